This design comes from an exercise in tuning for small area, a short achievable clock period and few clock cycles per item on the open sky130 flow, not from production work.
RTL that was checked went through simulation tests only; none was proved equivalent to the original.
Runs are listed by start time; runs that overlapped did not see each other's results, and the first one shown may already differ from the original design.
Some runs may be left out. An edit can pass the tests and still lose a function that they never use.
No functional check of the RTL was part of runs 2, 3 and 5 to 9.

$ cat flow/run.sh
#!/bin/bash
# synth_recipe.tcl (not shown) runs the flow's synth.tcl, then flattens the netlist and writes it again
# the make line also repeats each setting of config.mk as NAME=value (left out here)
make -C /OpenROAD-flow-scripts/flow DESIGN_CONFIG=/design/flow/config.mk WORK_HOME=/design/flow/orfs CLKGATE_MAP_FILE= SYNTH_SCRIPT=/design/flow/synth_recipe.tcl finish
$ cat flow/config.mk
export PLATFORM = sky130hd
export DESIGN_NAME = net_4_8_12_16_16_1_10
export DESIGN_NICKNAME = net_4_8_12_16_16_1_10
export VERILOG_FILES = /design/flow/design.v
export SDC_FILE = /design/flow/constraint.sdc
export NUM_CORES = 4
export LEC_CHECK = 0
export CAP_MARGIN = 20
export CORE_MARGIN = 2
export CORE_UTILIZATION = 40
export SLEW_MARGIN = 20
$ cat flow/constraint.sdc
create_clock -name core_clock -period 10.0 [get_ports {clk}]
set_input_delay 2.0000 -clock core_clock [delete_from_list [all_inputs] [get_ports {clk}]]
set_output_delay 2.0000 -clock core_clock [all_outputs]
set_load 0.01 [all_outputs]
$ cat flow/design.v
module net_4_8_12_16_16_1_10 (clk, reset, input_valid, input_ready, input_data, output_valid, output_ready, output_data);
parameter M1 = 8;
parameter M2 = 12;
parameter M3 = 16;
parameter N = 4;
parameter T = 16;
parameter R = 1;
parameter B = 10;
parameter P1 = 2;
parameter P2 = 3;
parameter P3 = 4;
input clk, reset, input_valid, output_ready;
input signed [T-1:0] input_data;
output logic signed [T-1:0] output_data;
output output_valid, input_ready;
logic output_ready1, output_ready2;
logic output_valid1, output_valid2;
logic [T-1:0] output_data1, output_data2;
l1_fc1_8_4_16_1_2 #(8, 4, 16, 1, 2) layer1(clk, reset, input_valid, input_ready, input_data, output_valid1, output_ready1, output_data1);
l2_fc2_12_8_16_1_3 #(12, 8, 16, 1, 3) layer2(clk, reset, output_valid1, output_ready1, output_data1, output_valid2, output_ready2, output_data2);
l3_fc3_16_12_16_1_4 #(16, 12, 16, 1, 4) layer3(clk, reset, output_valid2, output_ready2, output_data2, output_valid, output_ready, output_data);
endmodule
module l1_fc1_8_4_16_1_2(clk, reset, input_valid, input_ready, input_data, output_valid, output_ready, output_data);
parameter M = 8;
parameter N = 4;
parameter T = 16;
parameter R = 1;
parameter P = 2;
input clk, reset, input_valid, output_ready;
input signed [T-1:0] input_data;
output logic signed [T-1:0] output_data;
output output_valid, input_ready;
logic wr_en_x, clear_acc, en_acc, valid_en_acc;
localparam WIDTH_W=T, SIZE_W=(M*N);
localparam LOGSIZE_W = $clog2(SIZE_W); 
logic [LOGSIZE_W-1:0] addr_w;
localparam WIDTH_X=T, SIZE_X=(N);
localparam LOGSIZE_X = $clog2(SIZE_X); 
logic [LOGSIZE_X-1:0] addr_x;
logic signed [T-1:0] mem_x;
logic signed [T-1:0] mem_w_1;
logic signed [T-1:0] mem_w_2;
logic signed [T-1:0] output_data_1;
logic signed [T-1:0] output_data_2;
localparam SEL = P;
localparam LOGSIZE_SEL = $clog2(SEL);
logic [LOGSIZE_SEL:0] sel;
	memory #(16, 4) memV_l1_fc1_8_4_16_1_2(clk, input_data, mem_x, addr_x, wr_en_x);
	l1_fc1_8_4_16_1_2_W_rom_1 romW_1(clk, addr_w, mem_w_1);
	l1_fc1_8_4_16_1_2_W_rom_2 romW_2(clk, addr_w, mem_w_2);
	l1_fc1_8_4_16_1_2_control #(8, 4, 16, 1, 2) control_l1_fc1_8_4_16_1_2(clk, reset, input_valid, output_ready, addr_x, wr_en_x, addr_w, clear_acc, valid_en_acc, input_ready, output_valid, sel);
	l1_fc1_8_4_16_1_2_datapath #(8, 4, 16, 1, 2) dp_1_l1_fc1_8_4_16_1_2(clk, reset, input_data, addr_x, wr_en_x, addr_w, clear_acc, valid_en_acc, output_data_1, mem_x, mem_w_1);
	l1_fc1_8_4_16_1_2_datapath #(8, 4, 16, 1, 2) dp_2_l1_fc1_8_4_16_1_2(clk, reset, input_data, addr_x, wr_en_x, addr_w, clear_acc, valid_en_acc, output_data_2, mem_x, mem_w_2);
	always_comb begin
		if (sel == 0)
			output_data = output_data_1;
		else if (sel == 1)
			output_data = output_data_2;
		else 
			output_data = output_data_1;
	end
endmodule
module l1_fc1_8_4_16_1_2_datapath(clk, reset, input_data, addr_x, wr_en_x, addr_w, clear_acc, valid_en_acc, output_data, mem_x, mem_w);
parameter M = 8;
parameter N = 4;
parameter T = 16;
parameter R = 1;
parameter P = 2;
input clk, reset;
input signed [T-1:0] input_data;
input wr_en_x, clear_acc, valid_en_acc;
localparam WIDTH_W=T, SIZE_W=(M*N);
localparam LOGSIZE_W = $clog2(SIZE_W); 
input [LOGSIZE_W-1:0] addr_w;
localparam WIDTH_X=T, SIZE_X=(N);
localparam LOGSIZE_X = $clog2(SIZE_X); 
input [LOGSIZE_X-1:0] addr_x;
output logic signed [T-1:0] output_data;		
input logic signed [T-1:0] mem_x, mem_w;
logic en_acc, temp;
logic signed [T-1:0] wire_add, wire_mul_out, acc_in, wire_fb, output_acc, input_relu;
logic signed [(2*T)-1:0] wire_mul; 
	always_comb begin 
		wire_mul = mem_x * mem_w;
		if(wire_mul > ((2**(T-1)) -1)) begin
			wire_mul_out = (2**(T-1)) -1;
		end
		else if (wire_mul < (-(2**(T-1))))begin
			wire_mul_out = -(2**(T-1));
		end
		else begin
			wire_mul_out = wire_mul;  
		end
		wire_add = acc_in + output_acc;
		wire_fb = output_acc;
		if((wire_fb[T-1] && acc_in[T-1] && (~wire_add[T-1])) || (~wire_fb[T-1]) && (~acc_in[T-1]) && (wire_add[T-1])) begin
			if(wire_fb[T-1] == 0) begin
				wire_add = (2**(T-1)) -1;				
			end
			else begin
				wire_add = -(2**(T-1));			
			end
		end
		else begin
				wire_add = acc_in + wire_fb;
		end							
	end
	dff reg_C1(valid_en_acc, temp, clk, reset);
	dff reg_C2(temp, en_acc, clk, reset);
	dff #(T) reg_C3(wire_mul_out, acc_in, clk, reset);
	acc #(T) reg_acc(wire_add, output_acc, clk, en_acc, clear_acc);	
	always_comb begin
		input_relu = output_acc;
		if (R == 1) begin		
			if(output_acc[T-1] == 0) begin
				output_data = input_relu;				
			end
			else begin
				output_data = 0;			
			end
		end
		else begin
			output_data = input_relu;
		end
	end
endmodule
module l1_fc1_8_4_16_1_2_control(clk, reset, input_valid, output_ready, addr_x, wr_en_x, addr_w, clear_acc, valid_en_acc, input_ready, output_valid, sel);
input clk, reset, input_valid, output_ready;
output logic output_valid, input_ready;	
output logic wr_en_x, clear_acc, valid_en_acc;
parameter M = 8;
parameter N = 4;
parameter T = 16;
parameter R = 1;
parameter P = 2;
localparam WIDTH_W=T, SIZE_W=(M*N); 
localparam LOGSIZE_W = $clog2(SIZE_W); 
output logic [LOGSIZE_W-1:0] addr_w;
localparam WIDTH_X=T, SIZE_X=N;	
localparam LOGSIZE_X = $clog2(SIZE_X); 
output logic [LOGSIZE_X-1:0] addr_x;
localparam SIZE_M = (M/P);
localparam LOGSIZE_M = $clog2(SIZE_M);
localparam SIZE_COUNT_READ = N+1;
localparam LOGSIZE_COUNT_READ = $clog2(SIZE_COUNT_READ);
localparam SIZE_COUNT_ACC = ((M+1)/P);
localparam LOGSIZE_COUNT_ACC = $clog2(SIZE_COUNT_ACC);
localparam SIZE_COUNT_MUX = P;
localparam LOGSIZE_COUNT_MUX = $clog2(SIZE_COUNT_MUX);
parameter [2:0] rst=3'b000, idle=3'b001, load_x=3'b011, read=3'b100, output_state=3'b101, clear=3'b110, done=3'b111;   
logic [2:0] state;
logic reset_countX, reset_count_op, reset_count_acc, reset_count_read, reset_en_acc, reset_mux; 
logic incr_vector, incr_row, incr_count_read, incr_en_acc, incr_mux;
logic overflow_v, overflow_row, overflow_acc, overflow_count_read, overflow_en_acc, overflow_mux;
logic [LOGSIZE_X:0] count_x, count;
logic [LOGSIZE_M:0] count_acc;
logic flag_acc; 
logic [LOGSIZE_COUNT_READ:0] count_read;
logic [LOGSIZE_COUNT_ACC:0] count_en_acc;
output logic [LOGSIZE_COUNT_MUX:0] sel;
counter #(N) countV(clk, reset_countX, incr_vector, count_x, overflow_v);	
counter #(N) countOP(clk, reset_count_op, incr_row, count, overflow_row);  
counter #(M/P) countCLR(clk, reset_count_acc, flag_acc, count_acc, overflow_acc);  
counter #(N+1) countREAD(clk, reset_count_read, incr_count_read, count_read, overflow_count_read);
counter #((M+1)/P) countACC(clk, reset_en_acc, incr_en_acc, count_en_acc, overflow_en_acc);
counter #(P) countMUX(clk, reset_mux, incr_mux, sel, overflow_mux);
always_comb begin
	if (overflow_count_read == 1)
		flag_acc = 1;
	else
		flag_acc = 0;
end
always_comb begin
  if ((state == load_x) && (input_valid == 1) && (overflow_v == 0))
		incr_vector = 1;
	else
		incr_vector = 0;
end
always_comb begin 
 if ((input_valid == 1) && (state == load_x)) begin
 		if (overflow_v == 1) begin
		  input_ready = 0;
		  wr_en_x = 0;
		end
		else begin
		  input_ready = 1;
  		wr_en_x = 1;
		end
	end
	else begin
		wr_en_x =0;
		input_ready = 0;
	end
end
always_comb begin
	if (state == output_state) begin
		if (overflow_mux == 0)
			output_valid = 1;
		else
			output_valid = 0;
	end
	else
		output_valid = 0;
end
always_comb begin
	if (state == rst) begin
		addr_w = 0;
		addr_x = 0;
		clear_acc = 1;
	end
	else if (state == load_x) begin
		addr_w = 0;
		addr_x = count_x;
		clear_acc = 0;
	end
	else if (state == idle) begin
		addr_w = 0;
		addr_x = 0;
		clear_acc = 0;
	end
	else if (state == read) begin
		addr_w = (count + (count_acc*N));
		addr_x = count;
		clear_acc = 0;
	end
	else if (state == output_state) begin
		addr_w = 0;
		addr_x = 0;
		clear_acc = 0;
	end
	else if (state == clear) begin
		addr_w = 0;
		addr_x = 0;
		clear_acc = 1;
	end
	else if (state == done) begin
		addr_w = 0;
		addr_x = 0;
		clear_acc = 1;
	end
	else begin
		addr_w = 0;
		addr_x = 0;
		clear_acc = 0;
	end
end
always_comb begin
	if (state == read) begin
		if (overflow_row == 1)
		    incr_row = 0;
		else
    		incr_row = 1;
		if (overflow_en_acc == 0) begin
		    incr_en_acc = 1;
		end
		else begin
		    incr_en_acc = 0;
		end
		incr_count_read = 1;
	end
	else begin
		incr_row = 0;
		incr_en_acc = 0;
		incr_count_read = 0;
	end
end
always_comb begin
	if ((state == read) && (overflow_row ==0))
		valid_en_acc = 1;
	else
		valid_en_acc = 0;
end
always_comb begin
	if((state == output_state) && (output_ready == 1))
		incr_mux = 1;
	else
		incr_mux = 0;
end
	always_ff @(posedge clk) begin
		if (reset == 1) begin
			state <= rst;
			reset_countX <= 1;
 			reset_count_op <= 1;
			reset_count_acc <= 1;
			reset_count_read <= 1;
			reset_en_acc <= 1;
			reset_mux <= 1;
		end		
	else begin
 		 if ((overflow_v == 0) && (overflow_row == 0) && (overflow_acc == 0))begin 
			state <= load_x;
			reset_countX <= 0;
 			reset_count_op <= 0;
			reset_count_acc <= 0;
			reset_count_read <= 0;
			reset_en_acc <= 0;
			reset_mux <= 0;
		end
		else if (((state == load_x) || (state == clear)) && (overflow_v == 1) && (overflow_acc == 0))begin 
			state <= idle;
			reset_countX <= 0;
 			reset_count_op <= 0;
			reset_count_acc <= 0;
			reset_count_read <= 0;
			reset_en_acc <= 0;
			reset_mux <= 0;
		end
		else if ((state == idle) && (overflow_v == 1) && (overflow_acc == 0)) begin
			state <= read;
			reset_countX <= 0;
 			reset_count_op <= 0;
			reset_count_acc <= 0;
			reset_count_read <= 0;
			reset_en_acc <= 0;
			reset_mux <= 0;	
		end
		else if ((overflow_v == 1) && (overflow_row == 1) && (overflow_count_read == 1)) begin
			state <= output_state;
			reset_countX <= 0;
 			reset_count_op <= 0;
			reset_count_acc <= 0;
			reset_count_read <= 1;
			reset_en_acc <= 1;
			reset_mux <= 0;
		end
		else if ((state == output_state) && (overflow_mux == 1) && (overflow_v == 1) && (overflow_acc == 0)) begin
			state <= clear;
			reset_countX <= 0;
 			reset_count_op <= 1;
			reset_count_acc <= 0;
			reset_count_read <= 0;
			reset_en_acc <= 0;
			reset_mux <= 1;
		end
    else if ((state == output_state) && (overflow_mux == 1) && (overflow_v == 1) && (overflow_acc == 1)) begin
			state <= done;
			reset_countX <= 1;
 			reset_count_op <= 1;
			reset_count_acc <= 1;
			reset_count_read <= 1;
			reset_en_acc <= 1;
			reset_mux <= 1;
		end
	 end				
	end			
endmodule
module l1_fc1_8_4_16_1_2_W_rom_1(clk, addr, z);
   input clk;
   input [4:0] addr;
   output logic signed [15:0] z;
   always_ff @(posedge clk) begin
      case(addr)
        0: z <= 16'd1;
        1: z <= -16'd5;
        2: z <= -16'd8;
        3: z <= -16'd7;
        4: z <= 16'd2;
        5: z <= -16'd7;
        6: z <= 16'd5;
        7: z <= 16'd7;
        8: z <= 16'd4;
        9: z <= -16'd7;
        10: z <= 16'd6;
        11: z <= 16'd7;
        12: z <= -16'd2;
        13: z <= 16'd4;
        14: z <= 16'd1;
        15: z <= 16'd1;
      endcase
   end
endmodule
module l1_fc1_8_4_16_1_2_W_rom_2(clk, addr, z);
   input clk;
   input [4:0] addr;
   output logic signed [15:0] z;
   always_ff @(posedge clk) begin
      case(addr)
        0: z <= 16'd1;
        1: z <= -16'd3;
        2: z <= 16'd7;
        3: z <= 16'd4;
        4: z <= 16'd6;
        5: z <= -16'd1;
        6: z <= 16'd7;
        7: z <= 16'd5;
        8: z <= 16'd7;
        9: z <= 16'd7;
        10: z <= 16'd3;
        11: z <= -16'd8;
        12: z <= 16'd4;
        13: z <= 16'd2;
        14: z <= -16'd4;
        15: z <= -16'd3;
      endcase
   end
endmodule
module l2_fc2_12_8_16_1_3(clk, reset, input_valid, input_ready, input_data, output_valid, output_ready, output_data);
parameter M = 12;
parameter N = 8;
parameter T = 16;
parameter R = 1;
parameter P = 3;
input clk, reset, input_valid, output_ready;
input signed [T-1:0] input_data;
output logic signed [T-1:0] output_data;
output output_valid, input_ready;
logic wr_en_x, clear_acc, en_acc, valid_en_acc;
localparam WIDTH_W=T, SIZE_W=(M*N);
localparam LOGSIZE_W = $clog2(SIZE_W); 
logic [LOGSIZE_W-1:0] addr_w;
localparam WIDTH_X=T, SIZE_X=(N);
localparam LOGSIZE_X = $clog2(SIZE_X); 
logic [LOGSIZE_X-1:0] addr_x;
logic signed [T-1:0] mem_x;
logic signed [T-1:0] mem_w_1;
logic signed [T-1:0] mem_w_2;
logic signed [T-1:0] mem_w_3;
logic signed [T-1:0] output_data_1;
logic signed [T-1:0] output_data_2;
logic signed [T-1:0] output_data_3;
localparam SEL = P;
localparam LOGSIZE_SEL = $clog2(SEL);
logic [LOGSIZE_SEL:0] sel;
	memory #(16, 8) memV_l2_fc2_12_8_16_1_3(clk, input_data, mem_x, addr_x, wr_en_x);
	l2_fc2_12_8_16_1_3_W_rom_1 romW_1(clk, addr_w, mem_w_1);
	l2_fc2_12_8_16_1_3_W_rom_2 romW_2(clk, addr_w, mem_w_2);
	l2_fc2_12_8_16_1_3_W_rom_3 romW_3(clk, addr_w, mem_w_3);
	l2_fc2_12_8_16_1_3_control #(12, 8, 16, 1, 3) control_l2_fc2_12_8_16_1_3(clk, reset, input_valid, output_ready, addr_x, wr_en_x, addr_w, clear_acc, valid_en_acc, input_ready, output_valid, sel);
	l2_fc2_12_8_16_1_3_datapath #(12, 8, 16, 1, 3) dp_1_l2_fc2_12_8_16_1_3(clk, reset, input_data, addr_x, wr_en_x, addr_w, clear_acc, valid_en_acc, output_data_1, mem_x, mem_w_1);
	l2_fc2_12_8_16_1_3_datapath #(12, 8, 16, 1, 3) dp_2_l2_fc2_12_8_16_1_3(clk, reset, input_data, addr_x, wr_en_x, addr_w, clear_acc, valid_en_acc, output_data_2, mem_x, mem_w_2);
	l2_fc2_12_8_16_1_3_datapath #(12, 8, 16, 1, 3) dp_3_l2_fc2_12_8_16_1_3(clk, reset, input_data, addr_x, wr_en_x, addr_w, clear_acc, valid_en_acc, output_data_3, mem_x, mem_w_3);
	always_comb begin
		if (sel == 0)
			output_data = output_data_1;
		else if (sel == 1)
			output_data = output_data_2;
		else if (sel == 2)
			output_data = output_data_3;
		else 
			output_data = output_data_1;
	end
endmodule
module l2_fc2_12_8_16_1_3_datapath(clk, reset, input_data, addr_x, wr_en_x, addr_w, clear_acc, valid_en_acc, output_data, mem_x, mem_w);
parameter M = 12;
parameter N = 8;
parameter T = 16;
parameter R = 1;
parameter P = 3;
input clk, reset;
input signed [T-1:0] input_data;
input wr_en_x, clear_acc, valid_en_acc;
localparam WIDTH_W=T, SIZE_W=(M*N);
localparam LOGSIZE_W = $clog2(SIZE_W); 
input [LOGSIZE_W-1:0] addr_w;
localparam WIDTH_X=T, SIZE_X=(N);
localparam LOGSIZE_X = $clog2(SIZE_X); 
input [LOGSIZE_X-1:0] addr_x;
output logic signed [T-1:0] output_data;		
input logic signed [T-1:0] mem_x, mem_w;
logic en_acc, temp;
logic signed [T-1:0] wire_add, wire_mul_out, acc_in, wire_fb, output_acc, input_relu;
logic signed [(2*T)-1:0] wire_mul; 
	always_comb begin 
		wire_mul = mem_x * mem_w;
		if(wire_mul > ((2**(T-1)) -1)) begin
			wire_mul_out = (2**(T-1)) -1;
		end
		else if (wire_mul < (-(2**(T-1))))begin
			wire_mul_out = -(2**(T-1));
		end
		else begin
			wire_mul_out = wire_mul;  
		end
		wire_add = acc_in + output_acc;
		wire_fb = output_acc;
		if((wire_fb[T-1] && acc_in[T-1] && (~wire_add[T-1])) || (~wire_fb[T-1]) && (~acc_in[T-1]) && (wire_add[T-1])) begin
			if(wire_fb[T-1] == 0) begin
				wire_add = (2**(T-1)) -1;				
			end
			else begin
				wire_add = -(2**(T-1));			
			end
		end
		else begin
				wire_add = acc_in + wire_fb;
		end							
	end
	dff reg_C1(valid_en_acc, temp, clk, reset);
	dff reg_C2(temp, en_acc, clk, reset);
	dff #(T) reg_C3(wire_mul_out, acc_in, clk, reset);
	acc #(T) reg_acc(wire_add, output_acc, clk, en_acc, clear_acc);	
	always_comb begin
		input_relu = output_acc;
		if (R == 1) begin		
			if(output_acc[T-1] == 0) begin
				output_data = input_relu;				
			end
			else begin
				output_data = 0;			
			end
		end
		else begin
			output_data = input_relu;
		end
	end
endmodule
module l2_fc2_12_8_16_1_3_control(clk, reset, input_valid, output_ready, addr_x, wr_en_x, addr_w, clear_acc, valid_en_acc, input_ready, output_valid, sel);
input clk, reset, input_valid, output_ready;
output logic output_valid, input_ready;	
output logic wr_en_x, clear_acc, valid_en_acc;
parameter M = 12;
parameter N = 8;
parameter T = 16;
parameter R = 1;
parameter P = 3;
localparam WIDTH_W=T, SIZE_W=(M*N); 
localparam LOGSIZE_W = $clog2(SIZE_W); 
output logic [LOGSIZE_W-1:0] addr_w;
localparam WIDTH_X=T, SIZE_X=N;	
localparam LOGSIZE_X = $clog2(SIZE_X); 
output logic [LOGSIZE_X-1:0] addr_x;
localparam SIZE_M = (M/P);
localparam LOGSIZE_M = $clog2(SIZE_M);
localparam SIZE_COUNT_READ = N+1;
localparam LOGSIZE_COUNT_READ = $clog2(SIZE_COUNT_READ);
localparam SIZE_COUNT_ACC = ((M+1)/P);
localparam LOGSIZE_COUNT_ACC = $clog2(SIZE_COUNT_ACC);
localparam SIZE_COUNT_MUX = P;
localparam LOGSIZE_COUNT_MUX = $clog2(SIZE_COUNT_MUX);
parameter [2:0] rst=3'b000, idle=3'b001, load_x=3'b011, read=3'b100, output_state=3'b101, clear=3'b110, done=3'b111;   
logic [2:0] state;
logic reset_countX, reset_count_op, reset_count_acc, reset_count_read, reset_en_acc, reset_mux; 
logic incr_vector, incr_row, incr_count_read, incr_en_acc, incr_mux;
logic overflow_v, overflow_row, overflow_acc, overflow_count_read, overflow_en_acc, overflow_mux;
logic [LOGSIZE_X:0] count_x, count;
logic [LOGSIZE_M:0] count_acc;
logic flag_acc; 
logic [LOGSIZE_COUNT_READ:0] count_read;
logic [LOGSIZE_COUNT_ACC:0] count_en_acc;
output logic [LOGSIZE_COUNT_MUX:0] sel;
counter #(N) countV(clk, reset_countX, incr_vector, count_x, overflow_v);	
counter #(N) countOP(clk, reset_count_op, incr_row, count, overflow_row);  
counter #(M/P) countCLR(clk, reset_count_acc, flag_acc, count_acc, overflow_acc);  
counter #(N+1) countREAD(clk, reset_count_read, incr_count_read, count_read, overflow_count_read);
counter #((M+1)/P) countACC(clk, reset_en_acc, incr_en_acc, count_en_acc, overflow_en_acc);
counter #(P) countMUX(clk, reset_mux, incr_mux, sel, overflow_mux);
always_comb begin
	if (overflow_count_read == 1)
		flag_acc = 1;
	else
		flag_acc = 0;
end
always_comb begin
  if ((state == load_x) && (input_valid == 1) && (overflow_v == 0))
		incr_vector = 1;
	else
		incr_vector = 0;
end
always_comb begin 
 if ((input_valid == 1) && (state == load_x)) begin
 		if (overflow_v == 1) begin
		  input_ready = 0;
		  wr_en_x = 0;
		end
		else begin
		  input_ready = 1;
  		wr_en_x = 1;
		end
	end
	else begin
		wr_en_x =0;
		input_ready = 0;
	end
end
always_comb begin
	if (state == output_state) begin
		if (overflow_mux == 0)
			output_valid = 1;
		else
			output_valid = 0;
	end
	else
		output_valid = 0;
end
always_comb begin
	if (state == rst) begin
		addr_w = 0;
		addr_x = 0;
		clear_acc = 1;
	end
	else if (state == load_x) begin
		addr_w = 0;
		addr_x = count_x;
		clear_acc = 0;
	end
	else if (state == idle) begin
		addr_w = 0;
		addr_x = 0;
		clear_acc = 0;
	end
	else if (state == read) begin
		addr_w = (count + (count_acc*N));
		addr_x = count;
		clear_acc = 0;
	end
	else if (state == output_state) begin
		addr_w = 0;
		addr_x = 0;
		clear_acc = 0;
	end
	else if (state == clear) begin
		addr_w = 0;
		addr_x = 0;
		clear_acc = 1;
	end
	else if (state == done) begin
		addr_w = 0;
		addr_x = 0;
		clear_acc = 1;
	end
	else begin
		addr_w = 0;
		addr_x = 0;
		clear_acc = 0;
	end
end
always_comb begin
	if (state == read) begin
		if (overflow_row == 1)
		    incr_row = 0;
		else
    		incr_row = 1;
		if (overflow_en_acc == 0) begin
		    incr_en_acc = 1;
		end
		else begin
		    incr_en_acc = 0;
		end
		incr_count_read = 1;
	end
	else begin
		incr_row = 0;
		incr_en_acc = 0;
		incr_count_read = 0;
	end
end
always_comb begin
	if ((state == read) && (overflow_row ==0))
		valid_en_acc = 1;
	else
		valid_en_acc = 0;
end
always_comb begin
	if((state == output_state) && (output_ready == 1))
		incr_mux = 1;
	else
		incr_mux = 0;
end
	always_ff @(posedge clk) begin
		if (reset == 1) begin
			state <= rst;
			reset_countX <= 1;
 			reset_count_op <= 1;
			reset_count_acc <= 1;
			reset_count_read <= 1;
			reset_en_acc <= 1;
			reset_mux <= 1;
		end		
	else begin
 		 if ((overflow_v == 0) && (overflow_row == 0) && (overflow_acc == 0))begin 
			state <= load_x;
			reset_countX <= 0;
 			reset_count_op <= 0;
			reset_count_acc <= 0;
			reset_count_read <= 0;
			reset_en_acc <= 0;
			reset_mux <= 0;
		end
		else if (((state == load_x) || (state == clear)) && (overflow_v == 1) && (overflow_acc == 0))begin 
			state <= idle;
			reset_countX <= 0;
 			reset_count_op <= 0;
			reset_count_acc <= 0;
			reset_count_read <= 0;
			reset_en_acc <= 0;
			reset_mux <= 0;
		end
		else if ((state == idle) && (overflow_v == 1) && (overflow_acc == 0)) begin
			state <= read;
			reset_countX <= 0;
 			reset_count_op <= 0;
			reset_count_acc <= 0;
			reset_count_read <= 0;
			reset_en_acc <= 0;
			reset_mux <= 0;	
		end
		else if ((overflow_v == 1) && (overflow_row == 1) && (overflow_count_read == 1)) begin
			state <= output_state;
			reset_countX <= 0;
 			reset_count_op <= 0;
			reset_count_acc <= 0;
			reset_count_read <= 1;
			reset_en_acc <= 1;
			reset_mux <= 0;
		end
		else if ((state == output_state) && (overflow_mux == 1) && (overflow_v == 1) && (overflow_acc == 0)) begin
			state <= clear;
			reset_countX <= 0;
 			reset_count_op <= 1;
			reset_count_acc <= 0;
			reset_count_read <= 0;
			reset_en_acc <= 0;
			reset_mux <= 1;
		end
    else if ((state == output_state) && (overflow_mux == 1) && (overflow_v == 1) && (overflow_acc == 1)) begin
			state <= done;
			reset_countX <= 1;
 			reset_count_op <= 1;
			reset_count_acc <= 1;
			reset_count_read <= 1;
			reset_en_acc <= 1;
			reset_mux <= 1;
		end
	 end				
	end			
endmodule
module l2_fc2_12_8_16_1_3_W_rom_1(clk, addr, z);
   input clk;
   input [6:0] addr;
   output logic signed [15:0] z;
   always_ff @(posedge clk) begin
      case(addr)
        0: z <= 16'd5;
        1: z <= -16'd4;
        2: z <= -16'd1;
        3: z <= -16'd2;
        4: z <= 16'd2;
        5: z <= -16'd2;
        6: z <= -16'd6;
        7: z <= -16'd4;
        8: z <= 16'd3;
        9: z <= 16'd5;
        10: z <= -16'd8;
        11: z <= -16'd1;
        12: z <= -16'd1;
        13: z <= -16'd4;
        14: z <= 16'd4;
        15: z <= -16'd4;
        16: z <= 16'd6;
        17: z <= 16'd2;
        18: z <= -16'd5;
        19: z <= 16'd7;
        20: z <= 16'd0;
        21: z <= -16'd2;
        22: z <= -16'd1;
        23: z <= -16'd5;
        24: z <= 16'd1;
        25: z <= 16'd7;
        26: z <= -16'd2;
        27: z <= -16'd3;
        28: z <= 16'd3;
        29: z <= 16'd5;
        30: z <= -16'd3;
        31: z <= 16'd1;
      endcase
   end
endmodule
module l2_fc2_12_8_16_1_3_W_rom_2(clk, addr, z);
   input clk;
   input [6:0] addr;
   output logic signed [15:0] z;
   always_ff @(posedge clk) begin
      case(addr)
        0: z <= 16'd0;
        1: z <= 16'd7;
        2: z <= -16'd5;
        3: z <= -16'd2;
        4: z <= -16'd1;
        5: z <= -16'd6;
        6: z <= -16'd5;
        7: z <= -16'd5;
        8: z <= 16'd1;
        9: z <= -16'd5;
        10: z <= 16'd2;
        11: z <= -16'd5;
        12: z <= 16'd2;
        13: z <= 16'd5;
        14: z <= -16'd1;
        15: z <= -16'd6;
        16: z <= -16'd5;
        17: z <= -16'd1;
        18: z <= 16'd2;
        19: z <= 16'd2;
        20: z <= 16'd4;
        21: z <= -16'd1;
        22: z <= 16'd6;
        23: z <= -16'd3;
        24: z <= -16'd1;
        25: z <= 16'd0;
        26: z <= 16'd0;
        27: z <= 16'd7;
        28: z <= 16'd7;
        29: z <= 16'd7;
        30: z <= -16'd5;
        31: z <= -16'd6;
      endcase
   end
endmodule
module l2_fc2_12_8_16_1_3_W_rom_3(clk, addr, z);
   input clk;
   input [6:0] addr;
   output logic signed [15:0] z;
   always_ff @(posedge clk) begin
      case(addr)
        0: z <= -16'd5;
        1: z <= -16'd6;
        2: z <= -16'd5;
        3: z <= -16'd5;
        4: z <= -16'd7;
        5: z <= 16'd6;
        6: z <= -16'd5;
        7: z <= -16'd1;
        8: z <= 16'd4;
        9: z <= 16'd2;
        10: z <= 16'd0;
        11: z <= -16'd5;
        12: z <= 16'd4;
        13: z <= 16'd4;
        14: z <= -16'd1;
        15: z <= -16'd8;
        16: z <= 16'd2;
        17: z <= 16'd1;
        18: z <= 16'd0;
        19: z <= -16'd4;
        20: z <= -16'd2;
        21: z <= 16'd7;
        22: z <= -16'd2;
        23: z <= -16'd6;
        24: z <= -16'd1;
        25: z <= 16'd5;
        26: z <= 16'd5;
        27: z <= -16'd5;
        28: z <= -16'd4;
        29: z <= 16'd3;
        30: z <= 16'd0;
        31: z <= 16'd7;
      endcase
   end
endmodule
module l3_fc3_16_12_16_1_4(clk, reset, input_valid, input_ready, input_data, output_valid, output_ready, output_data);
parameter M = 16;
parameter N = 12;
parameter T = 16;
parameter R = 1;
parameter P = 4;
input clk, reset, input_valid, output_ready;
input signed [T-1:0] input_data;
output logic signed [T-1:0] output_data;
output output_valid, input_ready;
logic wr_en_x, clear_acc, en_acc, valid_en_acc;
localparam WIDTH_W=T, SIZE_W=(M*N);
localparam LOGSIZE_W = $clog2(SIZE_W); 
logic [LOGSIZE_W-1:0] addr_w;
localparam WIDTH_X=T, SIZE_X=(N);
localparam LOGSIZE_X = $clog2(SIZE_X); 
logic [LOGSIZE_X-1:0] addr_x;
logic signed [T-1:0] mem_x;
logic signed [T-1:0] mem_w_1;
logic signed [T-1:0] mem_w_2;
logic signed [T-1:0] mem_w_3;
logic signed [T-1:0] mem_w_4;
logic signed [T-1:0] output_data_1;
logic signed [T-1:0] output_data_2;
logic signed [T-1:0] output_data_3;
logic signed [T-1:0] output_data_4;
localparam SEL = P;
localparam LOGSIZE_SEL = $clog2(SEL);
logic [LOGSIZE_SEL:0] sel;
	memory #(16, 12) memV_l3_fc3_16_12_16_1_4(clk, input_data, mem_x, addr_x, wr_en_x);
	l3_fc3_16_12_16_1_4_W_rom_1 romW_1(clk, addr_w, mem_w_1);
	l3_fc3_16_12_16_1_4_W_rom_2 romW_2(clk, addr_w, mem_w_2);
	l3_fc3_16_12_16_1_4_W_rom_3 romW_3(clk, addr_w, mem_w_3);
	l3_fc3_16_12_16_1_4_W_rom_4 romW_4(clk, addr_w, mem_w_4);
	l3_fc3_16_12_16_1_4_control #(16, 12, 16, 1, 4) control_l3_fc3_16_12_16_1_4(clk, reset, input_valid, output_ready, addr_x, wr_en_x, addr_w, clear_acc, valid_en_acc, input_ready, output_valid, sel);
	l3_fc3_16_12_16_1_4_datapath #(16, 12, 16, 1, 4) dp_1_l3_fc3_16_12_16_1_4(clk, reset, input_data, addr_x, wr_en_x, addr_w, clear_acc, valid_en_acc, output_data_1, mem_x, mem_w_1);
	l3_fc3_16_12_16_1_4_datapath #(16, 12, 16, 1, 4) dp_2_l3_fc3_16_12_16_1_4(clk, reset, input_data, addr_x, wr_en_x, addr_w, clear_acc, valid_en_acc, output_data_2, mem_x, mem_w_2);
	l3_fc3_16_12_16_1_4_datapath #(16, 12, 16, 1, 4) dp_3_l3_fc3_16_12_16_1_4(clk, reset, input_data, addr_x, wr_en_x, addr_w, clear_acc, valid_en_acc, output_data_3, mem_x, mem_w_3);
	l3_fc3_16_12_16_1_4_datapath #(16, 12, 16, 1, 4) dp_4_l3_fc3_16_12_16_1_4(clk, reset, input_data, addr_x, wr_en_x, addr_w, clear_acc, valid_en_acc, output_data_4, mem_x, mem_w_4);
	always_comb begin
		if (sel == 0)
			output_data = output_data_1;
		else if (sel == 1)
			output_data = output_data_2;
		else if (sel == 2)
			output_data = output_data_3;
		else if (sel == 3)
			output_data = output_data_4;
		else 
			output_data = output_data_1;
	end
endmodule
module l3_fc3_16_12_16_1_4_datapath(clk, reset, input_data, addr_x, wr_en_x, addr_w, clear_acc, valid_en_acc, output_data, mem_x, mem_w);
parameter M = 16;
parameter N = 12;
parameter T = 16;
parameter R = 1;
parameter P = 4;
input clk, reset;
input signed [T-1:0] input_data;
input wr_en_x, clear_acc, valid_en_acc;
localparam WIDTH_W=T, SIZE_W=(M*N);
localparam LOGSIZE_W = $clog2(SIZE_W); 
input [LOGSIZE_W-1:0] addr_w;
localparam WIDTH_X=T, SIZE_X=(N);
localparam LOGSIZE_X = $clog2(SIZE_X); 
input [LOGSIZE_X-1:0] addr_x;
output logic signed [T-1:0] output_data;		
input logic signed [T-1:0] mem_x, mem_w;
logic en_acc, temp;
logic signed [T-1:0] wire_add, wire_mul_out, acc_in, wire_fb, output_acc, input_relu;
logic signed [(2*T)-1:0] wire_mul; 
	always_comb begin 
		wire_mul = mem_x * mem_w;
		if(wire_mul > ((2**(T-1)) -1)) begin
			wire_mul_out = (2**(T-1)) -1;
		end
		else if (wire_mul < (-(2**(T-1))))begin
			wire_mul_out = -(2**(T-1));
		end
		else begin
			wire_mul_out = wire_mul;  
		end
		wire_add = acc_in + output_acc;
		wire_fb = output_acc;
		if((wire_fb[T-1] && acc_in[T-1] && (~wire_add[T-1])) || (~wire_fb[T-1]) && (~acc_in[T-1]) && (wire_add[T-1])) begin
			if(wire_fb[T-1] == 0) begin
				wire_add = (2**(T-1)) -1;				
			end
			else begin
				wire_add = -(2**(T-1));			
			end
		end
		else begin
				wire_add = acc_in + wire_fb;
		end							
	end
	dff reg_C1(valid_en_acc, temp, clk, reset);
	dff reg_C2(temp, en_acc, clk, reset);
	dff #(T) reg_C3(wire_mul_out, acc_in, clk, reset);
	acc #(T) reg_acc(wire_add, output_acc, clk, en_acc, clear_acc);	
	always_comb begin
		input_relu = output_acc;
		if (R == 1) begin		
			if(output_acc[T-1] == 0) begin
				output_data = input_relu;				
			end
			else begin
				output_data = 0;			
			end
		end
		else begin
			output_data = input_relu;
		end
	end
endmodule
module l3_fc3_16_12_16_1_4_control(clk, reset, input_valid, output_ready, addr_x, wr_en_x, addr_w, clear_acc, valid_en_acc, input_ready, output_valid, sel);
input clk, reset, input_valid, output_ready;
output logic output_valid, input_ready;	
output logic wr_en_x, clear_acc, valid_en_acc;
parameter M = 16;
parameter N = 12;
parameter T = 16;
parameter R = 1;
parameter P = 4;
localparam WIDTH_W=T, SIZE_W=(M*N); 
localparam LOGSIZE_W = $clog2(SIZE_W); 
output logic [LOGSIZE_W-1:0] addr_w;
localparam WIDTH_X=T, SIZE_X=N;	
localparam LOGSIZE_X = $clog2(SIZE_X); 
output logic [LOGSIZE_X-1:0] addr_x;
localparam SIZE_M = (M/P);
localparam LOGSIZE_M = $clog2(SIZE_M);
localparam SIZE_COUNT_READ = N+1;
localparam LOGSIZE_COUNT_READ = $clog2(SIZE_COUNT_READ);
localparam SIZE_COUNT_ACC = ((M+1)/P);
localparam LOGSIZE_COUNT_ACC = $clog2(SIZE_COUNT_ACC);
localparam SIZE_COUNT_MUX = P;
localparam LOGSIZE_COUNT_MUX = $clog2(SIZE_COUNT_MUX);
parameter [2:0] rst=3'b000, idle=3'b001, load_x=3'b011, read=3'b100, output_state=3'b101, clear=3'b110, done=3'b111;   
logic [2:0] state;
logic reset_countX, reset_count_op, reset_count_acc, reset_count_read, reset_en_acc, reset_mux; 
logic incr_vector, incr_row, incr_count_read, incr_en_acc, incr_mux;
logic overflow_v, overflow_row, overflow_acc, overflow_count_read, overflow_en_acc, overflow_mux;
logic [LOGSIZE_X:0] count_x, count;
logic [LOGSIZE_M:0] count_acc;
logic flag_acc; 
logic [LOGSIZE_COUNT_READ:0] count_read;
logic [LOGSIZE_COUNT_ACC:0] count_en_acc;
output logic [LOGSIZE_COUNT_MUX:0] sel;
counter #(N) countV(clk, reset_countX, incr_vector, count_x, overflow_v);	
counter #(N) countOP(clk, reset_count_op, incr_row, count, overflow_row);  
counter #(M/P) countCLR(clk, reset_count_acc, flag_acc, count_acc, overflow_acc);  
counter #(N+1) countREAD(clk, reset_count_read, incr_count_read, count_read, overflow_count_read);
counter #((M+1)/P) countACC(clk, reset_en_acc, incr_en_acc, count_en_acc, overflow_en_acc);
counter #(P) countMUX(clk, reset_mux, incr_mux, sel, overflow_mux);
always_comb begin
	if (overflow_count_read == 1)
		flag_acc = 1;
	else
		flag_acc = 0;
end
always_comb begin
  if ((state == load_x) && (input_valid == 1) && (overflow_v == 0))
		incr_vector = 1;
	else
		incr_vector = 0;
end
always_comb begin 
 if ((input_valid == 1) && (state == load_x)) begin
 		if (overflow_v == 1) begin
		  input_ready = 0;
		  wr_en_x = 0;
		end
		else begin
		  input_ready = 1;
  		wr_en_x = 1;
		end
	end
	else begin
		wr_en_x =0;
		input_ready = 0;
	end
end
always_comb begin
	if (state == output_state) begin
		if (overflow_mux == 0)
			output_valid = 1;
		else
			output_valid = 0;
	end
	else
		output_valid = 0;
end
always_comb begin
	if (state == rst) begin
		addr_w = 0;
		addr_x = 0;
		clear_acc = 1;
	end
	else if (state == load_x) begin
		addr_w = 0;
		addr_x = count_x;
		clear_acc = 0;
	end
	else if (state == idle) begin
		addr_w = 0;
		addr_x = 0;
		clear_acc = 0;
	end
	else if (state == read) begin
		addr_w = (count + (count_acc*N));
		addr_x = count;
		clear_acc = 0;
	end
	else if (state == output_state) begin
		addr_w = 0;
		addr_x = 0;
		clear_acc = 0;
	end
	else if (state == clear) begin
		addr_w = 0;
		addr_x = 0;
		clear_acc = 1;
	end
	else if (state == done) begin
		addr_w = 0;
		addr_x = 0;
		clear_acc = 1;
	end
	else begin
		addr_w = 0;
		addr_x = 0;
		clear_acc = 0;
	end
end
always_comb begin
	if (state == read) begin
		if (overflow_row == 1)
		    incr_row = 0;
		else
    		incr_row = 1;
		if (overflow_en_acc == 0) begin
		    incr_en_acc = 1;
		end
		else begin
		    incr_en_acc = 0;
		end
		incr_count_read = 1;
	end
	else begin
		incr_row = 0;
		incr_en_acc = 0;
		incr_count_read = 0;
	end
end
always_comb begin
	if ((state == read) && (overflow_row ==0))
		valid_en_acc = 1;
	else
		valid_en_acc = 0;
end
always_comb begin
	if((state == output_state) && (output_ready == 1))
		incr_mux = 1;
	else
		incr_mux = 0;
end
	always_ff @(posedge clk) begin
		if (reset == 1) begin
			state <= rst;
			reset_countX <= 1;
 			reset_count_op <= 1;
			reset_count_acc <= 1;
			reset_count_read <= 1;
			reset_en_acc <= 1;
			reset_mux <= 1;
		end		
	else begin
 		 if ((overflow_v == 0) && (overflow_row == 0) && (overflow_acc == 0))begin 
			state <= load_x;
			reset_countX <= 0;
 			reset_count_op <= 0;
			reset_count_acc <= 0;
			reset_count_read <= 0;
			reset_en_acc <= 0;
			reset_mux <= 0;
		end
		else if (((state == load_x) || (state == clear)) && (overflow_v == 1) && (overflow_acc == 0))begin 
			state <= idle;
			reset_countX <= 0;
 			reset_count_op <= 0;
			reset_count_acc <= 0;
			reset_count_read <= 0;
			reset_en_acc <= 0;
			reset_mux <= 0;
		end
		else if ((state == idle) && (overflow_v == 1) && (overflow_acc == 0)) begin
			state <= read;
			reset_countX <= 0;
 			reset_count_op <= 0;
			reset_count_acc <= 0;
			reset_count_read <= 0;
			reset_en_acc <= 0;
			reset_mux <= 0;	
		end
		else if ((overflow_v == 1) && (overflow_row == 1) && (overflow_count_read == 1)) begin
			state <= output_state;
			reset_countX <= 0;
 			reset_count_op <= 0;
			reset_count_acc <= 0;
			reset_count_read <= 1;
			reset_en_acc <= 1;
			reset_mux <= 0;
		end
		else if ((state == output_state) && (overflow_mux == 1) && (overflow_v == 1) && (overflow_acc == 0)) begin
			state <= clear;
			reset_countX <= 0;
 			reset_count_op <= 1;
			reset_count_acc <= 0;
			reset_count_read <= 0;
			reset_en_acc <= 0;
			reset_mux <= 1;
		end
    else if ((state == output_state) && (overflow_mux == 1) && (overflow_v == 1) && (overflow_acc == 1)) begin
			state <= done;
			reset_countX <= 1;
 			reset_count_op <= 1;
			reset_count_acc <= 1;
			reset_count_read <= 1;
			reset_en_acc <= 1;
			reset_mux <= 1;
		end
	 end				
	end			
endmodule
module l3_fc3_16_12_16_1_4_W_rom_1(clk, addr, z);
   input clk;
   input [7:0] addr;
   output logic signed [15:0] z;
   always_ff @(posedge clk) begin
      case(addr)
        0: z <= -16'd4;
        1: z <= -16'd8;
        2: z <= -16'd5;
        3: z <= 16'd2;
        4: z <= 16'd7;
        5: z <= 16'd2;
        6: z <= 16'd5;
        7: z <= 16'd0;
        8: z <= 16'd1;
        9: z <= -16'd5;
        10: z <= 16'd5;
        11: z <= -16'd4;
        12: z <= -16'd1;
        13: z <= -16'd6;
        14: z <= -16'd4;
        15: z <= 16'd4;
        16: z <= 16'd3;
        17: z <= -16'd7;
        18: z <= 16'd0;
        19: z <= -16'd6;
        20: z <= 16'd3;
        21: z <= -16'd1;
        22: z <= 16'd6;
        23: z <= -16'd7;
        24: z <= 16'd2;
        25: z <= 16'd2;
        26: z <= -16'd7;
        27: z <= 16'd3;
        28: z <= -16'd5;
        29: z <= -16'd8;
        30: z <= -16'd7;
        31: z <= 16'd0;
        32: z <= -16'd3;
        33: z <= 16'd3;
        34: z <= 16'd4;
        35: z <= 16'd3;
        36: z <= -16'd6;
        37: z <= 16'd6;
        38: z <= 16'd7;
        39: z <= 16'd1;
        40: z <= 16'd7;
        41: z <= 16'd5;
        42: z <= 16'd2;
        43: z <= -16'd5;
        44: z <= 16'd3;
        45: z <= -16'd3;
        46: z <= -16'd5;
        47: z <= -16'd4;
      endcase
   end
endmodule
module l3_fc3_16_12_16_1_4_W_rom_2(clk, addr, z);
   input clk;
   input [7:0] addr;
   output logic signed [15:0] z;
   always_ff @(posedge clk) begin
      case(addr)
        0: z <= -16'd8;
        1: z <= -16'd5;
        2: z <= 16'd5;
        3: z <= -16'd1;
        4: z <= 16'd3;
        5: z <= -16'd3;
        6: z <= -16'd2;
        7: z <= 16'd2;
        8: z <= -16'd3;
        9: z <= 16'd1;
        10: z <= 16'd5;
        11: z <= 16'd4;
        12: z <= 16'd6;
        13: z <= 16'd0;
        14: z <= 16'd3;
        15: z <= -16'd3;
        16: z <= -16'd2;
        17: z <= 16'd7;
        18: z <= 16'd3;
        19: z <= 16'd6;
        20: z <= -16'd7;
        21: z <= 16'd1;
        22: z <= 16'd7;
        23: z <= -16'd3;
        24: z <= -16'd8;
        25: z <= 16'd1;
        26: z <= 16'd1;
        27: z <= 16'd0;
        28: z <= 16'd3;
        29: z <= -16'd4;
        30: z <= 16'd3;
        31: z <= 16'd7;
        32: z <= -16'd1;
        33: z <= -16'd8;
        34: z <= 16'd6;
        35: z <= -16'd7;
        36: z <= 16'd6;
        37: z <= -16'd3;
        38: z <= -16'd1;
        39: z <= -16'd7;
        40: z <= 16'd1;
        41: z <= -16'd2;
        42: z <= -16'd1;
        43: z <= 16'd5;
        44: z <= -16'd2;
        45: z <= -16'd2;
        46: z <= -16'd2;
        47: z <= -16'd7;
      endcase
   end
endmodule
module l3_fc3_16_12_16_1_4_W_rom_3(clk, addr, z);
   input clk;
   input [7:0] addr;
   output logic signed [15:0] z;
   always_ff @(posedge clk) begin
      case(addr)
        0: z <= -16'd1;
        1: z <= 16'd2;
        2: z <= 16'd7;
        3: z <= 16'd3;
        4: z <= -16'd3;
        5: z <= -16'd1;
        6: z <= 16'd2;
        7: z <= 16'd2;
        8: z <= -16'd1;
        9: z <= 16'd6;
        10: z <= -16'd4;
        11: z <= -16'd2;
        12: z <= -16'd3;
        13: z <= -16'd4;
        14: z <= 16'd2;
        15: z <= -16'd5;
        16: z <= -16'd2;
        17: z <= -16'd3;
        18: z <= 16'd5;
        19: z <= 16'd6;
        20: z <= -16'd1;
        21: z <= -16'd6;
        22: z <= 16'd2;
        23: z <= -16'd5;
        24: z <= -16'd4;
        25: z <= 16'd6;
        26: z <= 16'd2;
        27: z <= -16'd8;
        28: z <= 16'd1;
        29: z <= 16'd1;
        30: z <= -16'd6;
        31: z <= -16'd5;
        32: z <= -16'd5;
        33: z <= -16'd5;
        34: z <= 16'd7;
        35: z <= -16'd2;
        36: z <= -16'd7;
        37: z <= 16'd2;
        38: z <= 16'd5;
        39: z <= -16'd2;
        40: z <= 16'd0;
        41: z <= -16'd8;
        42: z <= -16'd2;
        43: z <= 16'd2;
        44: z <= 16'd7;
        45: z <= -16'd3;
        46: z <= -16'd5;
        47: z <= 16'd6;
      endcase
   end
endmodule
module l3_fc3_16_12_16_1_4_W_rom_4(clk, addr, z);
   input clk;
   input [7:0] addr;
   output logic signed [15:0] z;
   always_ff @(posedge clk) begin
      case(addr)
        0: z <= 16'd0;
        1: z <= -16'd7;
        2: z <= 16'd6;
        3: z <= -16'd7;
        4: z <= -16'd4;
        5: z <= 16'd3;
        6: z <= -16'd3;
        7: z <= -16'd4;
        8: z <= 16'd6;
        9: z <= -16'd6;
        10: z <= 16'd3;
        11: z <= 16'd2;
        12: z <= -16'd5;
        13: z <= -16'd5;
        14: z <= -16'd3;
        15: z <= 16'd7;
        16: z <= 16'd2;
        17: z <= -16'd5;
        18: z <= -16'd8;
        19: z <= 16'd1;
        20: z <= 16'd4;
        21: z <= 16'd3;
        22: z <= 16'd6;
        23: z <= -16'd6;
        24: z <= -16'd4;
        25: z <= -16'd8;
        26: z <= 16'd7;
        27: z <= 16'd1;
        28: z <= 16'd3;
        29: z <= 16'd3;
        30: z <= -16'd4;
        31: z <= 16'd3;
        32: z <= -16'd4;
        33: z <= 16'd6;
        34: z <= -16'd5;
        35: z <= -16'd8;
        36: z <= -16'd6;
        37: z <= 16'd6;
        38: z <= -16'd7;
        39: z <= 16'd5;
        40: z <= -16'd5;
        41: z <= -16'd4;
        42: z <= -16'd7;
        43: z <= -16'd7;
        44: z <= 16'd1;
        45: z <= 16'd0;
        46: z <= -16'd6;
        47: z <= -16'd6;
      endcase
   end
endmodule
module acc(d, q, clk, en_acc, clear_acc);
	parameter 	WIDTH=1;	
	input [WIDTH-1:0] d;
	input clk, en_acc, clear_acc;
	output logic signed [WIDTH-1:0] q;			
	always_ff @(posedge clk) begin
		if (clear_acc == 1 ) begin
			q <= 0;
		end
		else begin 
		if (en_acc == 1) 
			q <= d;
		end	
	end
endmodule
module dff(d,q,clk,reset);
	parameter 	WIDTH=1;	
	input [WIDTH-1:0] d;
	input clk, reset;
	output logic signed [WIDTH-1:0] q;			
	always_ff @(posedge clk) begin
		if (reset == 1 ) begin
			q <= 0;
		end
		else begin
			q <= d;
		end	
	end
endmodule
module counter (clk, reset, incr, regOut, overflow);
parameter OF = 2;
localparam LOGSIZE_OF = $clog2(OF);
input clk, reset, incr;
output logic overflow;
output logic [LOGSIZE_OF:0] regOut;
	always_ff @(posedge clk) begin
		if (reset == 1)
			regOut <= 0;
		else if (incr ==1) begin
			if (overflow == 1) begin
				regOut <= 0; 
			end
  			else begin
			regOut <= regOut+1;
			end
		end
	end
	always_comb begin 
		if (regOut == OF) begin
			overflow = 1; 
		end
		else begin 
			overflow = 0;
		end
	end
endmodule
module memory(clk, data_in, data_out, addr, wr_en);
parameter WIDTH=14, SIZE=9;
localparam LOGSIZE=$clog2(SIZE);
input [WIDTH-1:0] data_in;
output logic [WIDTH-1:0] data_out;
input [LOGSIZE-1:0] addr;
input clk, wr_en;
logic [SIZE-1:0][WIDTH-1:0] mem;
	always_ff @(posedge clk) begin	
		data_out <= mem[addr];
		if (wr_en)
 		mem[addr] <= data_in;
 	end
endmodule	
==> impl_metrics.csv, run 1 <==
group,metric,value,unit
timing,skew,0.105,ns
clock_network,hold_buffers,0,
setup_path,critPathCapture,"layer2.dp_3_l2_fc2_12_8_16_1_3.reg_C3.q[6]",
die,die_y,543,um
routing,dr_total_vias,87300,
clock_network,cts_setup_buffers,0,
timing,finalCritPeriodShare,91.1,%
setup_path,worst_path_max_delay_cell,"o41ai_1",
logic_synthesis,synthSimpleGateAreaFrac,13.8,%
global_route,track_usage,21.1,%
clock_network,ctsResizeCount,0,
routing,wire_per_inst,18.5,um
logic_synthesis,syn-num-nets,15700,
setup_path,r2r-start,"layer2.romW_3.z[14]",
logic_synthesis,yosysSeqAreaShare,18.0,%
placement,hpwl,245000,um
die,io_pins,38,
die,initial_core_util,40.3,%
clock_network,cts_sinks,835,
global_route,grtUsageMet1,29.3,%
die,rows,197,
timing,fin_setup_tns,0,ns
routing,first_iter_violations,6125,
global_route,top_usage_layer,"met2",
worst_hold_path,hold_class,"reg2reg",
clock_network,h-tree-depth,3,
logic_synthesis,ys.flop_type,"edfxtp_1",
global_route,grtUsageMet2,34.8,%
logic_synthesis,yosysMostFrequentCell,"inv_1",
clock_network,cts_made_buffers,108,
logic_synthesis,synth_top_family_by_area,"adder cells",
timing,slew_headroom,18.1,%
placement,place.gp.congestion,0.898,
logic_synthesis,synthAdderAreaFrac,40.5,%
cells_and_area,num-nets-final,15500,
setup_path,path_class,"reg2reg",
global_route,antenna_found_initial,9,
clock_network,path_clk_slew,0.06,ns
die,dieArea,295000,um2
logic_synthesis,syn_avg_cell_area,8.93,um2
logic_synthesis,synth_compound_area_share,12.6,%
logic_synthesis,synthCells,13000,
die,die_w,543,um
cells_and_area,drive_above_1_share,3.85,%
cells_and_area,area.growth.synth_to_final,7.03,%
logic_synthesis,muxShareOfSynthArea,1.08,%
timing,tightest_slew,1.21,ns
timing,finalSetupViolations,0,
logic_synthesis,synth_xor_area_share,3.36,%
placement,io_buffers,36,
logic_synthesis,synthDistinctLibCells,101,
setup_path,rr_endpoint,"layer2.dp_3_l2_fc2_12_8_16_1_3.reg_C3.q[6]",
setup_path,crit_arrival,9.90,ns
clock_network,clk_latency,0.86,ns
setup_path,worst_setup_path_start_kind,"flop",
timing,rsz0062_at_grt,"no",
logic_synthesis,synth_area,116000,um2
clock_network,cts_tree,"built",
logic_synthesis,synth_top_cell_area_share,30.2,%
logic_synthesis,synth-seq-cells,835,
logic_synthesis,ys_warn_count,32,
global_route,grt_overflow,0,
setup_path,r2r_slack,0.89,ns
timing,maxSlewViolCount,0,
logic_synthesis,synth-edff-count,420,
routing,drc,0,
setup_path,cpMostUsedCell,"fa_1",
global_route,grt_max_degree,119,
setup_path,slowest_delay,1.06,ns
setup_path,crit_path_cell_trace,"clkinv_1 -> nor2_1 -> ha_1 -> a31o_2 -> fa_1 -> fa_1 -> inv_1 -> fa_1 -> inv_1 -> fa_1 -> inv_1 -> fa_1 -> inv_1 -> ha_1 -> or2_2 -> a2111oi_0 -> o311a_1 -> o21a_1 -> nor2_1 -> nor3_1 -> nand2_1 -> o41ai_1 -> nand2_1 -> a21oi_1",
setup_path,end_kind,"flop",
setup_path,critical_path_required,10.78,ns
die,core,288000,um2
setup_path,critPathMaxFanout,25,
global_route,grtUsageMet3,2.22,%
clock_network,clock_path_buffers,4,
routing,drt_pre_antenna_iters,5,
logic_synthesis,ys_top_cells_by_area,"fa_1, edfxtp_1, ha_1",
routing,routed_via_density,5.24,
setup_path,setup.worst_path.start,"layer2.romW_3.z[14]",
timing,period_needed,9.11,ns
global_route,grt_pass1_wl,498000,um
timing,finalHoldViolations,0,
placement,pre_cts_slack,1.10,ns
routing,wl,308000,um
job,maxCapViolations,0,
clock_network,cts_root_buf,"clkbuf_16",
logic_synthesis,synthArstFlopShare,0,%
logic_synthesis,synth_common_cells,"inv_1, fa_1, nand2_1",
timing,worst_slack,0.887,ns
logic_synthesis,yosysTopAreaCell,"fa_1",
setup_path,reg2reg_depth,24,
global_route,grt_pass1_vias,88800,
run_status,status,"no timing/DRC/antenna violations",
timing,fmax,110,MHz
routing,detail-route-antenna-nets,0,
## cells by family after synthesis
logic type	Yosys count
compound gates	2224
xor+xnor	445
fa+ha+maj	2707
buf+inv	3271
flops	835
mux	103
other cells	1
simple gates	3418
## worst min-delay path by stage
stage	start	end	cells past startpoint
after floorplan	layer1.dp_1_l1_fc1_8_4_16_1_2.reg_C1.q	layer1.dp_1_l1_fc1_8_4_16_1_2.reg_C2.q	1
after global placement	layer1.dp_1_l1_fc1_8_4_16_1_2.reg_C1.q	layer1.dp_1_l1_fc1_8_4_16_1_2.reg_C2.q	1
after detailed placement	layer1.dp_1_l1_fc1_8_4_16_1_2.reg_C1.q	layer1.dp_1_l1_fc1_8_4_16_1_2.reg_C2.q	1
after CTS	layer3.dp_4_l3_fc3_16_12_16_1_4.reg_C1.q	layer3.dp_4_l3_fc3_16_12_16_1_4.reg_C2.q	1
after global routing	layer3.dp_4_l3_fc3_16_12_16_1_4.reg_C1.q	layer3.dp_4_l3_fc3_16_12_16_1_4.reg_C2.q	1
final	layer1.dp_1_l1_fc1_8_4_16_1_2.reg_C1.q	layer1.dp_1_l1_fc1_8_4_16_1_2.reg_C2.q	1
## worst max-delay path: cells and delay by family (launching register included)
kind	cells	cell delay, ns
AO/OA/AOI/OAI	6	2.95
adder cells (fa/ha/maj)	7	2.82
AND/OR/NAND/NOR	6	1.51
flip-flops	1	0.98
buffers and inverters	5	0.85
## stage by stage
step           cells  instance area (um2)  hold WS [ns]  util [%]
5_1_grt        16700               124000         0.448      43.1
6_report       16700               124000         0.434      43.1
2_1_floorplan  13000               116000         0.414         -
3_5_place_dp   16500               121000         0.425      41.8
3_3_place_gp   16500               121000         0.419      41.8
4_1_cts        16700               124000         0.433      43.1
## state kept, by name, indices dropped and copies added (netlist names), 16 cells and up
name / cells
layer3.dp_2_l3_fc3_16_12_16_1_4.reg_acc.q: 16
layer3.dp_3_l3_fc3_16_12_16_1_4.reg_acc.q: 16
layer3.dp_4_l3_fc3_16_12_16_1_4.reg_C3.q: 16
layer2.dp_1_l2_fc2_12_8_16_1_3.reg_C3.q: 16
layer2.dp_2_l2_fc2_12_8_16_1_3.reg_C3.q: 16
layer2.dp_3_l2_fc2_12_8_16_1_3.reg_C3.q: 16
layer3.dp_1_l3_fc3_16_12_16_1_4.reg_C3.q: 16
layer3.memV_l3_fc3_16_12_16_1_4.mem: 192
layer3.dp_2_l3_fc3_16_12_16_1_4.reg_C3.q: 16
layer2.dp_1_l2_fc2_12_8_16_1_3.reg_acc.q: 16
layer1.memV_l1_fc1_8_4_16_1_2.data_out: 16
layer1.dp_2_l1_fc1_8_4_16_1_2.reg_acc.q: 16
layer3.dp_1_l3_fc3_16_12_16_1_4.reg_acc.q: 16
layer2.memV_l2_fc2_12_8_16_1_3.mem: 128
layer1.memV_l1_fc1_8_4_16_1_2.mem: 64
layer2.dp_3_l2_fc2_12_8_16_1_3.reg_acc.q: 16
layer3.dp_3_l3_fc3_16_12_16_1_4.reg_C3.q: 16
layer1.dp_1_l1_fc1_8_4_16_1_2.reg_acc.q: 16
layer1.dp_1_l1_fc1_8_4_16_1_2.reg_C3.q: 16
layer2.memV_l2_fc2_12_8_16_1_3.data_out: 16
layer3.dp_4_l3_fc3_16_12_16_1_4.reg_acc.q: 16
layer1.dp_2_l1_fc1_8_4_16_1_2.reg_C3.q: 16
layer2.dp_2_l2_fc2_12_8_16_1_3.reg_acc.q: 16
layer3.memV_l3_fc3_16_12_16_1_4.data_out: 16
## per-layer routing
layer  wire length (um)  vias up
li1                   -    41600
met1             139000    43100
met2             144000     2193
met3              16100      383
met4               9390        0
met5                  0        -
## cell usage in the layout, fill, tap and decap left out, drive strengths merged, types with 182 or more instances in the layout
cell type,netlist,routed
ha,957,957
nand2,1343,1343
edfxtp,420,420
dfxtp,415,415
nor2,663,663
a21oi,455,455
and2,351,351
xor2,182,182
o21ai,615,615
nand3,281,281
fa,1750,1750
xnor2,263,263
inv,2737,2745
## final cells by class
type / instances / area (um2)
antenna: 6 / 15.0
fill: 28600 / 164000
sequential: 835 / 20900
inverter: 2750 / 10300
timing repair buffer: 189 / 1520
multi-input combinational: 8898 / 83100
clock buffer: 143 / 3020
clock inverter: 56 / 648
tap: 3781 / 4730
Testbench counts, summed over its fixed seeds: cycles 26,760, items 192.
Power of run 1 is not shown: the default activity estimate is doubtful for this run.
==> inputs of run 2 (changes only) <==
==> flow/design.v (replaced) <==
module fcn_mac_u #(parameter FIRST = 0) (
  input  logic [14:0]        h,
  input  logic signed [3:0]  w,
  input  logic signed [15:0] acc_in,
  output logic signed [15:0] acc_out
);
  logic signed [19:0] p;
  logic signed [15:0] ps;
  logic signed [16:0] sum;
  always_comb begin
    p = $signed({1'b0, h}) * w;
    ps = (p > 20'sd32767) ? 16'sh7fff : (p < -20'sd32768) ? 16'sh8000 : p[15:0];
    sum = (FIRST ? 17'sd0 : {acc_in[15], acc_in}) + {ps[15], ps};
    acc_out = (sum[16] != sum[15]) ? {sum[16], {15{~sum[16]}}} : sum[15:0];
  end
endmodule
module fcn_mac_s #(parameter FIRST = 0) (
  input  logic signed [15:0] x,
  input  logic signed [3:0]  w,
  input  logic signed [15:0] acc_in,
  output logic signed [15:0] acc_out
);
  logic signed [19:0] p;
  logic signed [15:0] ps;
  logic signed [16:0] sum;
  always_comb begin
    p = x * w;
    ps = (p > 20'sd32767) ? 16'sh7fff : (p < -20'sd32768) ? 16'sh8000 : p[15:0];
    sum = (FIRST ? 17'sd0 : {acc_in[15], acc_in}) + {ps[15], ps};
    acc_out = (sum[16] != sum[15]) ? {sum[16], {15{~sum[16]}}} : sum[15:0];
  end
endmodule
module net_4_8_12_16_16_1_10 (clk, reset, input_valid, input_ready, input_data, output_valid, output_ready, output_data);
input clk, reset, input_valid, output_ready;
input signed [15:0] input_data;
output logic signed [15:0] output_data;
output output_valid, input_ready;
function automatic logic signed [3:0] l1_w(input logic [3:0] c, input int j);
  logic signed [3:0] w;
  w = 4'sd0;
  case (j)
    0: case (c)
      4'd0: w = 4'sd1;
      4'd1: w = 4'sd1;
      4'd2: w = 4'sd2;
      4'd3: w = 4'sd6;
      4'd4: w = 4'sd4;
      4'd5: w = 4'sd7;
      4'd6: w = -4'sd2;
      4'd7: w = 4'sd4;
      default: w = 4'sd0;
    endcase
    1: case (c)
      4'd1: w = -4'sd5;
      4'd2: w = -4'sd3;
      4'd3: w = -4'sd7;
      4'd4: w = -4'sd1;
      4'd5: w = -4'sd7;
      4'd6: w = 4'sd7;
      4'd7: w = 4'sd4;
      4'd8: w = 4'sd2;
      default: w = 4'sd0;
    endcase
    2: case (c)
      4'd2: w = -4'sd8;
      4'd3: w = 4'sd7;
      4'd4: w = 4'sd5;
      4'd5: w = 4'sd7;
      4'd6: w = 4'sd6;
      4'd7: w = 4'sd3;
      4'd8: w = 4'sd1;
      4'd9: w = -4'sd4;
      default: w = 4'sd0;
    endcase
    3: case (c)
      4'd3: w = -4'sd7;
      4'd4: w = 4'sd4;
      4'd5: w = 4'sd7;
      4'd6: w = 4'sd5;
      4'd7: w = 4'sd7;
      4'd8: w = -4'sd8;
      4'd9: w = 4'sd1;
      4'd10: w = -4'sd3;
      default: w = 4'sd0;
    endcase
    default: w = 4'sd0;
  endcase
  l1_w = w;
endfunction
function automatic logic signed [3:0] l2_w(input logic [3:0] c, input int j);
  logic signed [3:0] w;
  w = 4'sd0;
  case (j)
    0: case (c)
      4'd4: w = 4'sd5;
      4'd5: w = 4'sd0;
      4'd6: w = -4'sd5;
      4'd7: w = 4'sd3;
      4'd8: w = 4'sd1;
      4'd9: w = 4'sd4;
      4'd10: w = 4'sd6;
      4'd11: w = -4'sd5;
      4'd12: w = 4'sd2;
      4'd13: w = 4'sd1;
      4'd14: w = -4'sd1;
      4'd15: w = -4'sd1;
      default: w = 4'sd0;
    endcase
    1: case (c)
      4'd0: w = 4'sd5;
      4'd5: w = -4'sd4;
      4'd6: w = 4'sd7;
      4'd7: w = -4'sd6;
      4'd8: w = 4'sd5;
      4'd9: w = -4'sd5;
      4'd10: w = 4'sd2;
      4'd11: w = 4'sd2;
      4'd12: w = -4'sd1;
      4'd13: w = 4'sd1;
      4'd14: w = 4'sd7;
      4'd15: w = 4'sd0;
      default: w = 4'sd0;
    endcase
    2: case (c)
      4'd0: w = 4'sd0;
      4'd1: w = 4'sd5;
      4'd6: w = -4'sd1;
      4'd7: w = -4'sd5;
      4'd8: w = -4'sd5;
      4'd9: w = -4'sd8;
      4'd10: w = 4'sd2;
      4'd11: w = 4'sd0;
      4'd12: w = -4'sd5;
      4'd13: w = 4'sd2;
      4'd14: w = 4'sd0;
      4'd15: w = -4'sd2;
      default: w = 4'sd0;
    endcase
    3: case (c)
      4'd0: w = -4'sd3;
      4'd1: w = 4'sd7;
      4'd2: w = -4'sd5;
      4'd7: w = -4'sd2;
      4'd8: w = -4'sd2;
      4'd9: w = -4'sd5;
      4'd10: w = -4'sd1;
      4'd11: w = -4'sd5;
      4'd12: w = -4'sd5;
      4'd13: w = 4'sd7;
      4'd14: w = 4'sd2;
      4'd15: w = -4'sd4;
      default: w = 4'sd0;
    endcase
    4: case (c)
      4'd0: w = -4'sd2;
      4'd1: w = 4'sd3;
      4'd2: w = 4'sd7;
      4'd3: w = -4'sd4;
      4'd8: w = 4'sd2;
      4'd9: w = -4'sd1;
      4'd10: w = -4'sd7;
      4'd11: w = -4'sd1;
      4'd12: w = 4'sd2;
      4'd13: w = 4'sd4;
      4'd14: w = 4'sd0;
      4'd15: w = 4'sd4;
      default: w = 4'sd0;
    endcase
    5: case (c)
      4'd0: w = -4'sd1;
      4'd1: w = 4'sd7;
      4'd2: w = 4'sd5;
      4'd3: w = 4'sd7;
      4'd4: w = 4'sd3;
      4'd9: w = -4'sd2;
      4'd10: w = -4'sd6;
      4'd11: w = 4'sd6;
      4'd12: w = -4'sd4;
      4'd13: w = 4'sd5;
      4'd14: w = 4'sd4;
      4'd15: w = -4'sd2;
      default: w = 4'sd0;
    endcase
    6: case (c)
      4'd0: w = -4'sd1;
      4'd1: w = 4'sd6;
      4'd2: w = -4'sd2;
      4'd3: w = -4'sd3;
      4'd4: w = -4'sd5;
      4'd5: w = 4'sd0;
      4'd10: w = -4'sd6;
      4'd11: w = -4'sd5;
      4'd12: w = -4'sd5;
      4'd13: w = 4'sd4;
      4'd14: w = -4'sd1;
      4'd15: w = -4'sd1;
      default: w = 4'sd0;
    endcase
    7: case (c)
      4'd0: w = -4'sd8;
      4'd1: w = -4'sd5;
      4'd2: w = -4'sd3;
      4'd3: w = -4'sd6;
      4'd4: w = 4'sd1;
      4'd5: w = -4'sd6;
      4'd6: w = 4'sd7;
      4'd11: w = -4'sd4;
      4'd12: w = -4'sd5;
      4'd13: w = -4'sd1;
      4'd14: w = -4'sd4;
      4'd15: w = -4'sd6;
      default: w = 4'sd0;
    endcase
    default: w = 4'sd0;
  endcase
  l2_w = w;
endfunction
function automatic logic signed [3:0] l3_w(input logic [3:0] c, input int j);
  logic signed [3:0] w;
  w = 4'sd0;
  case (j)
    0: case (c)
      4'd0: w = -4'sd1;
      4'd1: w = 4'sd6;
      4'd2: w = -4'sd3;
      4'd3: w = -4'sd5;
      4'd4: w = 4'sd2;
      4'd5: w = -4'sd8;
      4'd6: w = -4'sd4;
      4'd7: w = -4'sd4;
      4'd8: w = -4'sd6;
      4'd9: w = 4'sd6;
      4'd10: w = -4'sd7;
      4'd11: w = -4'sd6;
      4'd12: w = -4'sd4;
      4'd13: w = -4'sd8;
      4'd14: w = -4'sd1;
      4'd15: w = 4'sd0;
      default: w = 4'sd0;
    endcase
    1: case (c)
      4'd0: w = -4'sd7;
      4'd1: w = -4'sd6;
      4'd2: w = 4'sd0;
      4'd3: w = -4'sd4;
      4'd4: w = -4'sd5;
      4'd5: w = 4'sd2;
      4'd6: w = 4'sd1;
      4'd7: w = 4'sd6;
      4'd8: w = -4'sd8;
      4'd9: w = 4'sd6;
      4'd10: w = -4'sd3;
      4'd11: w = 4'sd2;
      4'd12: w = 4'sd6;
      4'd13: w = -4'sd8;
      4'd14: w = -4'sd5;
      4'd15: w = 4'sd2;
      default: w = 4'sd0;
    endcase
    2: case (c)
      4'd0: w = 4'sd7;
      4'd1: w = 4'sd6;
      4'd2: w = -4'sd4;
      4'd3: w = 4'sd3;
      4'd4: w = 4'sd2;
      4'd5: w = -4'sd3;
      4'd6: w = -4'sd7;
      4'd7: w = 4'sd1;
      4'd8: w = 4'sd2;
      4'd9: w = 4'sd7;
      4'd10: w = 4'sd7;
      4'd11: w = -4'sd1;
      4'd12: w = 4'sd5;
      4'd13: w = -4'sd7;
      4'd14: w = -4'sd5;
      4'd15: w = 4'sd5;
      default: w = 4'sd0;
    endcase
    3: case (c)
      4'd0: w = -4'sd1;
      4'd1: w = 4'sd3;
      4'd2: w = -4'sd7;
      4'd3: w = 4'sd4;
      4'd4: w = -4'sd3;
      4'd5: w = -4'sd5;
      4'd6: w = 4'sd7;
      4'd7: w = 4'sd3;
      4'd8: w = 4'sd0;
      4'd9: w = -4'sd8;
      4'd10: w = 4'sd1;
      4'd11: w = 4'sd1;
      4'd12: w = -4'sd7;
      4'd13: w = -4'sd2;
      4'd14: w = 4'sd5;
      4'd15: w = 4'sd2;
      default: w = 4'sd0;
    endcase
    4: case (c)
      4'd0: w = 4'sd7;
      4'd1: w = 4'sd3;
      4'd2: w = -4'sd3;
      4'd3: w = -4'sd4;
      4'd4: w = 4'sd3;
      4'd5: w = -4'sd2;
      4'd6: w = -4'sd2;
      4'd7: w = 4'sd2;
      4'd8: w = -4'sd5;
      4'd9: w = 4'sd3;
      4'd10: w = 4'sd1;
      4'd11: w = 4'sd3;
      4'd12: w = 4'sd7;
      4'd13: w = 4'sd1;
      4'd14: w = 4'sd0;
      4'd15: w = -4'sd5;
      default: w = 4'sd0;
    endcase
    5: case (c)
      4'd0: w = -4'sd4;
      4'd1: w = 4'sd2;
      4'd2: w = -4'sd3;
      4'd3: w = -4'sd1;
      4'd4: w = 4'sd3;
      4'd5: w = -4'sd7;
      4'd6: w = 4'sd7;
      4'd7: w = -4'sd3;
      4'd8: w = -4'sd5;
      4'd9: w = -4'sd8;
      4'd10: w = -4'sd4;
      4'd11: w = 4'sd1;
      4'd12: w = 4'sd3;
      4'd13: w = 4'sd5;
      4'd14: w = -4'sd2;
      4'd15: w = -4'sd8;
      default: w = 4'sd0;
    endcase
    6: case (c)
      4'd0: w = -4'sd2;
      4'd1: w = -4'sd7;
      4'd2: w = 4'sd5;
      4'd3: w = -4'sd2;
      4'd4: w = 4'sd2;
      4'd5: w = -4'sd3;
      4'd6: w = 4'sd0;
      4'd7: w = 4'sd3;
      4'd8: w = 4'sd5;
      4'd9: w = -4'sd8;
      4'd10: w = -4'sd7;
      4'd11: w = 4'sd3;
      4'd12: w = -4'sd6;
      4'd13: w = -4'sd4;
      4'd14: w = 4'sd2;
      4'd15: w = -4'sd1;
      default: w = 4'sd0;
    endcase
    7: case (c)
      4'd0: w = 4'sd5;
      4'd1: w = 4'sd2;
      4'd2: w = -4'sd7;
      4'd3: w = 4'sd0;
      4'd4: w = 4'sd2;
      4'd5: w = 4'sd2;
      4'd6: w = -4'sd4;
      4'd7: w = -4'sd6;
      4'd8: w = 4'sd6;
      4'd9: w = 4'sd6;
      4'd10: w = 4'sd1;
      4'd11: w = 4'sd0;
      4'd12: w = 4'sd7;
      4'd13: w = -4'sd5;
      4'd14: w = 4'sd3;
      4'd15: w = -4'sd5;
      default: w = 4'sd0;
    endcase
    8: case (c)
      4'd0: w = 4'sd3;
      4'd1: w = -4'sd2;
      4'd2: w = 4'sd7;
      4'd3: w = 4'sd1;
      4'd4: w = 4'sd1;
      4'd5: w = -4'sd3;
      4'd6: w = -4'sd1;
      4'd7: w = 4'sd6;
      4'd8: w = 4'sd3;
      4'd9: w = -4'sd7;
      4'd10: w = -4'sd1;
      4'd11: w = 4'sd4;
      4'd12: w = -4'sd3;
      4'd13: w = -4'sd1;
      4'd14: w = -4'sd5;
      4'd15: w = -4'sd4;
      default: w = 4'sd0;
    endcase
    9: case (c)
      4'd0: w = 4'sd6;
      4'd1: w = -4'sd3;
      4'd2: w = -4'sd2;
      4'd3: w = -4'sd3;
      4'd4: w = 4'sd0;
      4'd5: w = -4'sd5;
      4'd6: w = 4'sd1;
      4'd7: w = 4'sd6;
      4'd8: w = -4'sd6;
      4'd9: w = -4'sd1;
      4'd10: w = 4'sd1;
      4'd11: w = -4'sd6;
      4'd12: w = 4'sd3;
      4'd13: w = 4'sd3;
      4'd14: w = -4'sd8;
      4'd15: w = -4'sd5;
      default: w = 4'sd0;
    endcase
    10: case (c)
      4'd0: w = 4'sd7;
      4'd1: w = -4'sd5;
      4'd2: w = -4'sd5;
      4'd3: w = -4'sd2;
      4'd4: w = -4'sd5;
      4'd5: w = -4'sd6;
      4'd6: w = 4'sd5;
      4'd7: w = 4'sd5;
      4'd8: w = -4'sd4;
      4'd9: w = 4'sd3;
      4'd10: w = 4'sd6;
      4'd11: w = 4'sd7;
      4'd12: w = 4'sd2;
      4'd13: w = 4'sd6;
      4'd14: w = 4'sd4;
      4'd15: w = 4'sd6;
      default: w = 4'sd0;
    endcase
    11: case (c)
      4'd0: w = -4'sd7;
      4'd1: w = -4'sd2;
      4'd2: w = -4'sd8;
      4'd3: w = -4'sd4;
      4'd4: w = -4'sd7;
      4'd5: w = 4'sd6;
      4'd6: w = -4'sd6;
      4'd7: w = -4'sd4;
      4'd8: w = 4'sd4;
      4'd9: w = -4'sd2;
      4'd10: w = 4'sd2;
      4'd11: w = -4'sd7;
      4'd12: w = -4'sd3;
      4'd13: w = -4'sd5;
      4'd14: w = -4'sd6;
      4'd15: w = 4'sd3;
      default: w = 4'sd0;
    endcase
    default: w = 4'sd0;
  endcase
  l3_w = w;
endfunction
  logic [3:0] c;            
  logic       v0, v1, v2;   
  logic [2:0] wcnt;         
  logic       ovalid, adv, empty, take, full_next, launch;
  assign ovalid = c[3] ? v1 : v2;
  assign adv    = ~(ovalid & ~output_ready);
  assign empty  = ~(v0 | v1 | v2);
  assign input_ready = ~wcnt[2] & ~(v0 & ({1'b0, c} < 5'(wcnt) + 5'd8));
  assign take      = input_valid & input_ready;
  assign full_next = wcnt[2] | (wcnt[1] & wcnt[0] & take);
  assign launch    = adv & full_next & (empty | (c == 4'd15));
  always_ff @(posedge clk) begin
    if (reset) begin
      c <= 4'd0;
      v0 <= 1'b0; v1 <= 1'b0; v2 <= 1'b0;
      wcnt <= 3'd0;
    end else begin
      if (launch)
        wcnt <= 3'd0;
      else if (take)
        wcnt <= wcnt + 3'd1;
      if (adv) begin
        c <= launch ? 4'd0 : c + 4'd1;
        if (launch | (c == 4'd15)) begin
          v0 <= launch; v1 <= v0; v2 <= v1;
        end
      end
    end
  end
  assign output_valid = ovalid;
  logic signed [15:0] x [4];
  always_ff @(posedge clk)
    if (take) x[wcnt[1:0]] <= input_data;
  logic signed [15:0] a1 [4];    
  logic signed [15:0] r1 [3];    
  for (genvar j = 0; j < 4; j++) begin : g_l1
    fcn_mac_s #(.FIRST(j == 0)) u (.x(x[j]), .w(l1_w(c, j)), .acc_in(j == 0 ? 16'sd0 : r1[j == 0 ? 0 : j-1]), .acc_out(a1[j]));
    if (j < 3) begin : g_r
      always_ff @(posedge clk) if (adv) r1[j] <= a1[j];
    end
  end
  logic [14:0] h1bus;
  assign h1bus = a1[3][15] ? 15'd0 : a1[3][14:0];
  logic [14:0] h1 [8];
  logic signed [15:0] a2 [8];
  logic signed [15:0] r2 [7];
  for (genvar j = 0; j < 8; j++) begin : g_l2
    always_ff @(posedge clk) if (adv && c == 4'(3 + j)) h1[j] <= h1bus;
    fcn_mac_u #(.FIRST(j == 0)) u (.h(h1[j]), .w(l2_w(c, j)), .acc_in(j == 0 ? 16'sd0 : r2[j == 0 ? 0 : j-1]), .acc_out(a2[j]));
    if (j < 7) begin : g_r
      always_ff @(posedge clk) if (adv) r2[j] <= a2[j];
    end
  end
  logic [14:0] h2bus;
  assign h2bus = a2[7][15] ? 15'd0 : a2[7][14:0];
  logic [14:0] h2 [12];
  logic signed [15:0] a3 [12];
  logic signed [15:0] r3 [11];
  for (genvar j = 0; j < 12; j++) begin : g_l3
    always_ff @(posedge clk) if (adv && c == 4'((11 + j) % 16)) h2[j] <= h2bus;
    fcn_mac_u #(.FIRST(j == 0)) u (.h(h2[j]), .w(l3_w(c, j)), .acc_in(j == 0 ? 16'sd0 : r3[j == 0 ? 0 : j-1]), .acc_out(a3[j]));
    if (j < 11) begin : g_r
      always_ff @(posedge clk) if (adv) r3[j] <= a3[j];
    end
  end
  logic [14:0] yreg;
  always_ff @(posedge clk) if (adv) yreg <= a3[11][15] ? 15'd0 : a3[11][14:0];
  assign output_data = {1'b0, yreg};
endmodule
==> impl_metrics.csv, run 2 <==
group,metric,value,unit
die,rows,178,
run_status,status,"no timing/DRC/antenna violations",
routing,drt_pre_antenna_iters,5,
die,die_w,490,um
cells_and_area,final_common_cell,"ha_1",
logic_synthesis,ys.flop_type,"edfxtp_1",
timing,maxSlewViolCount,0,
cells_and_area,largest_reg_flops,180,
placement,io_buffers,36,
clock_network,cts_setup_buffers,0,
cells_and_area,num-nets-final,11700,
placement,place.gp.congestion,0.935,
routing,dr_wl_met3,11100,um
die,io_pins,38,
routing,drc,0,
job,maxCapViolations,0,
logic_synthesis,yosysSeqAreaShare,25.0,%
setup_path,critPathCapture,"r2[4][7]",
setup_path,path_class,"reg2reg",
clock_network,path_clk_slew,0.06,ns
logic_synthesis,yosysMostFrequentCell,"ha_1",
worst_hold_path,hold_class,"reg2reg",
setup_path,r2r-start,"g_l2[4].u.w[3]",
logic_synthesis,synthDistinctLibCells,119,
clock_network,cts_tree,"built",
timing,worst_slack,0.874,ns
cells_and_area,utilization,43.2,%
global_route,track_usage,20.5,%
clock_network,ctsResizeCount,0,
timing,fin_setup_tns,0,ns
routing,route.top_layer_used,"met5",
logic_synthesis,synthCells,9727,
routing,first_iter_violations,4912,
clock_network,h-tree-depth,3,
logic_synthesis,synthArstFlopShare,0,%
die,initial_core_util,40.2,%
clock_network,hold_buffers,0,
setup_path,setup.worst_path.start,"g_l2[4].u.w[3]",
setup_path,reg2reg_depth,28,
placement,hpwl,199000,um
logic_synthesis,syn-num-nets,11700,
clock_network,cts_root_buf,"clkbuf_16",
logic_synthesis,synth_common_cells,"ha_1, and2_1, a21oi_1",
global_route,grt_pass1_vias,69900,
cells_and_area,final_cell_mix,"ha_1, and2_1, edfxtp_1",
cells_and_area,nFillCells,22500,
global_route,grt_max_degree,102,
setup_path,slowest_delay,0.71,ns
setup_path,critical_path_required,10.47,ns
setup_path,cpMostUsedCell,"fa_1",
placement,placed_cell_area,98100,um2
timing,finalHoldViolations,0,
global_route,grt_overflow,0,
cells_and_area,regMostFlops,"h2",
routing,wire_per_inst,19.2,um
clock_network,cts_made_buffers,96,
setup_path,rr_endpoint,"r2[4][7]",
logic_synthesis,synth_top_cell_area_share,22.8,%
clock_network,clock_path_buffers,3,
timing,tightest_slew,1.12,ns
routing,wl,248000,um
setup_path,critPathMaxFanout,17,
logic_synthesis,synth-seq-cells,821,
clock_network,clk_latency,0.77,ns
timing,slew_headroom,25.6,%
clock_network,cts_sinks,821,
timing,finalSetupViolations,0,
logic_synthesis,syn_avg_cell_area,9.70,um2
placement,pre_cts_slack,1.05,ns
logic_synthesis,synth-edff-count,715,
setup_path,r2r_slack,0.87,ns
timing,period_needed,9.13,ns
logic_synthesis,ys_warn_count,18,
global_route,grt_pass1_wl,393000,um
timing,fmax,110,MHz
cells_and_area,final_cell_area,101000,um2
cells_and_area,drive_above_1_share,3.86,%
global_route,antenna_found_initial,23,
routing,routed_via_density,5.43,
timing,skew,0.0518,ns
logic_synthesis,ys_top_cells_by_area,"edfxtp_1, ha_1, fa_1",
setup_path,worst_setup_path_start_kind,"flop",
routing,wl_met1,116000,um
setup_path,crit_arrival,9.59,ns
routing,detail-route-antenna-nets,0,
logic_synthesis,synth_area,94300,um2
routing,dr_total_vias,70200,
die,dieArea,240000,um2
die,die_y,490,um
cells_and_area,reg_top3,"h2 x180, r3 x176, h1 x120",
setup_path,end_kind,"flop",
cells_and_area,area.growth.synth_to_final,7.51,%
routing,dr_wl_met2,113000,um
die,core,235000,um2
timing,rsz0062_at_grt,"no",
setup_path,worst_path_max_delay_cell,"dfxtp_1",
timing,finalCritPeriodShare,91.3,%
logic_synthesis,yosysTopAreaCell,"edfxtp_1",
[run 2: cell types whose count changed in the layout (fill, tap and decap cells not counted), moves of 188 or more]
cell	change
inv_1	-2061
ha_1	+323
a21oi_1	+259
o21ai_0	-236
dfxtp_1	-305
nand3_1	-188
nand2_1	-812
edfxtp_1	+295
and2_1	+558
fa_1	-1056
nor2b_1	+289
[run 2: critical path, delay by kind of cell (launching register included)]
family,cells,cell delay (ns)
AND/OR/NAND/NOR,6,1.59
buffers and inverters,2,0.14
multiplexers,1,0.36
adder cells (fa/ha/maj),7,2.71
AO/OA/AOI/OAI,12,3.32
flip-flops,1,0.71
[run 2: cells by family after synthesis]
family	share of synthesized area, %
AND/OR/NAND/NOR	16.7
AO/OA/AOI/OAI	16.9
adder cells (fa/ha/maj)	31.9
buffers and inverters	3.75
flip-flops	25.0
XOR/XNOR	5.32
multiplexers	0.326
other	0.00398
[run 2: routing by layer]
layer  vias up  GRT usage (%)
li1      34200              -
met1     34200           28.8
met2      1440           33.0
met3       314           2.51
met4         8           6.39
met5         -              0
[run 2: how the worst min path moves through the flow]
stage | start | endpoint | slack (ns) | cells past startpoint
floorplan | v2 | v2 | 0.45 | 2
global placement | v2 | v2 | 0.46 | 2
detailed placement | v2 | v2 | 0.48 | 2
CTS | v2 | v2 | 0.49 | 2
global route | v2 | v2 | 0.54 | 2
finish | v2 | v2 | 0.50 | 2
[run 2: layout make-up]
type	instances	area, um2	share of cell area [%]
multi-input combinational	7988	67300	66.3
sequential	821	23600	23.3
tap	3150	3940	3.89
clock buffer	118	2580	2.54
inverter	676	2540	2.51
timing repair buffer	92	781	0.770
clock inverter	63	703	0.693
antenna	9	22.5	0.0222
[run 2: per-stage QoR]
step / instances / hold WS (ns)
6_report: 12900 / 0.503
5_1_grt: 12900 / 0.540
4_1_cts: 12900 / 0.490
3_5_place_dp: 12700 / 0.480
3_3_place_gp: 12700 / 0.462
2_1_floorplan: 9727 / 0.448
Power of run 2 is not shown: default switching activity piles up to over one toggle a cycle in this logic, so the estimate is an artifact.
==> inputs of run 3 (changes only) <==
==> flow/design.v (replaced) <==
module fcn_prod_u (
  input  logic [14:0]       h,
  input  logic signed [3:0] w,
  output logic [15:0]       pm,
  output logic              s
);
  logic        op;
  logic [3:0]  mag;
  logic [17:0] a, b, bx, m;
  always_comb begin
    s   = w[3];
    mag = s ? 4'(-w) : 4'(w);
    case (mag)
      4'd3, 4'd4, 4'd5, 4'd6: a = {1'b0, h, 2'b00};
      4'd7, 4'd8:             a = {h, 3'b000};
      default:                a = 18'd0;
    endcase
    case (mag)
      4'd1, 4'd3, 4'd5, 4'd7: b = {3'b000, h};
      4'd2, 4'd6:             b = {2'b00, h, 1'b0};
      default:                b = 18'd0;
    endcase
    op = (mag == 4'd3) || (mag == 4'd7);
    bx = b ^ {18{op}};
  end
  assign m = a + bx + 18'(op);
  assign pm = (m[17:15] != 3'd0) ? {s, {15{~s}}} : {1'b0, m[14:0]};
endmodule
module fcn_acc #(parameter FIRST = 0) (
  input  logic [15:0]        pm,
  input  logic               s,
  input  logic signed [15:0] acc_in,
  output logic signed [15:0] acc_out
);
  logic [16:0] a, bx, sum;
  assign a  = FIRST ? 17'd0 : {acc_in[15], acc_in};
  assign bx = {1'b0, pm} ^ {17{s}};
  assign sum = a + bx + 17'(s);
  assign acc_out = (sum[16] != sum[15]) ? {sum[16], {15{~sum[16]}}} : sum[15:0];
endmodule
module fcn_prod_s (
  input  logic signed [15:0] x,
  input  logic signed [3:0]  w,
  output logic [15:0]        pm,
  output logic               s
);
  logic signed [19:0] p;
  logic signed [15:0] ps;
  always_comb begin
    p  = x * w;
    ps = (p > 20'sd32767) ? 16'sh7fff : (p < -20'sd32768) ? 16'sh8000 : p[15:0];
    s  = ps[15];
    pm = s ? 16'(-ps) : ps;
  end
endmodule
module net_4_8_12_16_16_1_10 (clk, reset, input_valid, input_ready, input_data, output_valid, output_ready, output_data);
input clk, reset, input_valid, output_ready;
input signed [15:0] input_data;
output logic signed [15:0] output_data;
output output_valid, input_ready;
function automatic logic signed [3:0] l1_w(input logic [3:0] c, input int j);
  logic signed [3:0] w;
  w = 4'sd0;
  case (j)
    0: case (c)
      4'd0: w = 4'sd1;
      4'd1: w = 4'sd2;
      4'd2: w = 4'sd6;
      4'd3: w = 4'sd4;
      4'd4: w = 4'sd7;
      4'd5: w = -4'sd2;
      4'd6: w = 4'sd4;
      4'd15: w = 4'sd1;
      default: w = 4'sd0;
    endcase
    1: case (c)
      4'd0: w = -4'sd5;
      4'd1: w = -4'sd3;
      4'd2: w = -4'sd7;
      4'd3: w = -4'sd1;
      4'd4: w = -4'sd7;
      4'd5: w = 4'sd7;
      4'd6: w = 4'sd4;
      4'd7: w = 4'sd2;
      default: w = 4'sd0;
    endcase
    2: case (c)
      4'd1: w = -4'sd8;
      4'd2: w = 4'sd7;
      4'd3: w = 4'sd5;
      4'd4: w = 4'sd7;
      4'd5: w = 4'sd6;
      4'd6: w = 4'sd3;
      4'd7: w = 4'sd1;
      4'd8: w = -4'sd4;
      default: w = 4'sd0;
    endcase
    3: case (c)
      4'd2: w = -4'sd7;
      4'd3: w = 4'sd4;
      4'd4: w = 4'sd7;
      4'd5: w = 4'sd5;
      4'd6: w = 4'sd7;
      4'd7: w = -4'sd8;
      4'd8: w = 4'sd1;
      4'd9: w = -4'sd3;
      default: w = 4'sd0;
    endcase
    default: w = 4'sd0;
  endcase
  l1_w = w;
endfunction
function automatic logic signed [3:0] l2_w(input logic [3:0] c, input int j);
  logic signed [3:0] w;
  w = 4'sd0;
  case (j)
    0: case (c)
      4'd4: w = 4'sd5;
      4'd5: w = 4'sd0;
      4'd6: w = -4'sd5;
      4'd7: w = 4'sd3;
      4'd8: w = 4'sd1;
      4'd9: w = 4'sd4;
      4'd10: w = 4'sd6;
      4'd11: w = -4'sd5;
      4'd12: w = 4'sd2;
      4'd13: w = 4'sd1;
      4'd14: w = -4'sd1;
      4'd15: w = -4'sd1;
      default: w = 4'sd0;
    endcase
    1: case (c)
      4'd0: w = 4'sd5;
      4'd5: w = -4'sd4;
      4'd6: w = 4'sd7;
      4'd7: w = -4'sd6;
      4'd8: w = 4'sd5;
      4'd9: w = -4'sd5;
      4'd10: w = 4'sd2;
      4'd11: w = 4'sd2;
      4'd12: w = -4'sd1;
      4'd13: w = 4'sd1;
      4'd14: w = 4'sd7;
      4'd15: w = 4'sd0;
      default: w = 4'sd0;
    endcase
    2: case (c)
      4'd0: w = 4'sd0;
      4'd1: w = 4'sd5;
      4'd6: w = -4'sd1;
      4'd7: w = -4'sd5;
      4'd8: w = -4'sd5;
      4'd9: w = -4'sd8;
      4'd10: w = 4'sd2;
      4'd11: w = 4'sd0;
      4'd12: w = -4'sd5;
      4'd13: w = 4'sd2;
      4'd14: w = 4'sd0;
      4'd15: w = -4'sd2;
      default: w = 4'sd0;
    endcase
    3: case (c)
      4'd0: w = -4'sd3;
      4'd1: w = 4'sd7;
      4'd2: w = -4'sd5;
      4'd7: w = -4'sd2;
      4'd8: w = -4'sd2;
      4'd9: w = -4'sd5;
      4'd10: w = -4'sd1;
      4'd11: w = -4'sd5;
      4'd12: w = -4'sd5;
      4'd13: w = 4'sd7;
      4'd14: w = 4'sd2;
      4'd15: w = -4'sd4;
      default: w = 4'sd0;
    endcase
    4: case (c)
      4'd0: w = -4'sd2;
      4'd1: w = 4'sd3;
      4'd2: w = 4'sd7;
      4'd3: w = -4'sd4;
      4'd8: w = 4'sd2;
      4'd9: w = -4'sd1;
      4'd10: w = -4'sd7;
      4'd11: w = -4'sd1;
      4'd12: w = 4'sd2;
      4'd13: w = 4'sd4;
      4'd14: w = 4'sd0;
      4'd15: w = 4'sd4;
      default: w = 4'sd0;
    endcase
    5: case (c)
      4'd0: w = -4'sd1;
      4'd1: w = 4'sd7;
      4'd2: w = 4'sd5;
      4'd3: w = 4'sd7;
      4'd4: w = 4'sd3;
      4'd9: w = -4'sd2;
      4'd10: w = -4'sd6;
      4'd11: w = 4'sd6;
      4'd12: w = -4'sd4;
      4'd13: w = 4'sd5;
      4'd14: w = 4'sd4;
      4'd15: w = -4'sd2;
      default: w = 4'sd0;
    endcase
    6: case (c)
      4'd0: w = -4'sd1;
      4'd1: w = 4'sd6;
      4'd2: w = -4'sd2;
      4'd3: w = -4'sd3;
      4'd4: w = -4'sd5;
      4'd5: w = 4'sd0;
      4'd10: w = -4'sd6;
      4'd11: w = -4'sd5;
      4'd12: w = -4'sd5;
      4'd13: w = 4'sd4;
      4'd14: w = -4'sd1;
      4'd15: w = -4'sd1;
      default: w = 4'sd0;
    endcase
    7: case (c)
      4'd0: w = -4'sd8;
      4'd1: w = -4'sd5;
      4'd2: w = -4'sd3;
      4'd3: w = -4'sd6;
      4'd4: w = 4'sd1;
      4'd5: w = -4'sd6;
      4'd6: w = 4'sd7;
      4'd11: w = -4'sd4;
      4'd12: w = -4'sd5;
      4'd13: w = -4'sd1;
      4'd14: w = -4'sd4;
      4'd15: w = -4'sd6;
      default: w = 4'sd0;
    endcase
    default: w = 4'sd0;
  endcase
  l2_w = w;
endfunction
function automatic logic signed [3:0] l3_w(input logic [3:0] c, input int j);
  logic signed [3:0] w;
  w = 4'sd0;
  case (j)
    0: case (c)
      4'd0: w = 4'sd0;
      4'd1: w = -4'sd1;
      4'd2: w = 4'sd6;
      4'd3: w = -4'sd3;
      4'd4: w = -4'sd5;
      4'd5: w = 4'sd2;
      4'd6: w = -4'sd8;
      4'd7: w = -4'sd4;
      4'd8: w = -4'sd4;
      4'd9: w = -4'sd6;
      4'd10: w = 4'sd6;
      4'd11: w = -4'sd7;
      4'd12: w = -4'sd6;
      4'd13: w = -4'sd4;
      4'd14: w = -4'sd8;
      4'd15: w = -4'sd1;
      default: w = 4'sd0;
    endcase
    1: case (c)
      4'd0: w = 4'sd2;
      4'd1: w = -4'sd7;
      4'd2: w = -4'sd6;
      4'd3: w = 4'sd0;
      4'd4: w = -4'sd4;
      4'd5: w = -4'sd5;
      4'd6: w = 4'sd2;
      4'd7: w = 4'sd1;
      4'd8: w = 4'sd6;
      4'd9: w = -4'sd8;
      4'd10: w = 4'sd6;
      4'd11: w = -4'sd3;
      4'd12: w = 4'sd2;
      4'd13: w = 4'sd6;
      4'd14: w = -4'sd8;
      4'd15: w = -4'sd5;
      default: w = 4'sd0;
    endcase
    2: case (c)
      4'd0: w = 4'sd5;
      4'd1: w = 4'sd7;
      4'd2: w = 4'sd6;
      4'd3: w = -4'sd4;
      4'd4: w = 4'sd3;
      4'd5: w = 4'sd2;
      4'd6: w = -4'sd3;
      4'd7: w = -4'sd7;
      4'd8: w = 4'sd1;
      4'd9: w = 4'sd2;
      4'd10: w = 4'sd7;
      4'd11: w = 4'sd7;
      4'd12: w = -4'sd1;
      4'd13: w = 4'sd5;
      4'd14: w = -4'sd7;
      4'd15: w = -4'sd5;
      default: w = 4'sd0;
    endcase
    3: case (c)
      4'd0: w = 4'sd2;
      4'd1: w = -4'sd1;
      4'd2: w = 4'sd3;
      4'd3: w = -4'sd7;
      4'd4: w = 4'sd4;
      4'd5: w = -4'sd3;
      4'd6: w = -4'sd5;
      4'd7: w = 4'sd7;
      4'd8: w = 4'sd3;
      4'd9: w = 4'sd0;
      4'd10: w = -4'sd8;
      4'd11: w = 4'sd1;
      4'd12: w = 4'sd1;
      4'd13: w = -4'sd7;
      4'd14: w = -4'sd2;
      4'd15: w = 4'sd5;
      default: w = 4'sd0;
    endcase
    4: case (c)
      4'd0: w = -4'sd5;
      4'd1: w = 4'sd7;
      4'd2: w = 4'sd3;
      4'd3: w = -4'sd3;
      4'd4: w = -4'sd4;
      4'd5: w = 4'sd3;
      4'd6: w = -4'sd2;
      4'd7: w = -4'sd2;
      4'd8: w = 4'sd2;
      4'd9: w = -4'sd5;
      4'd10: w = 4'sd3;
      4'd11: w = 4'sd1;
      4'd12: w = 4'sd3;
      4'd13: w = 4'sd7;
      4'd14: w = 4'sd1;
      4'd15: w = 4'sd0;
      default: w = 4'sd0;
    endcase
    5: case (c)
      4'd0: w = -4'sd8;
      4'd1: w = -4'sd4;
      4'd2: w = 4'sd2;
      4'd3: w = -4'sd3;
      4'd4: w = -4'sd1;
      4'd5: w = 4'sd3;
      4'd6: w = -4'sd7;
      4'd7: w = 4'sd7;
      4'd8: w = -4'sd3;
      4'd9: w = -4'sd5;
      4'd10: w = -4'sd8;
      4'd11: w = -4'sd4;
      4'd12: w = 4'sd1;
      4'd13: w = 4'sd3;
      4'd14: w = 4'sd5;
      4'd15: w = -4'sd2;
      default: w = 4'sd0;
    endcase
    6: case (c)
      4'd0: w = -4'sd1;
      4'd1: w = -4'sd2;
      4'd2: w = -4'sd7;
      4'd3: w = 4'sd5;
      4'd4: w = -4'sd2;
      4'd5: w = 4'sd2;
      4'd6: w = -4'sd3;
      4'd7: w = 4'sd0;
      4'd8: w = 4'sd3;
      4'd9: w = 4'sd5;
      4'd10: w = -4'sd8;
      4'd11: w = -4'sd7;
      4'd12: w = 4'sd3;
      4'd13: w = -4'sd6;
      4'd14: w = -4'sd4;
      4'd15: w = 4'sd2;
      default: w = 4'sd0;
    endcase
    7: case (c)
      4'd0: w = -4'sd5;
      4'd1: w = 4'sd5;
      4'd2: w = 4'sd2;
      4'd3: w = -4'sd7;
      4'd4: w = 4'sd0;
      4'd5: w = 4'sd2;
      4'd6: w = 4'sd2;
      4'd7: w = -4'sd4;
      4'd8: w = -4'sd6;
      4'd9: w = 4'sd6;
      4'd10: w = 4'sd6;
      4'd11: w = 4'sd1;
      4'd12: w = 4'sd0;
      4'd13: w = 4'sd7;
      4'd14: w = -4'sd5;
      4'd15: w = 4'sd3;
      default: w = 4'sd0;
    endcase
    8: case (c)
      4'd0: w = -4'sd4;
      4'd1: w = 4'sd3;
      4'd2: w = -4'sd2;
      4'd3: w = 4'sd7;
      4'd4: w = 4'sd1;
      4'd5: w = 4'sd1;
      4'd6: w = -4'sd3;
      4'd7: w = -4'sd1;
      4'd8: w = 4'sd6;
      4'd9: w = 4'sd3;
      4'd10: w = -4'sd7;
      4'd11: w = -4'sd1;
      4'd12: w = 4'sd4;
      4'd13: w = -4'sd3;
      4'd14: w = -4'sd1;
      4'd15: w = -4'sd5;
      default: w = 4'sd0;
    endcase
    9: case (c)
      4'd0: w = -4'sd5;
      4'd1: w = 4'sd6;
      4'd2: w = -4'sd3;
      4'd3: w = -4'sd2;
      4'd4: w = -4'sd3;
      4'd5: w = 4'sd0;
      4'd6: w = -4'sd5;
      4'd7: w = 4'sd1;
      4'd8: w = 4'sd6;
      4'd9: w = -4'sd6;
      4'd10: w = -4'sd1;
      4'd11: w = 4'sd1;
      4'd12: w = -4'sd6;
      4'd13: w = 4'sd3;
      4'd14: w = 4'sd3;
      4'd15: w = -4'sd8;
      default: w = 4'sd0;
    endcase
    10: case (c)
      4'd0: w = 4'sd6;
      4'd1: w = 4'sd7;
      4'd2: w = -4'sd5;
      4'd3: w = -4'sd5;
      4'd4: w = -4'sd2;
      4'd5: w = -4'sd5;
      4'd6: w = -4'sd6;
      4'd7: w = 4'sd5;
      4'd8: w = 4'sd5;
      4'd9: w = -4'sd4;
      4'd10: w = 4'sd3;
      4'd11: w = 4'sd6;
      4'd12: w = 4'sd7;
      4'd13: w = 4'sd2;
      4'd14: w = 4'sd6;
      4'd15: w = 4'sd4;
      default: w = 4'sd0;
    endcase
    11: case (c)
      4'd0: w = 4'sd3;
      4'd1: w = -4'sd7;
      4'd2: w = -4'sd2;
      4'd3: w = -4'sd8;
      4'd4: w = -4'sd4;
      4'd5: w = -4'sd7;
      4'd6: w = 4'sd6;
      4'd7: w = -4'sd6;
      4'd8: w = -4'sd4;
      4'd9: w = 4'sd4;
      4'd10: w = -4'sd2;
      4'd11: w = 4'sd2;
      4'd12: w = -4'sd7;
      4'd13: w = -4'sd3;
      4'd14: w = -4'sd5;
      4'd15: w = -4'sd6;
      default: w = 4'sd0;
    endcase
    default: w = 4'sd0;
  endcase
  l3_w = w;
endfunction
  logic [3:0] c;            
  logic       v0, v1, v2;   
  logic [2:0] wcnt;         
  logic       ovalid, adv, empty, take, full_next, launch;
  assign ovalid = (c >= 4'd10) ? v1 : v2;
  assign adv    = ~(ovalid & ~output_ready);
  assign empty  = ~(v0 | v1 | v2);
  assign input_ready = ~wcnt[2] & ~(v0 & ({1'b0, c} < 5'(wcnt) + 5'd8));
  assign take      = input_valid & input_ready;
  assign full_next = wcnt[2] | (wcnt[1] & wcnt[0] & take);
  assign launch    = adv & full_next & (c == 4'd15);
  always_ff @(posedge clk) begin
    if (reset) begin
      c <= 4'd15;
      v0 <= 1'b0; v1 <= 1'b0; v2 <= 1'b0;
      wcnt <= 3'd0;
    end else begin
      if (launch)
        wcnt <= 3'd0;
      else if (take)
        wcnt <= wcnt + 3'd1;
      if (adv) begin
        c <= (empty & ~launch) ? 4'd15 : c + 4'd1;
        if (c == 4'd15) begin
          v0 <= launch; v1 <= v0; v2 <= v1;
        end
      end
    end
  end
  assign output_valid = ovalid;
  logic signed [15:0] x [4];
  always_ff @(posedge clk)
    if (take) x[wcnt[1:0]] <= input_data;
  logic signed [15:0] a1 [4];
  logic signed [15:0] r1 [4];
  logic [15:0] pm1 [4];
  logic        ps1 [4];
  for (genvar j = 0; j < 4; j++) begin : g_l1
    logic [15:0] pmc; logic psc;
    fcn_prod_s u_p (.x(x[j]), .w(l1_w(c, j)), .pm(pmc), .s(psc));
    always_ff @(posedge clk) if (adv) begin pm1[j] <= pmc; ps1[j] <= psc; end
    fcn_acc #(.FIRST(j == 0)) u_a (.pm(pm1[j]), .s(ps1[j]), .acc_in(j == 0 ? 16'sd0 : r1[j == 0 ? 0 : j-1]), .acc_out(a1[j]));
    if (j < 3) begin : g_r
      always_ff @(posedge clk) if (adv) r1[j] <= a1[j];
    end
  end
  logic [14:0] h1bus;
  assign h1bus = a1[3][15] ? 15'd0 : a1[3][14:0];
  logic [14:0] h1 [8];
  logic signed [15:0] a2 [8];
  logic signed [15:0] r2 [8];
  logic [15:0] pm2 [8];
  logic        ps2 [8];
  for (genvar j = 0; j < 8; j++) begin : g_l2
    always_ff @(posedge clk) if (adv && c == 4'((3 + j) % 16)) h1[j] <= h1bus;
    logic [15:0] pmc; logic psc;
    fcn_prod_u u_p (.h(h1[j]), .w(l2_w(c, j)), .pm(pmc), .s(psc));
    always_ff @(posedge clk) if (adv) begin pm2[j] <= pmc; ps2[j] <= psc; end
    fcn_acc #(.FIRST(j == 0)) u_a (.pm(pm2[j]), .s(ps2[j]), .acc_in(j == 0 ? 16'sd0 : r2[j == 0 ? 0 : j-1]), .acc_out(a2[j]));
    if (j < 7) begin : g_r
      always_ff @(posedge clk) if (adv) r2[j] <= a2[j];
    end
  end
  logic [14:0] h2bus;
  assign h2bus = a2[7][15] ? 15'd0 : a2[7][14:0];
  logic [14:0] h2 [12];
  logic signed [15:0] a3 [12];
  logic signed [15:0] r3 [12];
  logic [15:0] pm3 [12];
  logic        ps3 [12];
  for (genvar j = 0; j < 12; j++) begin : g_l3
    always_ff @(posedge clk) if (adv && c == 4'((12 + j) % 16)) h2[j] <= h2bus;
    logic [15:0] pmc; logic psc;
    fcn_prod_u u_p (.h(h2[j]), .w(l3_w(c, j)), .pm(pmc), .s(psc));
    always_ff @(posedge clk) if (adv) begin pm3[j] <= pmc; ps3[j] <= psc; end
    fcn_acc #(.FIRST(j == 0)) u_a (.pm(pm3[j]), .s(ps3[j]), .acc_in(j == 0 ? 16'sd0 : r3[j == 0 ? 0 : j-1]), .acc_out(a3[j]));
    if (j < 11) begin : g_r
      always_ff @(posedge clk) if (adv) r3[j] <= a3[j];
    end
  end
  logic [14:0] yreg;
  always_ff @(posedge clk) if (adv) yreg <= a3[11][15] ? 15'd0 : a3[11][14:0];
  assign output_data = {1'b0, yreg};
endmodule
==> impl_metrics.csv, run 3 <==
group,metric,value,unit
cells_and_area,final_common_cell,"a21oi_1",
logic_synthesis,synth_area,102000,um2
setup_path,crit_arrival,8.69,ns
logic_synthesis,synthArstFlopShare,0,%
global_route,track_usage,19.3,%
routing,first_iter_violations,5762,
placement,hpwl,192000,um
timing,finalHoldViolations,0,
logic_synthesis,yosysSeqAreaShare,35.3,%
logic_synthesis,synthCells,10600,
global_route,grt_pass1_wl,404000,um
timing,period_needed,8.01,ns
cells_and_area,num-nets-final,11500,
worst_hold_path,hold_class,"reg2reg",
cells_and_area,reg_top3,"pm3 x192, h2 x180, r3 x176",
logic_synthesis,ys.flop_type,"edfxtp_1",
clock_network,clock_path_buffers,3,
timing,fmax,125,MHz
clock_network,clk_latency,0.84,ns
logic_synthesis,synth_common_cells,"a21oi_1, edfxtp_1, ha_1",
global_route,grt_max_degree,166,
timing,fin_setup_tns,0,ns
clock_network,cts_tree,"built",
run_status,status,"no timing/DRC/antenna violations",
clock_network,ctsResizeCount,0,
die,die_y,508,um
routing,wl,255000,um
logic_synthesis,syn_avg_cell_area,9.60,um2
logic_synthesis,ys_warn_count,28,
routing,detail-route-antenna-nets,0,
routing,wire_per_inst,18.3,um
logic_synthesis,synth-seq-cells,1229,
logic_synthesis,synthDistinctLibCells,131,
global_route,antenna_found_initial,16,
timing,slew_headroom,23.1,%
setup_path,worst_setup_path_start_kind,"flop",
die,rows,184,
cells_and_area,largest_reg_flops,192,
timing,rsz0062_at_grt,"no",
cells_and_area,nFillCells,23800,
logic_synthesis,ys_top_cells_by_area,"edfxtp_1, ha_1, a21oi_1",
cells_and_area,drive_above_1_share,5.70,%
global_route,grt_pass1_vias,74200,
timing,skew,0.0324,ns
die,dieArea,258000,um2
routing,drt_pre_antenna_iters,8,
clock_network,cts_root_buf,"clkbuf_16",
timing,fin_hold_ws,0.487,ns
clock_network,h-tree-depth,4,
clock_network,hold_buffers,0,
global_route,grt_overflow,0,
cells_and_area,final_cell_mix,"a21oi_1, edfxtp_1, ha_1",
setup_path,critPathMaxFanout,20,
setup_path,path_class,"reg2reg",
routing,routed_via_density,5.61,
cells_and_area,area.growth.synth_to_final,8.59,%
timing,finalSetupViolations,0,
clock_network,path_clk_slew,0.06,ns
setup_path,slowest_delay,0.69,ns
routing,drc,0,
logic_synthesis,synth-edff-count,1123,
logic_synthesis,syn-num-nets,11600,
setup_path,cpMostUsedCell,"fa_1",
cells_and_area,regMostFlops,"pm3",
timing,tightest_slew,1.15,ns
die,die_w,508,um
setup_path,worst_path_max_delay_cell,"dfxtp_1",
setup_path,critical_path_required,10.68,ns
routing,dr_total_vias,77900,
clock_network,cts_setup_buffers,0,
clock_network,cts_made_buffers,146,
logic_synthesis,synth_top_cell_area_share,33.2,%
die,core,252000,um2
die,io_pins,38,
placement,place.gp.congestion,0.900,
placement,io_buffers,36,
die,initial_core_util,40.3,%
setup_path,end_kind,"flop",
logic_synthesis,yosysTopAreaCell,"edfxtp_1",
timing,finalCritPeriodShare,80.1,%
logic_synthesis,yosysMostFrequentCell,"a21oi_1",
job,maxCapViolations,0,
clock_network,cts_sinks,1229,
timing,maxSlewViolCount,0,
[run 3: cell families (layout without fill, tap and decap cells)]
kind of cell	count (synthesis)	count (layout)	share of synthesized area, %
buffers and inverters	854	835	3.51
other	1	4	0.00369
AOI/OAI and AO/OA	3310	3310	21.2
xor gates and xnor gates	1144	1144	9.88
adders and majority gates	1059	1059	14.1
muxes	326	326	3.31
and+or+nand+nor	2647	2647	12.7
DFF	1229	1229	35.3
[run 3: path summary, 6_finish.rpt]
kind	start	to	slack (ns)	cells after the start
max	c[3]	pm1[1][12]	1.99	27
min	v1	v2	0.49	2
max reg2reg	c[3]	pm1[1][12]	1.99	27
min reg2reg	v1	v2	0.49	2
[run 3: metal layers]
metal  part of all wire, %  global-route usage (%)  up-vias  wire, um
met1                    45                    25.8    37100    114000
li1                      -                       -    38600         -
met5                     0                       0        -         0
met3                   4.8                    2.19      369     12100
met2                    47                    32.5     1843    121000
met4                   3.0                    5.97        0      7640
[run 3: metrics by stage]
step	cell area [um2]	util [%]	worst slack (ns)	cells
after detailed placement	105000	41.6	2.14	13600
after floorplan	102000	-	1.17	10600
final	110000	43.8	1.99	13900
after global placement	105000	41.6	2.24	13600
after global routing	110000	43.8	1.30	13900
after CTS	110000	43.7	2.07	13900
[run 3: layout make-up]
type	count	area, um2	share of cell area, %
clock inverter	93	1330	1.20
tap	3348	4190	3.80
inverter	429	1610	1.46
multi-input combinational	8487	62200	56.4
sequential	1229	35800	32.5
clock buffer	179	3890	3.53
antenna	3	7.51	0.00681
timing repair buffer	134	1140	1.04
[run 3: critical path: cells and delay by family (launching register included)]
| kind | cells | cell delay, ns |
|---|---|---|
| buf+inv | 5 | 0.85 |
| flops | 1 | 0.69 |
| simple gates | 6 | 1.89 |
| fa+ha+maj | 6 | 2.43 |
| compound gates | 9 | 1.90 |
| xor+xnor | 1 | 0.10 |
Power of run 3 is not shown: the default activity estimate is doubtful for this run.
==> inputs of run 4 (changes only) <==
==> flow/design.v (replaced) <==
module fcn_mac_u #(parameter FIRST = 0) (
  input  logic [14:0]        h,
  input  logic signed [3:0]  w,
  input  logic signed [15:0] acc_in,
  output logic signed [15:0] acc_out
);
  logic signed [19:0] p;
  logic signed [15:0] ps, hs;
  logic signed [16:0] sum;
  always_comb begin
    hs = {1'b0, h};
    p = hs * w;
    ps = (p > 20'sd32767) ? 16'sh7fff : (p < -20'sd32768) ? 16'sh8000 : p[15:0];
    sum = (FIRST ? 17'sd0 : {acc_in[15], acc_in}) + {ps[15], ps};
    acc_out = (sum[16] != sum[15]) ? {sum[16], {15{~sum[16]}}} : sum[15:0];
  end
endmodule
module fcn_mac_s #(parameter FIRST = 0) (
  input  logic signed [15:0] x,
  input  logic signed [3:0]  w,
  input  logic signed [15:0] acc_in,
  output logic signed [15:0] acc_out
);
  logic signed [19:0] p;
  logic signed [15:0] ps;
  logic signed [16:0] sum;
  always_comb begin
    p = x * w;
    ps = (p > 20'sd32767) ? 16'sh7fff : (p < -20'sd32768) ? 16'sh8000 : p[15:0];
    sum = (FIRST ? 17'sd0 : {acc_in[15], acc_in}) + {ps[15], ps};
    acc_out = (sum[16] != sum[15]) ? {sum[16], {15{~sum[16]}}} : sum[15:0];
  end
endmodule
module net_4_8_12_16_16_1_10 (clk, reset, input_valid, input_ready, input_data, output_valid, output_ready, output_data);
input clk, reset, input_valid, output_ready;
input signed [15:0] input_data;
output logic signed [15:0] output_data;
output output_valid, input_ready;
function automatic logic signed [3:0] l1_w(input logic [3:0] c, input int j);
  logic signed [3:0] w;
  w = 4'sd0;
  case (j)
    0: case (c)
      4'd0: w = 4'sd1;
      4'd1: w = 4'sd1;
      4'd2: w = 4'sd2;
      4'd3: w = 4'sd6;
      4'd4: w = 4'sd4;
      4'd5: w = 4'sd7;
      4'd6: w = -4'sd2;
      4'd7: w = 4'sd4;
      default: w = 4'sd0;
    endcase
    1: case (c)
      4'd1: w = -4'sd5;
      4'd2: w = -4'sd3;
      4'd3: w = -4'sd7;
      4'd4: w = -4'sd1;
      4'd5: w = -4'sd7;
      4'd6: w = 4'sd7;
      4'd7: w = 4'sd4;
      4'd8: w = 4'sd2;
      default: w = 4'sd0;
    endcase
    2: case (c)
      4'd2: w = -4'sd8;
      4'd3: w = 4'sd7;
      4'd4: w = 4'sd5;
      4'd5: w = 4'sd7;
      4'd6: w = 4'sd6;
      4'd7: w = 4'sd3;
      4'd8: w = 4'sd1;
      4'd9: w = -4'sd4;
      default: w = 4'sd0;
    endcase
    3: case (c)
      4'd3: w = -4'sd7;
      4'd4: w = 4'sd4;
      4'd5: w = 4'sd7;
      4'd6: w = 4'sd5;
      4'd7: w = 4'sd7;
      4'd8: w = -4'sd8;
      4'd9: w = 4'sd1;
      4'd10: w = -4'sd3;
      default: w = 4'sd0;
    endcase
    default: w = 4'sd0;
  endcase
  l1_w = w;
endfunction
function automatic logic signed [3:0] l2_w(input logic [3:0] c, input int j);
  logic signed [3:0] w;
  w = 4'sd0;
  case (j)
    0: case (c)
      4'd4: w = 4'sd5;
      4'd5: w = 4'sd0;
      4'd6: w = -4'sd5;
      4'd7: w = 4'sd3;
      4'd8: w = 4'sd1;
      4'd9: w = 4'sd4;
      4'd10: w = 4'sd6;
      4'd11: w = -4'sd5;
      4'd12: w = 4'sd2;
      4'd13: w = 4'sd1;
      4'd14: w = -4'sd1;
      4'd15: w = -4'sd1;
      default: w = 4'sd0;
    endcase
    1: case (c)
      4'd0: w = 4'sd5;
      4'd5: w = -4'sd4;
      4'd6: w = 4'sd7;
      4'd7: w = -4'sd6;
      4'd8: w = 4'sd5;
      4'd9: w = -4'sd5;
      4'd10: w = 4'sd2;
      4'd11: w = 4'sd2;
      4'd12: w = -4'sd1;
      4'd13: w = 4'sd1;
      4'd14: w = 4'sd7;
      4'd15: w = 4'sd0;
      default: w = 4'sd0;
    endcase
    2: case (c)
      4'd0: w = 4'sd0;
      4'd1: w = 4'sd5;
      4'd6: w = -4'sd1;
      4'd7: w = -4'sd5;
      4'd8: w = -4'sd5;
      4'd9: w = -4'sd8;
      4'd10: w = 4'sd2;
      4'd11: w = 4'sd0;
      4'd12: w = -4'sd5;
      4'd13: w = 4'sd2;
      4'd14: w = 4'sd0;
      4'd15: w = -4'sd2;
      default: w = 4'sd0;
    endcase
    3: case (c)
      4'd0: w = -4'sd3;
      4'd1: w = 4'sd7;
      4'd2: w = -4'sd5;
      4'd7: w = -4'sd2;
      4'd8: w = -4'sd2;
      4'd9: w = -4'sd5;
      4'd10: w = -4'sd1;
      4'd11: w = -4'sd5;
      4'd12: w = -4'sd5;
      4'd13: w = 4'sd7;
      4'd14: w = 4'sd2;
      4'd15: w = -4'sd4;
      default: w = 4'sd0;
    endcase
    4: case (c)
      4'd0: w = -4'sd2;
      4'd1: w = 4'sd3;
      4'd2: w = 4'sd7;
      4'd3: w = -4'sd4;
      4'd8: w = 4'sd2;
      4'd9: w = -4'sd1;
      4'd10: w = -4'sd7;
      4'd11: w = -4'sd1;
      4'd12: w = 4'sd2;
      4'd13: w = 4'sd4;
      4'd14: w = 4'sd0;
      4'd15: w = 4'sd4;
      default: w = 4'sd0;
    endcase
    5: case (c)
      4'd0: w = -4'sd1;
      4'd1: w = 4'sd7;
      4'd2: w = 4'sd5;
      4'd3: w = 4'sd7;
      4'd4: w = 4'sd3;
      4'd9: w = -4'sd2;
      4'd10: w = -4'sd6;
      4'd11: w = 4'sd6;
      4'd12: w = -4'sd4;
      4'd13: w = 4'sd5;
      4'd14: w = 4'sd4;
      4'd15: w = -4'sd2;
      default: w = 4'sd0;
    endcase
    6: case (c)
      4'd0: w = -4'sd1;
      4'd1: w = 4'sd6;
      4'd2: w = -4'sd2;
      4'd3: w = -4'sd3;
      4'd4: w = -4'sd5;
      4'd5: w = 4'sd0;
      4'd10: w = -4'sd6;
      4'd11: w = -4'sd5;
      4'd12: w = -4'sd5;
      4'd13: w = 4'sd4;
      4'd14: w = -4'sd1;
      4'd15: w = -4'sd1;
      default: w = 4'sd0;
    endcase
    7: case (c)
      4'd0: w = -4'sd8;
      4'd1: w = -4'sd5;
      4'd2: w = -4'sd3;
      4'd3: w = -4'sd6;
      4'd4: w = 4'sd1;
      4'd5: w = -4'sd6;
      4'd6: w = 4'sd7;
      4'd11: w = -4'sd4;
      4'd12: w = -4'sd5;
      4'd13: w = -4'sd1;
      4'd14: w = -4'sd4;
      4'd15: w = -4'sd6;
      default: w = 4'sd0;
    endcase
    default: w = 4'sd0;
  endcase
  l2_w = w;
endfunction
function automatic logic signed [3:0] l3_w(input logic [3:0] c, input int j);
  logic signed [3:0] w;
  w = 4'sd0;
  case (j)
    0: case (c)
      4'd0: w = -4'sd1;
      4'd1: w = 4'sd6;
      4'd2: w = -4'sd3;
      4'd3: w = -4'sd5;
      4'd4: w = 4'sd2;
      4'd5: w = -4'sd8;
      4'd6: w = -4'sd4;
      4'd7: w = -4'sd4;
      4'd8: w = -4'sd6;
      4'd9: w = 4'sd6;
      4'd10: w = -4'sd7;
      4'd11: w = -4'sd6;
      4'd12: w = -4'sd4;
      4'd13: w = -4'sd8;
      4'd14: w = -4'sd1;
      4'd15: w = 4'sd0;
      default: w = 4'sd0;
    endcase
    1: case (c)
      4'd0: w = -4'sd7;
      4'd1: w = -4'sd6;
      4'd2: w = 4'sd0;
      4'd3: w = -4'sd4;
      4'd4: w = -4'sd5;
      4'd5: w = 4'sd2;
      4'd6: w = 4'sd1;
      4'd7: w = 4'sd6;
      4'd8: w = -4'sd8;
      4'd9: w = 4'sd6;
      4'd10: w = -4'sd3;
      4'd11: w = 4'sd2;
      4'd12: w = 4'sd6;
      4'd13: w = -4'sd8;
      4'd14: w = -4'sd5;
      4'd15: w = 4'sd2;
      default: w = 4'sd0;
    endcase
    2: case (c)
      4'd0: w = 4'sd7;
      4'd1: w = 4'sd6;
      4'd2: w = -4'sd4;
      4'd3: w = 4'sd3;
      4'd4: w = 4'sd2;
      4'd5: w = -4'sd3;
      4'd6: w = -4'sd7;
      4'd7: w = 4'sd1;
      4'd8: w = 4'sd2;
      4'd9: w = 4'sd7;
      4'd10: w = 4'sd7;
      4'd11: w = -4'sd1;
      4'd12: w = 4'sd5;
      4'd13: w = -4'sd7;
      4'd14: w = -4'sd5;
      4'd15: w = 4'sd5;
      default: w = 4'sd0;
    endcase
    3: case (c)
      4'd0: w = -4'sd1;
      4'd1: w = 4'sd3;
      4'd2: w = -4'sd7;
      4'd3: w = 4'sd4;
      4'd4: w = -4'sd3;
      4'd5: w = -4'sd5;
      4'd6: w = 4'sd7;
      4'd7: w = 4'sd3;
      4'd8: w = 4'sd0;
      4'd9: w = -4'sd8;
      4'd10: w = 4'sd1;
      4'd11: w = 4'sd1;
      4'd12: w = -4'sd7;
      4'd13: w = -4'sd2;
      4'd14: w = 4'sd5;
      4'd15: w = 4'sd2;
      default: w = 4'sd0;
    endcase
    4: case (c)
      4'd0: w = 4'sd7;
      4'd1: w = 4'sd3;
      4'd2: w = -4'sd3;
      4'd3: w = -4'sd4;
      4'd4: w = 4'sd3;
      4'd5: w = -4'sd2;
      4'd6: w = -4'sd2;
      4'd7: w = 4'sd2;
      4'd8: w = -4'sd5;
      4'd9: w = 4'sd3;
      4'd10: w = 4'sd1;
      4'd11: w = 4'sd3;
      4'd12: w = 4'sd7;
      4'd13: w = 4'sd1;
      4'd14: w = 4'sd0;
      4'd15: w = -4'sd5;
      default: w = 4'sd0;
    endcase
    5: case (c)
      4'd0: w = -4'sd4;
      4'd1: w = 4'sd2;
      4'd2: w = -4'sd3;
      4'd3: w = -4'sd1;
      4'd4: w = 4'sd3;
      4'd5: w = -4'sd7;
      4'd6: w = 4'sd7;
      4'd7: w = -4'sd3;
      4'd8: w = -4'sd5;
      4'd9: w = -4'sd8;
      4'd10: w = -4'sd4;
      4'd11: w = 4'sd1;
      4'd12: w = 4'sd3;
      4'd13: w = 4'sd5;
      4'd14: w = -4'sd2;
      4'd15: w = -4'sd8;
      default: w = 4'sd0;
    endcase
    6: case (c)
      4'd0: w = -4'sd2;
      4'd1: w = -4'sd7;
      4'd2: w = 4'sd5;
      4'd3: w = -4'sd2;
      4'd4: w = 4'sd2;
      4'd5: w = -4'sd3;
      4'd6: w = 4'sd0;
      4'd7: w = 4'sd3;
      4'd8: w = 4'sd5;
      4'd9: w = -4'sd8;
      4'd10: w = -4'sd7;
      4'd11: w = 4'sd3;
      4'd12: w = -4'sd6;
      4'd13: w = -4'sd4;
      4'd14: w = 4'sd2;
      4'd15: w = -4'sd1;
      default: w = 4'sd0;
    endcase
    7: case (c)
      4'd0: w = 4'sd5;
      4'd1: w = 4'sd2;
      4'd2: w = -4'sd7;
      4'd3: w = 4'sd0;
      4'd4: w = 4'sd2;
      4'd5: w = 4'sd2;
      4'd6: w = -4'sd4;
      4'd7: w = -4'sd6;
      4'd8: w = 4'sd6;
      4'd9: w = 4'sd6;
      4'd10: w = 4'sd1;
      4'd11: w = 4'sd0;
      4'd12: w = 4'sd7;
      4'd13: w = -4'sd5;
      4'd14: w = 4'sd3;
      4'd15: w = -4'sd5;
      default: w = 4'sd0;
    endcase
    8: case (c)
      4'd0: w = 4'sd3;
      4'd1: w = -4'sd2;
      4'd2: w = 4'sd7;
      4'd3: w = 4'sd1;
      4'd4: w = 4'sd1;
      4'd5: w = -4'sd3;
      4'd6: w = -4'sd1;
      4'd7: w = 4'sd6;
      4'd8: w = 4'sd3;
      4'd9: w = -4'sd7;
      4'd10: w = -4'sd1;
      4'd11: w = 4'sd4;
      4'd12: w = -4'sd3;
      4'd13: w = -4'sd1;
      4'd14: w = -4'sd5;
      4'd15: w = -4'sd4;
      default: w = 4'sd0;
    endcase
    9: case (c)
      4'd0: w = 4'sd6;
      4'd1: w = -4'sd3;
      4'd2: w = -4'sd2;
      4'd3: w = -4'sd3;
      4'd4: w = 4'sd0;
      4'd5: w = -4'sd5;
      4'd6: w = 4'sd1;
      4'd7: w = 4'sd6;
      4'd8: w = -4'sd6;
      4'd9: w = -4'sd1;
      4'd10: w = 4'sd1;
      4'd11: w = -4'sd6;
      4'd12: w = 4'sd3;
      4'd13: w = 4'sd3;
      4'd14: w = -4'sd8;
      4'd15: w = -4'sd5;
      default: w = 4'sd0;
    endcase
    10: case (c)
      4'd0: w = 4'sd7;
      4'd1: w = -4'sd5;
      4'd2: w = -4'sd5;
      4'd3: w = -4'sd2;
      4'd4: w = -4'sd5;
      4'd5: w = -4'sd6;
      4'd6: w = 4'sd5;
      4'd7: w = 4'sd5;
      4'd8: w = -4'sd4;
      4'd9: w = 4'sd3;
      4'd10: w = 4'sd6;
      4'd11: w = 4'sd7;
      4'd12: w = 4'sd2;
      4'd13: w = 4'sd6;
      4'd14: w = 4'sd4;
      4'd15: w = 4'sd6;
      default: w = 4'sd0;
    endcase
    11: case (c)
      4'd0: w = -4'sd7;
      4'd1: w = -4'sd2;
      4'd2: w = -4'sd8;
      4'd3: w = -4'sd4;
      4'd4: w = -4'sd7;
      4'd5: w = 4'sd6;
      4'd6: w = -4'sd6;
      4'd7: w = -4'sd4;
      4'd8: w = 4'sd4;
      4'd9: w = -4'sd2;
      4'd10: w = 4'sd2;
      4'd11: w = -4'sd7;
      4'd12: w = -4'sd3;
      4'd13: w = -4'sd5;
      4'd14: w = -4'sd6;
      4'd15: w = 4'sd3;
      default: w = 4'sd0;
    endcase
    default: w = 4'sd0;
  endcase
  l3_w = w;
endfunction
  logic [3:0] c;            
  logic       v0, v1, v2;   
  logic [2:0] wcnt;         
  logic       ovalid, adv, empty, take, full_next, launch;
  assign ovalid = c[3] ? v1 : v2;
  assign adv    = ~(ovalid & ~output_ready);
  assign empty  = ~(v0 | v1 | v2);
  assign input_ready = ~wcnt[2] & ~(v0 & ({1'b0, c} < 5'(wcnt) + 5'd8));
  assign take      = input_valid & input_ready;
  assign full_next = wcnt[2] | (wcnt[1] & wcnt[0] & take);
  assign launch    = adv & full_next & (empty | (c == 4'd15));
  always_ff @(posedge clk) begin
    if (reset) begin
      c <= 4'd0;
      v0 <= 1'b0; v1 <= 1'b0; v2 <= 1'b0;
      wcnt <= 3'd0;
    end else begin
      if (launch)
        wcnt <= 3'd0;
      else if (take)
        wcnt <= wcnt + 3'd1;
      if (adv) begin
        c <= launch ? 4'd0 : c + 4'd1;
        if (launch | (c == 4'd15)) begin
          v0 <= launch; v1 <= v0; v2 <= v1;
        end
      end
    end
  end
  assign output_valid = ovalid;
  logic signed [15:0] x [4];
  always_ff @(posedge clk)
    if (take) x[wcnt[1:0]] <= input_data;
  logic signed [15:0] a1 [4];    
  logic signed [15:0] r1 [3];    
  for (genvar j = 0; j < 4; j++) begin : g_l1
    fcn_mac_s #(.FIRST(j == 0)) u (.x(x[j]), .w(l1_w(c, j)), .acc_in(j == 0 ? 16'sd0 : r1[j == 0 ? 0 : j-1]), .acc_out(a1[j]));
    if (j < 3) begin : g_r
      always_ff @(posedge clk) if (adv) r1[j] <= a1[j];
    end
  end
  logic [14:0] h1bus;
  assign h1bus = a1[3][15] ? 15'd0 : a1[3][14:0];
  logic [14:0] h1 [8];
  logic signed [15:0] a2 [8];
  logic signed [15:0] r2 [7];
  for (genvar j = 0; j < 8; j++) begin : g_l2
    always_ff @(posedge clk) if (adv && c == 4'(3 + j)) h1[j] <= h1bus;
    fcn_mac_u #(.FIRST(j == 0)) u (.h(h1[j]), .w(l2_w(c, j)), .acc_in(j == 0 ? 16'sd0 : r2[j == 0 ? 0 : j-1]), .acc_out(a2[j]));
    if (j < 7) begin : g_r
      always_ff @(posedge clk) if (adv) r2[j] <= a2[j];
    end
  end
  logic [14:0] h2bus;
  assign h2bus = a2[7][15] ? 15'd0 : a2[7][14:0];
  logic [14:0] h2 [12];
  logic signed [15:0] a3 [12];
  logic signed [15:0] r3 [11];
  for (genvar j = 0; j < 12; j++) begin : g_l3
    always_ff @(posedge clk) if (adv && c == 4'((11 + j) % 16)) h2[j] <= h2bus;
    fcn_mac_u #(.FIRST(j == 0)) u (.h(h2[j]), .w(l3_w(c, j)), .acc_in(j == 0 ? 16'sd0 : r3[j == 0 ? 0 : j-1]), .acc_out(a3[j]));
    if (j < 11) begin : g_r
      always_ff @(posedge clk) if (adv) r3[j] <= a3[j];
    end
  end
  logic [14:0] yreg;
  always_ff @(posedge clk) if (adv) yreg <= a3[11][15] ? 15'd0 : a3[11][14:0];
  assign output_data = {1'b0, yreg};
endmodule
==> impl_metrics.csv, run 4 <==
group,metric,value,unit
logic_synthesis,yosysSeqAreaShare,24.7,%
placement,dp_cells,12900,
job,maxCapViolations,0,
die,dieArea,243000,um2
die,die_w,493,um
die,initial_core_util,40.2,%
setup_path,crit_arrival,8.95,ns
timing,slew_headroom,21.6,%
global_route,grt_pass1_wl,394000,um
clock_network,hold_buffers,0,
routing,first_iter_violations,4425,
cells_and_area,num-nets-final,11800,
logic_synthesis,ys_warn_count,18,
timing,maxSlewViolCount,0,
logic_synthesis,synth-seq-cells,821,
setup_path,worst_setup_path_start_kind,"flop",
timing,finalCritPeriodShare,85.6,%
logic_synthesis,synthDistinctLibCells,114,
timing,tightest_slew,1.18,ns
clock_network,cts_sinks,821,
global_route,grt_pass1_vias,72100,
setup_path,worst-path-buf-inv,5,
die,die_y,493,um
clock_network,clk_latency,0.78,ns
cells_and_area,drive_above_1_share,4.24,%
cells_and_area,largest_reg_flops,180,
clock_network,path_clk_slew,0.06,ns
global_route,grt_max_degree,93,
clock_network,cts_setup_buffers,0,
routing,drc,0,
die,rows,179,
die,core,238000,um2
clock_network,clock_path_buffers,3,
logic_synthesis,ys.flop_type,"edfxtp_1",
cells_and_area,area.growth.synth_to_final,7.83,%
cells_and_area,reg_top3,"h2 x180, r3 x176, h1 x120",
timing,period_needed,8.56,ns
placement,place.gp.congestion,0.908,
setup_path,crit_family,"compound AO/OA/AOI/OAI gates",
timing,worst_slack,1.44,ns
routing,dr_total_vias,71700,
routing,routed_via_density,5.48,
setup_path,end_kind,"flop",
timing,finalHoldViolations,0,
logic_synthesis,synth-edff-count,715,
timing,fin_setup_tns,0,ns
timing,finalSetupViolations,0,
cells_and_area,layoutNonFillerInstCount,13100,
routing,wire_per_inst,18.6,um
logic_synthesis,synth_common_cells,"ha_1, and2_1, a21oi_1",
cells_and_area,utilization,43.3,%
worst_hold_path,hold_class,"reg2reg",
logic_synthesis,synth_top_cell_area_share,22.5,%
cells_and_area,final_common_cell,"ha_1",
clock_network,cts_made_buffers,99,
routing,wl,244000,um
cells_and_area,regMostFlops,"h2",
setup_path,critPathMaxFanout,16,
logic_synthesis,syn-num-nets,11900,
logic_synthesis,yosysMostFrequentCell,"ha_1",
clock_network,h-tree-depth,3,
placement,io_buffers,36,
setup_path,critical_path_required,10.39,ns
placement,hpwl,196000,um
routing,drt_pre_antenna_iters,6,
placement,pre_cts_slack,1.35,ns
logic_synthesis,synthCells,9874,
cells_and_area,final_cell_mix,"ha_1, and2_1, a21oi_1",
setup_path,cpMostUsedCell,"fa_1",
global_route,grt_overflow,0,
global_route,track_usage,20.0,%
logic_synthesis,yosysTopAreaCell,"edfxtp_1",
clock_network,ctsResizeCount,0,
logic_synthesis,synth_area,95500,um2
logic_synthesis,synthArstFlopShare,0,%
routing,detail-route-antenna-nets,0,
timing,skew,0.0566,ns
setup_path,slowest_delay,0.81,ns
global_route,antenna_found_initial,21,
run_status,status,"no timing/DRC/antenna violations",
setup_path,path_class,"reg2reg",
logic_synthesis,syn_avg_cell_area,9.67,um2
timing,rsz0062_at_grt,"no",
clock_network,cts_root_buf,"clkbuf_16",
clock_network,cts_tree,"built",
setup_path,worst_path_max_delay_cell,"a21oi_2",
die,io_pins,38,
logic_synthesis,ys_top_cells_by_area,"edfxtp_1, ha_1, fa_1",
timing,fmax,117,MHz
[run 4: path summary, 6_finish.rpt]
path                                     start  slack, ns        end  cells after the start
worst max-delay path            g_l2[7].u.w[2]       1.44  h2[11][6]                     29
worst min-delay path                        v0       0.51         v0                      2
worst max register to register  g_l2[7].u.w[2]       1.44  h2[11][6]                     29
worst min register to register              v0       0.51         v0                      2
[run 4: cell type report]
| cell class | count | area [um2] |
|---|---|---|
| diodes | 7 | 17.5 |
| clock buffers | 119 | 2640 |
| clock inverters | 68 | 893 |
| fillers | 22700 | 135000 |
| inverters | 683 | 2570 |
| multi-input cells | 8111 | 68500 |
| flip-flops and latches | 821 | 23600 |
| well taps | 3167 | 3960 |
| repair buffers | 99 | 832 |
[run 4: cells by family (layout without fill, tap and decap cells)]
kind of cell / Yosys count / after routing / synth area share (%)
and+or+nand+nor: 3002 / 3002 / 17.0
buffers and inverters: 942 / 969 / 3.83
other: 1 / 8 / 0.00393
adders and majority gates: 2007 / 2007 / 31.7
DFF: 821 / 821 / 24.7
xor gates and xnor gates: 552 / 552 / 5.07
AOI/OAI and AO/OA: 2505 / 2505 / 17.2
muxes: 44 / 44 / 0.477
[run 4: through the flow]
step                      hold slack (ns)  area (um2)
after floorplan                     0.460       95500
after global placement              0.486       99300
after global routing                0.540      103000
after detailed placement            0.493       99400
final                               0.508      103000
after CTS                           0.503      103000
[run 4: worst register-to-register path: cells and delay by family, from the launching register on]
family                     cells  cell delay (ns)
AOI/OAI and AO/OA             12             3.19
adders and majority gates      7             2.74
and+or+nand+nor                5             1.00
buffers and inverters          5             0.63
DFF                            1             0.59
[run 4: routing by layer]
layer,part of all wire (%),up-vias,global-route usage (%)
met5,0.0082,-,0
met4,2.8,2,5.20
met3,3.8,306,2.15
met2,47,1373,33.5
met1,47,35000,27.3
li1,-,35100,-
Testbench counts for the RTL of run 4, summed over its fixed seeds: cycles 3,296, items 192.
Power of run 4 is not shown: default switching activity piles up to over one toggle a cycle in this logic, so the estimate is an artifact.
==> inputs of run 5 (changes only) <==
==> flow/design.v (replaced) <==
module fcn_prod #(parameter HW = 15) (
  input  logic [HW-1:0]     h,
  input  logic              hs,
  input  logic signed [3:0] w,
  output logic [15:0]       pm,
  output logic              s
);
  logic          op;
  logic [3:0]    mag;
  logic [HW+2:0] a, b, m;
  always_comb begin
    s   = hs ^ w[3];
    mag = w[3] ? 4'(-w) : 4'(w);
    case (mag)
      4'd3, 4'd4, 4'd5, 4'd6: a = {1'b0, h, 2'b00};
      4'd7, 4'd8:             a = {h, 3'b000};
      default:                a = '0;
    endcase
    case (mag)
      4'd1, 4'd3, 4'd5, 4'd7: b = {3'b000, h};
      4'd2, 4'd6:             b = {2'b00, h, 1'b0};
      default:                b = '0;
    endcase
    op = (mag == 4'd3) || (mag == 4'd7);
    m  = a + (b ^ {(HW+3){op}}) + (HW+3)'(op);
    pm = (m[HW+2:15] != '0) ? {s, {15{~s}}} : {1'b0, m[14:0]};
  end
endmodule
module fcn_acc (
  input  logic [15:0]        pm,
  input  logic               s,
  input  logic signed [15:0] acc_in,
  output logic signed [15:0] acc_out
);
  logic [16:0] sum;
  always_comb begin
    sum = {acc_in[15], acc_in} + ({1'b0, pm} ^ {17{s}}) + 17'(s);
    acc_out = (sum[16] != sum[15]) ? {sum[16], {15{~sum[16]}}} : sum[15:0];
  end
endmodule
module net_4_8_12_16_16_1_10 (clk, reset, input_valid, input_ready, input_data, output_valid, output_ready, output_data);
input clk, reset, input_valid, output_ready;
input signed [15:0] input_data;
output logic signed [15:0] output_data;
output output_valid, input_ready;
function automatic logic signed [3:0] l1_w(input logic [3:0] c, input int j);
  logic signed [3:0] w;
  w = 4'sd0;
  case (j)
    0: case (c)
      4'd0: w = 4'sd1;
      4'd1: w = 4'sd1;
      4'd2: w = 4'sd2;
      4'd3: w = 4'sd6;
      4'd4: w = 4'sd4;
      4'd5: w = 4'sd7;
      4'd6: w = -4'sd2;
      4'd7: w = 4'sd4;
      default: w = 4'sd0;
    endcase
    1: case (c)
      4'd0: w = -4'sd5;
      4'd1: w = -4'sd3;
      4'd2: w = -4'sd7;
      4'd3: w = -4'sd1;
      4'd4: w = -4'sd7;
      4'd5: w = 4'sd7;
      4'd6: w = 4'sd4;
      4'd7: w = 4'sd2;
      default: w = 4'sd0;
    endcase
    2: case (c)
      4'd1: w = -4'sd8;
      4'd2: w = 4'sd7;
      4'd3: w = 4'sd5;
      4'd4: w = 4'sd7;
      4'd5: w = 4'sd6;
      4'd6: w = 4'sd3;
      4'd7: w = 4'sd1;
      4'd8: w = -4'sd4;
      default: w = 4'sd0;
    endcase
    3: case (c)
      4'd2: w = -4'sd7;
      4'd3: w = 4'sd4;
      4'd4: w = 4'sd7;
      4'd5: w = 4'sd5;
      4'd6: w = 4'sd7;
      4'd7: w = -4'sd8;
      4'd8: w = 4'sd1;
      4'd9: w = -4'sd3;
      default: w = 4'sd0;
    endcase
    default: w = 4'sd0;
  endcase
  l1_w = w;
endfunction
function automatic logic signed [3:0] l2_w(input logic [3:0] c, input int j);
  logic signed [3:0] w;
  w = 4'sd0;
  case (j)
    0: case (c)
      4'd0: w = -4'sd1;
      4'd5: w = 4'sd5;
      4'd6: w = 4'sd0;
      4'd7: w = -4'sd5;
      4'd8: w = 4'sd3;
      4'd9: w = 4'sd1;
      4'd10: w = 4'sd4;
      4'd11: w = 4'sd6;
      4'd12: w = -4'sd5;
      4'd13: w = 4'sd2;
      4'd14: w = 4'sd1;
      4'd15: w = -4'sd1;
      default: w = 4'sd0;
    endcase
    1: case (c)
      4'd0: w = 4'sd5;
      4'd5: w = -4'sd4;
      4'd6: w = 4'sd7;
      4'd7: w = -4'sd6;
      4'd8: w = 4'sd5;
      4'd9: w = -4'sd5;
      4'd10: w = 4'sd2;
      4'd11: w = 4'sd2;
      4'd12: w = -4'sd1;
      4'd13: w = 4'sd1;
      4'd14: w = 4'sd7;
      4'd15: w = 4'sd0;
      default: w = 4'sd0;
    endcase
    2: case (c)
      4'd0: w = 4'sd0;
      4'd1: w = 4'sd5;
      4'd6: w = -4'sd1;
      4'd7: w = -4'sd5;
      4'd8: w = -4'sd5;
      4'd9: w = -4'sd8;
      4'd10: w = 4'sd2;
      4'd11: w = 4'sd0;
      4'd12: w = -4'sd5;
      4'd13: w = 4'sd2;
      4'd14: w = 4'sd0;
      4'd15: w = -4'sd2;
      default: w = 4'sd0;
    endcase
    3: case (c)
      4'd0: w = -4'sd3;
      4'd1: w = 4'sd7;
      4'd2: w = -4'sd5;
      4'd7: w = -4'sd2;
      4'd8: w = -4'sd2;
      4'd9: w = -4'sd5;
      4'd10: w = -4'sd1;
      4'd11: w = -4'sd5;
      4'd12: w = -4'sd5;
      4'd13: w = 4'sd7;
      4'd14: w = 4'sd2;
      4'd15: w = -4'sd4;
      default: w = 4'sd0;
    endcase
    4: case (c)
      4'd0: w = -4'sd2;
      4'd1: w = 4'sd3;
      4'd2: w = 4'sd7;
      4'd3: w = -4'sd4;
      4'd8: w = 4'sd2;
      4'd9: w = -4'sd1;
      4'd10: w = -4'sd7;
      4'd11: w = -4'sd1;
      4'd12: w = 4'sd2;
      4'd13: w = 4'sd4;
      4'd14: w = 4'sd0;
      4'd15: w = 4'sd4;
      default: w = 4'sd0;
    endcase
    5: case (c)
      4'd0: w = -4'sd1;
      4'd1: w = 4'sd7;
      4'd2: w = 4'sd5;
      4'd3: w = 4'sd7;
      4'd4: w = 4'sd3;
      4'd9: w = -4'sd2;
      4'd10: w = -4'sd6;
      4'd11: w = 4'sd6;
      4'd12: w = -4'sd4;
      4'd13: w = 4'sd5;
      4'd14: w = 4'sd4;
      4'd15: w = -4'sd2;
      default: w = 4'sd0;
    endcase
    6: case (c)
      4'd0: w = -4'sd1;
      4'd1: w = 4'sd6;
      4'd2: w = -4'sd2;
      4'd3: w = -4'sd3;
      4'd4: w = -4'sd5;
      4'd5: w = 4'sd0;
      4'd10: w = -4'sd6;
      4'd11: w = -4'sd5;
      4'd12: w = -4'sd5;
      4'd13: w = 4'sd4;
      4'd14: w = -4'sd1;
      4'd15: w = -4'sd1;
      default: w = 4'sd0;
    endcase
    7: case (c)
      4'd0: w = -4'sd8;
      4'd1: w = -4'sd5;
      4'd2: w = -4'sd3;
      4'd3: w = -4'sd6;
      4'd4: w = 4'sd1;
      4'd5: w = -4'sd6;
      4'd6: w = 4'sd7;
      4'd11: w = -4'sd4;
      4'd12: w = -4'sd5;
      4'd13: w = -4'sd1;
      4'd14: w = -4'sd4;
      4'd15: w = -4'sd6;
      default: w = 4'sd0;
    endcase
    default: w = 4'sd0;
  endcase
  l2_w = w;
endfunction
function automatic logic signed [3:0] l3_w(input logic [3:0] c, input int j);
  logic signed [3:0] w;
  w = 4'sd0;
  case (j)
    0: case (c)
      4'd0: w = 4'sd0;
      4'd1: w = -4'sd1;
      4'd2: w = 4'sd6;
      4'd3: w = -4'sd3;
      4'd4: w = -4'sd5;
      4'd5: w = 4'sd2;
      4'd6: w = -4'sd8;
      4'd7: w = -4'sd4;
      4'd8: w = -4'sd4;
      4'd9: w = -4'sd6;
      4'd10: w = 4'sd6;
      4'd11: w = -4'sd7;
      4'd12: w = -4'sd6;
      4'd13: w = -4'sd4;
      4'd14: w = -4'sd8;
      4'd15: w = -4'sd1;
      default: w = 4'sd0;
    endcase
    1: case (c)
      4'd0: w = 4'sd2;
      4'd1: w = -4'sd7;
      4'd2: w = -4'sd6;
      4'd3: w = 4'sd0;
      4'd4: w = -4'sd4;
      4'd5: w = -4'sd5;
      4'd6: w = 4'sd2;
      4'd7: w = 4'sd1;
      4'd8: w = 4'sd6;
      4'd9: w = -4'sd8;
      4'd10: w = 4'sd6;
      4'd11: w = -4'sd3;
      4'd12: w = 4'sd2;
      4'd13: w = 4'sd6;
      4'd14: w = -4'sd8;
      4'd15: w = -4'sd5;
      default: w = 4'sd0;
    endcase
    2: case (c)
      4'd0: w = 4'sd5;
      4'd1: w = 4'sd7;
      4'd2: w = 4'sd6;
      4'd3: w = -4'sd4;
      4'd4: w = 4'sd3;
      4'd5: w = 4'sd2;
      4'd6: w = -4'sd3;
      4'd7: w = -4'sd7;
      4'd8: w = 4'sd1;
      4'd9: w = 4'sd2;
      4'd10: w = 4'sd7;
      4'd11: w = 4'sd7;
      4'd12: w = -4'sd1;
      4'd13: w = 4'sd5;
      4'd14: w = -4'sd7;
      4'd15: w = -4'sd5;
      default: w = 4'sd0;
    endcase
    3: case (c)
      4'd0: w = 4'sd2;
      4'd1: w = -4'sd1;
      4'd2: w = 4'sd3;
      4'd3: w = -4'sd7;
      4'd4: w = 4'sd4;
      4'd5: w = -4'sd3;
      4'd6: w = -4'sd5;
      4'd7: w = 4'sd7;
      4'd8: w = 4'sd3;
      4'd9: w = 4'sd0;
      4'd10: w = -4'sd8;
      4'd11: w = 4'sd1;
      4'd12: w = 4'sd1;
      4'd13: w = -4'sd7;
      4'd14: w = -4'sd2;
      4'd15: w = 4'sd5;
      default: w = 4'sd0;
    endcase
    4: case (c)
      4'd0: w = -4'sd5;
      4'd1: w = 4'sd7;
      4'd2: w = 4'sd3;
      4'd3: w = -4'sd3;
      4'd4: w = -4'sd4;
      4'd5: w = 4'sd3;
      4'd6: w = -4'sd2;
      4'd7: w = -4'sd2;
      4'd8: w = 4'sd2;
      4'd9: w = -4'sd5;
      4'd10: w = 4'sd3;
      4'd11: w = 4'sd1;
      4'd12: w = 4'sd3;
      4'd13: w = 4'sd7;
      4'd14: w = 4'sd1;
      4'd15: w = 4'sd0;
      default: w = 4'sd0;
    endcase
    5: case (c)
      4'd0: w = -4'sd8;
      4'd1: w = -4'sd4;
      4'd2: w = 4'sd2;
      4'd3: w = -4'sd3;
      4'd4: w = -4'sd1;
      4'd5: w = 4'sd3;
      4'd6: w = -4'sd7;
      4'd7: w = 4'sd7;
      4'd8: w = -4'sd3;
      4'd9: w = -4'sd5;
      4'd10: w = -4'sd8;
      4'd11: w = -4'sd4;
      4'd12: w = 4'sd1;
      4'd13: w = 4'sd3;
      4'd14: w = 4'sd5;
      4'd15: w = -4'sd2;
      default: w = 4'sd0;
    endcase
    6: case (c)
      4'd0: w = -4'sd1;
      4'd1: w = -4'sd2;
      4'd2: w = -4'sd7;
      4'd3: w = 4'sd5;
      4'd4: w = -4'sd2;
      4'd5: w = 4'sd2;
      4'd6: w = -4'sd3;
      4'd7: w = 4'sd0;
      4'd8: w = 4'sd3;
      4'd9: w = 4'sd5;
      4'd10: w = -4'sd8;
      4'd11: w = -4'sd7;
      4'd12: w = 4'sd3;
      4'd13: w = -4'sd6;
      4'd14: w = -4'sd4;
      4'd15: w = 4'sd2;
      default: w = 4'sd0;
    endcase
    7: case (c)
      4'd0: w = -4'sd5;
      4'd1: w = 4'sd5;
      4'd2: w = 4'sd2;
      4'd3: w = -4'sd7;
      4'd4: w = 4'sd0;
      4'd5: w = 4'sd2;
      4'd6: w = 4'sd2;
      4'd7: w = -4'sd4;
      4'd8: w = -4'sd6;
      4'd9: w = 4'sd6;
      4'd10: w = 4'sd6;
      4'd11: w = 4'sd1;
      4'd12: w = 4'sd0;
      4'd13: w = 4'sd7;
      4'd14: w = -4'sd5;
      4'd15: w = 4'sd3;
      default: w = 4'sd0;
    endcase
    8: case (c)
      4'd0: w = -4'sd4;
      4'd1: w = 4'sd3;
      4'd2: w = -4'sd2;
      4'd3: w = 4'sd7;
      4'd4: w = 4'sd1;
      4'd5: w = 4'sd1;
      4'd6: w = -4'sd3;
      4'd7: w = -4'sd1;
      4'd8: w = 4'sd6;
      4'd9: w = 4'sd3;
      4'd10: w = -4'sd7;
      4'd11: w = -4'sd1;
      4'd12: w = 4'sd4;
      4'd13: w = -4'sd3;
      4'd14: w = -4'sd1;
      4'd15: w = -4'sd5;
      default: w = 4'sd0;
    endcase
    9: case (c)
      4'd0: w = -4'sd5;
      4'd1: w = 4'sd6;
      4'd2: w = -4'sd3;
      4'd3: w = -4'sd2;
      4'd4: w = -4'sd3;
      4'd5: w = 4'sd0;
      4'd6: w = -4'sd5;
      4'd7: w = 4'sd1;
      4'd8: w = 4'sd6;
      4'd9: w = -4'sd6;
      4'd10: w = -4'sd1;
      4'd11: w = 4'sd1;
      4'd12: w = -4'sd6;
      4'd13: w = 4'sd3;
      4'd14: w = 4'sd3;
      4'd15: w = -4'sd8;
      default: w = 4'sd0;
    endcase
    10: case (c)
      4'd0: w = 4'sd6;
      4'd1: w = 4'sd7;
      4'd2: w = -4'sd5;
      4'd3: w = -4'sd5;
      4'd4: w = -4'sd2;
      4'd5: w = -4'sd5;
      4'd6: w = -4'sd6;
      4'd7: w = 4'sd5;
      4'd8: w = 4'sd5;
      4'd9: w = -4'sd4;
      4'd10: w = 4'sd3;
      4'd11: w = 4'sd6;
      4'd12: w = 4'sd7;
      4'd13: w = 4'sd2;
      4'd14: w = 4'sd6;
      4'd15: w = 4'sd4;
      default: w = 4'sd0;
    endcase
    11: case (c)
      4'd0: w = 4'sd3;
      4'd1: w = -4'sd7;
      4'd2: w = -4'sd2;
      4'd3: w = -4'sd8;
      4'd4: w = -4'sd4;
      4'd5: w = -4'sd7;
      4'd6: w = 4'sd6;
      4'd7: w = -4'sd6;
      4'd8: w = -4'sd4;
      4'd9: w = 4'sd4;
      4'd10: w = -4'sd2;
      4'd11: w = 4'sd2;
      4'd12: w = -4'sd7;
      4'd13: w = -4'sd3;
      4'd14: w = -4'sd5;
      4'd15: w = -4'sd6;
      default: w = 4'sd0;
    endcase
    default: w = 4'sd0;
  endcase
  l3_w = w;
endfunction
  logic [3:0] c;            
  logic       v0, v1, v2;   
  logic [2:0] wcnt;         
  logic       ovalid, adv, empty, take, full_next, launch;
  assign ovalid = (c >= 4'd10) ? v1 : v2;
  assign adv    = ~(ovalid & ~output_ready);
  assign empty  = ~(v0 | v1 | v2);
  assign input_ready = ~wcnt[2] & ~(v0 & ({1'b0, c} < 5'(wcnt) + 5'd8));
  assign take      = input_valid & input_ready;
  assign full_next = wcnt[2] | (wcnt[1] & wcnt[0] & take);
  assign launch    = adv & full_next & (c == 4'd15);
  always_ff @(posedge clk) begin
    if (reset) begin
      c <= 4'd15;
      v0 <= 1'b0; v1 <= 1'b0; v2 <= 1'b0;
      wcnt <= 3'd0;
    end else begin
      if (launch)
        wcnt <= 3'd0;
      else if (take)
        wcnt <= wcnt + 3'd1;
      if (adv) begin
        c <= (empty & ~launch) ? 4'd15 : c + 4'd1;
        if (c == 4'd15) begin
          v0 <= launch; v1 <= v0; v2 <= v1;
        end
      end
    end
  end
  assign output_valid = ovalid;
  logic [15:0] xm [4];
  logic        xs [4];
  always_ff @(posedge clk)
    if (take) begin
      xm[wcnt[1:0]] <= input_data[15] ? 16'(-input_data) : input_data;
      xs[wcnt[1:0]] <= input_data[15];
    end
  logic signed [15:0] a1 [4];    
  logic signed [15:0] r1 [3];    
  logic [15:0] l1_pm0; logic l1_s0;
  fcn_prod #(16) l1_p0 (.h(xm[0]), .hs(xs[0]), .w(l1_w(c, 0)), .pm(l1_pm0), .s(l1_s0));
  assign a1[0] = (l1_s0 ? 16'(-l1_pm0) : l1_pm0);
  always_ff @(posedge clk) if (adv) r1[0] <= a1[0];
  logic [15:0] l1_pm1; logic l1_s1;
  fcn_prod #(16) l1_p1 (.h(xm[1]), .hs(xs[1]), .w(l1_w(c, 1)), .pm(l1_pm1), .s(l1_s1));
  logic [15:0] l1_qm1; logic l1_qs1;
  always_ff @(posedge clk) if (adv) begin l1_qm1 <= l1_pm1; l1_qs1 <= l1_s1; end
  fcn_acc l1_a1 (.pm(l1_qm1), .s(l1_qs1), .acc_in(r1[0]), .acc_out(a1[1]));
  always_ff @(posedge clk) if (adv) r1[1] <= a1[1];
  logic [15:0] l1_pm2; logic l1_s2;
  fcn_prod #(16) l1_p2 (.h(xm[2]), .hs(xs[2]), .w(l1_w(c, 2)), .pm(l1_pm2), .s(l1_s2));
  logic [15:0] l1_qm2; logic l1_qs2;
  always_ff @(posedge clk) if (adv) begin l1_qm2 <= l1_pm2; l1_qs2 <= l1_s2; end
  fcn_acc l1_a2 (.pm(l1_qm2), .s(l1_qs2), .acc_in(r1[1]), .acc_out(a1[2]));
  always_ff @(posedge clk) if (adv) r1[2] <= a1[2];
  logic [15:0] l1_pm3; logic l1_s3;
  fcn_prod #(16) l1_p3 (.h(xm[3]), .hs(xs[3]), .w(l1_w(c, 3)), .pm(l1_pm3), .s(l1_s3));
  logic [15:0] l1_qm3; logic l1_qs3;
  always_ff @(posedge clk) if (adv) begin l1_qm3 <= l1_pm3; l1_qs3 <= l1_s3; end
  fcn_acc l1_a3 (.pm(l1_qm3), .s(l1_qs3), .acc_in(r1[2]), .acc_out(a1[3]));
  logic [14:0] h1bus;    
  assign h1bus = a1[3][15] ? 15'd0 : a1[3][14:0];
  logic [14:0] h1 [8];
  for (genvar j = 0; j < 8; j++) begin : g_h1
    always_ff @(posedge clk) if (adv && c == 4'((3 + j) % 16)) h1[j] <= h1bus;
  end
  logic signed [15:0] a2 [8];    
  logic signed [15:0] r2 [7];    
  logic [15:0] l2_pm0; logic l2_s0;
  fcn_prod #(15) l2_p0 (.h(h1[0]), .hs(1'b0), .w(l2_w(c, 0)), .pm(l2_pm0), .s(l2_s0));
  assign a2[0] = (l2_s0 ? 16'(-l2_pm0) : l2_pm0);
  always_ff @(posedge clk) if (adv) r2[0] <= a2[0];
  logic [15:0] l2_pm1; logic l2_s1;
  fcn_prod #(15) l2_p1 (.h(h1[1]), .hs(1'b0), .w(l2_w(c, 1)), .pm(l2_pm1), .s(l2_s1));
  logic [15:0] l2_qm1; logic l2_qs1;
  always_ff @(posedge clk) if (adv) begin l2_qm1 <= l2_pm1; l2_qs1 <= l2_s1; end
  fcn_acc l2_a1 (.pm(l2_qm1), .s(l2_qs1), .acc_in(r2[0]), .acc_out(a2[1]));
  always_ff @(posedge clk) if (adv) r2[1] <= a2[1];
  logic [15:0] l2_pm2; logic l2_s2;
  fcn_prod #(15) l2_p2 (.h(h1[2]), .hs(1'b0), .w(l2_w(c, 2)), .pm(l2_pm2), .s(l2_s2));
  logic [15:0] l2_qm2; logic l2_qs2;
  always_ff @(posedge clk) if (adv) begin l2_qm2 <= l2_pm2; l2_qs2 <= l2_s2; end
  fcn_acc l2_a2 (.pm(l2_qm2), .s(l2_qs2), .acc_in(r2[1]), .acc_out(a2[2]));
  always_ff @(posedge clk) if (adv) r2[2] <= a2[2];
  logic [15:0] l2_pm3; logic l2_s3;
  fcn_prod #(15) l2_p3 (.h(h1[3]), .hs(1'b0), .w(l2_w(c, 3)), .pm(l2_pm3), .s(l2_s3));
  logic [15:0] l2_qm3; logic l2_qs3;
  always_ff @(posedge clk) if (adv) begin l2_qm3 <= l2_pm3; l2_qs3 <= l2_s3; end
  fcn_acc l2_a3 (.pm(l2_qm3), .s(l2_qs3), .acc_in(r2[2]), .acc_out(a2[3]));
  always_ff @(posedge clk) if (adv) r2[3] <= a2[3];
  logic [15:0] l2_pm4; logic l2_s4;
  fcn_prod #(15) l2_p4 (.h(h1[4]), .hs(1'b0), .w(l2_w(c, 4)), .pm(l2_pm4), .s(l2_s4));
  logic [15:0] l2_qm4; logic l2_qs4;
  always_ff @(posedge clk) if (adv) begin l2_qm4 <= l2_pm4; l2_qs4 <= l2_s4; end
  fcn_acc l2_a4 (.pm(l2_qm4), .s(l2_qs4), .acc_in(r2[3]), .acc_out(a2[4]));
  always_ff @(posedge clk) if (adv) r2[4] <= a2[4];
  logic [15:0] l2_pm5; logic l2_s5;
  fcn_prod #(15) l2_p5 (.h(h1[5]), .hs(1'b0), .w(l2_w(c, 5)), .pm(l2_pm5), .s(l2_s5));
  logic [15:0] l2_qm5; logic l2_qs5;
  always_ff @(posedge clk) if (adv) begin l2_qm5 <= l2_pm5; l2_qs5 <= l2_s5; end
  fcn_acc l2_a5 (.pm(l2_qm5), .s(l2_qs5), .acc_in(r2[4]), .acc_out(a2[5]));
  always_ff @(posedge clk) if (adv) r2[5] <= a2[5];
  logic [15:0] l2_pm6; logic l2_s6;
  fcn_prod #(15) l2_p6 (.h(h1[6]), .hs(1'b0), .w(l2_w(c, 6)), .pm(l2_pm6), .s(l2_s6));
  logic [15:0] l2_qm6; logic l2_qs6;
  always_ff @(posedge clk) if (adv) begin l2_qm6 <= l2_pm6; l2_qs6 <= l2_s6; end
  fcn_acc l2_a6 (.pm(l2_qm6), .s(l2_qs6), .acc_in(r2[5]), .acc_out(a2[6]));
  always_ff @(posedge clk) if (adv) r2[6] <= a2[6];
  logic [15:0] l2_pm7; logic l2_s7;
  fcn_prod #(15) l2_p7 (.h(h1[7]), .hs(1'b0), .w(l2_w(c, 7)), .pm(l2_pm7), .s(l2_s7));
  logic [15:0] l2_qm7; logic l2_qs7;
  always_ff @(posedge clk) if (adv) begin l2_qm7 <= l2_pm7; l2_qs7 <= l2_s7; end
  fcn_acc l2_a7 (.pm(l2_qm7), .s(l2_qs7), .acc_in(r2[6]), .acc_out(a2[7]));
  logic [14:0] h2bus;    
  assign h2bus = a2[7][15] ? 15'd0 : a2[7][14:0];
  logic [14:0] h2 [12];
  for (genvar j = 0; j < 12; j++) begin : g_h2
    always_ff @(posedge clk) if (adv && c == 4'((12 + j) % 16)) h2[j] <= h2bus;
  end
  logic signed [15:0] a3 [12];    
  logic signed [15:0] r3 [11];    
  logic [15:0] l3_pm0; logic l3_s0;
  fcn_prod #(15) l3_p0 (.h(h2[0]), .hs(1'b0), .w(l3_w(c, 0)), .pm(l3_pm0), .s(l3_s0));
  logic signed [15:0] l3_q0;
  always_ff @(posedge clk) if (adv) l3_q0 <= (l3_s0 ? 16'(-l3_pm0) : l3_pm0);
  assign a3[0] = l3_q0;
  always_ff @(posedge clk) if (adv) r3[0] <= a3[0];
  logic [15:0] l3_pm1; logic l3_s1;
  fcn_prod #(15) l3_p1 (.h(h2[1]), .hs(1'b0), .w(l3_w(c, 1)), .pm(l3_pm1), .s(l3_s1));
  logic [15:0] l3_qm1; logic l3_qs1;
  always_ff @(posedge clk) if (adv) begin l3_qm1 <= l3_pm1; l3_qs1 <= l3_s1; end
  fcn_acc l3_a1 (.pm(l3_qm1), .s(l3_qs1), .acc_in(r3[0]), .acc_out(a3[1]));
  always_ff @(posedge clk) if (adv) r3[1] <= a3[1];
  logic [15:0] l3_pm2; logic l3_s2;
  fcn_prod #(15) l3_p2 (.h(h2[2]), .hs(1'b0), .w(l3_w(c, 2)), .pm(l3_pm2), .s(l3_s2));
  logic [15:0] l3_qm2; logic l3_qs2;
  always_ff @(posedge clk) if (adv) begin l3_qm2 <= l3_pm2; l3_qs2 <= l3_s2; end
  fcn_acc l3_a2 (.pm(l3_qm2), .s(l3_qs2), .acc_in(r3[1]), .acc_out(a3[2]));
  always_ff @(posedge clk) if (adv) r3[2] <= a3[2];
  logic [15:0] l3_pm3; logic l3_s3;
  fcn_prod #(15) l3_p3 (.h(h2[3]), .hs(1'b0), .w(l3_w(c, 3)), .pm(l3_pm3), .s(l3_s3));
  logic [15:0] l3_qm3; logic l3_qs3;
  always_ff @(posedge clk) if (adv) begin l3_qm3 <= l3_pm3; l3_qs3 <= l3_s3; end
  fcn_acc l3_a3 (.pm(l3_qm3), .s(l3_qs3), .acc_in(r3[2]), .acc_out(a3[3]));
  always_ff @(posedge clk) if (adv) r3[3] <= a3[3];
  logic [15:0] l3_pm4; logic l3_s4;
  fcn_prod #(15) l3_p4 (.h(h2[4]), .hs(1'b0), .w(l3_w(c, 4)), .pm(l3_pm4), .s(l3_s4));
  logic [15:0] l3_qm4; logic l3_qs4;
  always_ff @(posedge clk) if (adv) begin l3_qm4 <= l3_pm4; l3_qs4 <= l3_s4; end
  fcn_acc l3_a4 (.pm(l3_qm4), .s(l3_qs4), .acc_in(r3[3]), .acc_out(a3[4]));
  always_ff @(posedge clk) if (adv) r3[4] <= a3[4];
  logic [15:0] l3_pm5; logic l3_s5;
  fcn_prod #(15) l3_p5 (.h(h2[5]), .hs(1'b0), .w(l3_w(c, 5)), .pm(l3_pm5), .s(l3_s5));
  logic [15:0] l3_qm5; logic l3_qs5;
  always_ff @(posedge clk) if (adv) begin l3_qm5 <= l3_pm5; l3_qs5 <= l3_s5; end
  fcn_acc l3_a5 (.pm(l3_qm5), .s(l3_qs5), .acc_in(r3[4]), .acc_out(a3[5]));
  always_ff @(posedge clk) if (adv) r3[5] <= a3[5];
  logic [15:0] l3_pm6; logic l3_s6;
  fcn_prod #(15) l3_p6 (.h(h2[6]), .hs(1'b0), .w(l3_w(c, 6)), .pm(l3_pm6), .s(l3_s6));
  logic [15:0] l3_qm6; logic l3_qs6;
  always_ff @(posedge clk) if (adv) begin l3_qm6 <= l3_pm6; l3_qs6 <= l3_s6; end
  fcn_acc l3_a6 (.pm(l3_qm6), .s(l3_qs6), .acc_in(r3[5]), .acc_out(a3[6]));
  always_ff @(posedge clk) if (adv) r3[6] <= a3[6];
  logic [15:0] l3_pm7; logic l3_s7;
  fcn_prod #(15) l3_p7 (.h(h2[7]), .hs(1'b0), .w(l3_w(c, 7)), .pm(l3_pm7), .s(l3_s7));
  logic [15:0] l3_qm7; logic l3_qs7;
  always_ff @(posedge clk) if (adv) begin l3_qm7 <= l3_pm7; l3_qs7 <= l3_s7; end
  fcn_acc l3_a7 (.pm(l3_qm7), .s(l3_qs7), .acc_in(r3[6]), .acc_out(a3[7]));
  always_ff @(posedge clk) if (adv) r3[7] <= a3[7];
  logic [15:0] l3_pm8; logic l3_s8;
  fcn_prod #(15) l3_p8 (.h(h2[8]), .hs(1'b0), .w(l3_w(c, 8)), .pm(l3_pm8), .s(l3_s8));
  logic [15:0] l3_qm8; logic l3_qs8;
  always_ff @(posedge clk) if (adv) begin l3_qm8 <= l3_pm8; l3_qs8 <= l3_s8; end
  fcn_acc l3_a8 (.pm(l3_qm8), .s(l3_qs8), .acc_in(r3[7]), .acc_out(a3[8]));
  always_ff @(posedge clk) if (adv) r3[8] <= a3[8];
  logic [15:0] l3_pm9; logic l3_s9;
  fcn_prod #(15) l3_p9 (.h(h2[9]), .hs(1'b0), .w(l3_w(c, 9)), .pm(l3_pm9), .s(l3_s9));
  logic [15:0] l3_qm9; logic l3_qs9;
  always_ff @(posedge clk) if (adv) begin l3_qm9 <= l3_pm9; l3_qs9 <= l3_s9; end
  fcn_acc l3_a9 (.pm(l3_qm9), .s(l3_qs9), .acc_in(r3[8]), .acc_out(a3[9]));
  always_ff @(posedge clk) if (adv) r3[9] <= a3[9];
  logic [15:0] l3_pm10; logic l3_s10;
  fcn_prod #(15) l3_p10 (.h(h2[10]), .hs(1'b0), .w(l3_w(c, 10)), .pm(l3_pm10), .s(l3_s10));
  logic [15:0] l3_qm10; logic l3_qs10;
  always_ff @(posedge clk) if (adv) begin l3_qm10 <= l3_pm10; l3_qs10 <= l3_s10; end
  fcn_acc l3_a10 (.pm(l3_qm10), .s(l3_qs10), .acc_in(r3[9]), .acc_out(a3[10]));
  always_ff @(posedge clk) if (adv) r3[10] <= a3[10];
  logic [15:0] l3_pm11; logic l3_s11;
  fcn_prod #(15) l3_p11 (.h(h2[11]), .hs(1'b0), .w(l3_w(c, 11)), .pm(l3_pm11), .s(l3_s11));
  logic [15:0] l3_qm11; logic l3_qs11;
  always_ff @(posedge clk) if (adv) begin l3_qm11 <= l3_pm11; l3_qs11 <= l3_s11; end
  fcn_acc l3_a11 (.pm(l3_qm11), .s(l3_qs11), .acc_in(r3[10]), .acc_out(a3[11]));
  logic [14:0] yreg;
  always_ff @(posedge clk) if (adv) yreg <= a3[11][15] ? 15'd0 : a3[11][14:0];
  assign output_data = {1'b0, yreg};
endmodule
--- a/flow/config.mk
+++ b/flow/config.mk
@@ -6,6 +6,8 @@
 export NUM_CORES = 4
 export LEC_CHECK = 0
+export ABC_CLOCK_PERIOD_IN_PS = 5000
 export CAP_MARGIN = 20
 export CORE_MARGIN = 2
 export CORE_UTILIZATION = 40
+export SETUP_SLACK_MARGIN = 4
 export SLEW_MARGIN = 20
==> impl_metrics.csv, run 5 <==
group,metric,value,unit
setup_path,worst_setup_path_start_kind,"flop",
setup_path,end_kind,"flop",
timing,finalHoldViolations,0,
logic_synthesis,syn-num-nets,10900,
logic_synthesis,yosysMostFrequentCell,"a21oi_1",
cells_and_area,final_common_cell,"edfxtp_1",
logic_synthesis,synthDistinctLibCells,116,
die,rows,179,
cells_and_area,reg_top3,"h2 x180, r3 x176, h1 x120",
placement,hpwl,181000,um
clock_network,cts_tree,"built",
setup_path,reg2reg_depth,27,
setup_path,worst-path-buf-inv,3,
logic_synthesis,syn_avg_cell_area,9.45,um2
cells_and_area,regMostFlops,"h2",
logic_synthesis,ys_warn_count,20,
timing,fmax,173,MHz
die,dieArea,242000,um2
routing,detail-route-antenna-nets,0,
cells_and_area,nFillCells,22300,
die,io_pins,38,
cells_and_area,area.growth.synth_to_final,10.6,%
timing,tightest_slew,1.27,ns
routing,dr_total_vias,74800,
run_status,status,"no timing/DRC/antenna violations",
placement,pre_cts_slack,2.59,ns
routing,wire_per_inst,18.7,um
logic_synthesis,synthArstFlopShare,0,%
clock_network,cts_root_buf,"clkbuf_16",
timing,rsz0062_at_grt,"yes",
clock_network,cts_sinks,1198,
routing,drc,0,
timing,worst_slack,4.22,ns
logic_synthesis,ys_top_cells_by_area,"edfxtp_1, ha_1, a21oi_1",
setup_path,slowest_delay,0.39,ns
cells_and_area,drive_above_1_share,7.79,%
logic_synthesis,yosysTopAreaCell,"edfxtp_1",
logic_synthesis,synth_common_cells,"a21oi_1, edfxtp_1, nor2_1",
worst_hold_path,hold_class,"reg2reg",
die,die_w,492,um
logic_synthesis,synth_top_cell_area_share,34.5,%
global_route,track_usage,19.9,%
timing,period_needed,5.78,ns
setup_path,critPathMaxFanout,7,
clock_network,cts_made_buffers,144,
placement,io_buffers,36,
routing,first_iter_violations,5630,
clock_network,clk_latency,0.81,ns
setup_path,worst_path_max_delay_cell,"a221o_1",
clock_network,h-tree-depth,4,
worst_hold_path,holdPathStages,0,
timing,finalSetupViolations,0,
die,die_y,492,um
cells_and_area,num-nets-final,10900,
timing,maxSlewViolCount,0,
logic_synthesis,ys.flop_type,"edfxtp_1",
routing,drt_pre_antenna_iters,6,
global_route,grt_pass1_wl,391000,um
routing,routed_via_density,5.62,
setup_path,path_class,"reg2reg",
setup_path,cp.depth,27,
logic_synthesis,synth-edff-count,1092,
clock_network,clock_path_buffers,3,
global_route,grt_overflow,0,
logic_synthesis,synthCells,10100,
logic_synthesis,synth-seq-cells,1198,
placement,dp_cells,13000,
cells_and_area,layoutNonFillerInstCount,13300,
timing,finalCritPeriodShare,57.8,%
global_route,grt_pass1_vias,70400,
global_route,antenna_found_initial,15,
job,maxCapViolations,0,
die,initial_core_util,40.1,%
setup_path,crit_arrival,6.42,ns
setup_path,crit_family,"compound AO/OA/AOI/OAI gates",
clock_network,path_clk_slew,0.06,ns
setup_path,critical_path_required,10.64,ns
die,core,237000,um2
logic_synthesis,yosysSeqAreaShare,36.7,%
timing,fin_setup_tns,0,ns
cells_and_area,final_cell_mix,"edfxtp_1, a21oi_1, nor2_1",
timing,skew,0.0412,ns
logic_synthesis,synth_area,95100,um2
timing,fin_hold_ws,0.421,ns
timing,slew_headroom,14.2,%
placement,place.gp.congestion,0.888,
routing,wl,249000,um
cells_and_area,largest_reg_flops,180,
global_route,grt_max_degree,178,
## run 5: cell types whose count changed in the layout (fill, tap and decap cells not counted), sizes merged, moves of 182 or more
cell,change
and2,-865
fa,-673
ha,-480
inv,-410
edfxtp,+377
nor2,+370
a21oi,+369
xor2,+354
a22o,+336
xnor2,+277
nand2,+268
nor2b,-247
mux2i,+228
o21a,+182
## run 5: what timing repair did
action | 4_1_cts | 5_1_grt
pin swaps | 9 | 29
gates cloned | 3 | 5
gates resized for setup | 77 | 107
hold endpoints to repair | 0 | 0
hold buffers | 0 | 0
buffers inserted | 24 | 51
endpoints found under the setup margin | 289 | 310
## run 5: metrics by stage
stage / util, % / instance area, um2
floorplan: - / 95300
CTS: 43.9 / 104000
finish: 44.4 / 105000
detailed placement: 41.8 / 99000
global route: 44.4 / 105000
global placement: 41.8 / 99000
## run 5: kinds of logic (layout without fill, tap and decap cells)
| group | count (synthesis) | count (layout) | synth area share [%] |
|---|---|---|---|
| compound gates | 3375 | 3377 | 23.2 |
| xor+xnor | 1184 | 1184 | 10.9 |
| fa+ha+maj | 821 | 821 | 11.0 |
| buf+inv | 737 | 798 | 3.11 |
| flops | 1198 | 1198 | 36.7 |
| mux | 329 | 329 | 3.58 |
| other cells | 1 | 3 | 0.00394 |
| simple gates | 2421 | 2423 | 11.5 |
## run 5: worst paths after layout
kind / endpoint / start / slack, ns
setup / recovery: r2[0][14] / l2_p0.w[0] / 4.22
hold reg to reg: r3[0][7] / l3_q0[7] / 0.42
setup reg to reg: r2[0][14] / l2_p0.w[0] / 4.22
hold / removal: r3[0][7] / l3_q0[7] / 0.42
## run 5: cell type report
cell class              count  area [um2]  share of cell area, %
inverters                 303        1200                   1.15
flip-flops and latches   1198       35000                   33.2
clock buffers             174        3870                   3.68
well taps                3167        3960                   3.77
clock inverters            87         835                  0.793
diodes                      2        5.00                0.00476
multi-input cells        8135       58400                   55.5
repair buffers            234        2010                   1.91
## run 5: layer usage
metal	vias up	track usage, %	part of all wire, %
met3	330	2.49	4.7
li1	37100	-	-
met2	1801	32.7	46
met4	4	5.59	2.5
met1	35600	27.3	46
met5	-	0	0.0096
Power of run 5 is not shown: the default activity estimate is doubtful for this run.
==> inputs of run 6 (changes only) <==
--- a/flow/design.v
+++ b/flow/design.v
@@ -463,12 +463,14 @@
   logic       v0, v1, v2;   
   logic [2:0] wcnt;         
-  logic       ovalid, adv, empty, take, full_next, launch;
-  assign ovalid = (c >= 4'd10) ? v1 : v2;
-  assign adv    = ~(ovalid & ~output_ready);
+  logic       pvalid;       
+  logic       skv;          
+  logic       adv;          
+  logic       empty, take, launch;
+  assign pvalid = (c >= 4'd10) ? v1 : v2;
+  assign adv    = ~skv;
   assign empty  = ~(v0 | v1 | v2);
   assign input_ready = ~wcnt[2] & ~(v0 & ({1'b0, c} < 5'(wcnt) + 5'd8));
-  assign take      = input_valid & input_ready;
-  assign full_next = wcnt[2] | (wcnt[1] & wcnt[0] & take);
-  assign launch    = adv & full_next & (c == 4'd15);
+  assign take   = input_valid & input_ready;
+  assign launch = adv & wcnt[2] & (c == 4'd15);
   always_ff @(posedge clk) begin
     if (reset) begin
@@ -476,4 +478,5 @@
       v0 <= 1'b0; v1 <= 1'b0; v2 <= 1'b0;
       wcnt <= 3'd0;
+      skv <= 1'b0;
     end else begin
       if (launch)
@@ -487,7 +490,10 @@
         end
       end
+      if (skv)
+        skv <= ~output_ready;
+      else
+        skv <= pvalid & ~output_ready;
     end
   end
-  assign output_valid = ovalid;
   logic [15:0] xm [4];
   logic        xs [4];
@@ -652,6 +658,8 @@
   always_ff @(posedge clk) if (adv) begin l3_qm11 <= l3_pm11; l3_qs11 <= l3_s11; end
   fcn_acc l3_a11 (.pm(l3_qm11), .s(l3_qs11), .acc_in(r3[10]), .acc_out(a3[11]));
-  logic [14:0] yreg;
+  logic [14:0] yreg, skd;
   always_ff @(posedge clk) if (adv) yreg <= a3[11][15] ? 15'd0 : a3[11][14:0];
-  assign output_data = {1'b0, yreg};
+  always_ff @(posedge clk) if (~skv) skd <= yreg;
+  assign output_valid = skv | pvalid;
+  assign output_data  = {1'b0, skv ? skd : yreg};
 endmodule
==> impl_metrics.csv, run 6 <==
group,metric,value,unit
setup_path,worst_setup_path_start_kind,"flop",
timing,fin_setup_tns,0,ns
die,dieArea,244000,um2
die,initial_core_util,40.3,%
cells_and_area,ff_latch_area,35300,um2
logic_synthesis,yosysSeqAreaShare,36.7,%
routing,drt_pre_antenna_iters,8,
setup_path,worst-path-buf-inv,3,
timing,worst_slack,4.14,ns
routing,drc,0,
setup_path,critPathMaxFanout,7,
cells_and_area,multi_input_area,59300,um2
logic_synthesis,synthCells,10200,
cells_and_area,num-nets-final,10900,
logic_synthesis,synthArstFlopShare,0,%
logic_synthesis,syn_avg_cell_area,9.43,um2
cells_and_area,area.growth.synth_to_final,11.0,%
die,core,238000,um2
setup_path,crit_family,"compound AO/OA/AOI/OAI gates",
placement,io_buffers,36,
timing,period_needed,5.86,ns
die,rows,179,
placement,hpwl,184000,um
logic_synthesis,synth-seq-cells,1214,
timing,finalHoldViolations,0,
setup_path,cp.depth,28,
timing,rsz0062_at_grt,"yes",
clock_network,clock_path_buffers,3,
logic_synthesis,synth_top_cell_area_share,34.1,%
setup_path,end_kind,"flop",
routing,wire_per_inst,18.9,um
cells_and_area,largest_reg_flops,180,
timing,fmax,171,MHz
cells_and_area,nFillCells,22400,
timing,maxSlewViolCount,0,
logic_synthesis,ys_warn_count,20,
cells_and_area,layoutNonFillerInstCount,13400,
setup_path,setup.worst_path.start,"c[3]",
setup_path,critical_path_required,10.61,ns
timing,tightest_slew,1.19,ns
job,maxCapViolations,0,
setup_path,slowest_delay,0.41,ns
setup_path,path_class,"reg2reg",
global_route,track_usage,19.9,%
global_route,grt_pass1_vias,72000,
logic_synthesis,synth_common_cells,"a21oi_1, edfxtp_1, ha_1",
cells_and_area,drive_above_1_share,8.11,%
routing,routed_via_density,5.72,
logic_synthesis,synthDistinctLibCells,106,
clock_network,cts_root_buf,"clkbuf_16",
die,io_pins,38,
global_route,grt_pass1_wl,396000,um
setup_path,rr_endpoint,"r1[0][14]",
worst_hold_path,worstHoldStart,"l3_q0[1]",
setup_path,worst_path_max_delay_cell,"dfxtp_4",
logic_synthesis,synth-edff-count,1092,
setup_path,r2r_slack,4.14,ns
setup_path,critPathCapture,"r1[0][14]",
setup_path,reg2reg_depth,28,
logic_synthesis,ys.flop_type,"edfxtp_1",
run_status,status,"no timing/DRC/antenna violations",
logic_synthesis,syn-num-nets,11000,
clock_network,path_clk_slew,0.06,ns
clock_network,cts_made_buffers,145,
cells_and_area,final_common_cell,"a21oi_1",
clock_network,h-tree-depth,4,
routing,wl,253000,um
worst_hold_path,hold_class,"reg2reg",
timing,finalCritPeriodShare,58.6,%
clock_network,cts_sinks,1214,
routing,detail-route-antenna-nets,0,
routing,dr_total_vias,76600,
logic_synthesis,yosysTopAreaCell,"edfxtp_1",
die,die_w,494,um
global_route,grt_max_degree,186,
routing,first_iter_violations,6281,
cells_and_area,regMostFlops,"h2",
cells_and_area,reg_top3,"h2 x180, r3 x176, h1 x120",
timing,finalSetupViolations,0,
setup_path,crit_arrival,6.47,ns
global_route,grt_overflow,0,
setup_path,cpMostUsedCell,"a21o_1",
timing,slew_headroom,20.2,%
placement,pre_cts_slack,2.00,ns
global_route,antenna_found_initial,15,
logic_synthesis,ys_top_cells_by_area,"edfxtp_1, ha_1, a21oi_1",
timing,skew,0.0444,ns
setup_path,r2r-start,"c[3]",
logic_synthesis,yosysMostFrequentCell,"a21oi_1",
cells_and_area,final_cell_mix,"a21oi_1, edfxtp_1, ha_1",
placement,dp_cells,13000,
die,die_y,494,um
placement,place.gp.congestion,0.905,
clock_network,cts_tree,"built",
clock_network,clk_latency,0.82,ns
logic_synthesis,synth_area,96100,um2
run 6: per-stage QoR:
step	hold slack [ns]	instance area, um2	utilization [%]
after floorplan	0.400	96200	-
after global placement	0.406	99800	41.9
after detailed placement	0.405	99800	41.9
after CTS	0.422	106000	44.3
after global routing	0.431	107000	44.7
final	0.419	107000	44.7
run 6: cell type report:
cell class | instances | share of cell area (%)
repair buffers | 204 | 1.65
clock inverters | 92 | 1.01
multi-input cells | 8179 | 55.6
diodes | 5 | 0.0117
flip-flops and latches | 1214 | 33.1
inverters | 356 | 1.30
clock buffers | 171 | 3.64
well taps | 3167 | 3.72
run 6: worst min path at each step:
stage | to | slack, ns | cells past startpoint
floorplan | r3[0][0] | 0.40 | 0
global placement | r3[0][5] | 0.41 | 0
detailed placement | r3[0][7] | 0.40 | 0
CTS | r3[0][1] | 0.42 | 0
global route | r3[0][7] | 0.43 | 0
finish | r3[0][1] | 0.42 | 0
run 6: routing by layer:
metal | routed length (um) | track usage (%)
met1 | 113000 | 26.5
met2 | 119000 | 33.5
met3 | 12400 | 2.58
met4 | 8310 | 6.27
met5 | 26 | 0
run 6: what timing repair did:
item	CTS	global route
buffers inserted	27	40
pin swaps	18	37
setup endpoints to repair	361	356
cloned	3	2
gates resized for setup	108	150
hold buffers	0	0
run 6: cell families after synthesis:
| family | after synthesis | share of synthesized area [%] |
|---|---|---|
| buffers and inverters | 797 | 3.25 |
| AND/OR/NAND/NOR | 2464 | 12.0 |
| multiplexers | 400 | 4.30 |
| AO/OA/AOI/OAI | 3274 | 21.8 |
| flip-flops | 1214 | 36.7 |
| XOR/XNOR | 1222 | 11.1 |
| adder cells (fa/ha/maj) | 816 | 10.8 |
| other | 1 | 0.00390 |
run 6: worst reg2reg max path, delay by kind of cell, from the launching register on:
family          cells  cell delay (ns)
fa+ha+maj           3             0.74
buf+inv             3             0.44
mux                 1             0.22
flops               1             0.41
simple gates        8             1.35
compound gates     12             2.33
xor+xnor            1             0.18
Power of run 6 is not shown: the default activity estimate is doubtful for this run.
==> inputs of run 7 (changes only) <==
==> flow/design.v (replaced) <==
module fcn_prod #(parameter HW = 15) (
  input  logic [HW-1:0] h,
  input  logic          hs,
  input  logic [5:0]    wc,
  output logic [15:0]   pm,
  output logic          s
);
  logic          op;
  logic [HW+2:0] a, b, m;
  always_comb begin
    s  = hs ^ wc[5];
    op = wc[4];
    a  = ({(HW+3){wc[3]}} & {1'b0, h, 2'b00}) | ({(HW+3){wc[2]}} & {h, 3'b000});
    b  = ({(HW+3){wc[1]}} & {3'b000, h}) | ({(HW+3){wc[0]}} & {2'b00, h, 1'b0});
    m  = a + (b ^ {(HW+3){op}}) + (HW+3)'(op);
    pm = (m[HW+2:15] != '0) ? {s, {15{~s}}} : {1'b0, m[14:0]};
  end
endmodule
module fcn_acc (
  input  logic [15:0]        pm,
  input  logic               s,
  input  logic signed [15:0] acc_in,
  output logic signed [15:0] acc_out
);
  logic [16:0] sum;
  always_comb begin
    sum = {acc_in[15], acc_in} + ({1'b0, pm} ^ {17{s}}) + 17'(s);
    acc_out = (sum[16] != sum[15]) ? {sum[16], {15{~sum[16]}}} : sum[15:0];
  end
endmodule
module net_4_8_12_16_16_1_10 (clk, reset, input_valid, input_ready, input_data, output_valid, output_ready, output_data);
input clk, reset, input_valid, output_ready;
input signed [15:0] input_data;
output logic signed [15:0] output_data;
output output_valid, input_ready;
function automatic logic [5:0] l1_w(input logic [3:0] c, input int j);
  logic [5:0] w;
  w = 6'd0;
  case (j)
    0: case (c)
      4'd0: w = 6'b000010;   
      4'd1: w = 6'b000001;   
      4'd2: w = 6'b001001;   
      4'd3: w = 6'b001000;   
      4'd4: w = 6'b010110;   
      4'd5: w = 6'b100001;   
      4'd6: w = 6'b001000;   
      4'd15: w = 6'b000010;   
      default: w = 6'd0;
    endcase
    1: case (c)
      4'd0: w = 6'b101010;   
      4'd1: w = 6'b111010;   
      4'd2: w = 6'b110110;   
      4'd3: w = 6'b100010;   
      4'd4: w = 6'b110110;   
      4'd5: w = 6'b010110;   
      4'd6: w = 6'b001000;   
      4'd7: w = 6'b000001;   
      default: w = 6'd0;
    endcase
    2: case (c)
      4'd1: w = 6'b100100;   
      4'd2: w = 6'b010110;   
      4'd3: w = 6'b001010;   
      4'd4: w = 6'b010110;   
      4'd5: w = 6'b001001;   
      4'd6: w = 6'b011010;   
      4'd7: w = 6'b000010;   
      4'd8: w = 6'b101000;   
      default: w = 6'd0;
    endcase
    3: case (c)
      4'd2: w = 6'b110110;   
      4'd3: w = 6'b001000;   
      4'd4: w = 6'b010110;   
      4'd5: w = 6'b001010;   
      4'd6: w = 6'b010110;   
      4'd7: w = 6'b100100;   
      4'd8: w = 6'b000010;   
      4'd9: w = 6'b111010;   
      default: w = 6'd0;
    endcase
    default: w = 6'd0;
  endcase
  l1_w = w;
endfunction
function automatic logic [5:0] l2_w(input logic [3:0] c, input int j);
  logic [5:0] w;
  w = 6'd0;
  case (j)
    0: case (c)
      4'd4: w = 6'b001010;   
      4'd5: w = 6'b000000;   
      4'd6: w = 6'b101010;   
      4'd7: w = 6'b011010;   
      4'd8: w = 6'b000010;   
      4'd9: w = 6'b001000;   
      4'd10: w = 6'b001001;   
      4'd11: w = 6'b101010;   
      4'd12: w = 6'b000001;   
      4'd13: w = 6'b000010;   
      4'd14: w = 6'b100010;   
      4'd15: w = 6'b100010;   
      default: w = 6'd0;
    endcase
    1: case (c)
      4'd0: w = 6'b001010;   
      4'd5: w = 6'b101000;   
      4'd6: w = 6'b010110;   
      4'd7: w = 6'b101001;   
      4'd8: w = 6'b001010;   
      4'd9: w = 6'b101010;   
      4'd10: w = 6'b000001;   
      4'd11: w = 6'b000001;   
      4'd12: w = 6'b100010;   
      4'd13: w = 6'b000010;   
      4'd14: w = 6'b010110;   
      4'd15: w = 6'b000000;   
      default: w = 6'd0;
    endcase
    2: case (c)
      4'd0: w = 6'b000000;   
      4'd1: w = 6'b001010;   
      4'd6: w = 6'b100010;   
      4'd7: w = 6'b101010;   
      4'd8: w = 6'b101010;   
      4'd9: w = 6'b100100;   
      4'd10: w = 6'b000001;   
      4'd11: w = 6'b000000;   
      4'd12: w = 6'b101010;   
      4'd13: w = 6'b000001;   
      4'd14: w = 6'b000000;   
      4'd15: w = 6'b100001;   
      default: w = 6'd0;
    endcase
    3: case (c)
      4'd0: w = 6'b111010;   
      4'd1: w = 6'b010110;   
      4'd2: w = 6'b101010;   
      4'd7: w = 6'b100001;   
      4'd8: w = 6'b100001;   
      4'd9: w = 6'b101010;   
      4'd10: w = 6'b100010;   
      4'd11: w = 6'b101010;   
      4'd12: w = 6'b101010;   
      4'd13: w = 6'b010110;   
      4'd14: w = 6'b000001;   
      4'd15: w = 6'b101000;   
      default: w = 6'd0;
    endcase
    4: case (c)
      4'd0: w = 6'b100001;   
      4'd1: w = 6'b011010;   
      4'd2: w = 6'b010110;   
      4'd3: w = 6'b101000;   
      4'd8: w = 6'b000001;   
      4'd9: w = 6'b100010;   
      4'd10: w = 6'b110110;   
      4'd11: w = 6'b100010;   
      4'd12: w = 6'b000001;   
      4'd13: w = 6'b001000;   
      4'd14: w = 6'b000000;   
      4'd15: w = 6'b001000;   
      default: w = 6'd0;
    endcase
    5: case (c)
      4'd0: w = 6'b100010;   
      4'd1: w = 6'b010110;   
      4'd2: w = 6'b001010;   
      4'd3: w = 6'b010110;   
      4'd4: w = 6'b011010;   
      4'd9: w = 6'b100001;   
      4'd10: w = 6'b101001;   
      4'd11: w = 6'b001001;   
      4'd12: w = 6'b101000;   
      4'd13: w = 6'b001010;   
      4'd14: w = 6'b001000;   
      4'd15: w = 6'b100001;   
      default: w = 6'd0;
    endcase
    6: case (c)
      4'd0: w = 6'b100010;   
      4'd1: w = 6'b001001;   
      4'd2: w = 6'b100001;   
      4'd3: w = 6'b111010;   
      4'd4: w = 6'b101010;   
      4'd5: w = 6'b000000;   
      4'd10: w = 6'b101001;   
      4'd11: w = 6'b101010;   
      4'd12: w = 6'b101010;   
      4'd13: w = 6'b001000;   
      4'd14: w = 6'b100010;   
      4'd15: w = 6'b100010;   
      default: w = 6'd0;
    endcase
    7: case (c)
      4'd0: w = 6'b100100;   
      4'd1: w = 6'b101010;   
      4'd2: w = 6'b111010;   
      4'd3: w = 6'b101001;   
      4'd4: w = 6'b000010;   
      4'd5: w = 6'b101001;   
      4'd6: w = 6'b010110;   
      4'd11: w = 6'b101000;   
      4'd12: w = 6'b101010;   
      4'd13: w = 6'b100010;   
      4'd14: w = 6'b101000;   
      4'd15: w = 6'b101001;   
      default: w = 6'd0;
    endcase
    default: w = 6'd0;
  endcase
  l2_w = w;
endfunction
function automatic logic [5:0] l3_w(input logic [3:0] c, input int j);
  logic [5:0] w;
  w = 6'd0;
  case (j)
    0: case (c)
      4'd0: w = 6'b000000;   
      4'd1: w = 6'b100010;   
      4'd2: w = 6'b001001;   
      4'd3: w = 6'b111010;   
      4'd4: w = 6'b101010;   
      4'd5: w = 6'b000001;   
      4'd6: w = 6'b100100;   
      4'd7: w = 6'b101000;   
      4'd8: w = 6'b101000;   
      4'd9: w = 6'b101001;   
      4'd10: w = 6'b001001;   
      4'd11: w = 6'b110110;   
      4'd12: w = 6'b101001;   
      4'd13: w = 6'b101000;   
      4'd14: w = 6'b100100;   
      4'd15: w = 6'b100010;   
      default: w = 6'd0;
    endcase
    1: case (c)
      4'd0: w = 6'b000001;   
      4'd1: w = 6'b110110;   
      4'd2: w = 6'b101001;   
      4'd3: w = 6'b000000;   
      4'd4: w = 6'b101000;   
      4'd5: w = 6'b101010;   
      4'd6: w = 6'b000001;   
      4'd7: w = 6'b000010;   
      4'd8: w = 6'b001001;   
      4'd9: w = 6'b100100;   
      4'd10: w = 6'b001001;   
      4'd11: w = 6'b111010;   
      4'd12: w = 6'b000001;   
      4'd13: w = 6'b001001;   
      4'd14: w = 6'b100100;   
      4'd15: w = 6'b101010;   
      default: w = 6'd0;
    endcase
    2: case (c)
      4'd0: w = 6'b001010;   
      4'd1: w = 6'b010110;   
      4'd2: w = 6'b001001;   
      4'd3: w = 6'b101000;   
      4'd4: w = 6'b011010;   
      4'd5: w = 6'b000001;   
      4'd6: w = 6'b111010;   
      4'd7: w = 6'b110110;   
      4'd8: w = 6'b000010;   
      4'd9: w = 6'b000001;   
      4'd10: w = 6'b010110;   
      4'd11: w = 6'b010110;   
      4'd12: w = 6'b100010;   
      4'd13: w = 6'b001010;   
      4'd14: w = 6'b110110;   
      4'd15: w = 6'b101010;   
      default: w = 6'd0;
    endcase
    3: case (c)
      4'd0: w = 6'b000001;   
      4'd1: w = 6'b100010;   
      4'd2: w = 6'b011010;   
      4'd3: w = 6'b110110;   
      4'd4: w = 6'b001000;   
      4'd5: w = 6'b111010;   
      4'd6: w = 6'b101010;   
      4'd7: w = 6'b010110;   
      4'd8: w = 6'b011010;   
      4'd9: w = 6'b000000;   
      4'd10: w = 6'b100100;   
      4'd11: w = 6'b000010;   
      4'd12: w = 6'b000010;   
      4'd13: w = 6'b110110;   
      4'd14: w = 6'b100001;   
      4'd15: w = 6'b001010;   
      default: w = 6'd0;
    endcase
    4: case (c)
      4'd0: w = 6'b101010;   
      4'd1: w = 6'b010110;   
      4'd2: w = 6'b011010;   
      4'd3: w = 6'b111010;   
      4'd4: w = 6'b101000;   
      4'd5: w = 6'b011010;   
      4'd6: w = 6'b100001;   
      4'd7: w = 6'b100001;   
      4'd8: w = 6'b000001;   
      4'd9: w = 6'b101010;   
      4'd10: w = 6'b011010;   
      4'd11: w = 6'b000010;   
      4'd12: w = 6'b011010;   
      4'd13: w = 6'b010110;   
      4'd14: w = 6'b000010;   
      4'd15: w = 6'b000000;   
      default: w = 6'd0;
    endcase
    5: case (c)
      4'd0: w = 6'b100100;   
      4'd1: w = 6'b101000;   
      4'd2: w = 6'b000001;   
      4'd3: w = 6'b111010;   
      4'd4: w = 6'b100010;   
      4'd5: w = 6'b011010;   
      4'd6: w = 6'b110110;   
      4'd7: w = 6'b010110;   
      4'd8: w = 6'b111010;   
      4'd9: w = 6'b101010;   
      4'd10: w = 6'b100100;   
      4'd11: w = 6'b101000;   
      4'd12: w = 6'b000010;   
      4'd13: w = 6'b011010;   
      4'd14: w = 6'b001010;   
      4'd15: w = 6'b100001;   
      default: w = 6'd0;
    endcase
    6: case (c)
      4'd0: w = 6'b100010;   
      4'd1: w = 6'b100001;   
      4'd2: w = 6'b110110;   
      4'd3: w = 6'b001010;   
      4'd4: w = 6'b100001;   
      4'd5: w = 6'b000001;   
      4'd6: w = 6'b111010;   
      4'd7: w = 6'b000000;   
      4'd8: w = 6'b011010;   
      4'd9: w = 6'b001010;   
      4'd10: w = 6'b100100;   
      4'd11: w = 6'b110110;   
      4'd12: w = 6'b011010;   
      4'd13: w = 6'b101001;   
      4'd14: w = 6'b101000;   
      4'd15: w = 6'b000001;   
      default: w = 6'd0;
    endcase
    7: case (c)
      4'd0: w = 6'b101010;   
      4'd1: w = 6'b001010;   
      4'd2: w = 6'b000001;   
      4'd3: w = 6'b110110;   
      4'd4: w = 6'b000000;   
      4'd5: w = 6'b000001;   
      4'd6: w = 6'b000001;   
      4'd7: w = 6'b101000;   
      4'd8: w = 6'b101001;   
      4'd9: w = 6'b001001;   
      4'd10: w = 6'b001001;   
      4'd11: w = 6'b000010;   
      4'd12: w = 6'b000000;   
      4'd13: w = 6'b010110;   
      4'd14: w = 6'b101010;   
      4'd15: w = 6'b011010;   
      default: w = 6'd0;
    endcase
    8: case (c)
      4'd0: w = 6'b101000;   
      4'd1: w = 6'b011010;   
      4'd2: w = 6'b100001;   
      4'd3: w = 6'b010110;   
      4'd4: w = 6'b000010;   
      4'd5: w = 6'b000010;   
      4'd6: w = 6'b111010;   
      4'd7: w = 6'b100010;   
      4'd8: w = 6'b001001;   
      4'd9: w = 6'b011010;   
      4'd10: w = 6'b110110;   
      4'd11: w = 6'b100010;   
      4'd12: w = 6'b001000;   
      4'd13: w = 6'b111010;   
      4'd14: w = 6'b100010;   
      4'd15: w = 6'b101010;   
      default: w = 6'd0;
    endcase
    9: case (c)
      4'd0: w = 6'b101010;   
      4'd1: w = 6'b001001;   
      4'd2: w = 6'b111010;   
      4'd3: w = 6'b100001;   
      4'd4: w = 6'b111010;   
      4'd5: w = 6'b000000;   
      4'd6: w = 6'b101010;   
      4'd7: w = 6'b000010;   
      4'd8: w = 6'b001001;   
      4'd9: w = 6'b101001;   
      4'd10: w = 6'b100010;   
      4'd11: w = 6'b000010;   
      4'd12: w = 6'b101001;   
      4'd13: w = 6'b011010;   
      4'd14: w = 6'b011010;   
      4'd15: w = 6'b100100;   
      default: w = 6'd0;
    endcase
    10: case (c)
      4'd0: w = 6'b001001;   
      4'd1: w = 6'b010110;   
      4'd2: w = 6'b101010;   
      4'd3: w = 6'b101010;   
      4'd4: w = 6'b100001;   
      4'd5: w = 6'b101010;   
      4'd6: w = 6'b101001;   
      4'd7: w = 6'b001010;   
      4'd8: w = 6'b001010;   
      4'd9: w = 6'b101000;   
      4'd10: w = 6'b011010;   
      4'd11: w = 6'b001001;   
      4'd12: w = 6'b010110;   
      4'd13: w = 6'b000001;   
      4'd14: w = 6'b001001;   
      4'd15: w = 6'b001000;   
      default: w = 6'd0;
    endcase
    11: case (c)
      4'd0: w = 6'b011010;   
      4'd1: w = 6'b110110;   
      4'd2: w = 6'b100001;   
      4'd3: w = 6'b100100;   
      4'd4: w = 6'b101000;   
      4'd5: w = 6'b110110;   
      4'd6: w = 6'b001001;   
      4'd7: w = 6'b101001;   
      4'd8: w = 6'b101000;   
      4'd9: w = 6'b001000;   
      4'd10: w = 6'b100001;   
      4'd11: w = 6'b000001;   
      4'd12: w = 6'b110110;   
      4'd13: w = 6'b111010;   
      4'd14: w = 6'b101010;   
      4'd15: w = 6'b101001;   
      default: w = 6'd0;
    endcase
    default: w = 6'd0;
  endcase
  l3_w = w;
endfunction
  logic [3:0] c;            
  logic       v0, v1, v2;   
  logic [2:0] wcnt;         
  logic       pvalid;       
  logic       skv;          
  logic       adv;          
  logic       empty, take, launch;
  assign pvalid = (c >= 4'd10) ? v1 : v2;
  assign adv    = ~skv;
  assign empty  = ~(v0 | v1 | v2);
  assign input_ready = ~wcnt[2] & ~(v0 & ({1'b0, c} < 5'(wcnt) + 5'd8));
  assign take   = input_valid & input_ready;
  assign launch = adv & wcnt[2] & (c == 4'd15);
  always_ff @(posedge clk) begin
    if (reset) begin
      c <= 4'd15;
      v0 <= 1'b0; v1 <= 1'b0; v2 <= 1'b0;
      wcnt <= 3'd0;
      skv <= 1'b0;
    end else begin
      if (launch)
        wcnt <= 3'd0;
      else if (take)
        wcnt <= wcnt + 3'd1;
      if (adv) begin
        c <= (empty & ~launch) ? 4'd15 : c + 4'd1;
        if (c == 4'd15) begin
          v0 <= launch; v1 <= v0; v2 <= v1;
        end
      end
      if (skv)
        skv <= ~output_ready;
      else
        skv <= pvalid & ~output_ready;
    end
  end
  logic [15:0] xm [4];
  logic        xs [4];
  always_ff @(posedge clk)
    if (take) begin
      xm[wcnt[1:0]] <= input_data[15] ? 16'(-input_data) : input_data;
      xs[wcnt[1:0]] <= input_data[15];
    end
  logic signed [15:0] a1 [4];    
  logic signed [15:0] r1 [3];    
  logic [15:0] l1_pm0; logic l1_s0;
  fcn_prod #(16) l1_p0 (.h(xm[0]), .hs(xs[0]), .wc(l1_w(c, 0)), .pm(l1_pm0), .s(l1_s0));
  logic [15:0] l1_qm0; logic l1_qs0;
  always_ff @(posedge clk) if (adv) begin l1_qm0 <= l1_pm0; l1_qs0 <= l1_s0; end
  assign a1[0] = l1_qs0 ? 16'(-l1_qm0) : l1_qm0;
  always_ff @(posedge clk) if (adv) r1[0] <= a1[0];
  logic [15:0] l1_pm1; logic l1_s1;
  fcn_prod #(16) l1_p1 (.h(xm[1]), .hs(xs[1]), .wc(l1_w(c, 1)), .pm(l1_pm1), .s(l1_s1));
  logic [15:0] l1_qm1; logic l1_qs1;
  always_ff @(posedge clk) if (adv) begin l1_qm1 <= l1_pm1; l1_qs1 <= l1_s1; end
  fcn_acc l1_a1 (.pm(l1_qm1), .s(l1_qs1), .acc_in(r1[0]), .acc_out(a1[1]));
  always_ff @(posedge clk) if (adv) r1[1] <= a1[1];
  logic [15:0] l1_pm2; logic l1_s2;
  fcn_prod #(16) l1_p2 (.h(xm[2]), .hs(xs[2]), .wc(l1_w(c, 2)), .pm(l1_pm2), .s(l1_s2));
  logic [15:0] l1_qm2; logic l1_qs2;
  always_ff @(posedge clk) if (adv) begin l1_qm2 <= l1_pm2; l1_qs2 <= l1_s2; end
  fcn_acc l1_a2 (.pm(l1_qm2), .s(l1_qs2), .acc_in(r1[1]), .acc_out(a1[2]));
  always_ff @(posedge clk) if (adv) r1[2] <= a1[2];
  logic [15:0] l1_pm3; logic l1_s3;
  fcn_prod #(16) l1_p3 (.h(xm[3]), .hs(xs[3]), .wc(l1_w(c, 3)), .pm(l1_pm3), .s(l1_s3));
  logic [15:0] l1_qm3; logic l1_qs3;
  always_ff @(posedge clk) if (adv) begin l1_qm3 <= l1_pm3; l1_qs3 <= l1_s3; end
  fcn_acc l1_a3 (.pm(l1_qm3), .s(l1_qs3), .acc_in(r1[2]), .acc_out(a1[3]));
  logic [14:0] h1bus;    
  assign h1bus = a1[3][15] ? 15'd0 : a1[3][14:0];
  logic [14:0] h1 [8];
  for (genvar j = 0; j < 8; j++) begin : g_h1
    always_ff @(posedge clk) if (adv && c == 4'((3 + j) % 16)) h1[j] <= h1bus;
  end
  logic signed [15:0] a2 [8];    
  logic signed [15:0] r2 [7];    
  logic [15:0] l2_pm0; logic l2_s0;
  fcn_prod #(15) l2_p0 (.h(h1[0]), .hs(1'b0), .wc(l2_w(c, 0)), .pm(l2_pm0), .s(l2_s0));
  logic [15:0] l2_qm0; logic l2_qs0;
  always_ff @(posedge clk) if (adv) begin l2_qm0 <= l2_pm0; l2_qs0 <= l2_s0; end
  assign a2[0] = l2_qs0 ? 16'(-l2_qm0) : l2_qm0;
  always_ff @(posedge clk) if (adv) r2[0] <= a2[0];
  logic [15:0] l2_pm1; logic l2_s1;
  fcn_prod #(15) l2_p1 (.h(h1[1]), .hs(1'b0), .wc(l2_w(c, 1)), .pm(l2_pm1), .s(l2_s1));
  logic [15:0] l2_qm1; logic l2_qs1;
  always_ff @(posedge clk) if (adv) begin l2_qm1 <= l2_pm1; l2_qs1 <= l2_s1; end
  fcn_acc l2_a1 (.pm(l2_qm1), .s(l2_qs1), .acc_in(r2[0]), .acc_out(a2[1]));
  always_ff @(posedge clk) if (adv) r2[1] <= a2[1];
  logic [15:0] l2_pm2; logic l2_s2;
  fcn_prod #(15) l2_p2 (.h(h1[2]), .hs(1'b0), .wc(l2_w(c, 2)), .pm(l2_pm2), .s(l2_s2));
  logic [15:0] l2_qm2; logic l2_qs2;
  always_ff @(posedge clk) if (adv) begin l2_qm2 <= l2_pm2; l2_qs2 <= l2_s2; end
  fcn_acc l2_a2 (.pm(l2_qm2), .s(l2_qs2), .acc_in(r2[1]), .acc_out(a2[2]));
  always_ff @(posedge clk) if (adv) r2[2] <= a2[2];
  logic [15:0] l2_pm3; logic l2_s3;
  fcn_prod #(15) l2_p3 (.h(h1[3]), .hs(1'b0), .wc(l2_w(c, 3)), .pm(l2_pm3), .s(l2_s3));
  logic [15:0] l2_qm3; logic l2_qs3;
  always_ff @(posedge clk) if (adv) begin l2_qm3 <= l2_pm3; l2_qs3 <= l2_s3; end
  fcn_acc l2_a3 (.pm(l2_qm3), .s(l2_qs3), .acc_in(r2[2]), .acc_out(a2[3]));
  always_ff @(posedge clk) if (adv) r2[3] <= a2[3];
  logic [15:0] l2_pm4; logic l2_s4;
  fcn_prod #(15) l2_p4 (.h(h1[4]), .hs(1'b0), .wc(l2_w(c, 4)), .pm(l2_pm4), .s(l2_s4));
  logic [15:0] l2_qm4; logic l2_qs4;
  always_ff @(posedge clk) if (adv) begin l2_qm4 <= l2_pm4; l2_qs4 <= l2_s4; end
  fcn_acc l2_a4 (.pm(l2_qm4), .s(l2_qs4), .acc_in(r2[3]), .acc_out(a2[4]));
  always_ff @(posedge clk) if (adv) r2[4] <= a2[4];
  logic [15:0] l2_pm5; logic l2_s5;
  fcn_prod #(15) l2_p5 (.h(h1[5]), .hs(1'b0), .wc(l2_w(c, 5)), .pm(l2_pm5), .s(l2_s5));
  logic [15:0] l2_qm5; logic l2_qs5;
  always_ff @(posedge clk) if (adv) begin l2_qm5 <= l2_pm5; l2_qs5 <= l2_s5; end
  fcn_acc l2_a5 (.pm(l2_qm5), .s(l2_qs5), .acc_in(r2[4]), .acc_out(a2[5]));
  always_ff @(posedge clk) if (adv) r2[5] <= a2[5];
  logic [15:0] l2_pm6; logic l2_s6;
  fcn_prod #(15) l2_p6 (.h(h1[6]), .hs(1'b0), .wc(l2_w(c, 6)), .pm(l2_pm6), .s(l2_s6));
  logic [15:0] l2_qm6; logic l2_qs6;
  always_ff @(posedge clk) if (adv) begin l2_qm6 <= l2_pm6; l2_qs6 <= l2_s6; end
  fcn_acc l2_a6 (.pm(l2_qm6), .s(l2_qs6), .acc_in(r2[5]), .acc_out(a2[6]));
  always_ff @(posedge clk) if (adv) r2[6] <= a2[6];
  logic [15:0] l2_pm7; logic l2_s7;
  fcn_prod #(15) l2_p7 (.h(h1[7]), .hs(1'b0), .wc(l2_w(c, 7)), .pm(l2_pm7), .s(l2_s7));
  logic [15:0] l2_qm7; logic l2_qs7;
  always_ff @(posedge clk) if (adv) begin l2_qm7 <= l2_pm7; l2_qs7 <= l2_s7; end
  fcn_acc l2_a7 (.pm(l2_qm7), .s(l2_qs7), .acc_in(r2[6]), .acc_out(a2[7]));
  logic [14:0] h2bus;    
  assign h2bus = a2[7][15] ? 15'd0 : a2[7][14:0];
  logic [14:0] h2 [12];
  for (genvar j = 0; j < 12; j++) begin : g_h2
    always_ff @(posedge clk) if (adv && c == 4'((12 + j) % 16)) h2[j] <= h2bus;
  end
  logic signed [15:0] a3 [12];    
  logic signed [15:0] r3 [11];    
  logic [15:0] l3_pm0; logic l3_s0;
  fcn_prod #(15) l3_p0 (.h(h2[0]), .hs(1'b0), .wc(l3_w(c, 0)), .pm(l3_pm0), .s(l3_s0));
  logic [15:0] l3_qm0; logic l3_qs0;
  always_ff @(posedge clk) if (adv) begin l3_qm0 <= l3_pm0; l3_qs0 <= l3_s0; end
  assign a3[0] = l3_qs0 ? 16'(-l3_qm0) : l3_qm0;
  always_ff @(posedge clk) if (adv) r3[0] <= a3[0];
  logic [15:0] l3_pm1; logic l3_s1;
  fcn_prod #(15) l3_p1 (.h(h2[1]), .hs(1'b0), .wc(l3_w(c, 1)), .pm(l3_pm1), .s(l3_s1));
  logic [15:0] l3_qm1; logic l3_qs1;
  always_ff @(posedge clk) if (adv) begin l3_qm1 <= l3_pm1; l3_qs1 <= l3_s1; end
  fcn_acc l3_a1 (.pm(l3_qm1), .s(l3_qs1), .acc_in(r3[0]), .acc_out(a3[1]));
  always_ff @(posedge clk) if (adv) r3[1] <= a3[1];
  logic [15:0] l3_pm2; logic l3_s2;
  fcn_prod #(15) l3_p2 (.h(h2[2]), .hs(1'b0), .wc(l3_w(c, 2)), .pm(l3_pm2), .s(l3_s2));
  logic [15:0] l3_qm2; logic l3_qs2;
  always_ff @(posedge clk) if (adv) begin l3_qm2 <= l3_pm2; l3_qs2 <= l3_s2; end
  fcn_acc l3_a2 (.pm(l3_qm2), .s(l3_qs2), .acc_in(r3[1]), .acc_out(a3[2]));
  always_ff @(posedge clk) if (adv) r3[2] <= a3[2];
  logic [15:0] l3_pm3; logic l3_s3;
  fcn_prod #(15) l3_p3 (.h(h2[3]), .hs(1'b0), .wc(l3_w(c, 3)), .pm(l3_pm3), .s(l3_s3));
  logic [15:0] l3_qm3; logic l3_qs3;
  always_ff @(posedge clk) if (adv) begin l3_qm3 <= l3_pm3; l3_qs3 <= l3_s3; end
  fcn_acc l3_a3 (.pm(l3_qm3), .s(l3_qs3), .acc_in(r3[2]), .acc_out(a3[3]));
  always_ff @(posedge clk) if (adv) r3[3] <= a3[3];
  logic [15:0] l3_pm4; logic l3_s4;
  fcn_prod #(15) l3_p4 (.h(h2[4]), .hs(1'b0), .wc(l3_w(c, 4)), .pm(l3_pm4), .s(l3_s4));
  logic [15:0] l3_qm4; logic l3_qs4;
  always_ff @(posedge clk) if (adv) begin l3_qm4 <= l3_pm4; l3_qs4 <= l3_s4; end
  fcn_acc l3_a4 (.pm(l3_qm4), .s(l3_qs4), .acc_in(r3[3]), .acc_out(a3[4]));
  always_ff @(posedge clk) if (adv) r3[4] <= a3[4];
  logic [15:0] l3_pm5; logic l3_s5;
  fcn_prod #(15) l3_p5 (.h(h2[5]), .hs(1'b0), .wc(l3_w(c, 5)), .pm(l3_pm5), .s(l3_s5));
  logic [15:0] l3_qm5; logic l3_qs5;
  always_ff @(posedge clk) if (adv) begin l3_qm5 <= l3_pm5; l3_qs5 <= l3_s5; end
  fcn_acc l3_a5 (.pm(l3_qm5), .s(l3_qs5), .acc_in(r3[4]), .acc_out(a3[5]));
  always_ff @(posedge clk) if (adv) r3[5] <= a3[5];
  logic [15:0] l3_pm6; logic l3_s6;
  fcn_prod #(15) l3_p6 (.h(h2[6]), .hs(1'b0), .wc(l3_w(c, 6)), .pm(l3_pm6), .s(l3_s6));
  logic [15:0] l3_qm6; logic l3_qs6;
  always_ff @(posedge clk) if (adv) begin l3_qm6 <= l3_pm6; l3_qs6 <= l3_s6; end
  fcn_acc l3_a6 (.pm(l3_qm6), .s(l3_qs6), .acc_in(r3[5]), .acc_out(a3[6]));
  always_ff @(posedge clk) if (adv) r3[6] <= a3[6];
  logic [15:0] l3_pm7; logic l3_s7;
  fcn_prod #(15) l3_p7 (.h(h2[7]), .hs(1'b0), .wc(l3_w(c, 7)), .pm(l3_pm7), .s(l3_s7));
  logic [15:0] l3_qm7; logic l3_qs7;
  always_ff @(posedge clk) if (adv) begin l3_qm7 <= l3_pm7; l3_qs7 <= l3_s7; end
  fcn_acc l3_a7 (.pm(l3_qm7), .s(l3_qs7), .acc_in(r3[6]), .acc_out(a3[7]));
  always_ff @(posedge clk) if (adv) r3[7] <= a3[7];
  logic [15:0] l3_pm8; logic l3_s8;
  fcn_prod #(15) l3_p8 (.h(h2[8]), .hs(1'b0), .wc(l3_w(c, 8)), .pm(l3_pm8), .s(l3_s8));
  logic [15:0] l3_qm8; logic l3_qs8;
  always_ff @(posedge clk) if (adv) begin l3_qm8 <= l3_pm8; l3_qs8 <= l3_s8; end
  fcn_acc l3_a8 (.pm(l3_qm8), .s(l3_qs8), .acc_in(r3[7]), .acc_out(a3[8]));
  always_ff @(posedge clk) if (adv) r3[8] <= a3[8];
  logic [15:0] l3_pm9; logic l3_s9;
  fcn_prod #(15) l3_p9 (.h(h2[9]), .hs(1'b0), .wc(l3_w(c, 9)), .pm(l3_pm9), .s(l3_s9));
  logic [15:0] l3_qm9; logic l3_qs9;
  always_ff @(posedge clk) if (adv) begin l3_qm9 <= l3_pm9; l3_qs9 <= l3_s9; end
  fcn_acc l3_a9 (.pm(l3_qm9), .s(l3_qs9), .acc_in(r3[8]), .acc_out(a3[9]));
  always_ff @(posedge clk) if (adv) r3[9] <= a3[9];
  logic [15:0] l3_pm10; logic l3_s10;
  fcn_prod #(15) l3_p10 (.h(h2[10]), .hs(1'b0), .wc(l3_w(c, 10)), .pm(l3_pm10), .s(l3_s10));
  logic [15:0] l3_qm10; logic l3_qs10;
  always_ff @(posedge clk) if (adv) begin l3_qm10 <= l3_pm10; l3_qs10 <= l3_s10; end
  fcn_acc l3_a10 (.pm(l3_qm10), .s(l3_qs10), .acc_in(r3[9]), .acc_out(a3[10]));
  always_ff @(posedge clk) if (adv) r3[10] <= a3[10];
  logic [15:0] l3_pm11; logic l3_s11;
  fcn_prod #(15) l3_p11 (.h(h2[11]), .hs(1'b0), .wc(l3_w(c, 11)), .pm(l3_pm11), .s(l3_s11));
  logic [15:0] l3_qm11; logic l3_qs11;
  always_ff @(posedge clk) if (adv) begin l3_qm11 <= l3_pm11; l3_qs11 <= l3_s11; end
  fcn_acc l3_a11 (.pm(l3_qm11), .s(l3_qs11), .acc_in(r3[10]), .acc_out(a3[11]));
  logic [14:0] yreg, skd;
  always_ff @(posedge clk) if (adv) yreg <= a3[11][15] ? 15'd0 : a3[11][14:0];
  always_ff @(posedge clk) if (~skv) skd <= yreg;
  assign output_valid = skv | pvalid;
  assign output_data  = {1'b0, skv ? skd : yreg};
endmodule
==> impl_metrics.csv, run 7 <==
group,metric,value,unit
placement,io_buffers,36,
logic_synthesis,synth_top_cell_area_share,37.6,%
clock_network,cts_root_buf,"clkbuf_16",
timing,fmax,179,MHz
timing,maxSlewViolCount,0,
logic_synthesis,synthDistinctLibCells,96,
logic_synthesis,ys_warn_count,20,
routing,detail-route-antenna-nets,0,
clock_network,path_clk_slew,0.06,ns
logic_synthesis,synth_common_cells,"edfxtp_1, xnor2_1, ha_1",
clock_network,cts_setup_buffers,0,
setup_path,worst_setup_path_start_kind,"flop",
routing,dr_total_vias,64500,
die,dieArea,229000,um2
logic_synthesis,synth_area,89900,um2
timing,finalSetupViolations,0,
global_route,grt_overflow,0,
setup_path,worst_path_max_delay_cell,"dfxtp_2",
logic_synthesis,yosysSeqAreaShare,41.3,%
cells_and_area,reg_top3,"h2 x180, r3 x176, h1 x120",
setup_path,critPathMaxFanout,153,
setup_path,crit_arrival,3.58,ns
die,io_pins,38,
routing,drt_pre_antenna_iters,6,
run_status,status,"no timing/DRC/antenna violations",
timing,skew,0.0585,ns
worst_hold_path,holdPathStages,1,
setup_path,critical_path_required,8.00,ns
setup_path,rr_endpoint,"h2[5][13]",
cells_and_area,final_common_cell,"edfxtp_1",
timing,worst_slack,4.42,ns
clock_network,cts_made_buffers,153,
logic_synthesis,ys.flop_type,"edfxtp_1",
logic_synthesis,synth-edff-count,1127,
setup_path,slowest_delay,0.90,ns
placement,place.gp.congestion,0.899,
die,die_y,478,um
setup_path,r2r-start,"l2_qs7",
routing,wl,231000,um
job,maxCapViolations,0,
setup_path,r2r_slack,4.76,ns
timing,period_needed,5.58,ns
routing,first_iter_violations,5417,
timing,slew_headroom,24.2,%
die,initial_core_util,40.1,%
global_route,track_usage,19.7,%
routing,drc,0,
logic_synthesis,synthCells,8513,
cells_and_area,num-nets-final,9223,
timing,finalCritPeriodShare,55.8,%
cells_and_area,drive_above_1_share,4.88,%
logic_synthesis,syn-num-nets,9305,
global_route,antenna_found_initial,11,
timing,fin_setup_tns,0,ns
timing,finalHoldViolations,0,
timing,rsz0062_at_grt,"no",
logic_synthesis,synthArstFlopShare,0,%
global_route,grt_pass1_vias,62400,
clock_network,ctsResizeCount,0,
clock_network,h-tree-depth,4,
logic_synthesis,yosysTopAreaCell,"edfxtp_1",
logic_synthesis,ys_top_cells_by_area,"edfxtp_1, ha_1, xnor2_1",
setup_path,crit_path_cell_trace,"clkinv_16 -> buf_4 -> nand2_1 -> clkdlybuf4s50_1",
cells_and_area,regMostFlops,"h2",
placement,hpwl,173000,um
setup_path,end_kind,"primary output",
clock_network,hold_buffers,0,
clock_network,clk_latency,0.82,ns
clock_network,cts_tree,"built",
setup_path,critPathCapture,"output_valid",
routing,routed_via_density,5.58,
die,rows,174,
global_route,grt_pass1_wl,358000,um
die,die_w,478,um
setup_path,setup.worst_path.start,"skv",
cells_and_area,largest_reg_flops,180,
die,core,224000,um2
clock_network,cts_sinks,1289,
logic_synthesis,syn_avg_cell_area,10.6,um2
cells_and_area,final_cell_mix,"edfxtp_1, xnor2_1, ha_1",
global_route,grt_max_degree,154,
timing,tightest_slew,1.13,ns
logic_synthesis,synth-seq-cells,1289,
worst_hold_path,hold_class,"reg2reg",
routing,wire_per_inst,20.0,um
logic_synthesis,yosysMostFrequentCell,"edfxtp_1",
placement,pre_cts_slack,4.36,ns
clock_network,clock_path_buffers,3,
cells_and_area,area.growth.synth_to_final,9.53,%
setup_path,path_class,"reg2out",
setup_path,reg2reg_depth,13,
[run 7: kinds of logic after synthesis]
logic type      Yosys count  synth area share [%]
fa+ha+maj               827                  11.5
buf+inv                 574                  2.53
compound gates         2756                  20.6
other cells               1               0.00417
xor+xnor               1435                  14.0
mux                     247                  2.81
simple gates           1384                  7.29
flops                  1289                  41.3
[run 7: stage by stage]
stage               std cells  area (um2)  hold WS [ns]  utilization [%]
floorplan                8513       89900         0.413                -
global placement        11300       93200         0.462             41.6
detailed placement      11300       93200         0.462             41.6
CTS                     11500       98300         0.475             43.9
global route            11600       98500         0.498             44.0
finish                  11600       98500         0.475             44.0
[run 7: worst min path at each step]
| stage | slack, ns | start | to |
|---|---|---|---|
| 2_1_floorplan | 0.41 | l2_p1.wc[5] | l2_qs1 |
| 3_3_place_gp | 0.46 | skd[14] | skd[14] |
| 3_5_place_dp | 0.46 | skd[14] | skd[14] |
| 4_1_cts | 0.48 | skd[14] | skd[14] |
| 5_1_grt | 0.50 | skd[3] | skd[3] |
| 6_report | 0.47 | skd[14] | skd[14] |
[run 7: metal layers]
| layer | track usage [%] | share of wire (%) |
|---|---|---|
| met3 | 2.37 | 4.4 |
| met2 | 32.1 | 46 |
| met5 | 0 | 0 |
| met1 | 27.6 | 47 |
| met4 | 5.12 | 2.2 |
[run 7: area by class of cell]
type	instances	area, um2
inverters	237	916
flip-flops and latches	1289	37100
diodes	3	7.51
clock buffers	188	4090
well taps	2992	3740
multi-input cells	6650	50700
clock inverters	93	1010
fillers	20800	126000
repair buffers	100	868
[run 7: critical path, delay by kind of cell (launching register included)]
kind,cells,cell delay (ns)
buffers and inverters,3,1.63
and+or+nand+nor,1,0.23
DFF,1,0.90
Power of run 7 is not shown: the default activity estimate is doubtful for this run.
==> inputs of run 8 (changes only) <==
==> flow/design.v (replaced) <==
module fcn_prod #(parameter HW = 15) (
  input  logic [HW-1:0] h,
  input  logic          hs,
  input  logic [5:0]    wc,
  output logic [15:0]   pm,
  output logic          s
);
  logic          op;
  logic [HW+2:0] a, b, m;
  always_comb begin
    s  = hs ^ wc[5];
    op = wc[4];
    a  = ({(HW+3){wc[3]}} & {1'b0, h, 2'b00}) | ({(HW+3){wc[2]}} & {h, 3'b000});
    b  = ({(HW+3){wc[1]}} & {3'b000, h}) | ({(HW+3){wc[0]}} & {2'b00, h, 1'b0});
    m  = a + (b ^ {(HW+3){op}}) + (HW+3)'(op);
    pm = (m[HW+2:15] != '0) ? {s, {15{~s}}} : {1'b0, m[14:0]};
  end
endmodule
module fcn_acc (
  input  logic [15:0]        pm,
  input  logic               s,
  input  logic signed [15:0] acc_in,
  output logic signed [15:0] acc_out
);
  logic [16:0] sum;
  always_comb begin
    sum = {acc_in[15], acc_in} + ({1'b0, pm} ^ {17{s}}) + 17'(s);
    acc_out = (sum[16] != sum[15]) ? {sum[16], {15{~sum[16]}}} : sum[15:0];
  end
endmodule
module net_4_8_12_16_16_1_10 (clk, reset, input_valid, input_ready, input_data, output_valid, output_ready, output_data);
input clk, reset, input_valid, output_ready;
input signed [15:0] input_data;
output logic signed [15:0] output_data;
output output_valid, input_ready;
function automatic logic [6:0] rom_a(input logic [3:0] c, input int j);
  logic [6:0] w;
  w = 7'd0;
  case (j)
    0: case (c)
      4'd0: w = 7'b1000010;   
      4'd1: w = 7'b1000001;   
      4'd2: w = 7'b1001001;   
      4'd3: w = 7'b0100010;   
      4'd4: w = 7'b0001010;   
      4'd5: w = 7'b0000000;   
      4'd6: w = 7'b0101010;   
      4'd7: w = 7'b0011010;   
      4'd8: w = 7'b0000010;   
      4'd9: w = 7'b0001000;   
      4'd10: w = 7'b0001001;   
      4'd11: w = 7'b0101010;   
      4'd12: w = 7'b0000001;   
      4'd13: w = 7'b0000010;   
      4'd14: w = 7'b0100010;   
      4'd15: w = 7'b1000010;   
      default: w = 7'd0;
    endcase
    1: case (c)
      4'd0: w = 7'b1101010;   
      4'd1: w = 7'b1111010;   
      4'd2: w = 7'b1110110;   
      4'd3: w = 7'b1100010;   
      4'd4: w = 7'b0001010;   
      4'd5: w = 7'b0101000;   
      4'd6: w = 7'b0010110;   
      4'd7: w = 7'b0101001;   
      4'd8: w = 7'b0001010;   
      4'd9: w = 7'b0101010;   
      4'd10: w = 7'b0000001;   
      4'd11: w = 7'b0000001;   
      4'd12: w = 7'b0100010;   
      4'd13: w = 7'b0000010;   
      4'd14: w = 7'b0010110;   
      4'd15: w = 7'b0000000;   
      default: w = 7'd0;
    endcase
    2: case (c)
      4'd0: w = 7'b0000000;   
      4'd1: w = 7'b1100100;   
      4'd2: w = 7'b1010110;   
      4'd3: w = 7'b1001010;   
      4'd4: w = 7'b1010110;   
      4'd5: w = 7'b0001010;   
      4'd6: w = 7'b0100010;   
      4'd7: w = 7'b0101010;   
      4'd8: w = 7'b0101010;   
      4'd9: w = 7'b0100100;   
      4'd10: w = 7'b0000001;   
      4'd11: w = 7'b0000000;   
      4'd12: w = 7'b0101010;   
      4'd13: w = 7'b0000001;   
      4'd14: w = 7'b0000000;   
      4'd15: w = 7'b0100001;   
      default: w = 7'd0;
    endcase
    3: case (c)
      4'd0: w = 7'b0111010;   
      4'd1: w = 7'b0010110;   
      4'd2: w = 7'b1110110;   
      4'd3: w = 7'b1001000;   
      4'd4: w = 7'b1010110;   
      4'd5: w = 7'b1001010;   
      4'd6: w = 7'b0101010;   
      4'd7: w = 7'b0100001;   
      4'd8: w = 7'b0100001;   
      4'd9: w = 7'b0101010;   
      4'd10: w = 7'b0100010;   
      4'd11: w = 7'b0101010;   
      4'd12: w = 7'b0101010;   
      4'd13: w = 7'b0010110;   
      4'd14: w = 7'b0000001;   
      4'd15: w = 7'b0101000;   
      default: w = 7'd0;
    endcase
    4: case (c)
      4'd0: w = 7'b0100001;   
      4'd1: w = 7'b0011010;   
      4'd2: w = 7'b0010110;   
      4'd3: w = 7'b1001000;   
      4'd4: w = 7'b1010110;   
      4'd5: w = 7'b1100001;   
      4'd6: w = 7'b1001000;   
      4'd7: w = 7'b0101000;   
      4'd8: w = 7'b0000001;   
      4'd9: w = 7'b0100010;   
      4'd10: w = 7'b0110110;   
      4'd11: w = 7'b0100010;   
      4'd12: w = 7'b0000001;   
      4'd13: w = 7'b0001000;   
      4'd14: w = 7'b0000000;   
      4'd15: w = 7'b0001000;   
      default: w = 7'd0;
    endcase
    5: case (c)
      4'd0: w = 7'b0100010;   
      4'd1: w = 7'b0010110;   
      4'd2: w = 7'b0001010;   
      4'd3: w = 7'b0010110;   
      4'd4: w = 7'b1110110;   
      4'd5: w = 7'b1010110;   
      4'd6: w = 7'b1001000;   
      4'd7: w = 7'b1000001;   
      4'd8: w = 7'b0011010;   
      4'd9: w = 7'b0100001;   
      4'd10: w = 7'b0101001;   
      4'd11: w = 7'b0001001;   
      4'd12: w = 7'b0101000;   
      4'd13: w = 7'b0001010;   
      4'd14: w = 7'b0001000;   
      4'd15: w = 7'b0100001;   
      default: w = 7'd0;
    endcase
    6: case (c)
      4'd0: w = 7'b0100010;   
      4'd1: w = 7'b0001001;   
      4'd2: w = 7'b0100001;   
      4'd3: w = 7'b0111010;   
      4'd4: w = 7'b0101010;   
      4'd5: w = 7'b1001001;   
      4'd6: w = 7'b1011010;   
      4'd7: w = 7'b1000010;   
      4'd8: w = 7'b1101000;   
      4'd9: w = 7'b0000000;   
      4'd10: w = 7'b0101001;   
      4'd11: w = 7'b0101010;   
      4'd12: w = 7'b0101010;   
      4'd13: w = 7'b0001000;   
      4'd14: w = 7'b0100010;   
      4'd15: w = 7'b0100010;   
      default: w = 7'd0;
    endcase
    7: case (c)
      4'd0: w = 7'b0100100;   
      4'd1: w = 7'b0101010;   
      4'd2: w = 7'b0111010;   
      4'd3: w = 7'b0101001;   
      4'd4: w = 7'b0000010;   
      4'd5: w = 7'b0101001;   
      4'd6: w = 7'b1010110;   
      4'd7: w = 7'b1100100;   
      4'd8: w = 7'b1000010;   
      4'd9: w = 7'b1111010;   
      4'd10: w = 7'b0010110;   
      4'd11: w = 7'b0101000;   
      4'd12: w = 7'b0101010;   
      4'd13: w = 7'b0100010;   
      4'd14: w = 7'b0101000;   
      4'd15: w = 7'b0101001;   
      default: w = 7'd0;
    endcase
    default: w = 7'd0;
  endcase
  rom_a = w;
endfunction
function automatic logic [6:0] rom_b(input logic [3:0] c, input int j);
  logic [6:0] w;
  w = 7'd0;
  case (j)
    0: case (c)
      4'd0: w = 7'b0000000;   
      4'd1: w = 7'b0100010;   
      4'd2: w = 7'b0001001;   
      4'd3: w = 7'b0111010;   
      4'd4: w = 7'b0101010;   
      4'd5: w = 7'b0000001;   
      4'd6: w = 7'b0100100;   
      4'd7: w = 7'b0101000;   
      4'd8: w = 7'b0101000;   
      4'd9: w = 7'b0101001;   
      4'd10: w = 7'b0001001;   
      4'd11: w = 7'b0110110;   
      4'd12: w = 7'b0101001;   
      4'd13: w = 7'b0101000;   
      4'd14: w = 7'b0100100;   
      4'd15: w = 7'b0100010;   
      default: w = 7'd0;
    endcase
    1: case (c)
      4'd0: w = 7'b0000001;   
      4'd1: w = 7'b0110110;   
      4'd2: w = 7'b0101001;   
      4'd3: w = 7'b0000000;   
      4'd4: w = 7'b0101000;   
      4'd5: w = 7'b0101010;   
      4'd6: w = 7'b0000001;   
      4'd7: w = 7'b0000010;   
      4'd8: w = 7'b0001001;   
      4'd9: w = 7'b0100100;   
      4'd10: w = 7'b0001001;   
      4'd11: w = 7'b0111010;   
      4'd12: w = 7'b0000001;   
      4'd13: w = 7'b0001001;   
      4'd14: w = 7'b0100100;   
      4'd15: w = 7'b0101010;   
      default: w = 7'd0;
    endcase
    2: case (c)
      4'd0: w = 7'b0001010;   
      4'd1: w = 7'b0010110;   
      4'd2: w = 7'b0001001;   
      4'd3: w = 7'b0101000;   
      4'd4: w = 7'b0011010;   
      4'd5: w = 7'b0000001;   
      4'd6: w = 7'b0111010;   
      4'd7: w = 7'b0110110;   
      4'd8: w = 7'b0000010;   
      4'd9: w = 7'b0000001;   
      4'd10: w = 7'b0010110;   
      4'd11: w = 7'b0010110;   
      4'd12: w = 7'b0100010;   
      4'd13: w = 7'b0001010;   
      4'd14: w = 7'b0110110;   
      4'd15: w = 7'b0101010;   
      default: w = 7'd0;
    endcase
    3: case (c)
      4'd0: w = 7'b0000001;   
      4'd1: w = 7'b0100010;   
      4'd2: w = 7'b0011010;   
      4'd3: w = 7'b0110110;   
      4'd4: w = 7'b0001000;   
      4'd5: w = 7'b0111010;   
      4'd6: w = 7'b0101010;   
      4'd7: w = 7'b0010110;   
      4'd8: w = 7'b0011010;   
      4'd9: w = 7'b0000000;   
      4'd10: w = 7'b0100100;   
      4'd11: w = 7'b0000010;   
      4'd12: w = 7'b0000010;   
      4'd13: w = 7'b0110110;   
      4'd14: w = 7'b0100001;   
      4'd15: w = 7'b0001010;   
      default: w = 7'd0;
    endcase
    4: case (c)
      4'd0: w = 7'b0101010;   
      4'd1: w = 7'b0010110;   
      4'd2: w = 7'b0011010;   
      4'd3: w = 7'b0111010;   
      4'd4: w = 7'b0101000;   
      4'd5: w = 7'b0011010;   
      4'd6: w = 7'b0100001;   
      4'd7: w = 7'b0100001;   
      4'd8: w = 7'b0000001;   
      4'd9: w = 7'b0101010;   
      4'd10: w = 7'b0011010;   
      4'd11: w = 7'b0000010;   
      4'd12: w = 7'b0011010;   
      4'd13: w = 7'b0010110;   
      4'd14: w = 7'b0000010;   
      4'd15: w = 7'b0000000;   
      default: w = 7'd0;
    endcase
    5: case (c)
      4'd0: w = 7'b0100100;   
      4'd1: w = 7'b0101000;   
      4'd2: w = 7'b0000001;   
      4'd3: w = 7'b0111010;   
      4'd4: w = 7'b0100010;   
      4'd5: w = 7'b0011010;   
      4'd6: w = 7'b0110110;   
      4'd7: w = 7'b0010110;   
      4'd8: w = 7'b0111010;   
      4'd9: w = 7'b0101010;   
      4'd10: w = 7'b0100100;   
      4'd11: w = 7'b0101000;   
      4'd12: w = 7'b0000010;   
      4'd13: w = 7'b0011010;   
      4'd14: w = 7'b0001010;   
      4'd15: w = 7'b0100001;   
      default: w = 7'd0;
    endcase
    6: case (c)
      4'd0: w = 7'b0100010;   
      4'd1: w = 7'b0100001;   
      4'd2: w = 7'b0110110;   
      4'd3: w = 7'b0001010;   
      4'd4: w = 7'b0100001;   
      4'd5: w = 7'b0000001;   
      4'd6: w = 7'b0111010;   
      4'd7: w = 7'b0000000;   
      4'd8: w = 7'b0011010;   
      4'd9: w = 7'b0001010;   
      4'd10: w = 7'b0100100;   
      4'd11: w = 7'b0110110;   
      4'd12: w = 7'b0011010;   
      4'd13: w = 7'b0101001;   
      4'd14: w = 7'b0101000;   
      4'd15: w = 7'b0000001;   
      default: w = 7'd0;
    endcase
    7: case (c)
      4'd0: w = 7'b0101010;   
      4'd1: w = 7'b0001010;   
      4'd2: w = 7'b0000001;   
      4'd3: w = 7'b0110110;   
      4'd4: w = 7'b0000000;   
      4'd5: w = 7'b0000001;   
      4'd6: w = 7'b0000001;   
      4'd7: w = 7'b0101000;   
      4'd8: w = 7'b0101001;   
      4'd9: w = 7'b0001001;   
      4'd10: w = 7'b0001001;   
      4'd11: w = 7'b0000010;   
      4'd12: w = 7'b0000000;   
      4'd13: w = 7'b0010110;   
      4'd14: w = 7'b0101010;   
      4'd15: w = 7'b0011010;   
      default: w = 7'd0;
    endcase
    8: case (c)
      4'd0: w = 7'b0101000;   
      4'd1: w = 7'b0011010;   
      4'd2: w = 7'b0100001;   
      4'd3: w = 7'b0010110;   
      4'd4: w = 7'b0000010;   
      4'd5: w = 7'b0000010;   
      4'd6: w = 7'b0111010;   
      4'd7: w = 7'b0100010;   
      4'd8: w = 7'b0001001;   
      4'd9: w = 7'b0011010;   
      4'd10: w = 7'b0110110;   
      4'd11: w = 7'b0100010;   
      4'd12: w = 7'b0001000;   
      4'd13: w = 7'b0111010;   
      4'd14: w = 7'b0100010;   
      4'd15: w = 7'b0101010;   
      default: w = 7'd0;
    endcase
    9: case (c)
      4'd0: w = 7'b0101010;   
      4'd1: w = 7'b0001001;   
      4'd2: w = 7'b0111010;   
      4'd3: w = 7'b0100001;   
      4'd4: w = 7'b0111010;   
      4'd5: w = 7'b0000000;   
      4'd6: w = 7'b0101010;   
      4'd7: w = 7'b0000010;   
      4'd8: w = 7'b0001001;   
      4'd9: w = 7'b0101001;   
      4'd10: w = 7'b0100010;   
      4'd11: w = 7'b0000010;   
      4'd12: w = 7'b0101001;   
      4'd13: w = 7'b0011010;   
      4'd14: w = 7'b0011010;   
      4'd15: w = 7'b0100100;   
      default: w = 7'd0;
    endcase
    10: case (c)
      4'd0: w = 7'b0001001;   
      4'd1: w = 7'b0010110;   
      4'd2: w = 7'b0101010;   
      4'd3: w = 7'b0101010;   
      4'd4: w = 7'b0100001;   
      4'd5: w = 7'b0101010;   
      4'd6: w = 7'b0101001;   
      4'd7: w = 7'b0001010;   
      4'd8: w = 7'b0001010;   
      4'd9: w = 7'b0101000;   
      4'd10: w = 7'b0011010;   
      4'd11: w = 7'b0001001;   
      4'd12: w = 7'b0010110;   
      4'd13: w = 7'b0000001;   
      4'd14: w = 7'b0001001;   
      4'd15: w = 7'b0001000;   
      default: w = 7'd0;
    endcase
    11: case (c)
      4'd0: w = 7'b0110110;   
      4'd1: w = 7'b0111010;   
      4'd2: w = 7'b0101010;   
      4'd3: w = 7'b0101001;   
      4'd4: w = 7'b0011010;   
      4'd5: w = 7'b0110110;   
      4'd6: w = 7'b0100001;   
      4'd7: w = 7'b0100100;   
      4'd8: w = 7'b0101000;   
      4'd9: w = 7'b0110110;   
      4'd10: w = 7'b0001001;   
      4'd11: w = 7'b0101001;   
      4'd12: w = 7'b0101000;   
      4'd13: w = 7'b0001000;   
      4'd14: w = 7'b0100001;   
      4'd15: w = 7'b0000001;   
      default: w = 7'd0;
    endcase
    default: w = 7'd0;
  endcase
  rom_b = w;
endfunction
  logic [3:0] c;            
  logic       v0, v1, v2;   
  logic [2:0] wcnt;         
  logic       pvalid;       
  logic       skv;          
  logic       adv;          
  logic       empty, take, launch;
  assign pvalid = (c >= 4'd14) ? v1 : v2;
  assign adv    = ~skv;
  assign empty  = ~(v0 | v1 | v2);
  assign input_ready = ~wcnt[2] & ~(v0 & ({1'b0, c} < 5'(wcnt) + 5'd8));
  assign take   = input_valid & input_ready;
  assign launch = adv & wcnt[2] & (c == 4'd15);
  always_ff @(posedge clk) begin
    if (reset) begin
      c <= 4'd15;
      v0 <= 1'b0; v1 <= 1'b0; v2 <= 1'b0;
      wcnt <= 3'd0;
      skv <= 1'b0;
    end else begin
      if (launch)
        wcnt <= 3'd0;
      else if (take)
        wcnt <= wcnt + 3'd1;
      if (adv) begin
        c <= (empty & ~launch) ? 4'd15 : c + 4'd1;
        if (c == 4'd15) begin
          v0 <= launch; v1 <= v0; v2 <= v1;
        end
      end
      if (skv)
        skv <= ~output_ready;
      else
        skv <= pvalid & ~output_ready;
    end
  end
  logic [15:0] xm [4];
  logic        xs [4];
  always_ff @(posedge clk)
    if (take) begin
      xm[wcnt[1:0]] <= input_data[15] ? 16'(-input_data) : input_data;
      xs[wcnt[1:0]] <= input_data[15];
    end
  logic signed [15:0] aa [8];    
  logic signed [15:0] ra [7];    
  logic [14:0] h1 [8];           
  logic [6:0] a0_w; logic [15:0] a0_pm, a0_qm; logic a0_s, a0_qs;
  assign a0_w = rom_a(c, 0);
  logic [15:0] a0_h; logic a0_hs;
  assign a0_h  = a0_w[6] ? xm[0] : {1'b0, h1[0]};
  assign a0_hs = a0_w[6] & xs[0];
  fcn_prod #(16) a0_p (.h(a0_h), .hs(a0_hs), .wc(a0_w[5:0]), .pm(a0_pm), .s(a0_s));
  always_ff @(posedge clk) if (adv) begin a0_qm <= a0_pm; a0_qs <= a0_s; end
  assign aa[0] = a0_qs ? 16'(-a0_qm) : a0_qm;
  always_ff @(posedge clk) if (adv) ra[0] <= aa[0];
  logic [6:0] a1_w; logic [15:0] a1_pm, a1_qm; logic a1_s, a1_qs;
  assign a1_w = rom_a(c, 1);
  logic [15:0] a1_h; logic a1_hs;
  assign a1_h  = a1_w[6] ? xm[1] : {1'b0, h1[1]};
  assign a1_hs = a1_w[6] & xs[1];
  fcn_prod #(16) a1_p (.h(a1_h), .hs(a1_hs), .wc(a1_w[5:0]), .pm(a1_pm), .s(a1_s));
  always_ff @(posedge clk) if (adv) begin a1_qm <= a1_pm; a1_qs <= a1_s; end
  fcn_acc a1_a (.pm(a1_qm), .s(a1_qs), .acc_in(ra[0]), .acc_out(aa[1]));
  always_ff @(posedge clk) if (adv) ra[1] <= aa[1];
  logic [6:0] a2_w; logic [15:0] a2_pm, a2_qm; logic a2_s, a2_qs;
  assign a2_w = rom_a(c, 2);
  logic [15:0] a2_h; logic a2_hs;
  assign a2_h  = a2_w[6] ? xm[2] : {1'b0, h1[2]};
  assign a2_hs = a2_w[6] & xs[2];
  fcn_prod #(16) a2_p (.h(a2_h), .hs(a2_hs), .wc(a2_w[5:0]), .pm(a2_pm), .s(a2_s));
  always_ff @(posedge clk) if (adv) begin a2_qm <= a2_pm; a2_qs <= a2_s; end
  fcn_acc a2_a (.pm(a2_qm), .s(a2_qs), .acc_in(ra[1]), .acc_out(aa[2]));
  always_ff @(posedge clk) if (adv) ra[2] <= aa[2];
  logic [6:0] a3_w; logic [15:0] a3_pm, a3_qm; logic a3_s, a3_qs;
  assign a3_w = rom_a(c, 3);
  logic [15:0] a3_h; logic a3_hs;
  assign a3_h  = a3_w[6] ? xm[3] : {1'b0, h1[3]};
  assign a3_hs = a3_w[6] & xs[3];
  fcn_prod #(16) a3_p (.h(a3_h), .hs(a3_hs), .wc(a3_w[5:0]), .pm(a3_pm), .s(a3_s));
  always_ff @(posedge clk) if (adv) begin a3_qm <= a3_pm; a3_qs <= a3_s; end
  fcn_acc a3_a (.pm(a3_qm), .s(a3_qs), .acc_in(ra[2]), .acc_out(aa[3]));
  always_ff @(posedge clk) if (adv) ra[3] <= aa[3];
  logic [6:0] a4_w; logic [15:0] a4_pm, a4_qm; logic a4_s, a4_qs;
  assign a4_w = rom_a(c, 4);
  logic [15:0] a4_h; logic a4_hs;
  assign a4_h  = a4_w[6] ? xm[0] : {1'b0, h1[4]};
  assign a4_hs = a4_w[6] & xs[0];
  logic a4_z;
  always_ff @(posedge clk) if (adv) a4_z <= a4_w[6];
  fcn_prod #(16) a4_p (.h(a4_h), .hs(a4_hs), .wc(a4_w[5:0]), .pm(a4_pm), .s(a4_s));
  always_ff @(posedge clk) if (adv) begin a4_qm <= a4_pm; a4_qs <= a4_s; end
  fcn_acc a4_a (.pm(a4_qm), .s(a4_qs), .acc_in((a4_z ? 16'sd0 : ra[3])), .acc_out(aa[4]));
  always_ff @(posedge clk) if (adv) ra[4] <= aa[4];
  logic [6:0] a5_w; logic [15:0] a5_pm, a5_qm; logic a5_s, a5_qs;
  assign a5_w = rom_a(c, 5);
  logic [15:0] a5_h; logic a5_hs;
  assign a5_h  = a5_w[6] ? xm[1] : {1'b0, h1[5]};
  assign a5_hs = a5_w[6] & xs[1];
  fcn_prod #(16) a5_p (.h(a5_h), .hs(a5_hs), .wc(a5_w[5:0]), .pm(a5_pm), .s(a5_s));
  always_ff @(posedge clk) if (adv) begin a5_qm <= a5_pm; a5_qs <= a5_s; end
  fcn_acc a5_a (.pm(a5_qm), .s(a5_qs), .acc_in(ra[4]), .acc_out(aa[5]));
  always_ff @(posedge clk) if (adv) ra[5] <= aa[5];
  logic [6:0] a6_w; logic [15:0] a6_pm, a6_qm; logic a6_s, a6_qs;
  assign a6_w = rom_a(c, 6);
  logic [15:0] a6_h; logic a6_hs;
  assign a6_h  = a6_w[6] ? xm[2] : {1'b0, h1[6]};
  assign a6_hs = a6_w[6] & xs[2];
  fcn_prod #(16) a6_p (.h(a6_h), .hs(a6_hs), .wc(a6_w[5:0]), .pm(a6_pm), .s(a6_s));
  always_ff @(posedge clk) if (adv) begin a6_qm <= a6_pm; a6_qs <= a6_s; end
  fcn_acc a6_a (.pm(a6_qm), .s(a6_qs), .acc_in(ra[5]), .acc_out(aa[6]));
  always_ff @(posedge clk) if (adv) ra[6] <= aa[6];
  logic [6:0] a7_w; logic [15:0] a7_pm, a7_qm; logic a7_s, a7_qs;
  assign a7_w = rom_a(c, 7);
  logic [15:0] a7_h; logic a7_hs;
  assign a7_h  = a7_w[6] ? xm[3] : {1'b0, h1[7]};
  assign a7_hs = a7_w[6] & xs[3];
  fcn_prod #(16) a7_p (.h(a7_h), .hs(a7_hs), .wc(a7_w[5:0]), .pm(a7_pm), .s(a7_s));
  always_ff @(posedge clk) if (adv) begin a7_qm <= a7_pm; a7_qs <= a7_s; end
  fcn_acc a7_a (.pm(a7_qm), .s(a7_qs), .acc_in(ra[6]), .acc_out(aa[7]));
  logic [14:0] rl3, rl7;    
  assign rl3 = aa[3][15] ? 15'd0 : aa[3][14:0];
  assign rl7 = aa[7][15] ? 15'd0 : aa[7][14:0];
  always_ff @(posedge clk) if (adv && c == 4'd3) h1[0] <= rl3;
  always_ff @(posedge clk) if (adv && c == 4'd4) h1[1] <= rl3;
  always_ff @(posedge clk) if (adv && c == 4'd5) h1[2] <= rl3;
  always_ff @(posedge clk) if (adv && c == 4'd6) h1[3] <= rl3;
  always_ff @(posedge clk) if (adv && c == 4'd7) h1[4] <= rl7;
  always_ff @(posedge clk) if (adv && c == 4'd8) h1[5] <= rl7;
  always_ff @(posedge clk) if (adv && c == 4'd9) h1[6] <= rl7;
  always_ff @(posedge clk) if (adv && c == 4'd10) h1[7] <= rl7;
  logic signed [15:0] ab [12];   
  logic signed [15:0] rb [11];   
  logic signed [15:0] dl [4];    
  logic [14:0] h2 [12];          
  always_ff @(posedge clk) if (adv && c == 4'd12) h2[0] <= rl7;
  always_ff @(posedge clk) if (adv && c == 4'd13) h2[1] <= rl7;
  always_ff @(posedge clk) if (adv && c == 4'd14) h2[2] <= rl7;
  always_ff @(posedge clk) if (adv && c == 4'd15) h2[3] <= rl7;
  always_ff @(posedge clk) if (adv && c == 4'd0) h2[4] <= rl7;
  always_ff @(posedge clk) if (adv && c == 4'd1) h2[5] <= rl7;
  always_ff @(posedge clk) if (adv && c == 4'd2) h2[6] <= rl7;
  always_ff @(posedge clk) if (adv && c == 4'd3) h2[7] <= rl7;
  always_ff @(posedge clk) if (adv && c == 4'd4) h2[8] <= rl7;
  always_ff @(posedge clk) if (adv && c == 4'd5) h2[9] <= rl7;
  always_ff @(posedge clk) if (adv && c == 4'd6) h2[10] <= rl7;
  always_ff @(posedge clk) if (adv && c == 4'd11) h2[11] <= rl7;
  logic [6:0] b0_w; logic [15:0] b0_pm, b0_qm; logic b0_s, b0_qs;
  assign b0_w = rom_b(c, 0);
  fcn_prod #(15) b0_p (.h(h2[0]), .hs(1'b0), .wc(b0_w[5:0]), .pm(b0_pm), .s(b0_s));
  always_ff @(posedge clk) if (adv) begin b0_qm <= b0_pm; b0_qs <= b0_s; end
  assign ab[0] = b0_qs ? 16'(-b0_qm) : b0_qm;
  always_ff @(posedge clk) if (adv) rb[0] <= ab[0];
  logic [6:0] b1_w; logic [15:0] b1_pm, b1_qm; logic b1_s, b1_qs;
  assign b1_w = rom_b(c, 1);
  fcn_prod #(15) b1_p (.h(h2[1]), .hs(1'b0), .wc(b1_w[5:0]), .pm(b1_pm), .s(b1_s));
  always_ff @(posedge clk) if (adv) begin b1_qm <= b1_pm; b1_qs <= b1_s; end
  fcn_acc b1_a (.pm(b1_qm), .s(b1_qs), .acc_in(rb[0]), .acc_out(ab[1]));
  always_ff @(posedge clk) if (adv) rb[1] <= ab[1];
  logic [6:0] b2_w; logic [15:0] b2_pm, b2_qm; logic b2_s, b2_qs;
  assign b2_w = rom_b(c, 2);
  fcn_prod #(15) b2_p (.h(h2[2]), .hs(1'b0), .wc(b2_w[5:0]), .pm(b2_pm), .s(b2_s));
  always_ff @(posedge clk) if (adv) begin b2_qm <= b2_pm; b2_qs <= b2_s; end
  fcn_acc b2_a (.pm(b2_qm), .s(b2_qs), .acc_in(rb[1]), .acc_out(ab[2]));
  always_ff @(posedge clk) if (adv) rb[2] <= ab[2];
  logic [6:0] b3_w; logic [15:0] b3_pm, b3_qm; logic b3_s, b3_qs;
  assign b3_w = rom_b(c, 3);
  fcn_prod #(15) b3_p (.h(h2[3]), .hs(1'b0), .wc(b3_w[5:0]), .pm(b3_pm), .s(b3_s));
  always_ff @(posedge clk) if (adv) begin b3_qm <= b3_pm; b3_qs <= b3_s; end
  fcn_acc b3_a (.pm(b3_qm), .s(b3_qs), .acc_in(rb[2]), .acc_out(ab[3]));
  always_ff @(posedge clk) if (adv) rb[3] <= ab[3];
  logic [6:0] b4_w; logic [15:0] b4_pm, b4_qm; logic b4_s, b4_qs;
  assign b4_w = rom_b(c, 4);
  fcn_prod #(15) b4_p (.h(h2[4]), .hs(1'b0), .wc(b4_w[5:0]), .pm(b4_pm), .s(b4_s));
  always_ff @(posedge clk) if (adv) begin b4_qm <= b4_pm; b4_qs <= b4_s; end
  fcn_acc b4_a (.pm(b4_qm), .s(b4_qs), .acc_in(rb[3]), .acc_out(ab[4]));
  always_ff @(posedge clk) if (adv) rb[4] <= ab[4];
  logic [6:0] b5_w; logic [15:0] b5_pm, b5_qm; logic b5_s, b5_qs;
  assign b5_w = rom_b(c, 5);
  fcn_prod #(15) b5_p (.h(h2[5]), .hs(1'b0), .wc(b5_w[5:0]), .pm(b5_pm), .s(b5_s));
  always_ff @(posedge clk) if (adv) begin b5_qm <= b5_pm; b5_qs <= b5_s; end
  fcn_acc b5_a (.pm(b5_qm), .s(b5_qs), .acc_in(rb[4]), .acc_out(ab[5]));
  always_ff @(posedge clk) if (adv) rb[5] <= ab[5];
  logic [6:0] b6_w; logic [15:0] b6_pm, b6_qm; logic b6_s, b6_qs;
  assign b6_w = rom_b(c, 6);
  fcn_prod #(15) b6_p (.h(h2[6]), .hs(1'b0), .wc(b6_w[5:0]), .pm(b6_pm), .s(b6_s));
  always_ff @(posedge clk) if (adv) begin b6_qm <= b6_pm; b6_qs <= b6_s; end
  fcn_acc b6_a (.pm(b6_qm), .s(b6_qs), .acc_in(rb[5]), .acc_out(ab[6]));
  always_ff @(posedge clk) if (adv) rb[6] <= ab[6];
  logic [6:0] b7_w; logic [15:0] b7_pm, b7_qm; logic b7_s, b7_qs;
  assign b7_w = rom_b(c, 7);
  fcn_prod #(15) b7_p (.h(h2[7]), .hs(1'b0), .wc(b7_w[5:0]), .pm(b7_pm), .s(b7_s));
  always_ff @(posedge clk) if (adv) begin b7_qm <= b7_pm; b7_qs <= b7_s; end
  fcn_acc b7_a (.pm(b7_qm), .s(b7_qs), .acc_in(rb[6]), .acc_out(ab[7]));
  always_ff @(posedge clk) if (adv) rb[7] <= ab[7];
  logic [6:0] b8_w; logic [15:0] b8_pm, b8_qm; logic b8_s, b8_qs;
  assign b8_w = rom_b(c, 8);
  fcn_prod #(15) b8_p (.h(h2[8]), .hs(1'b0), .wc(b8_w[5:0]), .pm(b8_pm), .s(b8_s));
  always_ff @(posedge clk) if (adv) begin b8_qm <= b8_pm; b8_qs <= b8_s; end
  fcn_acc b8_a (.pm(b8_qm), .s(b8_qs), .acc_in(rb[7]), .acc_out(ab[8]));
  always_ff @(posedge clk) if (adv) rb[8] <= ab[8];
  logic [6:0] b9_w; logic [15:0] b9_pm, b9_qm; logic b9_s, b9_qs;
  assign b9_w = rom_b(c, 9);
  fcn_prod #(15) b9_p (.h(h2[9]), .hs(1'b0), .wc(b9_w[5:0]), .pm(b9_pm), .s(b9_s));
  always_ff @(posedge clk) if (adv) begin b9_qm <= b9_pm; b9_qs <= b9_s; end
  fcn_acc b9_a (.pm(b9_qm), .s(b9_qs), .acc_in(rb[8]), .acc_out(ab[9]));
  always_ff @(posedge clk) if (adv) rb[9] <= ab[9];
  logic [6:0] b10_w; logic [15:0] b10_pm, b10_qm; logic b10_s, b10_qs;
  assign b10_w = rom_b(c, 10);
  fcn_prod #(15) b10_p (.h(h2[10]), .hs(1'b0), .wc(b10_w[5:0]), .pm(b10_pm), .s(b10_s));
  always_ff @(posedge clk) if (adv) begin b10_qm <= b10_pm; b10_qs <= b10_s; end
  fcn_acc b10_a (.pm(b10_qm), .s(b10_qs), .acc_in(rb[9]), .acc_out(ab[10]));
  always_ff @(posedge clk) if (adv) rb[10] <= ab[10];
  logic [6:0] b11_w; logic [15:0] b11_pm, b11_qm; logic b11_s, b11_qs;
  assign b11_w = rom_b(c, 11);
  fcn_prod #(15) b11_p (.h(h2[11]), .hs(1'b0), .wc(b11_w[5:0]), .pm(b11_pm), .s(b11_s));
  always_ff @(posedge clk) if (adv) begin b11_qm <= b11_pm; b11_qs <= b11_s; end
  fcn_acc b11_a (.pm(b11_qm), .s(b11_qs), .acc_in(dl[3]), .acc_out(ab[11]));
  always_ff @(posedge clk) if (adv) begin dl[0] <= rb[10]; dl[1] <= dl[0]; dl[2] <= dl[1]; dl[3] <= dl[2]; end
  logic [14:0] yreg, skd;
  always_ff @(posedge clk) if (adv) yreg <= ab[11][15] ? 15'd0 : ab[11][14:0];
  always_ff @(posedge clk) if (~skv) skd <= yreg;
  assign output_valid = skv | pvalid;
  assign output_data  = {1'b0, skv ? skd : yreg};
endmodule
--- a/flow/config.mk
+++ b/flow/config.mk
@@ -6,8 +6,8 @@
 export NUM_CORES = 4
 export LEC_CHECK = 0
-export ABC_CLOCK_PERIOD_IN_PS = 5000
+export ABC_CLOCK_PERIOD_IN_PS = 4000
 export CAP_MARGIN = 20
 export CORE_MARGIN = 2
 export CORE_UTILIZATION = 40
-export SETUP_SLACK_MARGIN = 4
+export SETUP_SLACK_MARGIN = 5
 export SLEW_MARGIN = 20
==> impl_metrics.csv, run 8 <==
group,metric,value,unit
cells_and_area,reg_top3,"h2 x180, rb x176, h1 x120",
cells_and_area,final_common_cell,"edfxtp_1",
die,core,210000,um2
setup_path,critPathMaxFanout,5,
global_route,track_usage,20.1,%
global_route,grt_pass1_vias,59000,
timing,maxSlewViolCount,0,
timing,period_needed,4.87,ns
logic_synthesis,ys_warn_count,18,
timing,tightest_slew,1.18,ns
timing,fin_hold_ws,0.415,ns
placement,io_buffers,36,
routing,drc,0,
clock_network,hold_buffers,0,
logic_synthesis,synth_top_cell_area_share,38.2,%
job,maxCapViolations,0,
setup_path,critical_path_required,8.00,ns
timing,finalHoldViolations,0,
logic_synthesis,synthCells,7936,
setup_path,end_kind,"primary output",
timing,skew,0.0310,ns
clock_network,cts_tree,"built",
die,dieArea,215000,um2
setup_path,crit_path_cell_trace,"inv_1 -> ha_2 -> o211ai_1 -> mux2i_2 -> buf_4 -> nand2_1 -> clkdlybuf4s50_1",
setup_path,worst_path_max_delay_cell,"clkdlybuf4s50_1",
global_route,grt_overflow,0,
cells_and_area,area.growth.synth_to_final,10.1,%
logic_synthesis,yosysSeqAreaShare,41.8,%
setup_path,worst_setup_path_start_kind,"flop",
timing,finalSetupViolations,0,
routing,drt_pre_antenna_iters,6,
routing,dr_total_vias,61100,
placement,hpwl,164000,um
timing,finalCritPeriodShare,48.7,%
logic_synthesis,synth-seq-cells,1227,
die,die_y,464,um
die,initial_core_util,40.3,%
cells_and_area,num-nets-final,8576,
routing,first_iter_violations,4681,
cells_and_area,layoutNonFillerInstCount,10800,
cells_and_area,largest_reg_flops,180,
clock_network,cts_made_buffers,143,
logic_synthesis,yosysTopAreaCell,"edfxtp_1",
logic_synthesis,synthArstFlopShare,0,%
routing,routed_via_density,5.65,
timing,slew_headroom,21.5,%
logic_synthesis,synth-edff-count,1076,
worst_hold_path,worstHoldStart,"dl[0][4]",
placement,dp_cells,10500,
timing,fmax,205,MHz
logic_synthesis,yosysMostFrequentCell,"edfxtp_1",
global_route,grt_max_degree,173,
cells_and_area,utilization,44.3,%
global_route,grt_pass1_wl,343000,um
setup_path,slowest_delay,0.52,ns
clock_network,clk_latency,0.80,ns
logic_synthesis,synth_area,84500,um2
logic_synthesis,ys.flop_type,"edfxtp_1",
die,die_w,464,um
setup_path,setup.worst_path.start,"c[0]",
logic_synthesis,ys_top_cells_by_area,"edfxtp_1, ha_1, xnor2_1",
logic_synthesis,synth_common_cells,"edfxtp_1, xnor2_1, ha_1",
run_status,status,"no timing/DRC/antenna violations",
cells_and_area,nFillCells,19800,
setup_path,r2r-start,"a7_w[6]",
setup_path,crit_arrival,2.87,ns
timing,rsz0062_at_grt,"no",
setup_path,path_class,"reg2out",
clock_network,cts_root_buf,"clkbuf_16",
logic_synthesis,syn_avg_cell_area,10.6,um2
logic_synthesis,synthDistinctLibCells,94,
die,io_pins,38,
routing,detail-route-antenna-nets,0,
cells_and_area,drive_above_1_share,7.74,%
placement,place.gp.congestion,0.961,
logic_synthesis,syn-num-nets,8620,
cells_and_area,regMostFlops,"h2",
cells_and_area,final_cell_mix,"edfxtp_1, xnor2_1, ha_1",
setup_path,reg2reg_depth,14,
clock_network,clock_path_buffers,3,
global_route,antenna_found_initial,7,
worst_hold_path,hold_class,"reg2reg",
worst_hold_path,holdPathStages,0,
clock_network,cts_sinks,1227,
routing,wl,223000,um
routing,wire_per_inst,20.6,um
clock_network,h-tree-depth,4,
clock_network,path_clk_slew,0.06,ns
die,rows,168,
## run 8: timing repair
action                                 4_1_cts  5_1_grt
resized for setup                           18       30
setup buffers                                8       39
pin swaps                                    3        1
setup endpoints to repair                  211      356
cloned                                       1        0
endpoints found under the hold margin        0        0
## run 8: cell type report
cell class | count | area [um2] | area share [%]
antenna | 3 | 7.51 | 0.00807
clock buffer | 165 | 3710 | 3.99
clock inverter | 96 | 1080 | 1.17
inverter | 187 | 706 | 0.759
multi-input combinational | 6194 | 47400 | 51.0
sequential | 1227 | 35400 | 38.0
tap | 2805 | 3510 | 3.77
timing repair buffer | 138 | 1170 | 1.26
timing repair inverter | 1 | 5.00 | 0.00538
## run 8: cells by family after synthesis
logic type / count (synthesis) / synth area share, %
adders and majority gates: 702 / 10.4
muxes: 438 / 5.43
and+or+nand+nor: 1492 / 8.58
DFF: 1227 / 41.8
other: 1 / 0.00444
AOI/OAI and AO/OA: 2358 / 18.9
xor gates and xnor gates: 1203 / 12.5
buffers and inverters: 515 / 2.39
## run 8: critical path: cells and delay by family, from the launching register on
family                   cells  cell delay, ns
buffers and inverters        3            0.81
flip-flops                   1            0.42
adder cells (fa/ha/maj)      1            0.27
AO/OA/AOI/OAI                1            0.27
multiplexers                 1            0.23
AND/OR/NAND/NOR              1            0.08
## run 8: per-stage QoR
stage	setup WS (ns)	TNS, ns	cell area, um2
finish	5.13	0	93000
global route	4.98	0	93000
CTS	4.74	0	92600
detailed placement	3.53	0	87600
global placement	3.59	0	87600
floorplan	-3.51	-1437.91	84700
## run 8: metal layers
metal / routed length, um / global-route usage (%) / vias to the layer above
li1: - / - / 29800
met1: 101000 / 27.1 / 29500
met2: 106000 / 33.8 / 1456
met3: 10200 / 2.24 / 339
met4: 6600 / 6.14 / 0
met5: 0 / 0 / -
## run 8: worst paths after layout
path / to / slack (ns)
setup / recovery: output_valid / 5.13
hold / removal: dl[1][4] / 0.42
setup reg to reg: a7_qm[1] / 5.24
hold reg to reg: dl[1][4] / 0.42
Power of run 8 is not shown: the default activity estimate is doubtful for this run.
==> inputs of run 9 (changes only) <==
--- a/flow/config.mk
+++ b/flow/config.mk
@@ -6,8 +6,8 @@
 export NUM_CORES = 4
 export LEC_CHECK = 0
-export ABC_CLOCK_PERIOD_IN_PS = 4000
+export ABC_CLOCK_PERIOD_IN_PS = 5000
 export CAP_MARGIN = 20
 export CORE_MARGIN = 2
 export CORE_UTILIZATION = 40
-export SETUP_SLACK_MARGIN = 5
+export SETUP_SLACK_MARGIN = 4
 export SLEW_MARGIN = 20
==> impl_metrics.csv, run 9 <==
group,metric,value,unit
global_route,antenna_found_initial,7,
global_route,grt_pass1_wl,342000,um
cells_and_area,final_common_cell,"edfxtp_1",
setup_path,reg2reg_depth,14,
clock_network,cts_tree,"built",
routing,dr_wl_met3,9950,um
setup_path,setup.worst_path.start,"a7_w[6]",
die,die_w,464,um
logic_synthesis,synth_common_cells,"edfxtp_1, xnor2_1, ha_1",
clock_network,hold_buffers,0,
global_route,grt_pass1_vias,58900,
timing,finalCritPeriodShare,57.2,%
setup_path,critPathCapture,"a7_qm[1]",
logic_synthesis,synthCells,7936,
setup_path,worst_path_max_delay_cell,"dfxtp_1",
logic_synthesis,syn_avg_cell_area,10.6,um2
logic_synthesis,synth-seq-cells,1227,
timing,finalHoldViolations,0,
setup_path,end_kind,"flop",
die,die_y,464,um
die,core,210000,um2
timing,maxSlewViolCount,0,
cells_and_area,regMostFlops,"h2",
cells_and_area,drive_above_1_share,6.81,%
die,io_pins,38,
run_status,status,"no timing/DRC/antenna violations",
timing,rsz0062_at_grt,"no",
clock_network,clock_path_buffers,3,
job,maxCapViolations,0,
setup_path,crit_path_cell_trace,"mux2_2 -> a22oi_1 -> xnor2_1 -> ha_1 -> a2111oi_0 -> o21ai_0 -> a41oi_1 -> o21ai_0 -> o41a_1 -> o21ai_0 -> xnor2_1 -> and3_1 -> o21ai_2 -> mux2_2",
timing,fmax,175,MHz
logic_synthesis,ys_warn_count,18,
logic_synthesis,yosysSeqAreaShare,41.8,%
die,dieArea,215000,um2
routing,dr_total_vias,60800,
setup_path,critPathMaxFanout,20,
worst_hold_path,holdPathStages,0,
logic_synthesis,ys.flop_type,"edfxtp_1",
cells_and_area,reg_top3,"h2 x180, rb x176, h1 x120",
clock_network,cts_root_buf,"clkbuf_16",
setup_path,worst_setup_path_start_kind,"flop",
worst_hold_path,hold_class,"reg2reg",
setup_path,r2r-start,"a7_w[6]",
logic_synthesis,ys_top_cells_by_area,"edfxtp_1, ha_1, xnor2_1",
logic_synthesis,syn-num-nets,8620,
placement,place.gp.congestion,0.961,
die,rows,168,
clock_network,cts_sinks,1227,
logic_synthesis,synthDistinctLibCells,94,
cells_and_area,area.growth.synth_to_final,9.46,%
global_route,grt_overflow,0,
cells_and_area,nFillCells,19800,
timing,finalSetupViolations,0,
cells_and_area,final_cell_area,92500,um2
routing,detail-route-antenna-nets,0,
clock_network,clk_latency,0.80,ns
cells_and_area,multi_input_area,47300,um2
setup_path,critical_path_required,10.54,ns
logic_synthesis,synth-edff-count,1076,
cells_and_area,ff_latch_area,35300,um2
cells_and_area,num-nets-final,8528,
clock_network,h-tree-depth,4,
setup_path,cpMostUsedCell,"o21ai_0",
setup_path,path_class,"reg2reg",
logic_synthesis,yosysTopAreaCell,"edfxtp_1",
routing,first_iter_violations,4768,
logic_synthesis,synth_top_cell_area_share,38.2,%
logic_synthesis,synthArstFlopShare,0,%
setup_path,slowest_delay,0.85,ns
timing,slew_headroom,23.1,%
routing,wl,222000,um
cells_and_area,largest_reg_flops,180,
timing,tightest_slew,1.15,ns
routing,route.top_layer_used,"met4",
clock_network,cts_made_buffers,143,
routing,routed_via_density,5.64,
routing,drc,0,
clock_network,path_clk_slew,0.06,ns
setup_path,crit_arrival,6.26,ns
global_route,grt_max_degree,173,
global_route,track_usage,20.1,%
routing,wire_per_inst,20.6,um
timing,skew,0.0291,ns
placement,hpwl,164000,um
logic_synthesis,yosysMostFrequentCell,"edfxtp_1",
routing,dr_wl_met2,105000,um
routing,drt_pre_antenna_iters,6,
placement,io_buffers,36,
logic_synthesis,synth_area,84500,um2
setup_path,rr_endpoint,"a7_qm[1]",
routing,wl_met1,100000,um
clock_network,cts_setup_buffers,0,
cells_and_area,final_cell_mix,"edfxtp_1, xnor2_1, ha_1",
die,initial_core_util,40.3,%
placement,placed_cell_area,87600,um2
setup_path,r2r_slack,4.28,ns
clock_network,ctsResizeCount,0,
timing,period_needed,5.72,ns
==> run 9: cell counts after synthesis <==
Identical to the previous run, type by type.
==> run 9: final cells by class <==
class	instances	share of cell area, %
Inverter	187	0.763
Multi-Input combinational cell	6194	51.2
Clock inverter	96	1.17
Antenna cell	3	0.00812
Clock buffer	165	4.02
Sequential cell	1227	38.2
Tap cell	2805	3.80
Timing Repair Buffer	91	0.854
==> run 9: routing by layer <==
metal / vias up / track usage [%]
li1: 29700 / -
met1: 29400 / 27.1
met2: 1447 / 33.7
met3: 318 / 2.24
met4: 0 / 6.12
met5: - / 0
==> run 9: worst min-delay path by stage <==
stage	from	endpoint	slack, ns
after floorplan	rb[10][0]	dl[0][0]	0.40
after global placement	rb[10][8]	dl[0][8]	0.40
after detailed placement	dl[0][4]	dl[1][4]	0.40
after CTS	dl[0][4]	dl[1][4]	0.41
after global routing	dl[1][15]	dl[2][15]	0.42
final	dl[0][4]	dl[1][4]	0.42
==> run 9: logic make-up (layout without fill, tap and decap cells) <==
kind of cell	count (synthesis)	in the layout	share of synthesized area, %
XOR/XNOR	1203	1203	12.5
other	1	4	0.00444
AND/OR/NAND/NOR	1492	1492	8.58
buffers and inverters	515	539	2.39
multiplexers	438	438	5.43
adder cells (fa/ha/maj)	702	702	10.4
AO/OA/AOI/OAI	2358	2358	18.9
flip-flops	1227	1227	41.8
==> run 9: through the flow <==
step	hold WS (ns)	worst slack [ns]	utilization, %	TNS [ns]	instances
after detailed placement	0.405	3.53	41.8	0	10500
after global routing	0.420	4.02	44.1	0	10800
final	0.415	4.28	44.1	0	10800
after floorplan	0.400	-3.51	-	-1437.91	7936
after CTS	0.415	4.20	44.1	0	10800
after global placement	0.401	3.59	41.8	0	10500
==> run 9: critical path, delay by kind of cell (launching register included) <==
family	cells	cell delay, ns
compound gates	8	2.95
fa+ha+maj	1	0.41
flops	1	0.85
simple gates	1	0.19
mux	2	0.86
xor+xnor	2	0.19
Power of run 9 is not shown: the default activity estimate is doubtful for this run.
==> inputs of run 10 (changes only) <==
--- a/flow/design.v
+++ b/flow/design.v
@@ -3,5 +3,5 @@
   input  logic          hs,
   input  logic [5:0]    wc,
-  output logic [15:0]   pm,
+  output logic [15:0]   t,
   output logic          s
 );
@@ -14,9 +14,9 @@
     b  = ({(HW+3){wc[1]}} & {3'b000, h}) | ({(HW+3){wc[0]}} & {2'b00, h, 1'b0});
     m  = a + (b ^ {(HW+3){op}}) + (HW+3)'(op);
-    pm = (m[HW+2:15] != '0) ? {s, {15{~s}}} : {1'b0, m[14:0]};
+    t  = (m[HW+2:15] != '0) ? 16'h7fff : ({1'b0, m[14:0]} ^ {16{s}});
   end
 endmodule
 module fcn_acc (
-  input  logic [15:0]        pm,
+  input  logic [15:0]        t,
   input  logic               s,
   input  logic signed [15:0] acc_in,
@@ -25,5 +25,5 @@
   logic [16:0] sum;
   always_comb begin
-    sum = {acc_in[15], acc_in} + ({1'b0, pm} ^ {17{s}}) + 17'(s);
+    sum = {acc_in[15], acc_in} + {s, t} + 17'(s);
     acc_out = (sum[16] != sum[15]) ? {sum[16], {15{~sum[16]}}} : sum[15:0];
   end
@@ -443,4 +443,18 @@
   assign take   = input_valid & input_ready;
   assign launch = adv & wcnt[2] & (c == 4'd15);
+  logic [3:0] c_n;
+  logic       v0_n, v1_n, v2_n, skv_n;
+  always_comb begin
+    c_n = c; v0_n = v0; v1_n = v1; v2_n = v2;
+    if (adv) begin
+      c_n = (empty & ~launch) ? 4'd15 : c + 4'd1;
+      if (c == 4'd15) begin
+        v0_n = launch; v1_n = v0; v2_n = v1;
+      end
+    end
+    skv_n = skv ? ~output_ready : (pvalid & ~output_ready);
+  end
+  logic ov;       
+  logic skv_o;    
   always_ff @(posedge clk) begin
     if (reset) begin
@@ -449,4 +463,6 @@
       wcnt <= 3'd0;
       skv <= 1'b0;
+      skv_o <= 1'b0;
+      ov <= 1'b0;
     end else begin
       if (launch)
@@ -454,14 +470,9 @@
       else if (take)
         wcnt <= wcnt + 3'd1;
-      if (adv) begin
-        c <= (empty & ~launch) ? 4'd15 : c + 4'd1;
-        if (c == 4'd15) begin
-          v0 <= launch; v1 <= v0; v2 <= v1;
-        end
-      end
-      if (skv)
-        skv <= ~output_ready;
-      else
-        skv <= pvalid & ~output_ready;
+      c <= c_n;
+      v0 <= v0_n; v1 <= v1_n; v2 <= v2_n;
+      skv <= skv_n;
+      skv_o <= skv_o ? ~output_ready : (ov & ~output_ready);
+      ov <= skv_n | ((c_n >= 4'd14) ? v1_n : v2_n);
     end
   end
@@ -481,7 +492,7 @@
   assign a0_h  = a0_w[6] ? xm[0] : {1'b0, h1[0]};
   assign a0_hs = a0_w[6] & xs[0];
-  fcn_prod #(16) a0_p (.h(a0_h), .hs(a0_hs), .wc(a0_w[5:0]), .pm(a0_pm), .s(a0_s));
+  fcn_prod #(16) a0_p (.h(a0_h), .hs(a0_hs), .wc(a0_w[5:0]), .t(a0_pm), .s(a0_s));
   always_ff @(posedge clk) if (adv) begin a0_qm <= a0_pm; a0_qs <= a0_s; end
-  assign aa[0] = a0_qs ? 16'(-a0_qm) : a0_qm;
+  assign aa[0] = a0_qm + 16'(a0_qs);
   always_ff @(posedge clk) if (adv) ra[0] <= aa[0];
   logic [6:0] a1_w; logic [15:0] a1_pm, a1_qm; logic a1_s, a1_qs;
@@ -490,7 +501,7 @@
   assign a1_h  = a1_w[6] ? xm[1] : {1'b0, h1[1]};
   assign a1_hs = a1_w[6] & xs[1];
-  fcn_prod #(16) a1_p (.h(a1_h), .hs(a1_hs), .wc(a1_w[5:0]), .pm(a1_pm), .s(a1_s));
+  fcn_prod #(16) a1_p (.h(a1_h), .hs(a1_hs), .wc(a1_w[5:0]), .t(a1_pm), .s(a1_s));
   always_ff @(posedge clk) if (adv) begin a1_qm <= a1_pm; a1_qs <= a1_s; end
-  fcn_acc a1_a (.pm(a1_qm), .s(a1_qs), .acc_in(ra[0]), .acc_out(aa[1]));
+  fcn_acc a1_a (.t(a1_qm), .s(a1_qs), .acc_in(ra[0]), .acc_out(aa[1]));
   always_ff @(posedge clk) if (adv) ra[1] <= aa[1];
   logic [6:0] a2_w; logic [15:0] a2_pm, a2_qm; logic a2_s, a2_qs;
@@ -499,7 +510,7 @@
   assign a2_h  = a2_w[6] ? xm[2] : {1'b0, h1[2]};
   assign a2_hs = a2_w[6] & xs[2];
-  fcn_prod #(16) a2_p (.h(a2_h), .hs(a2_hs), .wc(a2_w[5:0]), .pm(a2_pm), .s(a2_s));
+  fcn_prod #(16) a2_p (.h(a2_h), .hs(a2_hs), .wc(a2_w[5:0]), .t(a2_pm), .s(a2_s));
   always_ff @(posedge clk) if (adv) begin a2_qm <= a2_pm; a2_qs <= a2_s; end
-  fcn_acc a2_a (.pm(a2_qm), .s(a2_qs), .acc_in(ra[1]), .acc_out(aa[2]));
+  fcn_acc a2_a (.t(a2_qm), .s(a2_qs), .acc_in(ra[1]), .acc_out(aa[2]));
   always_ff @(posedge clk) if (adv) ra[2] <= aa[2];
   logic [6:0] a3_w; logic [15:0] a3_pm, a3_qm; logic a3_s, a3_qs;
@@ -508,7 +519,7 @@
   assign a3_h  = a3_w[6] ? xm[3] : {1'b0, h1[3]};
   assign a3_hs = a3_w[6] & xs[3];
-  fcn_prod #(16) a3_p (.h(a3_h), .hs(a3_hs), .wc(a3_w[5:0]), .pm(a3_pm), .s(a3_s));
+  fcn_prod #(16) a3_p (.h(a3_h), .hs(a3_hs), .wc(a3_w[5:0]), .t(a3_pm), .s(a3_s));
   always_ff @(posedge clk) if (adv) begin a3_qm <= a3_pm; a3_qs <= a3_s; end
-  fcn_acc a3_a (.pm(a3_qm), .s(a3_qs), .acc_in(ra[2]), .acc_out(aa[3]));
+  fcn_acc a3_a (.t(a3_qm), .s(a3_qs), .acc_in(ra[2]), .acc_out(aa[3]));
   always_ff @(posedge clk) if (adv) ra[3] <= aa[3];
   logic [6:0] a4_w; logic [15:0] a4_pm, a4_qm; logic a4_s, a4_qs;
@@ -519,7 +530,7 @@
   logic a4_z;
   always_ff @(posedge clk) if (adv) a4_z <= a4_w[6];
-  fcn_prod #(16) a4_p (.h(a4_h), .hs(a4_hs), .wc(a4_w[5:0]), .pm(a4_pm), .s(a4_s));
+  fcn_prod #(16) a4_p (.h(a4_h), .hs(a4_hs), .wc(a4_w[5:0]), .t(a4_pm), .s(a4_s));
   always_ff @(posedge clk) if (adv) begin a4_qm <= a4_pm; a4_qs <= a4_s; end
-  fcn_acc a4_a (.pm(a4_qm), .s(a4_qs), .acc_in((a4_z ? 16'sd0 : ra[3])), .acc_out(aa[4]));
+  fcn_acc a4_a (.t(a4_qm), .s(a4_qs), .acc_in((a4_z ? 16'sd0 : ra[3])), .acc_out(aa[4]));
   always_ff @(posedge clk) if (adv) ra[4] <= aa[4];
   logic [6:0] a5_w; logic [15:0] a5_pm, a5_qm; logic a5_s, a5_qs;
@@ -528,7 +539,7 @@
   assign a5_h  = a5_w[6] ? xm[1] : {1'b0, h1[5]};
   assign a5_hs = a5_w[6] & xs[1];
-  fcn_prod #(16) a5_p (.h(a5_h), .hs(a5_hs), .wc(a5_w[5:0]), .pm(a5_pm), .s(a5_s));
+  fcn_prod #(16) a5_p (.h(a5_h), .hs(a5_hs), .wc(a5_w[5:0]), .t(a5_pm), .s(a5_s));
   always_ff @(posedge clk) if (adv) begin a5_qm <= a5_pm; a5_qs <= a5_s; end
-  fcn_acc a5_a (.pm(a5_qm), .s(a5_qs), .acc_in(ra[4]), .acc_out(aa[5]));
+  fcn_acc a5_a (.t(a5_qm), .s(a5_qs), .acc_in(ra[4]), .acc_out(aa[5]));
   always_ff @(posedge clk) if (adv) ra[5] <= aa[5];
   logic [6:0] a6_w; logic [15:0] a6_pm, a6_qm; logic a6_s, a6_qs;
@@ -537,7 +548,7 @@
   assign a6_h  = a6_w[6] ? xm[2] : {1'b0, h1[6]};
   assign a6_hs = a6_w[6] & xs[2];
-  fcn_prod #(16) a6_p (.h(a6_h), .hs(a6_hs), .wc(a6_w[5:0]), .pm(a6_pm), .s(a6_s));
+  fcn_prod #(16) a6_p (.h(a6_h), .hs(a6_hs), .wc(a6_w[5:0]), .t(a6_pm), .s(a6_s));
   always_ff @(posedge clk) if (adv) begin a6_qm <= a6_pm; a6_qs <= a6_s; end
-  fcn_acc a6_a (.pm(a6_qm), .s(a6_qs), .acc_in(ra[5]), .acc_out(aa[6]));
+  fcn_acc a6_a (.t(a6_qm), .s(a6_qs), .acc_in(ra[5]), .acc_out(aa[6]));
   always_ff @(posedge clk) if (adv) ra[6] <= aa[6];
   logic [6:0] a7_w; logic [15:0] a7_pm, a7_qm; logic a7_s, a7_qs;
@@ -546,7 +557,7 @@
   assign a7_h  = a7_w[6] ? xm[3] : {1'b0, h1[7]};
   assign a7_hs = a7_w[6] & xs[3];
-  fcn_prod #(16) a7_p (.h(a7_h), .hs(a7_hs), .wc(a7_w[5:0]), .pm(a7_pm), .s(a7_s));
+  fcn_prod #(16) a7_p (.h(a7_h), .hs(a7_hs), .wc(a7_w[5:0]), .t(a7_pm), .s(a7_s));
   always_ff @(posedge clk) if (adv) begin a7_qm <= a7_pm; a7_qs <= a7_s; end
-  fcn_acc a7_a (.pm(a7_qm), .s(a7_qs), .acc_in(ra[6]), .acc_out(aa[7]));
+  fcn_acc a7_a (.t(a7_qm), .s(a7_qs), .acc_in(ra[6]), .acc_out(aa[7]));
   logic [14:0] rl3, rl7;    
   assign rl3 = aa[3][15] ? 15'd0 : aa[3][14:0];
@@ -578,78 +589,78 @@
   logic [6:0] b0_w; logic [15:0] b0_pm, b0_qm; logic b0_s, b0_qs;
   assign b0_w = rom_b(c, 0);
-  fcn_prod #(15) b0_p (.h(h2[0]), .hs(1'b0), .wc(b0_w[5:0]), .pm(b0_pm), .s(b0_s));
+  fcn_prod #(15) b0_p (.h(h2[0]), .hs(1'b0), .wc(b0_w[5:0]), .t(b0_pm), .s(b0_s));
   always_ff @(posedge clk) if (adv) begin b0_qm <= b0_pm; b0_qs <= b0_s; end
-  assign ab[0] = b0_qs ? 16'(-b0_qm) : b0_qm;
+  assign ab[0] = b0_qm + 16'(b0_qs);
   always_ff @(posedge clk) if (adv) rb[0] <= ab[0];
   logic [6:0] b1_w; logic [15:0] b1_pm, b1_qm; logic b1_s, b1_qs;
   assign b1_w = rom_b(c, 1);
-  fcn_prod #(15) b1_p (.h(h2[1]), .hs(1'b0), .wc(b1_w[5:0]), .pm(b1_pm), .s(b1_s));
+  fcn_prod #(15) b1_p (.h(h2[1]), .hs(1'b0), .wc(b1_w[5:0]), .t(b1_pm), .s(b1_s));
   always_ff @(posedge clk) if (adv) begin b1_qm <= b1_pm; b1_qs <= b1_s; end
-  fcn_acc b1_a (.pm(b1_qm), .s(b1_qs), .acc_in(rb[0]), .acc_out(ab[1]));
+  fcn_acc b1_a (.t(b1_qm), .s(b1_qs), .acc_in(rb[0]), .acc_out(ab[1]));
   always_ff @(posedge clk) if (adv) rb[1] <= ab[1];
   logic [6:0] b2_w; logic [15:0] b2_pm, b2_qm; logic b2_s, b2_qs;
   assign b2_w = rom_b(c, 2);
-  fcn_prod #(15) b2_p (.h(h2[2]), .hs(1'b0), .wc(b2_w[5:0]), .pm(b2_pm), .s(b2_s));
+  fcn_prod #(15) b2_p (.h(h2[2]), .hs(1'b0), .wc(b2_w[5:0]), .t(b2_pm), .s(b2_s));
   always_ff @(posedge clk) if (adv) begin b2_qm <= b2_pm; b2_qs <= b2_s; end
-  fcn_acc b2_a (.pm(b2_qm), .s(b2_qs), .acc_in(rb[1]), .acc_out(ab[2]));
+  fcn_acc b2_a (.t(b2_qm), .s(b2_qs), .acc_in(rb[1]), .acc_out(ab[2]));
   always_ff @(posedge clk) if (adv) rb[2] <= ab[2];
   logic [6:0] b3_w; logic [15:0] b3_pm, b3_qm; logic b3_s, b3_qs;
   assign b3_w = rom_b(c, 3);
-  fcn_prod #(15) b3_p (.h(h2[3]), .hs(1'b0), .wc(b3_w[5:0]), .pm(b3_pm), .s(b3_s));
+  fcn_prod #(15) b3_p (.h(h2[3]), .hs(1'b0), .wc(b3_w[5:0]), .t(b3_pm), .s(b3_s));
   always_ff @(posedge clk) if (adv) begin b3_qm <= b3_pm; b3_qs <= b3_s; end
-  fcn_acc b3_a (.pm(b3_qm), .s(b3_qs), .acc_in(rb[2]), .acc_out(ab[3]));
+  fcn_acc b3_a (.t(b3_qm), .s(b3_qs), .acc_in(rb[2]), .acc_out(ab[3]));
   always_ff @(posedge clk) if (adv) rb[3] <= ab[3];
   logic [6:0] b4_w; logic [15:0] b4_pm, b4_qm; logic b4_s, b4_qs;
   assign b4_w = rom_b(c, 4);
-  fcn_prod #(15) b4_p (.h(h2[4]), .hs(1'b0), .wc(b4_w[5:0]), .pm(b4_pm), .s(b4_s));
+  fcn_prod #(15) b4_p (.h(h2[4]), .hs(1'b0), .wc(b4_w[5:0]), .t(b4_pm), .s(b4_s));
   always_ff @(posedge clk) if (adv) begin b4_qm <= b4_pm; b4_qs <= b4_s; end
-  fcn_acc b4_a (.pm(b4_qm), .s(b4_qs), .acc_in(rb[3]), .acc_out(ab[4]));
+  fcn_acc b4_a (.t(b4_qm), .s(b4_qs), .acc_in(rb[3]), .acc_out(ab[4]));
   always_ff @(posedge clk) if (adv) rb[4] <= ab[4];
   logic [6:0] b5_w; logic [15:0] b5_pm, b5_qm; logic b5_s, b5_qs;
   assign b5_w = rom_b(c, 5);
-  fcn_prod #(15) b5_p (.h(h2[5]), .hs(1'b0), .wc(b5_w[5:0]), .pm(b5_pm), .s(b5_s));
+  fcn_prod #(15) b5_p (.h(h2[5]), .hs(1'b0), .wc(b5_w[5:0]), .t(b5_pm), .s(b5_s));
   always_ff @(posedge clk) if (adv) begin b5_qm <= b5_pm; b5_qs <= b5_s; end
-  fcn_acc b5_a (.pm(b5_qm), .s(b5_qs), .acc_in(rb[4]), .acc_out(ab[5]));
+  fcn_acc b5_a (.t(b5_qm), .s(b5_qs), .acc_in(rb[4]), .acc_out(ab[5]));
   always_ff @(posedge clk) if (adv) rb[5] <= ab[5];
   logic [6:0] b6_w; logic [15:0] b6_pm, b6_qm; logic b6_s, b6_qs;
   assign b6_w = rom_b(c, 6);
-  fcn_prod #(15) b6_p (.h(h2[6]), .hs(1'b0), .wc(b6_w[5:0]), .pm(b6_pm), .s(b6_s));
+  fcn_prod #(15) b6_p (.h(h2[6]), .hs(1'b0), .wc(b6_w[5:0]), .t(b6_pm), .s(b6_s));
   always_ff @(posedge clk) if (adv) begin b6_qm <= b6_pm; b6_qs <= b6_s; end
-  fcn_acc b6_a (.pm(b6_qm), .s(b6_qs), .acc_in(rb[5]), .acc_out(ab[6]));
+  fcn_acc b6_a (.t(b6_qm), .s(b6_qs), .acc_in(rb[5]), .acc_out(ab[6]));
   always_ff @(posedge clk) if (adv) rb[6] <= ab[6];
   logic [6:0] b7_w; logic [15:0] b7_pm, b7_qm; logic b7_s, b7_qs;
   assign b7_w = rom_b(c, 7);
-  fcn_prod #(15) b7_p (.h(h2[7]), .hs(1'b0), .wc(b7_w[5:0]), .pm(b7_pm), .s(b7_s));
+  fcn_prod #(15) b7_p (.h(h2[7]), .hs(1'b0), .wc(b7_w[5:0]), .t(b7_pm), .s(b7_s));
   always_ff @(posedge clk) if (adv) begin b7_qm <= b7_pm; b7_qs <= b7_s; end
-  fcn_acc b7_a (.pm(b7_qm), .s(b7_qs), .acc_in(rb[6]), .acc_out(ab[7]));
+  fcn_acc b7_a (.t(b7_qm), .s(b7_qs), .acc_in(rb[6]), .acc_out(ab[7]));
   always_ff @(posedge clk) if (adv) rb[7] <= ab[7];
   logic [6:0] b8_w; logic [15:0] b8_pm, b8_qm; logic b8_s, b8_qs;
   assign b8_w = rom_b(c, 8);
-  fcn_prod #(15) b8_p (.h(h2[8]), .hs(1'b0), .wc(b8_w[5:0]), .pm(b8_pm), .s(b8_s));
+  fcn_prod #(15) b8_p (.h(h2[8]), .hs(1'b0), .wc(b8_w[5:0]), .t(b8_pm), .s(b8_s));
   always_ff @(posedge clk) if (adv) begin b8_qm <= b8_pm; b8_qs <= b8_s; end
-  fcn_acc b8_a (.pm(b8_qm), .s(b8_qs), .acc_in(rb[7]), .acc_out(ab[8]));
+  fcn_acc b8_a (.t(b8_qm), .s(b8_qs), .acc_in(rb[7]), .acc_out(ab[8]));
   always_ff @(posedge clk) if (adv) rb[8] <= ab[8];
   logic [6:0] b9_w; logic [15:0] b9_pm, b9_qm; logic b9_s, b9_qs;
   assign b9_w = rom_b(c, 9);
-  fcn_prod #(15) b9_p (.h(h2[9]), .hs(1'b0), .wc(b9_w[5:0]), .pm(b9_pm), .s(b9_s));
+  fcn_prod #(15) b9_p (.h(h2[9]), .hs(1'b0), .wc(b9_w[5:0]), .t(b9_pm), .s(b9_s));
   always_ff @(posedge clk) if (adv) begin b9_qm <= b9_pm; b9_qs <= b9_s; end
-  fcn_acc b9_a (.pm(b9_qm), .s(b9_qs), .acc_in(rb[8]), .acc_out(ab[9]));
+  fcn_acc b9_a (.t(b9_qm), .s(b9_qs), .acc_in(rb[8]), .acc_out(ab[9]));
   always_ff @(posedge clk) if (adv) rb[9] <= ab[9];
   logic [6:0] b10_w; logic [15:0] b10_pm, b10_qm; logic b10_s, b10_qs;
   assign b10_w = rom_b(c, 10);
-  fcn_prod #(15) b10_p (.h(h2[10]), .hs(1'b0), .wc(b10_w[5:0]), .pm(b10_pm), .s(b10_s));
+  fcn_prod #(15) b10_p (.h(h2[10]), .hs(1'b0), .wc(b10_w[5:0]), .t(b10_pm), .s(b10_s));
   always_ff @(posedge clk) if (adv) begin b10_qm <= b10_pm; b10_qs <= b10_s; end
-  fcn_acc b10_a (.pm(b10_qm), .s(b10_qs), .acc_in(rb[9]), .acc_out(ab[10]));
+  fcn_acc b10_a (.t(b10_qm), .s(b10_qs), .acc_in(rb[9]), .acc_out(ab[10]));
   always_ff @(posedge clk) if (adv) rb[10] <= ab[10];
   logic [6:0] b11_w; logic [15:0] b11_pm, b11_qm; logic b11_s, b11_qs;
   assign b11_w = rom_b(c, 11);
-  fcn_prod #(15) b11_p (.h(h2[11]), .hs(1'b0), .wc(b11_w[5:0]), .pm(b11_pm), .s(b11_s));
+  fcn_prod #(15) b11_p (.h(h2[11]), .hs(1'b0), .wc(b11_w[5:0]), .t(b11_pm), .s(b11_s));
   always_ff @(posedge clk) if (adv) begin b11_qm <= b11_pm; b11_qs <= b11_s; end
-  fcn_acc b11_a (.pm(b11_qm), .s(b11_qs), .acc_in(dl[3]), .acc_out(ab[11]));
+  fcn_acc b11_a (.t(b11_qm), .s(b11_qs), .acc_in(dl[3]), .acc_out(ab[11]));
   always_ff @(posedge clk) if (adv) begin dl[0] <= rb[10]; dl[1] <= dl[0]; dl[2] <= dl[1]; dl[3] <= dl[2]; end
   logic [14:0] yreg, skd;
   always_ff @(posedge clk) if (adv) yreg <= ab[11][15] ? 15'd0 : ab[11][14:0];
   always_ff @(posedge clk) if (~skv) skd <= yreg;
-  assign output_valid = skv | pvalid;
-  assign output_data  = {1'b0, skv ? skd : yreg};
+  assign output_valid = ov;
+  assign output_data  = {1'b0, skv_o ? skd : yreg};
 endmodule
--- a/flow/config.mk
+++ b/flow/config.mk
@@ -6,8 +6,8 @@
 export NUM_CORES = 4
 export LEC_CHECK = 0
-export ABC_CLOCK_PERIOD_IN_PS = 5000
+export ABC_CLOCK_PERIOD_IN_PS = 2500
 export CAP_MARGIN = 20
 export CORE_MARGIN = 2
 export CORE_UTILIZATION = 40
-export SETUP_SLACK_MARGIN = 4
+export SETUP_SLACK_MARGIN = 5
 export SLEW_MARGIN = 20
==> impl_metrics.csv, run 10 <==
group,metric,value,unit
setup_path,slowest_delay,0.63,ns
job,maxCapViolations,0,
setup_path,setup.worst_path.start,"reset",
cells_and_area,num-nets-final,8706,
logic_synthesis,yosysTopAreaCell,"edfxtp_1",
timing,fin_setup_tns,0,ns
timing,skew,0.0427,ns
logic_synthesis,ys_warn_count,18,
timing,tightest_slew,1.13,ns
routing,drc,0,
timing,worst_slack,5.21,ns
run_status,status,"no timing/DRC/antenna violations",
setup_path,critPathCapture,"b5_w[5]",
global_route,grt_max_degree,137,
timing,finalHoldViolations,0,
die,die_w,463,um
logic_synthesis,synthCells,8058,
die,rows,168,
cells_and_area,reg_top3,"h2 x180, rb x176, h1 x120",
clock_network,clock_path_buffers,3,
placement,io_buffers,36,
worst_hold_path,hold_class,"reg2reg",
routing,wire_per_inst,20.0,um
die,core,209000,um2
logic_synthesis,syn_avg_cell_area,10.4,um2
setup_path,cp.depth,10,
cells_and_area,ff_latch_area,35500,um2
logic_synthesis,syn-num-nets,8761,
routing,dr_total_vias,61600,
setup_path,worst_path_max_delay_cell,"o31ai_1",
cells_and_area,area.growth.synth_to_final,9.69,%
clock_network,cts_root_buf,"clkbuf_16",
logic_synthesis,synthArstFlopShare,0,%
timing,fmax,209,MHz
setup_path,worst-path-buf-inv,4,
placement,dp_cells,10700,
setup_path,critPathMaxFanout,32,
clock_network,cts_made_buffers,142,
setup_path,path_class,"in2reg",
clock_network,hold_buffers,0,
die,io_pins,38,
routing,drt_pre_antenna_iters,7,
setup_path,r2r-start,"b6_w[4]",
logic_synthesis,yosysSeqAreaShare,42.2,%
setup_path,rr_endpoint,"b6_qm[9]",
timing,rsz0062_at_grt,"no",
clock_network,path_clk_slew,0.06,ns
setup_path,end_kind,"flop",
routing,routed_via_density,5.63,
logic_synthesis,synth_top_cell_area_share,38.9,%
die,die_y,463,um
logic_synthesis,ys_top_cells_by_area,"edfxtp_1, xnor2_1, ha_1",
logic_synthesis,synth_area,84200,um2
die,dieArea,214000,um2
die,initial_core_util,40.2,%
routing,detail-route-antenna-nets,0,
clock_network,h-tree-depth,4,
clock_network,cts_tree,"built",
logic_synthesis,ys.flop_type,"edfxtp_1",
timing,maxSlewViolCount,0,
timing,period_needed,4.79,ns
global_route,grt_pass1_vias,59300,
cells_and_area,nFillCells,19700,
placement,place.gp.congestion,0.904,
setup_path,crit_arrival,5.45,ns
global_route,track_usage,19.8,%
cells_and_area,multi_input_area,46500,um2
clock_network,clk_latency,0.81,ns
routing,first_iter_violations,5073,
setup_path,crit_family,"buffers and inverters",
routing,wl,218000,um
logic_synthesis,synth-seq-cells,1229,
cells_and_area,drive_above_1_share,7.46,%
logic_synthesis,yosysMostFrequentCell,"edfxtp_1",
timing,finalCritPeriodShare,47.9,%
setup_path,r2r_slack,5.31,ns
clock_network,cts_sinks,1229,
logic_synthesis,synthDistinctLibCells,104,
placement,pre_cts_slack,4.49,ns
timing,finalSetupViolations,0,
setup_path,worst_setup_path_start_kind,"input port",
setup_path,reg2reg_depth,11,
global_route,grt_pass1_wl,339000,um
timing,slew_headroom,24.7,%
global_route,grt_overflow,0,
cells_and_area,layoutNonFillerInstCount,10900,
cells_and_area,largest_reg_flops,180,
setup_path,critical_path_required,10.65,ns
logic_synthesis,synth_common_cells,"edfxtp_1, xnor2_1, ha_1",
global_route,antenna_found_initial,14,
cells_and_area,utilization,44.1,%
logic_synthesis,synth-edff-count,1091,
cells_and_area,final_common_cell,"edfxtp_1",
cells_and_area,regMostFlops,"h2",
cells_and_area,final_cell_mix,"edfxtp_1, xnor2_1, ha_1",
setup_path,crit_path_cell_trace,"clkdlybuf4s50_1 -> buf_4 -> inv_1 -> nand2_1 -> inv_1 -> ha_1 -> o31ai_1 -> a21oi_1 -> nor2_1 -> a21oi_1",
placement,hpwl,163000,um
clock_network,cts_setup_buffers,0,
==> run 10: cell types whose count changed after synthesis, sizes merged, moves of 98 or more <==
cell | previous run | this run
a21o | 257 | 159
inv | 185 | 292
mux2i | 278 | 11
nand2 | 430 | 638
xnor2 | 679 | 960
xor2 | 524 | 266
==> run 10: area by class of cell <==
class | instances | share of cell area, %
clock buffers | 165 | 4.03
multi-input cells | 6219 | 50.4
well taps | 2805 | 3.80
diodes | 1 | 0.00271
clock inverters | 96 | 1.03
inverters | 294 | 1.22
flip-flops and latches | 1229 | 38.5
repair buffers | 117 | 1.05
==> run 10: stage by stage <==
step           hold slack, ns  area [um2]
2_1_floorplan           0.400       84200
3_3_place_gp            0.400       87500
3_5_place_dp            0.405       87500
4_1_cts                 0.415       92200
5_1_grt                 0.411       92300
6_report                0.414       92300
==> run 10: worst min path at each step <==
stage	from	endpoint	slack, ns	cells after the start
5_1_grt	dl[2][13]	dl[3][13]	0.41	0
6_report	dl[0][10]	dl[1][10]	0.41	0
2_1_floorplan	rb[10][0]	dl[0][0]	0.40	0
4_1_cts	dl[2][13]	dl[3][13]	0.42	0
3_3_place_gp	dl[1][2]	dl[2][2]	0.40	0
3_5_place_dp	dl[0][6]	dl[1][6]	0.40	0
==> run 10: worst reg2reg max path, stage by stage, from the launching register on <==
cell	delay (ns)
dfxtp_1	1.04
xnor2_1	0.19
ha_1	0.36
a21oi_1	0.28
o22ai_1	0.13
a211o_1	0.29
o31a_1	0.32
a31oi_4	0.23
o21ai_2	0.11
or4_1	0.49
a32oi_2	0.71
nand2_1	0.21
==> run 10: timing repair <==
item                                    in CTS  in global routing
endpoints found under the setup margin       1                120
cloned                                       0                  0
resized for setup                            2                 13
==> run 10: metal layers <==
metal  share of wire, %  GRT usage, %  vias up  wire, um
li1                   -             -    30000         -
met1                 45          26.7    29700     97900
met2                 47          32.8     1552    102000
met3                5.4          2.85      347     11800
met4                3.1          6.33        8      6770
met5              0.023             0        -        51
==> run 10: kinds of logic after synthesis <==
logic type / after synthesis / synth area share, %
simple gates: 1791 / 10.2
fa+ha+maj: 726 / 11.0
buf+inv: 610 / 2.92
flops: 1229 / 42.2
other cells: 1 / 0.00446
mux: 148 / 1.99
compound gates: 2327 / 18.9
xor+xnor: 1226 / 12.8
Testbench counts for the RTL of run 10, summed over its fixed seeds: cycles 3,352, items 192.
Power of run 10 is not shown: the default activity estimate is doubtful for this run.
==> inputs of run 11 (changes only) <==
==> flow/flow/run.sh (new file) <==
#!/bin/bash
set -euo pipefail
bash standard.sh SETUP_SLACK_MARGIN=7 finish > flow_make.log 2>&1
==> flow/standard.sh (new file) <==
#!/bin/bash
# synth_recipe.tcl (not shown) runs the flow's synth.tcl, then flattens the netlist and writes it again
# the make line also repeats each setting of config.mk as NAME=value (left out here)
make -C /OpenROAD-flow-scripts/flow DESIGN_CONFIG=/design/flow/config.mk WORK_HOME=/design/flow/orfs CLKGATE_MAP_FILE= SYNTH_SCRIPT=/design/flow/synth_recipe.tcl "${@:-finish}"
--- a/flow/config.mk
+++ b/flow/config.mk
@@ -6,5 +6,5 @@
 export NUM_CORES = 4
 export LEC_CHECK = 0
-export ABC_CLOCK_PERIOD_IN_PS = 2500
+export ABC_CLOCK_PERIOD_IN_PS = 4000
 export CAP_MARGIN = 20
 export CORE_MARGIN = 2
removed: flow/run.sh
==> impl_metrics.csv, run 11 <==
group,metric,value,unit
run_status,status,"no timing/DRC/antenna violations",
logic_synthesis,syn-num-nets,8761,
die,initial_core_util,40.2,%
routing,routed_via_density,5.66,
cells_and_area,final_common_cell,"edfxtp_1",
setup_path,worst_setup_path_start_kind,"flop",
logic_synthesis,synth_common_cells,"edfxtp_1, xnor2_1, ha_1",
cells_and_area,nFillCells,18000,
setup_path,slowest_delay,0.57,ns
cells_and_area,utilization,52.1,%
timing,tightest_slew,1.16,ns
logic_synthesis,syn_avg_cell_area,10.4,um2
cells_and_area,reg_top3,"h2 x180, rb x176, h1 x120",
clock_network,cts_tree,"built",
timing,skew,0.0337,ns
clock_network,h-tree-depth,4,
setup_path,end_kind,"primary output",
cells_and_area,num-nets-final,9521,
global_route,grt_pass1_wl,373000,um
timing,finalHoldViolations,0,
die,dieArea,214000,um2
timing,period_needed,4.16,ns
logic_synthesis,synthDistinctLibCells,104,
global_route,grt_max_degree,177,
setup_path,critPathMaxFanout,12,
global_route,track_usage,22.0,%
logic_synthesis,synthArstFlopShare,0,%
timing,fmax,240,MHz
placement,hpwl,165000,um
clock_network,clk_latency,0.81,ns
logic_synthesis,ys_warn_count,18,
cells_and_area,layoutNonFillerInstCount,11700,
global_route,grt_pass1_vias,64100,
clock_network,clock_path_buffers,3,
setup_path,path_class,"reg2out",
placement,dp_cells,10600,
global_route,antenna_found_initial,15,
logic_synthesis,synth_area,84200,um2
setup_path,crit_arrival,2.16,ns
cells_and_area,largest_reg_flops,180,
cells_and_area,area.growth.synth_to_final,29.6,%
die,die_y,463,um
cells_and_area,drive_above_1_share,30.6,%
timing,rsz0062_at_grt,"yes",
cells_and_area,regMostFlops,"h2",
setup_path,worst_path_max_delay_cell,"dfxtp_2",
routing,drt_pre_antenna_iters,6,
global_route,grt_overflow,0,
clock_network,cts_root_buf,"clkbuf_16",
routing,dr_total_vias,66500,
timing,finalCritPeriodShare,41.6,%
logic_synthesis,synth_top_cell_area_share,38.9,%
routing,detail-route-antenna-nets,0,
clock_network,path_clk_slew,0.06,ns
job,maxCapViolations,0,
logic_synthesis,yosysSeqAreaShare,42.2,%
routing,wl,251000,um
logic_synthesis,yosysTopAreaCell,"edfxtp_1",
setup_path,crit_path_cell_trace,"ha_1 -> o21a_1 -> o21ai_2 -> a21oi_2 -> buf_6",
timing,maxSlewViolCount,0,
logic_synthesis,synth-edff-count,1091,
clock_network,cts_made_buffers,140,
cells_and_area,final_cell_mix,"edfxtp_1, xnor2_1, ha_1",
die,io_pins,38,
placement,io_buffers,36,
routing,wire_per_inst,21.4,um
logic_synthesis,ys.flop_type,"edfxtp_1",
logic_synthesis,synthCells,8058,
logic_synthesis,ys_top_cells_by_area,"edfxtp_1, xnor2_1, ha_1",
setup_path,worst-path-buf-inv,1,
die,rows,168,
setup_path,critical_path_required,8.00,ns
die,core,209000,um2
timing,slew_headroom,22.6,%
worst_hold_path,hold_class,"reg2reg",
timing,fin_setup_tns,0,ns
logic_synthesis,yosysMostFrequentCell,"edfxtp_1",
logic_synthesis,synth-seq-cells,1229,
routing,first_iter_violations,5172,
placement,place.gp.congestion,0.904,
clock_network,hold_buffers,0,
timing,finalSetupViolations,0,
clock_network,cts_sinks,1229,
setup_path,crit_family,"flip-flops",
routing,drc,0,
die,die_w,463,um
## run 11: cell count changes in the layout (fill, tap and decap cells not counted), sizes merged, moves of 6 or more
cell / before / now
buf: 81 / 886
clkdlybuf4s50: 35 / 6
clkbuf: 165 / 178
clkinv: 67 / 56
nand2: 638 / 649
nor2: 309 / 317
bufinv: 9 / 16
inv: 306 / 299
diode: 1 / 7
## run 11: path summary, 6_finish.rpt
path	from	end	slack (ns)	depth (start not counted)
min reg2reg	dl[1][1]	dl[2][1]	0.41	0
max reg2reg	a2_w[6]	a2_qm[6]	5.94	17
max	c[2]	input_ready	5.84	5
min	dl[1][1]	dl[2][1]	0.41	0
## run 11: worst register-to-register path, delay by kind of cell (launching register included)
family          cells  cell delay, ns
compound gates     10            2.14
xor+xnor            1            0.09
fa+ha+maj           1            0.23
buf+inv             4            0.58
flops               1            0.44
mux                 1            0.33
## run 11: cells by family (layout without fill, tap and decap cells)
family                   count (synthesis)  in the layout  share of synthesized area [%]
multiplexers                           148            148                           1.99
AO/OA/AOI/OAI                         2327           2328                           18.9
buffers and inverters                  610           1460                           2.92
adder cells (fa/ha/maj)                726            726                           11.0
other                                    1              8                        0.00446
flip-flops                            1229           1229                           42.2
AND/OR/NAND/NOR                       1791           1810                           10.2
XOR/XNOR                              1226           1227                           12.8
## run 11: through the flow
stage / setup slack (ns) / cell area, um2 / hold WS [ns]
after floorplan: 5.66 / 84500 / 0.400
after global placement: 5.00 / 87600 / 0.401
after detailed placement: 4.94 / 87600 / 0.405
after CTS: 5.79 / 104000 / 0.413
after global routing: 5.74 / 109000 / 0.419
final: 5.84 / 109000 / 0.413
## run 11: routing by layer
layer  global-route usage (%)  part of all wire (%)  vias up
met2                     37.8                    49     1816
met4                     7.13                   3.5        4
met3                     2.90                   5.2      443
li1                         -                     -    31600
met1                     28.5                    43    32600
met5                        0                 0.011        -
## run 11: layout make-up
| type | instances | area (um2) | area share [%] |
|---|---|---|---|
| flip-flops and latches | 1229 | 35700 | 32.8 |
| inverters | 294 | 1180 | 1.08 |
| multi-input cells | 6240 | 54400 | 49.9 |
| diodes | 7 | 17.5 | 0.0161 |
| well taps | 2805 | 3510 | 3.22 |
| repair buffers | 910 | 9390 | 8.61 |
| clock inverters | 86 | 1080 | 0.987 |
| repair inverters | 3 | 48.8 | 0.0447 |
| clock buffers | 167 | 3660 | 3.36 |
## run 11: what timing repair did
item,CTS,global route
buffers inserted,545,228
endpoints found under the setup margin,1354,1019
pin swaps,542,438
hold endpoints to repair,0,0
gates resized for setup,1691,683
gates cloned,49,11
Power of run 11 is not shown: the default activity estimate is doubtful for this run.
==> inputs of run 12 (changes only) <==
==> flow/flow/run.sh (replaced) <==
#!/bin/bash
set -euo pipefail
bash standard.sh SETUP_SLACK_MARGIN=6 finish > flow_make.log 2>&1
==> impl_metrics.csv, run 12 <==
group,metric,value,unit
logic_synthesis,ys_warn_count,18,
logic_synthesis,synth_common_cells,"edfxtp_1, xnor2_1, ha_1",
clock_network,cts_tree,"built",
cells_and_area,regMostFlops,"h2",
setup_path,critPathMaxFanout,3,
logic_synthesis,ys.flop_type,"edfxtp_1",
timing,tightest_slew,1.09,ns
timing,fin_setup_tns,0,ns
global_route,grt_overflow,0,
clock_network,cts_sinks,1229,
worst_hold_path,hold_class,"reg2reg",
placement,place.gp.congestion,0.930,
clock_network,h-tree-depth,4,
cells_and_area,layoutNonFillerInstCount,11000,
timing,rsz0062_at_grt,"yes",
global_route,antenna_found_initial,25,
logic_synthesis,yosysSeqAreaShare,42.2,%
global_route,track_usage,20.3,%
timing,finalSetupViolations,0,
worst_hold_path,holdPathStages,0,
global_route,top_usage_layer,"met2",
timing,finalCritPeriodShare,41.9,%
setup_path,worst_path_max_delay_cell,"dfxtp_2",
die,rows,168,
logic_synthesis,synth_area,84200,um2
die,core,209000,um2
global_route,grtUsageMet2,33.6,%
placement,hpwl,165000,um
timing,fmax,239,MHz
global_route,grt_pass1_vias,59700,
logic_synthesis,ys_top_cells_by_area,"edfxtp_1, xnor2_1, ha_1",
logic_synthesis,syn-num-nets,8761,
timing,period_needed,4.19,ns
clock_network,cts_made_buffers,142,
routing,wl,227000,um
timing,worst_slack,5.81,ns
clock_network,clk_latency,0.81,ns
cells_and_area,final_common_cell,"edfxtp_1",
cells_and_area,utilization,45.3,%
logic_synthesis,synthArstFlopShare,0,%
clock_network,path_clk_slew,0.06,ns
setup_path,path_class,"reg2out",
die,die_w,463,um
routing,drt_pre_antenna_iters,6,
clock_network,cts_root_buf,"clkbuf_16",
global_route,grtUsageMet1,27.4,%
placement,pre_cts_slack,4.99,ns
logic_synthesis,yosysTopAreaCell,"edfxtp_1",
setup_path,reg2reg_depth,16,
logic_synthesis,syn_avg_cell_area,10.4,um2
routing,wire_per_inst,20.6,um
placement,dp_cells,10700,
global_route,grt_max_degree,142,
die,initial_core_util,40.2,%
setup_path,crit_arrival,2.19,ns
timing,maxSlewViolCount,0,
setup_path,crit_path_cell_trace,"inv_2 -> ha_4 -> a21boi_2 -> o21a_1 -> o21ai_2 -> a21oi_2 -> buf_6",
setup_path,end_kind,"primary output",
setup_path,worst_setup_path_start_kind,"flop",
routing,routed_via_density,5.66,
run_status,status,"no timing/DRC/antenna violations",
logic_synthesis,synth-edff-count,1091,
placement,io_buffers,36,
die,io_pins,38,
logic_synthesis,synth-seq-cells,1229,
cells_and_area,final_cell_mix,"edfxtp_1, xnor2_1, ha_1",
cells_and_area,reg_top3,"h2 x180, rb x176, h1 x120",
die,dieArea,214000,um2
logic_synthesis,synthCells,8058,
cells_and_area,nFillCells,19600,
timing,finalHoldViolations,0,
global_route,grt_pass1_wl,345000,um
routing,detail-route-antenna-nets,0,
global_route,grtUsageMet3,2.61,%
setup_path,slowest_delay,0.35,ns
job,maxCapViolations,0,
timing,skew,0.0381,ns
cells_and_area,area.growth.synth_to_final,12.6,%
logic_synthesis,synth_top_cell_area_share,38.9,%
routing,first_iter_violations,5579,
clock_network,hold_buffers,0,
logic_synthesis,yosysMostFrequentCell,"edfxtp_1",
logic_synthesis,synthDistinctLibCells,104,
cells_and_area,drive_above_1_share,11.4,%
routing,drc,0,
setup_path,critical_path_required,8.00,ns
die,die_y,463,um
routing,dr_total_vias,62400,
cells_and_area,num-nets-final,8808,
cells_and_area,largest_reg_flops,180,
clock_network,clock_path_buffers,3,
timing,slew_headroom,27.0,%
-- run 12: final cells by class --
class / count / area [um2] / share of cell area [%]
Antenna cell: 3 / 7.51 / 0.00792
Clock buffer: 175 / 3820 / 4.04
Clock inverter: 82 / 952 / 1.00
Inverter: 294 / 1150 / 1.21
Multi-Input combinational cell: 6219 / 47600 / 50.2
Sequential cell: 1229 / 35700 / 37.6
Tap cell: 2805 / 3510 / 3.70
Timing Repair Buffer: 217 / 2000 / 2.12
Timing Repair inverter: 2 / 32.5 / 0.0343
-- run 12: stage by stage --
step	instance area [um2]	hold slack, ns
6_report	94800	0.416
5_1_grt	94800	0.421
4_1_cts	93300	0.417
3_5_place_dp	87600	0.405
3_3_place_gp	87500	0.401
2_1_floorplan	84400	0.400
-- run 12: worst paths after layout --
| check | from | to | slack, ns |
|---|---|---|---|
| setup / recovery | wcnt[1] | input_ready | 5.81 |
| hold / removal | dl[1][9] | dl[2][9] | 0.42 |
| setup reg to reg | a2_w[6] | a2_qm[15] | 5.92 |
| hold reg to reg | dl[1][9] | dl[2][9] | 0.42 |
-- run 12: repair_timing --
action / in CTS / in global routing
setup endpoints to repair: 714 / 842
gates resized for setup: 143 / 255
cloned: 3 / 1
pin swaps: 24 / 80
setup buffers: 44 / 67
-- run 12: routing by layer --
metal | up-vias | wire length (um)
li1 | 30200 | -
met1 | 30200 | 101000
met2 | 1702 | 106000
met3 | 374 | 12100
met4 | 10 | 7350
met5 | - | 63
-- run 12: cells by family (layout without fill, tap and decap cells) --
logic type / count (synthesis) / count (layout) / synth area share [%]
compound gates: 2327 / 2327 / 18.9
xor+xnor: 1226 / 1226 / 12.8
fa+ha+maj: 726 / 726 / 11.0
buf+inv: 610 / 770 / 2.92
flops: 1229 / 1229 / 42.2
mux: 148 / 148 / 1.99
other cells: 1 / 4 / 0.00446
simple gates: 1791 / 1791 / 10.2
-- run 12: worst max-delay path, delay by kind of cell (launching register included) --
| kind | cells | cell delay (ns) |
|---|---|---|
| adders and majority gates | 1 | 0.25 |
| DFF | 1 | 0.35 |
| AOI/OAI and AO/OA | 4 | 0.56 |
| buffers and inverters | 2 | 0.23 |
Power of run 12 is not shown: the default activity estimate is doubtful for this run.
==> inputs of run 13 (changes only) <==
==> flow/run.sh (new file) <==
#!/bin/bash
# synth_recipe.tcl (not shown) runs the flow's synth.tcl, then flattens the netlist and writes it again
# the make line also repeats each setting of config.mk as NAME=value (left out here)
make -C /OpenROAD-flow-scripts/flow DESIGN_CONFIG=/design/flow/config.mk WORK_HOME=/design/flow/orfs CLKGATE_MAP_FILE= SYNTH_SCRIPT=/design/flow/synth_recipe.tcl finish
removed: flow/flow/run.sh
removed: flow/standard.sh
==> impl_metrics.csv, run 13 <==
group,metric,value,unit
run_status,status,"no timing/DRC/antenna violations",
timing,fmax,209,MHz
logic_synthesis,synth_common_cells,"edfxtp_1, xnor2_1, ha_1",
cells_and_area,largest_reg_flops,180,
die,core,209000,um2
logic_synthesis,synth_compound_area_share,18.9,%
cells_and_area,final_common_cell,"edfxtp_1",
setup_path,worst_setup_path_start_kind,"input port",
routing,dr_total_vias,61600,
global_route,track_usage,19.8,%
cells_and_area,utilization,44.1,%
logic_synthesis,syn_avg_cell_area,10.4,um2
routing,detail-route-antenna-nets,0,
die,die_w,463,um
cells_and_area,num-nets-final,8706,
clock_network,cts_setup_buffers,0,
routing,first_iter_violations,5073,
global_route,grt_pass1_wl,339000,um
routing,wire_per_inst,20.0,um
clock_network,cts_made_buffers,142,
setup_path,worst-path-buf-inv,4,
setup_path,slowest_delay,0.63,ns
timing,tightest_slew,1.13,ns
clock_network,ctsResizeCount,2,
logic_synthesis,synth_top_cell_area_share,38.9,%
placement,io_buffers,36,
setup_path,path_class,"in2reg",
timing,period_needed,4.79,ns
timing,finalCritPeriodShare,47.9,%
logic_synthesis,synth_xor_area_share,12.8,%
clock_network,hold_buffers,0,
logic_synthesis,synthDistinctLibCells,104,
logic_synthesis,synth_area,84200,um2
timing,skew,0.0427,ns
logic_synthesis,ys_top_cells_by_area,"edfxtp_1, xnor2_1, ha_1",
die,initial_core_util,40.2,%
timing,finalHoldViolations,0,
placement,place.gp.congestion,0.904,
timing,slew_headroom,24.7,%
logic_synthesis,muxShareOfSynthArea,1.99,%
logic_synthesis,yosysSeqAreaShare,42.2,%
worst_hold_path,hold_class,"reg2reg",
die,dieArea,214000,um2
logic_synthesis,synth_top_family_by_area,"compound AO/OA/AOI/OAI gates",
cells_and_area,drive_above_1_share,7.46,%
setup_path,cp.depth,10,
timing,rsz0062_at_grt,"no",
logic_synthesis,synth-seq-cells,1229,
routing,wl,218000,um
cells_and_area,final_cell_mix,"edfxtp_1, xnor2_1, ha_1",
global_route,antenna_found_initial,14,
die,io_pins,38,
clock_network,cts_tree,"built",
setup_path,crit_family,"buffers and inverters",
setup_path,crit_arrival,5.45,ns
timing,finalSetupViolations,0,
timing,maxSlewViolCount,0,
global_route,grt_pass1_vias,59300,
setup_path,critical_path_required,10.65,ns
logic_synthesis,synthAdderAreaFrac,11.0,%
routing,drc,0,
routing,routed_via_density,5.63,
routing,drt_pre_antenna_iters,7,
logic_synthesis,synth-edff-count,1091,
logic_synthesis,synthSimpleGateAreaFrac,10.2,%
setup_path,critPathMaxFanout,32,
job,maxCapViolations,0,
worst_hold_path,holdPathStages,0,
logic_synthesis,synthCells,8058,
logic_synthesis,yosysMostFrequentCell,"edfxtp_1",
clock_network,cts_root_buf,"clkbuf_16",
timing,fin_setup_tns,0,ns
global_route,grt_max_degree,137,
placement,hpwl,163000,um
cells_and_area,area.growth.synth_to_final,9.69,%
cells_and_area,reg_top3,"h2 x180, rb x176, h1 x120",
setup_path,worst_path_max_delay_cell,"o31ai_1",
logic_synthesis,synthArstFlopShare,0,%
logic_synthesis,yosysTopAreaCell,"edfxtp_1",
logic_synthesis,syn-num-nets,8761,
die,rows,168,
setup_path,crit_path_cell_trace,"clkdlybuf4s50_1 -> buf_4 -> inv_1 -> nand2_1 -> inv_1 -> ha_1 -> o31ai_1 -> a21oi_1 -> nor2_1 -> a21oi_1",
setup_path,end_kind,"flop",
clock_network,h-tree-depth,4,
global_route,grt_overflow,0,
cells_and_area,regMostFlops,"h2",
clock_network,path_clk_slew,0.06,ns
die,die_y,463,um
setup_path,reg2reg_depth,11,
clock_network,clk_latency,0.81,ns
clock_network,clock_path_buffers,3,
logic_synthesis,ys.flop_type,"edfxtp_1",
clock_network,cts_sinks,1229,
logic_synthesis,ys_warn_count,18,
==> run 13: final timing paths <==
check,start,end,slack (ns)
worst max-delay path,reset,b5_w[5],5.21
worst min-delay path,dl[0][10],dl[1][10],0.41
worst max register to register,b6_w[4],b6_qm[9],5.31
worst min register to register,dl[0][10],dl[1][10],0.41
==> run 13: per-layer routing <==
layer | GRT usage, % | routed length, um | part of all wire [%] | vias up
met5 | 0 | 51 | 0.023 | -
met4 | 6.33 | 6770 | 3.1 | 8
met3 | 2.85 | 11800 | 5.4 | 347
met2 | 32.8 | 102000 | 47 | 1552
met1 | 26.7 | 97900 | 45 | 29700
li1 | - | - | - | 30000
==> run 13: cells by family (layout without fill, tap and decap cells) <==
group	count (synthesis)	in the layout
buffers and inverters	610	672
xor gates and xnor gates	1226	1226
other	1	2
muxes	148	148
DFF	1229	1229
and+or+nand+nor	1791	1791
adders and majority gates	726	726
AOI/OAI and AO/OA	2327	2327
==> run 13: area by class of cell <==
class	instances	area, um2
fill	19700	117000
multi-input combinational	6219	46500
sequential	1229	35500
clock buffer	165	3720
tap	2805	3510
inverter	294	1130
timing repair buffer	117	968
clock inverter	96	951
antenna	1	2.50
==> run 13: through the flow <==
stage | worst slack (ns) | cell area [um2] | hold slack, ns | instances
after floorplan | 5.05 | 84200 | 0.400 | 8058
after global placement | 4.52 | 87500 | 0.400 | 10700
after detailed placement | 4.49 | 87500 | 0.405 | 10700
after CTS | 5.08 | 92200 | 0.415 | 10900
after global routing | 5.04 | 92300 | 0.411 | 10900
final | 5.21 | 92300 | 0.414 | 10900
Power of run 13 is not shown: the default activity estimate is doubtful for this run.
==> inputs of run 14 (changes only) <==
--- a/flow/design.v
+++ b/flow/design.v
@@ -440,11 +440,14 @@
   assign adv    = ~skv;
   assign empty  = ~(v0 | v1 | v2);
-  assign input_ready = ~wcnt[2] & ~(v0 & ({1'b0, c} < 5'(wcnt) + 5'd8));
-  assign take   = input_valid & input_ready;
+  logic       ir;           
+  assign input_ready = ir;
+  assign take   = input_valid & ir;
   assign launch = adv & wcnt[2] & (c == 4'd15);
   logic [3:0] c_n;
+  logic [2:0] wcnt_n;
   logic       v0_n, v1_n, v2_n, skv_n;
   always_comb begin
     c_n = c; v0_n = v0; v1_n = v1; v2_n = v2;
+    wcnt_n = launch ? 3'd0 : take ? wcnt + 3'd1 : wcnt;
     if (adv) begin
       c_n = (empty & ~launch) ? 4'd15 : c + 4'd1;
@@ -457,19 +460,17 @@
   logic ov;       
   logic skv_o;    
+  always_ff @(posedge clk) c <= c_n;
   always_ff @(posedge clk) begin
     if (reset) begin
-      c <= 4'd15;
       v0 <= 1'b0; v1 <= 1'b0; v2 <= 1'b0;
       wcnt <= 3'd0;
+      ir <= 1'b1;
       skv <= 1'b0;
       skv_o <= 1'b0;
       ov <= 1'b0;
     end else begin
-      if (launch)
-        wcnt <= 3'd0;
-      else if (take)
-        wcnt <= wcnt + 3'd1;
-      c <= c_n;
+      wcnt <= wcnt_n;
       v0 <= v0_n; v1 <= v1_n; v2 <= v2_n;
+      ir <= ~wcnt_n[2] & ~(v0_n & ({1'b0, c_n} < 5'(wcnt_n) + 5'd8));
       skv <= skv_n;
       skv_o <= skv_o ? ~output_ready : (ov & ~output_ready);
==> flow/flow/run.sh (new file) <==
#!/bin/bash
set -euo pipefail
bash standard.sh SETUP_SLACK_MARGIN=6 finish > flow_make.log 2>&1
==> flow/standard.sh (new file) <==
#!/bin/bash
# synth_recipe.tcl (not shown) runs the flow's synth.tcl, then flattens the netlist and writes it again
# the make line also repeats each setting of config.mk as NAME=value (left out here)
make -C /OpenROAD-flow-scripts/flow DESIGN_CONFIG=/design/flow/config.mk WORK_HOME=/design/flow/orfs CLKGATE_MAP_FILE= SYNTH_SCRIPT=/design/flow/synth_recipe.tcl "${@:-finish}"
--- a/flow/config.mk
+++ b/flow/config.mk
@@ -9,5 +9,5 @@
 export CAP_MARGIN = 20
 export CORE_MARGIN = 2
-export CORE_UTILIZATION = 40
+export CORE_UTILIZATION = 55
 export SETUP_SLACK_MARGIN = 5
 export SLEW_MARGIN = 20
removed: flow/run.sh
==> impl_metrics.csv, run 14 <==
group,metric,value,unit
logic_synthesis,yosysMostFrequentCell,"edfxtp_1",
timing,finalCritPeriodShare,39.3,%
clock_network,h-tree-depth,4,
global_route,track_usage,28.3,%
setup_path,worst_path_max_delay_cell,"edfxtp_1",
timing,slew_headroom,22.0,%
routing,dr_wl_met2,107000,um
cells_and_area,nFillCells,12700,
routing,routed_via_density,6.06,
placement,dp_cells,9669,
cells_and_area,final_common_cell,"edfxtp_1",
routing,detail-route-antenna-nets,0,
global_route,antenna_found_initial,20,
cells_and_area,area.growth.synth_to_final,10.9,%
die,die_y,394,um
timing,skew,0.0319,ns
routing,first_iter_violations,4971,
setup_path,critPathMaxFanout,15,
logic_synthesis,synthArstFlopShare,0,%
global_route,grt_overflow,0,
routing,wire_per_inst,22.5,um
run_status,status,"no timing/DRC/antenna violations",
global_route,grt_max_degree,183,
setup_path,slowest_delay,0.56,ns
setup_path,crit_arrival,4.42,ns
routing,route.top_layer_used,"met5",
die,initial_core_util,55.2,%
timing,fin_setup_tns,0,ns
logic_synthesis,ys_top_cells_by_area,"edfxtp_1, ha_1, xnor2_1",
die,core,152000,um2
placement,io_buffers,36,
logic_synthesis,yosysTopAreaCell,"edfxtp_1",
timing,tightest_slew,1.17,ns
clock_network,cts_root_buf,"clkbuf_16",
setup_path,end_kind,"flop",
logic_synthesis,ys_warn_count,18,
die,die_w,394,um
routing,drt_pre_antenna_iters,6,
timing,finalHoldViolations,0,
placement,placed_cell_area,86000,um2
logic_synthesis,synth_area,83700,um2
cells_and_area,regMostFlops,"h2",
logic_synthesis,synth_top_cell_area_share,39.1,%
cells_and_area,layoutNonFillerInstCount,10000,
setup_path,crit_path_cell_trace,"mux2_2 -> a22oi_2 -> xnor2_1 -> ha_1 -> a21o_1 -> a211oi_2 -> a21oi_2 -> a41o_1 -> o41a_1 -> a211o_1 -> mux2i_1 -> nor3_4 -> buf_12 -> nand2_1",
routing,dr_total_vias,60900,
timing,finalSetupViolations,0,
clock_network,clock_path_buffers,3,
routing,drc,0,
logic_synthesis,synth_common_cells,"edfxtp_1, xnor2_1, ha_1",
clock_network,cts_tree,"built",
cells_and_area,drive_above_1_share,10.4,%
cells_and_area,final_cell_area,92800,um2
cells_and_area,utilization,61.3,%
logic_synthesis,synth-seq-cells,1230,
logic_synthesis,synth-edff-count,1091,
clock_network,clk_latency,0.77,ns
setup_path,crit_family,"compound AO/OA/AOI/OAI gates",
timing,rsz0062_at_grt,"yes",
global_route,grt_pass1_wl,342000,um
logic_synthesis,synthDistinctLibCells,92,
setup_path,critical_path_required,10.49,ns
die,io_pins,38,
die,dieArea,155000,um2
job,maxCapViolations,0,
timing,fmax,254,MHz
clock_network,cts_made_buffers,140,
cells_and_area,num-nets-final,8594,
worst_hold_path,hold_class,"reg2reg",
logic_synthesis,yosysSeqAreaShare,42.5,%
cells_and_area,final_cell_mix,"edfxtp_1, xnor2_1, ha_1",
timing,maxSlewViolCount,0,
die,rows,143,
logic_synthesis,synthCells,7876,
setup_path,path_class,"reg2reg",
logic_synthesis,syn-num-nets,8580,
cells_and_area,reg_top3,"h2 x180, rb x176, h1 x120",
clock_network,cts_sinks,1230,
routing,wl,226000,um
global_route,grt_pass1_vias,57600,
logic_synthesis,syn_avg_cell_area,10.6,um2
logic_synthesis,ys.flop_type,"edfxtp_1",
timing,period_needed,3.93,ns
placement,hpwl,165000,um
routing,wl_met1,99000,um
placement,place.gp.congestion,0.951,
clock_network,path_clk_slew,0.06,ns
setup_path,worst_setup_path_start_kind,"flop",
routing,dr_wl_met3,12100,um
cells_and_area,largest_reg_flops,180,
setup_path,worst-path-buf-inv,1,
run 14: cell count changes in the layout (fill, tap and decap cells not counted), sizes merged, moves of 25 or more:
| cell | before | now |
|---|---|---|
| nand2b | 52 | 123 |
| buf | 81 | 153 |
| o21ai | 351 | 278 |
| nor4 | 43 | 10 |
| inv | 306 | 250 |
| nor3 | 147 | 70 |
| and2 | 91 | 125 |
| a21oi | 644 | 564 |
| nand2 | 638 | 613 |
| a21o | 159 | 203 |
| mux2i | 11 | 45 |
| o21bai | 77 | 26 |
| xnor2 | 960 | 925 |
| xor2 | 266 | 313 |
run 14: final cells by class:
class	instances	area, um2	share of cell area [%]
Inverter	237	896	0.965
Clock buffer	172	3780	4.07
Clock inverter	86	945	1.02
Tap cell	2030	2540	2.74
Timing Repair inverter	2	10.0	0.0108
Sequential cell	1230	35600	38.4
Antenna cell	9	22.5	0.0243
Timing Repair Buffer	191	1870	2.02
Multi-Input combinational cell	6088	47100	50.8
run 14: cells by family (layout without fill, tap and decap cells):
group                    after synthesis  count (layout)  synth area share (%)
AO/OA/AOI/OAI                       2136            2137                  17.7
AND/OR/NAND/NOR                     1789            1794                  10.6
XOR/XNOR                            1238            1238                  13.0
flip-flops                          1230            1230                  42.5
adder cells (fa/ha/maj)              734             734                  11.1
buffers and inverters                564             688                  2.63
multiplexers                         184             184                  2.41
other                                  1              10               0.00448
run 14: stage by stage:
step | worst slack [ns] | hold slack [ns]
global route | 5.94 | 0.423
floorplan | -2.52 | 0.400
finish | 6.07 | 0.416
detailed placement | 5.07 | 0.405
global placement | 5.20 | 0.406
CTS | 5.99 | 0.419
run 14: worst reg2reg max path, cell delays in order (launching register included):
cell and delay [ns]:
edfxtp_1 0.56, mux2_2 0.39, a22oi_2 0.18, xnor2_1 0.12, ha_1 0.23, a21o_1 0.22
a211oi_2 0.28, a21oi_2 0.11, a41o_1 0.27, o41a_1 0.35, a211o_1 0.29, mux2i_1 0.19
nor3_4 0.23, buf_12 0.17, nand2_1 0.08
run 14: metal layers:
layer	up-vias	track usage [%]
met1	29400	38.5
met5	-	0
met4	2	8.65
met2	1718	47.4
met3	385	3.24
li1	29300	-
run 14: what timing repair did:
item,4_1_cts,5_1_grt
buffers inserted,38,59
cloned,5,5
setup endpoints to repair,720,604
resized for setup,113,152
hold buffers,0,0
pin swaps,22,32
run 14: path summary, 6_finish.rpt:
check | slack [ns] | startpoint | cells past startpoint | to
setup / recovery | 6.07 | xm[3][0] | 14 | a7_qm[13]
hold / removal | 0.42 | dl[0][11] | 0 | dl[1][11]
setup reg to reg | 6.07 | xm[3][0] | 14 | a7_qm[13]
hold reg to reg | 0.42 | dl[0][11] | 0 | dl[1][11]
Testbench counts for the RTL of run 14, summed over its fixed seeds: cycles 3,352, items 192.
Power of run 14 is not shown: the default activity estimate is doubtful for this run.
==> inputs of run 15 (changes only) <==
--- a/flow/config.mk
+++ b/flow/config.mk
@@ -9,5 +9,5 @@
 export CAP_MARGIN = 20
 export CORE_MARGIN = 2
-export CORE_UTILIZATION = 55
+export CORE_UTILIZATION = 65
 export SETUP_SLACK_MARGIN = 5
 export SLEW_MARGIN = 20
==> impl_metrics.csv, run 15 <==
group,metric,value,unit
die,rows,131,
routing,drc,0,
routing,wire_per_inst,22.6,um
clock_network,h-tree-depth,4,
clock_network,cts_tree,"built",
cells_and_area,final_cell_mix,"edfxtp_1, xnor2_1, ha_1",
clock_network,cts_sinks,1230,
routing,wl,218000,um
worst_hold_path,hold_class,"reg2reg",
setup_path,critPathMaxFanout,9,
run_status,status,"no timing/DRC/antenna violations",
routing,routed_via_density,6.40,
timing,slew_headroom,26.9,%
placement,io_buffers,36,
timing,rsz0062_at_grt,"yes",
global_route,antenna_found_initial,17,
clock_network,path_clk_slew,0.06,ns
routing,first_iter_violations,6050,
die,core,128000,um2
setup_path,path_class,"reg2reg",
global_route,grt_pass1_vias,58400,
timing,tightest_slew,1.09,ns
die,initial_core_util,65.5,%
timing,period_needed,3.97,ns
logic_synthesis,ys_top_cells_by_area,"edfxtp_1, ha_1, xnor2_1",
global_route,grt_overflow,0,
die,dieArea,132000,um2
clock_network,cts_root_buf,"clkbuf_16",
setup_path,worst_setup_path_start_kind,"flop",
cells_and_area,largest_reg_flops,180,
setup_path,end_kind,"flop",
logic_synthesis,synth-seq-cells,1230,
cells_and_area,utilization,72.3,%
clock_network,cts_made_buffers,137,
timing,finalCritPeriodShare,39.7,%
logic_synthesis,synth_top_cell_area_share,39.1,%
timing,finalSetupViolations,0,
die,die_y,363,um
logic_synthesis,syn_avg_cell_area,10.6,um2
logic_synthesis,synth_common_cells,"edfxtp_1, xnor2_1, ha_1",
clock_network,clock_path_buffers,3,
routing,detail-route-antenna-nets,0,
placement,hpwl,157000,um
logic_synthesis,synthDistinctLibCells,92,
logic_synthesis,yosysTopAreaCell,"edfxtp_1",
cells_and_area,nFillCells,9159,
cells_and_area,drive_above_1_share,10.5,%
timing,fmax,252,MHz
timing,maxSlewViolCount,0,
routing,dr_total_vias,61800,
setup_path,crit_arrival,4.51,ns
cells_and_area,reg_top3,"h2 x180, rb x176, h1 x120",
logic_synthesis,ys_warn_count,18,
logic_synthesis,synth_area,83700,um2
routing,drt_pre_antenna_iters,6,
logic_synthesis,yosysMostFrequentCell,"edfxtp_1",
cells_and_area,area.growth.synth_to_final,10.3,%
job,maxCapViolations,0,
cells_and_area,regMostFlops,"h2",
logic_synthesis,ys.flop_type,"edfxtp_1",
placement,place.gp.congestion,0.952,
timing,skew,0.0442,ns
logic_synthesis,synthArstFlopShare,0,%
global_route,grt_pass1_wl,330000,um
global_route,grt_max_degree,195,
clock_network,clk_latency,0.82,ns
timing,fin_setup_tns,0,ns
logic_synthesis,synth-edff-count,1091,
global_route,track_usage,32.3,%
cells_and_area,final_common_cell,"edfxtp_1",
setup_path,critical_path_required,10.54,ns
logic_synthesis,yosysSeqAreaShare,42.5,%
logic_synthesis,syn-num-nets,8580,
cells_and_area,num-nets-final,8594,
clock_network,hold_buffers,0,
die,die_w,363,um
logic_synthesis,synthCells,7876,
die,io_pins,38,
timing,finalHoldViolations,0,
==> run 15: critical path: stages (launching register included) <==
cell and delay (ns):
dfxtp_4 0.42, buf_2 0.22, mux2_2 0.39, a22oi_1 0.22, xnor2_1 0.16, ha_1 0.32
a21o_1 0.20, a21oi_2 0.19, a21boi_2 0.21, a311oi_2 0.07, o31a_1 0.35, o32a_1 0.21
a2111oi_4 0.34, buf_4 0.19, clkbuf_16 0.16, nand2_2 0.04
==> run 15: repair_timing <==
item / CTS / global route
gates resized for setup: 95 / 187
pin swaps: 23 / 38
endpoints found under the setup margin: 726 / 813
endpoints found under the hold margin: 0 / 0
setup buffers: 43 / 56
gates cloned: 4 / 7
==> run 15: layer usage <==
layer | global-route usage [%] | share of wire, % | vias to the layer above
met1 | 42.2 | 41 | 29900
li1 | - | - | 29300
met3 | 5.00 | 6.9 | 485
met4 | 14.1 | 4.8 | 6
met2 | 53.3 | 47 | 2138
met5 | 0 | 0.017 | -
==> run 15: layout make-up <==
type,instances,area [um2],area share [%]
Multi-Input combinational cell,6090,47100,51.0
Timing Repair inverter,2,10.0,0.0108
Tap cell,1662,2080,2.25
Inverter,237,901,0.976
Clock inverter,77,1070,1.16
Timing Repair Buffer,192,1760,1.91
Antenna cell,2,5.00,0.00542
Sequential cell,1230,35600,38.6
Clock buffer,177,3740,4.06
==> run 15: per-stage QoR <==
| stage | hold WS (ns) | area [um2] | setup WS (ns) | instances |
|---|---|---|---|---|
| 2_1_floorplan | 0.400 | 84000 | -2.52 | 7876 |
| 3_3_place_gp | 0.402 | 85600 | 5.22 | 9303 |
| 3_5_place_dp | 0.405 | 85600 | 5.14 | 9303 |
| 4_1_cts | 0.413 | 91100 | 5.99 | 9604 |
| 5_1_grt | 0.421 | 92300 | 5.90 | 9667 |
| 6_report | 0.411 | 92300 | 6.03 | 9669 |
==> run 15: cell families after synthesis <==
group / after synthesis / share of synthesized area, %
other cells: 1 / 0.00448
buf+inv: 564 / 2.63
simple gates: 1789 / 10.6
compound gates: 2136 / 17.7
fa+ha+maj: 734 / 11.1
mux: 184 / 2.41
flops: 1230 / 42.5
xor+xnor: 1238 / 13.0
==> run 15: final timing paths <==
| path | start | endpoint | slack [ns] | cells after the start |
|---|---|---|---|---|
| hold / removal | rb[10][11] | dl[0][11] | 0.41 | 0 |
| setup / recovery | a6_w[6] | a6_qm[5] | 6.03 | 15 |
| hold reg to reg | rb[10][11] | dl[0][11] | 0.41 | 0 |
| setup reg to reg | a6_w[6] | a6_qm[5] | 6.03 | 15 |
Power of run 15 is not shown: the default activity estimate is doubtful for this run.
==> inputs of run 16 (changes only) <==
==> flow/flow/run.sh (replaced) <==
#!/bin/bash
set -euo pipefail
bash standard.sh SETUP_SLACK_MARGIN=6.5 finish > flow_make.log 2>&1
--- a/flow/config.mk
+++ b/flow/config.mk
@@ -9,5 +9,5 @@
 export CAP_MARGIN = 20
 export CORE_MARGIN = 2
-export CORE_UTILIZATION = 65
+export CORE_UTILIZATION = 55
 export SETUP_SLACK_MARGIN = 5
 export SLEW_MARGIN = 20
==> impl_metrics.csv, run 16 <==
group,metric,value,unit
setup_path,crit_arrival,4.35,ns
setup_path,path_class,"reg2reg",
worst_hold_path,hold_class,"reg2reg",
global_route,grt_pass1_wl,360000,um
timing,fmax,260,MHz
cells_and_area,reg_top3,"h2 x180, rb x176, h1 x120",
logic_synthesis,synthArstFlopShare,0,%
routing,wire_per_inst,22.8,um
logic_synthesis,synthDistinctLibCells,92,
logic_synthesis,syn-num-nets,8580,
die,io_pins,38,
global_route,track_usage,29.7,%
timing,slew_headroom,24.3,%
clock_network,cts_root_buf,"clkbuf_16",
logic_synthesis,muxShareOfSynthArea,2.41,%
placement,io_buffers,36,
setup_path,end_kind,"flop",
clock_network,hold_buffers,0,
placement,place.gp.congestion,0.951,
die,rows,143,
die,die_y,394,um
timing,rsz0062_at_grt,"yes",
timing,period_needed,3.85,ns
setup_path,critPathMaxFanout,8,
setup_path,slowest_delay,0.48,ns
logic_synthesis,synthCells,7876,
cells_and_area,area.growth.synth_to_final,21.3,%
routing,first_iter_violations,4816,
routing,wl,240000,um
logic_synthesis,synth_common_cells,"edfxtp_1, xnor2_1, ha_1",
logic_synthesis,synthSimpleGateAreaFrac,10.6,%
logic_synthesis,synthAdderAreaFrac,11.1,%
cells_and_area,layoutNonFillerInstCount,10500,
timing,finalHoldViolations,0,
logic_synthesis,synth_area,83700,um2
clock_network,h-tree-depth,4,
timing,maxSlewViolCount,0,
job,maxCapViolations,0,
die,initial_core_util,55.2,%
timing,tightest_slew,1.14,ns
timing,fin_hold_ws,0.417,ns
global_route,antenna_found_initial,20,
timing,skew,0.0302,ns
routing,detail-route-antenna-nets,0,
cells_and_area,drive_above_1_share,24.1,%
routing,drt_pre_antenna_iters,6,
routing,routed_via_density,6.07,
clock_network,path_clk_slew,0.06,ns
setup_path,worst-path-buf-inv,2,
clock_network,clk_latency,0.77,ns
logic_synthesis,synth-edff-count,1091,
logic_synthesis,ys_top_cells_by_area,"edfxtp_1, ha_1, xnor2_1",
cells_and_area,final_common_cell,"edfxtp_1",
cells_and_area,largest_reg_flops,180,
logic_synthesis,synth_compound_area_share,17.7,%
die,core,152000,um2
global_route,grt_overflow,0,
cells_and_area,num-nets-final,9050,
setup_path,critical_path_required,10.50,ns
logic_synthesis,synth_top_family_by_area,"compound AO/OA/AOI/OAI gates",
die,die_w,394,um
logic_synthesis,synth_top_cell_area_share,39.1,%
cells_and_area,final_cell_mix,"edfxtp_1, xnor2_1, ha_1",
timing,finalCritPeriodShare,38.5,%
cells_and_area,regMostFlops,"h2",
setup_path,worst_path_max_delay_cell,"edfxtp_1",
global_route,grt_max_degree,183,
logic_synthesis,ys.flop_type,"edfxtp_1",
logic_synthesis,yosysTopAreaCell,"edfxtp_1",
cells_and_area,utilization,67.0,%
placement,hpwl,165000,um
setup_path,crit_family,"compound AO/OA/AOI/OAI gates",
logic_synthesis,yosysMostFrequentCell,"edfxtp_1",
cells_and_area,nFillCells,11700,
setup_path,worst_setup_path_start_kind,"flop",
logic_synthesis,synth_xor_area_share,13.0,%
global_route,grt_pass1_vias,60800,
clock_network,cts_tree,"built",
placement,dp_cells,9669,
routing,drc,0,
logic_synthesis,ys_warn_count,18,
clock_network,clock_path_buffers,3,
clock_network,cts_sinks,1230,
setup_path,crit_path_cell_trace,"mux2_4 -> a22oi_2 -> xnor2_1 -> ha_1 -> a21o_1 -> a21oi_4 -> nand2_1 -> a31oi_4 -> a311oi_2 -> o31a_1 -> o32a_1 -> a2111oi_4 -> buf_4 -> buf_12 -> nand2_2",
die,dieArea,155000,um2
logic_synthesis,syn_avg_cell_area,10.6,um2
clock_network,cts_made_buffers,140,
run_status,status,"no timing/DRC/antenna violations",
routing,dr_total_vias,63700,
logic_synthesis,yosysSeqAreaShare,42.5,%
logic_synthesis,synth-seq-cells,1230,
timing,finalSetupViolations,0,
run 16: cell count changes in the layout (fill, tap and decap cells not counted), sizes merged, moves of 5 or more:
| cell | delta |
|---|---|
| buf | +446 |
| dlygate4sd2 | -13 |
| inv | +9 |
| nor2 | +9 |
| clkdlybuf4s50 | -7 |
| clkinv | -6 |
| dlymetal6s2s | +5 |
run 16: layout make-up:
type                            instances  area, um2  area share, %
Timing Repair inverter                  2       10.0        0.00986
Clock buffer                          172       3780           3.72
Multi-Input combinational cell       6102      51500           50.7
Sequential cell                      1230      35700           35.2
Tap cell                             2030       2540           2.50
Timing Repair Buffer                  633       6090           6.00
Clock inverter                         86        945          0.930
Inverter                              237        900          0.886
Antenna cell                            5       12.5         0.0123
run 16: path summary, 6_finish.rpt:
| kind | start | endpoint | slack (ns) | depth (start not counted) |
|---|---|---|---|---|
| worst max register to register | xm[2][4] | a6_qm[10] | 6.15 | 15 |
| worst min register to register | dl[2][5] | dl[3][5] | 0.42 | 0 |
| worst max-delay path | xm[2][4] | a6_qm[10] | 6.15 | 15 |
| worst min-delay path | dl[2][5] | dl[3][5] | 0.42 | 0 |
run 16: cell families after synthesis:
kind of cell / after synthesis
adders and majority gates: 734
AOI/OAI and AO/OA: 2136
other: 1
xor gates and xnor gates: 1238
buffers and inverters: 564
and+or+nand+nor: 1789
muxes: 184
DFF: 1230
run 16: per-layer routing:
layer	track usage, %	part of all wire, %	up-vias
met5	0	0.011	-
li1	-	-	30300
met3	3.67	5.3	458
met4	11.2	4.4	4
met1	39.8	43	31100
met2	49.3	47	1798
run 16: worst register-to-register path: cells and delay by family (launching register included):
kind	cells	cell delay (ns)
fa+ha+maj	1	0.35
simple gates	2	0.16
compound gates	8	1.83
flops	1	0.48
xor+xnor	1	0.09
buf+inv	2	0.36
mux	1	0.33
run 16: stage by stage:
stage / setup TNS (ns) / worst slack (ns) / cell area, um2
after floorplan: -1538.32 / -2.52 / 84000
after global placement: 0 / 5.20 / 86000
after detailed placement: 0 / 5.07 / 86000
after CTS: 0 / 6.18 / 97500
after global routing: 0 / 6.03 / 102000
final: 0 / 6.15 / 102000
run 16: what timing repair did:
item                                    in CTS  in global routing
buffers inserted                           364                156
pin swaps                                  282                258
hold endpoints to repair                     0                  0
gates cloned                                26                 17
endpoints found under the setup margin    1031                942
resized for setup                          857                629
Power of run 16 is not shown: the default activity estimate is doubtful for this run.
==> inputs of run 17 (changes only) <==
--- a/flow/design.v
+++ b/flow/design.v
@@ -433,21 +433,34 @@
   logic       v0, v1, v2;   
   logic [2:0] wcnt;         
+  logic       lch;          
   logic       pvalid;       
+  logic       used;         
   logic       skv;          
+  logic       starve;       
   logic       adv;          
+  logic       ir;           
+  logic       ov;           
   logic       empty, take, launch;
   assign pvalid = (c >= 4'd14) ? v1 : v2;
-  assign adv    = ~skv;
+  assign starve = lch & (((c == 4'd0) & (wcnt <= 3'd1)) | ((c == 4'd1) & (wcnt <= 3'd2)) |
+                         ((c == 4'd2) & (wcnt <= 3'd3)));
+  assign adv    = ~skv & ~starve;
   assign empty  = ~(v0 | v1 | v2);
-  logic       ir;           
   assign input_ready = ir;
   assign take   = input_valid & ir;
-  assign launch = adv & wcnt[2] & (c == 4'd15);
+  assign launch = adv & ~lch & (wcnt[2] | (empty & (wcnt != 3'd0))) & (c == 4'd15);
   logic [3:0] c_n;
-  logic [2:0] wcnt_n;
-  logic       v0_n, v1_n, v2_n, skv_n;
+  logic [2:0] wcnt_n, w1;
+  logic       v0_n, v1_n, v2_n, skv_n, lch_n, used_n;
   always_comb begin
     c_n = c; v0_n = v0; v1_n = v1; v2_n = v2;
-    wcnt_n = launch ? 3'd0 : take ? wcnt + 3'd1 : wcnt;
+    w1 = wcnt + 3'(take);
+    wcnt_n = w1; lch_n = lch;
+    if (launch | lch) begin
+      if (w1 == 3'd4) begin
+        wcnt_n = 3'd0; lch_n = 1'b0;
+      end else
+        lch_n = 1'b1;
+    end
     if (adv) begin
       c_n = (empty & ~launch) ? 4'd15 : c + 4'd1;
@@ -456,8 +469,7 @@
       end
     end
-    skv_n = skv ? ~output_ready : (pvalid & ~output_ready);
+    skv_n  = skv ? ~output_ready : (adv & pvalid & ~used & ~output_ready);
+    used_n = adv ? 1'b0 : skv ? used : (used | (pvalid & output_ready));
   end
-  logic ov;       
-  logic skv_o;    
   always_ff @(posedge clk) c <= c_n;
   always_ff @(posedge clk) begin
@@ -465,15 +477,17 @@
       v0 <= 1'b0; v1 <= 1'b0; v2 <= 1'b0;
       wcnt <= 3'd0;
+      lch <= 1'b0;
       ir <= 1'b1;
       skv <= 1'b0;
-      skv_o <= 1'b0;
+      used <= 1'b0;
       ov <= 1'b0;
     end else begin
       wcnt <= wcnt_n;
+      lch <= lch_n;
       v0 <= v0_n; v1 <= v1_n; v2 <= v2_n;
-      ir <= ~wcnt_n[2] & ~(v0_n & ({1'b0, c_n} < 5'(wcnt_n) + 5'd8));
+      ir <= ~wcnt_n[2] & (lch_n | ~(v0_n & ({1'b0, c_n} < 5'(wcnt_n) + 5'd8)));
       skv <= skv_n;
-      skv_o <= skv_o ? ~output_ready : (ov & ~output_ready);
-      ov <= skv_n | ((c_n >= 4'd14) ? v1_n : v2_n);
+      used <= used_n;
+      ov <= skv_n | (((c_n >= 4'd14) ? v1_n : v2_n) & ~used_n);
     end
   end
@@ -660,8 +674,14 @@
   fcn_acc b11_a (.t(b11_qm), .s(b11_qs), .acc_in(dl[3]), .acc_out(ab[11]));
   always_ff @(posedge clk) if (adv) begin dl[0] <= rb[10]; dl[1] <= dl[0]; dl[2] <= dl[1]; dl[3] <= dl[2]; end
-  logic [14:0] yreg, skd;
-  always_ff @(posedge clk) if (adv) yreg <= ab[11][15] ? 15'd0 : ab[11][14:0];
-  always_ff @(posedge clk) if (~skv) skd <= yreg;
+  logic [14:0] ynew, oreg, skd;
+  assign ynew = ab[11][15] ? 15'd0 : ab[11][14:0];
+  always_ff @(posedge clk) begin
+    if (skv) begin
+      if (output_ready) oreg <= skd;
+    end else if (adv & ~(pvalid & ~used & ~output_ready))
+      oreg <= ynew;
+  end
+  always_ff @(posedge clk) if (~skv) skd <= ynew;
   assign output_valid = ov;
-  assign output_data  = {1'b0, skv_o ? skd : yreg};
+  assign output_data  = {1'b0, oreg};
 endmodule
==> flow/flow/run.sh (replaced) <==
#!/bin/bash
set -euo pipefail
bash standard.sh SETUP_SLACK_MARGIN=5.7 finish > flow_make.log 2>&1
==> impl_metrics.csv, run 17 <==
group,metric,value,unit
run_status,status,"no timing/DRC/antenna violations",
setup_path,r2r-start,"c[0]",
logic_synthesis,synthAdderAreaFrac,11.1,%
die,dieArea,155000,um2
die,core,152000,um2
routing,detail-route-antenna-nets,0,
routing,drc,0,
logic_synthesis,yosysTopAreaCell,"edfxtp_1",
logic_synthesis,synthDistinctLibCells,104,
die,die_w,394,um
cells_and_area,final_cell_mix,"edfxtp_1, xnor2_1, nand2_1",
logic_synthesis,synth_xor_area_share,13.1,%
die,io_pins,38,
logic_synthesis,ys.flop_type,"edfxtp_1",
routing,routed_via_density,5.99,
timing,tightest_slew,1.15,ns
placement,place.gp.congestion,0.921,
routing,wl,218000,um
setup_path,crit_arrival,4.82,ns
die,initial_core_util,55.3,%
clock_network,cts_root_buf,"clkbuf_16",
setup_path,critical_path_required,10.57,ns
logic_synthesis,syn-num-nets,8774,
clock_network,h-tree-depth,4,
logic_synthesis,synthSimpleGateAreaFrac,10.2,%
logic_synthesis,synth_common_cells,"edfxtp_1, xnor2_1, nand2_1",
worst_hold_path,holdPathEnd,"dl[3][6]",
routing,wire_per_inst,21.4,um
timing,fin_setup_tns,0,ns
global_route,track_usage,27.4,%
setup_path,reg2reg_depth,13,
timing,finalHoldViolations,0,
clock_network,clk_latency,0.78,ns
cells_and_area,utilization,60.7,%
setup_path,path_class,"reg2reg",
setup_path,worst_setup_path_start_kind,"flop",
timing,slew_headroom,23.6,%
die,rows,143,
setup_path,r2r_slack,5.74,ns
logic_synthesis,ys_top_cells_by_area,"edfxtp_1, xnor2_1, ha_1",
clock_network,path_clk_slew,0.07,ns
logic_synthesis,yosysSeqAreaShare,42.4,%
cells_and_area,final_common_cell,"edfxtp_1",
setup_path,end_kind,"flop",
global_route,grt_pass1_vias,57900,
logic_synthesis,synthArstFlopShare,0,%
cells_and_area,drive_above_1_share,8.00,%
timing,fmax,235,MHz
timing,rsz0062_at_grt,"yes",
cells_and_area,num-nets-final,8740,
timing,finalCritPeriodShare,42.6,%
logic_synthesis,yosysMostFrequentCell,"edfxtp_1",
worst_hold_path,holdPathStages,0,
global_route,antenna_found_initial,11,
die,die_y,394,um
worst_hold_path,hold_class,"reg2reg",
timing,skew,0.0266,ns
placement,hpwl,162000,um
clock_network,hold_buffers,0,
timing,period_needed,4.26,ns
logic_synthesis,ys_warn_count,18,
job,maxCapViolations,0,
clock_network,cts_sinks,1231,
clock_network,clock_path_buffers,3,
logic_synthesis,synth_compound_area_share,18.6,%
global_route,grt_overflow,0,
setup_path,rr_endpoint,"b10_w[1]",
placement,io_buffers,36,
logic_synthesis,synthCells,8072,
routing,first_iter_violations,5128,
cells_and_area,nFillCells,12900,
clock_network,cts_made_buffers,140,
logic_synthesis,synth_area,83800,um2
cells_and_area,regMostFlops,"h2",
routing,drt_pre_antenna_iters,6,
logic_synthesis,synth_top_family_by_area,"compound AO/OA/AOI/OAI gates",
setup_path,critPathMaxFanout,19,
global_route,grt_pass1_wl,336000,um
clock_network,cts_tree,"built",
cells_and_area,area.growth.synth_to_final,9.86,%
routing,dr_total_vias,61000,
logic_synthesis,synth-seq-cells,1231,
cells_and_area,largest_reg_flops,180,
worst_hold_path,worstHoldStart,"dl[2][6]",
logic_synthesis,syn_avg_cell_area,10.4,um2
timing,maxSlewViolCount,0,
cells_and_area,reg_top3,"h2 x180, rb x176, h1 x120",
timing,finalSetupViolations,0,
logic_synthesis,synth-edff-count,1091,
logic_synthesis,synth_top_cell_area_share,39.1,%
logic_synthesis,muxShareOfSynthArea,1.98,%
global_route,grt_max_degree,153,
-- run 17: changes by cell type in the layout (fill, tap and decap cells not counted), moves of 74 or more --
cell	previous run	this run
a21oi_1	451	672
a21oi_2	102	5
a22oi_1	172	286
a22oi_2	114	5
buf_4	458	76
buf_6	80	6
nand2_1	388	676
nand2_2	128	9
nand2_4	98	6
nor2_1	276	413
xnor2_1	898	984
-- run 17: stage by stage --
stage	hold WS, ns	worst slack [ns]	instance area (um2)	instances
floorplan	0.400	5.23	84100	8072
global route	0.424	5.67	92000	10200
finish	0.414	5.74	92000	10200
CTS	0.417	5.70	91600	10200
detailed placement	0.405	4.28	86300	9883
global placement	0.400	4.38	86300	9883
-- run 17: critical path, cell delays in order (launching register included) --
cell and delay, ns:
dfxtp_2 0.39, inv_2 0.07, ha_4 0.17, nor2b_1 0.12, a2bb2oi_1 0.15, o2111ai_2 0.48, and2_4 0.41, a21oi_1 0.14
nand2_2 0.32, ha_4 0.41, nand2_1 0.30, o21ai_0 0.16, a22oi_1 0.08, o21ai_0 0.82
-- run 17: worst max path at each step --
stage	from	endpoint	cells after the start
2_1_floorplan	c[0]	ov	15
3_3_place_gp	c[0]	b11_qm[11]	10
3_5_place_dp	c[0]	dl[3][6]	10
4_1_cts	a5_w[6]	a5_qm[10]	14
5_1_grt	a0_w[6]	a0_qm[8]	14
6_report	c[0]	b10_w[1]	13
-- run 17: cell families after synthesis --
group           Yosys count
compound gates         2322
xor+xnor               1247
fa+ha+maj               728
buf+inv                 560
flops                  1231
mux                     150
other cells               1
simple gates           1833
-- run 17: area by class of cell --
class	count	area, um2	area share [%]
diodes	4	10.0	0.0109
clock buffers	164	3740	4.06
well taps	2030	2540	2.76
multi-input cells	6281	46700	50.7
repair inverters	1	5.00	0.00544
clock inverters	93	1130	1.23
flip-flops and latches	1231	35600	38.7
inverters	245	927	1.01
repair buffers	138	1390	1.51
-- run 17: per-layer routing --
layer | wire, um | GRT usage, % | vias to the layer above
met5 | 41 | 0 | -
met4 | 8500 | 10.5 | 6
met3 | 10700 | 3.26 | 402
met2 | 102000 | 45.2 | 1629
met1 | 96400 | 37.0 | 29100
li1 | - | - | 29900
-- run 17: what timing repair did --
action / in CTS / in global routing
cloned: 0 / 1
pin swaps: 10 / 7
gates resized for setup: 44 / 52
setup endpoints to repair: 680 / 605
setup buffers: 22 / 20
Testbench counts for the RTL of run 17, summed over its fixed seeds: cycles 3,328, items 192.
Power of run 17 is not shown: default switching activity piles up to over one toggle a cycle in this logic, so the estimate is an artifact.
==> inputs of run 18 (changes only) <==
==> flow/flow/run.sh (replaced) <==
#!/bin/bash
set -euo pipefail
bash standard.sh SETUP_SLACK_MARGIN=6 finish > flow_make.log 2>&1
==> impl_metrics.csv, run 18 <==
group,metric,value,unit
run_status,status,"no timing/DRC/antenna violations",
routing,wire_per_inst,21.7,um
timing,fin_setup_tns,0,ns
clock_network,clk_latency,0.79,ns
die,io_pins,38,
logic_synthesis,ys_top_cells_by_area,"edfxtp_1, xnor2_1, ha_1",
cells_and_area,area.growth.synth_to_final,11.1,%
clock_network,cts_sinks,1231,
routing,drc,0,
setup_path,rr_endpoint,"a2_qm[7]",
clock_network,path_clk_slew,0.07,ns
cells_and_area,reg_top3,"h2 x180, rb x176, h1 x120",
cells_and_area,final_common_cell,"edfxtp_1",
logic_synthesis,synthArstFlopShare,0,%
routing,dr_total_vias,61700,
global_route,track_usage,27.7,%
timing,skew,0.0330,ns
logic_synthesis,syn_avg_cell_area,10.4,um2
logic_synthesis,synth-edff-count,1091,
timing,finalSetupViolations,0,
die,dieArea,155000,um2
clock_network,h-tree-depth,4,
die,core,152000,um2
clock_network,clock_path_buffers,3,
clock_network,cts_root_buf,"clkbuf_16",
clock_network,hold_buffers,0,
worst_hold_path,holdPathStages,0,
timing,fmax,250,MHz
cells_and_area,largest_reg_flops,180,
logic_synthesis,syn-num-nets,8774,
placement,hpwl,165000,um
cells_and_area,num-nets-final,8795,
logic_synthesis,synthCells,8072,
placement,io_buffers,36,
setup_path,r2r_slack,6.00,ns
logic_synthesis,yosysMostFrequentCell,"edfxtp_1",
worst_hold_path,worstHoldStart,"rb[10][8]",
clock_network,cts_made_buffers,140,
placement,place.gp.congestion,0.926,
setup_path,critical_path_required,10.52,ns
timing,finalHoldViolations,0,
setup_path,end_kind,"flop",
setup_path,crit_arrival,4.52,ns
setup_path,worst_setup_path_start_kind,"flop",
timing,period_needed,4.00,ns
logic_synthesis,yosysSeqAreaShare,42.4,%
timing,maxSlewViolCount,0,
logic_synthesis,synth-seq-cells,1231,
global_route,grt_overflow,0,
global_route,antenna_found_initial,13,
timing,rsz0062_at_grt,"yes",
die,die_w,394,um
logic_synthesis,synth_area,83800,um2
setup_path,critPathMaxFanout,8,
setup_path,path_class,"reg2reg",
setup_path,setup.worst_path.start,"a2_w[6]",
global_route,grt_max_degree,184,
die,initial_core_util,55.3,%
logic_synthesis,synthDistinctLibCells,104,
cells_and_area,drive_above_1_share,9.83,%
setup_path,reg2reg_depth,15,
logic_synthesis,ys.flop_type,"edfxtp_1",
routing,drt_pre_antenna_iters,6,
cells_and_area,regMostFlops,"h2",
timing,finalCritPeriodShare,40.0,%
logic_synthesis,yosysTopAreaCell,"edfxtp_1",
routing,first_iter_violations,4523,
routing,detail-route-antenna-nets,0,
timing,tightest_slew,1.09,ns
clock_network,cts_tree,"built",
worst_hold_path,holdPathEnd,"dl[0][8]",
global_route,grt_pass1_wl,339000,um
job,maxCapViolations,0,
setup_path,r2r-start,"a2_w[6]",
die,die_y,394,um
routing,routed_via_density,6.02,
cells_and_area,final_cell_mix,"edfxtp_1, xnor2_1, nand2_1",
routing,wl,223000,um
logic_synthesis,synth_common_cells,"edfxtp_1, xnor2_1, nand2_1",
logic_synthesis,synth_top_cell_area_share,39.1,%
global_route,grt_pass1_vias,58800,
worst_hold_path,hold_class,"reg2reg",
die,rows,143,
logic_synthesis,ys_warn_count,18,
timing,slew_headroom,27.2,%
==> run 18: cell counts after synthesis <==
No cell type changed its count.
==> run 18: what timing repair did <==
action / in CTS / in global routing
resized for setup: 76 / 185
pin swaps: 13 / 51
endpoints found under the hold margin: 0 / 0
buffers inserted: 43 / 48
gates cloned: 4 / 6
endpoints found under the setup margin: 745 / 771
==> run 18: worst max path at each step <==
stage | endpoint | cells after the start | slack (ns)
after global placement | a1_qm[1] | 13 | 4.91
after global routing | a2_qm[9] | 15 | 5.94
final | a2_qm[7] | 15 | 6.00
after CTS | b2_qm[14] | 12 | 6.00
after detailed placement | a2_qm[7] | 13 | 4.88
after floorplan | ov | 15 | 5.23
==> run 18: metal layers <==
layer | vias up | share of wire [%] | global-route usage, %
li1 | 30000 | - | -
met1 | 29600 | 43 | 36.7
met2 | 1691 | 47 | 46.5
met3 | 401 | 5.4 | 3.62
met4 | 2 | 4.1 | 10.5
met5 | - | 0.0054 | 0
==> run 18: kinds of logic (layout without fill, tap and decap cells) <==
group / Yosys count / count (layout) / synth area share [%]
multiplexers: 150 / 150 / 1.98
AND/OR/NAND/NOR: 1833 / 1838 / 10.2
buffers and inverters: 560 / 693 / 2.61
AO/OA/AOI/OAI: 2322 / 2323 / 18.6
other: 1 / 3 / 0.00448
adder cells (fa/ha/maj): 728 / 728 / 11.1
XOR/XNOR: 1247 / 1247 / 13.1
flip-flops: 1231 / 1231 / 42.4
==> run 18: through the flow <==
step           utilization [%]  std cells  hold WS (ns)  cell area (um2)  worst slack [ns]
3_5_place_dp              56.9       9880         0.405            86300              4.88
4_1_cts                   60.6      10200         0.412            91900              6.00
6_report                  61.4      10200         0.410            93100              6.00
2_1_floorplan                -       8072         0.400            84200              5.23
5_1_grt                   61.4      10200         0.417            93100              5.94
3_3_place_gp              56.9       9880         0.401            86300              4.91
==> run 18: cell type report <==
class                   instances  area (um2)
well taps                    2030        2540
multi-input cells            6287       47400
repair buffers                187        1880
diodes                          2        5.00
clock buffers                 174        3790
flip-flops and latches       1231       35600
fillers                     12700       58400
inverters                     245         926
clock inverters                86         922
repair inverters                1        5.00
==> run 18: critical path, stage by stage (launching register included) <==
cell and delay (ns):
dfxtp_4 0.43, buf_8 0.15, mux2_4 0.33, a22oi_2 0.19, xnor2_1 0.12, ha_1 0.36, a21oi_4 0.19, o211ai_1 0.18
a21bo_2 0.28, nand4_1 0.15, a31oi_4 0.13, or4b_4 0.49, o32a_1 0.23, a21oi_4 0.24, clkbuf_16 0.20, nand2_1 0.05
Power of run 18 is left out for the same reason.
==> inputs of run 19 (changes only) <==
--- a/flow/config.mk
+++ b/flow/config.mk
@@ -6,5 +6,5 @@
 export NUM_CORES = 4
 export LEC_CHECK = 0
-export ABC_CLOCK_PERIOD_IN_PS = 4000
+export ABC_AREA = 1
 export CAP_MARGIN = 20
 export CORE_MARGIN = 2
==> impl_metrics.csv, run 19 <==
group,metric,value,unit
run_status,status,"no timing/DRC/antenna violations",
logic_synthesis,synth-seq-cells,1231,
cells_and_area,reg_top3,"h2 x180, rb x176, h1 x120",
job,maxCapViolations,0,
clock_network,clk_latency,0.82,ns
setup_path,critPathMaxFanout,2,
die,die_w,406,um
setup_path,reg2reg_depth,13,
placement,hpwl,196000,um
logic_synthesis,syn_avg_cell_area,8.46,um2
timing,tightest_slew,1.18,ns
logic_synthesis,synth_area,88800,um2
setup_path,crit_arrival,1.88,ns
routing,detail-route-antenna-nets,0,
timing,slew_headroom,21.5,%
cells_and_area,final_common_cell,"nand2_1",
logic_synthesis,yosysMostFrequentCell,"nand2_1",
timing,fmax,257,MHz
routing,dr_total_vias,72300,
placement,pre_cts_slack,5.31,ns
global_route,track_usage,30.3,%
cells_and_area,nFillCells,14500,
logic_synthesis,yosysSeqAreaShare,40.1,%
setup_path,worst-path-buf-inv,1,
die,rows,147,
routing,drt_pre_antenna_iters,7,
cells_and_area,drive_above_1_share,4.23,%
timing,period_needed,3.88,ns
logic_synthesis,synthCells,10500,
clock_network,h-tree-depth,4,
logic_synthesis,yosysTopAreaCell,"edfxtp_1",
routing,drc,0,
timing,finalHoldViolations,0,
logic_synthesis,synthDistinctLibCells,63,
global_route,antenna_found_initial,8,
worst_hold_path,holdPathStages,0,
logic_synthesis,synthSimpleGateAreaFrac,18.5,%
logic_synthesis,muxShareOfSynthArea,0,%
cells_and_area,regMostFlops,"h2",
logic_synthesis,ys_top_cells_by_area,"edfxtp_1, nand2_1, ha_1",
clock_network,cts_root_buf,"clkbuf_16",
clock_network,cts_made_buffers,138,
global_route,grt_overflow,0,
logic_synthesis,synth_xor_area_share,11.7,%
global_route,grt_pass1_vias,69100,
setup_path,path_class,"reg2out",
cells_and_area,final_cell_mix,"nand2_1, inv_1, edfxtp_1",
setup_path,r2r_slack,6.19,ns
setup_path,worst_path_max_delay_cell,"clkdlybuf4s50_1",
timing,finalCritPeriodShare,38.8,%
clock_network,cts_tree,"built",
setup_path,end_kind,"primary output",
setup_path,crit_path_cell_trace,"clkdlybuf4s50_1",
worst_hold_path,hold_class,"reg2reg",
routing,wl,252000,um
logic_synthesis,synthAdderAreaFrac,9.92,%
logic_synthesis,synth_common_cells,"nand2_1, inv_1, edfxtp_1",
die,initial_core_util,55.4,%
die,io_pins,38,
cells_and_area,num-nets-final,11100,
setup_path,critical_path_required,8.00,ns
global_route,grt_max_degree,177,
logic_synthesis,synth_top_cell_area_share,36.9,%
worst_hold_path,holdPathEnd,"dl[3][10]",
timing,worst_slack,6.12,ns
timing,finalSetupViolations,0,
cells_and_area,area.growth.synth_to_final,8.02,%
routing,first_iter_violations,6269,
clock_network,clock_path_buffers,3,
setup_path,worst_setup_path_start_kind,"flop",
timing,skew,0.0280,ns
die,core,160000,um2
global_route,grt_pass1_wl,387000,um
routing,wire_per_inst,19.8,um
die,die_y,406,um
setup_path,r2r-start,"ra[6][0]",
clock_network,path_clk_slew,0.06,ns
cells_and_area,largest_reg_flops,180,
placement,io_buffers,36,
setup_path,rr_endpoint,"h2[11][5]",
clock_network,cts_sinks,1231,
timing,rsz0062_at_grt,"no",
logic_synthesis,ys_warn_count,18,
setup_path,slowest_delay,0.60,ns
die,dieArea,165000,um2
timing,maxSlewViolCount,0,
logic_synthesis,ys.flop_type,"edfxtp_1",
logic_synthesis,synth_top_family_by_area,"simple AND/OR/NAND/NOR gates",
routing,routed_via_density,5.69,
logic_synthesis,syn-num-nets,11200,
logic_synthesis,synth-edff-count,1091,
setup_path,crit_family,"buffers and inverters",
logic_synthesis,synthArstFlopShare,0,%
logic_synthesis,synth_compound_area_share,12.8,%
worst_hold_path,worstHoldStart,"dl[2][10]",
placement,place.gp.congestion,0.956,
## run 19: changes by cell type in the layout (fill, tap and decap cells not counted), sizes merged, moves of 117 or more
cell / delta
a22o: -254
a22oi: -289
nand4: +171
nand3: +311
o22ai: +502
xnor2: -693
a21o: -117
o21ai: +170
nand2: +1762
xor2: +612
inv: +1054
mux2: -122
## run 19: cells by family (layout without fill, tap and decap cells)
group / after synthesis / after routing
AO/OA/AOI/OAI: 1946 / 1946
XOR/XNOR: 1171 / 1171
adder cells (fa/ha/maj): 682 / 682
buffers and inverters: 1578 / 1626
flip-flops: 1231 / 1231
other: 1 / 6
AND/OR/NAND/NOR: 3882 / 3882
## run 19: how the worst max path moves through the flow
stage | slack, ns | endpoint | cells past startpoint | start
detailed placement | 5.31 | b6_w[5] | 13 | c[0]
global route | 6.00 | a2_qm[15] | 14 | a2_w[6]
CTS | 5.97 | h2[2][12] | 13 | ra[6][0]
global placement | 5.33 | b6_w[5] | 13 | c[0]
floorplan | -4.79 | b4_w[4] | 13 | c[2]
finish | 6.12 | input_ready | 1 | ir
## run 19: repair_timing
item | 4_1_cts | 5_1_grt
resized for setup | 10 | 24
hold buffers | 0 | 0
pin swaps | 1 | 0
buffers inserted | 1 | 0
setup endpoints to repair | 232 | 241
gates cloned | 1 | 0
## run 19: cell type report
cell class / instances / area (um2) / area share [%]
Antenna cell: 5 / 12.5 / 0.0130
Clock buffer: 163 / 3590 / 3.75
Clock inverter: 88 / 1120 / 1.17
Inverter: 1298 / 4880 / 5.09
Multi-Input combinational cell: 7682 / 47200 / 49.2
Sequential cell: 1231 / 35600 / 37.1
Tap cell: 2160 / 2700 / 2.82
Timing Repair Buffer: 77 / 757 / 0.789
## run 19: stage by stage
step	utilization (%)	instance area [um2]	setup TNS, ns	hold slack, ns	instances
CTS	59.7	95800	0	0.415	12700
global route	59.8	95900	0	0.425	12700
global placement	56.7	90900	0	0.401	12400
floorplan	-	88900	-2488.53	0.400	10500
detailed placement	56.7	91000	0	0.405	12400
finish	59.8	95900	0	0.417	12700
## run 19: layer usage
metal	global-route usage, %	routed length [um]	part of all wire (%)	up-vias
li1	-	-	-	35700
met3	4.30	16800	6.7	459
met1	40.2	108000	43	34000
met4	12.4	10300	4.1	2
met2	49.7	117000	46	2208
met5	0	14	0.0056	-
Power of run 19 is left out for the same reason.
==> inputs of run 20 (changes only) <==
--- a/flow/config.mk
+++ b/flow/config.mk
@@ -7,7 +7,7 @@
 export LEC_CHECK = 0
 export ABC_AREA = 1
-export CAP_MARGIN = 20
+export CAP_MARGIN = 0
 export CORE_MARGIN = 2
 export CORE_UTILIZATION = 55
 export SETUP_SLACK_MARGIN = 5
-export SLEW_MARGIN = 20
+export SLEW_MARGIN = 0
==> impl_metrics.csv, run 20 <==
group,metric,value,unit
run_status,status,"no timing/DRC/antenna violations",
die,initial_core_util,55.4,%
cells_and_area,regMostFlops,"h2",
global_route,grt_pass1_vias,69100,
routing,wire_per_inst,19.9,um
timing,maxSlewViolCount,0,
timing,fin_setup_tns,0,ns
routing,dr_total_vias,72600,
timing,tightest_slew,1.40,ns
timing,finalCritPeriodShare,40.3,%
clock_network,cts_sinks,1231,
logic_synthesis,syn_avg_cell_area,8.46,um2
timing,rsz0062_at_grt,"yes",
placement,io_buffers,36,
cells_and_area,final_cell_mix,"nand2_1, inv_1, edfxtp_1",
setup_path,reg2reg_depth,13,
die,dieArea,165000,um2
timing,skew,0.0299,ns
clock_network,clk_latency,0.82,ns
global_route,grt_max_degree,177,
worst_hold_path,hold_class,"reg2reg",
timing,fmax,248,MHz
setup_path,crit_arrival,4.61,ns
placement,hpwl,196000,um
cells_and_area,final_cell_area,95800,um2
routing,drc,0,
global_route,track_usage,30.3,%
routing,wl,253000,um
cells_and_area,num-nets-final,11100,
cells_and_area,utilization,59.7,%
logic_synthesis,ys_warn_count,18,
cells_and_area,largest_reg_flops,180,
clock_network,hold_buffers,0,
die,rows,147,
logic_synthesis,synthDistinctLibCells,63,
logic_synthesis,synth_common_cells,"nand2_1, inv_1, edfxtp_1",
routing,routed_via_density,5.71,
clock_network,h-tree-depth,4,
global_route,grt_overflow,0,
logic_synthesis,synth-seq-cells,1231,
cells_and_area,area.growth.synth_to_final,7.90,%
logic_synthesis,synth_area,88800,um2
clock_network,path_clk_slew,0.06,ns
logic_synthesis,synthCells,10500,
clock_network,cts_made_buffers,139,
logic_synthesis,synthArstFlopShare,0,%
cells_and_area,reg_top3,"h2 x180, rb x176, h1 x120",
logic_synthesis,syn-num-nets,11200,
logic_synthesis,synth_top_cell_area_share,36.9,%
clock_network,cts_tree,"built",
job,maxCapViolations,0,
setup_path,path_class,"reg2reg",
worst_hold_path,holdPathStages,0,
logic_synthesis,yosysSeqAreaShare,40.1,%
timing,finalSetupViolations,0,
logic_synthesis,ys.flop_type,"edfxtp_1",
timing,period_needed,4.03,ns
global_route,antenna_found_initial,3,
logic_synthesis,synth-edff-count,1091,
setup_path,critPathMaxFanout,9,
routing,drt_pre_antenna_iters,8,
routing,first_iter_violations,6271,
die,core,160000,um2
die,die_y,406,um
global_route,grt_pass1_wl,387000,um
placement,placed_cell_area,90900,um2
routing,detail-route-antenna-nets,0,
clock_network,clock_path_buffers,3,
clock_network,cts_root_buf,"clkbuf_16",
die,io_pins,38,
cells_and_area,drive_above_1_share,4.27,%
die,die_w,406,um
logic_synthesis,yosysMostFrequentCell,"nand2_1",
timing,finalHoldViolations,0,
placement,place.gp.congestion,0.956,
cells_and_area,final_common_cell,"nand2_1",
setup_path,critical_path_required,10.57,ns
setup_path,worst_setup_path_start_kind,"flop",
timing,slew_headroom,6.10,%
logic_synthesis,yosysTopAreaCell,"edfxtp_1",
setup_path,end_kind,"flop",
logic_synthesis,ys_top_cells_by_area,"edfxtp_1, nand2_1, ha_1",
cells_and_area,n_antenna_cell,0,
## run 20: timing repair
| item | in CTS | in global routing |
|---|---|---|
| buffers inserted | 1 | 0 |
| pin swaps | 1 | 0 |
| setup endpoints to repair | 244 | 221 |
| gates resized for setup | 12 | 29 |
| gates cloned | 1 | 0 |
## run 20: logic make-up (layout without fill, tap and decap cells)
kind of cell / Yosys count / count (layout) / synth area share [%]
and+or+nand+nor: 3882 / 3882 / 18.5
xor gates and xnor gates: 1171 / 1171 / 11.7
AOI/OAI and AO/OA: 1946 / 1946 / 12.8
adders and majority gates: 682 / 682 / 9.92
other: 1 / 1 / 0.00422
DFF: 1231 / 1231 / 40.1
buffers and inverters: 1578 / 1627 / 7.08
## run 20: critical path, stage by stage (launching register included)
cell      delay, ns
edfxtp_1       0.42
fa_1           0.46
inv_1          0.08
fa_1           0.20
inv_1          0.05
nand3_1        0.06
nand2_1        0.11
a21oi_1        0.27
o21ai_1        0.17
nand3_1        0.10
nand4_1        0.18
xor2_1         0.30
a21oi_2        0.87
buf_4          0.47
## run 20: final cells by class
cell class	count	area, um2
multi-input cells	7682	47200
flip-flops and latches	1231	35600
well taps	2160	2700
fillers	14500	64600
clock buffers	164	3660
clock inverters	90	1060
inverters	1298	4880
repair buffers	75	727
## run 20: path summary, 6_finish.rpt
| path | from | to | slack, ns |
|---|---|---|---|
| max | ra[6][0] | h2[2][13] | 5.97 |
| min | dl[2][14] | dl[3][14] | 0.42 |
| min reg2reg | dl[2][14] | dl[3][14] | 0.42 |
| max reg2reg | ra[6][0] | h2[2][13] | 5.97 |
## run 20: per-stage QoR
stage	std cells	setup WS (ns)	hold WS, ns
2_1_floorplan	10500	-4.79	0.400
3_3_place_gp	12400	5.33	0.401
3_5_place_dp	12400	5.29	0.405
4_1_cts	12700	5.99	0.416
5_1_grt	12700	5.83	0.425
6_report	12700	5.97	0.417
## run 20: routing by layer
| layer | share of wire, % | track usage, % | vias to the layer above |
|---|---|---|---|
| met5 | 0 | 0 | - |
| met2 | 46 | 49.9 | 2239 |
| met3 | 5.9 | 3.75 | 499 |
| li1 | - | - | 35700 |
| met4 | 4.3 | 12.4 | 0 |
| met1 | 43 | 40.4 | 34200 |
Power of run 20 is left out for the same reason.
==> inputs of run 21 (changes only) <==
--- a/flow/config.mk
+++ b/flow/config.mk
@@ -7,7 +7,10 @@
 export LEC_CHECK = 0
 export ABC_AREA = 1
-export CAP_MARGIN = 0
+export CAP_MARGIN = 20
 export CORE_MARGIN = 2
 export CORE_UTILIZATION = 55
+export GPL_ROUTABILITY_DRIVEN = 0
+export GPL_TIMING_DRIVEN = 1
 export SETUP_SLACK_MARGIN = 5
-export SLEW_MARGIN = 0
+export SLEW_MARGIN = 20
+export TNS_END_PERCENT = 100
==> impl_metrics.csv, run 21 <==
group,metric,value,unit
timing,rsz0062_at_grt,"yes",
routing,wire_per_inst,19.5,um
setup_path,rr_endpoint,"b6_qm[12]",
logic_synthesis,synth_common_cells,"nand2_1, inv_1, edfxtp_1",
setup_path,critPathMaxFanout,2,
timing,skew,0.0305,ns
global_route,grt_max_degree,83,
routing,detail-route-antenna-nets,0,
routing,routed_via_density,5.69,
setup_path,critical_path_required,8.00,ns
cells_and_area,regMostFlops,"h2",
timing,finalCritPeriodShare,39.4,%
cells_and_area,num-nets-final,11100,
setup_path,path_class,"reg2out",
logic_synthesis,ys_top_cells_by_area,"edfxtp_1, nand2_1, ha_1",
die,initial_core_util,55.4,%
die,io_pins,38,
logic_synthesis,synth-seq-cells,1231,
logic_synthesis,yosysTopAreaCell,"edfxtp_1",
run_status,status,"no timing/DRC/antenna violations",
timing,finalHoldViolations,0,
setup_path,r2r-start,"b6_w[1]",
setup_path,critPathCapture,"input_ready",
worst_hold_path,hold_class,"reg2reg",
setup_path,r2r_slack,6.21,ns
setup_path,crit_family,"buffers and inverters",
logic_synthesis,synth_top_cell_area_share,36.9,%
cells_and_area,final_cell_mix,"nand2_1, inv_1, edfxtp_1",
routing,drt_pre_antenna_iters,7,
placement,hpwl,193000,um
clock_network,cts_tree,"built",
die,rows,147,
logic_synthesis,synthDistinctLibCells,63,
logic_synthesis,ys_warn_count,18,
logic_synthesis,ys.flop_type,"edfxtp_1",
setup_path,reg2reg_depth,13,
logic_synthesis,synth_xor_area_share,11.7,%
placement,dp_cells,12400,
clock_network,path_clk_slew,0.06,ns
logic_synthesis,synth-edff-count,1091,
setup_path,setup.worst_path.start,"ir",
cells_and_area,largest_reg_flops,180,
logic_synthesis,synthSimpleGateAreaFrac,18.5,%
logic_synthesis,yosysSeqAreaShare,40.1,%
timing,worst_slack,6.06,ns
logic_synthesis,yosysMostFrequentCell,"nand2_1",
clock_network,cts_setup_buffers,0,
setup_path,crit_arrival,1.94,ns
timing,maxSlewViolCount,0,
logic_synthesis,synth_compound_area_share,12.8,%
clock_network,clk_latency,0.79,ns
cells_and_area,drive_above_1_share,4.23,%
routing,wl,248000,um
cells_and_area,layoutNonFillerInstCount,12700,
timing,tightest_slew,1.13,ns
cells_and_area,n_antenna_cell,0,
routing,first_iter_violations,6586,
global_route,grt_pass1_vias,68200,
clock_network,cts_made_buffers,138,
logic_synthesis,synth_top_family_by_area,"simple AND/OR/NAND/NOR gates",
die,die_w,406,um
clock_network,hold_buffers,0,
logic_synthesis,synthArstFlopShare,0,%
setup_path,end_kind,"primary output",
cells_and_area,reg_top3,"h2 x180, rb x176, h1 x120",
placement,io_buffers,36,
logic_synthesis,muxShareOfSynthArea,0,%
logic_synthesis,synthCells,10500,
routing,dr_total_vias,72200,
clock_network,cts_sinks,1231,
global_route,grt_pass1_wl,382000,um
global_route,grt_overflow,0,
global_route,track_usage,29.7,%
cells_and_area,area.growth.synth_to_final,7.85,%
routing,drc,0,
setup_path,worst-path-buf-inv,1,
setup_path,slowest_delay,0.61,ns
clock_network,cts_root_buf,"clkbuf_16",
setup_path,crit_path_cell_trace,"clkdlybuf4s50_1",
logic_synthesis,synthAdderAreaFrac,9.92,%
logic_synthesis,syn_avg_cell_area,8.46,um2
die,die_y,406,um
global_route,antenna_found_initial,9,
die,core,160000,um2
logic_synthesis,synth_area,88800,um2
setup_path,cp.depth,1,
placement,pre_cts_slack,5.21,ns
clock_network,h-tree-depth,4,
timing,slew_headroom,24.5,%
clock_network,ctsResizeCount,13,
setup_path,worst_setup_path_start_kind,"flop",
job,maxCapViolations,0,
timing,finalSetupViolations,0,
setup_path,worst_path_max_delay_cell,"clkdlybuf4s50_1",
cells_and_area,final_common_cell,"nand2_1",
cells_and_area,nFillCells,14500,
timing,fmax,254,MHz
clock_network,clock_path_buffers,3,
logic_synthesis,syn-num-nets,11200,
timing,period_needed,3.94,ns
die,dieArea,165000,um2
run 21: through the flow:
stage	hold WS (ns)	area, um2	util [%]	TNS, ns
floorplan	0.400	88900	-	-2488.53
global placement	0.401	90900	56.7	0
detailed placement	0.405	91000	56.7	0
CTS	0.417	95600	59.6	0
global route	0.421	95700	59.7	0
finish	0.415	95700	59.7	0
run 21: logic make-up after synthesis:
logic type      Yosys count
other cells               1
compound gates         1946
flops                  1231
fa+ha+maj               682
xor+xnor               1171
simple gates           3882
buf+inv                1578
run 21: routing by layer:
metal	global-route usage [%]	part of all wire [%]
met1	39.7	43
met2	49.0	47
met3	3.94	6.2
met4	11.4	4.1
met5	0	0
run 21: worst min path at each step:
| stage | start | to | slack (ns) | cells past startpoint |
|---|---|---|---|---|
| after CTS | dl[2][10] | dl[3][10] | 0.42 | 0 |
| after global routing | dl[1][4] | dl[2][4] | 0.42 | 0 |
| after global placement | dl[1][14] | dl[2][14] | 0.40 | 0 |
| final | dl[2][10] | dl[3][10] | 0.41 | 0 |
| after floorplan | rb[10][0] | dl[0][0] | 0.40 | 0 |
| after detailed placement | rb[10][12] | dl[0][12] | 0.40 | 0 |
run 21: area by class of cell:
| type | instances | area [um2] | area share (%) |
|---|---|---|---|
| multi-input cells | 7682 | 47200 | 49.3 |
| inverters | 1298 | 4890 | 5.10 |
| repair buffers | 78 | 696 | 0.727 |
| clock inverters | 82 | 986 | 1.03 |
| clock buffers | 170 | 3660 | 3.82 |
| flip-flops and latches | 1231 | 35600 | 37.2 |
| well taps | 2160 | 2700 | 2.82 |
Power of run 21 is left out for the same reason.

-- re-timing with driven ports --
The results above use ideal ports. As a check the final layouts listed here were re-extracted and re-timed, cells and wires unchanged. Step 1 sets driving cells, clkbuf_16 on the clock port and buf_2 on the other inputs (assumed; they add their load-dependent delay and slew). Step 2 times the ports against the registers' clock, not the clock port: input delays grow and output delays shrink by t, the midpoint of the rising clock arrivals with the driver on. a / b / c = ideal / step 1 / step 2; a / b = the first two.
| run | t, ns | slack for setup (ns) | cell pins on the clock port's net |
|---|---|---|---|
| run 1 | 0.914 | 0.887 / 0.887 / 0.887 | 1 |
| run 2 | 0.840 | 0.874 / 0.874 / 0.874 | 1 |
| run 3 | 0.911 | 1.989 / 1.989 / 1.989 | 1 |
| run 4 | 0.845 | 1.442 / 1.442 / 1.442 | 1 |
| run 5 | 0.883 | 4.224 / 4.224 / 3.622 | 1 |
| run 6 | 0.885 | 4.138 / 4.138 / 3.645 | 1 |
| run 7 | 0.885 | 4.417 / 4.329 / 4.144 | 1 |
| run 8 | 0.875 | 5.132 / 5.040 / 4.690 | 1 |
| run 9 | 0.872 | 4.277 / 4.246 / 3.920 | 1 |
| run 10 | 0.873 | 5.207 / 5.174 / 4.399 | 1 |
| run 11 | 0.887 | 5.836 / 5.740 / 5.935 | 1 |
| run 12 | 0.881 | 5.811 / 5.718 / 5.144 | 1 |
| run 13 | 0.873 | 5.207 / 5.174 / 4.399 | 1 |
| run 14 | 0.841 | 6.066 / 5.991 / 5.328 | 1 |
| run 15 | 0.887 | 6.026 / 5.978 / 5.341 | 1 |
| run 16 | 0.847 | 6.152 / 6.152 / 5.698 | 1 |
| run 17 | 0.851 | 5.744 / 5.744 / 5.286 | 1 |
| run 18 | 0.853 | 6.000 / 5.979 / 5.329 | 1 |
| run 19 | 0.895 | 6.116 / 6.031 / 5.529 | 1 |
| run 20 | 0.885 | 5.968 / 5.968 / 5.489 | 1 |
| run 21 | 0.864 | 6.056 / 5.969 / 5.509 | 1 |
After both steps setup and hold are still met in every run listed.
